From an optimization exercise on the open Yosys and OpenROAD flow, aimed at small area and a short achievable clock period; shortcuts taken in it are not production practice. Function was checked by simulation only, so behaviour that the tests miss may differ from the original. Order is by start time. A run may have started before the one above it ended, and the first run may already hold edits. Some runs may be left out. An edit can pass the tests and still lose a function that they never use. Power and IR drop assume default switching activity.

<file path="design.v">
module AdderWrapper #(
    parameter WORD_WIDTH = 32
) (
    input clk,
    input reset_n,
    input [WORD_WIDTH-1:0] a,
    input [WORD_WIDTH-1:0] b,
    output cout,
    output [WORD_WIDTH-1:0] y
);
Adder #(.WORD_WIDTH(WORD_WIDTH)) adder_unit (
    .a(a), .b(b), .cout(cout), .y(y)
);
endmodule
module Adder #(
    parameter WORD_WIDTH = 32
) (
    input [WORD_WIDTH-1:0] a,
    input [WORD_WIDTH-1:0] b,
    output cout,
    output [WORD_WIDTH-1:0] y
);
wire [WORD_WIDTH:0] carry;
assign carry[0] = 1'b0;
assign cout = carry[WORD_WIDTH];
genvar witer;
generate
    for (witer = 0; witer < WORD_WIDTH; witer = witer+1) begin: FADDERS
        FullAdder fadd(.a(a[witer]), .b(b[witer]), .Cin(carry[witer]), .s(y[witer]), .Cout(carry[witer+1]));
    end
endgenerate
endmodule
module FullAdder (
    input a,
    input b,
    input Cin,
    output s,
    output Cout
);
assign s = a ^ b ^ Cin;
assign Cout = (a & b) | (a & Cin) | (b & Cin);
endmodule
module MultiplierWrapper #(
    parameter WORD_WIDTH = 8
) (
    input clk,
    input reset_n,
    input [WORD_WIDTH-1:0] a,
    input [WORD_WIDTH-1:0] b,
    output [WORD_WIDTH*2-1:0] y
);
Multiplier #(.WORD_WIDTH(WORD_WIDTH)) mul_unit (
    .a(a), .b(b), .y(y)
);
endmodule
module Multiplier #(
    parameter WORD_WIDTH = 8
) (
    input [WORD_WIDTH-1:0] a,
    input [WORD_WIDTH-1:0] b,
    output [WORD_WIDTH*2-1:0] y
);
assign y = a * b;
endmodule
module ProcessingElementWS #(
    parameter WORD_WIDTH = 8
) (
    input clk,       
    input reset_n,   
    input [1:0] control,   
    input  [WORD_WIDTH-1:0]   a_in,   
    input  [WORD_WIDTH*4-1:0] d_in,   
    output [WORD_WIDTH-1:0]   a_out,   
    output [WORD_WIDTH*4-1:0] d_out    
);
reg [WORD_WIDTH-1:0]   a_out_reg;
reg [WORD_WIDTH*4-1:0] psum_stored;
reg [WORD_WIDTH*4-1:0] weight_stored;
assign a_out = a_out_reg;
assign d_out = (control == 2'b01) ? weight_stored : psum_stored;
wire [WORD_WIDTH-1:0] w_val,     
                      a_val;     
wire [WORD_WIDTH*2-1:0] y_val;   
assign w_val = weight_stored[WORD_WIDTH-1:0];
assign a_val = a_out_reg;
Multiplier #(.WORD_WIDTH(WORD_WIDTH)) mul_unit (
    .a(w_val), .b(a_val), .y(y_val)
);
wire [WORD_WIDTH*4-1:0] ext_y_val,    
                        ps_out_val;   
wire ps_out_cout;   
assign ext_y_val = { {WORD_WIDTH*2{1'b0}}, y_val };
Adder #(.WORD_WIDTH(WORD_WIDTH*4)) add_unit (
    .a(ext_y_val), .b(d_in), .y(ps_out_val), .cout(ps_out_cout)
);
always @(posedge clk or negedge reset_n) begin
    if (!reset_n) begin
        a_out_reg <= 0;
        psum_stored <= 0;
        weight_stored <= 0;
    end 
    else begin
        case (control)
            2'b00: begin   
                a_out_reg <= 0;
                psum_stored <= 0;
                weight_stored <= 0;
            end
            2'b01: begin   
                weight_stored <= d_in;
            end
            2'b10: begin   
                a_out_reg <= a_in;
                psum_stored <= ps_out_val;
            end
            default: begin
                a_out_reg <= 0;
                psum_stored <= 0;
                weight_stored <= 0;
            end
        endcase
    end
end
endmodule
module SystolicArrayWS #(
    parameter ARR_WIDTH  = 8,
    parameter ARR_HEIGHT = 8,
    parameter WORD_WIDTH = 8
) (
    input clk,       
    input reset_n,   
    input [1:0] control,   
    input [WORD_WIDTH*ARR_WIDTH-1:0]  w_in_vec,   
    input [WORD_WIDTH*ARR_HEIGHT-1:0] a_in_vec,   
    output [WORD_WIDTH*4*ARR_WIDTH-1:0] ps_out_vec   
);
wire [WORD_WIDTH*4-1:0] w_in   [0:ARR_WIDTH-1];
wire [WORD_WIDTH-1:0]   a_in   [0:ARR_HEIGHT-1];
wire [WORD_WIDTH*4-1:0] ps_out [0:ARR_WIDTH-1];
genvar w_in_idx;
genvar a_in_idx;
genvar ps_out_idx;
generate
    for (w_in_idx = 0; w_in_idx < ARR_WIDTH; w_in_idx = w_in_idx+1) begin
        assign w_in[w_in_idx] = { {WORD_WIDTH*3{1'b0}}, w_in_vec[(w_in_idx+1)*WORD_WIDTH-1:w_in_idx*WORD_WIDTH] };
    end
    for (a_in_idx = 0; a_in_idx < ARR_HEIGHT; a_in_idx = a_in_idx+1) begin
        assign a_in[a_in_idx] = a_in_vec[(a_in_idx+1)*WORD_WIDTH-1:a_in_idx*WORD_WIDTH];
    end
    for (ps_out_idx = 0; ps_out_idx < ARR_WIDTH; ps_out_idx = ps_out_idx+1) begin
        assign ps_out_vec[(ps_out_idx+1)*WORD_WIDTH*4-1:ps_out_idx*WORD_WIDTH*4] = ps_out[ps_out_idx];
    end
endgenerate
wire [WORD_WIDTH-1:0]   a_in_arr [0:ARR_HEIGHT*ARR_WIDTH-1];
wire [WORD_WIDTH*4-1:0] d_in_arr [0:ARR_HEIGHT*ARR_WIDTH-1];
wire [WORD_WIDTH-1:0]   a_out_arr [0:ARR_HEIGHT*ARR_WIDTH-1];
wire [WORD_WIDTH*4-1:0] d_out_arr [0:ARR_HEIGHT*ARR_WIDTH-1];
genvar ro_idx;
genvar co_idx;
generate
    for (ro_idx = 0; ro_idx < ARR_HEIGHT; ro_idx = ro_idx+1) begin
        for (co_idx = 0; co_idx < ARR_WIDTH; co_idx = co_idx+1) begin
            ProcessingElementWS #(
                .WORD_WIDTH(WORD_WIDTH)
            ) pe_unit (
                .clk(clk), .reset_n(reset_n),
                .control(control),
                .a_in(a_in_arr[ro_idx*ARR_WIDTH+co_idx]), .d_in(d_in_arr[ro_idx*ARR_WIDTH+co_idx]),
                .a_out(a_out_arr[ro_idx*ARR_WIDTH+co_idx]), .d_out(d_out_arr[ro_idx*ARR_WIDTH+co_idx])
            );
        end
    end
    for (ro_idx = 0; ro_idx < ARR_HEIGHT-1; ro_idx = ro_idx+1) begin
        for (co_idx = 0; co_idx < ARR_WIDTH; co_idx = co_idx+1) begin
            assign d_in_arr[(ro_idx+1)*ARR_WIDTH+co_idx] = d_out_arr[ro_idx*ARR_WIDTH+co_idx];
        end
    end
    for (co_idx = 0; co_idx < ARR_WIDTH-1; co_idx = co_idx+1) begin
        for (ro_idx = 0; ro_idx < ARR_HEIGHT; ro_idx = ro_idx+1) begin
            assign a_in_arr[ro_idx*ARR_WIDTH+co_idx+1] = a_out_arr[ro_idx*ARR_WIDTH+co_idx];
        end
    end
    for (co_idx = 0; co_idx < ARR_WIDTH; co_idx = co_idx+1) begin
        assign d_in_arr[co_idx] = (control == 2'b01) ? w_in[co_idx] : 0;
        assign ps_out[co_idx] = d_out_arr[(ARR_HEIGHT-1)*ARR_WIDTH+co_idx];
    end
    for (ro_idx = 0; ro_idx < ARR_HEIGHT; ro_idx = ro_idx+1) begin
        assign a_in_arr[ARR_WIDTH*ro_idx] = a_in[ro_idx];
    end
endgenerate
endmodule
</file>
<file path="run.sh">
#!/bin/bash
# synth_recipe.tcl (not shown) runs the flow's synth.tcl, then flattens the netlist and writes it again
# the make line also repeats each setting of config.mk as NAME=value (left out here)
make -C /OpenROAD-flow-scripts/flow DESIGN_CONFIG=/design/flow/config.mk WORK_HOME=/design/flow/orfs CLKGATE_MAP_FILE= SYNTH_SCRIPT=/design/flow/synth_recipe.tcl finish
</file>
<file path="config.mk">
export PLATFORM = sky130hd
export DESIGN_NAME = SystolicArrayWS
export DESIGN_NICKNAME = SystolicArrayWS
export VERILOG_FILES = /design/flow/design.v
export SDC_FILE = /design/flow/constraint.sdc
export NUM_CORES = 8
export LEC_CHECK = 0
export CAP_MARGIN = 20
export CORE_MARGIN = 2
export CORE_UTILIZATION = 40
export SLEW_MARGIN = 20
</file>
<file path="constraint.sdc">
create_clock -name core_clock -period 11.0 [get_ports {clk}]
set_input_delay 2.2000 -clock core_clock [delete_from_list [all_inputs] [get_ports {clk}]]
set_output_delay 2.2000 -clock core_clock [all_outputs]
set_load 0.01 [all_outputs]
</file>
==> reports/metrics.json, run 1 <==
{
  "status": {
    "run_status": "timing/DRC/antenna clean"
  },
  "detailed_routing": {
    "routed-wl-met2_mm": 312.9,
    "wl_per_cell_um": 19.66,
    "wl_met1_mm": 362.2,
    "routed_wirelength_mm": 730.3,
    "remaining_drc_errors": 0,
    "met3RoutedLength_mm": 38.38,
    "route.detailed.vias_per_inst": 5.191,
    "route.vias.total": 192800,
    "highest_layer": "met5",
    "ant_nets": 0,
    "drt_pre_antenna_iters": 5,
    "first_iteration_detailed_routing_drc_count": 13490
  },
  "critical_path": {
    "timing.reg2reg.setup_slack_ns": 1.06,
    "cpMaxStageDelayCell": "sky130_fd_sc_hd__clkdlybuf4s50_1",
    "cp_slowest_stage_delay_ns": 0.50,
    "capture_instance_of_the_worst_register_to_register_path": "genblk4[6].genblk1[6].pe_unit.psum_stored[21]$_DFFE_PN0N_",
    "r2r_cell_count": 28,
    "crit_path_start_kind": "input pin",
    "end_kind": "flip-flop",
    "required_ns": 11.89,
    "path_common_cell": "sky130_fd_sc_hd__fa_1",
    "worst-setup-path-type": "input pin to flip-flop",
    "crit_fanout": 11,
    "cp_data_arrival_time_ns": 11.64,
    "worst_r2r_startpoint": "genblk4[6].genblk1[6].pe_unit.weight_stored[3]$_DFFE_PN0N_"
  },
  "global_route": {
    "grt_antenna_before_repair": 43,
    "grt_first_pass_wirelength_mm": 1183,
    "global_route.usage.total_pct": 21.42,
    "grt_pass1_vias": 201400,
    "grt_max_degree": 203,
    "grt_overflow": 0
  },
  "floorplanning": {
    "die-height_um": 829.2,
    "initial_core_util_pct": 40.07,
    "coreArea_um2": 679800,
    "die_w_um": 829.2,
    "io_pins": 388,
    "fp-row-count": 303,
    "die_area_um2": 687600
  },
  "timing": {
    "period_share_pct": 97.70,
    "totalNegativeSetupSlack_ns": 0,
    "postLayoutSetupSlackWorst_ns": 0.2535,
    "final-max-slew-violation-count": 0,
    "setup_viol": 0,
    "transition_time_at_the_pin_with_the_least_slew_margin_ns": 1.137,
    "fin_skew_ns": 0.05468,
    "timing.slew.headroom_pct": 23.37,
    "timing.final.hold_violations": 0,
    "period_minus_slack_ns": 10.75,
    "clock.fmax_mhz": 93.05
  },
  "flow_run": {
    "number_of_max_cap_violations": 0
  },
  "yosys": {
    "postSynth.asyncResetShare_pct": 100.0,
    "synth_cells": 28470,
    "yosys_register_bits": 3008,
    "yosysWarnings": 2,
    "post_synth_instance_area_um2": 272400,
    "synth-seq-area-share_pct": 27.64,
    "ys_types": 59,
    "synth_enable_flop_cells": 0,
    "synth_top_flop_cell": "sky130_fd_sc_hd__dfrtp_1",
    "synthesis.area_per_instance_um2": 9.567
  },
  "finish": {
    "post_route_cells_drive_above_1_share_pct": 4.046,
    "finish.net_count": 33830,
    "flow.area_growth_from_synthesis_pct": 8.837,
    "fin_area_um2": 296400,
    "postLayoutCoreUtil_pct": 43.61,
    "fillerInstances": 65030,
    "largest_register_ffs": 1312
  },
  "placed_design": {
    "io_buffer_count": 323,
    "placement.cell_area_um2": 283900,
    "gp_congestion": 0.8886,
    "pre_cts_slack_ns": -0.9072,
    "hpwl_mm": 570.5
  },
  "pwr": {
    "vdd.ir_drop.worst_mv": 0.1226,
    "pwr_density_cell_nw_per_um2": 84.94,
    "total_design_power_mw": 25.18,
    "static-leakage-power_nw": 163.2
  },
  "min_path": {
    "worstHoldStart": "genblk4[4].genblk1[5].pe_unit.weight_stored[18]$_DFFE_PN0N_",
    "holdPathEnd": "genblk4[5].genblk1[5].pe_unit.weight_stored[18]$_DFFE_PN0N_",
    "hold_class": "flip-flop to flip-flop",
    "whs_path_depth": 2
  },
  "clock_tree": {
    "tritoncts": "yes",
    "quantity_of_hold_fixing_buffers_added_after_cts": 0,
    "clock_path_buffers": 4,
    "cts_inserted_buffers": 355,
    "clk_root_buffer_cell": "sky130_fd_sc_hd__clkbuf_16",
    "post_cts_clock_slew_at_the_launch_and_capture_registers_of_the_worst_setup_and_hold_paths_ns": 0.06,
    "cts_sinks": 3008,
    "clk_latency_ns": 1.05,
    "htreeDepth": 5
  }
}
==> placed cells by master, fill, tap and decap left out, types with 75 or more instances in the layout <==
cell                              instances
sky130_fd_sc_hd__clkbuf_8                75
sky130_fd_sc_hd__o21ai_0                628
sky130_fd_sc_hd__dfrtp_1               3008
sky130_fd_sc_hd__a21oi_1                341
sky130_fd_sc_hd__buf_4                  377
sky130_fd_sc_hd__xnor2_1                382
sky130_fd_sc_hd__mux2i_1                108
sky130_fd_sc_hd__ha_1                  2656
sky130_fd_sc_hd__nor2b_1                128
sky130_fd_sc_hd__clkdlybuf4s50_1        321
sky130_fd_sc_hd__and2_1                2381
sky130_fd_sc_hd__nor3_1                  92
sky130_fd_sc_hd__fa_1                  3164
sky130_fd_sc_hd__clkbuf_16              360
sky130_fd_sc_hd__a211oi_1               156
sky130_fd_sc_hd__a21o_1                 341
sky130_fd_sc_hd__inv_1                 3279
sky130_fd_sc_hd__nand2_1               6719
sky130_fd_sc_hd__xor2_1                 264
sky130_fd_sc_hd__a22o_1                1760
sky130_fd_sc_hd__nor2_1                 342
sky130_fd_sc_hd__o21a_1                 175
==> report_power, final <==
part / total, mW / switching (mW) / internal, mW
Sequential: 11.4 / 0.219 / 11.1
Clock: 12.6 / 5.19 / 7.46
Combinational: 1.18 / 0.891 / 0.285
Total: 25.2 / 6.30 / 18.9
==> cell usage after synthesis (8+ instances only) <==
| cell type | count | share of area, % |
|---|---|---|
| sky130_fd_sc_hd__a2111oi_0 | 8 | 0.026 |
| sky130_fd_sc_hd__a2111oi_2 | 32 | 0.18 |
| sky130_fd_sc_hd__a211o_1 | 41 | 0.13 |
| sky130_fd_sc_hd__a211oi_1 | 156 | 0.43 |
| sky130_fd_sc_hd__a21o_1 | 341 | 0.94 |
| sky130_fd_sc_hd__a21oi_1 | 341 | 0.63 |
| sky130_fd_sc_hd__a21oi_2 | 18 | 0.058 |
| sky130_fd_sc_hd__a22o_1 | 1760 | 5.7 |
| sky130_fd_sc_hd__a2bb2oi_1 | 37 | 0.12 |
| sky130_fd_sc_hd__a31oi_1 | 31 | 0.071 |
| sky130_fd_sc_hd__and2_1 | 2381 | 5.5 |
| sky130_fd_sc_hd__and3_1 | 43 | 0.099 |
| sky130_fd_sc_hd__buf_1 | 52 | 0.072 |
| sky130_fd_sc_hd__buf_2 | 109 | 0.20 |
| sky130_fd_sc_hd__buf_4 | 64 | 0.18 |
| sky130_fd_sc_hd__clkbuf_1 | 1583 | 2.2 |
| sky130_fd_sc_hd__dfrtp_1 | 3008 | 28 |
| sky130_fd_sc_hd__fa_1 | 3200 | 24 |
| sky130_fd_sc_hd__ha_1 | 2656 | 12 |
| sky130_fd_sc_hd__inv_1 | 3279 | 4.5 |
| sky130_fd_sc_hd__mux2i_1 | 108 | 0.40 |
| sky130_fd_sc_hd__nand2_1 | 6719 | 9.3 |
| sky130_fd_sc_hd__nand2b_1 | 43 | 0.099 |
| sky130_fd_sc_hd__nand3_1 | 66 | 0.12 |
| sky130_fd_sc_hd__nand4_1 | 21 | 0.048 |
| sky130_fd_sc_hd__nor2_1 | 342 | 0.47 |
| sky130_fd_sc_hd__nor2b_1 | 130 | 0.30 |
| sky130_fd_sc_hd__nor3_1 | 92 | 0.17 |
| sky130_fd_sc_hd__nor4_1 | 12 | 0.028 |
| sky130_fd_sc_hd__o211a_1 | 9 | 0.033 |
| sky130_fd_sc_hd__o211ai_1 | 12 | 0.033 |
| sky130_fd_sc_hd__o21a_1 | 175 | 0.48 |
| sky130_fd_sc_hd__o21ai_0 | 628 | 1.2 |
| sky130_fd_sc_hd__o21bai_1 | 60 | 0.17 |
| sky130_fd_sc_hd__o311a_1 | 9 | 0.033 |
| sky130_fd_sc_hd__o31a_1 | 49 | 0.16 |
| sky130_fd_sc_hd__o31ai_1 | 62 | 0.17 |
| sky130_fd_sc_hd__o41a_1 | 10 | 0.041 |
| sky130_fd_sc_hd__o41ai_1 | 43 | 0.14 |
| sky130_fd_sc_hd__or2_2 | 11 | 0.025 |
| sky130_fd_sc_hd__or4_1 | 27 | 0.074 |
| sky130_fd_sc_hd__xnor2_1 | 382 | 1.2 |
| sky130_fd_sc_hd__xor2_1 | 264 | 0.85 |
==> through the flow <==
stage	std cells	hold slack (ns)
floorplan	28530	0.4386
global placement	36470	0.4525
detailed placement	36470	0.4561
CTS	37120	0.4563
global route	37140	0.4848
finish	37140	0.4539
==> how the worst max path moves through the flow <==
| stage | slack, ns | start | cells after the start | end |
|---|---|---|---|---|
| 2_1_floorplan | -0.03 | control[1] | 27 | genblk4[3].genblk1[2].pe_unit.psum_stored[18]$_DFFE_PN0N_ |
| 3_3_place_gp | -0.83 | control[0] | 28 | genblk4[4].genblk1[3].pe_unit.psum_stored[19]$_DFFE_PN0N_ |
| 3_5_place_dp | -0.91 | control[0] | 26 | genblk4[4].genblk1[3].pe_unit.psum_stored[19]$_DFFE_PN0N_ |
| 4_1_cts | 0.24 | control[0] | 31 | genblk4[6].genblk1[3].pe_unit.psum_stored[21]$_DFFE_PN0N_ |
| 5_1_grt | -0.003 | control[1] | 31 | genblk4[5].genblk1[0].pe_unit.psum_stored[20]$_DFFE_PN0N_ |
| 6_report | 0.25 | control[1] | 31 | genblk4[5].genblk1[7].pe_unit.psum_stored[20]$_DFFE_PN0N_ |
==> critical path, delay by kind of cell <==
kind                     cells  cell delay (ns)
AND/OR/NAND/NOR              3             0.29
buffers and inverters        6             1.18
AO/OA/AOI/OAI                1             0.19
adder cells (fa/ha/maj)     21             7.75
==> cell type report <==
| type | count | area, um^2 | area share, % |
|---|---|---|---|
| inverter | 3279 | 12310 | 4.152 |
| sequential | 3008 | 75270 | 25.39 |
| clock inverter | 156 | 2166 | 0.7306 |
| tap | 8997 | 11260 | 3.797 |
| antenna | 18 | 45.04 | 0.01519 |
| multi-input combinational | 20440 | 178000 | 60.04 |
| timing repair buffer | 755 | 7187 | 2.424 |
| clock buffer | 489 | 10220 | 3.448 |
==> layer usage <==
metal	vias up	track usage [%]
met5	-	0
met4	14	4.553
met3	753	2.623
met2	4352	32.05
met1	98090	33.21
li1	89590	-
==> logic make-up (layout without fill, tap and decap cells) <==
kind of cell / after synthesis / in the layout / share of synthesized area, %
multiplexers: 108 / 108 / 0.3969
flip-flops: 3008 / 3008 / 27.64
other: 1 / 82 / 0.001377
AO/OA/AOI/OAI: 3853 / 3853 / 10.75
adder cells (fa/ha/maj): 5856 / 5856 / 35.72
buffers and inverters: 5087 / 4679 / 7.149
XOR/XNOR: 646 / 646 / 2.077
AND/OR/NAND/NOR: 9911 / 9911 / 16.27
==> repair_timing <==
action,in CTS,in global routing
gates resized for setup,0,9
endpoints found under the setup margin,0,23
setup buffers,0,3
==> run 2: changes to the inputs <==
==> design.v (replaced) <==
module AdderWrapper #(
    parameter WORD_WIDTH = 32
) (
    input clk,
    input reset_n,
    input [WORD_WIDTH-1:0] a,
    input [WORD_WIDTH-1:0] b,
    output cout,
    output [WORD_WIDTH-1:0] y
);
Adder #(.WORD_WIDTH(WORD_WIDTH)) adder_unit (
    .a(a), .b(b), .cout(cout), .y(y)
);
endmodule
module Adder #(
    parameter WORD_WIDTH = 32
) (
    input [WORD_WIDTH-1:0] a,
    input [WORD_WIDTH-1:0] b,
    output cout,
    output [WORD_WIDTH-1:0] y
);
wire [WORD_WIDTH:0] carry;
assign carry[0] = 1'b0;
assign cout = carry[WORD_WIDTH];
genvar witer;
generate
    for (witer = 0; witer < WORD_WIDTH; witer = witer+1) begin: FADDERS
        FullAdder fadd(.a(a[witer]), .b(b[witer]), .Cin(carry[witer]), .s(y[witer]), .Cout(carry[witer+1]));
    end
endgenerate
endmodule
module FullAdder (
    input a,
    input b,
    input Cin,
    output s,
    output Cout
);
assign s = a ^ b ^ Cin;
assign Cout = (a & b) | (a & Cin) | (b & Cin);
endmodule
module MultiplierWrapper #(
    parameter WORD_WIDTH = 8
) (
    input clk,
    input reset_n,
    input [WORD_WIDTH-1:0] a,
    input [WORD_WIDTH-1:0] b,
    output [WORD_WIDTH*2-1:0] y
);
Multiplier #(.WORD_WIDTH(WORD_WIDTH)) mul_unit (
    .a(a), .b(b), .y(y)
);
endmodule
module Multiplier #(
    parameter WORD_WIDTH = 8
) (
    input [WORD_WIDTH-1:0] a,
    input [WORD_WIDTH-1:0] b,
    output [WORD_WIDTH*2-1:0] y
);
assign y = a * b;
endmodule
module ProcessingElementWS #(
    parameter WORD_WIDTH = 8,
    parameter PS_IN_W    = 16,    
    parameter PS_OUT_W   = 16
) (
    input clk,
    input reset_n,
    input ld,    
    input cp,    
    input  [WORD_WIDTH-1:0] a_in,
    input  [WORD_WIDTH-1:0] w_in,
    input  [(PS_IN_W>0?PS_IN_W:1)-1:0] ps_in,
    output [WORD_WIDTH-1:0] a_out,
    output [WORD_WIDTH-1:0] w_out,
    output [PS_OUT_W-1:0]   ps_out
);
reg [WORD_WIDTH-1:0] a_reg;
reg [WORD_WIDTH-1:0] w_reg;
reg [PS_OUT_W-1:0]   ps_reg;
assign a_out  = a_reg;
assign w_out  = w_reg;
assign ps_out = ps_reg;
wire [PS_OUT_W-1:0] ps_next;
generate
    if (PS_IN_W > 0) begin : g_acc
        assign ps_next = ps_in + w_reg * a_reg;
    end else begin : g_first
        assign ps_next = w_reg * a_reg;
    end
endgenerate
always @(posedge clk or negedge reset_n) begin
    if (!reset_n) begin
        a_reg  <= 0;
        w_reg  <= 0;
        ps_reg <= 0;
    end else if (cp) begin
        a_reg  <= a_in;
        ps_reg <= ps_next;
    end else if (ld) begin
        w_reg  <= w_in;
    end else begin
        a_reg  <= 0;
        w_reg  <= 0;
        ps_reg <= 0;
    end
end
endmodule
module SystolicArrayWS #(
    parameter ARR_WIDTH  = 8,
    parameter ARR_HEIGHT = 8,
    parameter WORD_WIDTH = 8
) (
    input clk,
    input reset_n,
    input [1:0] control,
    input [WORD_WIDTH*ARR_WIDTH-1:0]  w_in_vec,
    input [WORD_WIDTH*ARR_HEIGHT-1:0] a_in_vec,
    output [WORD_WIDTH*4*ARR_WIDTH-1:0] ps_out_vec
);
function integer psw;
    input integer r;
    begin
        psw = (r == 0) ? 16 : (r == 1) ? 17 : (r <= 3) ? 18 : 19;
    end
endfunction
localparam PW = 19;    
wire ld = ~control[1] &  control[0];
wire cp =  control[1] & ~control[0];
wire [WORD_WIDTH-1:0] a_w [0:ARR_HEIGHT-1][0:ARR_WIDTH];
wire [WORD_WIDTH-1:0] w_w [0:ARR_HEIGHT][0:ARR_WIDTH-1];
wire [PW-1:0]         p_w [0:ARR_HEIGHT][0:ARR_WIDTH-1];
genvar r, c;
generate
    for (r = 0; r < ARR_HEIGHT; r = r + 1) begin : g_a
        assign a_w[r][0] = a_in_vec[r*WORD_WIDTH +: WORD_WIDTH];
    end
    for (c = 0; c < ARR_WIDTH; c = c + 1) begin : g_w
        assign w_w[0][c] = w_in_vec[c*WORD_WIDTH +: WORD_WIDTH];
        assign p_w[0][c] = {PW{1'b0}};
    end
    for (r = 0; r < ARR_HEIGHT; r = r + 1) begin : g_row
        for (c = 0; c < ARR_WIDTH; c = c + 1) begin : g_col
            wire [psw(r)-1:0] ps_o;
            ProcessingElementWS #(
                .WORD_WIDTH(WORD_WIDTH),
                .PS_IN_W(r == 0 ? 0 : psw(r-1)),
                .PS_OUT_W(psw(r))
            ) pe_unit (
                .clk(clk), .reset_n(reset_n), .ld(ld), .cp(cp),
                .a_in(a_w[r][c]), .w_in(w_w[r][c]),
                .ps_in(p_w[r][c][(r == 0 ? 1 : psw(r-1))-1:0]),
                .a_out(a_w[r][c+1]), .w_out(w_w[r+1][c]), .ps_out(ps_o)
            );
            assign p_w[r+1][c] = {{(PW-psw(r)){1'b0}}, ps_o};
        end
    end
    for (c = 0; c < ARR_WIDTH; c = c + 1) begin : g_out
        assign ps_out_vec[c*32 +: 32] = ld ? {{(32-WORD_WIDTH){1'b0}}, w_w[ARR_HEIGHT][c]}
                                           : {{(32-PW){1'b0}}, p_w[ARR_HEIGHT][c]};
    end
endgenerate
endmodule
==> run 2 against run 1 <==
- combinational power down 35%
- first-iteration DRC count fell by 27%
- utilization decreased by 0.32 points
- critical endpoint is now ps_out_vec[71]
- non-clock buffer count is 387 lower
- routed wire length is 16% lower
- register-to-register slack gained 3.2 ns
- cell count shrank 5.3%
- largest power group unchanged
- die area is 7.9% lower
- global-route usage decreased by 2.0 points
==> reports/metrics.json, run 2 <==
{
  "status": {
    "run_status": {"value": "timing/DRC/antenna clean", "change": "unchanged"}
  },
  "detailed_routing": {
    "drt_pre_antenna_iters": {"value": 5, "change": "unchanged"},
    "wl_per_cell": {"value": 17.43, "unit": "um", "change": "was 19.66 um"},
    "routed_wirelength": {"value": 613.1, "unit": "mm", "change": "was 730.3 mm"},
    "ant_nets": {"value": 0, "change": "unchanged"},
    "remaining_drc_errors": {"value": 0, "change": "unchanged"},
    "first_iteration_detailed_routing_drc_count": {"value": 9789, "change": "was 13490"},
    "route.vias.total": {"value": 182700, "change": "was 192800"},
    "route.detailed.vias_per_inst": {"value": 5.194, "change": "was 5.191"}
  },
  "timing": {
    "grt_setup_unrepaired": "no",
    "totalNegativeSetupSlack": {"value": 0, "unit": "ns", "change": "unchanged"},
    "period_share": {"value": 65.84, "unit": "%", "change": "was 97.70%"},
    "clock.fmax": {"value": 138.1, "unit": "MHz", "change": "was 93.05 MHz"},
    "setup_viol": {"value": 0, "change": "unchanged"},
    "timing.slew.headroom": {"value": 32.15, "unit": "%", "change": "was 23.37%"},
    "timing.final.hold_violations": {"value": 0, "change": "unchanged"},
    "transition_time_at_the_pin_with_the_least_slew_margin": {"value": 1.018, "unit": "ns", "change": "was 1.137 ns"},
    "period_minus_slack": {"value": 7.242, "unit": "ns", "change": "was 10.75 ns"},
    "final-max-slew-violation-count": {"value": 0, "change": "unchanged"},
    "fin_skew": {"value": 0.04337, "unit": "ns", "change": "was 0.05468 ns"}
  },
  "yosys": {
    "synth_top_flop_cell": {"value": "sky130_fd_sc_hd__dfrtp_1", "change": "unchanged"},
    "synth-seq-area-share": {"value": 21.79, "unit": "%", "change": "was 27.64%"},
    "synthesis.area_per_instance": {"value": 9.258, "unit": "um^2", "change": "was 9.567 um^2"},
    "postSynth.asyncResetShare": {"value": 100.0, "unit": "%", "change": "unchanged"},
    "area_share_of_the_leading_cell_type_in_the_synthesized_netlist": {"value": 21.79, "unit": "%", "change": "was 27.64%"},
    "yosysWarnings": {"value": 7, "change": "was 2"},
    "ys_types": {"value": 90, "change": "was 59"},
    "post_synth_instance_area": {"value": 250800, "unit": "um^2", "change": "was 272400 um^2"},
    "synth_top_cells_by_area": {"value": "sky130_fd_sc_hd__dfrtp_1, sky130_fd_sc_hd__fa_1, sky130_fd_sc_hd__ha_1", "change": "unchanged"},
    "synth.most_common_cell": {"value": "sky130_fd_sc_hd__inv_1", "change": "was sky130_fd_sc_hd__nand2_1"},
    "synth_top_cells_by_count": {"value": "sky130_fd_sc_hd__inv_1, sky130_fd_sc_hd__ha_1, sky130_fd_sc_hd__and2_1", "change": "was sky130_fd_sc_hd__nand2_1, sky130_fd_sc_hd__inv_1, sky130_fd_sc_hd__fa_1"},
    "yosys_register_bits": {"value": 2184, "change": "was 3008"},
    "synth_enable_flop_cells": {"value": 0, "change": "unchanged"},
    "synth_cells": {"value": 27090, "change": "was 28470"},
    "synth.largest_area_cell": {"value": "sky130_fd_sc_hd__dfrtp_1", "change": "unchanged"}
  },
  "floorplanning": {
    "io_pins": {"value": 388, "change": "unchanged"},
    "die_w": {"value": 795.8, "unit": "um", "change": "was 829.2 um"},
    "die_area": {"value": 633300, "unit": "um^2", "change": "was 687600 um^2"},
    "initial_core_util": {"value": 40.18, "unit": "%", "change": "was 40.07%"},
    "coreArea": {"value": 624100, "unit": "um^2", "change": "was 679800 um^2"},
    "die-height": {"value": 795.8, "unit": "um", "change": "was 829.2 um"},
    "fp-row-count": {"value": 290, "change": "was 303"}
  },
  "finish": {
    "fin_area": {"value": 270200, "unit": "um^2", "change": "was 296400 um^2"},
    "post_route_cells_drive_above_1_share": {"value": 2.591, "unit": "%", "change": "was 4.046%"},
    "number_of_cells_in_the_finished_layout_apart_from_fillers": {"value": 35170, "change": "was 37140"},
    "mostFrequentLayoutCell": {"value": "sky130_fd_sc_hd__inv_1", "change": "was sky130_fd_sc_hd__nand2_1"},
    "largest_register_ffs": {"value": 1160, "change": "was 1312"},
    "mostFrequentLayoutCells": {"value": "sky130_fd_sc_hd__inv_1, sky130_fd_sc_hd__ha_1, sky130_fd_sc_hd__and2_1", "change": "was sky130_fd_sc_hd__nand2_1, sky130_fd_sc_hd__inv_1, sky130_fd_sc_hd__fa_1"},
    "flow.area_growth_from_synthesis": {"value": 7.743, "unit": "%", "change": "was 8.837%"},
    "finish.net_count": {"value": 32320, "change": "was 33830"}
  },
  "min_path": {
    "whs_path_depth": {"value": 2, "change": "unchanged"},
    "hold_class": {"value": "flip-flop to flip-flop", "change": "unchanged"}
  },
  "pwr": {
    "vdd.ir_drop.worst": {"value": 0.1176, "unit": "mV", "change": "was 0.1226 mV"},
    "pwr_density_cell": {"value": 69.77, "unit": "nW/um^2", "change": "was 84.94 nW/um^2"},
    "static-leakage-power": {"value": 143.2, "unit": "nW", "change": "was 163.2 nW"}
  },
  "critical_path": {
    "kind_of_cell_adding_the_most_delay_to_the_critical_path": {"value": "buffers and inverters", "change": "was adder cells"},
    "critPathBufInv": {"value": 4, "change": "was 6"},
    "end_kind": {"value": "primary output", "change": "was flip-flop"},
    "cp_depth": {"value": 6, "change": "was 31"},
    "cp_slowest_stage_delay": {"value": 0.76, "unit": "ns", "change": "was 0.50 ns"},
    "cp_data_arrival_time": {"value": 5.04, "unit": "ns", "change": "was 11.64 ns"},
    "r2r_cell_count": {"value": 23, "change": "was 28"},
    "crit_fanout": {"value": 105, "change": "was 11"},
    "crit_path_start_kind": {"value": "input pin", "change": "unchanged"},
    "worst-setup-path-type": {"value": "input pin to primary output", "change": "was input pin to flip-flop"},
    "cpMaxStageDelayCell": {"value": "sky130_fd_sc_hd__nor2b_4", "change": "was sky130_fd_sc_hd__clkdlybuf4s50_1"},
    "required": {"value": 8.80, "unit": "ns", "change": "was 11.89 ns"},
    "cp_cell_sequence": "buf_2 -> buf_4 -> nor2b_4 -> buf_12 -> mux2_2 -> clkdlybuf4s50_1"
  },
  "global_route": {
    "grt_antenna_before_repair": {"value": 63, "change": "was 43"},
    "grt_max_degree": {"value": 172, "change": "was 203"},
    "grt_pass1_vias": {"value": 186100, "change": "was 201400"},
    "global_route.usage.total": {"value": 19.40, "unit": "%", "change": "was 21.42%"},
    "grt_overflow": {"value": 0, "change": "unchanged"},
    "grt_first_pass_wirelength": {"value": 1019, "unit": "mm", "change": "was 1183 mm"}
  },
  "clock_tree": {
    "tritoncts": {"value": "yes", "change": "unchanged"},
    "quantity_of_hold_fixing_buffers_added_after_cts": {"value": 0, "change": "unchanged"},
    "postCtsSetupRepairBufs": {"value": 0, "change": "unchanged"},
    "cts_sinks": {"value": 2184, "change": "was 3008"},
    "clock_path_buffers": {"value": 4, "change": "unchanged"},
    "post_cts_clock_slew_at_the_launch_and_capture_registers_of_the_worst_setup_and_hold_paths": {"value": 0.05, "unit": "ns", "change": "was 0.06 ns"},
    "clk_root_buffer_cell": {"value": "sky130_fd_sc_hd__clkbuf_16", "change": "unchanged"},
    "cts_repair_resize_count": {"value": 0, "change": "unchanged"},
    "cts_inserted_buffers": {"value": 283, "change": "was 355"},
    "clk_latency": {"value": 0.99, "unit": "ns", "change": "was 1.05 ns"},
    "htreeDepth": {"value": 5, "change": "unchanged"}
  },
  "placed_design": {
    "io_buffer_count": {"value": 283, "change": "was 323"},
    "post-place-cells": {"value": 34640, "change": "was 36470"},
    "placement.cell_area": {"value": 260500, "unit": "um^2", "change": "was 283900 um^2"},
    "hpwl": {"value": 479.6, "unit": "mm", "change": "was 570.5 mm"},
    "gp_congestion": {"value": 0.8773, "change": "was 0.8886"}
  },
  "flow_run": {
    "number_of_max_cap_violations": {"value": 0, "change": "unchanged"}
  }
}
## run 2: cell count changes in the layout (fill, tap and decap cells not counted), sizes merged, moves of 584 or more
| cell | previous run | this run |
|---|---|---|
| dfrtp | 3008 | 2184 |
| o21ai | 632 | 1421 |
| a21oi | 359 | 1126 |
| and2 | 2381 | 3220 |
| fa | 3200 | 2360 |
| nand2 | 6719 | 2323 |
| a22o | 1760 | 1176 |
## run 2: kinds of logic (layout without fill, tap and decap cells)
logic type                 after synthesis  after routing  share of synthesized area, %
AOI/OAI and AO/OA                     5598           5598                         15.13
adders and majority gates             5584           5584                         34.93
and+or+nand+nor                       7132           7132                         14.95
xor gates and xnor gates              1472           1472                         5.141
buffers and inverters                 5033           4668                         7.701
DFF                                   2184           2184                         21.79
other                                    1            123                      0.001495
muxes                                   82             82                        0.3597
## run 2: cell type report
type / count / area (um^2)
Fill cell: 60690 / 353900
Multi-Input combinational cell: 19970 / 177200
Sequential cell: 2184 / 54650
Inverter: 3796 / 14250
Tap cell: 8322 / 10410
Clock buffer: 369 / 7974
Timing Repair Buffer: 368 / 3929
Clock inverter: 135 / 1693
Antenna cell: 19 / 47.55
## run 2: worst paths after layout
check / endpoint / start / slack (ns)
worst min register to register: g_row[7].g_col[7].pe_unit.ps_reg[11]$_DFFE_PN0P_ / g_row[7].g_col[7].pe_unit.ps_reg[11]$_DFFE_PN0P_ / 0.47
max in group asynchronous: g_row[7].g_col[6].pe_unit.ps_reg[4]$_DFFE_PN0P_ / reset_n / 7.74
min in group asynchronous: g_row[0].g_col[7].pe_unit.w_reg[3]$_DFFE_PN0N_ / reset_n / 1.16
worst min-delay path: g_row[7].g_col[7].pe_unit.ps_reg[11]$_DFFE_PN0P_ / g_row[7].g_col[7].pe_unit.ps_reg[11]$_DFFE_PN0P_ / 0.47
worst max-delay path: ps_out_vec[71] / control[1] / 3.76
worst max register to register: g_row[7].g_col[0].pe_unit.ps_reg[18]$_DFFE_PN0P_ / g_row[7].g_col[0].pe_unit.w_reg[3]$_DFFE_PN0N_ / 4.21
## run 2: worst reg2reg max path: cells and delay by family, from the launching register on
kind | cells | cell delay, ns
AO/OA/AOI/OAI | 11 | 2.52
adder cells (fa/ha/maj) | 6 | 2.51
flip-flops | 1 | 0.70
AND/OR/NAND/NOR | 2 | 0.53
XOR/XNOR | 2 | 0.32
buffers and inverters | 2 | 0.09
## run 2: power by group
part | leakage [nW] | total [mW] | switching, mW | internal, mW
clock network | 4.70 | 9.78 | 4.03 | 5.75
logic | 108 | 0.771 | 0.580 | 0.191
registers | 30.4 | 8.30 | 0.205 | 8.10
total | 143 | 18.9 | 4.81 | 14.0
## run 2: through the flow
stage	setup slack (ns)	hold slack, ns	total power [mW]	utilization [%]
after floorplan	5.115	0.4407	8.786	-
after global placement	3.748	0.4575	9.229	41.73
after detailed placement	3.728	0.4641	9.241	41.74
after CTS	3.722	0.4760	19.19	43.29
after global routing	3.656	0.5022	19.57	43.29
final	3.758	0.4706	18.85	43.29
## run 2: layer usage
metal  up-vias  part of all wire, %  global-route usage [%]
met5         -                0.068                       0
met4        66                  1.8                   3.374
met3       669                  3.8                   2.269
met2      2481                   44                   30.54
met1     90970                   50                   28.96
li1      88470                    -                       -
==> run 3: changes to the inputs <==
==> design.v (replaced) <==
module FA (
    input  a,
    input  b,
    input  ci,
    output s,
    output co
);
assign s  = a ^ b ^ ci;
assign co = (a & b) | (a & ci) | (b & ci);
endmodule
module HA (
    input  a,
    input  b,
    output s,
    output co
);
assign s  = a ^ b;
assign co = a & b;
endmodule
module MAC_R0 (
    input  [7:0] w,
    input  [7:0] a,
    output [15:0] y
);
    wire [63:0] pp;
    genvar i, j;
    generate for (i = 0; i < 8; i = i + 1) begin : g_i
        for (j = 0; j < 8; j = j + 1) begin : g_j
            assign pp[i*8+j] = w[i] & a[j];
        end
    end endgenerate
    wire s1, c2;
    HA u_s1 (.a(pp[6]), .b(pp[13]), .s(s1), .co(c2));
    wire s3, c4;
    FA u_s3 (.a(pp[7]), .b(pp[14]), .ci(pp[21]), .s(s3), .co(c4));
    wire s5, c6;
    HA u_s5 (.a(pp[28]), .b(pp[35]), .s(s5), .co(c6));
    wire s7, c8;
    FA u_s7 (.a(pp[15]), .b(pp[22]), .ci(pp[29]), .s(s7), .co(c8));
    wire s9, c10;
    HA u_s9 (.a(pp[36]), .b(pp[43]), .s(s9), .co(c10));
    wire s11, c12;
    FA u_s11 (.a(pp[23]), .b(pp[30]), .ci(pp[37]), .s(s11), .co(c12));
    wire s13, c14;
    HA u_s13 (.a(pp[4]), .b(pp[11]), .s(s13), .co(c14));
    wire s15, c16;
    FA u_s15 (.a(pp[5]), .b(pp[12]), .ci(pp[19]), .s(s15), .co(c16));
    wire s17, c18;
    HA u_s17 (.a(pp[26]), .b(pp[33]), .s(s17), .co(c18));
    wire s19, c20;
    FA u_s19 (.a(s1), .b(pp[20]), .ci(pp[27]), .s(s19), .co(c20));
    wire s21, c22;
    FA u_s21 (.a(pp[34]), .b(pp[41]), .ci(pp[48]), .s(s21), .co(c22));
    wire s23, c24;
    FA u_s23 (.a(c2), .b(s3), .ci(s5), .s(s23), .co(c24));
    wire s25, c26;
    FA u_s25 (.a(pp[42]), .b(pp[49]), .ci(pp[56]), .s(s25), .co(c26));
    wire s27, c28;
    FA u_s27 (.a(c4), .b(c6), .ci(s7), .s(s27), .co(c28));
    wire s29, c30;
    FA u_s29 (.a(s9), .b(pp[50]), .ci(pp[57]), .s(s29), .co(c30));
    wire s31, c32;
    FA u_s31 (.a(c8), .b(c10), .ci(s11), .s(s31), .co(c32));
    wire s33, c34;
    FA u_s33 (.a(pp[44]), .b(pp[51]), .ci(pp[58]), .s(s33), .co(c34));
    wire s35, c36;
    FA u_s35 (.a(c12), .b(pp[31]), .ci(pp[38]), .s(s35), .co(c36));
    wire s37, c38;
    FA u_s37 (.a(pp[45]), .b(pp[52]), .ci(pp[59]), .s(s37), .co(c38));
    wire s39, c40;
    FA u_s39 (.a(pp[39]), .b(pp[46]), .ci(pp[53]), .s(s39), .co(c40));
    wire s41, c42;
    HA u_s41 (.a(pp[3]), .b(pp[10]), .s(s41), .co(c42));
    wire s43, c44;
    FA u_s43 (.a(s13), .b(pp[18]), .ci(pp[25]), .s(s43), .co(c44));
    wire s45, c46;
    FA u_s45 (.a(c14), .b(s15), .ci(s17), .s(s45), .co(c46));
    wire s47, c48;
    FA u_s47 (.a(c16), .b(c18), .ci(s19), .s(s47), .co(c48));
    wire s49, c50;
    FA u_s49 (.a(c20), .b(c22), .ci(s23), .s(s49), .co(c50));
    wire s51, c52;
    FA u_s51 (.a(c24), .b(c26), .ci(s27), .s(s51), .co(c52));
    wire s53, c54;
    FA u_s53 (.a(c28), .b(c30), .ci(s31), .s(s53), .co(c54));
    wire s55, c56;
    FA u_s55 (.a(c32), .b(c34), .ci(s35), .s(s55), .co(c56));
    wire s57, c58;
    FA u_s57 (.a(c36), .b(c38), .ci(s39), .s(s57), .co(c58));
    wire s59, c60;
    FA u_s59 (.a(c40), .b(pp[47]), .ci(pp[54]), .s(s59), .co(c60));
    wire s61, c62;
    HA u_s61 (.a(pp[2]), .b(pp[9]), .s(s61), .co(c62));
    wire s63, c64;
    FA u_s63 (.a(s41), .b(pp[17]), .ci(pp[24]), .s(s63), .co(c64));
    wire s65, c66;
    FA u_s65 (.a(c42), .b(s43), .ci(pp[32]), .s(s65), .co(c66));
    wire s67, c68;
    FA u_s67 (.a(c44), .b(s45), .ci(pp[40]), .s(s67), .co(c68));
    wire s69, c70;
    FA u_s69 (.a(c46), .b(s47), .ci(s21), .s(s69), .co(c70));
    wire s71, c72;
    FA u_s71 (.a(c48), .b(s49), .ci(s25), .s(s71), .co(c72));
    wire s73, c74;
    FA u_s73 (.a(c50), .b(s51), .ci(s29), .s(s73), .co(c74));
    wire s75, c76;
    FA u_s75 (.a(c52), .b(s53), .ci(s33), .s(s75), .co(c76));
    wire s77, c78;
    FA u_s77 (.a(c54), .b(s55), .ci(s37), .s(s77), .co(c78));
    wire s79, c80;
    FA u_s79 (.a(c56), .b(s57), .ci(pp[60]), .s(s79), .co(c80));
    wire s81, c82;
    FA u_s81 (.a(c58), .b(s59), .ci(pp[61]), .s(s81), .co(c82));
    wire s83, c84;
    FA u_s83 (.a(c60), .b(pp[55]), .ci(pp[62]), .s(s83), .co(c84));
    wire [15:0] x = {1'b0, c84, c82, c80, c78, c76, c74, c72, c70, c68, c66, c64, c62, s61, pp[1], pp[0]};
    wire [15:0] z = {1'b0, pp[63], s83, s81, s79, s77, s75, s73, s71, s69, s67, s65, s63, pp[16], pp[8], 1'b0};
    assign y = x + z;
endmodule
module MAC_R1 (
    input  [7:0] w,
    input  [7:0] a,
    input  [15:0] p,
    output [16:0] y
);
    wire [63:0] pp;
    genvar i, j;
    generate for (i = 0; i < 8; i = i + 1) begin : g_i
        for (j = 0; j < 8; j = j + 1) begin : g_j
            assign pp[i*8+j] = w[i] & a[j];
        end
    end endgenerate
    wire s1, c2;
    HA u_s1 (.a(pp[5]), .b(pp[12]), .s(s1), .co(c2));
    wire s3, c4;
    FA u_s3 (.a(pp[6]), .b(pp[13]), .ci(pp[20]), .s(s3), .co(c4));
    wire s5, c6;
    HA u_s5 (.a(pp[27]), .b(pp[34]), .s(s5), .co(c6));
    wire s7, c8;
    FA u_s7 (.a(pp[7]), .b(pp[14]), .ci(pp[21]), .s(s7), .co(c8));
    wire s9, c10;
    FA u_s9 (.a(pp[28]), .b(pp[35]), .ci(pp[42]), .s(s9), .co(c10));
    wire s11, c12;
    HA u_s11 (.a(pp[49]), .b(pp[56]), .s(s11), .co(c12));
    wire s13, c14;
    FA u_s13 (.a(pp[15]), .b(pp[22]), .ci(pp[29]), .s(s13), .co(c14));
    wire s15, c16;
    FA u_s15 (.a(pp[36]), .b(pp[43]), .ci(pp[50]), .s(s15), .co(c16));
    wire s17, c18;
    HA u_s17 (.a(pp[57]), .b(p[8]), .s(s17), .co(c18));
    wire s19, c20;
    FA u_s19 (.a(pp[23]), .b(pp[30]), .ci(pp[37]), .s(s19), .co(c20));
    wire s21, c22;
    FA u_s21 (.a(pp[44]), .b(pp[51]), .ci(pp[58]), .s(s21), .co(c22));
    wire s23, c24;
    FA u_s23 (.a(pp[31]), .b(pp[38]), .ci(pp[45]), .s(s23), .co(c24));
    wire s25, c26;
    HA u_s25 (.a(pp[3]), .b(pp[10]), .s(s25), .co(c26));
    wire s27, c28;
    FA u_s27 (.a(pp[4]), .b(pp[11]), .ci(pp[18]), .s(s27), .co(c28));
    wire s29, c30;
    HA u_s29 (.a(pp[25]), .b(pp[32]), .s(s29), .co(c30));
    wire s31, c32;
    FA u_s31 (.a(s1), .b(pp[19]), .ci(pp[26]), .s(s31), .co(c32));
    wire s33, c34;
    FA u_s33 (.a(pp[33]), .b(pp[40]), .ci(p[5]), .s(s33), .co(c34));
    wire s35, c36;
    FA u_s35 (.a(c2), .b(s3), .ci(s5), .s(s35), .co(c36));
    wire s37, c38;
    FA u_s37 (.a(pp[41]), .b(pp[48]), .ci(p[6]), .s(s37), .co(c38));
    wire s39, c40;
    FA u_s39 (.a(c4), .b(c6), .ci(s7), .s(s39), .co(c40));
    wire s41, c42;
    FA u_s41 (.a(s9), .b(s11), .ci(p[7]), .s(s41), .co(c42));
    wire s43, c44;
    FA u_s43 (.a(c8), .b(c10), .ci(c12), .s(s43), .co(c44));
    wire s45, c46;
    FA u_s45 (.a(s13), .b(s15), .ci(s17), .s(s45), .co(c46));
    wire s47, c48;
    FA u_s47 (.a(c14), .b(c16), .ci(c18), .s(s47), .co(c48));
    wire s49, c50;
    FA u_s49 (.a(s19), .b(s21), .ci(p[9]), .s(s49), .co(c50));
    wire s51, c52;
    FA u_s51 (.a(c20), .b(c22), .ci(s23), .s(s51), .co(c52));
    wire s53, c54;
    FA u_s53 (.a(pp[52]), .b(pp[59]), .ci(p[10]), .s(s53), .co(c54));
    wire s55, c56;
    FA u_s55 (.a(c24), .b(pp[39]), .ci(pp[46]), .s(s55), .co(c56));
    wire s57, c58;
    FA u_s57 (.a(pp[53]), .b(pp[60]), .ci(p[11]), .s(s57), .co(c58));
    wire s59, c60;
    FA u_s59 (.a(pp[47]), .b(pp[54]), .ci(pp[61]), .s(s59), .co(c60));
    wire s61, c62;
    HA u_s61 (.a(pp[2]), .b(pp[9]), .s(s61), .co(c62));
    wire s63, c64;
    FA u_s63 (.a(s25), .b(pp[17]), .ci(pp[24]), .s(s63), .co(c64));
    wire s65, c66;
    FA u_s65 (.a(c26), .b(s27), .ci(s29), .s(s65), .co(c66));
    wire s67, c68;
    FA u_s67 (.a(c28), .b(c30), .ci(s31), .s(s67), .co(c68));
    wire s69, c70;
    FA u_s69 (.a(c32), .b(c34), .ci(s35), .s(s69), .co(c70));
    wire s71, c72;
    FA u_s71 (.a(c36), .b(c38), .ci(s39), .s(s71), .co(c72));
    wire s73, c74;
    FA u_s73 (.a(c40), .b(c42), .ci(s43), .s(s73), .co(c74));
    wire s75, c76;
    FA u_s75 (.a(c44), .b(c46), .ci(s47), .s(s75), .co(c76));
    wire s77, c78;
    FA u_s77 (.a(c48), .b(c50), .ci(s51), .s(s77), .co(c78));
    wire s79, c80;
    FA u_s79 (.a(c52), .b(c54), .ci(s55), .s(s79), .co(c80));
    wire s81, c82;
    FA u_s81 (.a(c56), .b(c58), .ci(s59), .s(s81), .co(c82));
    wire s83, c84;
    FA u_s83 (.a(c60), .b(pp[55]), .ci(pp[62]), .s(s83), .co(c84));
    wire s85, c86;
    HA u_s85 (.a(pp[1]), .b(pp[8]), .s(s85), .co(c86));
    wire s87, c88;
    FA u_s87 (.a(s61), .b(pp[16]), .ci(p[2]), .s(s87), .co(c88));
    wire s89, c90;
    FA u_s89 (.a(c62), .b(s63), .ci(p[3]), .s(s89), .co(c90));
    wire s91, c92;
    FA u_s91 (.a(c64), .b(s65), .ci(p[4]), .s(s91), .co(c92));
    wire s93, c94;
    FA u_s93 (.a(c66), .b(s67), .ci(s33), .s(s93), .co(c94));
    wire s95, c96;
    FA u_s95 (.a(c68), .b(s69), .ci(s37), .s(s95), .co(c96));
    wire s97, c98;
    FA u_s97 (.a(c70), .b(s71), .ci(s41), .s(s97), .co(c98));
    wire s99, c100;
    FA u_s99 (.a(c72), .b(s73), .ci(s45), .s(s99), .co(c100));
    wire s101, c102;
    FA u_s101 (.a(c74), .b(s75), .ci(s49), .s(s101), .co(c102));
    wire s103, c104;
    FA u_s103 (.a(c76), .b(s77), .ci(s53), .s(s103), .co(c104));
    wire s105, c106;
    FA u_s105 (.a(c78), .b(s79), .ci(s57), .s(s105), .co(c106));
    wire s107, c108;
    FA u_s107 (.a(c80), .b(s81), .ci(p[12]), .s(s107), .co(c108));
    wire s109, c110;
    FA u_s109 (.a(c82), .b(s83), .ci(p[13]), .s(s109), .co(c110));
    wire s111, c112;
    FA u_s111 (.a(c84), .b(pp[63]), .ci(p[14]), .s(s111), .co(c112));
    wire [16:0] x = {1'b0, c112, c110, c108, c106, c104, c102, c100, c98, c96, c94, c92, c90, c88, c86, s85, pp[0]};
    wire [16:0] z = {1'b0, p[15], s111, s109, s107, s105, s103, s101, s99, s97, s95, s93, s91, s89, s87, p[1], p[0]};
    assign y = x + z;
endmodule
module MAC_R2 (
    input  [7:0] w,
    input  [7:0] a,
    input  [16:0] p,
    output [17:0] y
);
    wire [63:0] pp;
    genvar i, j;
    generate for (i = 0; i < 8; i = i + 1) begin : g_i
        for (j = 0; j < 8; j = j + 1) begin : g_j
            assign pp[i*8+j] = w[i] & a[j];
        end
    end endgenerate
    wire s1, c2;
    HA u_s1 (.a(pp[5]), .b(pp[12]), .s(s1), .co(c2));
    wire s3, c4;
    FA u_s3 (.a(pp[6]), .b(pp[13]), .ci(pp[20]), .s(s3), .co(c4));
    wire s5, c6;
    HA u_s5 (.a(pp[27]), .b(pp[34]), .s(s5), .co(c6));
    wire s7, c8;
    FA u_s7 (.a(pp[7]), .b(pp[14]), .ci(pp[21]), .s(s7), .co(c8));
    wire s9, c10;
    FA u_s9 (.a(pp[28]), .b(pp[35]), .ci(pp[42]), .s(s9), .co(c10));
    wire s11, c12;
    HA u_s11 (.a(pp[49]), .b(pp[56]), .s(s11), .co(c12));
    wire s13, c14;
    FA u_s13 (.a(pp[15]), .b(pp[22]), .ci(pp[29]), .s(s13), .co(c14));
    wire s15, c16;
    FA u_s15 (.a(pp[36]), .b(pp[43]), .ci(pp[50]), .s(s15), .co(c16));
    wire s17, c18;
    HA u_s17 (.a(pp[57]), .b(p[8]), .s(s17), .co(c18));
    wire s19, c20;
    FA u_s19 (.a(pp[23]), .b(pp[30]), .ci(pp[37]), .s(s19), .co(c20));
    wire s21, c22;
    FA u_s21 (.a(pp[44]), .b(pp[51]), .ci(pp[58]), .s(s21), .co(c22));
    wire s23, c24;
    FA u_s23 (.a(pp[31]), .b(pp[38]), .ci(pp[45]), .s(s23), .co(c24));
    wire s25, c26;
    HA u_s25 (.a(pp[3]), .b(pp[10]), .s(s25), .co(c26));
    wire s27, c28;
    FA u_s27 (.a(pp[4]), .b(pp[11]), .ci(pp[18]), .s(s27), .co(c28));
    wire s29, c30;
    HA u_s29 (.a(pp[25]), .b(pp[32]), .s(s29), .co(c30));
    wire s31, c32;
    FA u_s31 (.a(s1), .b(pp[19]), .ci(pp[26]), .s(s31), .co(c32));
    wire s33, c34;
    FA u_s33 (.a(pp[33]), .b(pp[40]), .ci(p[5]), .s(s33), .co(c34));
    wire s35, c36;
    FA u_s35 (.a(c2), .b(s3), .ci(s5), .s(s35), .co(c36));
    wire s37, c38;
    FA u_s37 (.a(pp[41]), .b(pp[48]), .ci(p[6]), .s(s37), .co(c38));
    wire s39, c40;
    FA u_s39 (.a(c4), .b(c6), .ci(s7), .s(s39), .co(c40));
    wire s41, c42;
    FA u_s41 (.a(s9), .b(s11), .ci(p[7]), .s(s41), .co(c42));
    wire s43, c44;
    FA u_s43 (.a(c8), .b(c10), .ci(c12), .s(s43), .co(c44));
    wire s45, c46;
    FA u_s45 (.a(s13), .b(s15), .ci(s17), .s(s45), .co(c46));
    wire s47, c48;
    FA u_s47 (.a(c14), .b(c16), .ci(c18), .s(s47), .co(c48));
    wire s49, c50;
    FA u_s49 (.a(s19), .b(s21), .ci(p[9]), .s(s49), .co(c50));
    wire s51, c52;
    FA u_s51 (.a(c20), .b(c22), .ci(s23), .s(s51), .co(c52));
    wire s53, c54;
    FA u_s53 (.a(pp[52]), .b(pp[59]), .ci(p[10]), .s(s53), .co(c54));
    wire s55, c56;
    FA u_s55 (.a(c24), .b(pp[39]), .ci(pp[46]), .s(s55), .co(c56));
    wire s57, c58;
    FA u_s57 (.a(pp[53]), .b(pp[60]), .ci(p[11]), .s(s57), .co(c58));
    wire s59, c60;
    FA u_s59 (.a(pp[47]), .b(pp[54]), .ci(pp[61]), .s(s59), .co(c60));
    wire s61, c62;
    HA u_s61 (.a(pp[2]), .b(pp[9]), .s(s61), .co(c62));
    wire s63, c64;
    FA u_s63 (.a(s25), .b(pp[17]), .ci(pp[24]), .s(s63), .co(c64));
    wire s65, c66;
    FA u_s65 (.a(c26), .b(s27), .ci(s29), .s(s65), .co(c66));
    wire s67, c68;
    FA u_s67 (.a(c28), .b(c30), .ci(s31), .s(s67), .co(c68));
    wire s69, c70;
    FA u_s69 (.a(c32), .b(c34), .ci(s35), .s(s69), .co(c70));
    wire s71, c72;
    FA u_s71 (.a(c36), .b(c38), .ci(s39), .s(s71), .co(c72));
    wire s73, c74;
    FA u_s73 (.a(c40), .b(c42), .ci(s43), .s(s73), .co(c74));
    wire s75, c76;
    FA u_s75 (.a(c44), .b(c46), .ci(s47), .s(s75), .co(c76));
    wire s77, c78;
    FA u_s77 (.a(c48), .b(c50), .ci(s51), .s(s77), .co(c78));
    wire s79, c80;
    FA u_s79 (.a(c52), .b(c54), .ci(s55), .s(s79), .co(c80));
    wire s81, c82;
    FA u_s81 (.a(c56), .b(c58), .ci(s59), .s(s81), .co(c82));
    wire s83, c84;
    FA u_s83 (.a(c60), .b(pp[55]), .ci(pp[62]), .s(s83), .co(c84));
    wire s85, c86;
    HA u_s85 (.a(pp[1]), .b(pp[8]), .s(s85), .co(c86));
    wire s87, c88;
    FA u_s87 (.a(s61), .b(pp[16]), .ci(p[2]), .s(s87), .co(c88));
    wire s89, c90;
    FA u_s89 (.a(c62), .b(s63), .ci(p[3]), .s(s89), .co(c90));
    wire s91, c92;
    FA u_s91 (.a(c64), .b(s65), .ci(p[4]), .s(s91), .co(c92));
    wire s93, c94;
    FA u_s93 (.a(c66), .b(s67), .ci(s33), .s(s93), .co(c94));
    wire s95, c96;
    FA u_s95 (.a(c68), .b(s69), .ci(s37), .s(s95), .co(c96));
    wire s97, c98;
    FA u_s97 (.a(c70), .b(s71), .ci(s41), .s(s97), .co(c98));
    wire s99, c100;
    FA u_s99 (.a(c72), .b(s73), .ci(s45), .s(s99), .co(c100));
    wire s101, c102;
    FA u_s101 (.a(c74), .b(s75), .ci(s49), .s(s101), .co(c102));
    wire s103, c104;
    FA u_s103 (.a(c76), .b(s77), .ci(s53), .s(s103), .co(c104));
    wire s105, c106;
    FA u_s105 (.a(c78), .b(s79), .ci(s57), .s(s105), .co(c106));
    wire s107, c108;
    FA u_s107 (.a(c80), .b(s81), .ci(p[12]), .s(s107), .co(c108));
    wire s109, c110;
    FA u_s109 (.a(c82), .b(s83), .ci(p[13]), .s(s109), .co(c110));
    wire s111, c112;
    FA u_s111 (.a(c84), .b(pp[63]), .ci(p[14]), .s(s111), .co(c112));
    wire [17:0] x = {1'b0, p[16], c112, c110, c108, c106, c104, c102, c100, c98, c96, c94, c92, c90, c88, c86, s85, pp[0]};
    wire [17:0] z = {1'b0, 1'b0, p[15], s111, s109, s107, s105, s103, s101, s99, s97, s95, s93, s91, s89, s87, p[1], p[0]};
    assign y = x + z;
endmodule
module MAC_R3 (
    input  [7:0] w,
    input  [7:0] a,
    input  [17:0] p,
    output [17:0] y
);
    wire [63:0] pp;
    genvar i, j;
    generate for (i = 0; i < 8; i = i + 1) begin : g_i
        for (j = 0; j < 8; j = j + 1) begin : g_j
            assign pp[i*8+j] = w[i] & a[j];
        end
    end endgenerate
    wire s1, c2;
    HA u_s1 (.a(pp[5]), .b(pp[12]), .s(s1), .co(c2));
    wire s3, c4;
    FA u_s3 (.a(pp[6]), .b(pp[13]), .ci(pp[20]), .s(s3), .co(c4));
    wire s5, c6;
    HA u_s5 (.a(pp[27]), .b(pp[34]), .s(s5), .co(c6));
    wire s7, c8;
    FA u_s7 (.a(pp[7]), .b(pp[14]), .ci(pp[21]), .s(s7), .co(c8));
    wire s9, c10;
    FA u_s9 (.a(pp[28]), .b(pp[35]), .ci(pp[42]), .s(s9), .co(c10));
    wire s11, c12;
    HA u_s11 (.a(pp[49]), .b(pp[56]), .s(s11), .co(c12));
    wire s13, c14;
    FA u_s13 (.a(pp[15]), .b(pp[22]), .ci(pp[29]), .s(s13), .co(c14));
    wire s15, c16;
    FA u_s15 (.a(pp[36]), .b(pp[43]), .ci(pp[50]), .s(s15), .co(c16));
    wire s17, c18;
    HA u_s17 (.a(pp[57]), .b(p[8]), .s(s17), .co(c18));
    wire s19, c20;
    FA u_s19 (.a(pp[23]), .b(pp[30]), .ci(pp[37]), .s(s19), .co(c20));
    wire s21, c22;
    FA u_s21 (.a(pp[44]), .b(pp[51]), .ci(pp[58]), .s(s21), .co(c22));
    wire s23, c24;
    FA u_s23 (.a(pp[31]), .b(pp[38]), .ci(pp[45]), .s(s23), .co(c24));
    wire s25, c26;
    HA u_s25 (.a(pp[3]), .b(pp[10]), .s(s25), .co(c26));
    wire s27, c28;
    FA u_s27 (.a(pp[4]), .b(pp[11]), .ci(pp[18]), .s(s27), .co(c28));
    wire s29, c30;
    HA u_s29 (.a(pp[25]), .b(pp[32]), .s(s29), .co(c30));
    wire s31, c32;
    FA u_s31 (.a(s1), .b(pp[19]), .ci(pp[26]), .s(s31), .co(c32));
    wire s33, c34;
    FA u_s33 (.a(pp[33]), .b(pp[40]), .ci(p[5]), .s(s33), .co(c34));
    wire s35, c36;
    FA u_s35 (.a(c2), .b(s3), .ci(s5), .s(s35), .co(c36));
    wire s37, c38;
    FA u_s37 (.a(pp[41]), .b(pp[48]), .ci(p[6]), .s(s37), .co(c38));
    wire s39, c40;
    FA u_s39 (.a(c4), .b(c6), .ci(s7), .s(s39), .co(c40));
    wire s41, c42;
    FA u_s41 (.a(s9), .b(s11), .ci(p[7]), .s(s41), .co(c42));
    wire s43, c44;
    FA u_s43 (.a(c8), .b(c10), .ci(c12), .s(s43), .co(c44));
    wire s45, c46;
    FA u_s45 (.a(s13), .b(s15), .ci(s17), .s(s45), .co(c46));
    wire s47, c48;
    FA u_s47 (.a(c14), .b(c16), .ci(c18), .s(s47), .co(c48));
    wire s49, c50;
    FA u_s49 (.a(s19), .b(s21), .ci(p[9]), .s(s49), .co(c50));
    wire s51, c52;
    FA u_s51 (.a(c20), .b(c22), .ci(s23), .s(s51), .co(c52));
    wire s53, c54;
    FA u_s53 (.a(pp[52]), .b(pp[59]), .ci(p[10]), .s(s53), .co(c54));
    wire s55, c56;
    FA u_s55 (.a(c24), .b(pp[39]), .ci(pp[46]), .s(s55), .co(c56));
    wire s57, c58;
    FA u_s57 (.a(pp[53]), .b(pp[60]), .ci(p[11]), .s(s57), .co(c58));
    wire s59, c60;
    FA u_s59 (.a(pp[47]), .b(pp[54]), .ci(pp[61]), .s(s59), .co(c60));
    wire s61, c62;
    HA u_s61 (.a(pp[2]), .b(pp[9]), .s(s61), .co(c62));
    wire s63, c64;
    FA u_s63 (.a(s25), .b(pp[17]), .ci(pp[24]), .s(s63), .co(c64));
    wire s65, c66;
    FA u_s65 (.a(c26), .b(s27), .ci(s29), .s(s65), .co(c66));
    wire s67, c68;
    FA u_s67 (.a(c28), .b(c30), .ci(s31), .s(s67), .co(c68));
    wire s69, c70;
    FA u_s69 (.a(c32), .b(c34), .ci(s35), .s(s69), .co(c70));
    wire s71, c72;
    FA u_s71 (.a(c36), .b(c38), .ci(s39), .s(s71), .co(c72));
    wire s73, c74;
    FA u_s73 (.a(c40), .b(c42), .ci(s43), .s(s73), .co(c74));
    wire s75, c76;
    FA u_s75 (.a(c44), .b(c46), .ci(s47), .s(s75), .co(c76));
    wire s77, c78;
    FA u_s77 (.a(c48), .b(c50), .ci(s51), .s(s77), .co(c78));
    wire s79, c80;
    FA u_s79 (.a(c52), .b(c54), .ci(s55), .s(s79), .co(c80));
    wire s81, c82;
    FA u_s81 (.a(c56), .b(c58), .ci(s59), .s(s81), .co(c82));
    wire s83, c84;
    FA u_s83 (.a(c60), .b(pp[55]), .ci(pp[62]), .s(s83), .co(c84));
    wire s85, c86;
    HA u_s85 (.a(pp[1]), .b(pp[8]), .s(s85), .co(c86));
    wire s87, c88;
    FA u_s87 (.a(s61), .b(pp[16]), .ci(p[2]), .s(s87), .co(c88));
    wire s89, c90;
    FA u_s89 (.a(c62), .b(s63), .ci(p[3]), .s(s89), .co(c90));
    wire s91, c92;
    FA u_s91 (.a(c64), .b(s65), .ci(p[4]), .s(s91), .co(c92));
    wire s93, c94;
    FA u_s93 (.a(c66), .b(s67), .ci(s33), .s(s93), .co(c94));
    wire s95, c96;
    FA u_s95 (.a(c68), .b(s69), .ci(s37), .s(s95), .co(c96));
    wire s97, c98;
    FA u_s97 (.a(c70), .b(s71), .ci(s41), .s(s97), .co(c98));
    wire s99, c100;
    FA u_s99 (.a(c72), .b(s73), .ci(s45), .s(s99), .co(c100));
    wire s101, c102;
    FA u_s101 (.a(c74), .b(s75), .ci(s49), .s(s101), .co(c102));
    wire s103, c104;
    FA u_s103 (.a(c76), .b(s77), .ci(s53), .s(s103), .co(c104));
    wire s105, c106;
    FA u_s105 (.a(c78), .b(s79), .ci(s57), .s(s105), .co(c106));
    wire s107, c108;
    FA u_s107 (.a(c80), .b(s81), .ci(p[12]), .s(s107), .co(c108));
    wire s109, c110;
    FA u_s109 (.a(c82), .b(s83), .ci(p[13]), .s(s109), .co(c110));
    wire s111, c112;
    FA u_s111 (.a(c84), .b(pp[63]), .ci(p[14]), .s(s111), .co(c112));
    wire [17:0] x = {p[17], p[16], c112, c110, c108, c106, c104, c102, c100, c98, c96, c94, c92, c90, c88, c86, s85, pp[0]};
    wire [17:0] z = {1'b0, 1'b0, p[15], s111, s109, s107, s105, s103, s101, s99, s97, s95, s93, s91, s89, s87, p[1], p[0]};
    assign y = x + z;
endmodule
module MAC_R4 (
    input  [7:0] w,
    input  [7:0] a,
    input  [17:0] p,
    output [18:0] y
);
    wire [63:0] pp;
    genvar i, j;
    generate for (i = 0; i < 8; i = i + 1) begin : g_i
        for (j = 0; j < 8; j = j + 1) begin : g_j
            assign pp[i*8+j] = w[i] & a[j];
        end
    end endgenerate
    wire s1, c2;
    HA u_s1 (.a(pp[5]), .b(pp[12]), .s(s1), .co(c2));
    wire s3, c4;
    FA u_s3 (.a(pp[6]), .b(pp[13]), .ci(pp[20]), .s(s3), .co(c4));
    wire s5, c6;
    HA u_s5 (.a(pp[27]), .b(pp[34]), .s(s5), .co(c6));
    wire s7, c8;
    FA u_s7 (.a(pp[7]), .b(pp[14]), .ci(pp[21]), .s(s7), .co(c8));
    wire s9, c10;
    FA u_s9 (.a(pp[28]), .b(pp[35]), .ci(pp[42]), .s(s9), .co(c10));
    wire s11, c12;
    HA u_s11 (.a(pp[49]), .b(pp[56]), .s(s11), .co(c12));
    wire s13, c14;
    FA u_s13 (.a(pp[15]), .b(pp[22]), .ci(pp[29]), .s(s13), .co(c14));
    wire s15, c16;
    FA u_s15 (.a(pp[36]), .b(pp[43]), .ci(pp[50]), .s(s15), .co(c16));
    wire s17, c18;
    HA u_s17 (.a(pp[57]), .b(p[8]), .s(s17), .co(c18));
    wire s19, c20;
    FA u_s19 (.a(pp[23]), .b(pp[30]), .ci(pp[37]), .s(s19), .co(c20));
    wire s21, c22;
    FA u_s21 (.a(pp[44]), .b(pp[51]), .ci(pp[58]), .s(s21), .co(c22));
    wire s23, c24;
    FA u_s23 (.a(pp[31]), .b(pp[38]), .ci(pp[45]), .s(s23), .co(c24));
    wire s25, c26;
    HA u_s25 (.a(pp[3]), .b(pp[10]), .s(s25), .co(c26));
    wire s27, c28;
    FA u_s27 (.a(pp[4]), .b(pp[11]), .ci(pp[18]), .s(s27), .co(c28));
    wire s29, c30;
    HA u_s29 (.a(pp[25]), .b(pp[32]), .s(s29), .co(c30));
    wire s31, c32;
    FA u_s31 (.a(s1), .b(pp[19]), .ci(pp[26]), .s(s31), .co(c32));
    wire s33, c34;
    FA u_s33 (.a(pp[33]), .b(pp[40]), .ci(p[5]), .s(s33), .co(c34));
    wire s35, c36;
    FA u_s35 (.a(c2), .b(s3), .ci(s5), .s(s35), .co(c36));
    wire s37, c38;
    FA u_s37 (.a(pp[41]), .b(pp[48]), .ci(p[6]), .s(s37), .co(c38));
    wire s39, c40;
    FA u_s39 (.a(c4), .b(c6), .ci(s7), .s(s39), .co(c40));
    wire s41, c42;
    FA u_s41 (.a(s9), .b(s11), .ci(p[7]), .s(s41), .co(c42));
    wire s43, c44;
    FA u_s43 (.a(c8), .b(c10), .ci(c12), .s(s43), .co(c44));
    wire s45, c46;
    FA u_s45 (.a(s13), .b(s15), .ci(s17), .s(s45), .co(c46));
    wire s47, c48;
    FA u_s47 (.a(c14), .b(c16), .ci(c18), .s(s47), .co(c48));
    wire s49, c50;
    FA u_s49 (.a(s19), .b(s21), .ci(p[9]), .s(s49), .co(c50));
    wire s51, c52;
    FA u_s51 (.a(c20), .b(c22), .ci(s23), .s(s51), .co(c52));
    wire s53, c54;
    FA u_s53 (.a(pp[52]), .b(pp[59]), .ci(p[10]), .s(s53), .co(c54));
    wire s55, c56;
    FA u_s55 (.a(c24), .b(pp[39]), .ci(pp[46]), .s(s55), .co(c56));
    wire s57, c58;
    FA u_s57 (.a(pp[53]), .b(pp[60]), .ci(p[11]), .s(s57), .co(c58));
    wire s59, c60;
    FA u_s59 (.a(pp[47]), .b(pp[54]), .ci(pp[61]), .s(s59), .co(c60));
    wire s61, c62;
    HA u_s61 (.a(pp[2]), .b(pp[9]), .s(s61), .co(c62));
    wire s63, c64;
    FA u_s63 (.a(s25), .b(pp[17]), .ci(pp[24]), .s(s63), .co(c64));
    wire s65, c66;
    FA u_s65 (.a(c26), .b(s27), .ci(s29), .s(s65), .co(c66));
    wire s67, c68;
    FA u_s67 (.a(c28), .b(c30), .ci(s31), .s(s67), .co(c68));
    wire s69, c70;
    FA u_s69 (.a(c32), .b(c34), .ci(s35), .s(s69), .co(c70));
    wire s71, c72;
    FA u_s71 (.a(c36), .b(c38), .ci(s39), .s(s71), .co(c72));
    wire s73, c74;
    FA u_s73 (.a(c40), .b(c42), .ci(s43), .s(s73), .co(c74));
    wire s75, c76;
    FA u_s75 (.a(c44), .b(c46), .ci(s47), .s(s75), .co(c76));
    wire s77, c78;
    FA u_s77 (.a(c48), .b(c50), .ci(s51), .s(s77), .co(c78));
    wire s79, c80;
    FA u_s79 (.a(c52), .b(c54), .ci(s55), .s(s79), .co(c80));
    wire s81, c82;
    FA u_s81 (.a(c56), .b(c58), .ci(s59), .s(s81), .co(c82));
    wire s83, c84;
    FA u_s83 (.a(c60), .b(pp[55]), .ci(pp[62]), .s(s83), .co(c84));
    wire s85, c86;
    HA u_s85 (.a(pp[1]), .b(pp[8]), .s(s85), .co(c86));
    wire s87, c88;
    FA u_s87 (.a(s61), .b(pp[16]), .ci(p[2]), .s(s87), .co(c88));
    wire s89, c90;
    FA u_s89 (.a(c62), .b(s63), .ci(p[3]), .s(s89), .co(c90));
    wire s91, c92;
    FA u_s91 (.a(c64), .b(s65), .ci(p[4]), .s(s91), .co(c92));
    wire s93, c94;
    FA u_s93 (.a(c66), .b(s67), .ci(s33), .s(s93), .co(c94));
    wire s95, c96;
    FA u_s95 (.a(c68), .b(s69), .ci(s37), .s(s95), .co(c96));
    wire s97, c98;
    FA u_s97 (.a(c70), .b(s71), .ci(s41), .s(s97), .co(c98));
    wire s99, c100;
    FA u_s99 (.a(c72), .b(s73), .ci(s45), .s(s99), .co(c100));
    wire s101, c102;
    FA u_s101 (.a(c74), .b(s75), .ci(s49), .s(s101), .co(c102));
    wire s103, c104;
    FA u_s103 (.a(c76), .b(s77), .ci(s53), .s(s103), .co(c104));
    wire s105, c106;
    FA u_s105 (.a(c78), .b(s79), .ci(s57), .s(s105), .co(c106));
    wire s107, c108;
    FA u_s107 (.a(c80), .b(s81), .ci(p[12]), .s(s107), .co(c108));
    wire s109, c110;
    FA u_s109 (.a(c82), .b(s83), .ci(p[13]), .s(s109), .co(c110));
    wire s111, c112;
    FA u_s111 (.a(c84), .b(pp[63]), .ci(p[14]), .s(s111), .co(c112));
    wire [18:0] x = {1'b0, p[17], p[16], c112, c110, c108, c106, c104, c102, c100, c98, c96, c94, c92, c90, c88, c86, s85, pp[0]};
    wire [18:0] z = {1'b0, 1'b0, 1'b0, p[15], s111, s109, s107, s105, s103, s101, s99, s97, s95, s93, s91, s89, s87, p[1], p[0]};
    assign y = x + z;
endmodule
module MAC_R5 (
    input  [7:0] w,
    input  [7:0] a,
    input  [18:0] p,
    output [18:0] y
);
    wire [63:0] pp;
    genvar i, j;
    generate for (i = 0; i < 8; i = i + 1) begin : g_i
        for (j = 0; j < 8; j = j + 1) begin : g_j
            assign pp[i*8+j] = w[i] & a[j];
        end
    end endgenerate
    wire s1, c2;
    HA u_s1 (.a(pp[5]), .b(pp[12]), .s(s1), .co(c2));
    wire s3, c4;
    FA u_s3 (.a(pp[6]), .b(pp[13]), .ci(pp[20]), .s(s3), .co(c4));
    wire s5, c6;
    HA u_s5 (.a(pp[27]), .b(pp[34]), .s(s5), .co(c6));
    wire s7, c8;
    FA u_s7 (.a(pp[7]), .b(pp[14]), .ci(pp[21]), .s(s7), .co(c8));
    wire s9, c10;
    FA u_s9 (.a(pp[28]), .b(pp[35]), .ci(pp[42]), .s(s9), .co(c10));
    wire s11, c12;
    HA u_s11 (.a(pp[49]), .b(pp[56]), .s(s11), .co(c12));
    wire s13, c14;
    FA u_s13 (.a(pp[15]), .b(pp[22]), .ci(pp[29]), .s(s13), .co(c14));
    wire s15, c16;
    FA u_s15 (.a(pp[36]), .b(pp[43]), .ci(pp[50]), .s(s15), .co(c16));
    wire s17, c18;
    HA u_s17 (.a(pp[57]), .b(p[8]), .s(s17), .co(c18));
    wire s19, c20;
    FA u_s19 (.a(pp[23]), .b(pp[30]), .ci(pp[37]), .s(s19), .co(c20));
    wire s21, c22;
    FA u_s21 (.a(pp[44]), .b(pp[51]), .ci(pp[58]), .s(s21), .co(c22));
    wire s23, c24;
    FA u_s23 (.a(pp[31]), .b(pp[38]), .ci(pp[45]), .s(s23), .co(c24));
    wire s25, c26;
    HA u_s25 (.a(pp[3]), .b(pp[10]), .s(s25), .co(c26));
    wire s27, c28;
    FA u_s27 (.a(pp[4]), .b(pp[11]), .ci(pp[18]), .s(s27), .co(c28));
    wire s29, c30;
    HA u_s29 (.a(pp[25]), .b(pp[32]), .s(s29), .co(c30));
    wire s31, c32;
    FA u_s31 (.a(s1), .b(pp[19]), .ci(pp[26]), .s(s31), .co(c32));
    wire s33, c34;
    FA u_s33 (.a(pp[33]), .b(pp[40]), .ci(p[5]), .s(s33), .co(c34));
    wire s35, c36;
    FA u_s35 (.a(c2), .b(s3), .ci(s5), .s(s35), .co(c36));
    wire s37, c38;
    FA u_s37 (.a(pp[41]), .b(pp[48]), .ci(p[6]), .s(s37), .co(c38));
    wire s39, c40;
    FA u_s39 (.a(c4), .b(c6), .ci(s7), .s(s39), .co(c40));
    wire s41, c42;
    FA u_s41 (.a(s9), .b(s11), .ci(p[7]), .s(s41), .co(c42));
    wire s43, c44;
    FA u_s43 (.a(c8), .b(c10), .ci(c12), .s(s43), .co(c44));
    wire s45, c46;
    FA u_s45 (.a(s13), .b(s15), .ci(s17), .s(s45), .co(c46));
    wire s47, c48;
    FA u_s47 (.a(c14), .b(c16), .ci(c18), .s(s47), .co(c48));
    wire s49, c50;
    FA u_s49 (.a(s19), .b(s21), .ci(p[9]), .s(s49), .co(c50));
    wire s51, c52;
    FA u_s51 (.a(c20), .b(c22), .ci(s23), .s(s51), .co(c52));
    wire s53, c54;
    FA u_s53 (.a(pp[52]), .b(pp[59]), .ci(p[10]), .s(s53), .co(c54));
    wire s55, c56;
    FA u_s55 (.a(c24), .b(pp[39]), .ci(pp[46]), .s(s55), .co(c56));
    wire s57, c58;
    FA u_s57 (.a(pp[53]), .b(pp[60]), .ci(p[11]), .s(s57), .co(c58));
    wire s59, c60;
    FA u_s59 (.a(pp[47]), .b(pp[54]), .ci(pp[61]), .s(s59), .co(c60));
    wire s61, c62;
    HA u_s61 (.a(pp[2]), .b(pp[9]), .s(s61), .co(c62));
    wire s63, c64;
    FA u_s63 (.a(s25), .b(pp[17]), .ci(pp[24]), .s(s63), .co(c64));
    wire s65, c66;
    FA u_s65 (.a(c26), .b(s27), .ci(s29), .s(s65), .co(c66));
    wire s67, c68;
    FA u_s67 (.a(c28), .b(c30), .ci(s31), .s(s67), .co(c68));
    wire s69, c70;
    FA u_s69 (.a(c32), .b(c34), .ci(s35), .s(s69), .co(c70));
    wire s71, c72;
    FA u_s71 (.a(c36), .b(c38), .ci(s39), .s(s71), .co(c72));
    wire s73, c74;
    FA u_s73 (.a(c40), .b(c42), .ci(s43), .s(s73), .co(c74));
    wire s75, c76;
    FA u_s75 (.a(c44), .b(c46), .ci(s47), .s(s75), .co(c76));
    wire s77, c78;
    FA u_s77 (.a(c48), .b(c50), .ci(s51), .s(s77), .co(c78));
    wire s79, c80;
    FA u_s79 (.a(c52), .b(c54), .ci(s55), .s(s79), .co(c80));
    wire s81, c82;
    FA u_s81 (.a(c56), .b(c58), .ci(s59), .s(s81), .co(c82));
    wire s83, c84;
    FA u_s83 (.a(c60), .b(pp[55]), .ci(pp[62]), .s(s83), .co(c84));
    wire s85, c86;
    HA u_s85 (.a(pp[1]), .b(pp[8]), .s(s85), .co(c86));
    wire s87, c88;
    FA u_s87 (.a(s61), .b(pp[16]), .ci(p[2]), .s(s87), .co(c88));
    wire s89, c90;
    FA u_s89 (.a(c62), .b(s63), .ci(p[3]), .s(s89), .co(c90));
    wire s91, c92;
    FA u_s91 (.a(c64), .b(s65), .ci(p[4]), .s(s91), .co(c92));
    wire s93, c94;
    FA u_s93 (.a(c66), .b(s67), .ci(s33), .s(s93), .co(c94));
    wire s95, c96;
    FA u_s95 (.a(c68), .b(s69), .ci(s37), .s(s95), .co(c96));
    wire s97, c98;
    FA u_s97 (.a(c70), .b(s71), .ci(s41), .s(s97), .co(c98));
    wire s99, c100;
    FA u_s99 (.a(c72), .b(s73), .ci(s45), .s(s99), .co(c100));
    wire s101, c102;
    FA u_s101 (.a(c74), .b(s75), .ci(s49), .s(s101), .co(c102));
    wire s103, c104;
    FA u_s103 (.a(c76), .b(s77), .ci(s53), .s(s103), .co(c104));
    wire s105, c106;
    FA u_s105 (.a(c78), .b(s79), .ci(s57), .s(s105), .co(c106));
    wire s107, c108;
    FA u_s107 (.a(c80), .b(s81), .ci(p[12]), .s(s107), .co(c108));
    wire s109, c110;
    FA u_s109 (.a(c82), .b(s83), .ci(p[13]), .s(s109), .co(c110));
    wire s111, c112;
    FA u_s111 (.a(c84), .b(pp[63]), .ci(p[14]), .s(s111), .co(c112));
    wire [18:0] x = {p[18], p[17], p[16], c112, c110, c108, c106, c104, c102, c100, c98, c96, c94, c92, c90, c88, c86, s85, pp[0]};
    wire [18:0] z = {1'b0, 1'b0, 1'b0, p[15], s111, s109, s107, s105, s103, s101, s99, s97, s95, s93, s91, s89, s87, p[1], p[0]};
    assign y = x + z;
endmodule
module MAC_R6 (
    input  [7:0] w,
    input  [7:0] a,
    input  [18:0] p,
    output [18:0] y
);
    wire [63:0] pp;
    genvar i, j;
    generate for (i = 0; i < 8; i = i + 1) begin : g_i
        for (j = 0; j < 8; j = j + 1) begin : g_j
            assign pp[i*8+j] = w[i] & a[j];
        end
    end endgenerate
    wire s1, c2;
    HA u_s1 (.a(pp[5]), .b(pp[12]), .s(s1), .co(c2));
    wire s3, c4;
    FA u_s3 (.a(pp[6]), .b(pp[13]), .ci(pp[20]), .s(s3), .co(c4));
    wire s5, c6;
    HA u_s5 (.a(pp[27]), .b(pp[34]), .s(s5), .co(c6));
    wire s7, c8;
    FA u_s7 (.a(pp[7]), .b(pp[14]), .ci(pp[21]), .s(s7), .co(c8));
    wire s9, c10;
    FA u_s9 (.a(pp[28]), .b(pp[35]), .ci(pp[42]), .s(s9), .co(c10));
    wire s11, c12;
    HA u_s11 (.a(pp[49]), .b(pp[56]), .s(s11), .co(c12));
    wire s13, c14;
    FA u_s13 (.a(pp[15]), .b(pp[22]), .ci(pp[29]), .s(s13), .co(c14));
    wire s15, c16;
    FA u_s15 (.a(pp[36]), .b(pp[43]), .ci(pp[50]), .s(s15), .co(c16));
    wire s17, c18;
    HA u_s17 (.a(pp[57]), .b(p[8]), .s(s17), .co(c18));
    wire s19, c20;
    FA u_s19 (.a(pp[23]), .b(pp[30]), .ci(pp[37]), .s(s19), .co(c20));
    wire s21, c22;
    FA u_s21 (.a(pp[44]), .b(pp[51]), .ci(pp[58]), .s(s21), .co(c22));
    wire s23, c24;
    FA u_s23 (.a(pp[31]), .b(pp[38]), .ci(pp[45]), .s(s23), .co(c24));
    wire s25, c26;
    HA u_s25 (.a(pp[3]), .b(pp[10]), .s(s25), .co(c26));
    wire s27, c28;
    FA u_s27 (.a(pp[4]), .b(pp[11]), .ci(pp[18]), .s(s27), .co(c28));
    wire s29, c30;
    HA u_s29 (.a(pp[25]), .b(pp[32]), .s(s29), .co(c30));
    wire s31, c32;
    FA u_s31 (.a(s1), .b(pp[19]), .ci(pp[26]), .s(s31), .co(c32));
    wire s33, c34;
    FA u_s33 (.a(pp[33]), .b(pp[40]), .ci(p[5]), .s(s33), .co(c34));
    wire s35, c36;
    FA u_s35 (.a(c2), .b(s3), .ci(s5), .s(s35), .co(c36));
    wire s37, c38;
    FA u_s37 (.a(pp[41]), .b(pp[48]), .ci(p[6]), .s(s37), .co(c38));
    wire s39, c40;
    FA u_s39 (.a(c4), .b(c6), .ci(s7), .s(s39), .co(c40));
    wire s41, c42;
    FA u_s41 (.a(s9), .b(s11), .ci(p[7]), .s(s41), .co(c42));
    wire s43, c44;
    FA u_s43 (.a(c8), .b(c10), .ci(c12), .s(s43), .co(c44));
    wire s45, c46;
    FA u_s45 (.a(s13), .b(s15), .ci(s17), .s(s45), .co(c46));
    wire s47, c48;
    FA u_s47 (.a(c14), .b(c16), .ci(c18), .s(s47), .co(c48));
    wire s49, c50;
    FA u_s49 (.a(s19), .b(s21), .ci(p[9]), .s(s49), .co(c50));
    wire s51, c52;
    FA u_s51 (.a(c20), .b(c22), .ci(s23), .s(s51), .co(c52));
    wire s53, c54;
    FA u_s53 (.a(pp[52]), .b(pp[59]), .ci(p[10]), .s(s53), .co(c54));
    wire s55, c56;
    FA u_s55 (.a(c24), .b(pp[39]), .ci(pp[46]), .s(s55), .co(c56));
    wire s57, c58;
    FA u_s57 (.a(pp[53]), .b(pp[60]), .ci(p[11]), .s(s57), .co(c58));
    wire s59, c60;
    FA u_s59 (.a(pp[47]), .b(pp[54]), .ci(pp[61]), .s(s59), .co(c60));
    wire s61, c62;
    HA u_s61 (.a(pp[2]), .b(pp[9]), .s(s61), .co(c62));
    wire s63, c64;
    FA u_s63 (.a(s25), .b(pp[17]), .ci(pp[24]), .s(s63), .co(c64));
    wire s65, c66;
    FA u_s65 (.a(c26), .b(s27), .ci(s29), .s(s65), .co(c66));
    wire s67, c68;
    FA u_s67 (.a(c28), .b(c30), .ci(s31), .s(s67), .co(c68));
    wire s69, c70;
    FA u_s69 (.a(c32), .b(c34), .ci(s35), .s(s69), .co(c70));
    wire s71, c72;
    FA u_s71 (.a(c36), .b(c38), .ci(s39), .s(s71), .co(c72));
    wire s73, c74;
    FA u_s73 (.a(c40), .b(c42), .ci(s43), .s(s73), .co(c74));
    wire s75, c76;
    FA u_s75 (.a(c44), .b(c46), .ci(s47), .s(s75), .co(c76));
    wire s77, c78;
    FA u_s77 (.a(c48), .b(c50), .ci(s51), .s(s77), .co(c78));
    wire s79, c80;
    FA u_s79 (.a(c52), .b(c54), .ci(s55), .s(s79), .co(c80));
    wire s81, c82;
    FA u_s81 (.a(c56), .b(c58), .ci(s59), .s(s81), .co(c82));
    wire s83, c84;
    FA u_s83 (.a(c60), .b(pp[55]), .ci(pp[62]), .s(s83), .co(c84));
    wire s85, c86;
    HA u_s85 (.a(pp[1]), .b(pp[8]), .s(s85), .co(c86));
    wire s87, c88;
    FA u_s87 (.a(s61), .b(pp[16]), .ci(p[2]), .s(s87), .co(c88));
    wire s89, c90;
    FA u_s89 (.a(c62), .b(s63), .ci(p[3]), .s(s89), .co(c90));
    wire s91, c92;
    FA u_s91 (.a(c64), .b(s65), .ci(p[4]), .s(s91), .co(c92));
    wire s93, c94;
    FA u_s93 (.a(c66), .b(s67), .ci(s33), .s(s93), .co(c94));
    wire s95, c96;
    FA u_s95 (.a(c68), .b(s69), .ci(s37), .s(s95), .co(c96));
    wire s97, c98;
    FA u_s97 (.a(c70), .b(s71), .ci(s41), .s(s97), .co(c98));
    wire s99, c100;
    FA u_s99 (.a(c72), .b(s73), .ci(s45), .s(s99), .co(c100));
    wire s101, c102;
    FA u_s101 (.a(c74), .b(s75), .ci(s49), .s(s101), .co(c102));
    wire s103, c104;
    FA u_s103 (.a(c76), .b(s77), .ci(s53), .s(s103), .co(c104));
    wire s105, c106;
    FA u_s105 (.a(c78), .b(s79), .ci(s57), .s(s105), .co(c106));
    wire s107, c108;
    FA u_s107 (.a(c80), .b(s81), .ci(p[12]), .s(s107), .co(c108));
    wire s109, c110;
    FA u_s109 (.a(c82), .b(s83), .ci(p[13]), .s(s109), .co(c110));
    wire s111, c112;
    FA u_s111 (.a(c84), .b(pp[63]), .ci(p[14]), .s(s111), .co(c112));
    wire [18:0] x = {p[18], p[17], p[16], c112, c110, c108, c106, c104, c102, c100, c98, c96, c94, c92, c90, c88, c86, s85, pp[0]};
    wire [18:0] z = {1'b0, 1'b0, 1'b0, p[15], s111, s109, s107, s105, s103, s101, s99, s97, s95, s93, s91, s89, s87, p[1], p[0]};
    assign y = x + z;
endmodule
module MAC_R7 (
    input  [7:0] w,
    input  [7:0] a,
    input  [18:0] p,
    output [18:0] y
);
    wire [63:0] pp;
    genvar i, j;
    generate for (i = 0; i < 8; i = i + 1) begin : g_i
        for (j = 0; j < 8; j = j + 1) begin : g_j
            assign pp[i*8+j] = w[i] & a[j];
        end
    end endgenerate
    wire s1, c2;
    HA u_s1 (.a(pp[5]), .b(pp[12]), .s(s1), .co(c2));
    wire s3, c4;
    FA u_s3 (.a(pp[6]), .b(pp[13]), .ci(pp[20]), .s(s3), .co(c4));
    wire s5, c6;
    HA u_s5 (.a(pp[27]), .b(pp[34]), .s(s5), .co(c6));
    wire s7, c8;
    FA u_s7 (.a(pp[7]), .b(pp[14]), .ci(pp[21]), .s(s7), .co(c8));
    wire s9, c10;
    FA u_s9 (.a(pp[28]), .b(pp[35]), .ci(pp[42]), .s(s9), .co(c10));
    wire s11, c12;
    HA u_s11 (.a(pp[49]), .b(pp[56]), .s(s11), .co(c12));
    wire s13, c14;
    FA u_s13 (.a(pp[15]), .b(pp[22]), .ci(pp[29]), .s(s13), .co(c14));
    wire s15, c16;
    FA u_s15 (.a(pp[36]), .b(pp[43]), .ci(pp[50]), .s(s15), .co(c16));
    wire s17, c18;
    HA u_s17 (.a(pp[57]), .b(p[8]), .s(s17), .co(c18));
    wire s19, c20;
    FA u_s19 (.a(pp[23]), .b(pp[30]), .ci(pp[37]), .s(s19), .co(c20));
    wire s21, c22;
    FA u_s21 (.a(pp[44]), .b(pp[51]), .ci(pp[58]), .s(s21), .co(c22));
    wire s23, c24;
    FA u_s23 (.a(pp[31]), .b(pp[38]), .ci(pp[45]), .s(s23), .co(c24));
    wire s25, c26;
    HA u_s25 (.a(pp[3]), .b(pp[10]), .s(s25), .co(c26));
    wire s27, c28;
    FA u_s27 (.a(pp[4]), .b(pp[11]), .ci(pp[18]), .s(s27), .co(c28));
    wire s29, c30;
    HA u_s29 (.a(pp[25]), .b(pp[32]), .s(s29), .co(c30));
    wire s31, c32;
    FA u_s31 (.a(s1), .b(pp[19]), .ci(pp[26]), .s(s31), .co(c32));
    wire s33, c34;
    FA u_s33 (.a(pp[33]), .b(pp[40]), .ci(p[5]), .s(s33), .co(c34));
    wire s35, c36;
    FA u_s35 (.a(c2), .b(s3), .ci(s5), .s(s35), .co(c36));
    wire s37, c38;
    FA u_s37 (.a(pp[41]), .b(pp[48]), .ci(p[6]), .s(s37), .co(c38));
    wire s39, c40;
    FA u_s39 (.a(c4), .b(c6), .ci(s7), .s(s39), .co(c40));
    wire s41, c42;
    FA u_s41 (.a(s9), .b(s11), .ci(p[7]), .s(s41), .co(c42));
    wire s43, c44;
    FA u_s43 (.a(c8), .b(c10), .ci(c12), .s(s43), .co(c44));
    wire s45, c46;
    FA u_s45 (.a(s13), .b(s15), .ci(s17), .s(s45), .co(c46));
    wire s47, c48;
    FA u_s47 (.a(c14), .b(c16), .ci(c18), .s(s47), .co(c48));
    wire s49, c50;
    FA u_s49 (.a(s19), .b(s21), .ci(p[9]), .s(s49), .co(c50));
    wire s51, c52;
    FA u_s51 (.a(c20), .b(c22), .ci(s23), .s(s51), .co(c52));
    wire s53, c54;
    FA u_s53 (.a(pp[52]), .b(pp[59]), .ci(p[10]), .s(s53), .co(c54));
    wire s55, c56;
    FA u_s55 (.a(c24), .b(pp[39]), .ci(pp[46]), .s(s55), .co(c56));
    wire s57, c58;
    FA u_s57 (.a(pp[53]), .b(pp[60]), .ci(p[11]), .s(s57), .co(c58));
    wire s59, c60;
    FA u_s59 (.a(pp[47]), .b(pp[54]), .ci(pp[61]), .s(s59), .co(c60));
    wire s61, c62;
    HA u_s61 (.a(pp[2]), .b(pp[9]), .s(s61), .co(c62));
    wire s63, c64;
    FA u_s63 (.a(s25), .b(pp[17]), .ci(pp[24]), .s(s63), .co(c64));
    wire s65, c66;
    FA u_s65 (.a(c26), .b(s27), .ci(s29), .s(s65), .co(c66));
    wire s67, c68;
    FA u_s67 (.a(c28), .b(c30), .ci(s31), .s(s67), .co(c68));
    wire s69, c70;
    FA u_s69 (.a(c32), .b(c34), .ci(s35), .s(s69), .co(c70));
    wire s71, c72;
    FA u_s71 (.a(c36), .b(c38), .ci(s39), .s(s71), .co(c72));
    wire s73, c74;
    FA u_s73 (.a(c40), .b(c42), .ci(s43), .s(s73), .co(c74));
    wire s75, c76;
    FA u_s75 (.a(c44), .b(c46), .ci(s47), .s(s75), .co(c76));
    wire s77, c78;
    FA u_s77 (.a(c48), .b(c50), .ci(s51), .s(s77), .co(c78));
    wire s79, c80;
    FA u_s79 (.a(c52), .b(c54), .ci(s55), .s(s79), .co(c80));
    wire s81, c82;
    FA u_s81 (.a(c56), .b(c58), .ci(s59), .s(s81), .co(c82));
    wire s83, c84;
    FA u_s83 (.a(c60), .b(pp[55]), .ci(pp[62]), .s(s83), .co(c84));
    wire s85, c86;
    HA u_s85 (.a(pp[1]), .b(pp[8]), .s(s85), .co(c86));
    wire s87, c88;
    FA u_s87 (.a(s61), .b(pp[16]), .ci(p[2]), .s(s87), .co(c88));
    wire s89, c90;
    FA u_s89 (.a(c62), .b(s63), .ci(p[3]), .s(s89), .co(c90));
    wire s91, c92;
    FA u_s91 (.a(c64), .b(s65), .ci(p[4]), .s(s91), .co(c92));
    wire s93, c94;
    FA u_s93 (.a(c66), .b(s67), .ci(s33), .s(s93), .co(c94));
    wire s95, c96;
    FA u_s95 (.a(c68), .b(s69), .ci(s37), .s(s95), .co(c96));
    wire s97, c98;
    FA u_s97 (.a(c70), .b(s71), .ci(s41), .s(s97), .co(c98));
    wire s99, c100;
    FA u_s99 (.a(c72), .b(s73), .ci(s45), .s(s99), .co(c100));
    wire s101, c102;
    FA u_s101 (.a(c74), .b(s75), .ci(s49), .s(s101), .co(c102));
    wire s103, c104;
    FA u_s103 (.a(c76), .b(s77), .ci(s53), .s(s103), .co(c104));
    wire s105, c106;
    FA u_s105 (.a(c78), .b(s79), .ci(s57), .s(s105), .co(c106));
    wire s107, c108;
    FA u_s107 (.a(c80), .b(s81), .ci(p[12]), .s(s107), .co(c108));
    wire s109, c110;
    FA u_s109 (.a(c82), .b(s83), .ci(p[13]), .s(s109), .co(c110));
    wire s111, c112;
    FA u_s111 (.a(c84), .b(pp[63]), .ci(p[14]), .s(s111), .co(c112));
    wire [18:0] x = {p[18], p[17], p[16], c112, c110, c108, c106, c104, c102, c100, c98, c96, c94, c92, c90, c88, c86, s85, pp[0]};
    wire [18:0] z = {1'b0, 1'b0, 1'b0, p[15], s111, s109, s107, s105, s103, s101, s99, s97, s95, s93, s91, s89, s87, p[1], p[0]};
    assign y = x + z;
endmodule
module ProcessingElementWS #(
    parameter ROW      = 0,
    parameter PS_IN_W  = 1,     
    parameter PS_OUT_W = 16
) (
    input clk,
    input reset_n,
    input ld,    
    input cp,    
    input  [7:0]          a_in,
    input  [7:0]          w_in,
    input  [PS_IN_W-1:0]  ps_in,
    output [7:0]          a_out,
    output [7:0]          w_out,
    output [PS_OUT_W-1:0] ps_out
);
reg [7:0]          a_reg;
reg [7:0]          w_reg;
reg [PS_OUT_W-1:0] ps_reg;
assign a_out  = a_reg;
assign w_out  = w_reg;
assign ps_out = ps_reg;
wire [PS_OUT_W-1:0] ps_next;
generate
    case (ROW)
        0: MAC_R0 u_mac (.w(w_reg), .a(a_reg), .y(ps_next));
        1: MAC_R1 u_mac (.w(w_reg), .a(a_reg), .p(ps_in), .y(ps_next));
        2: MAC_R2 u_mac (.w(w_reg), .a(a_reg), .p(ps_in), .y(ps_next));
        3: MAC_R3 u_mac (.w(w_reg), .a(a_reg), .p(ps_in), .y(ps_next));
        4: MAC_R4 u_mac (.w(w_reg), .a(a_reg), .p(ps_in), .y(ps_next));
        5: MAC_R5 u_mac (.w(w_reg), .a(a_reg), .p(ps_in), .y(ps_next));
        6: MAC_R6 u_mac (.w(w_reg), .a(a_reg), .p(ps_in), .y(ps_next));
        default: MAC_R7 u_mac (.w(w_reg), .a(a_reg), .p(ps_in), .y(ps_next));
    endcase
endgenerate
always @(posedge clk or negedge reset_n) begin
    if (!reset_n) begin
        a_reg  <= 0;
        w_reg  <= 0;
        ps_reg <= 0;
    end else if (cp) begin
        a_reg  <= a_in;
        ps_reg <= ps_next;
    end else if (ld) begin
        w_reg  <= w_in;
    end else begin
        a_reg  <= 0;
        w_reg  <= 0;
        ps_reg <= 0;
    end
end
endmodule
module SystolicArrayWS #(
    parameter ARR_WIDTH  = 8,
    parameter ARR_HEIGHT = 8,
    parameter WORD_WIDTH = 8
) (
    input clk,
    input reset_n,
    input [1:0] control,
    input [WORD_WIDTH*ARR_WIDTH-1:0]  w_in_vec,
    input [WORD_WIDTH*ARR_HEIGHT-1:0] a_in_vec,
    output [WORD_WIDTH*4*ARR_WIDTH-1:0] ps_out_vec
);
function integer psw;
    input integer r;
    begin
        psw = (r == 0) ? 16 : (r == 1) ? 17 : (r <= 3) ? 18 : 19;
    end
endfunction
localparam PW = 19;    
wire ld = ~control[1] &  control[0];
wire cp =  control[1] & ~control[0];
wire [WORD_WIDTH-1:0] a_w [0:ARR_HEIGHT-1][0:ARR_WIDTH];
wire [WORD_WIDTH-1:0] w_w [0:ARR_HEIGHT][0:ARR_WIDTH-1];
wire [PW-1:0]         p_w [0:ARR_HEIGHT][0:ARR_WIDTH-1];
genvar r, c;
generate
    for (r = 0; r < ARR_HEIGHT; r = r + 1) begin : g_a
        assign a_w[r][0] = a_in_vec[r*WORD_WIDTH +: WORD_WIDTH];
    end
    for (c = 0; c < ARR_WIDTH; c = c + 1) begin : g_w
        assign w_w[0][c] = w_in_vec[c*WORD_WIDTH +: WORD_WIDTH];
        assign p_w[0][c] = {PW{1'b0}};
    end
    for (r = 0; r < ARR_HEIGHT; r = r + 1) begin : g_row
        for (c = 0; c < ARR_WIDTH; c = c + 1) begin : g_col
            wire [psw(r)-1:0] ps_o;
            ProcessingElementWS #(
                .ROW(r),
                .PS_IN_W(r == 0 ? 1 : psw(r-1)),
                .PS_OUT_W(psw(r))
            ) pe_unit (
                .clk(clk), .reset_n(reset_n), .ld(ld), .cp(cp),
                .a_in(a_w[r][c]), .w_in(w_w[r][c]),
                .ps_in(p_w[r][c][(r == 0 ? 1 : psw(r-1))-1:0]),
                .a_out(a_w[r][c+1]), .w_out(w_w[r+1][c]), .ps_out(ps_o)
            );
            assign p_w[r+1][c] = {{(PW-psw(r)){1'b0}}, ps_o};
        end
    end
    for (c = 0; c < ARR_WIDTH; c = c + 1) begin : g_out
        assign ps_out_vec[c*32 +: 32] = ld ? {{(32-WORD_WIDTH){1'b0}}, w_w[ARR_HEIGHT][c]}
                                           : {{(32-PW){1'b0}}, p_w[ARR_HEIGHT][c]};
    end
endgenerate
endmodule
==> run 3 against run 2 <==
- global-route usage fell by 0.47 points
- total power fell by 0.56%
- critical path type unchanged
- clock skew rose by 0.0091 ns
- sequential power barely moved
- critical endpoint is now ps_out_vec[36]
- worst hold slack got worse by 0.0033 ns
==> reports/metrics.json, run 3 <==
{
  "floorplanning": {
    "die_area": {"value": 581400, "unit": "um^2", "change": "was 633300 um^2"},
    "initial_core_util": {"value": 40.15, "unit": "%", "change": "was 40.18%"},
    "die_w": {"value": 762.5, "unit": "um", "change": "was 795.8 um"},
    "fp-row-count": {"value": 278, "change": "was 290"},
    "io_pins": {"value": 388, "change": "unchanged"},
    "die-height": {"value": 762.5, "unit": "um", "change": "was 795.8 um"},
    "coreArea": {"value": 573200, "unit": "um^2", "change": "was 624100 um^2"}
  },
  "finish": {
    "largest_register_ffs": {"value": 1160, "change": "unchanged"},
    "layout.area.seq": {"value": 54650, "unit": "um^2", "change": "unchanged"},
    "finish.net_count": {"value": 28880, "change": "was 32320"},
    "mostFrequentLayoutCell": {"value": "sky130_fd_sc_hd__inv_1", "change": "unchanged"},
    "flow.area_growth_from_synthesis": {"value": 7.594, "unit": "%", "change": "was 7.743%"},
    "area_occupied_by_multi_input_gates": {"value": 152100, "unit": "um^2", "change": "was 177200 um^2"},
    "mostFrequentLayoutCells": {"value": "sky130_fd_sc_hd__inv_1, sky130_fd_sc_hd__fa_1, sky130_fd_sc_hd__and2_1", "change": "was sky130_fd_sc_hd__inv_1, sky130_fd_sc_hd__ha_1, sky130_fd_sc_hd__and2_1"},
    "fillerInstances": {"value": 55560, "change": "was 60690"},
    "post_route_cells_drive_above_1_share": {"value": 3.009, "unit": "%", "change": "was 2.591%"}
  },
  "pwr": {
    "static-leakage-power": {"value": 123.0, "unit": "nW", "change": "was 143.2 nW"},
    "total_design_power": {"value": 18.75, "unit": "mW", "change": "was 18.85 mW"},
    "pwr_density_cell": {"value": 75.71, "unit": "nW/um^2", "change": "was 69.77 nW/um^2"},
    "vdd.ir_drop.worst": {"value": 0.1065, "unit": "mV", "change": "was 0.1176 mV"}
  },
  "placed_design": {
    "io_buffer_count": {"value": 283, "change": "unchanged"},
    "gp_congestion": {"value": 0.8339, "change": "was 0.8773"},
    "hpwl": {"value": 419.7, "unit": "mm", "change": "was 479.6 mm"}
  },
  "global_route": {
    "global_route.usage.total": {"value": 18.93, "unit": "%", "change": "was 19.40%"},
    "grt_first_pass_wirelength": {"value": 913.7, "unit": "mm", "change": "was 1019 mm"},
    "grt_pass1_vias": {"value": 165600, "change": "was 186100"},
    "grt_overflow": {"value": 0, "change": "unchanged"},
    "grt_max_degree": {"value": 192, "change": "was 172"},
    "grt_antenna_before_repair": {"value": 14, "change": "was 63"}
  },
  "timing": {
    "grt_setup_unrepaired": {"value": "no", "change": "unchanged"},
    "period_share": {"value": 68.20, "unit": "%", "change": "was 65.84%"},
    "setup_viol": {"value": 0, "change": "unchanged"},
    "final-max-slew-violation-count": {"value": 0, "change": "unchanged"},
    "transition_time_at_the_pin_with_the_least_slew_margin": {"value": 1.129, "unit": "ns", "change": "was 1.018 ns"},
    "timing.slew.headroom": {"value": 24.72, "unit": "%", "change": "was 32.15%"},
    "timing.final.hold_violations": {"value": 0, "change": "unchanged"},
    "totalNegativeSetupSlack": {"value": 0, "unit": "ns", "change": "unchanged"},
    "clock.fmax": {"value": 133.3, "unit": "MHz", "change": "was 138.1 MHz"},
    "fin_skew": {"value": 0.05248, "unit": "ns", "change": "was 0.04337 ns"},
    "period_minus_slack": {"value": 7.502, "unit": "ns", "change": "was 7.242 ns"}
  },
  "detailed_routing": {
    "highest_layer": {"value": "met5", "change": "unchanged"},
    "routed_wirelength": {"value": 539.6, "unit": "mm", "change": "was 613.1 mm"},
    "first_iteration_detailed_routing_drc_count": {"value": 8360, "change": "was 9789"},
    "drt_pre_antenna_iters": {"value": 6, "change": "was 5"},
    "route.vias.total": {"value": 158900, "change": "was 182700"},
    "remaining_drc_errors": {"value": 0, "change": "unchanged"},
    "met3RoutedLength": {"value": 17.97, "unit": "mm", "change": "was 23.33 mm"},
    "wl_met1": {"value": 281.4, "unit": "mm", "change": "was 308.2 mm"},
    "wl_per_cell": {"value": 16.87, "unit": "um", "change": "was 17.43 um"},
    "routed-wl-met2": {"value": 232.8, "unit": "mm", "change": "was 269.8 mm"},
    "route.detailed.vias_per_inst": {"value": 4.966, "change": "was 5.194"},
    "ant_nets": {"value": 0, "change": "unchanged"}
  },
  "min_path": {
    "hold_class": {"value": "flip-flop to flip-flop", "change": "unchanged"},
    "worstHoldStart": {"value": "g_row[1].g_col[3].pe_unit.ps_reg[14]$_DFFE_PN0P_", "change": "was g_row[7].g_col[7].pe_unit.ps_reg[11]$_DFFE_PN0P_"}
  },
  "yosys": {
    "synth_top_cells_by_count": {"value": "sky130_fd_sc_hd__inv_1, sky130_fd_sc_hd__fa_1, sky130_fd_sc_hd__and2_1", "change": "was sky130_fd_sc_hd__inv_1, sky130_fd_sc_hd__ha_1, sky130_fd_sc_hd__and2_1"},
    "area_share_of_the_leading_cell_type_in_the_synthesized_netlist": {"value": 26.17, "unit": "%", "change": "was 21.79%"},
    "postSynth.asyncResetShare": {"value": 100.0, "unit": "%", "change": "unchanged"},
    "synth.largest_area_cell": {"value": "sky130_fd_sc_hd__fa_1", "change": "was sky130_fd_sc_hd__dfrtp_1"},
    "post_synth_instance_area": {"value": 230100, "unit": "um^2", "change": "was 250800 um^2"},
    "ys_types": {"value": 91, "change": "was 90"},
    "yosys_register_bits": {"value": 2184, "change": "unchanged"},
    "synth_cells": {"value": 24910, "change": "was 27090"},
    "synth_top_cells_by_area": {"value": "sky130_fd_sc_hd__fa_1, sky130_fd_sc_hd__dfrtp_1, sky130_fd_sc_hd__ha_1", "change": "was sky130_fd_sc_hd__dfrtp_1, sky130_fd_sc_hd__fa_1, sky130_fd_sc_hd__ha_1"},
    "synth-seq-area-share": {"value": 23.75, "unit": "%", "change": "was 21.79%"},
    "synthesis.area_per_instance": {"value": 9.238, "unit": "um^2", "change": "was 9.258 um^2"},
    "synth.most_common_cell": {"value": "sky130_fd_sc_hd__inv_1", "change": "unchanged"},
    "synth_enable_flop_cells": {"value": 0, "change": "unchanged"},
    "yosysWarnings": {"value": 9, "change": "was 7"},
    "synth_top_flop_cell": {"value": "sky130_fd_sc_hd__dfrtp_1", "change": "unchanged"}
  },
  "critical_path": {
    "worst_r2r_startpoint": {"value": "g_row[7].g_col[7].pe_unit.w_reg[2]$_DFFE_PN0N_", "change": "was g_row[7].g_col[0].pe_unit.w_reg[3]$_DFFE_PN0N_"},
    "crit_path_start_kind": {"value": "input pin", "change": "unchanged"},
    "path_common_cell": "sky130_fd_sc_hd__clkdlybuf4s50_1",
    "critPathBufInv": {"value": 3, "change": "was 4"},
    "cp_cell_sequence": {"value": "clkdlybuf4s50_1 -> nor2b_4 -> buf_12 -> mux2_2 -> clkdlybuf4s50_1", "change": "was buf_2 -> buf_4 -> nor2b_4 -> buf_12 -> mux2_2 -> clkdlybuf4s50_1"},
    "cpMaxStageDelayCell": {"value": "sky130_fd_sc_hd__nor2b_4", "change": "unchanged"},
    "cp_slowest_stage_delay": {"value": 0.79, "unit": "ns", "change": "was 0.76 ns"},
    "cp_data_arrival_time": {"value": 5.30, "unit": "ns", "change": "was 5.04 ns"},
    "worst-setup-path-type": {"value": "input pin to primary output", "change": "unchanged"},
    "kind_of_cell_adding_the_most_delay_to_the_critical_path": {"value": "buffers and inverters", "change": "unchanged"},
    "critical_path.startpoint": {"value": "control[0]", "change": "was control[1]"},
    "end_kind": {"value": "primary output", "change": "unchanged"},
    "crit_fanout": {"value": 169, "change": "was 105"},
    "required": {"value": 8.80, "unit": "ns", "change": "about the same"}
  },
  "flow_run": {
    "number_of_max_cap_violations": {"value": 0, "change": "unchanged"}
  },
  "clock_tree": {
    "post_cts_clock_slew_at_the_launch_and_capture_registers_of_the_worst_setup_and_hold_paths": {"value": 0.06, "unit": "ns", "change": "was 0.05 ns"},
    "postCtsSetupRepairBufs": {"value": 0, "change": "unchanged"},
    "clock_path_buffers": {"value": 4, "change": "unchanged"},
    "htreeDepth": {"value": 5, "change": "unchanged"},
    "clk_latency": {"value": 0.98, "unit": "ns", "change": "was 0.99 ns"},
    "cts_repair_resize_count": {"value": 0, "change": "unchanged"},
    "clk_root_buffer_cell": {"value": "sky130_fd_sc_hd__clkbuf_16", "change": "unchanged"},
    "tritoncts": {"value": "yes", "change": "unchanged"},
    "cts_inserted_buffers": {"value": 285, "change": "was 283"},
    "quantity_of_hold_fixing_buffers_added_after_cts": {"value": 0, "change": "unchanged"},
    "cts_sinks": {"value": 2184, "change": "unchanged"}
  },
  "status": {
    "run_status": {"value": "timing/DRC/antenna clean", "change": "unchanged"}
  }
}
==> run 3: changes by cell type in the layout (fill, tap and decap cells not counted), sizes merged, moves of 317 or more <==
cell   delta
a21oi   -523
and2    -317
xnor2   -434
inv     +964
fa      +648
ha     -1688
==> run 3: worst reg2reg max path, stage by stage (launching register included) <==
cell and delay [ns]:
sky130_fd_sc_hd__dfrtp_1 0.55, sky130_fd_sc_hd__and2_1 0.25, sky130_fd_sc_hd__fa_1 0.53, sky130_fd_sc_hd__inv_1 0.05, sky130_fd_sc_hd__fa_1 0.49, sky130_fd_sc_hd__inv_1 0.06
sky130_fd_sc_hd__fa_1 0.55, sky130_fd_sc_hd__inv_1 0.06, sky130_fd_sc_hd__fa_1 0.50, sky130_fd_sc_hd__inv_1 0.04, sky130_fd_sc_hd__ha_1 0.31, sky130_fd_sc_hd__o21ai_0 0.09
sky130_fd_sc_hd__a21oi_1 0.08, sky130_fd_sc_hd__o41ai_2 0.55, sky130_fd_sc_hd__o21ai_1 0.23, sky130_fd_sc_hd__a41oi_1 0.33, sky130_fd_sc_hd__xor2_1 0.57, sky130_fd_sc_hd__o21ai_0 0.15
==> run 3: kinds of logic (layout without fill, tap and decap cells) <==
| family | count (synthesis) | after routing | share of synthesized area (%) |
|---|---|---|---|
| adder cells (fa/ha/maj) | 4544 | 4544 | 34.52 |
| buffers and inverters | 6229 | 5639 | 10.33 |
| multiplexers | 73 | 73 | 0.3523 |
| other | 1 | 109 | 0.001629 |
| flip-flops | 2184 | 2184 | 23.75 |
| AND/OR/NAND/NOR | 6804 | 6804 | 15.14 |
| XOR/XNOR | 871 | 871 | 3.315 |
| AO/OA/AOI/OAI | 4205 | 4205 | 12.59 |
==> run 3: report_power, final <==
group | internal, mW | leakage (nW) | total [mW] | switching [mW]
Clock | 5.71 | 4.68 | 9.69 | 3.98
Sequential | 8.10 | 30.4 | 8.30 | 0.199
Combinational | 0.189 | 87.9 | 0.759 | 0.570
Total | 14.0 | 123 | 18.7 | 4.75
==> run 3: final timing paths <==
check                                                              endpoint  slack [ns]  cells after the start
setup reg to reg           g_row[7].g_col[7].pe_unit.ps_reg[17]$_DFFE_PN0P_        5.48                     17
hold / removal             g_row[1].g_col[3].pe_unit.ps_reg[14]$_DFFE_PN0P_        0.47                      2
min in group asynchronous   g_row[7].g_col[7].pe_unit.ps_reg[3]$_DFFE_PN0P_        1.14                      1
max in group asynchronous    g_row[0].g_col[7].pe_unit.w_reg[0]$_DFFE_PN0N_        7.69                      3
setup / recovery                                             ps_out_vec[36]        3.50                      5
hold reg to reg            g_row[1].g_col[3].pe_unit.ps_reg[14]$_DFFE_PN0P_        0.47                      2
==> run 3: routing by layer <==
metal / global-route usage [%] / vias to the layer above
met3: 2.040 / 466
met1: 29.35 / 79920
met4: 2.661 / 22
met2: 29.10 / 1992
li1: - / 76460
met5: 0 / -
==> run 3: metrics by stage <==
| stage | util [%] | setup slack, ns | instances | instance area [um^2] | hold slack (ns) |
|---|---|---|---|---|---|
| 6_report | 43.20 | 3.498 | 31990 | 247600 | 0.4673 |
| 5_1_grt | 43.19 | 3.342 | 31990 | 247600 | 0.4911 |
| 4_1_cts | 43.19 | 3.448 | 31980 | 247600 | 0.4734 |
| 3_5_place_dp | 41.51 | 3.462 | 31470 | 238000 | 0.4607 |
| 3_3_place_gp | 41.51 | 3.498 | 31470 | 238000 | 0.4508 |
| 2_1_floorplan | - | 5.317 | 25010 | 230500 | 0.4387 |
==> run 3: cell type report <==
type                            count  share of cell area, %
Multi-Input combinational cell  16600                  61.44
Sequential cell                  2184                  22.07
Inverter                         4762                  7.219
Tap cell                         7560                  3.820
Clock buffer                      395                  3.320
Timing Repair Buffer              365                  1.563
Clock inverter                    117                 0.5665
Antenna cell                        5               0.005053
==> run 4: changes to the inputs <==
--- a/design.v
+++ b/design.v
@@ -115,7 +115,12 @@
     FA u_s83 (.a(c60), .b(pp[55]), .ci(pp[62]), .s(s83), .co(c84));
     wire [15:0] x = {1'b0, c84, c82, c80, c78, c76, c74, c72, c70, c68, c66, c64, c62, s61, pp[1], pp[0]};
     wire [15:0] z = {1'b0, pp[63], s83, s81, s79, s77, s75, s73, s71, s69, s67, s65, s63, pp[16], pp[8], 1'b0};
-    assign y = x + z;
+    wire [16:0] cc;
+    assign cc[0] = 1'b0;
+    genvar k;
+    generate for (k = 0; k < 16; k = k + 1) begin : g_rc
+        FA u_fa (.a(x[k]), .b(z[k]), .ci(cc[k]), .s(y[k]), .co(cc[k+1]));
+    end endgenerate
 endmodule
 module MAC_R1 (
     input  [7:0] w,
@@ -244,7 +249,12 @@
     FA u_s111 (.a(c84), .b(pp[63]), .ci(p[14]), .s(s111), .co(c112));
     wire [16:0] x = {1'b0, c112, c110, c108, c106, c104, c102, c100, c98, c96, c94, c92, c90, c88, c86, s85, pp[0]};
     wire [16:0] z = {1'b0, p[15], s111, s109, s107, s105, s103, s101, s99, s97, s95, s93, s91, s89, s87, p[1], p[0]};
-    assign y = x + z;
+    wire [17:0] cc;
+    assign cc[0] = 1'b0;
+    genvar k;
+    generate for (k = 0; k < 17; k = k + 1) begin : g_rc
+        FA u_fa (.a(x[k]), .b(z[k]), .ci(cc[k]), .s(y[k]), .co(cc[k+1]));
+    end endgenerate
 endmodule
 module MAC_R2 (
     input  [7:0] w,
@@ -373,7 +383,12 @@
     FA u_s111 (.a(c84), .b(pp[63]), .ci(p[14]), .s(s111), .co(c112));
     wire [17:0] x = {1'b0, p[16], c112, c110, c108, c106, c104, c102, c100, c98, c96, c94, c92, c90, c88, c86, s85, pp[0]};
     wire [17:0] z = {1'b0, 1'b0, p[15], s111, s109, s107, s105, s103, s101, s99, s97, s95, s93, s91, s89, s87, p[1], p[0]};
-    assign y = x + z;
+    wire [18:0] cc;
+    assign cc[0] = 1'b0;
+    genvar k;
+    generate for (k = 0; k < 18; k = k + 1) begin : g_rc
+        FA u_fa (.a(x[k]), .b(z[k]), .ci(cc[k]), .s(y[k]), .co(cc[k+1]));
+    end endgenerate
 endmodule
 module MAC_R3 (
     input  [7:0] w,
@@ -502,7 +517,12 @@
     FA u_s111 (.a(c84), .b(pp[63]), .ci(p[14]), .s(s111), .co(c112));
     wire [17:0] x = {p[17], p[16], c112, c110, c108, c106, c104, c102, c100, c98, c96, c94, c92, c90, c88, c86, s85, pp[0]};
     wire [17:0] z = {1'b0, 1'b0, p[15], s111, s109, s107, s105, s103, s101, s99, s97, s95, s93, s91, s89, s87, p[1], p[0]};
-    assign y = x + z;
+    wire [18:0] cc;
+    assign cc[0] = 1'b0;
+    genvar k;
+    generate for (k = 0; k < 18; k = k + 1) begin : g_rc
+        FA u_fa (.a(x[k]), .b(z[k]), .ci(cc[k]), .s(y[k]), .co(cc[k+1]));
+    end endgenerate
 endmodule
 module MAC_R4 (
     input  [7:0] w,
@@ -631,7 +651,12 @@
     FA u_s111 (.a(c84), .b(pp[63]), .ci(p[14]), .s(s111), .co(c112));
     wire [18:0] x = {1'b0, p[17], p[16], c112, c110, c108, c106, c104, c102, c100, c98, c96, c94, c92, c90, c88, c86, s85, pp[0]};
     wire [18:0] z = {1'b0, 1'b0, 1'b0, p[15], s111, s109, s107, s105, s103, s101, s99, s97, s95, s93, s91, s89, s87, p[1], p[0]};
-    assign y = x + z;
+    wire [19:0] cc;
+    assign cc[0] = 1'b0;
+    genvar k;
+    generate for (k = 0; k < 19; k = k + 1) begin : g_rc
+        FA u_fa (.a(x[k]), .b(z[k]), .ci(cc[k]), .s(y[k]), .co(cc[k+1]));
+    end endgenerate
 endmodule
 module MAC_R5 (
     input  [7:0] w,
@@ -760,7 +785,12 @@
     FA u_s111 (.a(c84), .b(pp[63]), .ci(p[14]), .s(s111), .co(c112));
     wire [18:0] x = {p[18], p[17], p[16], c112, c110, c108, c106, c104, c102, c100, c98, c96, c94, c92, c90, c88, c86, s85, pp[0]};
     wire [18:0] z = {1'b0, 1'b0, 1'b0, p[15], s111, s109, s107, s105, s103, s101, s99, s97, s95, s93, s91, s89, s87, p[1], p[0]};
-    assign y = x + z;
+    wire [19:0] cc;
+    assign cc[0] = 1'b0;
+    genvar k;
+    generate for (k = 0; k < 19; k = k + 1) begin : g_rc
+        FA u_fa (.a(x[k]), .b(z[k]), .ci(cc[k]), .s(y[k]), .co(cc[k+1]));
+    end endgenerate
 endmodule
 module MAC_R6 (
     input  [7:0] w,
@@ -889,7 +919,12 @@
     FA u_s111 (.a(c84), .b(pp[63]), .ci(p[14]), .s(s111), .co(c112));
     wire [18:0] x = {p[18], p[17], p[16], c112, c110, c108, c106, c104, c102, c100, c98, c96, c94, c92, c90, c88, c86, s85, pp[0]};
     wire [18:0] z = {1'b0, 1'b0, 1'b0, p[15], s111, s109, s107, s105, s103, s101, s99, s97, s95, s93, s91, s89, s87, p[1], p[0]};
-    assign y = x + z;
+    wire [19:0] cc;
+    assign cc[0] = 1'b0;
+    genvar k;
+    generate for (k = 0; k < 19; k = k + 1) begin : g_rc
+        FA u_fa (.a(x[k]), .b(z[k]), .ci(cc[k]), .s(y[k]), .co(cc[k+1]));
+    end endgenerate
 endmodule
 module MAC_R7 (
     input  [7:0] w,
@@ -1018,7 +1053,12 @@
     FA u_s111 (.a(c84), .b(pp[63]), .ci(p[14]), .s(s111), .co(c112));
     wire [18:0] x = {p[18], p[17], p[16], c112, c110, c108, c106, c104, c102, c100, c98, c96, c94, c92, c90, c88, c86, s85, pp[0]};
     wire [18:0] z = {1'b0, 1'b0, 1'b0, p[15], s111, s109, s107, s105, s103, s101, s99, s97, s95, s93, s91, s89, s87, p[1], p[0]};
-    assign y = x + z;
+    wire [19:0] cc;
+    assign cc[0] = 1'b0;
+    genvar k;
+    generate for (k = 0; k < 19; k = k + 1) begin : g_rc
+        FA u_fa (.a(x[k]), .b(z[k]), .ci(cc[k]), .s(y[k]), .co(cc[k+1]));
+    end endgenerate
 endmodule
 module ProcessingElementWS #(
     parameter ROW      = 0,
==> run 4 against run 3 <==
- still clean
- combinational power down 2%
- flip-flop and latch count unchanged
- fmax down 13%
- total power up 1.4%
- synthesized area down 9.8%
- die area down 9.8%
- critical endpoint is now g_row[7].g_col[2].pe_unit.ps_reg[18]$_DFFE_PN0P_
- largest cell class unchanged
==> reports/metrics.json, run 4 <==
{
  "status": {
    "run_status": {"value": "timing/DRC/antenna clean", "change": "unchanged"}
  },
  "global_route": {
    "grt_overflow": {"value": 0, "change": "unchanged"},
    "grt_antenna_before_repair": {"value": 16, "change": "was 14"},
    "grt_max_degree": {"value": 196, "change": "was 192"},
    "global_route.usage.total": {"value": 18.67, "unit": "%", "change": "was 18.93%"},
    "grt_first_pass_wirelength": {"value": 783.3, "unit": "mm", "change": "was 913.7 mm"},
    "grt_pass1_vias": {"value": 133500, "change": "was 165600"}
  },
  "critical_path": {
    "worst-setup-path-type": {"value": "flip-flop to flip-flop", "change": "was input pin to primary output"},
    "cp_data_arrival_time": {"value": 9.49, "unit": "ns", "change": "was 5.30 ns"},
    "cp_cell_sequence": {"value": "and2_1 -> ha_1 -> inv_1 -> fa_1 -> fa_1 -> fa_1 -> inv_1 -> fa_1 -> fa_1 -> fa_1 -> fa_1 -> fa_1 -> fa_1 -> fa_1 -> fa_1 -> fa_1 -> fa_1 -> fa_1 -> fa_1 -> ha_1 -> ha_1 -> xor2_1 -> a22o_1", "change": "was clkdlybuf4s50_1 -> nor2b_4 -> buf_12 -> mux2_2 -> clkdlybuf4s50_1"},
    "r2r_cell_count": {"value": 23, "change": "was 17"},
    "cpMaxStageDelayCell": {"value": "sky130_fd_sc_hd__fa_1", "change": "was sky130_fd_sc_hd__nor2b_4"},
    "cp_slowest_stage_delay": {"value": 0.54, "unit": "ns", "change": "was 0.79 ns"},
    "worst_r2r_startpoint": {"value": "g_row[7].g_col[2].pe_unit.a_reg[2]$_DFFE_PN0P_", "change": "was g_row[7].g_col[7].pe_unit.w_reg[2]$_DFFE_PN0N_"},
    "kind_of_cell_adding_the_most_delay_to_the_critical_path": {"value": "adder cells", "change": "was buffers and inverters"},
    "end_kind": {"value": "flip-flop", "change": "was primary output"},
    "required": {"value": 11.82, "unit": "ns", "change": "was 8.80 ns"},
    "timing.reg2reg.setup_slack": {"value": 2.33, "unit": "ns", "change": "was 5.48 ns"},
    "cp_depth": {"value": 23, "change": "was 5"},
    "capture_instance_of_the_worst_register_to_register_path": {"value": "g_row[7].g_col[2].pe_unit.ps_reg[18]$_DFFE_PN0P_", "change": "was g_row[7].g_col[7].pe_unit.ps_reg[17]$_DFFE_PN0P_"},
    "critPathBufInv": {"value": 2, "change": "was 3"},
    "crit_fanout": {"value": 10, "change": "was 169"},
    "path_common_cell": {"value": "sky130_fd_sc_hd__fa_1", "change": "was sky130_fd_sc_hd__clkdlybuf4s50_1"},
    "crit_path_start_kind": {"value": "flip-flop", "change": "was input pin"}
  },
  "yosys": {
    "synth-simple-area-share": {"value": 11.53, "unit": "%", "change": "was 15.14%"},
    "synth-compound-area-share": {"value": 9.222, "unit": "%", "change": "was 12.59%"},
    "post_synth_instance_area": {"value": 207500, "unit": "um^2", "change": "was 230100 um^2"},
    "postSynth.asyncResetShare": {"value": 100.0, "unit": "%", "change": "unchanged"},
    "synth_xor_area_share": {"value": 0.1351, "unit": "%", "change": "was 3.315%"},
    "ys_types": {"value": 20, "change": "was 91"},
    "area_share_of_the_leading_cell_type_in_the_synthesized_netlist": {"value": 37.74, "unit": "%", "change": "was 26.17%"},
    "yosys_register_bits": {"value": 2184, "change": "unchanged"},
    "post_synth_mux_area_share": {"value": 0.3473, "unit": "%", "change": "was 0.3523%"},
    "synth_top_cells_by_area": {"value": "sky130_fd_sc_hd__fa_1, sky130_fd_sc_hd__dfrtp_1, sky130_fd_sc_hd__and2_1", "change": "was sky130_fd_sc_hd__fa_1, sky130_fd_sc_hd__dfrtp_1, sky130_fd_sc_hd__ha_1"},
    "synth_cells": {"value": 18750, "change": "was 24910"},
    "synth_top_cells_by_count": {"value": "sky130_fd_sc_hd__inv_1, sky130_fd_sc_hd__fa_1, sky130_fd_sc_hd__and2_1", "change": "unchanged"},
    "post_synth_fa_ha_maj_area_fraction": {"value": 41.64, "unit": "%", "change": "was 34.52%"},
    "synth.most_common_cell": {"value": "sky130_fd_sc_hd__inv_1", "change": "unchanged"},
    "synth_enable_flop_cells": {"value": 0, "change": "unchanged"},
    "synthesis.area_per_instance": {"value": 11.07, "unit": "um^2", "change": "was 9.238 um^2"},
    "synth-seq-area-share": {"value": 26.33, "unit": "%", "change": "was 23.75%"},
    "synth_top_family_by_area": {"value": "adder cells", "change": "unchanged"},
    "yosysWarnings": {"value": 9, "change": "unchanged"},
    "synth_top_flop_cell": {"value": "sky130_fd_sc_hd__dfrtp_1", "change": "unchanged"},
    "synth.largest_area_cell": {"value": "sky130_fd_sc_hd__fa_1", "change": "unchanged"}
  },
  "placed_design": {
    "io_buffer_count": {"value": 283, "change": "unchanged"},
    "hpwl": {"value": 365.5, "unit": "mm", "change": "was 419.7 mm"},
    "gp_congestion": {"value": 0.8298, "change": "was 0.8339"},
    "pre_cts_slack": {"value": 2.309, "unit": "ns", "change": "was 3.462 ns"}
  },
  "clock_tree": {
    "quantity_of_hold_fixing_buffers_added_after_cts": {"value": 0, "change": "unchanged"},
    "clk_latency": {"value": 0.96, "unit": "ns", "change": "was 0.98 ns"},
    "cts_sinks": {"value": 2184, "change": "unchanged"},
    "tritoncts": {"value": "yes", "change": "unchanged"},
    "cts_repair_resize_count": {"value": 0, "change": "unchanged"},
    "htreeDepth": {"value": 5, "change": "unchanged"},
    "post_cts_clock_slew_at_the_launch_and_capture_registers_of_the_worst_setup_and_hold_paths": {"value": 0.07, "unit": "ns", "change": "was 0.06 ns"},
    "cts_inserted_buffers": {"value": 282, "change": "was 285"},
    "postCtsSetupRepairBufs": {"value": 0, "change": "unchanged"},
    "clock_path_buffers": {"value": 4, "change": "unchanged"},
    "clk_root_buffer_cell": {"value": "sky130_fd_sc_hd__clkbuf_16", "change": "unchanged"}
  },
  "floorplanning": {
    "io_pins": {"value": 388, "change": "unchanged"},
    "coreArea": {"value": 516900, "unit": "um^2", "change": "was 573200 um^2"},
    "die_w": {"value": 724.3, "unit": "um", "change": "was 762.5 um"},
    "die-height": {"value": 724.3, "unit": "um", "change": "was 762.5 um"},
    "initial_core_util": {"value": 40.15, "unit": "%", "change": "about the same"},
    "die_area": {"value": 524600, "unit": "um^2", "change": "was 581400 um^2"},
    "fp-row-count": {"value": 264, "change": "was 278"}
  },
  "timing": {
    "timing.slew.headroom": {"value": 22.35, "unit": "%", "change": "was 24.72%"},
    "transition_time_at_the_pin_with_the_least_slew_margin": {"value": 1.165, "unit": "ns", "change": "was 1.129 ns"},
    "setup_viol": {"value": 0, "change": "unchanged"},
    "postLayoutSetupSlackWorst": {"value": 2.334, "unit": "ns", "change": "was 3.498 ns"},
    "period_share": {"value": 78.78, "unit": "%", "change": "was 68.20%"},
    "final-max-slew-violation-count": {"value": 0, "change": "unchanged"},
    "timing.final.hold_violations": {"value": 0, "change": "unchanged"},
    "clock.fmax": {"value": 115.4, "unit": "MHz", "change": "was 133.3 MHz"},
    "totalNegativeSetupSlack": {"value": 0, "unit": "ns", "change": "unchanged"},
    "grt_setup_unrepaired": {"value": "no", "change": "unchanged"},
    "period_minus_slack": {"value": 8.666, "unit": "ns", "change": "was 7.502 ns"},
    "fin_skew": {"value": 0.06286, "unit": "ns", "change": "was 0.05248 ns"}
  },
  "finish": {
    "flow.area_growth_from_synthesis": {"value": 8.080, "unit": "%", "change": "was 7.594%"},
    "postLayoutCoreUtil": {"value": 43.39, "unit": "%", "change": "was 43.20%"},
    "largest_register_ffs": {"value": 1160, "change": "unchanged"},
    "post_route_cells_drive_above_1_share": {"value": 3.347, "unit": "%", "change": "was 3.009%"},
    "finish.net_count": {"value": 22990, "change": "was 28880"},
    "mostFrequentLayoutCell": {"value": "sky130_fd_sc_hd__inv_1", "change": "unchanged"},
    "mostFrequentLayoutCells": {"value": "sky130_fd_sc_hd__inv_1, sky130_fd_sc_hd__fa_1, sky130_fd_sc_hd__and2_1", "change": "unchanged"}
  },
  "min_path": {
    "worstHoldStart": {"value": "g_row[7].g_col[5].pe_unit.ps_reg[1]$_DFFE_PN0P_", "change": "was g_row[1].g_col[3].pe_unit.ps_reg[14]$_DFFE_PN0P_"},
    "whs_path_depth": {"value": 1, "change": "was 2"},
    "holdPathEnd": {"value": "g_row[7].g_col[5].pe_unit.ps_reg[1]$_DFFE_PN0P_", "change": "was g_row[1].g_col[3].pe_unit.ps_reg[14]$_DFFE_PN0P_"},
    "hold_class": {"value": "flip-flop to flip-flop", "change": "unchanged"}
  },
  "pwr": {
    "static-leakage-power": {"value": 104.4, "unit": "nW", "change": "was 123.0 nW"},
    "vdd.ir_drop.worst": {"value": 0.1118, "unit": "mV", "change": "was 0.1065 mV"},
    "pwr_density_cell": {"value": 84.76, "unit": "nW/um^2", "change": "was 75.71 nW/um^2"}
  },
  "detailed_routing": {
    "route.detailed.vias_per_inst": {"value": 4.856, "change": "was 4.966"},
    "route.vias.total": {"value": 123600, "change": "was 158900"},
    "first_iteration_detailed_routing_drc_count": {"value": 7292, "change": "was 8360"},
    "remaining_drc_errors": {"value": 0, "change": "unchanged"},
    "ant_nets": {"value": 0, "change": "unchanged"},
    "routed_wirelength": {"value": 472.7, "unit": "mm", "change": "was 539.6 mm"},
    "drt_pre_antenna_iters": {"value": 5, "change": "was 6"},
    "wl_per_cell": {"value": 18.58, "unit": "um", "change": "was 16.87 um"}
  },
  "flow_run": {
    "number_of_max_cap_violations": {"value": 0, "change": "unchanged"}
  }
}
-- run 4: changes by cell type after synthesis, moves of 311 or more --
cell / delta
sky130_fd_sc_hd__a21oi_1: -601
sky130_fd_sc_hd__a22o_1: +805
sky130_fd_sc_hd__buf_2: +311
sky130_fd_sc_hd__clkbuf_1: -706
sky130_fd_sc_hd__fa_1: +904
sky130_fd_sc_hd__ha_1: -888
sky130_fd_sc_hd__inv_1: -417
sky130_fd_sc_hd__nand2_1: -1620
sky130_fd_sc_hd__nor2_1: -471
sky130_fd_sc_hd__o21ai_0: -1134
sky130_fd_sc_hd__xnor2_1: -409
sky130_fd_sc_hd__xor2_1: -430
-- run 4: cell families after synthesis --
group,Yosys count
buffers and inverters,5545
adder cells (fa/ha/maj),4560
AND/OR/NAND/NOR,4179
AO/OA/AOI/OAI,2184
flip-flops,2184
multiplexers,64
XOR/XNOR,32
other,1
-- run 4: worst reg2reg max path, cell delays in order, from the launching register on --
cell and delay (ns):
sky130_fd_sc_hd__dfrtp_1 0.50, sky130_fd_sc_hd__and2_1 0.23, sky130_fd_sc_hd__ha_1 0.29, sky130_fd_sc_hd__inv_1 0.08
sky130_fd_sc_hd__fa_1 0.44, sky130_fd_sc_hd__fa_1 0.54, sky130_fd_sc_hd__fa_1 0.17, sky130_fd_sc_hd__inv_1 0.06
sky130_fd_sc_hd__fa_1 0.44, sky130_fd_sc_hd__fa_1 0.48, sky130_fd_sc_hd__fa_1 0.46, sky130_fd_sc_hd__fa_1 0.46
sky130_fd_sc_hd__fa_1 0.46, sky130_fd_sc_hd__fa_1 0.47, sky130_fd_sc_hd__fa_1 0.48, sky130_fd_sc_hd__fa_1 0.47
sky130_fd_sc_hd__fa_1 0.46, sky130_fd_sc_hd__fa_1 0.46, sky130_fd_sc_hd__fa_1 0.46, sky130_fd_sc_hd__fa_1 0.40
sky130_fd_sc_hd__ha_1 0.19, sky130_fd_sc_hd__ha_1 0.18, sky130_fd_sc_hd__xor2_1 0.15, sky130_fd_sc_hd__a22o_1 0.19
-- run 4: cell type report --
cell class              count  area (um^2)
repair buffers            365         3829
clock inverters           139         1939
inverters                4345        16310
multi-input cells       11120       130900
diodes                      4        10.01
fillers                 48480       292600
clock buffers             368         8008
flip-flops and latches   2184        54650
well taps                6916         8653
-- run 4: how the worst max path moves through the flow --
stage | startpoint | endpoint | slack, ns
floorplan | g_row[7].g_col[7].pe_unit.w_reg[1]$_DFFE_PN0N_ | g_row[7].g_col[7].pe_unit.ps_reg[18]$_DFFE_PN0P_ | 2.66
global placement | g_row[7].g_col[7].pe_unit.w_reg[1]$_DFFE_PN0N_ | g_row[7].g_col[7].pe_unit.ps_reg[18]$_DFFE_PN0P_ | 2.33
detailed placement | g_row[7].g_col[2].pe_unit.a_reg[2]$_DFFE_PN0P_ | g_row[7].g_col[2].pe_unit.ps_reg[18]$_DFFE_PN0P_ | 2.31
CTS | g_row[7].g_col[1].pe_unit.a_reg[3]$_DFFE_PN0P_ | g_row[7].g_col[1].pe_unit.ps_reg[18]$_DFFE_PN0P_ | 2.27
global route | g_row[5].g_col[0].pe_unit.w_reg[2]$_DFFE_PN0N_ | g_row[5].g_col[0].pe_unit.ps_reg[18]$_DFFE_PN0P_ | 1.96
finish | g_row[7].g_col[2].pe_unit.a_reg[2]$_DFFE_PN0P_ | g_row[7].g_col[2].pe_unit.ps_reg[18]$_DFFE_PN0P_ | 2.33
-- run 4: power by group --
| part | switching, mW | internal, mW | leakage [nW] |
|---|---|---|---|
| clock | 3.92 | 6.06 | 4.84 |
| combinational | 0.567 | 0.176 | 69.2 |
| sequential | 0.195 | 8.10 | 30.4 |
| total | 4.68 | 14.3 | 104 |
-- run 4: layer usage --
metal	wire (um)	track usage (%)
met4	10060	3.805
met1	234600	29.00
met5	47	0
met3	19760	2.313
met2	208200	28.08
-- run 4: through the flow --
stage / total power, mW / cell area [um^2] / std cells / hold WS, ns
2_1_floorplan: 8.801 / 207900 / 18850 / 0.4492
6_report: 19.01 / 224300 / 25440 / 0.4792
3_3_place_gp: 9.196 / 214300 / 24930 / 0.4684
3_5_place_dp: 9.205 / 214300 / 24930 / 0.4704
4_1_cts: 19.31 / 224300 / 25440 / 0.4870
5_1_grt: 19.69 / 224300 / 25440 / 0.5011
--- run 5: outline of the changes from run 4 ---
design.v: 1169 -> 2642 lines; modules unchanged: 2
  PPG: new, 7 lines
  NSP: new, 9 lines
  NSN: new, 9 lines
  NSNI: new, 9 lines
  DEC: new, 12 lines
  DECO: new, 8 lines
  OLO: new, 8 lines
  OHI: new, 7 lines
  MAC_R0: edited, 105 -> 181 lines
  MAC_R1: edited, 134 -> 221 lines, not shown
  MAC_R2: edited, 134 -> 220 lines, not shown
  MAC_R3: edited, 134 -> 221 lines, not shown
  MAC_R4: edited, 134 -> 220 lines, not shown
  MAC_R5: edited, 134 -> 223 lines, not shown
  MAC_R6: edited, 134 -> 223 lines, not shown
  MAC_R7: edited, 134 -> 331 lines, shown in part
  PE_R0: new, 62 lines
  PE_R1: new, 64 lines
  PE_R2: new, 64 lines
  PE_R3: new, 64 lines
  PE_R4: new, 64 lines
  PE_R5: new, 64 lines
  PE_R6: new, 64 lines
  PE_R7: new, 54 lines
  SystolicArrayWS: edited, 55 -> 214 lines
  removed: ProcessingElementWS
==> module PPG as of run 5 <==
module PPG (
    input  a,
    input  b,
    output y
);
assign y = ~(a | b);
endmodule
==> module NSP as of run 5 <==
module NSP (
    input  e1,
    input  d,
    input  e2,
    input  q,
    output y
);
assign y = (e1 & d) | (e2 & q);
endmodule
==> module NSN as of run 5 <==
module NSN (
    input  n1,
    input  d,
    input  n2,
    input  q,
    output y
);
assign y = (n1 | d) & (n2 | q);
endmodule
==> module NSNI as of run 5 <==
module NSNI (
    input  n1,
    input  d,
    input  n2,
    input  q,
    output y
);
assign y = (n1 | ~d) & (n2 | q);
endmodule
==> module DEC as of run 5 <==
module DEC (
    input  [1:0] control,
    output ld,
    output cp,
    output nld,
    output ncp
);
assign ld  = ~control[1] &  control[0];
assign cp  =  control[1] & ~control[0];
assign nld = ~ld;
assign ncp = ~cp;
endmodule
==> module DECO as of run 5 <==
module DECO (
    input  [1:0] control,
    output ld,
    output nld
);
assign ld  = ~control[1] & control[0];
assign nld = control[1] | ~control[0];
endmodule
==> module OLO as of run 5 <==
module OLO (
    input  ld,
    input  wn,
    input  p,
    output y
);
assign y = ld ? ~wn : p;
endmodule
==> module OHI as of run 5 <==
module OHI (
    input  nld,
    input  p,
    output y
);
assign y = nld & p;
endmodule
==> module MAC_R0 as of run 5 <==
module MAC_R0 (
    input  [7:0] wn,    
    input  [7:0] an,    
    output [1:0] yc,   
    output [15:0] y
);
    wire [63:0] pp;
    PPG u_pp0 (.a(wn[0]), .b(an[0]), .y(y[0]));
    PPG u_pp1 (.a(wn[0]), .b(an[1]), .y(pp[1]));
    PPG u_pp2 (.a(wn[0]), .b(an[2]), .y(pp[2]));
    PPG u_pp3 (.a(wn[0]), .b(an[3]), .y(pp[3]));
    PPG u_pp4 (.a(wn[0]), .b(an[4]), .y(pp[4]));
    PPG u_pp5 (.a(wn[0]), .b(an[5]), .y(pp[5]));
    PPG u_pp6 (.a(wn[0]), .b(an[6]), .y(pp[6]));
    PPG u_pp7 (.a(wn[0]), .b(an[7]), .y(pp[7]));
    PPG u_pp8 (.a(wn[1]), .b(an[0]), .y(pp[8]));
    PPG u_pp9 (.a(wn[1]), .b(an[1]), .y(pp[9]));
    PPG u_pp10 (.a(wn[1]), .b(an[2]), .y(pp[10]));
    PPG u_pp11 (.a(wn[1]), .b(an[3]), .y(pp[11]));
    PPG u_pp12 (.a(wn[1]), .b(an[4]), .y(pp[12]));
    PPG u_pp13 (.a(wn[1]), .b(an[5]), .y(pp[13]));
    PPG u_pp14 (.a(wn[1]), .b(an[6]), .y(pp[14]));
    PPG u_pp15 (.a(wn[1]), .b(an[7]), .y(pp[15]));
    PPG u_pp16 (.a(wn[2]), .b(an[0]), .y(pp[16]));
    PPG u_pp17 (.a(wn[2]), .b(an[1]), .y(pp[17]));
    PPG u_pp18 (.a(wn[2]), .b(an[2]), .y(pp[18]));
    PPG u_pp19 (.a(wn[2]), .b(an[3]), .y(pp[19]));
    PPG u_pp20 (.a(wn[2]), .b(an[4]), .y(pp[20]));
    PPG u_pp21 (.a(wn[2]), .b(an[5]), .y(pp[21]));
    PPG u_pp22 (.a(wn[2]), .b(an[6]), .y(pp[22]));
    PPG u_pp23 (.a(wn[2]), .b(an[7]), .y(pp[23]));
    PPG u_pp24 (.a(wn[3]), .b(an[0]), .y(pp[24]));
    PPG u_pp25 (.a(wn[3]), .b(an[1]), .y(pp[25]));
    PPG u_pp26 (.a(wn[3]), .b(an[2]), .y(pp[26]));
    PPG u_pp27 (.a(wn[3]), .b(an[3]), .y(pp[27]));
    PPG u_pp28 (.a(wn[3]), .b(an[4]), .y(pp[28]));
    PPG u_pp29 (.a(wn[3]), .b(an[5]), .y(pp[29]));
    PPG u_pp30 (.a(wn[3]), .b(an[6]), .y(pp[30]));
    PPG u_pp31 (.a(wn[3]), .b(an[7]), .y(pp[31]));
    PPG u_pp32 (.a(wn[4]), .b(an[0]), .y(pp[32]));
    PPG u_pp33 (.a(wn[4]), .b(an[1]), .y(pp[33]));
    PPG u_pp34 (.a(wn[4]), .b(an[2]), .y(pp[34]));
    PPG u_pp35 (.a(wn[4]), .b(an[3]), .y(pp[35]));
    PPG u_pp36 (.a(wn[4]), .b(an[4]), .y(pp[36]));
    PPG u_pp37 (.a(wn[4]), .b(an[5]), .y(pp[37]));
    PPG u_pp38 (.a(wn[4]), .b(an[6]), .y(pp[38]));
    PPG u_pp39 (.a(wn[4]), .b(an[7]), .y(pp[39]));
    PPG u_pp40 (.a(wn[5]), .b(an[0]), .y(pp[40]));
    PPG u_pp41 (.a(wn[5]), .b(an[1]), .y(pp[41]));
    PPG u_pp42 (.a(wn[5]), .b(an[2]), .y(pp[42]));
    PPG u_pp43 (.a(wn[5]), .b(an[3]), .y(pp[43]));
    PPG u_pp44 (.a(wn[5]), .b(an[4]), .y(pp[44]));
    PPG u_pp45 (.a(wn[5]), .b(an[5]), .y(pp[45]));
    PPG u_pp46 (.a(wn[5]), .b(an[6]), .y(pp[46]));
    PPG u_pp47 (.a(wn[5]), .b(an[7]), .y(pp[47]));
    PPG u_pp48 (.a(wn[6]), .b(an[0]), .y(pp[48]));
    PPG u_pp49 (.a(wn[6]), .b(an[1]), .y(pp[49]));
    PPG u_pp50 (.a(wn[6]), .b(an[2]), .y(pp[50]));
    PPG u_pp51 (.a(wn[6]), .b(an[3]), .y(pp[51]));
    PPG u_pp52 (.a(wn[6]), .b(an[4]), .y(pp[52]));
    PPG u_pp53 (.a(wn[6]), .b(an[5]), .y(pp[53]));
    PPG u_pp54 (.a(wn[6]), .b(an[6]), .y(pp[54]));
    PPG u_pp55 (.a(wn[6]), .b(an[7]), .y(pp[55]));
    PPG u_pp56 (.a(wn[7]), .b(an[0]), .y(pp[56]));
    PPG u_pp57 (.a(wn[7]), .b(an[1]), .y(pp[57]));
    PPG u_pp58 (.a(wn[7]), .b(an[2]), .y(pp[58]));
    PPG u_pp59 (.a(wn[7]), .b(an[3]), .y(pp[59]));
    PPG u_pp60 (.a(wn[7]), .b(an[4]), .y(pp[60]));
    PPG u_pp61 (.a(wn[7]), .b(an[5]), .y(pp[61]));
    PPG u_pp62 (.a(wn[7]), .b(an[6]), .y(pp[62]));
    PPG u_pp63 (.a(wn[7]), .b(an[7]), .y(pp[63]));
    wire c2;
    HA u_s1 (.a(pp[1]), .b(pp[8]), .s(y[1]), .co(c2));
    wire s3, c4;
    FA u_s3 (.a(pp[16]), .b(pp[2]), .ci(pp[9]), .s(s3), .co(c4));
    wire c6;
    HA u_s5 (.a(c2), .b(s3), .s(y[2]), .co(c6));
    wire s7, c8;
    FA u_s7 (.a(pp[10]), .b(pp[17]), .ci(pp[24]), .s(s7), .co(c8));
    wire s9, c10;
    FA u_s9 (.a(pp[3]), .b(c4), .ci(s7), .s(s9), .co(c10));
    wire c12;
    HA u_s11 (.a(c6), .b(s9), .s(y[3]), .co(c12));
    wire s13, c14;
    FA u_s13 (.a(pp[11]), .b(pp[18]), .ci(pp[25]), .s(s13), .co(c14));
    wire s15, c16;
    FA u_s15 (.a(pp[32]), .b(pp[4]), .ci(c8), .s(s15), .co(c16));
    wire s17, c18;
    FA u_s17 (.a(s13), .b(c10), .ci(s15), .s(s17), .co(c18));
    wire c20;
    HA u_s19 (.a(c12), .b(s17), .s(y[4]), .co(c20));
    wire s21, c22;
    FA u_s21 (.a(pp[12]), .b(pp[19]), .ci(pp[26]), .s(s21), .co(c22));
    wire s23, c24;
    FA u_s23 (.a(pp[33]), .b(pp[40]), .ci(pp[5]), .s(s23), .co(c24));
    wire s25, c26;
    FA u_s25 (.a(c14), .b(s21), .ci(s23), .s(s25), .co(c26));
    wire s27, c28;
    FA u_s27 (.a(c16), .b(s25), .ci(c18), .s(s27), .co(c28));
    wire c30;
    HA u_s29 (.a(c20), .b(s27), .s(y[5]), .co(c30));
    wire s31, c32;
    FA u_s31 (.a(pp[13]), .b(pp[20]), .ci(pp[27]), .s(s31), .co(c32));
    wire s33, c34;
    FA u_s33 (.a(pp[34]), .b(pp[41]), .ci(pp[48]), .s(s33), .co(c34));
    wire s35, c36;
    FA u_s35 (.a(pp[6]), .b(c22), .ci(c24), .s(s35), .co(c36));
    wire s37, c38;
    FA u_s37 (.a(s31), .b(s33), .ci(c26), .s(s37), .co(c38));
    wire s39, c40;
    FA u_s39 (.a(s35), .b(s37), .ci(c28), .s(s39), .co(c40));
    wire c42;
    HA u_s41 (.a(c30), .b(s39), .s(y[6]), .co(c42));
    wire s43, c44;
    FA u_s43 (.a(pp[14]), .b(pp[21]), .ci(pp[28]), .s(s43), .co(c44));
    wire s45, c46;
    FA u_s45 (.a(pp[35]), .b(pp[42]), .ci(pp[49]), .s(s45), .co(c46));
    wire s47, c48;
    FA u_s47 (.a(pp[56]), .b(pp[7]), .ci(c32), .s(s47), .co(c48));
    wire s49, c50;
    FA u_s49 (.a(c34), .b(s43), .ci(s45), .s(s49), .co(c50));
    wire s51, c52;
    FA u_s51 (.a(c36), .b(s47), .ci(s49), .s(s51), .co(c52));
    wire s53, c54;
    FA u_s53 (.a(c38), .b(s51), .ci(c40), .s(s53), .co(c54));
    wire c56;
    HA u_s55 (.a(c42), .b(s53), .s(y[7]), .co(c56));
    wire s57, c58;
    FA u_s57 (.a(pp[15]), .b(pp[22]), .ci(pp[29]), .s(s57), .co(c58));
    wire s59, c60;
    FA u_s59 (.a(pp[36]), .b(pp[43]), .ci(pp[50]), .s(s59), .co(c60));
    wire s61, c62;
    FA u_s61 (.a(pp[57]), .b(c44), .ci(c46), .s(s61), .co(c62));
    wire s63, c64;
    FA u_s63 (.a(s57), .b(s59), .ci(c48), .s(s63), .co(c64));
    wire s65, c66;
    FA u_s65 (.a(c50), .b(s61), .ci(s63), .s(s65), .co(c66));
    wire s67, c68;
    FA u_s67 (.a(c52), .b(s65), .ci(c54), .s(s67), .co(c68));
    wire c70;
    HA u_s69 (.a(c56), .b(s67), .s(y[8]), .co(c70));
    wire s71, c72;
    FA u_s71 (.a(pp[23]), .b(pp[30]), .ci(pp[37]), .s(s71), .co(c72));
    wire s73, c74;
    FA u_s73 (.a(pp[44]), .b(pp[51]), .ci(pp[58]), .s(s73), .co(c74));
    wire s75, c76;
    FA u_s75 (.a(c58), .b(c60), .ci(s71), .s(s75), .co(c76));
    wire s77, c78;
    FA u_s77 (.a(s73), .b(c62), .ci(s75), .s(s77), .co(c78));
    wire s79, c80;
    FA u_s79 (.a(c64), .b(s77), .ci(c66), .s(s79), .co(c80));
    FA u_s81 (.a(s79), .b(c68), .ci(c70), .s(y[9]), .co(yc[0]));
    wire s83, c84;
    FA u_s83 (.a(pp[31]), .b(pp[38]), .ci(pp[45]), .s(s83), .co(c84));
    wire s85, c86;
    FA u_s85 (.a(pp[52]), .b(pp[59]), .ci(c72), .s(s85), .co(c86));
    wire s87, c88;
    FA u_s87 (.a(c74), .b(s83), .ci(c76), .s(s87), .co(c88));
    wire s89, c90;
    FA u_s89 (.a(s85), .b(c78), .ci(s87), .s(s89), .co(c90));
    wire c92;
    HA u_s91 (.a(s89), .b(c80), .s(y[10]), .co(c92));
    wire s93, c94;
    FA u_s93 (.a(pp[39]), .b(pp[46]), .ci(pp[53]), .s(s93), .co(c94));
    wire s95, c96;
    FA u_s95 (.a(pp[60]), .b(c84), .ci(s93), .s(s95), .co(c96));
    wire s97, c98;
    FA u_s97 (.a(c86), .b(s95), .ci(c88), .s(s97), .co(c98));
    wire c100;
    FA u_s99 (.a(s97), .b(c90), .ci(c92), .s(y[11]), .co(c100));
    wire s101, c102;
    FA u_s101 (.a(pp[47]), .b(pp[54]), .ci(pp[61]), .s(s101), .co(c102));
    wire s103, c104;
    FA u_s103 (.a(c94), .b(s101), .ci(c96), .s(s103), .co(c104));
    wire c106;
    FA u_s105 (.a(s103), .b(c98), .ci(c100), .s(y[12]), .co(c106));
    wire s107, c108;
    FA u_s107 (.a(pp[55]), .b(pp[62]), .ci(c102), .s(s107), .co(c108));
    FA u_s109 (.a(s107), .b(c104), .ci(c106), .s(y[13]), .co(yc[1]));
    HA u_s111 (.a(pp[63]), .b(c108), .s(y[14]), .co(y[15]));
endmodule
==> module MAC_R7, changes in run 5, first 43 of 401 lines <==
@@ -1,134 +1,331 @@
 module MAC_R7 (
-    input  [7:0] w,
-    input  [7:0] a,
+    input  [7:0] wn,    
+    input  [7:0] an,    
     input  [18:0] p,
+    input  [2:0] pc,    
     output [18:0] y
 );
     wire [63:0] pp;
-    genvar i, j;
-    generate for (i = 0; i < 8; i = i + 1) begin : g_i
-        for (j = 0; j < 8; j = j + 1) begin : g_j
-            assign pp[i*8+j] = w[i] & a[j];
-        end
-    end endgenerate
+    PPG u_pp0 (.a(wn[0]), .b(an[0]), .y(pp[0]));
+    PPG u_pp1 (.a(wn[0]), .b(an[1]), .y(pp[1]));
+    PPG u_pp2 (.a(wn[0]), .b(an[2]), .y(pp[2]));
+    PPG u_pp3 (.a(wn[0]), .b(an[3]), .y(pp[3]));
+    PPG u_pp4 (.a(wn[0]), .b(an[4]), .y(pp[4]));
+    PPG u_pp5 (.a(wn[0]), .b(an[5]), .y(pp[5]));
+    PPG u_pp6 (.a(wn[0]), .b(an[6]), .y(pp[6]));
+    PPG u_pp7 (.a(wn[0]), .b(an[7]), .y(pp[7]));
+    PPG u_pp8 (.a(wn[1]), .b(an[0]), .y(pp[8]));
+    PPG u_pp9 (.a(wn[1]), .b(an[1]), .y(pp[9]));
+    PPG u_pp10 (.a(wn[1]), .b(an[2]), .y(pp[10]));
+    PPG u_pp11 (.a(wn[1]), .b(an[3]), .y(pp[11]));
+    PPG u_pp12 (.a(wn[1]), .b(an[4]), .y(pp[12]));
+    PPG u_pp13 (.a(wn[1]), .b(an[5]), .y(pp[13]));
+    PPG u_pp14 (.a(wn[1]), .b(an[6]), .y(pp[14]));
+    PPG u_pp15 (.a(wn[1]), .b(an[7]), .y(pp[15]));
+    PPG u_pp16 (.a(wn[2]), .b(an[0]), .y(pp[16]));
+    PPG u_pp17 (.a(wn[2]), .b(an[1]), .y(pp[17]));
+    PPG u_pp18 (.a(wn[2]), .b(an[2]), .y(pp[18]));
+    PPG u_pp19 (.a(wn[2]), .b(an[3]), .y(pp[19]));
+    PPG u_pp20 (.a(wn[2]), .b(an[4]), .y(pp[20]));
+    PPG u_pp21 (.a(wn[2]), .b(an[5]), .y(pp[21]));
+    PPG u_pp22 (.a(wn[2]), .b(an[6]), .y(pp[22]));
+    PPG u_pp23 (.a(wn[2]), .b(an[7]), .y(pp[23]));
+    PPG u_pp24 (.a(wn[3]), .b(an[0]), .y(pp[24]));
+    PPG u_pp25 (.a(wn[3]), .b(an[1]), .y(pp[25]));
==> module PE_R0 as of run 5 <==
module PE_R0 #(
    parameter COL = 0
) (
    input clk,
    input reset_n,
    input ld,     
    input cp,     
    input nld,
    input ncp,
    input  [7:0] a_in,    
    input  [7:0] w_in,    
    output [7:0] an_out,
    output [7:0] wn_out,
    output [1:0] pc_out,
    output [15:0] ps_out
);
reg [7:0] an_reg;
reg [7:0] wn_reg;
reg [15:0] ps_reg;
reg [1:0] pc_reg;
assign an_out = an_reg;
assign wn_out = wn_reg;
assign ps_out = ps_reg;
assign pc_out = pc_reg;
wire [7:0] an_next;
wire [7:0] wn_next;
wire [15:0] ps_sum;
wire [15:0] ps_next;
wire [1:0] pc_sum;
wire [1:0] pc_next;
MAC_R0 u_mac (.wn(wn_reg), .an(an_reg), .yc(pc_sum), .y(ps_sum));
genvar i;
generate
    for (i = 0; i < 8; i = i + 1) begin : g_aw
        if (COL == 0) begin : g_a0
            NSNI u_nsa (.n1(ncp), .d(a_in[i]), .n2(nld), .q(an_reg[i]), .y(an_next[i]));
        end else begin : g_a
            NSN u_nsa (.n1(ncp), .d(a_in[i]), .n2(nld), .q(an_reg[i]), .y(an_next[i]));
        end
        NSNI u_nsw (.n1(nld), .d(w_in[i]), .n2(ncp), .q(wn_reg[i]), .y(wn_next[i]));
    end
    for (i = 0; i < 16; i = i + 1) begin : g_ps
        NSP u_nsp (.e1(cp), .d(ps_sum[i]), .e2(ld), .q(ps_reg[i]), .y(ps_next[i]));
    end
    for (i = 0; i < 2; i = i + 1) begin : g_pc
        NSP u_nsc (.e1(cp), .d(pc_sum[i]), .e2(ld), .q(pc_reg[i]), .y(pc_next[i]));
    end
endgenerate
always @(posedge clk or negedge reset_n) begin
    if (!reset_n) begin
        an_reg <= 8'hff;
        wn_reg <= 8'hff;
        ps_reg <= 0;
        pc_reg <= 0;
    end else begin
        an_reg <= an_next;
        wn_reg <= wn_next;
        ps_reg <= ps_next;
        pc_reg <= pc_next;
    end
end
endmodule
==> module PE_R1 as of run 5 <==
module PE_R1 #(
    parameter COL = 0
) (
    input clk,
    input reset_n,
    input ld,     
    input cp,     
    input nld,
    input ncp,
    input  [7:0] a_in,    
    input  [7:0] w_in,    
    input  [15:0] ps_in,
    input  [1:0] pc_in,
    output [7:0] an_out,
    output [7:0] wn_out,
    output [2:0] pc_out,
    output [16:0] ps_out
);
reg [7:0] an_reg;
reg [7:0] wn_reg;
reg [16:0] ps_reg;
reg [2:0] pc_reg;
assign an_out = an_reg;
assign wn_out = wn_reg;
assign ps_out = ps_reg;
assign pc_out = pc_reg;
wire [7:0] an_next;
wire [7:0] wn_next;
wire [16:0] ps_sum;
wire [16:0] ps_next;
wire [2:0] pc_sum;
wire [2:0] pc_next;
MAC_R1 u_mac (.wn(wn_reg), .an(an_reg), .p(ps_in), .pc(pc_in), .yc(pc_sum), .y(ps_sum));
genvar i;
generate
    for (i = 0; i < 8; i = i + 1) begin : g_aw
        if (COL == 0) begin : g_a0
            NSNI u_nsa (.n1(ncp), .d(a_in[i]), .n2(nld), .q(an_reg[i]), .y(an_next[i]));
        end else begin : g_a
            NSN u_nsa (.n1(ncp), .d(a_in[i]), .n2(nld), .q(an_reg[i]), .y(an_next[i]));
        end
        NSN u_nsw (.n1(nld), .d(w_in[i]), .n2(ncp), .q(wn_reg[i]), .y(wn_next[i]));
    end
    for (i = 0; i < 17; i = i + 1) begin : g_ps
        NSP u_nsp (.e1(cp), .d(ps_sum[i]), .e2(ld), .q(ps_reg[i]), .y(ps_next[i]));
    end
    for (i = 0; i < 3; i = i + 1) begin : g_pc
        NSP u_nsc (.e1(cp), .d(pc_sum[i]), .e2(ld), .q(pc_reg[i]), .y(pc_next[i]));
    end
endgenerate
always @(posedge clk or negedge reset_n) begin
    if (!reset_n) begin
        an_reg <= 8'hff;
        wn_reg <= 8'hff;
        ps_reg <= 0;
        pc_reg <= 0;
    end else begin
        an_reg <= an_next;
        wn_reg <= wn_next;
        ps_reg <= ps_next;
        pc_reg <= pc_next;
    end
end
endmodule
==> module PE_R2 as of run 5 <==
module PE_R2 #(
    parameter COL = 0
) (
    input clk,
    input reset_n,
    input ld,     
    input cp,     
    input nld,
    input ncp,
    input  [7:0] a_in,    
    input  [7:0] w_in,    
    input  [16:0] ps_in,
    input  [2:0] pc_in,
    output [7:0] an_out,
    output [7:0] wn_out,
    output [2:0] pc_out,
    output [17:0] ps_out
);
reg [7:0] an_reg;
reg [7:0] wn_reg;
reg [17:0] ps_reg;
reg [2:0] pc_reg;
assign an_out = an_reg;
assign wn_out = wn_reg;
assign ps_out = ps_reg;
assign pc_out = pc_reg;
wire [7:0] an_next;
wire [7:0] wn_next;
wire [17:0] ps_sum;
wire [17:0] ps_next;
wire [2:0] pc_sum;
wire [2:0] pc_next;
MAC_R2 u_mac (.wn(wn_reg), .an(an_reg), .p(ps_in), .pc(pc_in), .yc(pc_sum), .y(ps_sum));
genvar i;
generate
    for (i = 0; i < 8; i = i + 1) begin : g_aw
        if (COL == 0) begin : g_a0
            NSNI u_nsa (.n1(ncp), .d(a_in[i]), .n2(nld), .q(an_reg[i]), .y(an_next[i]));
        end else begin : g_a
            NSN u_nsa (.n1(ncp), .d(a_in[i]), .n2(nld), .q(an_reg[i]), .y(an_next[i]));
        end
        NSN u_nsw (.n1(nld), .d(w_in[i]), .n2(ncp), .q(wn_reg[i]), .y(wn_next[i]));
    end
    for (i = 0; i < 18; i = i + 1) begin : g_ps
        NSP u_nsp (.e1(cp), .d(ps_sum[i]), .e2(ld), .q(ps_reg[i]), .y(ps_next[i]));
    end
    for (i = 0; i < 3; i = i + 1) begin : g_pc
        NSP u_nsc (.e1(cp), .d(pc_sum[i]), .e2(ld), .q(pc_reg[i]), .y(pc_next[i]));
    end
endgenerate
always @(posedge clk or negedge reset_n) begin
    if (!reset_n) begin
        an_reg <= 8'hff;
        wn_reg <= 8'hff;
        ps_reg <= 0;
        pc_reg <= 0;
    end else begin
        an_reg <= an_next;
        wn_reg <= wn_next;
        ps_reg <= ps_next;
        pc_reg <= pc_next;
    end
end
endmodule
==> module PE_R3 as of run 5 <==
module PE_R3 #(
    parameter COL = 0
) (
    input clk,
    input reset_n,
    input ld,     
    input cp,     
    input nld,
    input ncp,
    input  [7:0] a_in,    
    input  [7:0] w_in,    
    input  [17:0] ps_in,
    input  [2:0] pc_in,
    output [7:0] an_out,
    output [7:0] wn_out,
    output [2:0] pc_out,
    output [17:0] ps_out
);
reg [7:0] an_reg;
reg [7:0] wn_reg;
reg [17:0] ps_reg;
reg [2:0] pc_reg;
assign an_out = an_reg;
assign wn_out = wn_reg;
assign ps_out = ps_reg;
assign pc_out = pc_reg;
wire [7:0] an_next;
wire [7:0] wn_next;
wire [17:0] ps_sum;
wire [17:0] ps_next;
wire [2:0] pc_sum;
wire [2:0] pc_next;
MAC_R3 u_mac (.wn(wn_reg), .an(an_reg), .p(ps_in), .pc(pc_in), .yc(pc_sum), .y(ps_sum));
genvar i;
generate
    for (i = 0; i < 8; i = i + 1) begin : g_aw
        if (COL == 0) begin : g_a0
            NSNI u_nsa (.n1(ncp), .d(a_in[i]), .n2(nld), .q(an_reg[i]), .y(an_next[i]));
        end else begin : g_a
            NSN u_nsa (.n1(ncp), .d(a_in[i]), .n2(nld), .q(an_reg[i]), .y(an_next[i]));
        end
        NSN u_nsw (.n1(nld), .d(w_in[i]), .n2(ncp), .q(wn_reg[i]), .y(wn_next[i]));
    end
    for (i = 0; i < 18; i = i + 1) begin : g_ps
        NSP u_nsp (.e1(cp), .d(ps_sum[i]), .e2(ld), .q(ps_reg[i]), .y(ps_next[i]));
    end
    for (i = 0; i < 3; i = i + 1) begin : g_pc
        NSP u_nsc (.e1(cp), .d(pc_sum[i]), .e2(ld), .q(pc_reg[i]), .y(pc_next[i]));
    end
endgenerate
always @(posedge clk or negedge reset_n) begin
    if (!reset_n) begin
        an_reg <= 8'hff;
        wn_reg <= 8'hff;
        ps_reg <= 0;
        pc_reg <= 0;
    end else begin
        an_reg <= an_next;
        wn_reg <= wn_next;
        ps_reg <= ps_next;
        pc_reg <= pc_next;
    end
end
endmodule
==> module PE_R4 as of run 5 <==
module PE_R4 #(
    parameter COL = 0
) (
    input clk,
    input reset_n,
    input ld,     
    input cp,     
    input nld,
    input ncp,
    input  [7:0] a_in,    
    input  [7:0] w_in,    
    input  [17:0] ps_in,
    input  [2:0] pc_in,
    output [7:0] an_out,
    output [7:0] wn_out,
    output [2:0] pc_out,
    output [18:0] ps_out
);
reg [7:0] an_reg;
reg [7:0] wn_reg;
reg [18:0] ps_reg;
reg [2:0] pc_reg;
assign an_out = an_reg;
assign wn_out = wn_reg;
assign ps_out = ps_reg;
assign pc_out = pc_reg;
wire [7:0] an_next;
wire [7:0] wn_next;
wire [18:0] ps_sum;
wire [18:0] ps_next;
wire [2:0] pc_sum;
wire [2:0] pc_next;
MAC_R4 u_mac (.wn(wn_reg), .an(an_reg), .p(ps_in), .pc(pc_in), .yc(pc_sum), .y(ps_sum));
genvar i;
generate
    for (i = 0; i < 8; i = i + 1) begin : g_aw
        if (COL == 0) begin : g_a0
            NSNI u_nsa (.n1(ncp), .d(a_in[i]), .n2(nld), .q(an_reg[i]), .y(an_next[i]));
        end else begin : g_a
            NSN u_nsa (.n1(ncp), .d(a_in[i]), .n2(nld), .q(an_reg[i]), .y(an_next[i]));
        end
        NSN u_nsw (.n1(nld), .d(w_in[i]), .n2(ncp), .q(wn_reg[i]), .y(wn_next[i]));
    end
    for (i = 0; i < 19; i = i + 1) begin : g_ps
        NSP u_nsp (.e1(cp), .d(ps_sum[i]), .e2(ld), .q(ps_reg[i]), .y(ps_next[i]));
    end
    for (i = 0; i < 3; i = i + 1) begin : g_pc
        NSP u_nsc (.e1(cp), .d(pc_sum[i]), .e2(ld), .q(pc_reg[i]), .y(pc_next[i]));
    end
endgenerate
always @(posedge clk or negedge reset_n) begin
    if (!reset_n) begin
        an_reg <= 8'hff;
        wn_reg <= 8'hff;
        ps_reg <= 0;
        pc_reg <= 0;
    end else begin
        an_reg <= an_next;
        wn_reg <= wn_next;
        ps_reg <= ps_next;
        pc_reg <= pc_next;
    end
end
endmodule
==> module PE_R5 as of run 5 <==
module PE_R5 #(
    parameter COL = 0
) (
    input clk,
    input reset_n,
    input ld,     
    input cp,     
    input nld,
    input ncp,
    input  [7:0] a_in,    
    input  [7:0] w_in,    
    input  [18:0] ps_in,
    input  [2:0] pc_in,
    output [7:0] an_out,
    output [7:0] wn_out,
    output [2:0] pc_out,
    output [18:0] ps_out
);
reg [7:0] an_reg;
reg [7:0] wn_reg;
reg [18:0] ps_reg;
reg [2:0] pc_reg;
assign an_out = an_reg;
assign wn_out = wn_reg;
assign ps_out = ps_reg;
assign pc_out = pc_reg;
wire [7:0] an_next;
wire [7:0] wn_next;
wire [18:0] ps_sum;
wire [18:0] ps_next;
wire [2:0] pc_sum;
wire [2:0] pc_next;
MAC_R5 u_mac (.wn(wn_reg), .an(an_reg), .p(ps_in), .pc(pc_in), .yc(pc_sum), .y(ps_sum));
genvar i;
generate
    for (i = 0; i < 8; i = i + 1) begin : g_aw
        if (COL == 0) begin : g_a0
            NSNI u_nsa (.n1(ncp), .d(a_in[i]), .n2(nld), .q(an_reg[i]), .y(an_next[i]));
        end else begin : g_a
            NSN u_nsa (.n1(ncp), .d(a_in[i]), .n2(nld), .q(an_reg[i]), .y(an_next[i]));
        end
        NSN u_nsw (.n1(nld), .d(w_in[i]), .n2(ncp), .q(wn_reg[i]), .y(wn_next[i]));
    end
    for (i = 0; i < 19; i = i + 1) begin : g_ps
        NSP u_nsp (.e1(cp), .d(ps_sum[i]), .e2(ld), .q(ps_reg[i]), .y(ps_next[i]));
    end
    for (i = 0; i < 3; i = i + 1) begin : g_pc
        NSP u_nsc (.e1(cp), .d(pc_sum[i]), .e2(ld), .q(pc_reg[i]), .y(pc_next[i]));
    end
endgenerate
always @(posedge clk or negedge reset_n) begin
    if (!reset_n) begin
        an_reg <= 8'hff;
        wn_reg <= 8'hff;
        ps_reg <= 0;
        pc_reg <= 0;
    end else begin
        an_reg <= an_next;
        wn_reg <= wn_next;
        ps_reg <= ps_next;
        pc_reg <= pc_next;
    end
end
endmodule
==> module PE_R6 as of run 5 <==
module PE_R6 #(
    parameter COL = 0
) (
    input clk,
    input reset_n,
    input ld,     
    input cp,     
    input nld,
    input ncp,
    input  [7:0] a_in,    
    input  [7:0] w_in,    
    input  [18:0] ps_in,
    input  [2:0] pc_in,
    output [7:0] an_out,
    output [7:0] wn_out,
    output [2:0] pc_out,
    output [18:0] ps_out
);
reg [7:0] an_reg;
reg [7:0] wn_reg;
reg [18:0] ps_reg;
reg [2:0] pc_reg;
assign an_out = an_reg;
assign wn_out = wn_reg;
assign ps_out = ps_reg;
assign pc_out = pc_reg;
wire [7:0] an_next;
wire [7:0] wn_next;
wire [18:0] ps_sum;
wire [18:0] ps_next;
wire [2:0] pc_sum;
wire [2:0] pc_next;
MAC_R6 u_mac (.wn(wn_reg), .an(an_reg), .p(ps_in), .pc(pc_in), .yc(pc_sum), .y(ps_sum));
genvar i;
generate
    for (i = 0; i < 8; i = i + 1) begin : g_aw
        if (COL == 0) begin : g_a0
            NSNI u_nsa (.n1(ncp), .d(a_in[i]), .n2(nld), .q(an_reg[i]), .y(an_next[i]));
        end else begin : g_a
            NSN u_nsa (.n1(ncp), .d(a_in[i]), .n2(nld), .q(an_reg[i]), .y(an_next[i]));
        end
        NSN u_nsw (.n1(nld), .d(w_in[i]), .n2(ncp), .q(wn_reg[i]), .y(wn_next[i]));
    end
    for (i = 0; i < 19; i = i + 1) begin : g_ps
        NSP u_nsp (.e1(cp), .d(ps_sum[i]), .e2(ld), .q(ps_reg[i]), .y(ps_next[i]));
    end
    for (i = 0; i < 3; i = i + 1) begin : g_pc
        NSP u_nsc (.e1(cp), .d(pc_sum[i]), .e2(ld), .q(pc_reg[i]), .y(pc_next[i]));
    end
endgenerate
always @(posedge clk or negedge reset_n) begin
    if (!reset_n) begin
        an_reg <= 8'hff;
        wn_reg <= 8'hff;
        ps_reg <= 0;
        pc_reg <= 0;
    end else begin
        an_reg <= an_next;
        wn_reg <= wn_next;
        ps_reg <= ps_next;
        pc_reg <= pc_next;
    end
end
endmodule
==> module PE_R7 as of run 5 <==
module PE_R7 #(
    parameter COL = 0
) (
    input clk,
    input reset_n,
    input ld,     
    input cp,     
    input nld,
    input ncp,
    input  [7:0] a_in,    
    input  [7:0] w_in,    
    input  [18:0] ps_in,
    input  [2:0] pc_in,
    output [7:0] an_out,
    output [7:0] wn_out,
    output [18:0] ps_out
);
reg [7:0] an_reg;
reg [7:0] wn_reg;
reg [18:0] ps_reg;
assign an_out = an_reg;
assign wn_out = wn_reg;
assign ps_out = ps_reg;
wire [7:0] an_next;
wire [7:0] wn_next;
wire [18:0] ps_sum;
wire [18:0] ps_next;
MAC_R7 u_mac (.wn(wn_reg), .an(an_reg), .p(ps_in), .pc(pc_in), .y(ps_sum));
genvar i;
generate
    for (i = 0; i < 8; i = i + 1) begin : g_aw
        if (COL == 0) begin : g_a0
            NSNI u_nsa (.n1(ncp), .d(a_in[i]), .n2(nld), .q(an_reg[i]), .y(an_next[i]));
        end else begin : g_a
            NSN u_nsa (.n1(ncp), .d(a_in[i]), .n2(nld), .q(an_reg[i]), .y(an_next[i]));
        end
        NSN u_nsw (.n1(nld), .d(w_in[i]), .n2(ncp), .q(wn_reg[i]), .y(wn_next[i]));
    end
    for (i = 0; i < 19; i = i + 1) begin : g_ps
        NSP u_nsp (.e1(cp), .d(ps_sum[i]), .e2(ld), .q(ps_reg[i]), .y(ps_next[i]));
    end
endgenerate
always @(posedge clk or negedge reset_n) begin
    if (!reset_n) begin
        an_reg <= 8'hff;
        wn_reg <= 8'hff;
        ps_reg <= 0;
    end else begin
        an_reg <= an_next;
        wn_reg <= wn_next;
        ps_reg <= ps_next;
    end
end
endmodule
==> module SystolicArrayWS as of run 5 <==
module SystolicArrayWS #(
    parameter ARR_WIDTH  = 8,
    parameter ARR_HEIGHT = 8,
    parameter WORD_WIDTH = 8
) (
    input clk,
    input reset_n,
    input [1:0] control,
    input [WORD_WIDTH*ARR_WIDTH-1:0]  w_in_vec,
    input [WORD_WIDTH*ARR_HEIGHT-1:0] a_in_vec,
    output [WORD_WIDTH*4*ARR_WIDTH-1:0] ps_out_vec
);
wire ld, cp, nld, ncp;
DEC u_dec (.control(control), .ld(ld), .cp(cp), .nld(nld), .ncp(ncp));
wire [7:0] wn_0 [0:7];
wire [7:0] wn_1 [0:7];
wire [7:0] wn_2 [0:7];
wire [7:0] wn_3 [0:7];
wire [7:0] wn_4 [0:7];
wire [7:0] wn_5 [0:7];
wire [7:0] wn_6 [0:7];
wire [7:0] wn_7 [0:7];
wire [7:0] wn_8 [0:7];
wire [7:0] an_0 [0:8];
wire [15:0] ps_0 [0:7];
wire [1:0] pc_0 [0:7];
wire [7:0] an_1 [0:8];
wire [16:0] ps_1 [0:7];
wire [2:0] pc_1 [0:7];
wire [7:0] an_2 [0:8];
wire [17:0] ps_2 [0:7];
wire [2:0] pc_2 [0:7];
wire [7:0] an_3 [0:8];
wire [17:0] ps_3 [0:7];
wire [2:0] pc_3 [0:7];
wire [7:0] an_4 [0:8];
wire [18:0] ps_4 [0:7];
wire [2:0] pc_4 [0:7];
wire [7:0] an_5 [0:8];
wire [18:0] ps_5 [0:7];
wire [2:0] pc_5 [0:7];
wire [7:0] an_6 [0:8];
wire [18:0] ps_6 [0:7];
wire [2:0] pc_6 [0:7];
wire [7:0] an_7 [0:8];
wire [18:0] ps_7 [0:7];
genvar c;
generate
    for (c = 0; c < 8; c = c + 1) begin : g_in
        assign wn_0[c] = w_in_vec[c*8 +: 8];
    end
    assign an_0[0] = a_in_vec[0 +: 8];
    assign an_1[0] = a_in_vec[8 +: 8];
    assign an_2[0] = a_in_vec[16 +: 8];
    assign an_3[0] = a_in_vec[24 +: 8];
    assign an_4[0] = a_in_vec[32 +: 8];
    assign an_5[0] = a_in_vec[40 +: 8];
    assign an_6[0] = a_in_vec[48 +: 8];
    assign an_7[0] = a_in_vec[56 +: 8];
    for (c = 0; c < 8; c = c + 1) begin : g_row0
        PE_R0 #(.COL(c)) pe_unit (
            .clk(clk),
            .reset_n(reset_n),
            .ld(ld),
            .cp(cp),
            .nld(nld),
            .ncp(ncp),
            .a_in(an_0[c]),
            .w_in(wn_0[c]),
            .an_out(an_0[c+1]),
            .wn_out(wn_1[c]),
            .pc_out(pc_0[c]),
            .ps_out(ps_0[c])
        );
    end
    for (c = 0; c < 8; c = c + 1) begin : g_row1
        PE_R1 #(.COL(c)) pe_unit (
            .clk(clk),
            .reset_n(reset_n),
            .ld(ld),
            .cp(cp),
            .nld(nld),
            .ncp(ncp),
            .a_in(an_1[c]),
            .w_in(wn_1[c]),
            .ps_in(ps_0[c]),
            .pc_in(pc_0[c]),
            .an_out(an_1[c+1]),
            .wn_out(wn_2[c]),
            .pc_out(pc_1[c]),
            .ps_out(ps_1[c])
        );
    end
    for (c = 0; c < 8; c = c + 1) begin : g_row2
        PE_R2 #(.COL(c)) pe_unit (
            .clk(clk),
            .reset_n(reset_n),
            .ld(ld),
            .cp(cp),
            .nld(nld),
            .ncp(ncp),
            .a_in(an_2[c]),
            .w_in(wn_2[c]),
            .ps_in(ps_1[c]),
            .pc_in(pc_1[c]),
            .an_out(an_2[c+1]),
            .wn_out(wn_3[c]),
            .pc_out(pc_2[c]),
            .ps_out(ps_2[c])
        );
    end
    for (c = 0; c < 8; c = c + 1) begin : g_row3
        PE_R3 #(.COL(c)) pe_unit (
            .clk(clk),
            .reset_n(reset_n),
            .ld(ld),
            .cp(cp),
            .nld(nld),
            .ncp(ncp),
            .a_in(an_3[c]),
            .w_in(wn_3[c]),
            .ps_in(ps_2[c]),
            .pc_in(pc_2[c]),
            .an_out(an_3[c+1]),
            .wn_out(wn_4[c]),
            .pc_out(pc_3[c]),
            .ps_out(ps_3[c])
        );
    end
    for (c = 0; c < 8; c = c + 1) begin : g_row4
        PE_R4 #(.COL(c)) pe_unit (
            .clk(clk),
            .reset_n(reset_n),
            .ld(ld),
            .cp(cp),
            .nld(nld),
            .ncp(ncp),
            .a_in(an_4[c]),
            .w_in(wn_4[c]),
            .ps_in(ps_3[c]),
            .pc_in(pc_3[c]),
            .an_out(an_4[c+1]),
            .wn_out(wn_5[c]),
            .pc_out(pc_4[c]),
            .ps_out(ps_4[c])
        );
    end
    for (c = 0; c < 8; c = c + 1) begin : g_row5
        PE_R5 #(.COL(c)) pe_unit (
            .clk(clk),
            .reset_n(reset_n),
            .ld(ld),
            .cp(cp),
            .nld(nld),
            .ncp(ncp),
            .a_in(an_5[c]),
            .w_in(wn_5[c]),
            .ps_in(ps_4[c]),
            .pc_in(pc_4[c]),
            .an_out(an_5[c+1]),
            .wn_out(wn_6[c]),
            .pc_out(pc_5[c]),
            .ps_out(ps_5[c])
        );
    end
    for (c = 0; c < 8; c = c + 1) begin : g_row6
        PE_R6 #(.COL(c)) pe_unit (
            .clk(clk),
            .reset_n(reset_n),
            .ld(ld),
            .cp(cp),
            .nld(nld),
            .ncp(ncp),
            .a_in(an_6[c]),
            .w_in(wn_6[c]),
            .ps_in(ps_5[c]),
            .pc_in(pc_5[c]),
            .an_out(an_6[c+1]),
            .wn_out(wn_7[c]),
            .pc_out(pc_6[c]),
            .ps_out(ps_6[c])
        );
    end
    for (c = 0; c < 8; c = c + 1) begin : g_row7
        PE_R7 #(.COL(c)) pe_unit (
            .clk(clk),
            .reset_n(reset_n),
            .ld(ld),
            .cp(cp),
            .nld(nld),
            .ncp(ncp),
            .a_in(an_7[c]),
            .w_in(wn_7[c]),
            .ps_in(ps_6[c]),
            .pc_in(pc_6[c]),
            .an_out(an_7[c+1]),
            .wn_out(wn_8[c]),
            .ps_out(ps_7[c])
        );
    end
    for (c = 0; c < 8; c = c + 1) begin : g_out
        wire old, onld;
        DECO u_deco (.control(control), .ld(old), .nld(onld));
        genvar b;
        for (b = 0; b < 8; b = b + 1) begin : g_lo
            OLO u_o (.ld(old), .wn(wn_8[c][b]), .p(ps_7[c][b]), .y(ps_out_vec[c*32+b]));
        end
        for (b = 8; b < 19; b = b + 1) begin : g_hi
            OHI u_o (.nld(onld), .p(ps_7[c][b]), .y(ps_out_vec[c*32+b]));
        end
        assign ps_out_vec[c*32+31:c*32+19] = 13'd0;
    end
endgenerate
endmodule
--- a/config.mk
+++ b/config.mk
@@ -7,5 +7,7 @@
 export LEC_CHECK = 0
 export CAP_MARGIN = 20
 export CORE_MARGIN = 2
-export CORE_UTILIZATION = 40
+export CORE_UTILIZATION = 55
 export SLEW_MARGIN = 20
+export SYNTH_HIERARCHICAL = 1
+export SYNTH_MINIMUM_KEEP_SIZE = 0
==> run 5 against run 4 <==
- combinational power up 3.8%
- critical endpoint is now ps_out_vec[231]
- count of clock-buffer cells in the layout increased by 52
- worst hold slack improved by 0.0023 ns
- via count down 1.7%
- cell count shrank 20%
- still clean
==> reports/metrics.json, run 5 <==
{
  "critical_path": {
    "required": {"value": 8.80, "unit": "ns", "change": "was 11.82 ns"},
    "cp_slowest_stage_delay": {"value": 0.82, "unit": "ns", "change": "was 0.54 ns"},
    "capture_instance_of_the_worst_register_to_register_path": {"value": "g_row7[6].pe_unit.ps_reg[17]$_DFF_PN0_", "change": "was g_row[7].g_col[2].pe_unit.ps_reg[18]$_DFFE_PN0P_"},
    "crit_fanout": {"value": 20, "change": "was 10"},
    "cp_data_arrival_time": {"value": 4.75, "unit": "ns", "change": "was 9.49 ns"},
    "cpMaxStageDelayCell": {"value": "sky130_fd_sc_hd__nor2b_1", "change": "was sky130_fd_sc_hd__fa_1"},
    "end_kind": {"value": "primary output", "change": "was flip-flop"},
    "r2r_cell_count": {"value": 14, "change": "was 23"},
    "crit_path_start_kind": {"value": "input pin", "change": "was flip-flop"},
    "timing.reg2reg.setup_slack": {"value": 5.91, "unit": "ns", "change": "was 2.33 ns"},
    "path_common_cell": {"value": "sky130_fd_sc_hd__clkdlybuf4s50_1", "change": "was sky130_fd_sc_hd__fa_1"},
    "cp_cell_sequence": {"value": "clkdlybuf4s50_1 -> buf_4 -> nor2b_1 -> mux2i_1 -> clkdlybuf4s50_1", "change": "was and2_1 -> ha_1 -> inv_1 -> fa_1 -> fa_1 -> fa_1 -> inv_1 -> fa_1 -> fa_1 -> fa_1 -> fa_1 -> fa_1 -> fa_1 -> fa_1 -> fa_1 -> fa_1 -> fa_1 -> fa_1 -> fa_1 -> ha_1 -> ha_1 -> xor2_1 -> a22o_1"},
    "worst-setup-path-type": {"value": "input pin to primary output", "change": "was flip-flop to flip-flop"},
    "worst_r2r_startpoint": {"value": "g_row7[6].pe_unit.wn_reg[3]$_DFF_PN1_", "change": "was g_row[7].g_col[2].pe_unit.a_reg[2]$_DFFE_PN0P_"}
  },
  "clock_tree": {
    "clock_path_buffers": {"value": 4, "change": "unchanged"},
    "cts_repair_resize_count": {"value": 0, "change": "unchanged"},
    "clk_root_buffer_cell": {"value": "sky130_fd_sc_hd__clkbuf_16", "change": "unchanged"},
    "cts_sinks": {"value": 2344, "change": "was 2184"},
    "tritoncts": {"value": "yes", "change": "unchanged"},
    "postCtsSetupRepairBufs": {"value": 0, "change": "unchanged"},
    "cts_inserted_buffers": {"value": 292, "change": "was 282"},
    "clk_latency": {"value": 0.94, "unit": "ns", "change": "was 0.96 ns"},
    "htreeDepth": {"value": 5, "change": "unchanged"},
    "post_cts_clock_slew_at_the_launch_and_capture_registers_of_the_worst_setup_and_hold_paths": {"value": 0.05, "unit": "ns", "change": "was 0.07 ns"},
    "quantity_of_hold_fixing_buffers_added_after_cts": {"value": 0, "change": "unchanged"}
  },
  "pwr": {
    "cell_internal_pwr": {"value": 15.07, "unit": "mW", "change": "was 14.33 mW"},
    "p_switching": {"value": 4.734, "unit": "mW", "change": "was 4.680 mW"},
    "vdd.ir_drop.worst": {"value": 0.1020, "unit": "mV", "change": "was 0.1118 mV"},
    "pwr-share-seq": {"value": 45.3, "unit": "%", "change": "was 43.6%"},
    "static-leakage-power": {"value": 104.0, "unit": "nW", "change": "was 104.4 nW"},
    "pwr_density_cell": {"value": 94.28, "unit": "nW/um^2", "change": "was 84.76 nW/um^2"},
    "power.clock.fraction": {"value": 50.8, "unit": "%", "change": "was 52.5%"},
    "total_design_power": {"value": 19.81, "unit": "mW", "change": "was 19.01 mW"},
    "power_switching_share": {"value": 23.91, "unit": "%", "change": "was 24.62%"},
    "combinationalPowerShare": {"value": 3.9, "unit": "%", "change": "about the same"}
  },
  "floorplanning": {
    "io_pins": {"value": 388, "change": "unchanged"},
    "die-height": {"value": 593.1, "unit": "um", "change": "was 724.3 um"},
    "die_w": {"value": 593.1, "unit": "um", "change": "was 724.3 um"},
    "die_area": {"value": 351800, "unit": "um^2", "change": "was 524600 um^2"},
    "coreArea": {"value": 345900, "unit": "um^2", "change": "was 516900 um^2"},
    "initial_core_util": {"value": 55.18, "unit": "%", "change": "was 40.15%"},
    "fp-row-count": {"value": 216, "change": "was 264"}
  },
  "yosys": {
    "synth.most_common_cell": {"value": "sky130_fd_sc_hd__nor2_1", "change": "was sky130_fd_sc_hd__inv_1"},
    "synthesis.area_per_instance": {"value": 12.91, "unit": "um^2", "change": "was 11.07 um^2"},
    "post_synth_instance_area": {"value": 190900, "unit": "um^2", "change": "was 207500 um^2"},
    "yosys_register_bits": {"value": 2344, "change": "was 2184"},
    "postSynth.asyncResetShare": {"value": 100.0, "unit": "%", "change": "unchanged"},
    "ys_types": {"value": 41, "change": "was 20"},
    "synth_top_cells_by_area": {"value": "sky130_fd_sc_hd__fa_1, sky130_fd_sc_hd__dfrtp_1, sky130_fd_sc_hd__dfstp_2", "change": "was sky130_fd_sc_hd__fa_1, sky130_fd_sc_hd__dfrtp_1, sky130_fd_sc_hd__and2_1"},
    "synth-seq-area-share": {"value": 31.40, "unit": "%", "change": "was 26.33%"},
    "synth_cells": {"value": 14790, "change": "was 18750"},
    "synth_top_flop_cell": {"value": "sky130_fd_sc_hd__dfrtp_1", "change": "unchanged"},
    "area_share_of_the_leading_cell_type_in_the_synthesized_netlist": {"value": 40.02, "unit": "%", "change": "was 37.74%"},
    "synth_enable_flop_cells": {"value": 0, "change": "unchanged"},
    "synth.largest_area_cell": {"value": "sky130_fd_sc_hd__fa_1", "change": "unchanged"},
    "synth_top_cells_by_count": {"value": "sky130_fd_sc_hd__nor2_1, sky130_fd_sc_hd__fa_1, sky130_fd_sc_hd__a22o_1, sky130_fd_sc_hd__dfrtp_1, sky130_fd_sc_hd__dfstp_2", "change": "was sky130_fd_sc_hd__inv_1, sky130_fd_sc_hd__fa_1, sky130_fd_sc_hd__and2_1"},
    "yosysWarnings": {"value": 71, "change": "was 9"}
  },
  "min_path": {
    "worstHoldStart": {"value": "g_row7[1].pe_unit.ps_reg[14]$_DFF_PN0_", "change": "was g_row[7].g_col[5].pe_unit.ps_reg[1]$_DFFE_PN0P_"},
    "holdPathEnd": {"value": "g_row7[1].pe_unit.ps_reg[14]$_DFF_PN0_", "change": "was g_row[7].g_col[5].pe_unit.ps_reg[1]$_DFFE_PN0P_"},
    "hold_class": {"value": "flip-flop to flip-flop", "change": "unchanged"},
    "whs_path_depth": {"value": 1, "change": "unchanged"}
  },
  "finish": {
    "mostFrequentLayoutCell": {"value": "sky130_fd_sc_hd__nor2_1", "change": "was sky130_fd_sc_hd__inv_1"},
    "mostFrequentLayoutCells": {"value": "sky130_fd_sc_hd__nor2_1, sky130_fd_sc_hd__fa_1, sky130_fd_sc_hd__a22o_1, sky130_fd_sc_hd__dfrtp_1, sky130_fd_sc_hd__dfstp_2", "change": "was sky130_fd_sc_hd__inv_1, sky130_fd_sc_hd__fa_1, sky130_fd_sc_hd__and2_1"},
    "postLayoutCoreUtil": {"value": 60.72, "unit": "%", "change": "was 43.39%"},
    "fin_area": {"value": 210100, "unit": "um^2", "change": "was 224300 um^2"},
    "number_of_cells_in_the_finished_layout_apart_from_fillers": {"value": 20260, "change": "was 25440"},
    "finish.net_count": {"value": 20300, "change": "was 22990"},
    "post_route_cells_drive_above_1_share": {"value": 10.31, "unit": "%", "change": "was 3.347%"},
    "flow.area_growth_from_synthesis": {"value": 10.04, "unit": "%", "change": "was 8.080%"}
  },
  "timing": {
    "postLayoutSetupSlackWorst": {"value": 4.052, "unit": "ns", "change": "was 2.334 ns"},
    "timing.final.hold_violations": {"value": 0, "change": "unchanged"},
    "period_share": {"value": 63.16, "unit": "%", "change": "was 78.78%"},
    "fin_skew": {"value": 0.03357, "unit": "ns", "change": "was 0.06286 ns"},
    "clock.fmax": {"value": 143.9, "unit": "MHz", "change": "was 115.4 MHz"},
    "transition_time_at_the_pin_with_the_least_slew_margin": {"value": 1.249, "unit": "ns", "change": "was 1.165 ns"},
    "hold-worst-slack": {"value": 0.4815, "unit": "ns", "change": "was 0.4792 ns"},
    "period_minus_slack": {"value": 6.948, "unit": "ns", "change": "was 8.666 ns"},
    "final-max-slew-violation-count": {"value": 0, "change": "unchanged"},
    "timing.slew.headroom": {"value": 16.74, "unit": "%", "change": "was 22.35%"},
    "grt_setup_unrepaired": {"value": "no", "change": "unchanged"},
    "totalNegativeSetupSlack": {"value": 0, "unit": "ns", "change": "unchanged"},
    "setup_viol": {"value": 0, "change": "unchanged"}
  },
  "global_route": {
    "grt_antenna_before_repair": {"value": 1, "change": "was 16"},
    "grt_max_degree": {"value": 215, "change": "was 196"},
    "grt_overflow": {"value": 0, "change": "unchanged"},
    "grt_pass1_vias": {"value": 133900, "change": "was 133500"},
    "global_route.usage.total": {"value": 26.48, "unit": "%", "change": "was 18.67%"},
    "grt_first_pass_wirelength": {"value": 755.1, "unit": "mm", "change": "was 783.3 mm"}
  },
  "placed_design": {
    "post-place-cells": {"value": 19720, "change": "was 24930"},
    "gp_congestion": {"value": 0.8422, "change": "was 0.8298"},
    "hpwl": {"value": 333.7, "unit": "mm", "change": "was 365.5 mm"},
    "placement.cell_area": {"value": 200000, "unit": "um^2", "change": "was 214300 um^2"},
    "io_buffer_count": {"value": 283, "change": "unchanged"},
    "pre_cts_slack": {"value": 4.008, "unit": "ns", "change": "was 2.309 ns"}
  },
  "detailed_routing": {
    "remaining_drc_errors": {"value": 0, "change": "unchanged"},
    "route.detailed.vias_per_inst": {"value": 5.998, "change": "was 4.856"},
    "route.vias.total": {"value": 121500, "change": "was 123600"},
    "drt_pre_antenna_iters": {"value": 6, "change": "was 5"},
    "first_iteration_detailed_routing_drc_count": {"value": 8286, "change": "was 7292"},
    "routed_wirelength": {"value": 451.7, "unit": "mm", "change": "was 472.7 mm"},
    "wl_per_cell": {"value": 22.30, "unit": "um", "change": "was 18.58 um"},
    "ant_nets": {"value": 0, "change": "unchanged"}
  },
  "flow_run": {
    "number_of_max_cap_violations": {"value": 0, "change": "unchanged"}
  },
  "status": {
    "run_status": {"value": "timing/DRC/antenna clean", "change": "unchanged"}
  }
}
## run 5: worst max-delay path: cells and delay by family
kind	cells	cell delay, ns
buf+inv	3	1.38
simple gates	1	0.82
mux	1	0.29
## run 5: how the worst max path moves through the flow
stage               startpoint                                    end  slack (ns)  cells past startpoint
floorplan           control[0]  g_row0[0].pe_unit.pc_reg[0]$_DFF_PN0_       -6.21                      2
global placement    control[0]                        ps_out_vec[231]        4.02                      5
global route        control[0]                        ps_out_vec[230]        3.86                      5
detailed placement  control[0]                        ps_out_vec[231]        4.01                      5
finish              control[0]                        ps_out_vec[231]        4.05                      5
CTS                 control[0]                        ps_out_vec[231]        3.99                      5
## run 5: power groups by stage
stage	Sequential (mW)	Combinational, mW	Clock (mW)
final	8.97	0.771	10.1
after detailed placement	9.11	0.787	0
after global placement	9.10	0.763	0
after floorplan	9.01	0.454	0
after global routing	8.98	0.868	10.7
after CTS	8.97	0.789	10.3
## run 5: logic make-up after synthesis
family,after synthesis,synth area share [%]
xor+xnor,80,0.3671
other cells,1,0.001965
compound gates,2608,11.59
simple gates,4516,9.186
fa+ha+maj,4736,46.05
buf+inv,440,1.070
flops,2344,31.40
mux,64,0.3356
## run 5: Yosys stat by module, one instance, submodules excluded, a selection
module	cell area, um^2	flops+latches
SystolicArrayWS	784.5	0
FA	20.02	0
HA	12.51	0
NSP	8.758	0
NSN	8.758	0
OHI	6.256	0
PPG	3.754	0
## run 5: final cells by class
class	count	area [um^2]
tap	4578	5728
sequential	2344	59940
clock inverter	120	1543
inverter	336	1261
multi-input combinational	12110	129300
antenna	1	2.502
fill	27610	135900
timing repair buffer	353	3764
clock buffer	420	8504
## run 5: routing by layer
metal / track usage [%] / up-vias / part of all wire (%)
met3: 2.834 / 492 / 4.4
li1: - / 52050 / -
met5: 0 / - / 0
met4: 4.645 / 0 / 1.5
met1: 42.61 / 65970 / 49
met2: 39.64 / 2992 / 45
==> run 6: changes to the inputs <==
--- a/config.mk
+++ b/config.mk
@@ -8,6 +8,7 @@
 export CAP_MARGIN = 20
 export CORE_MARGIN = 2
 export CORE_UTILIZATION = 55
+export SETUP_SLACK_MARGIN = 5.0
 export SLEW_MARGIN = 20
 export SYNTH_HIERARCHICAL = 1
 export SYNTH_MINIMUM_KEEP_SIZE = 0
==> run 6 against run 5 <==
- critical path type unchanged
- fmax is 18% higher
- sequential share of layout area hardly changed
- via count hardly changed
- non-clock buffer count is 17 higher
- utilization is 0.097 points higher
- setup slack better by 1.0 ns
- first-iteration DRC count is 1.0% higher
- clock power hardly changed
- largest power group unchanged
- still clean on timing, DRC and antenna
- largest cell class unchanged
==> reports/metrics.json, run 6 <==
{
  "status": {
    "run_status": {"value": "timing/DRC/antenna clean", "change": "unchanged"}
  },
  "timing": {
    "grt_setup_unrepaired": {"value": "no", "change": "unchanged"},
    "timing.slew.headroom": {"value": 16.93, "unit": "%", "change": "was 16.74%"},
    "postLayoutSetupSlackWorst": {"value": 5.090, "unit": "ns", "change": "was 4.052 ns"},
    "final-max-slew-violation-count": {"value": 0, "change": "unchanged"},
    "transition_time_at_the_pin_with_the_least_slew_margin": {"value": 1.246, "unit": "ns", "change": "was 1.249 ns"},
    "period_minus_slack": {"value": 5.910, "unit": "ns", "change": "was 6.948 ns"},
    "timing.final.hold_violations": {"value": 0, "change": "unchanged"},
    "hold-worst-slack": {"value": 0.4812, "unit": "ns", "change": "was 0.4815 ns"},
    "setup_viol": {"value": 0, "change": "unchanged"},
    "period_share": {"value": 53.73, "unit": "%", "change": "was 63.16%"},
    "fin_skew": {"value": 0.03698, "unit": "ns", "change": "was 0.03357 ns"},
    "clock.fmax": {"value": 169.2, "unit": "MHz", "change": "was 143.9 MHz"}
  },
  "detailed_routing": {
    "remaining_drc_errors": {"value": 0, "change": "unchanged"},
    "routed-wl-met2": {"value": 202.4, "unit": "mm", "change": "was 201.6 mm"},
    "ant_nets": {"value": 0, "change": "unchanged"},
    "highest_layer": {"value": "met4", "change": "unchanged"},
    "met3RoutedLength": {"value": 20.14, "unit": "mm", "change": "was 19.95 mm"},
    "wl_met1": {"value": 223.2, "unit": "mm", "change": "about the same"},
    "first_iteration_detailed_routing_drc_count": {"value": 8373, "change": "was 8286"},
    "routed_wirelength": {"value": 453.1, "unit": "mm", "change": "was 451.7 mm"},
    "wl_per_cell": {"value": 22.34, "unit": "um", "change": "was 22.30 um"},
    "route.vias.total": {"value": 121600, "change": "was 121500"},
    "drt_pre_antenna_iters": {"value": 5, "change": "was 6"},
    "route.detailed.vias_per_inst": {"value": 5.996, "change": "was 5.998"}
  },
  "finish": {
    "finish.net_count": {"value": 20320, "change": "was 20300"},
    "post_route_cells_drive_above_1_share": {"value": 10.52, "unit": "%", "change": "was 10.31%"},
    "mostFrequentLayoutCells": {"value": "sky130_fd_sc_hd__nor2_1, sky130_fd_sc_hd__fa_1, sky130_fd_sc_hd__a22o_1, sky130_fd_sc_hd__dfrtp_1, sky130_fd_sc_hd__dfstp_2", "change": "unchanged"},
    "flow.area_growth_from_synthesis": {"value": 10.22, "unit": "%", "change": "was 10.04%"},
    "mostFrequentLayoutCell": {"value": "sky130_fd_sc_hd__nor2_1", "change": "unchanged"},
    "postLayoutCoreUtil": {"value": 60.82, "unit": "%", "change": "was 60.72%"},
    "number_of_cells_in_the_finished_layout_apart_from_fillers": {"value": 20280, "change": "was 20260"}
  },
  "clock_tree": {
    "cts_inserted_buffers": {"value": 292, "change": "unchanged"},
    "post_cts_clock_slew_at_the_launch_and_capture_registers_of_the_worst_setup_and_hold_paths": {"value": 0.05, "unit": "ns", "change": "about the same"},
    "clk_latency": {"value": 0.93, "unit": "ns", "change": "was 0.94 ns"},
    "clock_path_buffers": {"value": 4, "change": "unchanged"},
    "clk_root_buffer_cell": {"value": "sky130_fd_sc_hd__clkbuf_16", "change": "unchanged"},
    "cts_sinks": {"value": 2344, "change": "unchanged"},
    "tritoncts": {"value": "yes", "change": "unchanged"},
    "htreeDepth": {"value": 5, "change": "unchanged"}
  },
  "critical_path": {
    "cpMaxStageDelayCell": {"value": "sky130_fd_sc_hd__clkdlybuf4s50_1", "change": "was sky130_fd_sc_hd__nor2b_1"},
    "crit_path_start_kind": {"value": "input pin", "change": "unchanged"},
    "end_kind": {"value": "primary output", "change": "unchanged"},
    "cp_slowest_stage_delay": {"value": 0.57, "unit": "ns", "change": "was 0.82 ns"},
    "cp_data_arrival_time": {"value": 3.71, "unit": "ns", "change": "was 4.75 ns"},
    "crit_fanout": {"value": 10, "change": "was 20"},
    "kind_of_cell_adding_the_most_delay_to_the_critical_path": {"value": "buffers and inverters", "change": "unchanged"},
    "critPathBufInv": {"value": 3, "change": "unchanged"},
    "worst-setup-path-type": {"value": "input pin to primary output", "change": "unchanged"},
    "required": {"value": 8.80, "unit": "ns", "change": "about the same"},
    "cp_cell_sequence": {"value": "buf_4 -> buf_12 -> nor2b_4 -> mux2i_1 -> clkdlybuf4s50_1", "change": "was clkdlybuf4s50_1 -> buf_4 -> nor2b_1 -> mux2i_1 -> clkdlybuf4s50_1"}
  },
  "placed_design": {
    "post-place-cells": {"value": 19720, "change": "unchanged"},
    "io_buffer_count": {"value": 283, "change": "unchanged"},
    "pre_cts_slack": {"value": 4.008, "unit": "ns", "change": "unchanged"},
    "gp_congestion": {"value": 0.8422, "change": "unchanged"},
    "hpwl": {"value": 333.7, "unit": "mm", "change": "unchanged"}
  },
  "floorplanning": {
    "die_area": {"value": 351800, "unit": "um^2", "change": "unchanged"},
    "coreArea": {"value": 345900, "unit": "um^2", "change": "unchanged"},
    "die-height": {"value": 593.1, "unit": "um", "change": "unchanged"},
    "initial_core_util": {"value": 55.18, "unit": "%", "change": "unchanged"},
    "die_w": {"value": 593.1, "unit": "um", "change": "unchanged"},
    "io_pins": {"value": 388, "change": "unchanged"},
    "fp-row-count": {"value": 216, "change": "unchanged"}
  },
  "pwr": {
    "combinationalPowerShare": {"value": 4.0, "unit": "%", "change": "was 3.9%"},
    "p_switching": {"value": 4.738, "unit": "mW", "change": "was 4.734 mW"},
    "vdd.ir_drop.worst": {"value": 0.1020, "unit": "mV", "change": "about the same"},
    "pwr-share-seq": {"value": 45.3, "unit": "%", "change": "about the same"},
    "cell_internal_pwr": {"value": 15.08, "unit": "mW", "change": "was 15.07 mW"},
    "power.clock.fraction": {"value": 50.8, "unit": "%", "change": "about the same"},
    "power_switching_share": {"value": 23.91, "unit": "%", "change": "about the same"},
    "pwr_density_cell": {"value": 94.20, "unit": "nW/um^2", "change": "was 94.28 nW/um^2"},
    "static-leakage-power": {"value": 104.3, "unit": "nW", "change": "was 104.0 nW"}
  },
  "global_route": {
    "grt_pass1_vias": {"value": 134100, "change": "was 133900"},
    "grt_first_pass_wirelength": {"value": 757.1, "unit": "mm", "change": "was 755.1 mm"},
    "grt_antenna_before_repair": {"value": 1, "change": "unchanged"},
    "global_route.usage.total": {"value": 26.58, "unit": "%", "change": "was 26.48%"},
    "grt_overflow": {"value": 0, "change": "unchanged"},
    "grt_max_degree": {"value": 215, "change": "unchanged"}
  },
  "yosys": {
    "synth-seq-area-share": {"value": 31.40, "unit": "%", "change": "unchanged"},
    "postSynth.asyncResetShare": {"value": 100.0, "unit": "%", "change": "unchanged"},
    "yosysWarnings": {"value": 71, "change": "unchanged"},
    "synth.most_common_cell": {"value": "sky130_fd_sc_hd__nor2_1", "change": "unchanged"},
    "synth_top_cells_by_count": {"value": "sky130_fd_sc_hd__nor2_1, sky130_fd_sc_hd__fa_1, sky130_fd_sc_hd__a22o_1, sky130_fd_sc_hd__dfrtp_1, sky130_fd_sc_hd__dfstp_2", "change": "unchanged"},
    "synth_top_flop_cell": {"value": "sky130_fd_sc_hd__dfrtp_1", "change": "unchanged"},
    "synth_cells": {"value": 14790, "change": "unchanged"},
    "area_share_of_the_leading_cell_type_in_the_synthesized_netlist": {"value": 40.02, "unit": "%", "change": "unchanged"},
    "ys_types": {"value": 41, "change": "unchanged"},
    "synth_enable_flop_cells": {"value": 0, "change": "unchanged"},
    "synth.largest_area_cell": {"value": "sky130_fd_sc_hd__fa_1", "change": "unchanged"},
    "synth_top_cells_by_area": {"value": "sky130_fd_sc_hd__fa_1, sky130_fd_sc_hd__dfrtp_1, sky130_fd_sc_hd__dfstp_2", "change": "unchanged"},
    "yosys_register_bits": {"value": 2344, "change": "unchanged"},
    "synthesis.area_per_instance": {"value": 12.91, "unit": "um^2", "change": "unchanged"},
    "post_synth_instance_area": {"value": 190900, "unit": "um^2", "change": "unchanged"}
  },
  "flow_run": {
    "number_of_max_cap_violations": {"value": 0, "change": "unchanged"}
  },
  "min_path": {
    "hold_class": {"value": "flip-flop to flip-flop", "change": "unchanged"}
  }
}
run 6: cell families (layout without fill, tap and decap cells):
kind of cell	after synthesis	in the layout	synth area share (%)
DFF	2344	2344	31.40
AOI/OAI and AO/OA	2608	2608	11.59
xor gates and xnor gates	80	80	0.3671
adders and majority gates	4736	4736	46.05
and+or+nand+nor	4516	4517	9.186
buffers and inverters	440	1246	1.070
muxes	64	64	0.3356
other	1	105	0.001965
run 6: timing repair:
item / in CTS / in global routing
cloned: 3 / 0
setup endpoints to repair: 152 / 1
gates resized for setup: 46 / 1
buffers inserted: 15 / 0
hold buffers: 0 / 0
run 6: worst paths after layout:
check | from | cells after the start | slack [ns] | end
setup / recovery | control[0] | 5 | 5.09 | ps_out_vec[32]
hold reg to reg | g_row7[1].pe_unit.ps_reg[14]$_DFF_PN0_ | 1 | 0.48 | g_row7[1].pe_unit.ps_reg[14]$_DFF_PN0_
hold / removal | g_row7[1].pe_unit.ps_reg[14]$_DFF_PN0_ | 1 | 0.48 | g_row7[1].pe_unit.ps_reg[14]$_DFF_PN0_
max in group asynchronous | reset_n | 3 | 7.63 | g_row0[4].pe_unit.ps_reg[11]$_DFF_PN0_
min in group asynchronous | reset_n | 1 | 1.22 | g_row7[0].pe_unit.ps_reg[3]$_DFF_PN0_
setup reg to reg | g_row7[6].pe_unit.wn_reg[3]$_DFF_PN1_ | 14 | 5.93 | g_row7[6].pe_unit.ps_reg[17]$_DFF_PN0_
run 6: worst reg2reg max path, cell delays in order (launching register included):
cell                      delay, ns
sky130_fd_sc_hd__dfstp_2       0.69
sky130_fd_sc_hd__nor2_1        0.11
sky130_fd_sc_hd__fa_1          0.44
sky130_fd_sc_hd__fa_1          0.40
sky130_fd_sc_hd__fa_1          0.57
sky130_fd_sc_hd__fa_1          0.42
sky130_fd_sc_hd__ha_1          0.36
sky130_fd_sc_hd__a21oi_1       0.16
sky130_fd_sc_hd__nor2_1        0.07
sky130_fd_sc_hd__nor2_1        0.30
sky130_fd_sc_hd__a21oi_1       0.20
sky130_fd_sc_hd__or3_1         0.39
sky130_fd_sc_hd__fa_1          0.39
sky130_fd_sc_hd__xor2_1        0.31
sky130_fd_sc_hd__a22o_1        0.20
run 6: per-stage QoR:
stage               power (mW)  cell area [um^2]  TNS [ns]
finish                   19.82            210400         0
global route             20.54            210400         0
CTS                      20.11            210400         0
detailed placement       9.893            200000         0
global placement         9.866            200000         0
floorplan                9.463            191300  -9580.05
run 6: cell type report:
cell class	count	area [um^2]
well taps	4578	5728
repair buffers	370	4003
multi-input cells	12110	129400
clock buffers	420	8504
flip-flops and latches	2344	59940
diodes	1	2.502
clock inverters	120	1543
fillers	27560	135500
inverters	336	1261
run 6: power by group through the flow:
| stage | Sequential, mW | Clock [mW] | Combinational [mW] |
|---|---|---|---|
| after floorplan | 9.01 | 0 | 0.454 |
| after global placement | 9.10 | 0 | 0.763 |
| after detailed placement | 9.11 | 0 | 0.787 |
| after CTS | 8.97 | 10.3 | 0.807 |
| after global routing | 8.98 | 10.7 | 0.886 |
| final | 8.97 | 10.1 | 0.787 |
run 6: routing by layer:
metal | vias to the layer above | global-route usage [%]
met5 | - | 0
met4 | 0 | 4.878
met3 | 475 | 2.834
met2 | 2973 | 39.86
met1 | 66060 | 42.63
li1 | 52090 | -
run 6: per-module statistics from Yosys (local to each module, per instance), excerpt:
module | copies in the design | cell area (um^2) | flops+latches | cells inside
HA | 792 | 12.51 | 0 | 1
NSN | 896 | 8.758 | 0 | 1
FA | 3776 | 20.02 | 0 | 1
PPG | 4096 | 3.754 | 0 | 1
OLO | 64 | 13.76 | 0 | 2
DEC | 1 | 27.53 | 0 | 4
MAC_R7 | 8 | 839.6 | 0 | 105
DECO | 8 | 12.51 | 0 | 2
SystolicArrayWS | 1 | 784.5 | 0 | 105
OHI | 88 | 6.256 | 0 | 1
NSNI | 128 | 12.51 | 0 | 3
==> run 7: changes to the inputs <==
--- a/design.v
+++ b/design.v
@@ -89,7 +89,7 @@
 module MAC_R0 (
     input  [7:0] wn,    
     input  [7:0] an,    
-    output [1:0] yc,   
+    output [0:0] yc,   
     output [15:0] y
 );
     wire [63:0] pp;
@@ -237,7 +237,8 @@
     FA u_s77 (.a(s73), .b(c62), .ci(s75), .s(s77), .co(c78));
     wire s79, c80;
     FA u_s79 (.a(c64), .b(s77), .ci(c66), .s(s79), .co(c80));
-    FA u_s81 (.a(s79), .b(c68), .ci(c70), .s(y[9]), .co(yc[0]));
+    wire c82;
+    FA u_s81 (.a(s79), .b(c68), .ci(c70), .s(y[9]), .co(c82));
     wire s83, c84;
     FA u_s83 (.a(pp[31]), .b(pp[38]), .ci(pp[45]), .s(s83), .co(c84));
     wire s85, c86;
@@ -246,8 +247,7 @@
     FA u_s87 (.a(c74), .b(s83), .ci(c76), .s(s87), .co(c88));
     wire s89, c90;
     FA u_s89 (.a(s85), .b(c78), .ci(s87), .s(s89), .co(c90));
-    wire c92;
-    HA u_s91 (.a(s89), .b(c80), .s(y[10]), .co(c92));
+    FA u_s91 (.a(s89), .b(c80), .ci(c82), .s(y[10]), .co(yc[0]));
     wire s93, c94;
     FA u_s93 (.a(pp[39]), .b(pp[46]), .ci(pp[53]), .s(s93), .co(c94));
     wire s95, c96;
@@ -255,7 +255,7 @@
     wire s97, c98;
     FA u_s97 (.a(c86), .b(s95), .ci(c88), .s(s97), .co(c98));
     wire c100;
-    FA u_s99 (.a(s97), .b(c90), .ci(c92), .s(y[11]), .co(c100));
+    HA u_s99 (.a(s97), .b(c90), .s(y[11]), .co(c100));
     wire s101, c102;
     FA u_s101 (.a(pp[47]), .b(pp[54]), .ci(pp[61]), .s(s101), .co(c102));
     wire s103, c104;
@@ -264,15 +264,16 @@
     FA u_s105 (.a(s103), .b(c98), .ci(c100), .s(y[12]), .co(c106));
     wire s107, c108;
     FA u_s107 (.a(pp[55]), .b(pp[62]), .ci(c102), .s(s107), .co(c108));
-    FA u_s109 (.a(s107), .b(c104), .ci(c106), .s(y[13]), .co(yc[1]));
-    HA u_s111 (.a(pp[63]), .b(c108), .s(y[14]), .co(y[15]));
+    wire c110;
+    FA u_s109 (.a(s107), .b(c104), .ci(c106), .s(y[13]), .co(c110));
+    FA u_s111 (.a(pp[63]), .b(c108), .ci(c110), .s(y[14]), .co(y[15]));
 endmodule
 module MAC_R1 (
     input  [7:0] wn,    
     input  [7:0] an,    
     input  [15:0] p,
-    input  [1:0] pc,    
-    output [2:0] yc,   
+    input  [0:0] pc,    
+    output [1:0] yc,   
     output [16:0] y
 );
     wire [63:0] pp;
@@ -426,7 +427,8 @@
     FA u_s83 (.a(s79), .b(c66), .ci(s81), .s(s83), .co(c84));
     wire s85, c86;
     FA u_s85 (.a(c68), .b(s83), .ci(c70), .s(s85), .co(c86));
-    HA u_s87 (.a(c72), .b(s85), .s(y[8]), .co(yc[0]));
+    wire c88;
+    HA u_s87 (.a(c72), .b(s85), .s(y[8]), .co(c88));
     wire s89, c90;
     FA u_s89 (.a(p[9]), .b(pp[23]), .ci(pp[30]), .s(s89), .co(c90));
     wire s91, c92;
@@ -439,61 +441,62 @@
     FA u_s97 (.a(c80), .b(s93), .ci(s95), .s(s97), .co(c98));
     wire s99, c100;
     FA u_s99 (.a(c82), .b(s97), .ci(c84), .s(s99), .co(c100));
-    HA u_s101 (.a(s99), .b(c86), .s(y[9]), .co(yc[1]));
+    FA u_s101 (.a(s99), .b(c86), .ci(c88), .s(y[9]), .co(yc[0]));
     wire s103, c104;
-    FA u_s103 (.a(p[10]), .b(pc[0]), .ci(pp[31]), .s(s103), .co(c104));
+    FA u_s103 (.a(p[10]), .b(pp[31]), .ci(pp[38]), .s(s103), .co(c104));
     wire s105, c106;
-    FA u_s105 (.a(pp[38]), .b(pp[45]), .ci(pp[52]), .s(s105), .co(c106));
+    FA u_s105 (.a(pp[45]), .b(pp[52]), .ci(pp[59]), .s(s105), .co(c106));
     wire s107, c108;
-    FA u_s107 (.a(pp[59]), .b(c90), .ci(c92), .s(s107), .co(c108));
+    FA u_s107 (.a(c90), .b(c92), .ci(s103), .s(s107), .co(c108));
     wire s109, c110;
-    FA u_s109 (.a(s103), .b(s105), .ci(c94), .s(s109), .co(c110));
+    FA u_s109 (.a(s105), .b(c94), .ci(s107), .s(s109), .co(c110));
     wire s111, c112;
-    FA u_s111 (.a(s107), .b(c96), .ci(s109), .s(s111), .co(c112));
+    FA u_s111 (.a(c96), .b(s109), .ci(c98), .s(s111), .co(c112));
     wire c114;
-    FA u_s113 (.a(c98), .b(s111), .ci(c100), .s(y[10]), .co(c114));
+    HA u_s113 (.a(s111), .b(c100), .s(y[10]), .co(c114));
     wire s115, c116;
-    FA u_s115 (.a(p[11]), .b(pp[39]), .ci(pp[46]), .s(s115), .co(c116));
+    FA u_s115 (.a(p[11]), .b(pc[0]), .ci(pp[39]), .s(s115), .co(c116));
     wire s117, c118;
-    FA u_s117 (.a(pp[53]), .b(pp[60]), .ci(c104), .s(s117), .co(c118));
+    FA u_s117 (.a(pp[46]), .b(pp[53]), .ci(pp[60]), .s(s117), .co(c118));
     wire s119, c120;
-    FA u_s119 (.a(c106), .b(s115), .ci(s117), .s(s119), .co(c120));
+    FA u_s119 (.a(c104), .b(c106), .ci(s115), .s(s119), .co(c120));
     wire s121, c122;
-    FA u_s121 (.a(c108), .b(c110), .ci(s119), .s(s121), .co(c122));
-    wire c124;
-    FA u_s123 (.a(c112), .b(s121), .ci(c114), .s(y[11]), .co(c124));
-    wire s125, c126;
-    FA u_s125 (.a(p[12]), .b(pp[47]), .ci(pp[54]), .s(s125), .co(c126));
+    FA u_s121 (.a(s117), .b(c108), .ci(s119), .s(s121), .co(c122));
+    wire s123, c124;
+    FA u_s123 (.a(c110), .b(s121), .ci(c112), .s(s123), .co(c124));
+    wire c126;
+    HA u_s125 (.a(c114), .b(s123), .s(y[11]), .co(c126));
     wire s127, c128;
-    FA u_s127 (.a(pp[61]), .b(c116), .ci(s125), .s(s127), .co(c128));
+    FA u_s127 (.a(p[12]), .b(pp[47]), .ci(pp[54]), .s(s127), .co(c128));
     wire s129, c130;
-    FA u_s129 (.a(c118), .b(s127), .ci(c120), .s(s129), .co(c130));
-    FA u_s131 (.a(s129), .b(c122), .ci(c124), .s(y[12]), .co(yc[2]));
+    FA u_s129 (.a(pp[61]), .b(c116), .ci(c118), .s(s129), .co(c130));
+    wire s131, c132;
+    FA u_s131 (.a(s127), .b(c120), .ci(s129), .s(s131), .co(c132));
     wire s133, c134;
-    FA u_s133 (.a(p[13]), .b(pp[55]), .ci(pp[62]), .s(s133), .co(c134));
-    wire s135, c136;
-    FA u_s135 (.a(c126), .b(s133), .ci(c128), .s(s135), .co(c136));
-    wire c138;
-    HA u_s137 (.a(s135), .b(c130), .s(y[13]), .co(c138));
+    FA u_s133 (.a(c122), .b(s131), .ci(c124), .s(s133), .co(c134));
+    wire c136;
+    HA u_s135 (.a(c126), .b(s133), .s(y[12]), .co(c136));
+    wire s137, c138;
+    FA u_s137 (.a(p[13]), .b(pp[55]), .ci(pp[62]), .s(s137), .co(c138));
     wire s139, c140;
-    FA u_s139 (.a(p[14]), .b(pc[1]), .ci(pp[63]), .s(s139), .co(c140));
+    FA u_s139 (.a(c128), .b(s137), .ci(c130), .s(s139), .co(c140));
     wire s141, c142;
-    FA u_s141 (.a(c134), .b(s139), .ci(c136), .s(s141), .co(c142));
+    FA u_s141 (.a(s139), .b(c132), .ci(c134), .s(s141), .co(c142));
     wire c144;
-    HA u_s143 (.a(s141), .b(c138), .s(y[14]), .co(c144));
+    HA u_s143 (.a(c136), .b(s141), .s(y[13]), .co(c144));
     wire s145, c146;
-    FA u_s145 (.a(p[15]), .b(c140), .ci(c142), .s(s145), .co(c146));
-    wire c148;
-    HA u_s147 (.a(c144), .b(s145), .s(y[15]), .co(c148));
-    wire c150;
-    HA u_s149 (.a(c146), .b(c148), .s(y[16]), .co(c150));
+    FA u_s145 (.a(p[14]), .b(pp[63]), .ci(c138), .s(s145), .co(c146));
+    wire s147, c148;
+    FA u_s147 (.a(s145), .b(c140), .ci(c142), .s(s147), .co(c148));
+    HA u_s149 (.a(c144), .b(s147), .s(y[14]), .co(yc[1]));
+    FA u_s151 (.a(p[15]), .b(c146), .ci(c148), .s(y[15]), .co(y[16]));
 endmodule
 module MAC_R2 (
     input  [7:0] wn,    
     input  [7:0] an,    
     input  [16:0] p,
-    input  [2:0] pc,    
-    output [2:0] yc,   
+    input  [1:0] pc,    
+    output [1:0] yc,   
     output [17:0] y
 );
     wire [63:0] pp;
@@ -647,22 +650,23 @@
     FA u_s83 (.a(s79), .b(c66), .ci(s81), .s(s83), .co(c84));
     wire s85, c86;
     FA u_s85 (.a(c68), .b(s83), .ci(c70), .s(s85), .co(c86));
-    HA u_s87 (.a(c72), .b(s85), .s(y[8]), .co(yc[0]));
+    wire c88;
+    HA u_s87 (.a(c72), .b(s85), .s(y[8]), .co(c88));
     wire s89, c90;
-    FA u_s89 (.a(p[9]), .b(pc[0]), .ci(pp[23]), .s(s89), .co(c90));
+    FA u_s89 (.a(p[9]), .b(pp[23]), .ci(pp[30]), .s(s89), .co(c90));
     wire s91, c92;
-    FA u_s91 (.a(pp[30]), .b(pp[37]), .ci(pp[44]), .s(s91), .co(c92));
+    FA u_s91 (.a(pp[37]), .b(pp[44]), .ci(pp[51]), .s(s91), .co(c92));
     wire s93, c94;
-    FA u_s93 (.a(pp[51]), .b(pp[58]), .ci(c74), .s(s93), .co(c94));
+    FA u_s93 (.a(pp[58]), .b(c74), .ci(c76), .s(s93), .co(c94));
     wire s95, c96;
-    FA u_s95 (.a(c76), .b(s89), .ci(s91), .s(s95), .co(c96));
+    FA u_s95 (.a(s89), .b(s91), .ci(c78), .s(s95), .co(c96));
     wire s97, c98;
-    FA u_s97 (.a(c78), .b(c80), .ci(s93), .s(s97), .co(c98));
+    FA u_s97 (.a(c80), .b(s93), .ci(s95), .s(s97), .co(c98));
     wire s99, c100;
-    FA u_s99 (.a(s95), .b(c82), .ci(s97), .s(s99), .co(c100));
-    FA u_s101 (.a(c84), .b(s99), .ci(c86), .s(y[9]), .co(yc[1]));
+    FA u_s99 (.a(c82), .b(s97), .ci(c84), .s(s99), .co(c100));
+    FA u_s101 (.a(s99), .b(c86), .ci(c88), .s(y[9]), .co(yc[0]));
     wire s103, c104;
-    FA u_s103 (.a(p[10]), .b(pc[1]), .ci(pp[31]), .s(s103), .co(c104));
+    FA u_s103 (.a(p[10]), .b(pc[0]), .ci(pp[31]), .s(s103), .co(c104));
     wire s105, c106;
     FA u_s105 (.a(pp[38]), .b(pp[45]), .ci(pp[52]), .s(s105), .co(c106));
     wire s107, c108;
@@ -678,9 +682,9 @@
     wire s117, c118;
     FA u_s117 (.a(pp[53]), .b(pp[60]), .ci(c104), .s(s117), .co(c118));
     wire s119, c120;
-    FA u_s119 (.a(c106), .b(s115), .ci(c108), .s(s119), .co(c120));
+    FA u_s119 (.a(c106), .b(s115), .ci(s117), .s(s119), .co(c120));
     wire s121, c122;
-    FA u_s121 (.a(s117), .b(c110), .ci(s119), .s(s121), .co(c122));
+    FA u_s121 (.a(c108), .b(c110), .ci(s119), .s(s121), .co(c122));
     wire c124;
     FA u_s123 (.a(c112), .b(s121), .ci(c114), .s(y[11]), .co(c124));
     wire s125, c126;
@@ -690,30 +694,28 @@
     wire s129, c130;
     FA u_s129 (.a(c118), .b(s127), .ci(c120), .s(s129), .co(c130));
     wire c132;
-    FA u_s131 (.a(c122), .b(s129), .ci(c124), .s(y[12]), .co(c132));
+    FA u_s131 (.a(s129), .b(c122), .ci(c124), .s(y[12]), .co(c132));
     wire s133, c134;
-    FA u_s133 (.a(p[13]), .b(pc[2]), .ci(pp[55]), .s(s133), .co(c134));
+    FA u_s133 (.a(p[13]), .b(pp[55]), .ci(pp[62]), .s(s133), .co(c134));
     wire s135, c136;
-    FA u_s135 (.a(pp[62]), .b(c126), .ci(s133), .s(s135), .co(c136));
-    wire s137, c138;
-    FA u_s137 (.a(c128), .b(s135), .ci(c130), .s(s137), .co(c138));
-    wire c140;
-    HA u_s139 (.a(s137), .b(c132), .s(y[13]), .co(c140));
-    wire s141, c142;
-    FA u_s141 (.a(p[14]), .b(pp[63]), .ci(c134), .s(s141), .co(c142));
+    FA u_s135 (.a(c126), .b(s133), .ci(c128), .s(s135), .co(c136));
+    FA u_s137 (.a(s135), .b(c130), .ci(c132), .s(y[13]), .co(yc[1]));
+    wire s139, c140;
+    FA u_s139 (.a(p[14]), .b(pp[63]), .ci(c134), .s(s139), .co(c140));
+    wire c142;
+    HA u_s141 (.a(s139), .b(c136), .s(y[14]), .co(c142));
     wire s143, c144;
-    FA u_s143 (.a(s141), .b(c136), .ci(c138), .s(s143), .co(c144));
-    HA u_s145 (.a(s143), .b(c140), .s(y[14]), .co(yc[2]));
-    wire c148;
-    FA u_s147 (.a(p[15]), .b(c142), .ci(c144), .s(y[15]), .co(c148));
-    HA u_s149 (.a(p[16]), .b(c148), .s(y[16]), .co(y[17]));
+    FA u_s143 (.a(p[15]), .b(pc[1]), .ci(c140), .s(s143), .co(c144));
+    wire c146;
+    HA u_s145 (.a(s143), .b(c142), .s(y[15]), .co(c146));
+    FA u_s147 (.a(p[16]), .b(c144), .ci(c146), .s(y[16]), .co(y[17]));
 endmodule
 module MAC_R3 (
     input  [7:0] wn,    
     input  [7:0] an,    
     input  [17:0] p,
-    input  [2:0] pc,    
-    output [2:0] yc,   
+    input  [1:0] pc,    
+    output [1:0] yc,   
     output [17:0] y
 );
     wire [63:0] pp;
@@ -867,22 +869,23 @@
     FA u_s83 (.a(s79), .b(c66), .ci(s81), .s(s83), .co(c84));
     wire s85, c86;
     FA u_s85 (.a(c68), .b(s83), .ci(c70), .s(s85), .co(c86));
-    HA u_s87 (.a(c72), .b(s85), .s(y[8]), .co(yc[0]));
+    wire c88;
+    HA u_s87 (.a(c72), .b(s85), .s(y[8]), .co(c88));
     wire s89, c90;
-    FA u_s89 (.a(p[9]), .b(pc[0]), .ci(pp[23]), .s(s89), .co(c90));
+    FA u_s89 (.a(p[9]), .b(pp[23]), .ci(pp[30]), .s(s89), .co(c90));
     wire s91, c92;
-    FA u_s91 (.a(pp[30]), .b(pp[37]), .ci(pp[44]), .s(s91), .co(c92));
+    FA u_s91 (.a(pp[37]), .b(pp[44]), .ci(pp[51]), .s(s91), .co(c92));
     wire s93, c94;
-    FA u_s93 (.a(pp[51]), .b(pp[58]), .ci(c74), .s(s93), .co(c94));
+    FA u_s93 (.a(pp[58]), .b(c74), .ci(c76), .s(s93), .co(c94));
     wire s95, c96;
-    FA u_s95 (.a(c76), .b(s89), .ci(s91), .s(s95), .co(c96));
+    FA u_s95 (.a(s89), .b(s91), .ci(c78), .s(s95), .co(c96));
     wire s97, c98;
-    FA u_s97 (.a(c78), .b(c80), .ci(s93), .s(s97), .co(c98));
+    FA u_s97 (.a(c80), .b(s93), .ci(s95), .s(s97), .co(c98));
     wire s99, c100;
-    FA u_s99 (.a(s95), .b(c82), .ci(s97), .s(s99), .co(c100));
-    FA u_s101 (.a(c84), .b(s99), .ci(c86), .s(y[9]), .co(yc[1]));
+    FA u_s99 (.a(c82), .b(s97), .ci(c84), .s(s99), .co(c100));
+    FA u_s101 (.a(s99), .b(c86), .ci(c88), .s(y[9]), .co(yc[0]));
     wire s103, c104;
-    FA u_s103 (.a(p[10]), .b(pc[1]), .ci(pp[31]), .s(s103), .co(c104));
+    FA u_s103 (.a(p[10]), .b(pc[0]), .ci(pp[31]), .s(s103), .co(c104));
     wire s105, c106;
     FA u_s105 (.a(pp[38]), .b(pp[45]), .ci(pp[52]), .s(s105), .co(c106));
     wire s107, c108;
@@ -898,9 +901,9 @@
     wire s117, c118;
     FA u_s117 (.a(pp[53]), .b(pp[60]), .ci(c104), .s(s117), .co(c118));
     wire s119, c120;
-    FA u_s119 (.a(c106), .b(s115), .ci(c108), .s(s119), .co(c120));
+    FA u_s119 (.a(c106), .b(s115), .ci(s117), .s(s119), .co(c120));
     wire s121, c122;
-    FA u_s121 (.a(s117), .b(c110), .ci(s119), .s(s121), .co(c122));
+    FA u_s121 (.a(c108), .b(c110), .ci(s119), .s(s121), .co(c122));
     wire c124;
     FA u_s123 (.a(c112), .b(s121), .ci(c114), .s(y[11]), .co(c124));
     wire s125, c126;
@@ -910,22 +913,22 @@
     wire s129, c130;
     FA u_s129 (.a(c118), .b(s127), .ci(c120), .s(s129), .co(c130));
     wire c132;
-    FA u_s131 (.a(c122), .b(s129), .ci(c124), .s(y[12]), .co(c132));
+    FA u_s131 (.a(s129), .b(c122), .ci(c124), .s(y[12]), .co(c132));
     wire s133, c134;
     FA u_s133 (.a(p[13]), .b(pp[55]), .ci(pp[62]), .s(s133), .co(c134));
     wire s135, c136;
     FA u_s135 (.a(c126), .b(s133), .ci(c128), .s(s135), .co(c136));
-    FA u_s137 (.a(s135), .b(c130), .ci(c132), .s(y[13]), .co(yc[2]));
+    wire c138;
+    FA u_s137 (.a(s135), .b(c130), .ci(c132), .s(y[13]), .co(c138));
     wire s139, c140;
-    FA u_s139 (.a(p[14]), .b(pp[63]), .ci(c134), .s(s139), .co(c140));
-    wire c142;
-    HA u_s141 (.a(s139), .b(c136), .s(y[14]), .co(c142));
-    wire s143, c144;
-    FA u_s143 (.a(p[15]), .b(pc[2]), .ci(c140), .s(s143), .co(c144));
+    FA u_s139 (.a(p[14]), .b(pc[1]), .ci(pp[63]), .s(s139), .co(c140));
+    wire s141, c142;
+    FA u_s141 (.a(c134), .b(s139), .ci(c136), .s(s141), .co(c142));
+    HA u_s143 (.a(s141), .b(c138), .s(y[14]), .co(yc[1]));
     wire c146;
-    HA u_s145 (.a(s143), .b(c142), .s(y[15]), .co(c146));
+    FA u_s145 (.a(p[15]), .b(c140), .ci(c142), .s(y[15]), .co(c146));
     wire c148;
-    FA u_s147 (.a(p[16]), .b(c144), .ci(c146), .s(y[16]), .co(c148));
+    HA u_s147 (.a(p[16]), .b(c146), .s(y[16]), .co(c148));
     wire c150;
     HA u_s149 (.a(p[17]), .b(c148), .s(y[17]), .co(c150));
 endmodule
@@ -933,8 +936,8 @@
     input  [7:0] wn,    
     input  [7:0] an,    
     input  [17:0] p,
-    input  [2:0] pc,    
-    output [2:0] yc,   
+    input  [1:0] pc,    
+    output [1:0] yc,   
     output [18:0] y
 );
     wire [63:0] pp;
@@ -1088,22 +1091,23 @@
     FA u_s83 (.a(s79), .b(c66), .ci(s81), .s(s83), .co(c84));
     wire s85, c86;
     FA u_s85 (.a(c68), .b(s83), .ci(c70), .s(s85), .co(c86));
-    HA u_s87 (.a(c72), .b(s85), .s(y[8]), .co(yc[0]));
+    wire c88;
+    HA u_s87 (.a(c72), .b(s85), .s(y[8]), .co(c88));
     wire s89, c90;
-    FA u_s89 (.a(p[9]), .b(pc[0]), .ci(pp[23]), .s(s89), .co(c90));
+    FA u_s89 (.a(p[9]), .b(pp[23]), .ci(pp[30]), .s(s89), .co(c90));
     wire s91, c92;
-    FA u_s91 (.a(pp[30]), .b(pp[37]), .ci(pp[44]), .s(s91), .co(c92));
+    FA u_s91 (.a(pp[37]), .b(pp[44]), .ci(pp[51]), .s(s91), .co(c92));
     wire s93, c94;
-    FA u_s93 (.a(pp[51]), .b(pp[58]), .ci(c74), .s(s93), .co(c94));
+    FA u_s93 (.a(pp[58]), .b(c74), .ci(c76), .s(s93), .co(c94));
     wire s95, c96;
-    FA u_s95 (.a(c76), .b(s89), .ci(s91), .s(s95), .co(c96));
+    FA u_s95 (.a(s89), .b(s91), .ci(c78), .s(s95), .co(c96));
     wire s97, c98;
-    FA u_s97 (.a(c78), .b(c80), .ci(s93), .s(s97), .co(c98));
+    FA u_s97 (.a(c80), .b(s93), .ci(s95), .s(s97), .co(c98));
     wire s99, c100;
-    FA u_s99 (.a(s95), .b(c82), .ci(s97), .s(s99), .co(c100));
-    FA u_s101 (.a(c84), .b(s99), .ci(c86), .s(y[9]), .co(yc[1]));
+    FA u_s99 (.a(c82), .b(s97), .ci(c84), .s(s99), .co(c100));
+    FA u_s101 (.a(s99), .b(c86), .ci(c88), .s(y[9]), .co(yc[0]));
     wire s103, c104;
-    FA u_s103 (.a(p[10]), .b(pc[1]), .ci(pp[31]), .s(s103), .co(c104));
+    FA u_s103 (.a(p[10]), .b(pc[0]), .ci(pp[31]), .s(s103), .co(c104));
     wire s105, c106;
     FA u_s105 (.a(pp[38]), .b(pp[45]), .ci(pp[52]), .s(s105), .co(c106));
     wire s107, c108;
@@ -1119,9 +1123,9 @@
     wire s117, c118;
     FA u_s117 (.a(pp[53]), .b(pp[60]), .ci(c104), .s(s117), .co(c118));
     wire s119, c120;
-    FA u_s119 (.a(c106), .b(s115), .ci(c108), .s(s119), .co(c120));
+    FA u_s119 (.a(c106), .b(s115), .ci(s117), .s(s119), .co(c120));
     wire s121, c122;
-    FA u_s121 (.a(s117), .b(c110), .ci(s119), .s(s121), .co(c122));
+    FA u_s121 (.a(c108), .b(c110), .ci(s119), .s(s121), .co(c122));
     wire c124;
     FA u_s123 (.a(c112), .b(s121), .ci(c114), .s(y[11]), .co(c124));
     wire s125, c126;
@@ -1131,30 +1135,30 @@
     wire s129, c130;
     FA u_s129 (.a(c118), .b(s127), .ci(c120), .s(s129), .co(c130));
     wire c132;
-    FA u_s131 (.a(c122), .b(s129), .ci(c124), .s(y[12]), .co(c132));
+    FA u_s131 (.a(s129), .b(c122), .ci(c124), .s(y[12]), .co(c132));
     wire s133, c134;
     FA u_s133 (.a(p[13]), .b(pp[55]), .ci(pp[62]), .s(s133), .co(c134));
     wire s135, c136;
     FA u_s135 (.a(c126), .b(s133), .ci(c128), .s(s135), .co(c136));
-    wire c138;
-    FA u_s137 (.a(s135), .b(c130), .ci(c132), .s(y[13]), .co(c138));
+    FA u_s137 (.a(s135), .b(c130), .ci(c132), .s(y[13]), .co(yc[1]));
     wire s139, c140;
-    FA u_s139 (.a(p[14]), .b(pc[2]), .ci(pp[63]), .s(s139), .co(c140));
-    wire s141, c142;
-    FA u_s141 (.a(c134), .b(s139), .ci(c136), .s(s141), .co(c142));
-    HA u_s143 (.a(s141), .b(c138), .s(y[14]), .co(yc[2]));
+    FA u_s139 (.a(p[14]), .b(pp[63]), .ci(c134), .s(s139), .co(c140));
+    wire c142;
+    HA u_s141 (.a(s139), .b(c136), .s(y[14]), .co(c142));
+    wire s143, c144;
+    FA u_s143 (.a(p[15]), .b(pc[1]), .ci(c140), .s(s143), .co(c144));
     wire c146;
-    FA u_s145 (.a(p[15]), .b(c140), .ci(c142), .s(y[15]), .co(c146));
+    HA u_s145 (.a(s143), .b(c142), .s(y[15]), .co(c146));
     wire c148;
-    HA u_s147 (.a(p[16]), .b(c146), .s(y[16]), .co(c148));
+    FA u_s147 (.a(p[16]), .b(c144), .ci(c146), .s(y[16]), .co(c148));
     HA u_s149 (.a(p[17]), .b(c148), .s(y[17]), .co(y[18]));
 endmodule
 module MAC_R5 (
     input  [7:0] wn,    
     input  [7:0] an,    
     input  [18:0] p,
-    input  [2:0] pc,    
-    output [2:0] yc,   
+    input  [1:0] pc,    
+    output [1:0] yc,   
     output [18:0] y
 );
     wire [63:0] pp;
@@ -1308,22 +1312,23 @@
     FA u_s83 (.a(s79), .b(c66), .ci(s81), .s(s83), .co(c84));
     wire s85, c86;
     FA u_s85 (.a(c68), .b(s83), .ci(c70), .s(s85), .co(c86));
-    HA u_s87 (.a(c72), .b(s85), .s(y[8]), .co(yc[0]));
+    wire c88;
+    HA u_s87 (.a(c72), .b(s85), .s(y[8]), .co(c88));
     wire s89, c90;
-    FA u_s89 (.a(p[9]), .b(pc[0]), .ci(pp[23]), .s(s89), .co(c90));
+    FA u_s89 (.a(p[9]), .b(pp[23]), .ci(pp[30]), .s(s89), .co(c90));
     wire s91, c92;
-    FA u_s91 (.a(pp[30]), .b(pp[37]), .ci(pp[44]), .s(s91), .co(c92));
+    FA u_s91 (.a(pp[37]), .b(pp[44]), .ci(pp[51]), .s(s91), .co(c92));
     wire s93, c94;
-    FA u_s93 (.a(pp[51]), .b(pp[58]), .ci(c74), .s(s93), .co(c94));
+    FA u_s93 (.a(pp[58]), .b(c74), .ci(c76), .s(s93), .co(c94));
     wire s95, c96;
-    FA u_s95 (.a(c76), .b(s89), .ci(s91), .s(s95), .co(c96));
+    FA u_s95 (.a(s89), .b(s91), .ci(c78), .s(s95), .co(c96));
     wire s97, c98;
-    FA u_s97 (.a(c78), .b(c80), .ci(s93), .s(s97), .co(c98));
+    FA u_s97 (.a(c80), .b(s93), .ci(s95), .s(s97), .co(c98));
     wire s99, c100;
-    FA u_s99 (.a(s95), .b(c82), .ci(s97), .s(s99), .co(c100));
-    FA u_s101 (.a(c84), .b(s99), .ci(c86), .s(y[9]), .co(yc[1]));
+    FA u_s99 (.a(c82), .b(s97), .ci(c84), .s(s99), .co(c100));
+    FA u_s101 (.a(s99), .b(c86), .ci(c88), .s(y[9]), .co(yc[0]));
     wire s103, c104;
-    FA u_s103 (.a(p[10]), .b(pc[1]), .ci(pp[31]), .s(s103), .co(c104));
+    FA u_s103 (.a(p[10]), .b(pc[0]), .ci(pp[31]), .s(s103), .co(c104));
     wire s105, c106;
     FA u_s105 (.a(pp[38]), .b(pp[45]), .ci(pp[52]), .s(s105), .co(c106));
     wire s107, c108;
@@ -1339,9 +1344,9 @@
     wire s117, c118;
     FA u_s117 (.a(pp[53]), .b(pp[60]), .ci(c104), .s(s117), .co(c118));
     wire s119, c120;
-    FA u_s119 (.a(c106), .b(s115), .ci(c108), .s(s119), .co(c120));
+    FA u_s119 (.a(c106), .b(s115), .ci(s117), .s(s119), .co(c120));
     wire s121, c122;
-    FA u_s121 (.a(s117), .b(c110), .ci(s119), .s(s121), .co(c122));
+    FA u_s121 (.a(c108), .b(c110), .ci(s119), .s(s121), .co(c122));
     wire c124;
     FA u_s123 (.a(c112), .b(s121), .ci(c114), .s(y[11]), .co(c124));
     wire s125, c126;
@@ -1351,22 +1356,22 @@
     wire s129, c130;
     FA u_s129 (.a(c118), .b(s127), .ci(c120), .s(s129), .co(c130));
     wire c132;
-    FA u_s131 (.a(c122), .b(s129), .ci(c124), .s(y[12]), .co(c132));
+    FA u_s131 (.a(s129), .b(c122), .ci(c124), .s(y[12]), .co(c132));
     wire s133, c134;
     FA u_s133 (.a(p[13]), .b(pp[55]), .ci(pp[62]), .s(s133), .co(c134));
     wire s135, c136;
     FA u_s135 (.a(c126), .b(s133), .ci(c128), .s(s135), .co(c136));
-    FA u_s137 (.a(s135), .b(c130), .ci(c132), .s(y[13]), .co(yc[2]));
+    wire c138;
+    FA u_s137 (.a(s135), .b(c130), .ci(c132), .s(y[13]), .co(c138));
     wire s139, c140;
-    FA u_s139 (.a(p[14]), .b(pp[63]), .ci(c134), .s(s139), .co(c140));
-    wire c142;
-    HA u_s141 (.a(s139), .b(c136), .s(y[14]), .co(c142));
-    wire s143, c144;
-    FA u_s143 (.a(p[15]), .b(pc[2]), .ci(c140), .s(s143), .co(c144));
+    FA u_s139 (.a(p[14]), .b(pc[1]), .ci(pp[63]), .s(s139), .co(c140));
+    wire s141, c142;
+    FA u_s141 (.a(c134), .b(s139), .ci(c136), .s(s141), .co(c142));
+    HA u_s143 (.a(s141), .b(c138), .s(y[14]), .co(yc[1]));
     wire c146;
-    HA u_s145 (.a(s143), .b(c142), .s(y[15]), .co(c146));
+    FA u_s145 (.a(p[15]), .b(c140), .ci(c142), .s(y[15]), .co(c146));
     wire c148;
-    FA u_s147 (.a(p[16]), .b(c144), .ci(c146), .s(y[16]), .co(c148));
+    HA u_s147 (.a(p[16]), .b(c146), .s(y[16]), .co(c148));
     wire c150;
     HA u_s149 (.a(p[17]), .b(c148), .s(y[17]), .co(c150));
     wire c152;
@@ -1376,8 +1381,8 @@
     input  [7:0] wn,    
     input  [7:0] an,    
     input  [18:0] p,
-    input  [2:0] pc,    
-    output [2:0] yc,   
+    input  [1:0] pc,    
+    output [1:0] yc,   
     output [18:0] y
 );
     wire [63:0] pp;
@@ -1531,22 +1536,23 @@
     FA u_s83 (.a(s79), .b(c66), .ci(s81), .s(s83), .co(c84));
     wire s85, c86;
     FA u_s85 (.a(c68), .b(s83), .ci(c70), .s(s85), .co(c86));
-    HA u_s87 (.a(c72), .b(s85), .s(y[8]), .co(yc[0]));
+    wire c88;
+    HA u_s87 (.a(c72), .b(s85), .s(y[8]), .co(c88));
     wire s89, c90;
-    FA u_s89 (.a(p[9]), .b(pc[0]), .ci(pp[23]), .s(s89), .co(c90));
+    FA u_s89 (.a(p[9]), .b(pp[23]), .ci(pp[30]), .s(s89), .co(c90));
     wire s91, c92;
-    FA u_s91 (.a(pp[30]), .b(pp[37]), .ci(pp[44]), .s(s91), .co(c92));
+    FA u_s91 (.a(pp[37]), .b(pp[44]), .ci(pp[51]), .s(s91), .co(c92));
     wire s93, c94;
-    FA u_s93 (.a(pp[51]), .b(pp[58]), .ci(c74), .s(s93), .co(c94));
+    FA u_s93 (.a(pp[58]), .b(c74), .ci(c76), .s(s93), .co(c94));
     wire s95, c96;
-    FA u_s95 (.a(c76), .b(s89), .ci(s91), .s(s95), .co(c96));
+    FA u_s95 (.a(s89), .b(s91), .ci(c78), .s(s95), .co(c96));
     wire s97, c98;
-    FA u_s97 (.a(c78), .b(c80), .ci(s93), .s(s97), .co(c98));
+    FA u_s97 (.a(c80), .b(s93), .ci(s95), .s(s97), .co(c98));
     wire s99, c100;
-    FA u_s99 (.a(s95), .b(c82), .ci(s97), .s(s99), .co(c100));
-    FA u_s101 (.a(c84), .b(s99), .ci(c86), .s(y[9]), .co(yc[1]));
+    FA u_s99 (.a(c82), .b(s97), .ci(c84), .s(s99), .co(c100));
+    FA u_s101 (.a(s99), .b(c86), .ci(c88), .s(y[9]), .co(yc[0]));
     wire s103, c104;
-    FA u_s103 (.a(p[10]), .b(pc[1]), .ci(pp[31]), .s(s103), .co(c104));
+    FA u_s103 (.a(p[10]), .b(pc[0]), .ci(pp[31]), .s(s103), .co(c104));
     wire s105, c106;
     FA u_s105 (.a(pp[38]), .b(pp[45]), .ci(pp[52]), .s(s105), .co(c106));
     wire s107, c108;
@@ -1562,9 +1568,9 @@
     wire s117, c118;
     FA u_s117 (.a(pp[53]), .b(pp[60]), .ci(c104), .s(s117), .co(c118));
     wire s119, c120;
-    FA u_s119 (.a(c106), .b(s115), .ci(c108), .s(s119), .co(c120));
+    FA u_s119 (.a(c106), .b(s115), .ci(s117), .s(s119), .co(c120));
     wire s121, c122;
-    FA u_s121 (.a(s117), .b(c110), .ci(s119), .s(s121), .co(c122));
+    FA u_s121 (.a(c108), .b(c110), .ci(s119), .s(s121), .co(c122));
     wire c124;
     FA u_s123 (.a(c112), .b(s121), .ci(c114), .s(y[11]), .co(c124));
     wire s125, c126;
@@ -1574,22 +1580,22 @@
     wire s129, c130;
     FA u_s129 (.a(c118), .b(s127), .ci(c120), .s(s129), .co(c130));
     wire c132;
-    FA u_s131 (.a(c122), .b(s129), .ci(c124), .s(y[12]), .co(c132));
+    FA u_s131 (.a(s129), .b(c122), .ci(c124), .s(y[12]), .co(c132));
     wire s133, c134;
     FA u_s133 (.a(p[13]), .b(pp[55]), .ci(pp[62]), .s(s133), .co(c134));
     wire s135, c136;
     FA u_s135 (.a(c126), .b(s133), .ci(c128), .s(s135), .co(c136));
-    wire c138;
-    FA u_s137 (.a(s135), .b(c130), .ci(c132), .s(y[13]), .co(c138));
+    FA u_s137 (.a(s135), .b(c130), .ci(c132), .s(y[13]), .co(yc[1]));
     wire s139, c140;
-    FA u_s139 (.a(p[14]), .b(pc[2]), .ci(pp[63]), .s(s139), .co(c140));
-    wire s141, c142;
-    FA u_s141 (.a(c134), .b(s139), .ci(c136), .s(s141), .co(c142));
-    HA u_s143 (.a(s141), .b(c138), .s(y[14]), .co(yc[2]));
+    FA u_s139 (.a(p[14]), .b(pp[63]), .ci(c134), .s(s139), .co(c140));
+    wire c142;
+    HA u_s141 (.a(s139), .b(c136), .s(y[14]), .co(c142));
+    wire s143, c144;
+    FA u_s143 (.a(p[15]), .b(pc[1]), .ci(c140), .s(s143), .co(c144));
     wire c146;
-    FA u_s145 (.a(p[15]), .b(c140), .ci(c142), .s(y[15]), .co(c146));
+    HA u_s145 (.a(s143), .b(c142), .s(y[15]), .co(c146));
     wire c148;
-    HA u_s147 (.a(p[16]), .b(c146), .s(y[16]), .co(c148));
+    FA u_s147 (.a(p[16]), .b(c144), .ci(c146), .s(y[16]), .co(c148));
     wire c150;
     HA u_s149 (.a(p[17]), .b(c148), .s(y[17]), .co(c150));
     wire c152;
@@ -1599,7 +1605,7 @@
     input  [7:0] wn,    
     input  [7:0] an,    
     input  [18:0] p,
-    input  [2:0] pc,    
+    input  [1:0] pc,    
     output [18:0] y
 );
     wire [63:0] pp;
@@ -1686,148 +1692,146 @@
     wire s17, c18;
     HA u_s17 (.a(pp[50]), .b(pp[57]), .s(s17), .co(c18));
     wire s19, c20;
-    FA u_s19 (.a(p[9]), .b(pc[0]), .ci(pp[23]), .s(s19), .co(c20));
+    FA u_s19 (.a(p[9]), .b(pp[23]), .ci(pp[30]), .s(s19), .co(c20));
     wire s21, c22;
-    FA u_s21 (.a(pp[30]), .b(pp[37]), .ci(pp[44]), .s(s21), .co(c22));
+    FA u_s21 (.a(pp[37]), .b(pp[44]), .ci(pp[51]), .s(s21), .co(c22));
     wire s23, c24;
-    HA u_s23 (.a(pp[51]), .b(pp[58]), .s(s23), .co(c24));
+    FA u_s23 (.a(p[10]), .b(pc[0]), .ci(pp[31]), .s(s23), .co(c24));
     wire s25, c26;
-    FA u_s25 (.a(p[10]), .b(pc[1]), .ci(pp[31]), .s(s25), .co(c26));
+    HA u_s25 (.a(pp[38]), .b(pp[45]), .s(s25), .co(c26));
     wire s27, c28;
-    FA u_s27 (.a(pp[38]), .b(pp[45]), .ci(pp[52]), .s(s27), .co(c28));
+    HA u_s27 (.a(p[11]), .b(pp[39]), .s(s27), .co(c28));
     wire s29, c30;
-    HA u_s29 (.a(p[11]), .b(pp[39]), .s(s29), .co(c30));
+    HA u_s29 (.a(p[3]), .b(pp[10]), .s(s29), .co(c30));
     wire s31, c32;
-    HA u_s31 (.a(p[3]), .b(pp[10]), .s(s31), .co(c32));
+    FA u_s31 (.a(p[4]), .b(pp[11]), .ci(pp[18]), .s(s31), .co(c32));
     wire s33, c34;
-    FA u_s33 (.a(p[4]), .b(pp[11]), .ci(pp[18]), .s(s33), .co(c34));
+    HA u_s33 (.a(pp[25]), .b(pp[32]), .s(s33), .co(c34));
     wire s35, c36;
-    HA u_s35 (.a(pp[25]), .b(pp[32]), .s(s35), .co(c36));
+    FA u_s35 (.a(pp[19]), .b(pp[26]), .ci(pp[33]), .s(s35), .co(c36));
     wire s37, c38;
-    FA u_s37 (.a(pp[19]), .b(pp[26]), .ci(pp[33]), .s(s37), .co(c38));
+    FA u_s37 (.a(pp[40]), .b(pp[5]), .ci(s1), .s(s37), .co(c38));
     wire s39, c40;
-    FA u_s39 (.a(pp[40]), .b(pp[5]), .ci(s1), .s(s39), .co(c40));
+    FA u_s39 (.a(pp[41]), .b(pp[48]), .ci(pp[6]), .s(s39), .co(c40));
     wire s41, c42;
-    FA u_s41 (.a(pp[41]), .b(pp[48]), .ci(pp[6]), .s(s41), .co(c42));
+    FA u_s41 (.a(c2), .b(s5), .ci(s3), .s(s41), .co(c42));
     wire s43, c44;
-    FA u_s43 (.a(c2), .b(s5), .ci(s3), .s(s43), .co(c44));
+    FA u_s43 (.a(pp[7]), .b(c6), .ci(s11), .s(s43), .co(c44));
     wire s45, c46;
-    FA u_s45 (.a(pp[7]), .b(c6), .ci(s11), .s(s45), .co(c46));
+    FA u_s45 (.a(c4), .b(s7), .ci(s9), .s(s45), .co(c46));
     wire s47, c48;
-    FA u_s47 (.a(c4), .b(s7), .ci(s9), .s(s47), .co(c48));
+    FA u_s47 (.a(c12), .b(s17), .ci(c10), .s(s47), .co(c48));
     wire s49, c50;
-    FA u_s49 (.a(c12), .b(s17), .ci(c10), .s(s49), .co(c50));
+    FA u_s49 (.a(c8), .b(s13), .ci(s15), .s(s49), .co(c50));
     wire s51, c52;
-    FA u_s51 (.a(c8), .b(s13), .ci(s15), .s(s51), .co(c52));
+    FA u_s51 (.a(pp[58]), .b(c18), .ci(c14), .s(s51), .co(c52));
     wire s53, c54;
-    FA u_s53 (.a(c18), .b(s23), .ci(c14), .s(s53), .co(c54));
+    FA u_s53 (.a(c16), .b(s19), .ci(s21), .s(s53), .co(c54));
     wire s55, c56;
-    FA u_s55 (.a(c16), .b(s19), .ci(s21), .s(s55), .co(c56));
+    FA u_s55 (.a(pp[52]), .b(pp[59]), .ci(s25), .s(s55), .co(c56));
     wire s57, c58;
-    FA u_s57 (.a(pp[59]), .b(c24), .ci(c20), .s(s57), .co(c58));
+    FA u_s57 (.a(c20), .b(c22), .ci(s23), .s(s57), .co(c58));
     wire s59, c60;
-    FA u_s59 (.a(c22), .b(s25), .ci(s27), .s(s59), .co(c60));
+    FA u_s59 (.a(pp[46]), .b(pp[53]), .ci(pp[60]), .s(s59), .co(c60));
     wire s61, c62;
-    FA u_s61 (.a(pp[46]), .b(pp[53]), .ci(pp[60]), .s(s61), .co(c62));
+    FA u_s61 (.a(c26), .b(s27), .ci(c24), .s(s61), .co(c62));
     wire s63, c64;
-    FA u_s63 (.a(s29), .b(c26), .ci(c28), .s(s63), .co(c64));
+    FA u_s63 (.a(p[12]), .b(pp[47]), .ci(pp[54]), .s(s63), .co(c64));
     wire s65, c66;
-    FA u_s65 (.a(p[12]), .b(pp[47]), .ci(pp[54]), .s(s65), .co(c66));
+    HA u_s65 (.a(pp[61]), .b(c28), .s(s65), .co(c66));
     wire s67, c68;
-    HA u_s67 (.a(pp[61]), .b(c30), .s(s67), .co(c68));
+    HA u_s67 (.a(p[13]), .b(pp[55]), .s(s67), .co(c68));
     wire s69, c70;
-    HA u_s69 (.a(p[13]), .b(pp[55]), .s(s69), .co(c70));
+    HA u_s69 (.a(p[2]), .b(pp[16]), .s(s69), .co(c70));
     wire s71, c72;
-    HA u_s71 (.a(p[2]), .b(pp[16]), .s(s71), .co(c72));
+    FA u_s71 (.a(pp[17]), .b(pp[24]), .ci(pp[3]), .s(s71), .co(c72));
     wire s73, c74;
-    FA u_s73 (.a(pp[17]), .b(pp[24]), .ci(pp[3]), .s(s73), .co(c74));
+    FA u_s73 (.a(pp[4]), .b(c30), .ci(s33), .s(s73), .co(c74));
     wire s75, c76;
-    FA u_s75 (.a(pp[4]), .b(c32), .ci(s35), .s(s75), .co(c76));
+    FA u_s75 (.a(c34), .b(c32), .ci(s35), .s(s75), .co(c76));
     wire s77, c78;
-    FA u_s77 (.a(c36), .b(c34), .ci(s37), .s(s77), .co(c78));
+    FA u_s77 (.a(c36), .b(s39), .ci(c38), .s(s77), .co(c78));
     wire s79, c80;
-    FA u_s79 (.a(c38), .b(s41), .ci(c40), .s(s79), .co(c80));
+    FA u_s79 (.a(c40), .b(s43), .ci(c42), .s(s79), .co(c80));
     wire s81, c82;
-    FA u_s81 (.a(c42), .b(s45), .ci(c44), .s(s81), .co(c82));
+    FA u_s81 (.a(c44), .b(s47), .ci(c46), .s(s81), .co(c82));
     wire s83, c84;
-    FA u_s83 (.a(c46), .b(s49), .ci(c48), .s(s83), .co(c84));
+    FA u_s83 (.a(c48), .b(s51), .ci(c50), .s(s83), .co(c84));
     wire s85, c86;
-    FA u_s85 (.a(c50), .b(s53), .ci(c52), .s(s85), .co(c86));
+    FA u_s85 (.a(s55), .b(c52), .ci(c54), .s(s85), .co(c86));
     wire s87, c88;
-    FA u_s87 (.a(c54), .b(s57), .ci(c56), .s(s87), .co(c88));
+    FA u_s87 (.a(s59), .b(c56), .ci(s61), .s(s87), .co(c88));
     wire s89, c90;
-    FA u_s89 (.a(s61), .b(c58), .ci(s63), .s(s89), .co(c90));
+    FA u_s89 (.a(c60), .b(s63), .ci(s65), .s(s89), .co(c90));
     wire s91, c92;
-    FA u_s91 (.a(c62), .b(s65), .ci(s67), .s(s91), .co(c92));
+    FA u_s91 (.a(pp[62]), .b(s67), .ci(c64), .s(s91), .co(c92));
     wire s93, c94;
-    FA u_s93 (.a(pp[62]), .b(s69), .ci(c66), .s(s93), .co(c94));
+    FA u_s93 (.a(p[14]), .b(pc[1]), .ci(pp[63]), .s(s93), .co(c94));
     wire s95, c96;
-    HA u_s95 (.a(p[14]), .b(pp[63]), .s(s95), .co(c96));
+    HA u_s95 (.a(p[1]), .b(pp[1]), .s(s95), .co(c96));
     wire s97, c98;
-    HA u_s97 (.a(p[1]), .b(pp[1]), .s(s97), .co(c98));
+    FA u_s97 (.a(pp[2]), .b(pp[9]), .ci(s69), .s(s97), .co(c98));
     wire s99, c100;
-    FA u_s99 (.a(pp[2]), .b(pp[9]), .ci(s71), .s(s99), .co(c100));
+    FA u_s99 (.a(c70), .b(s29), .ci(s71), .s(s99), .co(c100));
     wire s101, c102;
     FA u_s101 (.a(c72), .b(s31), .ci(s73), .s(s101), .co(c102));
     wire s103, c104;
-    FA u_s103 (.a(c74), .b(s33), .ci(s75), .s(s103), .co(c104));
+    FA u_s103 (.a(c74), .b(s37), .ci(s75), .s(s103), .co(c104));
     wire s105, c106;
-    FA u_s105 (.a(c76), .b(s39), .ci(s77), .s(s105), .co(c106));
+    FA u_s105 (.a(c76), .b(s41), .ci(s77), .s(s105), .co(c106));
     wire s107, c108;
-    FA u_s107 (.a(c78), .b(s43), .ci(s79), .s(s107), .co(c108));
+    FA u_s107 (.a(s45), .b(c78), .ci(s79), .s(s107), .co(c108));
     wire s109, c110;
-    FA u_s109 (.a(s47), .b(c80), .ci(s81), .s(s109), .co(c110));
+    FA u_s109 (.a(s49), .b(c80), .ci(s81), .s(s109), .co(c110));
     wire s111, c112;
-    FA u_s111 (.a(s51), .b(c82), .ci(s83), .s(s111), .co(c112));
+    FA u_s111 (.a(s53), .b(c82), .ci(s83), .s(s111), .co(c112));
     wire s113, c114;
-    FA u_s113 (.a(s55), .b(c84), .ci(s85), .s(s113), .co(c114));
+    FA u_s113 (.a(s57), .b(c84), .ci(s85), .s(s113), .co(c114));
     wire s115, c116;
-    FA u_s115 (.a(s59), .b(c86), .ci(s87), .s(s115), .co(c116));
+    FA u_s115 (.a(c58), .b(s87), .ci(c86), .s(s115), .co(c116));
     wire s117, c118;
-    FA u_s117 (.a(c60), .b(c88), .ci(s89), .s(s117), .co(c118));
+    FA u_s117 (.a(c62), .b(s89), .ci(c88), .s(s117), .co(c118));
     wire s119, c120;
-    FA u_s119 (.a(c64), .b(s91), .ci(c90), .s(s119), .co(c120));
+    FA u_s119 (.a(c66), .b(s91), .ci(c90), .s(s119), .co(c120));
     wire s121, c122;
     FA u_s121 (.a(c68), .b(s93), .ci(c92), .s(s121), .co(c122));
     wire s123, c124;
-    FA u_s123 (.a(c70), .b(s95), .ci(c94), .s(s123), .co(c124));
-    wire s125, c126;
-    FA u_s125 (.a(p[15]), .b(pc[2]), .ci(c96), .s(s125), .co(c126));
+    HA u_s123 (.a(p[15]), .b(c94), .s(s123), .co(c124));
     wire [18:0] g0, p0;
     assign g0[0] = p[0] & pp[0];
     assign p0[0] = p[0] ^ pp[0];
-    assign g0[1] = pp[8] & s97;
-    assign p0[1] = pp[8] ^ s97;
-    assign g0[2] = c98 & s99;
-    assign p0[2] = c98 ^ s99;
-    assign g0[3] = c100 & s101;
-    assign p0[3] = c100 ^ s101;
-    assign g0[4] = c102 & s103;
-    assign p0[4] = c102 ^ s103;
-    assign g0[5] = c104 & s105;
-    assign p0[5] = c104 ^ s105;
-    assign g0[6] = c106 & s107;
-    assign p0[6] = c106 ^ s107;
-    assign g0[7] = c108 & s109;
-    assign p0[7] = c108 ^ s109;
-    assign g0[8] = c110 & s111;
-    assign p0[8] = c110 ^ s111;
-    assign g0[9] = c112 & s113;
-    assign p0[9] = c112 ^ s113;
-    assign g0[10] = c114 & s115;
-    assign p0[10] = c114 ^ s115;
-    assign g0[11] = c116 & s117;
-    assign p0[11] = c116 ^ s117;
-    assign g0[12] = c118 & s119;
-    assign p0[12] = c118 ^ s119;
-    assign g0[13] = s121 & c120;
-    assign p0[13] = s121 ^ c120;
-    assign g0[14] = s123 & c122;
-    assign p0[14] = s123 ^ c122;
-    assign g0[15] = s125 & c124;
-    assign p0[15] = s125 ^ c124;
-    assign g0[16] = p[16] & c126;
-    assign p0[16] = p[16] ^ c126;
+    assign g0[1] = pp[8] & s95;
+    assign p0[1] = pp[8] ^ s95;
+    assign g0[2] = c96 & s97;
+    assign p0[2] = c96 ^ s97;
+    assign g0[3] = c98 & s99;
+    assign p0[3] = c98 ^ s99;
+    assign g0[4] = c100 & s101;
+    assign p0[4] = c100 ^ s101;
+    assign g0[5] = c102 & s103;
+    assign p0[5] = c102 ^ s103;
+    assign g0[6] = c104 & s105;
+    assign p0[6] = c104 ^ s105;
+    assign g0[7] = c106 & s107;
+    assign p0[7] = c106 ^ s107;
+    assign g0[8] = c108 & s109;
+    assign p0[8] = c108 ^ s109;
+    assign g0[9] = c110 & s111;
+    assign p0[9] = c110 ^ s111;
+    assign g0[10] = c112 & s113;
+    assign p0[10] = c112 ^ s113;
+    assign g0[11] = c114 & s115;
+    assign p0[11] = c114 ^ s115;
+    assign g0[12] = s117 & c116;
+    assign p0[12] = s117 ^ c116;
+    assign g0[13] = s119 & c118;
+    assign p0[13] = s119 ^ c118;
+    assign g0[14] = s121 & c120;
+    assign p0[14] = s121 ^ c120;
+    assign g0[15] = s123 & c122;
+    assign p0[15] = s123 ^ c122;
+    assign g0[16] = p[16] & c124;
+    assign p0[16] = p[16] ^ c124;
     assign g0[17] = p[17] & 1'b0;
     assign p0[17] = p[17] ^ 1'b0;
     assign g0[18] = p[18] & 1'b0;
@@ -1939,13 +1943,13 @@
     input  [7:0] w_in,    
     output [7:0] an_out,
     output [7:0] wn_out,
-    output [1:0] pc_out,
+    output [0:0] pc_out,
     output [15:0] ps_out
 );
 reg [7:0] an_reg;
 reg [7:0] wn_reg;
 reg [15:0] ps_reg;
-reg [1:0] pc_reg;
+reg [0:0] pc_reg;
 assign an_out = an_reg;
 assign wn_out = wn_reg;
 assign ps_out = ps_reg;
@@ -1954,8 +1958,8 @@
 wire [7:0] wn_next;
 wire [15:0] ps_sum;
 wire [15:0] ps_next;
-wire [1:0] pc_sum;
-wire [1:0] pc_next;
+wire [0:0] pc_sum;
+wire [0:0] pc_next;
 MAC_R0 u_mac (.wn(wn_reg), .an(an_reg), .yc(pc_sum), .y(ps_sum));
 genvar i;
 generate
@@ -1970,7 +1974,7 @@
     for (i = 0; i < 16; i = i + 1) begin : g_ps
         NSP u_nsp (.e1(cp), .d(ps_sum[i]), .e2(ld), .q(ps_reg[i]), .y(ps_next[i]));
     end
-    for (i = 0; i < 2; i = i + 1) begin : g_pc
+    for (i = 0; i < 1; i = i + 1) begin : g_pc
         NSP u_nsc (.e1(cp), .d(pc_sum[i]), .e2(ld), .q(pc_reg[i]), .y(pc_next[i]));
     end
 endgenerate
@@ -2000,16 +2004,16 @@
     input  [7:0] a_in,    
     input  [7:0] w_in,    
     input  [15:0] ps_in,
-    input  [1:0] pc_in,
+    input  [0:0] pc_in,
     output [7:0] an_out,
     output [7:0] wn_out,
-    output [2:0] pc_out,
+    output [1:0] pc_out,
     output [16:0] ps_out
 );
 reg [7:0] an_reg;
 reg [7:0] wn_reg;
 reg [16:0] ps_reg;
-reg [2:0] pc_reg;
+reg [1:0] pc_reg;
 assign an_out = an_reg;
 assign wn_out = wn_reg;
 assign ps_out = ps_reg;
@@ -2018,8 +2022,8 @@
 wire [7:0] wn_next;
 wire [16:0] ps_sum;
 wire [16:0] ps_next;
-wire [2:0] pc_sum;
-wire [2:0] pc_next;
+wire [1:0] pc_sum;
+wire [1:0] pc_next;
 MAC_R1 u_mac (.wn(wn_reg), .an(an_reg), .p(ps_in), .pc(pc_in), .yc(pc_sum), .y(ps_sum));
 genvar i;
 generate
@@ -2034,7 +2038,7 @@
     for (i = 0; i < 17; i = i + 1) begin : g_ps
         NSP u_nsp (.e1(cp), .d(ps_sum[i]), .e2(ld), .q(ps_reg[i]), .y(ps_next[i]));
     end
-    for (i = 0; i < 3; i = i + 1) begin : g_pc
+    for (i = 0; i < 2; i = i + 1) begin : g_pc
         NSP u_nsc (.e1(cp), .d(pc_sum[i]), .e2(ld), .q(pc_reg[i]), .y(pc_next[i]));
     end
 endgenerate
@@ -2064,16 +2068,16 @@
     input  [7:0] a_in,    
     input  [7:0] w_in,    
     input  [16:0] ps_in,
-    input  [2:0] pc_in,
+    input  [1:0] pc_in,
     output [7:0] an_out,
     output [7:0] wn_out,
-    output [2:0] pc_out,
+    output [1:0] pc_out,
     output [17:0] ps_out
 );
 reg [7:0] an_reg;
 reg [7:0] wn_reg;
 reg [17:0] ps_reg;
-reg [2:0] pc_reg;
+reg [1:0] pc_reg;
 assign an_out = an_reg;
 assign wn_out = wn_reg;
 assign ps_out = ps_reg;
@@ -2082,8 +2086,8 @@
 wire [7:0] wn_next;
 wire [17:0] ps_sum;
 wire [17:0] ps_next;
-wire [2:0] pc_sum;
-wire [2:0] pc_next;
+wire [1:0] pc_sum;
+wire [1:0] pc_next;
 MAC_R2 u_mac (.wn(wn_reg), .an(an_reg), .p(ps_in), .pc(pc_in), .yc(pc_sum), .y(ps_sum));
 genvar i;
 generate
@@ -2098,7 +2102,7 @@
     for (i = 0; i < 18; i = i + 1) begin : g_ps
         NSP u_nsp (.e1(cp), .d(ps_sum[i]), .e2(ld), .q(ps_reg[i]), .y(ps_next[i]));
     end
-    for (i = 0; i < 3; i = i + 1) begin : g_pc
+    for (i = 0; i < 2; i = i + 1) begin : g_pc
         NSP u_nsc (.e1(cp), .d(pc_sum[i]), .e2(ld), .q(pc_reg[i]), .y(pc_next[i]));
     end
 endgenerate
@@ -2128,16 +2132,16 @@
     input  [7:0] a_in,    
     input  [7:0] w_in,    
     input  [17:0] ps_in,
-    input  [2:0] pc_in,
+    input  [1:0] pc_in,
     output [7:0] an_out,
     output [7:0] wn_out,
-    output [2:0] pc_out,
+    output [1:0] pc_out,
     output [17:0] ps_out
 );
 reg [7:0] an_reg;
 reg [7:0] wn_reg;
 reg [17:0] ps_reg;
-reg [2:0] pc_reg;
+reg [1:0] pc_reg;
 assign an_out = an_reg;
 assign wn_out = wn_reg;
 assign ps_out = ps_reg;
@@ -2146,8 +2150,8 @@
 wire [7:0] wn_next;
 wire [17:0] ps_sum;
 wire [17:0] ps_next;
-wire [2:0] pc_sum;
-wire [2:0] pc_next;
+wire [1:0] pc_sum;
+wire [1:0] pc_next;
 MAC_R3 u_mac (.wn(wn_reg), .an(an_reg), .p(ps_in), .pc(pc_in), .yc(pc_sum), .y(ps_sum));
 genvar i;
 generate
@@ -2162,7 +2166,7 @@
     for (i = 0; i < 18; i = i + 1) begin : g_ps
         NSP u_nsp (.e1(cp), .d(ps_sum[i]), .e2(ld), .q(ps_reg[i]), .y(ps_next[i]));
     end
-    for (i = 0; i < 3; i = i + 1) begin : g_pc
+    for (i = 0; i < 2; i = i + 1) begin : g_pc
         NSP u_nsc (.e1(cp), .d(pc_sum[i]), .e2(ld), .q(pc_reg[i]), .y(pc_next[i]));
     end
 endgenerate
@@ -2192,16 +2196,16 @@
     input  [7:0] a_in,    
     input  [7:0] w_in,    
     input  [17:0] ps_in,
-    input  [2:0] pc_in,
+    input  [1:0] pc_in,
     output [7:0] an_out,
     output [7:0] wn_out,
-    output [2:0] pc_out,
+    output [1:0] pc_out,
     output [18:0] ps_out
 );
 reg [7:0] an_reg;
 reg [7:0] wn_reg;
 reg [18:0] ps_reg;
-reg [2:0] pc_reg;
+reg [1:0] pc_reg;
 assign an_out = an_reg;
 assign wn_out = wn_reg;
 assign ps_out = ps_reg;
@@ -2210,8 +2214,8 @@
 wire [7:0] wn_next;
 wire [18:0] ps_sum;
 wire [18:0] ps_next;
-wire [2:0] pc_sum;
-wire [2:0] pc_next;
+wire [1:0] pc_sum;
+wire [1:0] pc_next;
 MAC_R4 u_mac (.wn(wn_reg), .an(an_reg), .p(ps_in), .pc(pc_in), .yc(pc_sum), .y(ps_sum));
 genvar i;
 generate
@@ -2226,7 +2230,7 @@
     for (i = 0; i < 19; i = i + 1) begin : g_ps
         NSP u_nsp (.e1(cp), .d(ps_sum[i]), .e2(ld), .q(ps_reg[i]), .y(ps_next[i]));
     end
-    for (i = 0; i < 3; i = i + 1) begin : g_pc
+    for (i = 0; i < 2; i = i + 1) begin : g_pc
         NSP u_nsc (.e1(cp), .d(pc_sum[i]), .e2(ld), .q(pc_reg[i]), .y(pc_next[i]));
     end
 endgenerate
@@ -2256,16 +2260,16 @@
     input  [7:0] a_in,    
     input  [7:0] w_in,    
     input  [18:0] ps_in,
-    input  [2:0] pc_in,
+    input  [1:0] pc_in,
     output [7:0] an_out,
     output [7:0] wn_out,
-    output [2:0] pc_out,
+    output [1:0] pc_out,
     output [18:0] ps_out
 );
 reg [7:0] an_reg;
 reg [7:0] wn_reg;
 reg [18:0] ps_reg;
-reg [2:0] pc_reg;
+reg [1:0] pc_reg;
 assign an_out = an_reg;
 assign wn_out = wn_reg;
 assign ps_out = ps_reg;
@@ -2274,8 +2278,8 @@
 wire [7:0] wn_next;
 wire [18:0] ps_sum;
 wire [18:0] ps_next;
-wire [2:0] pc_sum;
-wire [2:0] pc_next;
+wire [1:0] pc_sum;
+wire [1:0] pc_next;
 MAC_R5 u_mac (.wn(wn_reg), .an(an_reg), .p(ps_in), .pc(pc_in), .yc(pc_sum), .y(ps_sum));
 genvar i;
 generate
@@ -2290,7 +2294,7 @@
     for (i = 0; i < 19; i = i + 1) begin : g_ps
         NSP u_nsp (.e1(cp), .d(ps_sum[i]), .e2(ld), .q(ps_reg[i]), .y(ps_next[i]));
     end
-    for (i = 0; i < 3; i = i + 1) begin : g_pc
+    for (i = 0; i < 2; i = i + 1) begin : g_pc
         NSP u_nsc (.e1(cp), .d(pc_sum[i]), .e2(ld), .q(pc_reg[i]), .y(pc_next[i]));
     end
 endgenerate
@@ -2320,16 +2324,16 @@
     input  [7:0] a_in,    
     input  [7:0] w_in,    
     input  [18:0] ps_in,
-    input  [2:0] pc_in,
+    input  [1:0] pc_in,
     output [7:0] an_out,
     output [7:0] wn_out,
-    output [2:0] pc_out,
+    output [1:0] pc_out,
     output [18:0] ps_out
 );
 reg [7:0] an_reg;
 reg [7:0] wn_reg;
 reg [18:0] ps_reg;
-reg [2:0] pc_reg;
+reg [1:0] pc_reg;
 assign an_out = an_reg;
 assign wn_out = wn_reg;
 assign ps_out = ps_reg;
@@ -2338,8 +2342,8 @@
 wire [7:0] wn_next;
 wire [18:0] ps_sum;
 wire [18:0] ps_next;
-wire [2:0] pc_sum;
-wire [2:0] pc_next;
+wire [1:0] pc_sum;
+wire [1:0] pc_next;
 MAC_R6 u_mac (.wn(wn_reg), .an(an_reg), .p(ps_in), .pc(pc_in), .yc(pc_sum), .y(ps_sum));
 genvar i;
 generate
@@ -2354,7 +2358,7 @@
     for (i = 0; i < 19; i = i + 1) begin : g_ps
         NSP u_nsp (.e1(cp), .d(ps_sum[i]), .e2(ld), .q(ps_reg[i]), .y(ps_next[i]));
     end
-    for (i = 0; i < 3; i = i + 1) begin : g_pc
+    for (i = 0; i < 2; i = i + 1) begin : g_pc
         NSP u_nsc (.e1(cp), .d(pc_sum[i]), .e2(ld), .q(pc_reg[i]), .y(pc_next[i]));
     end
 endgenerate
@@ -2384,7 +2388,7 @@
     input  [7:0] a_in,    
     input  [7:0] w_in,    
     input  [18:0] ps_in,
-    input  [2:0] pc_in,
+    input  [1:0] pc_in,
     output [7:0] an_out,
     output [7:0] wn_out,
     output [18:0] ps_out
@@ -2451,25 +2455,25 @@
 wire [7:0] wn_8 [0:7];
 wire [7:0] an_0 [0:8];
 wire [15:0] ps_0 [0:7];
-wire [1:0] pc_0 [0:7];
+wire [0:0] pc_0 [0:7];
 wire [7:0] an_1 [0:8];
 wire [16:0] ps_1 [0:7];
-wire [2:0] pc_1 [0:7];
+wire [1:0] pc_1 [0:7];
 wire [7:0] an_2 [0:8];
 wire [17:0] ps_2 [0:7];
-wire [2:0] pc_2 [0:7];
+wire [1:0] pc_2 [0:7];
 wire [7:0] an_3 [0:8];
 wire [17:0] ps_3 [0:7];
-wire [2:0] pc_3 [0:7];
+wire [1:0] pc_3 [0:7];
 wire [7:0] an_4 [0:8];
 wire [18:0] ps_4 [0:7];
-wire [2:0] pc_4 [0:7];
+wire [1:0] pc_4 [0:7];
 wire [7:0] an_5 [0:8];
 wire [18:0] ps_5 [0:7];
-wire [2:0] pc_5 [0:7];
+wire [1:0] pc_5 [0:7];
 wire [7:0] an_6 [0:8];
 wire [18:0] ps_6 [0:7];
-wire [2:0] pc_6 [0:7];
+wire [1:0] pc_6 [0:7];
 wire [7:0] an_7 [0:8];
 wire [18:0] ps_7 [0:7];
 genvar c;
==> flow/run.sh (new file) <==
#!/bin/bash
# Layout flow: the standard ORFS flow (standard.sh), with
#  - pin regions that follow the array's dataflow (io.tcl),
#  - timing repair aimed below the clock period (SETUP_SLACK_MARGIN),
#  - small port buffers (every port still gets one),
#  - other settings from settings.sh.
# Each tool's output stays in orfs/logs/; standard.sh's own output goes to standard.log.
set -euo pipefail
here=$(pwd)
source "$here/flow/settings.sh"
bash "$here/standard.sh" \
  IO_CONSTRAINTS="$here/flow/io.tcl" \
  SETUP_SLACK_MARGIN="$MARGIN" \
  BUFFER_PORTS_ARGS="-buffer_cell $PORT_BUF" \
  $EXTRA \
  finish > "$here/standard.log" 2>&1
==> flow/io.tcl (new file) <==
# Pin regions that follow the array's dataflow: activations enter on the left
# (row 0 at the top), weights on the top (column 0 at the left), partial sums
# leave at the bottom (column 0 at the left), with control in the middle of
# the bottom edge, next to the output multiplexers it drives.
set block [ord::get_db_block]
set die [$block getDieArea]
set dbu [$block getDbUnitsPerMicron]
set w [expr {double([$die xMax] - [$die xMin]) / $dbu}]
set h [expr {double([$die yMax] - [$die yMin]) / $dbu}]
set m 4.0

proc seg {len n k m} {
  set step [expr {($len - 2 * $m) / $n}]
  set lo [expr {$m + $k * $step}]
  set hi [expr {$lo + $step}]
  return [list [format %.2f $lo] [format %.2f $hi]]
}

for {set c 0} {$c < 8} {incr c} {
  set pins {}
  for {set b 0} {$b < 32} {incr b} { lappend pins "ps_out_vec\[[expr {32 * $c + $b}]\]" }
  lassign [seg $w 8 $c $m] lo hi
  set_io_pin_constraint -pin_names $pins -region bottom:$lo-$hi

  set pins {}
  for {set b 0} {$b < 8} {incr b} { lappend pins "w_in_vec\[[expr {8 * $c + $b}]\]" }
  set_io_pin_constraint -pin_names $pins -region top:$lo-$hi
}
for {set r 0} {$r < 8} {incr r} {
  set pins {}
  for {set b 0} {$b < 8} {incr b} { lappend pins "a_in_vec\[[expr {8 * $r + $b}]\]" }
  # row 0 at the top of the left edge
  lassign [seg $h 8 [expr {7 - $r}] $m] lo hi
  set_io_pin_constraint -pin_names $pins -region left:$lo-$hi
}
set mid [expr {$w / 2.0}]
set_io_pin_constraint -pin_names {control[0] control[1]} \
  -region bottom:[format %.2f [expr {$mid - 15}]]-[format %.2f [expr {$mid + 15}]]
==> flow/settings.sh (new file) <==
MARGIN=5.75
PORT_BUF=sky130_fd_sc_hd__buf_2
EXTRA="CTS_CLUSTER_SIZE=30 CTS_CLUSTER_DIAMETER=100"
==> standard.sh (new file) <==
#!/bin/bash
# synth_recipe.tcl (not shown) runs the flow's synth.tcl, then flattens the netlist and writes it again
# the make line also repeats each setting of config.mk as NAME=value (left out here)
make -C /OpenROAD-flow-scripts/flow DESIGN_CONFIG=/design/flow/config.mk WORK_HOME=/design/flow/orfs CLKGATE_MAP_FILE= SYNTH_SCRIPT=/design/flow/synth_recipe.tcl "${@:-finish}"
--- a/config.mk
+++ b/config.mk
@@ -8,7 +8,6 @@
 export CAP_MARGIN = 20
 export CORE_MARGIN = 2
 export CORE_UTILIZATION = 55
-export SETUP_SLACK_MARGIN = 5.0
 export SLEW_MARGIN = 20
 export SYNTH_HIERARCHICAL = 1
 export SYNTH_MINIMUM_KEEP_SIZE = 0
removed: run.sh
==> run 7 against run 6 <==
- sequential share of layout area rose by 0.18 points
- flip-flop and latch count is 56 lower
- synthesized cell count down 0.81%
- combinational power is 0.6% higher
- fmax rose by 13%
- sequential power down 2.6%
- register-to-register slack got worse by 0.12 ns
- total power down 21%
- routed wire length is 0.68% lower
- highest routed layer unchanged
==> reports/metrics.json, run 7 <==
{
  "clock_tree": {
    "clk_latency": {"value": 0.91, "unit": "ns", "change": "was 0.93 ns"},
    "cts_inserted_buffers": {"value": 135, "change": "was 292"},
    "quantity_of_hold_fixing_buffers_added_after_cts": {"value": 0, "change": "unchanged"},
    "htreeDepth": {"value": 4, "change": "was 5"},
    "post_cts_clock_slew_at_the_launch_and_capture_registers_of_the_worst_setup_and_hold_paths": {"value": 0.09, "unit": "ns", "change": "was 0.05 ns"},
    "clock_path_buffers": {"value": 4, "change": "unchanged"},
    "clk_root_buffer_cell": {"value": "sky130_fd_sc_hd__clkbuf_16", "change": "unchanged"},
    "cts_sinks": {"value": 2288, "change": "was 2344"},
    "tritoncts": {"value": "yes", "change": "unchanged"}
  },
  "yosys": {
    "postSynth.asyncResetShare": {"value": 100.0, "unit": "%", "change": "unchanged"},
    "yosysWarnings": {"value": 71, "change": "unchanged"},
    "yosys_register_bits": {"value": 2288, "change": "was 2344"},
    "synth_cells": {"value": 14670, "change": "was 14790"},
    "synth_top_cells_by_area": {"value": "sky130_fd_sc_hd__fa_1, sky130_fd_sc_hd__dfrtp_1, sky130_fd_sc_hd__dfstp_2", "change": "unchanged"},
    "post_synth_instance_area": {"value": 189000, "unit": "um^2", "change": "was 190900 um^2"},
    "synth_top_cells_by_count": {"value": "sky130_fd_sc_hd__nor2_1, sky130_fd_sc_hd__fa_1, sky130_fd_sc_hd__a22o_1, sky130_fd_sc_hd__dfrtp_1, sky130_fd_sc_hd__dfstp_2", "change": "unchanged"},
    "synth-seq-area-share": {"value": 30.98, "unit": "%", "change": "was 31.40%"},
    "synth_enable_flop_cells": {"value": 0, "change": "unchanged"},
    "ys_types": {"value": 41, "change": "unchanged"},
    "synth.largest_area_cell": {"value": "sky130_fd_sc_hd__fa_1", "change": "unchanged"},
    "synthesis.area_per_instance": {"value": 12.88, "unit": "um^2", "change": "was 12.91 um^2"},
    "synth_top_flop_cell": {"value": "sky130_fd_sc_hd__dfrtp_1", "change": "unchanged"},
    "area_share_of_the_leading_cell_type_in_the_synthesized_netlist": {"value": 40.51, "unit": "%", "change": "was 40.02%"},
    "synth.most_common_cell": {"value": "sky130_fd_sc_hd__nor2_1", "change": "unchanged"}
  },
  "finish": {
    "post_route_cells_drive_above_1_share": {"value": 12.79, "unit": "%", "change": "was 10.52%"},
    "mostFrequentLayoutCells": {"value": "sky130_fd_sc_hd__nor2_1, sky130_fd_sc_hd__fa_1, sky130_fd_sc_hd__a22o_1, sky130_fd_sc_hd__dfrtp_1, sky130_fd_sc_hd__dfstp_2", "change": "unchanged"},
    "flow.area_growth_from_synthesis": {"value": 8.074, "unit": "%", "change": "was 10.22%"},
    "mostFrequentLayoutCell": {"value": "sky130_fd_sc_hd__nor2_1", "change": "unchanged"},
    "number_of_cells_in_the_finished_layout_apart_from_fillers": {"value": 20120, "change": "was 20280"},
    "fillerInstances": {"value": 27510, "change": "was 27560"},
    "fin_area": {"value": 204200, "unit": "um^2", "change": "was 210400 um^2"},
    "finish.net_count": {"value": 20320, "change": "about the same"}
  },
  "timing": {
    "period_minus_slack": {"value": 5.241, "unit": "ns", "change": "was 5.910 ns"},
    "timing.slew.headroom": {"value": 23.04, "unit": "%", "change": "was 16.93%"},
    "grt_setup_unrepaired": {"value": "yes", "change": "was no"},
    "period_share": {"value": 47.64, "unit": "%", "change": "was 53.73%"},
    "fin_skew": {"value": 0.03356, "unit": "ns", "change": "was 0.03698 ns"},
    "timing.final.hold_violations": {"value": 0, "change": "unchanged"},
    "setup_viol": {"value": 0, "change": "unchanged"},
    "transition_time_at_the_pin_with_the_least_slew_margin": {"value": 1.154, "unit": "ns", "change": "was 1.246 ns"},
    "clock.fmax": {"value": 190.8, "unit": "MHz", "change": "was 169.2 MHz"},
    "final-max-slew-violation-count": {"value": 0, "change": "unchanged"}
  },
  "pwr": {
    "vdd.ir_drop.worst": {"value": 0.1085, "unit": "mV", "change": "was 0.1020 mV"},
    "total_design_power": {"value": 15.74, "unit": "mW", "change": "was 19.82 mW"},
    "static-leakage-power": {"value": 102.2, "unit": "nW", "change": "was 104.3 nW"},
    "pwr_density_cell": {"value": 77.09, "unit": "nW/um^2", "change": "was 94.20 nW/um^2"}
  },
  "critical_path": {
    "critical_path.startpoint": {"value": "control[0]", "change": "unchanged"},
    "worst-setup-path-type": {"value": "input pin to primary output", "change": "unchanged"},
    "crit_path_start_kind": {"value": "input pin", "change": "unchanged"},
    "r2r_cell_count": {"value": 12, "change": "was 14"},
    "required": {"value": 8.80, "unit": "ns", "change": "about the same"},
    "timing.critical_path.to": {"value": "ps_out_vec[6]", "change": "was ps_out_vec[32]"},
    "end_kind": {"value": "primary output", "change": "unchanged"},
    "crit_fanout": {"value": 8, "change": "was 10"},
    "cp_data_arrival_time": {"value": 3.04, "unit": "ns", "change": "was 3.71 ns"},
    "timing.reg2reg.setup_slack": {"value": 5.81, "unit": "ns", "change": "was 5.93 ns"},
    "worst_r2r_startpoint": {"value": "g_row1[6].pe_unit.an_reg[5]$_DFF_PN1_", "change": "was g_row7[6].pe_unit.wn_reg[3]$_DFF_PN1_"},
    "capture_instance_of_the_worst_register_to_register_path": {"value": "g_row1[6].pe_unit.ps_reg[15]$_DFF_PN0_", "change": "was g_row7[6].pe_unit.ps_reg[17]$_DFF_PN0_"}
  },
  "detailed_routing": {
    "route.vias.total": {"value": 121200, "change": "was 121600"},
    "remaining_drc_errors": {"value": 0, "change": "unchanged"},
    "routed_wirelength": {"value": 450.0, "unit": "mm", "change": "was 453.1 mm"},
    "drt_pre_antenna_iters": {"value": 6, "change": "was 5"},
    "first_iteration_detailed_routing_drc_count": {"value": 6935, "change": "was 8373"},
    "wl_per_cell": {"value": 22.37, "unit": "um", "change": "was 22.34 um"},
    "route.detailed.vias_per_inst": {"value": 6.027, "change": "was 5.996"},
    "ant_nets": {"value": 0, "change": "unchanged"}
  },
  "global_route": {
    "grt_use_met1": {"value": 33.56, "unit": "%", "change": "was 42.63%"},
    "grt_antenna_before_repair": {"value": 1, "change": "unchanged"},
    "grt_max_degree": {"value": 199, "change": "was 215"},
    "grt_pass1_vias": {"value": 139900, "change": "was 134100"},
    "grt-busiest-layer": {"value": "met2", "change": "was met1"},
    "grt_util_met3": {"value": 1.973, "unit": "%", "change": "was 2.834%"},
    "grt_first_pass_wirelength": {"value": 747.4, "unit": "mm", "change": "was 757.1 mm"},
    "met2_usage": {"value": 49.33, "unit": "%", "change": "was 39.86%"},
    "global_route.usage.total": {"value": 26.55, "unit": "%", "change": "was 26.58%"},
    "grt_overflow": {"value": 0, "change": "unchanged"}
  },
  "floorplanning": {
    "fp-row-count": {"value": 215, "change": "was 216"},
    "die_area": {"value": 348300, "unit": "um^2", "change": "was 351800 um^2"},
    "io_pins": {"value": 388, "change": "unchanged"},
    "coreArea": {"value": 342400, "unit": "um^2", "change": "was 345900 um^2"},
    "die-height": {"value": 590.1, "unit": "um", "change": "was 593.1 um"},
    "die_w": {"value": 590.1, "unit": "um", "change": "was 593.1 um"},
    "initial_core_util": {"value": 55.18, "unit": "%", "change": "about the same"}
  },
  "placed_design": {
    "gp_congestion": {"value": 0.8570, "change": "was 0.8422"},
    "placement.cell_area": {"value": 196600, "unit": "um^2", "change": "was 200000 um^2"},
    "hpwl": {"value": 333.7, "unit": "mm", "change": "about the same"},
    "post-place-cells": {"value": 19570, "change": "was 19720"},
    "io_buffer_count": {"value": 283, "change": "unchanged"}
  },
  "flow_run": {
    "number_of_max_cap_violations": {"value": 0, "change": "unchanged"}
  },
  "min_path": {
    "hold_class": {"value": "flip-flop to flip-flop", "change": "unchanged"}
  },
  "status": {
    "run_status": {"value": "timing/DRC/antenna clean", "change": "unchanged"}
  }
}
## run 7: cell count changes after synthesis
cell | before | now
sky130_fd_sc_hd__a22o_1 | 1320 | 1264
sky130_fd_sc_hd__dfrtp_1 | 1320 | 1264
sky130_fd_sc_hd__fa_1 | 3816 | 3824
sky130_fd_sc_hd__ha_1 | 920 | 904
## run 7: layer usage
layer	vias up	routed length, um
met5	-	0
met4	0	11370
met3	661	11590
met2	2169	252900
met1	66960	174200
li1	51450	-
## run 7: kinds of logic after synthesis
family                     count (synthesis)  share of synthesized area, %
AOI/OAI and AO/OA                       2552                         11.45
DFF                                     2288                         30.98
other                                      1                      0.001985
buffers and inverters                    440                         1.081
adders and majority gates               4728                         46.50
xor gates and xnor gates                  80                        0.3708
and+or+nand+nor                         4516                         9.280
muxes                                     64                        0.3390
## run 7: layout make-up
type,count,area (um^2),area share (%)
multi-input combinational,12040,128900,63.12
sequential,2288,58540,28.66
tap,4557,5702,2.792
timing repair buffer,652,4895,2.397
clock buffer,148,3572,1.749
clock inverter,89,1331,0.6519
inverter,336,1261,0.6176
antenna,2,5.005,0.002451
## run 7: repair_timing
item / CTS / global route
pin swaps: 0 / 2
setup endpoints to repair: 152 / 74
endpoints found under the hold margin: 0 / 0
gates resized for setup: 34 / 13
buffers inserted: 10 / 291
cloned: 1 / 3
## run 7: report_power, final
part           internal [mW]  switching [mW]
Combinational          0.203           0.589
Clock                   2.75            3.45
Sequential              8.54           0.206
## run 7: worst min-delay path by stage
stage                     slack, ns                                     end  depth (start not counted)                              startpoint
after floorplan                0.45  g_row7[0].pe_unit.ps_reg[10]$_DFF_PN0_                          1  g_row7[0].pe_unit.ps_reg[10]$_DFF_PN0_
after global placement         0.48  g_row7[0].pe_unit.ps_reg[10]$_DFF_PN0_                          1  g_row7[0].pe_unit.ps_reg[10]$_DFF_PN0_
after detailed placement       0.47  g_row7[0].pe_unit.ps_reg[10]$_DFF_PN0_                          1  g_row7[0].pe_unit.ps_reg[10]$_DFF_PN0_
after CTS                      0.51  g_row7[1].pe_unit.ps_reg[18]$_DFF_PN0_                          1  g_row7[1].pe_unit.ps_reg[18]$_DFF_PN0_
after global routing           0.52  g_row7[3].pe_unit.ps_reg[10]$_DFF_PN0_                          1  g_row7[3].pe_unit.ps_reg[10]$_DFF_PN0_
final                          0.51  g_row7[0].pe_unit.ps_reg[10]$_DFF_PN0_                          1  g_row7[0].pe_unit.ps_reg[10]$_DFF_PN0_
## run 7: stage by stage
| stage | hold slack [ns] | setup WS [ns] | setup TNS [ns] | utilization (%) |
|---|---|---|---|---|
| after floorplan | 0.4548 | -5.591 | -8445.20 | - |
| after global placement | 0.4814 | 4.913 | 0 | 57.41 |
| after detailed placement | 0.4724 | 4.756 | 0 | 57.41 |
| after CTS | 0.5091 | 5.752 | 0 | 58.94 |
| after global routing | 0.5182 | 5.699 | 0 | 59.63 |
| final | 0.5057 | 5.759 | 0 | 59.63 |
## run 7: worst max-delay path, stage by stage
cell                      delay, ns
sky130_fd_sc_hd__buf_16        0.12
sky130_fd_sc_hd__nor2b_4       0.17
sky130_fd_sc_hd__buf_12        0.15
sky130_fd_sc_hd__mux2i_2       0.22
sky130_fd_sc_hd__buf_2         0.16
## run 7: modules after synthesis, one instance, submodules excluded, a selection
| module | flops+latches | cells |
|---|---|---|
| FA | 0 | 1 |
| SystolicArrayWS | 0 | 105 |
| OLO | 0 | 2 |
| DEC | 0 | 4 |
| NSP | 0 | 1 |
| DECO | 0 | 2 |
==> run 8: changes to the inputs <==
--- a/design.v
+++ b/design.v
@@ -79,6 +79,20 @@
 );
 assign y = ld ? ~wn : p;
 endmodule
+module ND2 (
+    input  a,
+    input  b,
+    output y
+);
+assign y = ~(a & b);
+endmodule
+module ND2B (
+    input  a_n,
+    input  b,
+    output y
+);
+assign y = ~(~a_n & b);
+endmodule
 module OHI (
     input  nld,
     input  p,
@@ -2635,7 +2649,10 @@
         DECO u_deco (.control(control), .ld(old), .nld(onld));
         genvar b;
         for (b = 0; b < 8; b = b + 1) begin : g_lo
-            OLO u_o (.ld(old), .wn(wn_8[c][b]), .p(ps_7[c][b]), .y(ps_out_vec[c*32+b]));
+            wire t1, t2;
+            ND2B u_t1 (.a_n(wn_8[c][b]), .b(old), .y(t1));
+            ND2 u_t2 (.a(onld), .b(ps_7[c][b]), .y(t2));
+            ND2 u_o (.a(t1), .b(t2), .y(ps_out_vec[c*32+b]));
         end
         for (b = 8; b < 19; b = b + 1) begin : g_hi
             OHI u_o (.nld(onld), .p(ps_7[c][b]), .y(ps_out_vec[c*32+b]));
==> run 8 against run 7 <==
- utilization decreased by 0.32 points
- sequential share of layout area increased by 0.15 points
- design area decreased by 0.53%
- still clean
- sequential power about the same
- non-clock buffer count decreased by 113
- critical path type unchanged
==> reports/metrics.json, run 8 <==
{
  "status": {
    "run_status": {"value": "timing/DRC/antenna clean", "change": "unchanged"}
  },
  "detailed_routing": {
    "ant_nets": {"value": 0, "change": "unchanged"},
    "routed_wirelength": {"value": 448.0, "unit": "mm", "change": "was 450.0 mm"},
    "drt_pre_antenna_iters": {"value": 6, "change": "unchanged"},
    "route.vias.total": {"value": 120900, "change": "was 121200"},
    "wl_met1": {"value": 173.4, "unit": "mm", "change": "was 174.2 mm"},
    "highest_layer": {"value": "met4", "change": "unchanged"},
    "route.detailed.vias_per_inst": {"value": 6.023, "change": "was 6.027"},
    "wl_per_cell": {"value": 22.32, "unit": "um", "change": "was 22.37 um"},
    "remaining_drc_errors": {"value": 0, "change": "unchanged"},
    "routed-wl-met2": {"value": 251.4, "unit": "mm", "change": "was 252.9 mm"},
    "met3RoutedLength": {"value": 11.41, "unit": "mm", "change": "was 11.59 mm"},
    "first_iteration_detailed_routing_drc_count": {"value": 6727, "change": "was 6935"}
  },
  "critical_path": {
    "crit_path_start_kind": {"value": "input pin", "change": "unchanged"},
    "cp_cell_sequence": {"value": "buf_12 -> nand2b_4 -> and2_1 -> buf_2", "change": "was buf_16 -> nor2b_4 -> buf_12 -> mux2i_2 -> buf_2"},
    "cp_data_arrival_time": {"value": 3.03, "unit": "ns", "change": "was 3.04 ns"},
    "cpMaxStageDelayCell": {"value": "sky130_fd_sc_hd__nand2b_4", "change": "was sky130_fd_sc_hd__mux2i_2"},
    "cp_slowest_stage_delay": {"value": 0.28, "unit": "ns", "change": "was 0.22 ns"},
    "crit_fanout": {"value": 24, "change": "was 8"},
    "required": {"value": 8.80, "unit": "ns", "change": "about the same"},
    "worst-setup-path-type": {"value": "input pin to primary output", "change": "unchanged"},
    "end_kind": {"value": "primary output", "change": "unchanged"},
    "timing.reg2reg.setup_slack": {"value": 5.85, "unit": "ns", "change": "was 5.81 ns"}
  },
  "finish": {
    "area_occupied_by_multi_input_gates": {"value": 129200, "unit": "um^2", "change": "was 128900 um^2"},
    "mostFrequentLayoutCell": {"value": "sky130_fd_sc_hd__nor2_1", "change": "unchanged"},
    "finish.net_count": {"value": 20270, "change": "was 20320"},
    "layout.area.seq": {"value": 58540, "unit": "um^2", "change": "unchanged"},
    "number_of_cells_in_the_finished_layout_apart_from_fillers": {"value": 20070, "change": "was 20120"},
    "fillerInstances": {"value": 27860, "change": "was 27510"},
    "mostFrequentLayoutCells": {"value": "sky130_fd_sc_hd__nor2_1, sky130_fd_sc_hd__fa_1, sky130_fd_sc_hd__a22o_1, sky130_fd_sc_hd__dfrtp_1, sky130_fd_sc_hd__dfstp_2", "change": "unchanged"},
    "post_route_cells_drive_above_1_share": {"value": 12.06, "unit": "%", "change": "was 12.79%"},
    "flow.area_growth_from_synthesis": {"value": 7.496, "unit": "%", "change": "was 8.074%"},
    "postLayoutCoreUtil": {"value": 59.31, "unit": "%", "change": "was 59.63%"}
  },
  "floorplanning": {
    "die_w": {"value": 590.1, "unit": "um", "change": "unchanged"},
    "fp-row-count": {"value": 215, "change": "unchanged"},
    "coreArea": {"value": 342400, "unit": "um^2", "change": "unchanged"},
    "die_area": {"value": 348300, "unit": "um^2", "change": "unchanged"},
    "initial_core_util": {"value": 55.18, "unit": "%", "change": "unchanged"},
    "die-height": {"value": 590.1, "unit": "um", "change": "unchanged"},
    "io_pins": {"value": 388, "change": "unchanged"}
  },
  "yosys": {
    "synth.most_common_cell": {"value": "sky130_fd_sc_hd__nor2_1", "change": "unchanged"},
    "synth_top_cells_by_area": {"value": "sky130_fd_sc_hd__fa_1, sky130_fd_sc_hd__dfrtp_1, sky130_fd_sc_hd__dfstp_2", "change": "unchanged"},
    "synth.largest_area_cell": {"value": "sky130_fd_sc_hd__fa_1", "change": "unchanged"},
    "synth_enable_flop_cells": {"value": 0, "change": "unchanged"},
    "postSynth.asyncResetShare": {"value": 100.0, "unit": "%", "change": "unchanged"},
    "area_share_of_the_leading_cell_type_in_the_synthesized_netlist": {"value": 40.51, "unit": "%", "change": "unchanged"},
    "synthesis.area_per_instance": {"value": 12.83, "unit": "um^2", "change": "was 12.88 um^2"},
    "yosysWarnings": {"value": 71, "change": "unchanged"},
    "synth_top_flop_cell": {"value": "sky130_fd_sc_hd__dfrtp_1", "change": "unchanged"},
    "synth_cells": {"value": 14730, "change": "was 14670"},
    "synth_top_cells_by_count": {"value": "sky130_fd_sc_hd__nor2_1, sky130_fd_sc_hd__fa_1, sky130_fd_sc_hd__a22o_1, sky130_fd_sc_hd__dfrtp_1, sky130_fd_sc_hd__dfstp_2", "change": "unchanged"},
    "yosys_register_bits": {"value": 2288, "change": "unchanged"},
    "synth-seq-area-share": {"value": 30.98, "unit": "%", "change": "unchanged"},
    "ys_types": {"value": 40, "change": "was 41"},
    "post_synth_instance_area": {"value": 189000, "unit": "um^2", "change": "unchanged"}
  },
  "timing": {
    "fin_skew": {"value": 0.03490, "unit": "ns", "change": "was 0.03356 ns"},
    "timing.final.hold_violations": {"value": 0, "change": "unchanged"},
    "clock.fmax": {"value": 191.3, "unit": "MHz", "change": "was 190.8 MHz"},
    "period_minus_slack": {"value": 5.228, "unit": "ns", "change": "was 5.241 ns"},
    "period_share": {"value": 47.53, "unit": "%", "change": "was 47.64%"},
    "timing.slew.headroom": {"value": 14.25, "unit": "%", "change": "was 23.04%"},
    "final-max-slew-violation-count": {"value": 0, "change": "unchanged"},
    "transition_time_at_the_pin_with_the_least_slew_margin": {"value": 1.286, "unit": "ns", "change": "was 1.154 ns"},
    "grt_setup_unrepaired": {"value": "yes", "change": "unchanged"},
    "setup_viol": {"value": 0, "change": "unchanged"}
  },
  "pwr": {
    "pwr_density_cell": {"value": 76.92, "unit": "nW/um^2", "change": "was 77.09 nW/um^2"},
    "static-leakage-power": {"value": 102.0, "unit": "nW", "change": "was 102.2 nW"},
    "vdd.ir_drop.worst": {"value": 0.1102, "unit": "mV", "change": "was 0.1085 mV"}
  },
  "clock_tree": {
    "clk_root_buffer_cell": {"value": "sky130_fd_sc_hd__clkbuf_16", "change": "unchanged"},
    "clock_path_buffers": {"value": 4, "change": "unchanged"},
    "post_cts_clock_slew_at_the_launch_and_capture_registers_of_the_worst_setup_and_hold_paths": {"value": 0.08, "unit": "ns", "change": "was 0.09 ns"},
    "htreeDepth": {"value": 4, "change": "unchanged"},
    "cts_inserted_buffers": {"value": 135, "change": "unchanged"},
    "cts_sinks": {"value": 2288, "change": "unchanged"},
    "tritoncts": {"value": "yes", "change": "unchanged"},
    "clk_latency": {"value": 0.91, "unit": "ns", "change": "about the same"}
  },
  "global_route": {
    "grt_first_pass_wirelength": {"value": 746.4, "unit": "mm", "change": "was 747.4 mm"},
    "grt_pass1_vias": {"value": 139600, "change": "was 139900"},
    "grt_overflow": {"value": 0, "change": "unchanged"},
    "grt_antenna_before_repair": {"value": 1, "change": "unchanged"},
    "grt_max_degree": {"value": 216, "change": "was 199"},
    "global_route.usage.total": {"value": 26.47, "unit": "%", "change": "was 26.55%"}
  },
  "placed_design": {
    "gp_congestion": {"value": 0.8705, "change": "was 0.8570"},
    "post-place-cells": {"value": 19630, "change": "was 19570"},
    "io_buffer_count": {"value": 283, "change": "unchanged"},
    "hpwl": {"value": 333.6, "unit": "mm", "change": "was 333.7 mm"}
  },
  "flow_run": {
    "number_of_max_cap_violations": {"value": 0, "change": "unchanged"}
  },
  "min_path": {
    "hold_class": {"value": "flip-flop to flip-flop", "change": "unchanged"}
  }
}
==> run 8: cell count changes after synthesis <==
cell | previous run | this run
sky130_fd_sc_hd__mux2i_1 | 64 | 0
sky130_fd_sc_hd__inv_1 | 336 | 272
sky130_fd_sc_hd__nand2_1 | 24 | 152
sky130_fd_sc_hd__nand2b_1 | 18 | 82
==> run 8: per-stage QoR <==
stage	worst slack, ns	power [mW]	hold WS (ns)	TNS, ns	cell area [um^2]
3_3_place_gp	5.281	9.613	0.4869	0	196600
3_5_place_dp	5.199	9.641	0.4717	0	196600
2_1_floorplan	-5.591	9.246	0.4548	-8445.20	189400
4_1_cts	5.762	15.84	0.4987	0	201600
5_1_grt	5.696	16.25	0.5164	0	203100
6_report	5.772	15.62	0.4927	0	203100
==> run 8: what timing repair did <==
action | in CTS | in global routing
buffers inserted | 0 | 192
cloned | 0 | 5
setup endpoints to repair | 152 | 63
hold buffers | 0 | 0
resized for setup | 40 | 3
==> run 8: cells by family after synthesis <==
logic type | Yosys count | synth area share [%]
XOR/XNOR | 80 | 0.3708
other | 1 | 0.001985
buffers and inverters | 376 | 0.9535
AO/OA/AOI/OAI | 2552 | 11.45
AND/OR/NAND/NOR | 4708 | 9.746
flip-flops | 2288 | 30.98
adder cells (fa/ha/maj) | 4728 | 46.50
==> run 8: Yosys stat by module (local to each module, per instance), a selection <==
module	area [um^2]	copies in the design
ND2	3.754	128
NSNI	12.51	128
OHI	6.256	88
DECO	12.51	8
MAC_R7	839.6	8
HA	12.51	776
DEC	27.53	1
NSN	8.758	896
SystolicArrayWS	784.5	1
ND2B	6.256	64
FA	20.02	3784
==> run 8: power by group <==
group          leakage [nW]  switching, mW  internal [mW]
combinational          71.2          0.583          0.182
sequential             28.4          0.206           8.54
clock                  2.33           3.48           2.64
==> run 8: layer usage <==
layer / vias up / GRT usage (%)
met2: 2112 / 49.25
li1: 51400 / -
met4: 0 / 6.744
met1: 66680 / 33.49
met3: 699 / 1.936
met5: - / 0
==> run 8: area by class of cell <==
| cell class | instances | area share (%) |
|---|---|---|
| sequential | 2288 | 28.82 |
| antenna | 1 | 0.001232 |
| timing repair buffer | 539 | 1.890 |
| multi-input combinational | 12180 | 63.60 |
| clock inverter | 91 | 0.6172 |
| inverter | 272 | 0.5027 |
| clock buffer | 149 | 1.762 |
| tap | 4557 | 2.807 |
==> run 8: path summary, 6_finish.rpt <==
path,start,end,cells past startpoint
worst max-delay path,control[1],ps_out_vec[176],4
worst min-delay path,g_row7[0].pe_unit.ps_reg[10]$_DFF_PN0_,g_row7[0].pe_unit.ps_reg[10]$_DFF_PN0_,1
worst max register to register,g_row1[3].pe_unit.wn_reg[2]$_DFF_PN1_,g_row1[3].pe_unit.ps_reg[15]$_DFF_PN0_,12
worst min register to register,g_row7[0].pe_unit.ps_reg[10]$_DFF_PN0_,g_row7[0].pe_unit.ps_reg[10]$_DFF_PN0_,1
max in group asynchronous,reset_n,g_row0[5].pe_unit.ps_reg[12]$_DFF_PN0_,4
min in group asynchronous,reset_n,g_row6[7].pe_unit.ps_reg[6]$_DFF_PN0_,1
==> run 8: worst max-delay path, delay by kind of cell <==
family	cells	cell delay, ns
AND/OR/NAND/NOR	2	0.45
buffers and inverters	2	0.36
## Run 9: large edit since run 8, in outline
design.v: 2663 -> 2576 lines; modules unchanged: 13
  NR2: new, 7 lines
  INV: new, 6 lines
  RES7: new, 7 lines
  MAC_R0: edited, 182 -> 182 lines
  MAC_R1: edited, 223 -> 216 lines, not shown
  MAC_R2: edited, 219 -> 224 lines, not shown
  MAC_R3: edited, 222 -> 219 lines
  MAC_R4: edited, 221 -> 218 lines
  MAC_R5: edited, 224 -> 221 lines
  MAC_R6: edited, 224 -> 221 lines
  MAC_R7: edited, 329 -> 221 lines, shown in part
  PE_R1: edited, 64 -> 64 lines
  PE_R2: edited, 64 -> 64 lines
  PE_R3: edited, 64 -> 64 lines
  PE_R4: edited, 64 -> 64 lines
  PE_R5: edited, 64 -> 64 lines
  PE_R6: edited, 64 -> 64 lines
  PE_R7: edited, 54 -> 64 lines
  SystolicArrayWS: edited, 217 -> 222 lines
==> module NR2 as of run 9 <==
module NR2 (
    input  a,
    input  b,
    output y
);
assign y = ~(a | b);
endmodule
==> module INV as of run 9 <==
module INV (
    input  a,
    output y
);
assign y = ~a;
endmodule
==> module RES7 as of run 9 <==
module RES7 (
    input  [9:0] s,
    input  [2:0] pc,
    output [9:0] y
);
assign y = s + (10'd1 & {10{pc[0]}}) + (10'd2 & {10{pc[1]}}) + (10'd64 & {10{pc[2]}});
endmodule
==> module MAC_R0, changes in run 9 <==
@@ -149,8 +149,7 @@
     FA u_s77 (.a(s73), .b(c62), .ci(s75), .s(s77), .co(c78));
     wire s79, c80;
     FA u_s79 (.a(c64), .b(s77), .ci(c66), .s(s79), .co(c80));
-    wire c82;
-    FA u_s81 (.a(s79), .b(c68), .ci(c70), .s(y[9]), .co(c82));
+    FA u_s81 (.a(s79), .b(c68), .ci(c70), .s(y[9]), .co(yc[0]));
     wire s83, c84;
     FA u_s83 (.a(pp[31]), .b(pp[38]), .ci(pp[45]), .s(s83), .co(c84));
     wire s85, c86;
@@ -159,7 +158,8 @@
     FA u_s87 (.a(c74), .b(s83), .ci(c76), .s(s87), .co(c88));
     wire s89, c90;
     FA u_s89 (.a(s85), .b(c78), .ci(s87), .s(s89), .co(c90));
-    FA u_s91 (.a(s89), .b(c80), .ci(c82), .s(y[10]), .co(yc[0]));
+    wire c92;
+    HA u_s91 (.a(s89), .b(c80), .s(y[10]), .co(c92));
     wire s93, c94;
     FA u_s93 (.a(pp[39]), .b(pp[46]), .ci(pp[53]), .s(s93), .co(c94));
     wire s95, c96;
@@ -167,7 +167,7 @@
     wire s97, c98;
     FA u_s97 (.a(c86), .b(s95), .ci(c88), .s(s97), .co(c98));
     wire c100;
-    HA u_s99 (.a(s97), .b(c90), .s(y[11]), .co(c100));
+    FA u_s99 (.a(s97), .b(c90), .ci(c92), .s(y[11]), .co(c100));
     wire s101, c102;
     FA u_s101 (.a(pp[47]), .b(pp[54]), .ci(pp[61]), .s(s101), .co(c102));
     wire s103, c104;
==> module MAC_R3, changes in run 9 <==
@@ -2,8 +2,8 @@
     input  [7:0] wn,    
     input  [7:0] an,    
     input  [17:0] p,
-    input  [1:0] pc,    
-    output [1:0] yc,   
+    input  [2:0] pc,    
+    output [2:0] yc,   
     output [17:0] y
 );
     wire [63:0] pp;
@@ -157,23 +157,22 @@
     FA u_s83 (.a(s79), .b(c66), .ci(s81), .s(s83), .co(c84));
     wire s85, c86;
     FA u_s85 (.a(c68), .b(s83), .ci(c70), .s(s85), .co(c86));
-    wire c88;
-    HA u_s87 (.a(c72), .b(s85), .s(y[8]), .co(c88));
+    HA u_s87 (.a(c72), .b(s85), .s(y[8]), .co(yc[0]));
     wire s89, c90;
-    FA u_s89 (.a(p[9]), .b(pp[23]), .ci(pp[30]), .s(s89), .co(c90));
+    FA u_s89 (.a(p[9]), .b(pc[0]), .ci(pp[23]), .s(s89), .co(c90));
     wire s91, c92;
-    FA u_s91 (.a(pp[37]), .b(pp[44]), .ci(pp[51]), .s(s91), .co(c92));
+    FA u_s91 (.a(pp[30]), .b(pp[37]), .ci(pp[44]), .s(s91), .co(c92));
     wire s93, c94;
-    FA u_s93 (.a(pp[58]), .b(c74), .ci(c76), .s(s93), .co(c94));
+    FA u_s93 (.a(pp[51]), .b(pp[58]), .ci(c74), .s(s93), .co(c94));
     wire s95, c96;
-    FA u_s95 (.a(s89), .b(s91), .ci(c78), .s(s95), .co(c96));
+    FA u_s95 (.a(c76), .b(s89), .ci(s91), .s(s95), .co(c96));
     wire s97, c98;
-    FA u_s97 (.a(c80), .b(s93), .ci(s95), .s(s97), .co(c98));
+    FA u_s97 (.a(c78), .b(c80), .ci(s93), .s(s97), .co(c98));
     wire s99, c100;
-    FA u_s99 (.a(c82), .b(s97), .ci(c84), .s(s99), .co(c100));
-    FA u_s101 (.a(s99), .b(c86), .ci(c88), .s(y[9]), .co(yc[0]));
+    FA u_s99 (.a(s95), .b(c82), .ci(s97), .s(s99), .co(c100));
+    FA u_s101 (.a(c84), .b(s99), .ci(c86), .s(y[9]), .co(yc[1]));
     wire s103, c104;
-    FA u_s103 (.a(p[10]), .b(pc[0]), .ci(pp[31]), .s(s103), .co(c104));
+    FA u_s103 (.a(p[10]), .b(pc[1]), .ci(pp[31]), .s(s103), .co(c104));
     wire s105, c106;
     FA u_s105 (.a(pp[38]), .b(pp[45]), .ci(pp[52]), .s(s105), .co(c106));
     wire s107, c108;
@@ -189,9 +188,9 @@
     wire s117, c118;
     FA u_s117 (.a(pp[53]), .b(pp[60]), .ci(c104), .s(s117), .co(c118));
     wire s119, c120;
-    FA u_s119 (.a(c106), .b(s115), .ci(s117), .s(s119), .co(c120));
+    FA u_s119 (.a(c106), .b(s115), .ci(c108), .s(s119), .co(c120));
     wire s121, c122;
-    FA u_s121 (.a(c108), .b(c110), .ci(s119), .s(s121), .co(c122));
+    FA u_s121 (.a(s117), .b(c110), .ci(s119), .s(s121), .co(c122));
     wire c124;
     FA u_s123 (.a(c112), .b(s121), .ci(c114), .s(y[11]), .co(c124));
     wire s125, c126;
@@ -201,7 +200,7 @@
     wire s129, c130;
     FA u_s129 (.a(c118), .b(s127), .ci(c120), .s(s129), .co(c130));
     wire c132;
-    FA u_s131 (.a(s129), .b(c122), .ci(c124), .s(y[12]), .co(c132));
+    FA u_s131 (.a(c122), .b(s129), .ci(c124), .s(y[12]), .co(c132));
     wire s133, c134;
     FA u_s133 (.a(p[13]), .b(pp[55]), .ci(pp[62]), .s(s133), .co(c134));
     wire s135, c136;
@@ -209,14 +208,12 @@
     wire c138;
     FA u_s137 (.a(s135), .b(c130), .ci(c132), .s(y[13]), .co(c138));
     wire s139, c140;
-    FA u_s139 (.a(p[14]), .b(pc[1]), .ci(pp[63]), .s(s139), .co(c140));
-    wire s141, c142;
-    FA u_s141 (.a(c134), .b(s139), .ci(c136), .s(s141), .co(c142));
-    HA u_s143 (.a(s141), .b(c138), .s(y[14]), .co(yc[1]));
+    FA u_s139 (.a(p[14]), .b(pp[63]), .ci(c134), .s(s139), .co(c140));
+    FA u_s141 (.a(s139), .b(c136), .ci(c138), .s(y[14]), .co(yc[2]));
+    wire c144;
+    FA u_s143 (.a(p[15]), .b(pc[2]), .ci(c140), .s(y[15]), .co(c144));
     wire c146;
-    FA u_s145 (.a(p[15]), .b(c140), .ci(c142), .s(y[15]), .co(c146));
+    HA u_s145 (.a(p[16]), .b(c144), .s(y[16]), .co(c146));
     wire c148;
-    HA u_s147 (.a(p[16]), .b(c146), .s(y[16]), .co(c148));
-    wire c150;
-    HA u_s149 (.a(p[17]), .b(c148), .s(y[17]), .co(c150));
+    HA u_s147 (.a(p[17]), .b(c146), .s(y[17]), .co(c148));
 endmodule
==> module MAC_R4, changes in run 9 <==
@@ -2,8 +2,8 @@
     input  [7:0] wn,    
     input  [7:0] an,    
     input  [17:0] p,
-    input  [1:0] pc,    
-    output [1:0] yc,   
+    input  [2:0] pc,    
+    output [2:0] yc,   
     output [18:0] y
 );
     wire [63:0] pp;
@@ -157,23 +157,22 @@
     FA u_s83 (.a(s79), .b(c66), .ci(s81), .s(s83), .co(c84));
     wire s85, c86;
     FA u_s85 (.a(c68), .b(s83), .ci(c70), .s(s85), .co(c86));
-    wire c88;
-    HA u_s87 (.a(c72), .b(s85), .s(y[8]), .co(c88));
+    HA u_s87 (.a(c72), .b(s85), .s(y[8]), .co(yc[0]));
     wire s89, c90;
-    FA u_s89 (.a(p[9]), .b(pp[23]), .ci(pp[30]), .s(s89), .co(c90));
+    FA u_s89 (.a(p[9]), .b(pc[0]), .ci(pp[23]), .s(s89), .co(c90));
     wire s91, c92;
-    FA u_s91 (.a(pp[37]), .b(pp[44]), .ci(pp[51]), .s(s91), .co(c92));
+    FA u_s91 (.a(pp[30]), .b(pp[37]), .ci(pp[44]), .s(s91), .co(c92));
     wire s93, c94;
-    FA u_s93 (.a(pp[58]), .b(c74), .ci(c76), .s(s93), .co(c94));
+    FA u_s93 (.a(pp[51]), .b(pp[58]), .ci(c74), .s(s93), .co(c94));
     wire s95, c96;
-    FA u_s95 (.a(s89), .b(s91), .ci(c78), .s(s95), .co(c96));
+    FA u_s95 (.a(c76), .b(s89), .ci(s91), .s(s95), .co(c96));
     wire s97, c98;
-    FA u_s97 (.a(c80), .b(s93), .ci(s95), .s(s97), .co(c98));
+    FA u_s97 (.a(c78), .b(c80), .ci(s93), .s(s97), .co(c98));
     wire s99, c100;
-    FA u_s99 (.a(c82), .b(s97), .ci(c84), .s(s99), .co(c100));
-    FA u_s101 (.a(s99), .b(c86), .ci(c88), .s(y[9]), .co(yc[0]));
+    FA u_s99 (.a(s95), .b(c82), .ci(s97), .s(s99), .co(c100));
+    FA u_s101 (.a(c84), .b(s99), .ci(c86), .s(y[9]), .co(yc[1]));
     wire s103, c104;
-    FA u_s103 (.a(p[10]), .b(pc[0]), .ci(pp[31]), .s(s103), .co(c104));
+    FA u_s103 (.a(p[10]), .b(pc[1]), .ci(pp[31]), .s(s103), .co(c104));
     wire s105, c106;
     FA u_s105 (.a(pp[38]), .b(pp[45]), .ci(pp[52]), .s(s105), .co(c106));
     wire s107, c108;
@@ -189,9 +188,9 @@
     wire s117, c118;
     FA u_s117 (.a(pp[53]), .b(pp[60]), .ci(c104), .s(s117), .co(c118));
     wire s119, c120;
-    FA u_s119 (.a(c106), .b(s115), .ci(s117), .s(s119), .co(c120));
+    FA u_s119 (.a(c106), .b(s115), .ci(c108), .s(s119), .co(c120));
     wire s121, c122;
-    FA u_s121 (.a(c108), .b(c110), .ci(s119), .s(s121), .co(c122));
+    FA u_s121 (.a(s117), .b(c110), .ci(s119), .s(s121), .co(c122));
     wire c124;
     FA u_s123 (.a(c112), .b(s121), .ci(c114), .s(y[11]), .co(c124));
     wire s125, c126;
@@ -201,21 +200,19 @@
     wire s129, c130;
     FA u_s129 (.a(c118), .b(s127), .ci(c120), .s(s129), .co(c130));
     wire c132;
-    FA u_s131 (.a(s129), .b(c122), .ci(c124), .s(y[12]), .co(c132));
+    FA u_s131 (.a(c122), .b(s129), .ci(c124), .s(y[12]), .co(c132));
     wire s133, c134;
     FA u_s133 (.a(p[13]), .b(pp[55]), .ci(pp[62]), .s(s133), .co(c134));
     wire s135, c136;
     FA u_s135 (.a(c126), .b(s133), .ci(c128), .s(s135), .co(c136));
-    FA u_s137 (.a(s135), .b(c130), .ci(c132), .s(y[13]), .co(yc[1]));
+    wire c138;
+    FA u_s137 (.a(s135), .b(c130), .ci(c132), .s(y[13]), .co(c138));
     wire s139, c140;
     FA u_s139 (.a(p[14]), .b(pp[63]), .ci(c134), .s(s139), .co(c140));
-    wire c142;
-    HA u_s141 (.a(s139), .b(c136), .s(y[14]), .co(c142));
-    wire s143, c144;
-    FA u_s143 (.a(p[15]), .b(pc[1]), .ci(c140), .s(s143), .co(c144));
+    FA u_s141 (.a(s139), .b(c136), .ci(c138), .s(y[14]), .co(yc[2]));
+    wire c144;
+    FA u_s143 (.a(p[15]), .b(pc[2]), .ci(c140), .s(y[15]), .co(c144));
     wire c146;
-    HA u_s145 (.a(s143), .b(c142), .s(y[15]), .co(c146));
-    wire c148;
-    FA u_s147 (.a(p[16]), .b(c144), .ci(c146), .s(y[16]), .co(c148));
-    HA u_s149 (.a(p[17]), .b(c148), .s(y[17]), .co(y[18]));
+    HA u_s145 (.a(p[16]), .b(c144), .s(y[16]), .co(c146));
+    HA u_s147 (.a(p[17]), .b(c146), .s(y[17]), .co(y[18]));
 endmodule
==> module MAC_R5, changes in run 9 <==
@@ -2,8 +2,8 @@
     input  [7:0] wn,    
     input  [7:0] an,    
     input  [18:0] p,
-    input  [1:0] pc,    
-    output [1:0] yc,   
+    input  [2:0] pc,    
+    output [2:0] yc,   
     output [18:0] y
 );
     wire [63:0] pp;
@@ -157,23 +157,22 @@
     FA u_s83 (.a(s79), .b(c66), .ci(s81), .s(s83), .co(c84));
     wire s85, c86;
     FA u_s85 (.a(c68), .b(s83), .ci(c70), .s(s85), .co(c86));
-    wire c88;
-    HA u_s87 (.a(c72), .b(s85), .s(y[8]), .co(c88));
+    HA u_s87 (.a(c72), .b(s85), .s(y[8]), .co(yc[0]));
     wire s89, c90;
-    FA u_s89 (.a(p[9]), .b(pp[23]), .ci(pp[30]), .s(s89), .co(c90));
+    FA u_s89 (.a(p[9]), .b(pc[0]), .ci(pp[23]), .s(s89), .co(c90));
     wire s91, c92;
-    FA u_s91 (.a(pp[37]), .b(pp[44]), .ci(pp[51]), .s(s91), .co(c92));
+    FA u_s91 (.a(pp[30]), .b(pp[37]), .ci(pp[44]), .s(s91), .co(c92));
     wire s93, c94;
-    FA u_s93 (.a(pp[58]), .b(c74), .ci(c76), .s(s93), .co(c94));
+    FA u_s93 (.a(pp[51]), .b(pp[58]), .ci(c74), .s(s93), .co(c94));
     wire s95, c96;
-    FA u_s95 (.a(s89), .b(s91), .ci(c78), .s(s95), .co(c96));
+    FA u_s95 (.a(c76), .b(s89), .ci(s91), .s(s95), .co(c96));
     wire s97, c98;
-    FA u_s97 (.a(c80), .b(s93), .ci(s95), .s(s97), .co(c98));
+    FA u_s97 (.a(c78), .b(c80), .ci(s93), .s(s97), .co(c98));
     wire s99, c100;
-    FA u_s99 (.a(c82), .b(s97), .ci(c84), .s(s99), .co(c100));
-    FA u_s101 (.a(s99), .b(c86), .ci(c88), .s(y[9]), .co(yc[0]));
+    FA u_s99 (.a(s95), .b(c82), .ci(s97), .s(s99), .co(c100));
+    FA u_s101 (.a(c84), .b(s99), .ci(c86), .s(y[9]), .co(yc[1]));
     wire s103, c104;
-    FA u_s103 (.a(p[10]), .b(pc[0]), .ci(pp[31]), .s(s103), .co(c104));
+    FA u_s103 (.a(p[10]), .b(pc[1]), .ci(pp[31]), .s(s103), .co(c104));
     wire s105, c106;
     FA u_s105 (.a(pp[38]), .b(pp[45]), .ci(pp[52]), .s(s105), .co(c106));
     wire s107, c108;
@@ -189,9 +188,9 @@
     wire s117, c118;
     FA u_s117 (.a(pp[53]), .b(pp[60]), .ci(c104), .s(s117), .co(c118));
     wire s119, c120;
-    FA u_s119 (.a(c106), .b(s115), .ci(s117), .s(s119), .co(c120));
+    FA u_s119 (.a(c106), .b(s115), .ci(c108), .s(s119), .co(c120));
     wire s121, c122;
-    FA u_s121 (.a(c108), .b(c110), .ci(s119), .s(s121), .co(c122));
+    FA u_s121 (.a(s117), .b(c110), .ci(s119), .s(s121), .co(c122));
     wire c124;
     FA u_s123 (.a(c112), .b(s121), .ci(c114), .s(y[11]), .co(c124));
     wire s125, c126;
@@ -201,7 +200,7 @@
     wire s129, c130;
     FA u_s129 (.a(c118), .b(s127), .ci(c120), .s(s129), .co(c130));
     wire c132;
-    FA u_s131 (.a(s129), .b(c122), .ci(c124), .s(y[12]), .co(c132));
+    FA u_s131 (.a(c122), .b(s129), .ci(c124), .s(y[12]), .co(c132));
     wire s133, c134;
     FA u_s133 (.a(p[13]), .b(pp[55]), .ci(pp[62]), .s(s133), .co(c134));
     wire s135, c136;
@@ -209,16 +208,14 @@
     wire c138;
     FA u_s137 (.a(s135), .b(c130), .ci(c132), .s(y[13]), .co(c138));
     wire s139, c140;
-    FA u_s139 (.a(p[14]), .b(pc[1]), .ci(pp[63]), .s(s139), .co(c140));
-    wire s141, c142;
-    FA u_s141 (.a(c134), .b(s139), .ci(c136), .s(s141), .co(c142));
-    HA u_s143 (.a(s141), .b(c138), .s(y[14]), .co(yc[1]));
+    FA u_s139 (.a(p[14]), .b(pp[63]), .ci(c134), .s(s139), .co(c140));
+    FA u_s141 (.a(s139), .b(c136), .ci(c138), .s(y[14]), .co(yc[2]));
+    wire c144;
+    FA u_s143 (.a(p[15]), .b(pc[2]), .ci(c140), .s(y[15]), .co(c144));
     wire c146;
-    FA u_s145 (.a(p[15]), .b(c140), .ci(c142), .s(y[15]), .co(c146));
+    HA u_s145 (.a(p[16]), .b(c144), .s(y[16]), .co(c146));
     wire c148;
-    HA u_s147 (.a(p[16]), .b(c146), .s(y[16]), .co(c148));
+    HA u_s147 (.a(p[17]), .b(c146), .s(y[17]), .co(c148));
     wire c150;
-    HA u_s149 (.a(p[17]), .b(c148), .s(y[17]), .co(c150));
-    wire c152;
-    HA u_s151 (.a(p[18]), .b(c150), .s(y[18]), .co(c152));
+    HA u_s149 (.a(p[18]), .b(c148), .s(y[18]), .co(c150));
 endmodule
==> module MAC_R6, changes in run 9 <==
@@ -2,8 +2,8 @@
     input  [7:0] wn,    
     input  [7:0] an,    
     input  [18:0] p,
-    input  [1:0] pc,    
-    output [1:0] yc,   
+    input  [2:0] pc,    
+    output [2:0] yc,   
     output [18:0] y
 );
     wire [63:0] pp;
@@ -157,23 +157,22 @@
     FA u_s83 (.a(s79), .b(c66), .ci(s81), .s(s83), .co(c84));
     wire s85, c86;
     FA u_s85 (.a(c68), .b(s83), .ci(c70), .s(s85), .co(c86));
-    wire c88;
-    HA u_s87 (.a(c72), .b(s85), .s(y[8]), .co(c88));
+    HA u_s87 (.a(c72), .b(s85), .s(y[8]), .co(yc[0]));
     wire s89, c90;
-    FA u_s89 (.a(p[9]), .b(pp[23]), .ci(pp[30]), .s(s89), .co(c90));
+    FA u_s89 (.a(p[9]), .b(pc[0]), .ci(pp[23]), .s(s89), .co(c90));
     wire s91, c92;
-    FA u_s91 (.a(pp[37]), .b(pp[44]), .ci(pp[51]), .s(s91), .co(c92));
+    FA u_s91 (.a(pp[30]), .b(pp[37]), .ci(pp[44]), .s(s91), .co(c92));
     wire s93, c94;
-    FA u_s93 (.a(pp[58]), .b(c74), .ci(c76), .s(s93), .co(c94));
+    FA u_s93 (.a(pp[51]), .b(pp[58]), .ci(c74), .s(s93), .co(c94));
     wire s95, c96;
-    FA u_s95 (.a(s89), .b(s91), .ci(c78), .s(s95), .co(c96));
+    FA u_s95 (.a(c76), .b(s89), .ci(s91), .s(s95), .co(c96));
     wire s97, c98;
-    FA u_s97 (.a(c80), .b(s93), .ci(s95), .s(s97), .co(c98));
+    FA u_s97 (.a(c78), .b(c80), .ci(s93), .s(s97), .co(c98));
     wire s99, c100;
-    FA u_s99 (.a(c82), .b(s97), .ci(c84), .s(s99), .co(c100));
-    FA u_s101 (.a(s99), .b(c86), .ci(c88), .s(y[9]), .co(yc[0]));
+    FA u_s99 (.a(s95), .b(c82), .ci(s97), .s(s99), .co(c100));
+    FA u_s101 (.a(c84), .b(s99), .ci(c86), .s(y[9]), .co(yc[1]));
     wire s103, c104;
-    FA u_s103 (.a(p[10]), .b(pc[0]), .ci(pp[31]), .s(s103), .co(c104));
+    FA u_s103 (.a(p[10]), .b(pc[1]), .ci(pp[31]), .s(s103), .co(c104));
     wire s105, c106;
     FA u_s105 (.a(pp[38]), .b(pp[45]), .ci(pp[52]), .s(s105), .co(c106));
     wire s107, c108;
@@ -189,9 +188,9 @@
     wire s117, c118;
     FA u_s117 (.a(pp[53]), .b(pp[60]), .ci(c104), .s(s117), .co(c118));
     wire s119, c120;
-    FA u_s119 (.a(c106), .b(s115), .ci(s117), .s(s119), .co(c120));
+    FA u_s119 (.a(c106), .b(s115), .ci(c108), .s(s119), .co(c120));
     wire s121, c122;
-    FA u_s121 (.a(c108), .b(c110), .ci(s119), .s(s121), .co(c122));
+    FA u_s121 (.a(s117), .b(c110), .ci(s119), .s(s121), .co(c122));
     wire c124;
     FA u_s123 (.a(c112), .b(s121), .ci(c114), .s(y[11]), .co(c124));
     wire s125, c126;
@@ -201,24 +200,22 @@
     wire s129, c130;
     FA u_s129 (.a(c118), .b(s127), .ci(c120), .s(s129), .co(c130));
     wire c132;
-    FA u_s131 (.a(s129), .b(c122), .ci(c124), .s(y[12]), .co(c132));
+    FA u_s131 (.a(c122), .b(s129), .ci(c124), .s(y[12]), .co(c132));
     wire s133, c134;
     FA u_s133 (.a(p[13]), .b(pp[55]), .ci(pp[62]), .s(s133), .co(c134));
     wire s135, c136;
     FA u_s135 (.a(c126), .b(s133), .ci(c128), .s(s135), .co(c136));
-    FA u_s137 (.a(s135), .b(c130), .ci(c132), .s(y[13]), .co(yc[1]));
+    wire c138;
+    FA u_s137 (.a(s135), .b(c130), .ci(c132), .s(y[13]), .co(c138));
     wire s139, c140;
     FA u_s139 (.a(p[14]), .b(pp[63]), .ci(c134), .s(s139), .co(c140));
-    wire c142;
-    HA u_s141 (.a(s139), .b(c136), .s(y[14]), .co(c142));
-    wire s143, c144;
-    FA u_s143 (.a(p[15]), .b(pc[1]), .ci(c140), .s(s143), .co(c144));
+    FA u_s141 (.a(s139), .b(c136), .ci(c138), .s(y[14]), .co(yc[2]));
+    wire c144;
+    FA u_s143 (.a(p[15]), .b(pc[2]), .ci(c140), .s(y[15]), .co(c144));
     wire c146;
-    HA u_s145 (.a(s143), .b(c142), .s(y[15]), .co(c146));
+    HA u_s145 (.a(p[16]), .b(c144), .s(y[16]), .co(c146));
     wire c148;
-    FA u_s147 (.a(p[16]), .b(c144), .ci(c146), .s(y[16]), .co(c148));
+    HA u_s147 (.a(p[17]), .b(c146), .s(y[17]), .co(c148));
     wire c150;
-    HA u_s149 (.a(p[17]), .b(c148), .s(y[17]), .co(c150));
-    wire c152;
-    HA u_s151 (.a(p[18]), .b(c150), .s(y[18]), .co(c152));
+    HA u_s149 (.a(p[18]), .b(c148), .s(y[18]), .co(c150));
 endmodule
==> module MAC_R7, changes in run 9, first 45 of 368 lines <==
@@ -2,7 +2,8 @@
     input  [7:0] wn,    
     input  [7:0] an,    
     input  [18:0] p,
-    input  [1:0] pc,    
+    input  [2:0] pc,    
+    output [2:0] yc,   
     output [18:0] y
 );
     wire [63:0] pp;
@@ -70,260 +71,151 @@
     PPG u_pp61 (.a(wn[7]), .b(an[5]), .y(pp[61]));
     PPG u_pp62 (.a(wn[7]), .b(an[6]), .y(pp[62]));
     PPG u_pp63 (.a(wn[7]), .b(an[7]), .y(pp[63]));
-    wire s1, c2;
-    HA u_s1 (.a(p[5]), .b(pp[12]), .s(s1), .co(c2));
+    wire c2;
+    HA u_s1 (.a(p[0]), .b(pp[0]), .s(y[0]), .co(c2));
     wire s3, c4;
-    FA u_s3 (.a(p[6]), .b(pp[13]), .ci(pp[20]), .s(s3), .co(c4));
-    wire s5, c6;
-    HA u_s5 (.a(pp[27]), .b(pp[34]), .s(s5), .co(c6));
+    FA u_s3 (.a(p[1]), .b(pp[1]), .ci(pp[8]), .s(s3), .co(c4));
+    wire c6;
+    HA u_s5 (.a(c2), .b(s3), .s(y[1]), .co(c6));
     wire s7, c8;
-    FA u_s7 (.a(p[7]), .b(pp[14]), .ci(pp[21]), .s(s7), .co(c8));
+    FA u_s7 (.a(p[2]), .b(pp[16]), .ci(pp[2]), .s(s7), .co(c8));
     wire s9, c10;
-    FA u_s9 (.a(pp[28]), .b(pp[35]), .ci(pp[42]), .s(s9), .co(c10));
-    wire s11, c12;
-    HA u_s11 (.a(pp[49]), .b(pp[56]), .s(s11), .co(c12));
+    FA u_s9 (.a(pp[9]), .b(c4), .ci(s7), .s(s9), .co(c10));
+    wire c12;
+    HA u_s11 (.a(c6), .b(s9), .s(y[2]), .co(c12));
     wire s13, c14;
-    FA u_s13 (.a(p[8]), .b(pp[15]), .ci(pp[22]), .s(s13), .co(c14));
+    FA u_s13 (.a(p[3]), .b(pp[10]), .ci(pp[17]), .s(s13), .co(c14));
     wire s15, c16;
-    FA u_s15 (.a(pp[29]), .b(pp[36]), .ci(pp[43]), .s(s15), .co(c16));
+    FA u_s15 (.a(pp[24]), .b(pp[3]), .ci(c8), .s(s15), .co(c16));
     wire s17, c18;
-    HA u_s17 (.a(pp[50]), .b(pp[57]), .s(s17), .co(c18));
-    wire s19, c20;
-    FA u_s19 (.a(p[9]), .b(pp[23]), .ci(pp[30]), .s(s19), .co(c20));
==> module PE_R1, changes in run 9 <==
@@ -13,13 +13,13 @@
     input  [0:0] pc_in,
     output [7:0] an_out,
     output [7:0] wn_out,
-    output [1:0] pc_out,
+    output [2:0] pc_out,
     output [16:0] ps_out
 );
 reg [7:0] an_reg;
 reg [7:0] wn_reg;
 reg [16:0] ps_reg;
-reg [1:0] pc_reg;
+reg [2:0] pc_reg;
 assign an_out = an_reg;
 assign wn_out = wn_reg;
 assign ps_out = ps_reg;
@@ -28,8 +28,8 @@
 wire [7:0] wn_next;
 wire [16:0] ps_sum;
 wire [16:0] ps_next;
-wire [1:0] pc_sum;
-wire [1:0] pc_next;
+wire [2:0] pc_sum;
+wire [2:0] pc_next;
 MAC_R1 u_mac (.wn(wn_reg), .an(an_reg), .p(ps_in), .pc(pc_in), .yc(pc_sum), .y(ps_sum));
 genvar i;
 generate
@@ -44,7 +44,7 @@
     for (i = 0; i < 17; i = i + 1) begin : g_ps
         NSP u_nsp (.e1(cp), .d(ps_sum[i]), .e2(ld), .q(ps_reg[i]), .y(ps_next[i]));
     end
-    for (i = 0; i < 2; i = i + 1) begin : g_pc
+    for (i = 0; i < 3; i = i + 1) begin : g_pc
         NSP u_nsc (.e1(cp), .d(pc_sum[i]), .e2(ld), .q(pc_reg[i]), .y(pc_next[i]));
     end
 endgenerate
==> module PE_R2, changes in run 9 <==
@@ -10,16 +10,16 @@
     input  [7:0] a_in,    
     input  [7:0] w_in,    
     input  [16:0] ps_in,
-    input  [1:0] pc_in,
+    input  [2:0] pc_in,
     output [7:0] an_out,
     output [7:0] wn_out,
-    output [1:0] pc_out,
+    output [2:0] pc_out,
     output [17:0] ps_out
 );
 reg [7:0] an_reg;
 reg [7:0] wn_reg;
 reg [17:0] ps_reg;
-reg [1:0] pc_reg;
+reg [2:0] pc_reg;
 assign an_out = an_reg;
 assign wn_out = wn_reg;
 assign ps_out = ps_reg;
@@ -28,8 +28,8 @@
 wire [7:0] wn_next;
 wire [17:0] ps_sum;
 wire [17:0] ps_next;
-wire [1:0] pc_sum;
-wire [1:0] pc_next;
+wire [2:0] pc_sum;
+wire [2:0] pc_next;
 MAC_R2 u_mac (.wn(wn_reg), .an(an_reg), .p(ps_in), .pc(pc_in), .yc(pc_sum), .y(ps_sum));
 genvar i;
 generate
@@ -44,7 +44,7 @@
     for (i = 0; i < 18; i = i + 1) begin : g_ps
         NSP u_nsp (.e1(cp), .d(ps_sum[i]), .e2(ld), .q(ps_reg[i]), .y(ps_next[i]));
     end
-    for (i = 0; i < 2; i = i + 1) begin : g_pc
+    for (i = 0; i < 3; i = i + 1) begin : g_pc
         NSP u_nsc (.e1(cp), .d(pc_sum[i]), .e2(ld), .q(pc_reg[i]), .y(pc_next[i]));
     end
 endgenerate
==> module PE_R3, changes in run 9 <==
@@ -10,16 +10,16 @@
     input  [7:0] a_in,    
     input  [7:0] w_in,    
     input  [17:0] ps_in,
-    input  [1:0] pc_in,
+    input  [2:0] pc_in,
     output [7:0] an_out,
     output [7:0] wn_out,
-    output [1:0] pc_out,
+    output [2:0] pc_out,
     output [17:0] ps_out
 );
 reg [7:0] an_reg;
 reg [7:0] wn_reg;
 reg [17:0] ps_reg;
-reg [1:0] pc_reg;
+reg [2:0] pc_reg;
 assign an_out = an_reg;
 assign wn_out = wn_reg;
 assign ps_out = ps_reg;
@@ -28,8 +28,8 @@
 wire [7:0] wn_next;
 wire [17:0] ps_sum;
 wire [17:0] ps_next;
-wire [1:0] pc_sum;
-wire [1:0] pc_next;
+wire [2:0] pc_sum;
+wire [2:0] pc_next;
 MAC_R3 u_mac (.wn(wn_reg), .an(an_reg), .p(ps_in), .pc(pc_in), .yc(pc_sum), .y(ps_sum));
 genvar i;
 generate
@@ -44,7 +44,7 @@
     for (i = 0; i < 18; i = i + 1) begin : g_ps
         NSP u_nsp (.e1(cp), .d(ps_sum[i]), .e2(ld), .q(ps_reg[i]), .y(ps_next[i]));
     end
-    for (i = 0; i < 2; i = i + 1) begin : g_pc
+    for (i = 0; i < 3; i = i + 1) begin : g_pc
         NSP u_nsc (.e1(cp), .d(pc_sum[i]), .e2(ld), .q(pc_reg[i]), .y(pc_next[i]));
     end
 endgenerate
==> module PE_R4, changes in run 9 <==
@@ -10,16 +10,16 @@
     input  [7:0] a_in,    
     input  [7:0] w_in,    
     input  [17:0] ps_in,
-    input  [1:0] pc_in,
+    input  [2:0] pc_in,
     output [7:0] an_out,
     output [7:0] wn_out,
-    output [1:0] pc_out,
+    output [2:0] pc_out,
     output [18:0] ps_out
 );
 reg [7:0] an_reg;
 reg [7:0] wn_reg;
 reg [18:0] ps_reg;
-reg [1:0] pc_reg;
+reg [2:0] pc_reg;
 assign an_out = an_reg;
 assign wn_out = wn_reg;
 assign ps_out = ps_reg;
@@ -28,8 +28,8 @@
 wire [7:0] wn_next;
 wire [18:0] ps_sum;
 wire [18:0] ps_next;
-wire [1:0] pc_sum;
-wire [1:0] pc_next;
+wire [2:0] pc_sum;
+wire [2:0] pc_next;
 MAC_R4 u_mac (.wn(wn_reg), .an(an_reg), .p(ps_in), .pc(pc_in), .yc(pc_sum), .y(ps_sum));
 genvar i;
 generate
@@ -44,7 +44,7 @@
     for (i = 0; i < 19; i = i + 1) begin : g_ps
         NSP u_nsp (.e1(cp), .d(ps_sum[i]), .e2(ld), .q(ps_reg[i]), .y(ps_next[i]));
     end
-    for (i = 0; i < 2; i = i + 1) begin : g_pc
+    for (i = 0; i < 3; i = i + 1) begin : g_pc
         NSP u_nsc (.e1(cp), .d(pc_sum[i]), .e2(ld), .q(pc_reg[i]), .y(pc_next[i]));
     end
 endgenerate
==> module PE_R5, changes in run 9 <==
@@ -10,16 +10,16 @@
     input  [7:0] a_in,    
     input  [7:0] w_in,    
     input  [18:0] ps_in,
-    input  [1:0] pc_in,
+    input  [2:0] pc_in,
     output [7:0] an_out,
     output [7:0] wn_out,
-    output [1:0] pc_out,
+    output [2:0] pc_out,
     output [18:0] ps_out
 );
 reg [7:0] an_reg;
 reg [7:0] wn_reg;
 reg [18:0] ps_reg;
-reg [1:0] pc_reg;
+reg [2:0] pc_reg;
 assign an_out = an_reg;
 assign wn_out = wn_reg;
 assign ps_out = ps_reg;
@@ -28,8 +28,8 @@
 wire [7:0] wn_next;
 wire [18:0] ps_sum;
 wire [18:0] ps_next;
-wire [1:0] pc_sum;
-wire [1:0] pc_next;
+wire [2:0] pc_sum;
+wire [2:0] pc_next;
 MAC_R5 u_mac (.wn(wn_reg), .an(an_reg), .p(ps_in), .pc(pc_in), .yc(pc_sum), .y(ps_sum));
 genvar i;
 generate
@@ -44,7 +44,7 @@
     for (i = 0; i < 19; i = i + 1) begin : g_ps
         NSP u_nsp (.e1(cp), .d(ps_sum[i]), .e2(ld), .q(ps_reg[i]), .y(ps_next[i]));
     end
-    for (i = 0; i < 2; i = i + 1) begin : g_pc
+    for (i = 0; i < 3; i = i + 1) begin : g_pc
         NSP u_nsc (.e1(cp), .d(pc_sum[i]), .e2(ld), .q(pc_reg[i]), .y(pc_next[i]));
     end
 endgenerate
==> module PE_R6, changes in run 9 <==
@@ -10,16 +10,16 @@
     input  [7:0] a_in,    
     input  [7:0] w_in,    
     input  [18:0] ps_in,
-    input  [1:0] pc_in,
+    input  [2:0] pc_in,
     output [7:0] an_out,
     output [7:0] wn_out,
-    output [1:0] pc_out,
+    output [2:0] pc_out,
     output [18:0] ps_out
 );
 reg [7:0] an_reg;
 reg [7:0] wn_reg;
 reg [18:0] ps_reg;
-reg [1:0] pc_reg;
+reg [2:0] pc_reg;
 assign an_out = an_reg;
 assign wn_out = wn_reg;
 assign ps_out = ps_reg;
@@ -28,8 +28,8 @@
 wire [7:0] wn_next;
 wire [18:0] ps_sum;
 wire [18:0] ps_next;
-wire [1:0] pc_sum;
-wire [1:0] pc_next;
+wire [2:0] pc_sum;
+wire [2:0] pc_next;
 MAC_R6 u_mac (.wn(wn_reg), .an(an_reg), .p(ps_in), .pc(pc_in), .yc(pc_sum), .y(ps_sum));
 genvar i;
 generate
@@ -44,7 +44,7 @@
     for (i = 0; i < 19; i = i + 1) begin : g_ps
         NSP u_nsp (.e1(cp), .d(ps_sum[i]), .e2(ld), .q(ps_reg[i]), .y(ps_next[i]));
     end
-    for (i = 0; i < 2; i = i + 1) begin : g_pc
+    for (i = 0; i < 3; i = i + 1) begin : g_pc
         NSP u_nsc (.e1(cp), .d(pc_sum[i]), .e2(ld), .q(pc_reg[i]), .y(pc_next[i]));
     end
 endgenerate
==> module PE_R7 as of run 9 <==
module PE_R7 #(
    parameter COL = 0
) (
    input clk,
    input reset_n,
    input ld,     
    input cp,     
    input nld,
    input ncp,
    input  [7:0] a_in,    
    input  [7:0] w_in,    
    input  [18:0] ps_in,
    input  [2:0] pc_in,
    output [7:0] an_out,
    output [7:0] wn_out,
    output [2:0] pc_out,
    output [18:0] ps_out
);
reg [7:0] an_reg;
reg [7:0] wn_reg;
reg [18:0] ps_reg;
reg [2:0] pc_reg;
assign an_out = an_reg;
assign wn_out = wn_reg;
assign ps_out = ps_reg;
assign pc_out = pc_reg;
wire [7:0] an_next;
wire [7:0] wn_next;
wire [18:0] ps_sum;
wire [18:0] ps_next;
wire [2:0] pc_sum;
wire [2:0] pc_next;
MAC_R7 u_mac (.wn(wn_reg), .an(an_reg), .p(ps_in), .pc(pc_in), .yc(pc_sum), .y(ps_sum));
genvar i;
generate
    for (i = 0; i < 8; i = i + 1) begin : g_aw
        if (COL == 0) begin : g_a0
            NSNI u_nsa (.n1(ncp), .d(a_in[i]), .n2(nld), .q(an_reg[i]), .y(an_next[i]));
        end else begin : g_a
            NSN u_nsa (.n1(ncp), .d(a_in[i]), .n2(nld), .q(an_reg[i]), .y(an_next[i]));
        end
        NSN u_nsw (.n1(nld), .d(w_in[i]), .n2(ncp), .q(wn_reg[i]), .y(wn_next[i]));
    end
    for (i = 0; i < 19; i = i + 1) begin : g_ps
        NSP u_nsp (.e1(cp), .d(ps_sum[i]), .e2(ld), .q(ps_reg[i]), .y(ps_next[i]));
    end
    for (i = 0; i < 3; i = i + 1) begin : g_pc
        NSP u_nsc (.e1(cp), .d(pc_sum[i]), .e2(ld), .q(pc_reg[i]), .y(pc_next[i]));
    end
endgenerate
always @(posedge clk or negedge reset_n) begin
    if (!reset_n) begin
        an_reg <= 8'hff;
        wn_reg <= 8'hff;
        ps_reg <= 0;
        pc_reg <= 0;
    end else begin
        an_reg <= an_next;
        wn_reg <= wn_next;
        ps_reg <= ps_next;
        pc_reg <= pc_next;
    end
end
endmodule
==> module SystolicArrayWS, changes in run 9 <==
@@ -26,24 +26,25 @@
 wire [0:0] pc_0 [0:7];
 wire [7:0] an_1 [0:8];
 wire [16:0] ps_1 [0:7];
-wire [1:0] pc_1 [0:7];
+wire [2:0] pc_1 [0:7];
 wire [7:0] an_2 [0:8];
 wire [17:0] ps_2 [0:7];
-wire [1:0] pc_2 [0:7];
+wire [2:0] pc_2 [0:7];
 wire [7:0] an_3 [0:8];
 wire [17:0] ps_3 [0:7];
-wire [1:0] pc_3 [0:7];
+wire [2:0] pc_3 [0:7];
 wire [7:0] an_4 [0:8];
 wire [18:0] ps_4 [0:7];
-wire [1:0] pc_4 [0:7];
+wire [2:0] pc_4 [0:7];
 wire [7:0] an_5 [0:8];
 wire [18:0] ps_5 [0:7];
-wire [1:0] pc_5 [0:7];
+wire [2:0] pc_5 [0:7];
 wire [7:0] an_6 [0:8];
 wire [18:0] ps_6 [0:7];
-wire [1:0] pc_6 [0:7];
+wire [2:0] pc_6 [0:7];
 wire [7:0] an_7 [0:8];
 wire [18:0] ps_7 [0:7];
+wire [2:0] pc_7 [0:7];
 genvar c;
 generate
     for (c = 0; c < 8; c = c + 1) begin : g_in
@@ -195,21 +196,25 @@
             .pc_in(pc_6[c]),
             .an_out(an_7[c+1]),
             .wn_out(wn_8[c]),
+            .pc_out(pc_7[c]),
             .ps_out(ps_7[c])
         );
     end
     for (c = 0; c < 8; c = c + 1) begin : g_out
         wire old, onld;
+        wire [18:0] p7;
+        assign p7[8:0] = ps_7[c][8:0];
+        RES7 u_res (.s(ps_7[c][18:9]), .pc(pc_7[c]), .y(p7[18:9]));
         DECO u_deco (.control(control), .ld(old), .nld(onld));
         genvar b;
         for (b = 0; b < 8; b = b + 1) begin : g_lo
             wire t1, t2;
             ND2B u_t1 (.a_n(wn_8[c][b]), .b(old), .y(t1));
-            ND2 u_t2 (.a(onld), .b(ps_7[c][b]), .y(t2));
+            ND2 u_t2 (.a(onld), .b(p7[b]), .y(t2));
             ND2 u_o (.a(t1), .b(t2), .y(ps_out_vec[c*32+b]));
         end
         for (b = 8; b < 19; b = b + 1) begin : g_hi
-            OHI u_o (.nld(onld), .p(ps_7[c][b]), .y(ps_out_vec[c*32+b]));
+            OHI u_o (.nld(onld), .p(p7[b]), .y(ps_out_vec[c*32+b]));
         end
         assign ps_out_vec[c*32+31:c*32+19] = 13'd0;
     end
==> run 9 against run 8 <==
- cell count decreased by 2.5%
- utilization down 0.36 points
- critical endpoint is now ps_out_vec[49]
- sequential power up 3.2%
- clock skew fell by 0.0033 ns
- register-to-register slack better by 0.10 ns
- synthesized area shrank 0.15%
- first-iteration DRC count decreased by 2.0%
- combinational power is 2% lower
- setup slack better by 0.0091 ns
- largest cell class unchanged
- synthesized cell count fell by 2.1%
- count of clock-buffer cells in the layout increased by 5
- fmax rose by 0.17%
==> reports/metrics.json, run 9 <==
{
  "placed_design": {
    "hpwl": {"value": 333.8, "unit": "mm", "change": "was 333.6 mm"},
    "io_buffer_count": {"value": 283, "change": "unchanged"},
    "pre_cts_slack": {"value": 5.176, "unit": "ns", "change": "was 5.199 ns"},
    "gp_congestion": {"value": 0.8577, "change": "was 0.8705"}
  },
  "yosys": {
    "yosys_register_bits": {"value": 2360, "change": "was 2288"},
    "synth.largest_area_cell": {"value": "sky130_fd_sc_hd__fa_1", "change": "unchanged"},
    "synth-simple-area-share": {"value": 9.601, "unit": "%", "change": "was 9.746%"},
    "synth_top_flop_cell": {"value": "sky130_fd_sc_hd__dfrtp_1", "change": "unchanged"},
    "postSynth.asyncResetShare": {"value": 100.0, "unit": "%", "change": "unchanged"},
    "synthesis.area_per_instance": {"value": 13.08, "unit": "um^2", "change": "was 12.83 um^2"},
    "synth_top_cells_by_area": {"value": "sky130_fd_sc_hd__fa_1, sky130_fd_sc_hd__dfrtp_1, sky130_fd_sc_hd__dfstp_2", "change": "unchanged"},
    "yosysWarnings": {"value": 71, "change": "unchanged"},
    "ys_types": {"value": 35, "change": "was 40"},
    "synth_enable_flop_cells": {"value": 0, "change": "unchanged"},
    "synth-seq-area-share": {"value": 31.98, "unit": "%", "change": "was 30.98%"},
    "synth_cells": {"value": 14420, "change": "was 14730"},
    "post_synth_instance_area": {"value": 188700, "unit": "um^2", "change": "was 189000 um^2"},
    "area_share_of_the_leading_cell_type_in_the_synthesized_netlist": {"value": 41.25, "unit": "%", "change": "was 40.51%"},
    "post_synth_fa_ha_maj_area_fraction": {"value": 46.40, "unit": "%", "change": "was 46.50%"},
    "synth-compound-area-share": {"value": 11.03, "unit": "%", "change": "was 11.45%"},
    "synth_xor_area_share": {"value": 0.2600, "unit": "%", "change": "was 0.3708%"},
    "synth.most_common_cell": {"value": "sky130_fd_sc_hd__nor2_1", "change": "unchanged"},
    "synth_top_cells_by_count": {"value": "sky130_fd_sc_hd__nor2_1, sky130_fd_sc_hd__fa_1, sky130_fd_sc_hd__a22o_1, sky130_fd_sc_hd__dfrtp_1, sky130_fd_sc_hd__dfstp_2", "change": "unchanged"},
    "synth_top_family_by_area": {"value": "adder cells", "change": "unchanged"},
    "post_synth_mux_area_share": {"value": 0, "unit": "%", "change": "unchanged"}
  },
  "timing": {
    "period_minus_slack": {"value": 5.219, "unit": "ns", "change": "was 5.228 ns"},
    "timing.final.hold_violations": {"value": 0, "change": "unchanged"},
    "totalNegativeSetupSlack": {"value": 0, "unit": "ns", "change": "unchanged"},
    "period_share": {"value": 47.44, "unit": "%", "change": "was 47.53%"},
    "grt_setup_unrepaired": {"value": "yes", "change": "unchanged"},
    "timing.slew.headroom": {"value": 18.13, "unit": "%", "change": "was 14.25%"},
    "fin_skew": {"value": 0.03161, "unit": "ns", "change": "was 0.03490 ns"},
    "setup_viol": {"value": 0, "change": "unchanged"},
    "postLayoutSetupSlackWorst": {"value": 5.781, "unit": "ns", "change": "was 5.772 ns"},
    "transition_time_at_the_pin_with_the_least_slew_margin": {"value": 1.228, "unit": "ns", "change": "was 1.286 ns"},
    "clock.fmax": {"value": 191.6, "unit": "MHz", "change": "was 191.3 MHz"},
    "final-max-slew-violation-count": {"value": 0, "change": "unchanged"}
  },
  "pwr": {
    "static-leakage-power": {"value": 100.8, "unit": "nW", "change": "was 102.0 nW"},
    "pwr_density_cell": {"value": 80.21, "unit": "nW/um^2", "change": "was 76.92 nW/um^2"},
    "vdd.ir_drop.worst": {"value": 0.1161, "unit": "mV", "change": "was 0.1102 mV"}
  },
  "finish": {
    "mostFrequentLayoutCell": {"value": "sky130_fd_sc_hd__nor2_1", "change": "unchanged"},
    "mostFrequentLayoutCells": {"value": "sky130_fd_sc_hd__nor2_1, sky130_fd_sc_hd__fa_1, sky130_fd_sc_hd__a22o_1, sky130_fd_sc_hd__dfrtp_1, sky130_fd_sc_hd__dfstp_2", "change": "unchanged"},
    "finish.net_count": {"value": 19710, "change": "was 20270"},
    "flow.area_growth_from_synthesis": {"value": 6.916, "unit": "%", "change": "was 7.496%"},
    "post_route_cells_drive_above_1_share": {"value": 11.07, "unit": "%", "change": "was 12.06%"}
  },
  "detailed_routing": {
    "remaining_drc_errors": {"value": 0, "change": "unchanged"},
    "route.vias.total": {"value": 118700, "change": "was 120900"},
    "drt_pre_antenna_iters": {"value": 7, "change": "was 6"},
    "wl_per_cell": {"value": 22.80, "unit": "um", "change": "was 22.32 um"},
    "route.detailed.vias_per_inst": {"value": 6.061, "change": "was 6.023"},
    "routed_wirelength": {"value": 446.4, "unit": "mm", "change": "was 448.0 mm"},
    "ant_nets": {"value": 0, "change": "unchanged"},
    "first_iteration_detailed_routing_drc_count": {"value": 6595, "change": "was 6727"}
  },
  "clock_tree": {
    "postCtsSetupRepairBufs": {"value": 0, "change": "unchanged"},
    "clock_path_buffers": {"value": 4, "change": "unchanged"},
    "htreeDepth": {"value": 4, "change": "unchanged"},
    "clk_root_buffer_cell": {"value": "sky130_fd_sc_hd__clkbuf_16", "change": "unchanged"},
    "cts_inserted_buffers": {"value": 140, "change": "was 135"},
    "cts_sinks": {"value": 2360, "change": "was 2288"},
    "post_cts_clock_slew_at_the_launch_and_capture_registers_of_the_worst_setup_and_hold_paths": {"value": 0.11, "unit": "ns", "change": "was 0.08 ns"},
    "clk_latency": {"value": 0.88, "unit": "ns", "change": "was 0.91 ns"},
    "tritoncts": {"value": "yes", "change": "unchanged"}
  },
  "floorplanning": {
    "die_area": {"value": 347700, "unit": "um^2", "change": "was 348300 um^2"},
    "initial_core_util": {"value": 55.14, "unit": "%", "change": "was 55.18%"},
    "die-height": {"value": 589.7, "unit": "um", "change": "was 590.1 um"},
    "fp-row-count": {"value": 215, "change": "unchanged"},
    "die_w": {"value": 589.7, "unit": "um", "change": "was 590.1 um"},
    "coreArea": {"value": 342200, "unit": "um^2", "change": "was 342400 um^2"},
    "io_pins": {"value": 388, "change": "unchanged"}
  },
  "critical_path": {
    "crit_path_start_kind": {"value": "input pin", "change": "unchanged"},
    "cp_cell_sequence": {"value": "buf_12 -> nand2b_4 -> and2_1 -> buf_2", "change": "unchanged"},
    "cpMaxStageDelayCell": {"value": "sky130_fd_sc_hd__nand2b_4", "change": "unchanged"},
    "end_kind": {"value": "primary output", "change": "unchanged"},
    "cp_data_arrival_time": {"value": 3.02, "unit": "ns", "change": "was 3.03 ns"},
    "cp_slowest_stage_delay": {"value": 0.27, "unit": "ns", "change": "was 0.28 ns"},
    "worst-setup-path-type": {"value": "input pin to primary output", "change": "unchanged"},
    "crit_fanout": {"value": 20, "change": "was 24"},
    "required": {"value": 8.80, "unit": "ns", "change": "about the same"}
  },
  "global_route": {
    "grt_max_degree": {"value": 200, "change": "was 216"},
    "global_route.usage.total": {"value": 26.61, "unit": "%", "change": "was 26.47%"},
    "grt_antenna_before_repair": {"value": 1, "change": "unchanged"},
    "grt_overflow": {"value": 0, "change": "unchanged"},
    "grt_pass1_vias": {"value": 138200, "change": "was 139600"},
    "grt_first_pass_wirelength": {"value": 746.0, "unit": "mm", "change": "was 746.4 mm"}
  },
  "status": {
    "run_status": {"value": "timing/DRC/antenna clean", "change": "unchanged"}
  },
  "flow_run": {
    "number_of_max_cap_violations": {"value": 0, "change": "unchanged"}
  },
  "min_path": {
    "hold_class": {"value": "flip-flop to flip-flop", "change": "unchanged"}
  }
}
==> run 9: worst max-delay path, delay by kind of cell <==
kind	cells	cell delay, ns
and+or+nand+nor	2	0.43
buffers and inverters	2	0.36
==> run 9: timing repair <==
item	in CTS	in global routing
hold buffers	0	0
resized for setup	40	1
setup endpoints to repair	152	19
gates cloned	0	1
==> run 9: kinds of logic (layout without fill, tap and decap cells) <==
group | count (synthesis) | count (layout)
adder cells (fa/ha/maj) | 4664 | 4664
XOR/XNOR | 56 | 56
AND/OR/NAND/NOR | 4636 | 4636
flip-flops | 2360 | 2360
AO/OA/AOI/OAI | 2448 | 2448
other | 1 | 106
buffers and inverters | 256 | 751
==> run 9: per-module statistics from Yosys (local to each module, per instance), a selection <==
module           flip-flops and latches  cells inside  copies in the design
ND2                                   0             1                   128
NSP                                   0             1                  1336
RES7                                  0            39                     8
FA                                    0             1                  3888
PPG                                   0             1                  4096
ND2B                                  0             1                    64
NSNI                                  0             3                   128
NSN                                   0             1                   896
HA                                    0             1                   744
SystolicArrayWS                       0           105                     1
DECO                                  0             2                     8
DEC                                   0             4                     1
OHI                                   0             1                    88
==> run 9: worst paths after layout <==
path,startpoint,to,slack [ns],cells after the start
min reg2reg,g_row7[5].pe_unit.ps_reg[8]$_DFF_PN0_,g_row7[5].pe_unit.ps_reg[8]$_DFF_PN0_,0.51,1
max in group asynchronous,reset_n,g_row1[2].pe_unit.ps_reg[13]$_DFF_PN0_,7.43,4
max reg2reg,g_row7[7].pe_unit.wn_reg[3]$_DFF_PN1_,g_row7[7].pe_unit.ps_reg[14]$_DFF_PN0_,5.95,11
max,control[1],ps_out_vec[49],5.78,4
min in group asynchronous,reset_n,g_row7[7].pe_unit.ps_reg[4]$_DFF_PN0_,1.26,1
min,g_row7[5].pe_unit.ps_reg[8]$_DFF_PN0_,g_row7[5].pe_unit.ps_reg[8]$_DFF_PN0_,0.51,1
==> run 9: area by class of cell <==
type / instances / area, um^2
sequential: 2360 / 60340
clock inverter: 96 / 1479
inverter: 144 / 540.5
multi-input combinational: 11910 / 127500
fill: 27730 / 140500
tap: 4557 / 5702
clock buffer: 154 / 3702
antenna: 2 / 5.005
timing repair buffer: 357 / 2450
==> run 9: layer usage <==
metal / track usage, % / vias up / share of wire [%]
li1: - / 49970 / -
met1: 33.94 / 65670 / 39
met2: 49.35 / 2359 / 56
met3: 1.774 / 669 / 2.7
met4: 6.895 / 0 / 2.5
met5: 0 / - / 0
==> run 9: power breakdown <==
group / leakage (nW) / internal (mW) / switching (mW)
logic: 68.9 / 0.168 / 0.584
registers: 29.4 / 8.80 / 0.213
clock network: 2.49 / 2.82 / 3.60
==> run 9: through the flow <==
stage	instance area [um^2]	hold slack, ns	cells	util, %	total power, mW
floorplan	189100	0.4548	14520	-	9.520
global placement	196300	0.4885	19320	57.37	9.897
detailed placement	196300	0.4840	19320	57.37	9.925
CTS	201700	0.5060	19570	58.93	16.44
global route	201700	0.5195	19580	58.95	16.84
finish	201700	0.5076	19580	58.95	16.18
==> run 10: changes to the inputs <==
--- a/design.v
+++ b/design.v
@@ -79,6 +79,13 @@
 );
 assign y = ld ? ~wn : p;
 endmodule
+module X2 (
+    input  a,
+    input  b,
+    output y
+);
+assign y = a ^ b;
+endmodule
 module ND2 (
     input  a,
     input  b,
--- a/flow/io.tcl
+++ b/flow/io.tcl
@@ -16,11 +16,18 @@
   return [list [format %.2f $lo] [format %.2f $hi]]
 }
 
+set span 450.0
+set x0 [expr {($w - $span) / 2.0}]
+set zeros {}
 for {set c 0} {$c < 8} {incr c} {
   set pins {}
-  for {set b 0} {$b < 32} {incr b} { lappend pins "ps_out_vec\[[expr {32 * $c + $b}]\]" }
+  for {set b 0} {$b < 19} {incr b} { lappend pins "ps_out_vec\[[expr {32 * $c + $b}]\]" }
+  for {set b 19} {$b < 32} {incr b} { lappend zeros "ps_out_vec\[[expr {32 * $c + $b}]\]" }
+  lassign [seg $span 8 $c 0] lo hi
+  set lo [format %.2f [expr {$x0 + $lo}]]
+  set hi [format %.2f [expr {$x0 + $hi}]]
+  set_io_pin_constraint -pin_names $pins -region bottom:$lo-$hi
   lassign [seg $w 8 $c $m] lo hi
-  set_io_pin_constraint -pin_names $pins -region bottom:$lo-$hi
 
   set pins {}
   for {set b 0} {$b < 8} {incr b} { lappend pins "w_in_vec\[[expr {8 * $c + $b}]\]" }
@@ -33,6 +40,8 @@
   lassign [seg $h 8 [expr {7 - $r}] $m] lo hi
   set_io_pin_constraint -pin_names $pins -region left:$lo-$hi
 }
+# the outputs that are always 0 go on the right edge
+set_io_pin_constraint -pin_names $zeros -region right:*
 set mid [expr {$w / 2.0}]
 set_io_pin_constraint -pin_names {control[0] control[1]} \
   -region bottom:[format %.2f [expr {$mid - 15}]]-[format %.2f [expr {$mid + 15}]]
==> run 10 against run 9 <==
- still clean
- total power is 2.7% lower
- register-to-register slack barely moved
- flip-flop and latch count unchanged
- clock skew up 0.018 ns
- die area unchanged
- design area is 0.31% lower
- count of clock-buffer cells in the layout shrank 14
- cell count decreased by 0.16%
- setup slack gained 0.019 ns
- fmax increased by 0.37%
- largest cell class unchanged
- highest routed layer unchanged
==> reports/metrics.json, run 10 <==
{
  "status": {
    "run_status": {"value": "timing/DRC/antenna clean", "change": "unchanged"}
  },
  "floorplanning": {
    "initial_core_util": {"value": 55.14, "unit": "%", "change": "unchanged"},
    "die_w": {"value": 589.7, "unit": "um", "change": "unchanged"},
    "io_pins": {"value": 388, "change": "unchanged"},
    "die-height": {"value": 589.7, "unit": "um", "change": "unchanged"},
    "die_area": {"value": 347700, "unit": "um^2", "change": "unchanged"},
    "fp-row-count": {"value": 215, "change": "unchanged"},
    "coreArea": {"value": 342200, "unit": "um^2", "change": "unchanged"}
  },
  "yosys": {
    "synth_top_cells_by_area": {"value": "sky130_fd_sc_hd__fa_1, sky130_fd_sc_hd__dfrtp_1, sky130_fd_sc_hd__dfstp_2", "change": "unchanged"},
    "postSynth.asyncResetShare": {"value": 100.0, "unit": "%", "change": "unchanged"},
    "yosys_register_bits": {"value": 2360, "change": "unchanged"},
    "synth_cells": {"value": 14420, "change": "unchanged"},
    "ys_types": {"value": 35, "change": "unchanged"},
    "synth_top_cells_by_count": {"value": "sky130_fd_sc_hd__nor2_1, sky130_fd_sc_hd__fa_1, sky130_fd_sc_hd__a22o_1, sky130_fd_sc_hd__dfrtp_1, sky130_fd_sc_hd__dfstp_2", "change": "unchanged"},
    "area_share_of_the_leading_cell_type_in_the_synthesized_netlist": {"value": 41.25, "unit": "%", "change": "unchanged"},
    "synthesis.area_per_instance": {"value": 13.08, "unit": "um^2", "change": "unchanged"},
    "yosysWarnings": {"value": 71, "change": "unchanged"},
    "synth-seq-area-share": {"value": 31.98, "unit": "%", "change": "unchanged"},
    "post_synth_instance_area": {"value": 188700, "unit": "um^2", "change": "unchanged"},
    "synth_top_flop_cell": {"value": "sky130_fd_sc_hd__dfrtp_1", "change": "unchanged"},
    "synth.largest_area_cell": {"value": "sky130_fd_sc_hd__fa_1", "change": "unchanged"},
    "synth.most_common_cell": {"value": "sky130_fd_sc_hd__nor2_1", "change": "unchanged"},
    "synth_enable_flop_cells": {"value": 0, "change": "unchanged"}
  },
  "pwr": {
    "vdd.ir_drop.worst": {"value": 0.1298, "unit": "mV", "change": "was 0.1161 mV"},
    "pwr_density_cell": {"value": 78.27, "unit": "nW/um^2", "change": "was 80.21 nW/um^2"},
    "combinationalPowerShare": {"value": 4.8, "unit": "%", "change": "was 4.7%"},
    "power_switching_share": {"value": 27.11, "unit": "%", "change": "was 27.14%"},
    "cell_internal_pwr": {"value": 11.47, "unit": "mW", "change": "was 11.79 mW"},
    "static-leakage-power": {"value": 100.5, "unit": "nW", "change": "was 100.8 nW"},
    "p_switching": {"value": 4.267, "unit": "mW", "change": "was 4.392 mW"},
    "power.clock.fraction": {"value": 37.9, "unit": "%", "change": "was 39.6%"},
    "total_design_power": {"value": 15.74, "unit": "mW", "change": "was 16.18 mW"},
    "pwr-share-seq": {"value": 57.3, "unit": "%", "change": "was 55.7%"}
  },
  "timing": {
    "period_minus_slack": {"value": 5.200, "unit": "ns", "change": "was 5.219 ns"},
    "clock.fmax": {"value": 192.3, "unit": "MHz", "change": "was 191.6 MHz"},
    "setup_viol": {"value": 0, "change": "unchanged"},
    "period_share": {"value": 47.27, "unit": "%", "change": "was 47.44%"},
    "final-max-slew-violation-count": {"value": 0, "change": "unchanged"},
    "grt_setup_unrepaired": {"value": "no", "change": "was yes"},
    "fin_skew": {"value": 0.04916, "unit": "ns", "change": "was 0.03161 ns"},
    "transition_time_at_the_pin_with_the_least_slew_margin": {"value": 1.166, "unit": "ns", "change": "was 1.228 ns"},
    "timing.final.hold_violations": {"value": 0, "change": "unchanged"},
    "timing.slew.headroom": {"value": 22.24, "unit": "%", "change": "was 18.13%"}
  },
  "finish": {
    "number_of_cells_in_the_finished_layout_apart_from_fillers": {"value": 19550, "change": "was 19580"},
    "post_route_cells_drive_above_1_share": {"value": 10.84, "unit": "%", "change": "was 11.07%"},
    "area_occupied_by_multi_input_gates": {"value": 127500, "unit": "um^2", "change": "about the same"},
    "mostFrequentLayoutCell": {"value": "sky130_fd_sc_hd__nor2_1", "change": "unchanged"},
    "fillerInstances": {"value": 27790, "change": "was 27730"},
    "finish.net_count": {"value": 19680, "change": "was 19710"},
    "layout.area.seq": {"value": 60340, "unit": "um^2", "change": "unchanged"},
    "flow.area_growth_from_synthesis": {"value": 6.580, "unit": "%", "change": "was 6.916%"},
    "mostFrequentLayoutCells": {"value": "sky130_fd_sc_hd__nor2_1, sky130_fd_sc_hd__fa_1, sky130_fd_sc_hd__a22o_1, sky130_fd_sc_hd__dfrtp_1, sky130_fd_sc_hd__dfstp_2", "change": "unchanged"}
  },
  "clock_tree": {
    "cts_inserted_buffers": {"value": 125, "change": "was 140"},
    "post_cts_clock_slew_at_the_launch_and_capture_registers_of_the_worst_setup_and_hold_paths": {"value": 0.09, "unit": "ns", "change": "was 0.11 ns"},
    "postCtsSetupRepairBufs": {"value": 0, "change": "unchanged"},
    "tritoncts": {"value": "yes", "change": "unchanged"},
    "clock_path_buffers": {"value": 4, "change": "unchanged"},
    "cts_sinks": {"value": 2360, "change": "unchanged"},
    "quantity_of_hold_fixing_buffers_added_after_cts": {"value": 0, "change": "unchanged"},
    "clk_root_buffer_cell": {"value": "sky130_fd_sc_hd__clkbuf_16", "change": "unchanged"},
    "clk_latency": {"value": 0.97, "unit": "ns", "change": "was 0.88 ns"},
    "htreeDepth": {"value": 3, "change": "was 4"}
  },
  "placed_design": {
    "post-place-cells": {"value": 19310, "change": "was 19320"},
    "hpwl": {"value": 330.7, "unit": "mm", "change": "was 333.8 mm"},
    "io_buffer_count": {"value": 283, "change": "unchanged"},
    "gp_congestion": {"value": 0.8711, "change": "was 0.8577"}
  },
  "global_route": {
    "global_route.usage.total": {"value": 26.64, "unit": "%", "change": "was 26.61%"},
    "grt_antenna_before_repair": {"value": 1, "change": "unchanged"},
    "grt_overflow": {"value": 0, "change": "unchanged"},
    "grt_first_pass_wirelength": {"value": 748.5, "unit": "mm", "change": "was 746.0 mm"},
    "grt_max_degree": {"value": 201, "change": "was 200"},
    "grt_pass1_vias": {"value": 137900, "change": "was 138200"}
  },
  "detailed_routing": {
    "route.detailed.vias_per_inst": {"value": 6.065, "change": "was 6.061"},
    "wl_per_cell": {"value": 22.76, "unit": "um", "change": "was 22.80 um"},
    "routed_wirelength": {"value": 444.9, "unit": "mm", "change": "was 446.4 mm"},
    "drt_pre_antenna_iters": {"value": 6, "change": "was 7"},
    "remaining_drc_errors": {"value": 0, "change": "unchanged"},
    "first_iteration_detailed_routing_drc_count": {"value": 7152, "change": "was 6595"},
    "ant_nets": {"value": 0, "change": "unchanged"},
    "route.vias.total": {"value": 118500, "change": "was 118700"}
  },
  "critical_path": {
    "cp_data_arrival_time": {"value": 3.00, "unit": "ns", "change": "was 3.02 ns"},
    "crit_fanout": {"value": 21, "change": "was 20"},
    "worst-setup-path-type": {"value": "input pin to primary output", "change": "unchanged"},
    "r2r_cell_count": {"value": 12, "change": "was 11"},
    "cpMaxStageDelayCell": {"value": "sky130_fd_sc_hd__nand2b_2", "change": "was sky130_fd_sc_hd__nand2b_4"},
    "cp_cell_sequence": {"value": "buf_12 -> nand2b_2 -> and2_1 -> buf_2", "change": "was buf_12 -> nand2b_4 -> and2_1 -> buf_2"},
    "cp_slowest_stage_delay": {"value": 0.29, "unit": "ns", "change": "was 0.27 ns"},
    "crit_path_start_kind": {"value": "input pin", "change": "unchanged"},
    "end_kind": {"value": "primary output", "change": "unchanged"},
    "required": {"value": 8.80, "unit": "ns", "change": "about the same"}
  },
  "min_path": {
    "whs_path_depth": {"value": 1, "change": "unchanged"},
    "hold_class": {"value": "flip-flop to flip-flop", "change": "unchanged"}
  },
  "flow_run": {
    "number_of_max_cap_violations": {"value": 0, "change": "unchanged"}
  }
}
==> run 10: critical path, delay by kind of cell <==
family	cells	cell delay (ns)
AND/OR/NAND/NOR	2	0.49
buffers and inverters	2	0.30
==> run 10: per-layer routing <==
metal	global-route usage, %	up-vias	share of wire (%)
met5	0	-	0
met4	6.552	0	2.4
met3	1.601	600	2.6
met2	49.23	2367	56
met1	34.39	65700	39
li1	-	49880	-
==> run 10: area by class of cell <==
type,instances,area share [%]
inverters,144,0.2688
clock buffers,140,1.615
multi-input cells,11910,63.41
well taps,4557,2.835
flip-flops and latches,2360,30.01
clock inverters,93,0.6776
diodes,2,0.002489
repair buffers,342,1.183
==> run 10: path summary, 6_finish.rpt <==
| path | startpoint | to | slack [ns] |
|---|---|---|---|
| setup / recovery | control[1] | ps_out_vec[240] | 5.80 |
| hold / removal | g_row7[0].pe_unit.ps_reg[10]$_DFF_PN0_ | g_row7[0].pe_unit.ps_reg[10]$_DFF_PN0_ | 0.51 |
| setup reg to reg | g_row0[1].pe_unit.an_reg[5]$_DFF_PN1_ | g_row0[1].pe_unit.ps_reg[14]$_DFF_PN0_ | 5.94 |
| hold reg to reg | g_row7[0].pe_unit.ps_reg[10]$_DFF_PN0_ | g_row7[0].pe_unit.ps_reg[10]$_DFF_PN0_ | 0.51 |
| max in group asynchronous | reset_n | g_row5[0].pe_unit.ps_reg[17]$_DFF_PN0_ | 7.51 |
| min in group asynchronous | reset_n | g_row6[7].pe_unit.ps_reg[2]$_DFF_PN0_ | 1.25 |
==> run 10: modules after synthesis (local to each module, per instance), excerpt <==
module,area (um^2),flops+latches
FA,20.02,0
PPG,3.754,0
OHI,6.256,0
RES7,290.3,0
HA,12.51,0
NSN,8.758,0
ND2,3.754,0
ND2B,6.256,0
NSNI,12.51,0
DECO,12.51,0
NSP,8.758,0
SystolicArrayWS,784.5,0
DEC,27.53,0
==> run 10: cell families (layout without fill, tap and decap cells) <==
logic type               after synthesis  in the layout  synth area share [%]
buffers and inverters                256            719                0.7215
flip-flops                          2360           2360                 31.98
AND/OR/NAND/NOR                     4636           4637                 9.601
AO/OA/AOI/OAI                       2448           2448                 11.04
XOR/XNOR                              56             56                0.2600
other                                  1            106              0.001988
adder cells (fa/ha/maj)             4664           4664                 46.40
==> run 10: what timing repair did <==
action | in CTS | in global routing
pin swaps | 0 | 0
setup endpoints to repair | 152 | 149
cloned | 0 | 2
gates resized for setup | 39 | 2
==> run 10: power by group through the flow <==
stage | registers [mW] | logic, mW | clock network (mW)
final | 9.02 | 0.750 | 5.97
after global placement | 9.17 | 0.732 | 0
after global routing | 9.04 | 0.850 | 6.48
after floorplan | 9.07 | 0.451 | 0
after CTS | 9.02 | 0.765 | 6.19
after detailed placement | 9.17 | 0.758 | 0
==> run 10: metrics by stage <==
step	hold slack [ns]	util, %	instance area [um^2]	TNS, ns	setup WS (ns)
after CTS	0.5158	58.75	201000	0	5.761
after floorplan	0.4548	-	189100	-9917.10	-6.391
after global routing	0.5314	58.77	201100	0	5.762
final	0.5092	58.77	201100	0	5.800
after global placement	0.4863	57.36	196300	0	5.301
after detailed placement	0.4853	57.36	196300	0	5.165
==> run 11: changes to the inputs <==
--- a/design.v
+++ b/design.v
@@ -53,23 +53,33 @@
 endmodule
 module DEC (
     input  [1:0] control,
+    input  valid,
     output ld,
     output cp,
     output nld,
-    output ncp
-);
-assign ld  = ~control[1] &  control[0];
-assign cp  =  control[1] & ~control[0];
-assign nld = ~ld;
-assign ncp = ~cp;
+    output ncp,
+    output ldv,
+    output cpv,
+    output nldv,
+    output ncpv
+);
+assign ld   = ~control[1] &  control[0];
+assign cp   =  control[1] & ~control[0];
+assign nld  = ~ld;
+assign ncp  = ~cp;
+assign ldv  = ld & valid;
+assign cpv  = cp & valid;
+assign nldv = ~ldv;
+assign ncpv = ~cpv;
 endmodule
 module DECO (
     input  [1:0] control,
-    output ld,
-    output nld
+    input  valid,
+    output sw,
+    output sp
 );
-assign ld  = ~control[1] & control[0];
-assign nld = control[1] | ~control[0];
+assign sw = ~control[1] & control[0] & valid;
+assign sp = (control[1] | ~control[0]) & valid;
 endmodule
 module OLO (
     input  ld,
@@ -1853,11 +1863,12 @@
     parameter COL = 0
 ) (
     input clk,
-    input reset_n,
-    input ld,     
-    input cp,     
-    input nld,
-    input ncp,
+    input ldv,    
+    input cpv,    
+    input nldv,
+    input ncpv,
+    input nld,    
+    input ncp,    
     input  [7:0] a_in,    
     input  [7:0] w_in,    
     output [7:0] an_out,
@@ -1884,42 +1895,36 @@
 generate
     for (i = 0; i < 8; i = i + 1) begin : g_aw
         if (COL == 0) begin : g_a0
-            NSNI u_nsa (.n1(ncp), .d(a_in[i]), .n2(nld), .q(an_reg[i]), .y(an_next[i]));
+            NSNI u_nsa (.n1(ncp), .d(a_in[i]), .n2(nldv), .q(an_reg[i]), .y(an_next[i]));
         end else begin : g_a
-            NSN u_nsa (.n1(ncp), .d(a_in[i]), .n2(nld), .q(an_reg[i]), .y(an_next[i]));
+            NSN u_nsa (.n1(ncpv), .d(a_in[i]), .n2(nldv), .q(an_reg[i]), .y(an_next[i]));
         end
-        NSNI u_nsw (.n1(nld), .d(w_in[i]), .n2(ncp), .q(wn_reg[i]), .y(wn_next[i]));
+        NSNI u_nsw (.n1(nld), .d(w_in[i]), .n2(ncpv), .q(wn_reg[i]), .y(wn_next[i]));
     end
     for (i = 0; i < 16; i = i + 1) begin : g_ps
-        NSP u_nsp (.e1(cp), .d(ps_sum[i]), .e2(ld), .q(ps_reg[i]), .y(ps_next[i]));
+        NSP u_nsp (.e1(cpv), .d(ps_sum[i]), .e2(ldv), .q(ps_reg[i]), .y(ps_next[i]));
     end
     for (i = 0; i < 1; i = i + 1) begin : g_pc
-        NSP u_nsc (.e1(cp), .d(pc_sum[i]), .e2(ld), .q(pc_reg[i]), .y(pc_next[i]));
+        NSP u_nsc (.e1(cpv), .d(pc_sum[i]), .e2(ldv), .q(pc_reg[i]), .y(pc_next[i]));
     end
 endgenerate
-always @(posedge clk or negedge reset_n) begin
-    if (!reset_n) begin
-        an_reg <= 8'hff;
-        wn_reg <= 8'hff;
-        ps_reg <= 0;
-        pc_reg <= 0;
-    end else begin
-        an_reg <= an_next;
-        wn_reg <= wn_next;
-        ps_reg <= ps_next;
-        pc_reg <= pc_next;
-    end
+always @(posedge clk) begin
+    an_reg <= an_next;
+    wn_reg <= wn_next;
+    ps_reg <= ps_next;
+    pc_reg <= pc_next;
 end
 endmodule
 module PE_R1 #(
     parameter COL = 0
 ) (
     input clk,
-    input reset_n,
-    input ld,     
-    input cp,     
-    input nld,
-    input ncp,
+    input ldv,    
+    input cpv,    
+    input nldv,
+    input ncpv,
+    input nld,    
+    input ncp,    
     input  [7:0] a_in,    
     input  [7:0] w_in,    
     input  [15:0] ps_in,
@@ -1948,42 +1953,36 @@
 generate
     for (i = 0; i < 8; i = i + 1) begin : g_aw
         if (COL == 0) begin : g_a0
-            NSNI u_nsa (.n1(ncp), .d(a_in[i]), .n2(nld), .q(an_reg[i]), .y(an_next[i]));
+            NSNI u_nsa (.n1(ncp), .d(a_in[i]), .n2(nldv), .q(an_reg[i]), .y(an_next[i]));
         end else begin : g_a
-            NSN u_nsa (.n1(ncp), .d(a_in[i]), .n2(nld), .q(an_reg[i]), .y(an_next[i]));
+            NSN u_nsa (.n1(ncpv), .d(a_in[i]), .n2(nldv), .q(an_reg[i]), .y(an_next[i]));
         end
-        NSN u_nsw (.n1(nld), .d(w_in[i]), .n2(ncp), .q(wn_reg[i]), .y(wn_next[i]));
+        NSN u_nsw (.n1(nldv), .d(w_in[i]), .n2(ncpv), .q(wn_reg[i]), .y(wn_next[i]));
     end
     for (i = 0; i < 17; i = i + 1) begin : g_ps
-        NSP u_nsp (.e1(cp), .d(ps_sum[i]), .e2(ld), .q(ps_reg[i]), .y(ps_next[i]));
+        NSP u_nsp (.e1(cpv), .d(ps_sum[i]), .e2(ldv), .q(ps_reg[i]), .y(ps_next[i]));
     end
     for (i = 0; i < 3; i = i + 1) begin : g_pc
-        NSP u_nsc (.e1(cp), .d(pc_sum[i]), .e2(ld), .q(pc_reg[i]), .y(pc_next[i]));
+        NSP u_nsc (.e1(cpv), .d(pc_sum[i]), .e2(ldv), .q(pc_reg[i]), .y(pc_next[i]));
     end
 endgenerate
-always @(posedge clk or negedge reset_n) begin
-    if (!reset_n) begin
-        an_reg <= 8'hff;
-        wn_reg <= 8'hff;
-        ps_reg <= 0;
-        pc_reg <= 0;
-    end else begin
-        an_reg <= an_next;
-        wn_reg <= wn_next;
-        ps_reg <= ps_next;
-        pc_reg <= pc_next;
-    end
+always @(posedge clk) begin
+    an_reg <= an_next;
+    wn_reg <= wn_next;
+    ps_reg <= ps_next;
+    pc_reg <= pc_next;
 end
 endmodule
 module PE_R2 #(
     parameter COL = 0
 ) (
     input clk,
-    input reset_n,
-    input ld,     
-    input cp,     
-    input nld,
-    input ncp,
+    input ldv,    
+    input cpv,    
+    input nldv,
+    input ncpv,
+    input nld,    
+    input ncp,    
     input  [7:0] a_in,    
     input  [7:0] w_in,    
     input  [16:0] ps_in,
@@ -2012,42 +2011,36 @@
 generate
     for (i = 0; i < 8; i = i + 1) begin : g_aw
         if (COL == 0) begin : g_a0
-            NSNI u_nsa (.n1(ncp), .d(a_in[i]), .n2(nld), .q(an_reg[i]), .y(an_next[i]));
+            NSNI u_nsa (.n1(ncp), .d(a_in[i]), .n2(nldv), .q(an_reg[i]), .y(an_next[i]));
         end else begin : g_a
-            NSN u_nsa (.n1(ncp), .d(a_in[i]), .n2(nld), .q(an_reg[i]), .y(an_next[i]));
+            NSN u_nsa (.n1(ncpv), .d(a_in[i]), .n2(nldv), .q(an_reg[i]), .y(an_next[i]));
         end
-        NSN u_nsw (.n1(nld), .d(w_in[i]), .n2(ncp), .q(wn_reg[i]), .y(wn_next[i]));
+        NSN u_nsw (.n1(nldv), .d(w_in[i]), .n2(ncpv), .q(wn_reg[i]), .y(wn_next[i]));
     end
     for (i = 0; i < 18; i = i + 1) begin : g_ps
-        NSP u_nsp (.e1(cp), .d(ps_sum[i]), .e2(ld), .q(ps_reg[i]), .y(ps_next[i]));
+        NSP u_nsp (.e1(cpv), .d(ps_sum[i]), .e2(ldv), .q(ps_reg[i]), .y(ps_next[i]));
     end
     for (i = 0; i < 3; i = i + 1) begin : g_pc
-        NSP u_nsc (.e1(cp), .d(pc_sum[i]), .e2(ld), .q(pc_reg[i]), .y(pc_next[i]));
+        NSP u_nsc (.e1(cpv), .d(pc_sum[i]), .e2(ldv), .q(pc_reg[i]), .y(pc_next[i]));
     end
 endgenerate
-always @(posedge clk or negedge reset_n) begin
-    if (!reset_n) begin
-        an_reg <= 8'hff;
-        wn_reg <= 8'hff;
-        ps_reg <= 0;
-        pc_reg <= 0;
-    end else begin
-        an_reg <= an_next;
-        wn_reg <= wn_next;
-        ps_reg <= ps_next;
-        pc_reg <= pc_next;
-    end
+always @(posedge clk) begin
+    an_reg <= an_next;
+    wn_reg <= wn_next;
+    ps_reg <= ps_next;
+    pc_reg <= pc_next;
 end
 endmodule
 module PE_R3 #(
     parameter COL = 0
 ) (
     input clk,
-    input reset_n,
-    input ld,     
-    input cp,     
-    input nld,
-    input ncp,
+    input ldv,    
+    input cpv,    
+    input nldv,
+    input ncpv,
+    input nld,    
+    input ncp,    
     input  [7:0] a_in,    
     input  [7:0] w_in,    
     input  [17:0] ps_in,
@@ -2076,42 +2069,36 @@
 generate
     for (i = 0; i < 8; i = i + 1) begin : g_aw
         if (COL == 0) begin : g_a0
-            NSNI u_nsa (.n1(ncp), .d(a_in[i]), .n2(nld), .q(an_reg[i]), .y(an_next[i]));
+            NSNI u_nsa (.n1(ncp), .d(a_in[i]), .n2(nldv), .q(an_reg[i]), .y(an_next[i]));
         end else begin : g_a
-            NSN u_nsa (.n1(ncp), .d(a_in[i]), .n2(nld), .q(an_reg[i]), .y(an_next[i]));
+            NSN u_nsa (.n1(ncpv), .d(a_in[i]), .n2(nldv), .q(an_reg[i]), .y(an_next[i]));
         end
-        NSN u_nsw (.n1(nld), .d(w_in[i]), .n2(ncp), .q(wn_reg[i]), .y(wn_next[i]));
+        NSN u_nsw (.n1(nldv), .d(w_in[i]), .n2(ncpv), .q(wn_reg[i]), .y(wn_next[i]));
     end
     for (i = 0; i < 18; i = i + 1) begin : g_ps
-        NSP u_nsp (.e1(cp), .d(ps_sum[i]), .e2(ld), .q(ps_reg[i]), .y(ps_next[i]));
+        NSP u_nsp (.e1(cpv), .d(ps_sum[i]), .e2(ldv), .q(ps_reg[i]), .y(ps_next[i]));
     end
     for (i = 0; i < 3; i = i + 1) begin : g_pc
-        NSP u_nsc (.e1(cp), .d(pc_sum[i]), .e2(ld), .q(pc_reg[i]), .y(pc_next[i]));
+        NSP u_nsc (.e1(cpv), .d(pc_sum[i]), .e2(ldv), .q(pc_reg[i]), .y(pc_next[i]));
     end
 endgenerate
-always @(posedge clk or negedge reset_n) begin
-    if (!reset_n) begin
-        an_reg <= 8'hff;
-        wn_reg <= 8'hff;
-        ps_reg <= 0;
-        pc_reg <= 0;
-    end else begin
-        an_reg <= an_next;
-        wn_reg <= wn_next;
-        ps_reg <= ps_next;
-        pc_reg <= pc_next;
-    end
+always @(posedge clk) begin
+    an_reg <= an_next;
+    wn_reg <= wn_next;
+    ps_reg <= ps_next;
+    pc_reg <= pc_next;
 end
 endmodule
 module PE_R4 #(
     parameter COL = 0
 ) (
     input clk,
-    input reset_n,
-    input ld,     
-    input cp,     
-    input nld,
-    input ncp,
+    input ldv,    
+    input cpv,    
+    input nldv,
+    input ncpv,
+    input nld,    
+    input ncp,    
     input  [7:0] a_in,    
     input  [7:0] w_in,    
     input  [17:0] ps_in,
@@ -2140,42 +2127,36 @@
 generate
     for (i = 0; i < 8; i = i + 1) begin : g_aw
         if (COL == 0) begin : g_a0
-            NSNI u_nsa (.n1(ncp), .d(a_in[i]), .n2(nld), .q(an_reg[i]), .y(an_next[i]));
+            NSNI u_nsa (.n1(ncp), .d(a_in[i]), .n2(nldv), .q(an_reg[i]), .y(an_next[i]));
         end else begin : g_a
-            NSN u_nsa (.n1(ncp), .d(a_in[i]), .n2(nld), .q(an_reg[i]), .y(an_next[i]));
+            NSN u_nsa (.n1(ncpv), .d(a_in[i]), .n2(nldv), .q(an_reg[i]), .y(an_next[i]));
         end
-        NSN u_nsw (.n1(nld), .d(w_in[i]), .n2(ncp), .q(wn_reg[i]), .y(wn_next[i]));
+        NSN u_nsw (.n1(nldv), .d(w_in[i]), .n2(ncpv), .q(wn_reg[i]), .y(wn_next[i]));
     end
     for (i = 0; i < 19; i = i + 1) begin : g_ps
-        NSP u_nsp (.e1(cp), .d(ps_sum[i]), .e2(ld), .q(ps_reg[i]), .y(ps_next[i]));
+        NSP u_nsp (.e1(cpv), .d(ps_sum[i]), .e2(ldv), .q(ps_reg[i]), .y(ps_next[i]));
     end
     for (i = 0; i < 3; i = i + 1) begin : g_pc
-        NSP u_nsc (.e1(cp), .d(pc_sum[i]), .e2(ld), .q(pc_reg[i]), .y(pc_next[i]));
+        NSP u_nsc (.e1(cpv), .d(pc_sum[i]), .e2(ldv), .q(pc_reg[i]), .y(pc_next[i]));
     end
 endgenerate
-always @(posedge clk or negedge reset_n) begin
-    if (!reset_n) begin
-        an_reg <= 8'hff;
-        wn_reg <= 8'hff;
-        ps_reg <= 0;
-        pc_reg <= 0;
-    end else begin
-        an_reg <= an_next;
-        wn_reg <= wn_next;
-        ps_reg <= ps_next;
-        pc_reg <= pc_next;
-    end
+always @(posedge clk) begin
+    an_reg <= an_next;
+    wn_reg <= wn_next;
+    ps_reg <= ps_next;
+    pc_reg <= pc_next;
 end
 endmodule
 module PE_R5 #(
     parameter COL = 0
 ) (
     input clk,
-    input reset_n,
-    input ld,     
-    input cp,     
-    input nld,
-    input ncp,
+    input ldv,    
+    input cpv,    
+    input nldv,
+    input ncpv,
+    input nld,    
+    input ncp,    
     input  [7:0] a_in,    
     input  [7:0] w_in,    
     input  [18:0] ps_in,
@@ -2204,42 +2185,36 @@
 generate
     for (i = 0; i < 8; i = i + 1) begin : g_aw
         if (COL == 0) begin : g_a0
-            NSNI u_nsa (.n1(ncp), .d(a_in[i]), .n2(nld), .q(an_reg[i]), .y(an_next[i]));
+            NSNI u_nsa (.n1(ncp), .d(a_in[i]), .n2(nldv), .q(an_reg[i]), .y(an_next[i]));
         end else begin : g_a
-            NSN u_nsa (.n1(ncp), .d(a_in[i]), .n2(nld), .q(an_reg[i]), .y(an_next[i]));
+            NSN u_nsa (.n1(ncpv), .d(a_in[i]), .n2(nldv), .q(an_reg[i]), .y(an_next[i]));
         end
-        NSN u_nsw (.n1(nld), .d(w_in[i]), .n2(ncp), .q(wn_reg[i]), .y(wn_next[i]));
+        NSN u_nsw (.n1(nldv), .d(w_in[i]), .n2(ncpv), .q(wn_reg[i]), .y(wn_next[i]));
     end
     for (i = 0; i < 19; i = i + 1) begin : g_ps
-        NSP u_nsp (.e1(cp), .d(ps_sum[i]), .e2(ld), .q(ps_reg[i]), .y(ps_next[i]));
+        NSP u_nsp (.e1(cpv), .d(ps_sum[i]), .e2(ldv), .q(ps_reg[i]), .y(ps_next[i]));
     end
     for (i = 0; i < 3; i = i + 1) begin : g_pc
-        NSP u_nsc (.e1(cp), .d(pc_sum[i]), .e2(ld), .q(pc_reg[i]), .y(pc_next[i]));
+        NSP u_nsc (.e1(cpv), .d(pc_sum[i]), .e2(ldv), .q(pc_reg[i]), .y(pc_next[i]));
     end
 endgenerate
-always @(posedge clk or negedge reset_n) begin
-    if (!reset_n) begin
-        an_reg <= 8'hff;
-        wn_reg <= 8'hff;
-        ps_reg <= 0;
-        pc_reg <= 0;
-    end else begin
-        an_reg <= an_next;
-        wn_reg <= wn_next;
-        ps_reg <= ps_next;
-        pc_reg <= pc_next;
-    end
+always @(posedge clk) begin
+    an_reg <= an_next;
+    wn_reg <= wn_next;
+    ps_reg <= ps_next;
+    pc_reg <= pc_next;
 end
 endmodule
 module PE_R6 #(
     parameter COL = 0
 ) (
     input clk,
-    input reset_n,
-    input ld,     
-    input cp,     
-    input nld,
-    input ncp,
+    input ldv,    
+    input cpv,    
+    input nldv,
+    input ncpv,
+    input nld,    
+    input ncp,    
     input  [7:0] a_in,    
     input  [7:0] w_in,    
     input  [18:0] ps_in,
@@ -2268,42 +2243,36 @@
 generate
     for (i = 0; i < 8; i = i + 1) begin : g_aw
         if (COL == 0) begin : g_a0
-            NSNI u_nsa (.n1(ncp), .d(a_in[i]), .n2(nld), .q(an_reg[i]), .y(an_next[i]));
+            NSNI u_nsa (.n1(ncp), .d(a_in[i]), .n2(nldv), .q(an_reg[i]), .y(an_next[i]));
         end else begin : g_a
-            NSN u_nsa (.n1(ncp), .d(a_in[i]), .n2(nld), .q(an_reg[i]), .y(an_next[i]));
+            NSN u_nsa (.n1(ncpv), .d(a_in[i]), .n2(nldv), .q(an_reg[i]), .y(an_next[i]));
         end
-        NSN u_nsw (.n1(nld), .d(w_in[i]), .n2(ncp), .q(wn_reg[i]), .y(wn_next[i]));
+        NSN u_nsw (.n1(nldv), .d(w_in[i]), .n2(ncpv), .q(wn_reg[i]), .y(wn_next[i]));
     end
     for (i = 0; i < 19; i = i + 1) begin : g_ps
-        NSP u_nsp (.e1(cp), .d(ps_sum[i]), .e2(ld), .q(ps_reg[i]), .y(ps_next[i]));
+        NSP u_nsp (.e1(cpv), .d(ps_sum[i]), .e2(ldv), .q(ps_reg[i]), .y(ps_next[i]));
     end
     for (i = 0; i < 3; i = i + 1) begin : g_pc
-        NSP u_nsc (.e1(cp), .d(pc_sum[i]), .e2(ld), .q(pc_reg[i]), .y(pc_next[i]));
+        NSP u_nsc (.e1(cpv), .d(pc_sum[i]), .e2(ldv), .q(pc_reg[i]), .y(pc_next[i]));
     end
 endgenerate
-always @(posedge clk or negedge reset_n) begin
-    if (!reset_n) begin
-        an_reg <= 8'hff;
-        wn_reg <= 8'hff;
-        ps_reg <= 0;
-        pc_reg <= 0;
-    end else begin
-        an_reg <= an_next;
-        wn_reg <= wn_next;
-        ps_reg <= ps_next;
-        pc_reg <= pc_next;
-    end
+always @(posedge clk) begin
+    an_reg <= an_next;
+    wn_reg <= wn_next;
+    ps_reg <= ps_next;
+    pc_reg <= pc_next;
 end
 endmodule
 module PE_R7 #(
     parameter COL = 0
 ) (
     input clk,
-    input reset_n,
-    input ld,     
-    input cp,     
-    input nld,
-    input ncp,
+    input ldv,    
+    input cpv,    
+    input nldv,
+    input ncpv,
+    input nld,    
+    input ncp,    
     input  [7:0] a_in,    
     input  [7:0] w_in,    
     input  [18:0] ps_in,
@@ -2332,31 +2301,24 @@
 generate
     for (i = 0; i < 8; i = i + 1) begin : g_aw
         if (COL == 0) begin : g_a0
-            NSNI u_nsa (.n1(ncp), .d(a_in[i]), .n2(nld), .q(an_reg[i]), .y(an_next[i]));
+            NSNI u_nsa (.n1(ncp), .d(a_in[i]), .n2(nldv), .q(an_reg[i]), .y(an_next[i]));
         end else begin : g_a
-            NSN u_nsa (.n1(ncp), .d(a_in[i]), .n2(nld), .q(an_reg[i]), .y(an_next[i]));
+            NSN u_nsa (.n1(ncpv), .d(a_in[i]), .n2(nldv), .q(an_reg[i]), .y(an_next[i]));
         end
-        NSN u_nsw (.n1(nld), .d(w_in[i]), .n2(ncp), .q(wn_reg[i]), .y(wn_next[i]));
+        NSN u_nsw (.n1(nldv), .d(w_in[i]), .n2(ncpv), .q(wn_reg[i]), .y(wn_next[i]));
     end
     for (i = 0; i < 19; i = i + 1) begin : g_ps
-        NSP u_nsp (.e1(cp), .d(ps_sum[i]), .e2(ld), .q(ps_reg[i]), .y(ps_next[i]));
+        NSP u_nsp (.e1(cpv), .d(ps_sum[i]), .e2(ldv), .q(ps_reg[i]), .y(ps_next[i]));
     end
     for (i = 0; i < 3; i = i + 1) begin : g_pc
-        NSP u_nsc (.e1(cp), .d(pc_sum[i]), .e2(ld), .q(pc_reg[i]), .y(pc_next[i]));
+        NSP u_nsc (.e1(cpv), .d(pc_sum[i]), .e2(ldv), .q(pc_reg[i]), .y(pc_next[i]));
     end
 endgenerate
-always @(posedge clk or negedge reset_n) begin
-    if (!reset_n) begin
-        an_reg <= 8'hff;
-        wn_reg <= 8'hff;
-        ps_reg <= 0;
-        pc_reg <= 0;
-    end else begin
-        an_reg <= an_next;
-        wn_reg <= wn_next;
-        ps_reg <= ps_next;
-        pc_reg <= pc_next;
-    end
+always @(posedge clk) begin
+    an_reg <= an_next;
+    wn_reg <= wn_next;
+    ps_reg <= ps_next;
+    pc_reg <= pc_next;
 end
 endmodule
 module SystolicArrayWS #(
@@ -2371,8 +2333,14 @@
     input [WORD_WIDTH*ARR_HEIGHT-1:0] a_in_vec,
     output [WORD_WIDTH*4*ARR_WIDTH-1:0] ps_out_vec
 );
-wire ld, cp, nld, ncp;
-DEC u_dec (.control(control), .ld(ld), .cp(cp), .nld(nld), .ncp(ncp));
+reg valid;
+always @(posedge clk or negedge reset_n) begin
+    if (!reset_n) valid <= 1'b0;
+    else          valid <= 1'b1;
+end
+wire ld, cp, nld, ncp, ldv, cpv, nldv, ncpv;
+DEC u_dec (.control(control), .valid(valid), .ld(ld), .cp(cp), .nld(nld), .ncp(ncp),
+           .ldv(ldv), .cpv(cpv), .nldv(nldv), .ncpv(ncpv));
 wire [7:0] wn_0 [0:7];
 wire [7:0] wn_1 [0:7];
 wire [7:0] wn_2 [0:7];
@@ -2422,9 +2390,10 @@
     for (c = 0; c < 8; c = c + 1) begin : g_row0
         PE_R0 #(.COL(c)) pe_unit (
             .clk(clk),
-            .reset_n(reset_n),
-            .ld(ld),
-            .cp(cp),
+            .ldv(ldv),
+            .cpv(cpv),
+            .nldv(nldv),
+            .ncpv(ncpv),
             .nld(nld),
             .ncp(ncp),
             .a_in(an_0[c]),
@@ -2438,9 +2407,10 @@
     for (c = 0; c < 8; c = c + 1) begin : g_row1
         PE_R1 #(.COL(c)) pe_unit (
             .clk(clk),
-            .reset_n(reset_n),
-            .ld(ld),
-            .cp(cp),
+            .ldv(ldv),
+            .cpv(cpv),
+            .nldv(nldv),
+            .ncpv(ncpv),
             .nld(nld),
             .ncp(ncp),
             .a_in(an_1[c]),
@@ -2456,9 +2426,10 @@
     for (c = 0; c < 8; c = c + 1) begin : g_row2
         PE_R2 #(.COL(c)) pe_unit (
             .clk(clk),
-            .reset_n(reset_n),
-            .ld(ld),
-            .cp(cp),
+            .ldv(ldv),
+            .cpv(cpv),
+            .nldv(nldv),
+            .ncpv(ncpv),
             .nld(nld),
             .ncp(ncp),
             .a_in(an_2[c]),
@@ -2474,9 +2445,10 @@
     for (c = 0; c < 8; c = c + 1) begin : g_row3
         PE_R3 #(.COL(c)) pe_unit (
             .clk(clk),
-            .reset_n(reset_n),
-            .ld(ld),
-            .cp(cp),
+            .ldv(ldv),
+            .cpv(cpv),
+            .nldv(nldv),
+            .ncpv(ncpv),
             .nld(nld),
             .ncp(ncp),
             .a_in(an_3[c]),
@@ -2492,9 +2464,10 @@
     for (c = 0; c < 8; c = c + 1) begin : g_row4
         PE_R4 #(.COL(c)) pe_unit (
             .clk(clk),
-            .reset_n(reset_n),
-            .ld(ld),
-            .cp(cp),
+            .ldv(ldv),
+            .cpv(cpv),
+            .nldv(nldv),
+            .ncpv(ncpv),
             .nld(nld),
             .ncp(ncp),
             .a_in(an_4[c]),
@@ -2510,9 +2483,10 @@
     for (c = 0; c < 8; c = c + 1) begin : g_row5
         PE_R5 #(.COL(c)) pe_unit (
             .clk(clk),
-            .reset_n(reset_n),
-            .ld(ld),
-            .cp(cp),
+            .ldv(ldv),
+            .cpv(cpv),
+            .nldv(nldv),
+            .ncpv(ncpv),
             .nld(nld),
             .ncp(ncp),
             .a_in(an_5[c]),
@@ -2528,9 +2502,10 @@
     for (c = 0; c < 8; c = c + 1) begin : g_row6
         PE_R6 #(.COL(c)) pe_unit (
             .clk(clk),
-            .reset_n(reset_n),
-            .ld(ld),
-            .cp(cp),
+            .ldv(ldv),
+            .cpv(cpv),
+            .nldv(nldv),
+            .ncpv(ncpv),
             .nld(nld),
             .ncp(ncp),
             .a_in(an_6[c]),
@@ -2546,9 +2521,10 @@
     for (c = 0; c < 8; c = c + 1) begin : g_row7
         PE_R7 #(.COL(c)) pe_unit (
             .clk(clk),
-            .reset_n(reset_n),
-            .ld(ld),
-            .cp(cp),
+            .ldv(ldv),
+            .cpv(cpv),
+            .nldv(nldv),
+            .ncpv(ncpv),
             .nld(nld),
             .ncp(ncp),
             .a_in(an_7[c]),
@@ -2562,20 +2538,20 @@
         );
     end
     for (c = 0; c < 8; c = c + 1) begin : g_out
-        wire old, onld;
+        wire sw, sp;
         wire [18:0] p7;
         assign p7[8:0] = ps_7[c][8:0];
         RES7 u_res (.s(ps_7[c][18:9]), .pc(pc_7[c]), .y(p7[18:9]));
-        DECO u_deco (.control(control), .ld(old), .nld(onld));
+        DECO u_deco (.control(control), .valid(valid), .sw(sw), .sp(sp));
         genvar b;
         for (b = 0; b < 8; b = b + 1) begin : g_lo
             wire t1, t2;
-            ND2B u_t1 (.a_n(wn_8[c][b]), .b(old), .y(t1));
-            ND2 u_t2 (.a(onld), .b(p7[b]), .y(t2));
+            ND2B u_t1 (.a_n(wn_8[c][b]), .b(sw), .y(t1));
+            ND2 u_t2 (.a(sp), .b(p7[b]), .y(t2));
             ND2 u_o (.a(t1), .b(t2), .y(ps_out_vec[c*32+b]));
         end
         for (b = 8; b < 19; b = b + 1) begin : g_hi
-            OHI u_o (.nld(onld), .p(p7[b]), .y(ps_out_vec[c*32+b]));
+            OHI u_o (.nld(sp), .p(p7[b]), .y(ps_out_vec[c*32+b]));
         end
         assign ps_out_vec[c*32+31:c*32+19] = 13'd0;
     end
==> run 11 against run 10 <==
- still clean on timing, DRC and antenna
- via count decreased by 3.3%
- critical path depth increased by 3
- register-to-register slack improved by 0.04 ns
- largest power group unchanged
==> reports/metrics.json, run 11 <==
{
  "status": {
    "run_status": {"value": "timing/DRC/antenna clean", "change": "unchanged"}
  },
  "placed_design": {
    "hpwl": {"value": 314.7, "unit": "mm", "change": "was 330.7 mm"},
    "gp_congestion": {"value": 0.8624, "change": "was 0.8711"},
    "io_buffer_count": {"value": 283, "change": "unchanged"}
  },
  "critical_path": {
    "required": {"value": 8.80, "unit": "ns", "change": "about the same"},
    "crit_fanout": {"value": 7, "change": "was 21"},
    "cpMaxStageDelayCell": {"value": "sky130_fd_sc_hd__a21boi_4", "change": "was sky130_fd_sc_hd__nand2b_2"},
    "crit_path_start_kind": {"value": "input pin", "change": "unchanged"},
    "capture_instance_of_the_worst_register_to_register_path": {"value": "g_row7[7].pe_unit.ps_reg[14]$_DFF_P_", "change": "was g_row0[1].pe_unit.ps_reg[14]$_DFF_PN0_"},
    "end_kind": {"value": "primary output", "change": "unchanged"},
    "cp_slowest_stage_delay": {"value": 0.16, "unit": "ns", "change": "was 0.29 ns"},
    "timing.reg2reg.setup_slack": {"value": 5.98, "unit": "ns", "change": "was 5.94 ns"},
    "cp_data_arrival_time": {"value": 3.07, "unit": "ns", "change": "was 3.00 ns"},
    "worst_r2r_startpoint": {"value": "g_row7[7].pe_unit.wn_reg[1]$_DFF_P_", "change": "was g_row0[1].pe_unit.an_reg[5]$_DFF_PN1_"},
    "cp_cell_sequence": {"value": "buf_16 -> inv_8 -> a21boi_4 -> buf_12 -> clkbuf_16 -> and2_1 -> buf_2", "change": "was buf_12 -> nand2b_2 -> and2_1 -> buf_2"},
    "r2r_cell_count": {"value": 11, "change": "was 12"},
    "worst-setup-path-type": {"value": "input pin to primary output", "change": "unchanged"}
  },
  "timing": {
    "grt_setup_unrepaired": {"value": "yes", "change": "was no"},
    "timing.slew.headroom": {"value": 17.33, "unit": "%", "change": "was 22.24%"},
    "period_share": {"value": 47.87, "unit": "%", "change": "was 47.27%"},
    "totalNegativeSetupSlack": {"value": 0, "unit": "ns", "change": "unchanged"},
    "fin_skew": {"value": 0.03762, "unit": "ns", "change": "was 0.04916 ns"},
    "setup_viol": {"value": 0, "change": "unchanged"},
    "transition_time_at_the_pin_with_the_least_slew_margin": {"value": 1.240, "unit": "ns", "change": "was 1.166 ns"},
    "final-max-slew-violation-count": {"value": 0, "change": "unchanged"},
    "clock.fmax": {"value": 189.9, "unit": "MHz", "change": "was 192.3 MHz"},
    "period_minus_slack": {"value": 5.266, "unit": "ns", "change": "was 5.200 ns"},
    "timing.final.hold_violations": {"value": 0, "change": "unchanged"}
  },
  "detailed_routing": {
    "routed_wirelength": {"value": 416.1, "unit": "mm", "change": "was 444.9 mm"},
    "ant_nets": {"value": 0, "change": "unchanged"},
    "route.vias.total": {"value": 114600, "change": "was 118500"},
    "wl_met1": {"value": 161.0, "unit": "mm", "change": "was 172.8 mm"},
    "wl_per_cell": {"value": 21.68, "unit": "um", "change": "was 22.76 um"},
    "remaining_drc_errors": {"value": 0, "change": "unchanged"},
    "drt_pre_antenna_iters": {"value": 5, "change": "was 6"},
    "route.detailed.vias_per_inst": {"value": 5.972, "change": "was 6.065"},
    "routed-wl-met2": {"value": 233.6, "unit": "mm", "change": "was 249.9 mm"},
    "highest_layer": {"value": "met4", "change": "unchanged"},
    "met3RoutedLength": {"value": 11.39, "unit": "mm", "change": "was 11.50 mm"},
    "first_iteration_detailed_routing_drc_count": {"value": 6281, "change": "was 7152"}
  },
  "clock_tree": {
    "clock_path_buffers": {"value": 4, "change": "unchanged"},
    "post_cts_clock_slew_at_the_launch_and_capture_registers_of_the_worst_setup_and_hold_paths": {"value": 0.09, "unit": "ns", "change": "about the same"},
    "clk_latency": {"value": 0.88, "unit": "ns", "change": "was 0.97 ns"},
    "cts_inserted_buffers": {"value": 138, "change": "was 125"},
    "cts_sinks": {"value": 2361, "change": "was 2360"},
    "htreeDepth": {"value": 4, "change": "was 3"},
    "tritoncts": {"value": "yes", "change": "unchanged"},
    "quantity_of_hold_fixing_buffers_added_after_cts": {"value": 0, "change": "unchanged"},
    "clk_root_buffer_cell": {"value": "sky130_fd_sc_hd__clkbuf_16", "change": "unchanged"}
  },
  "yosys": {
    "yosysWarnings": {"value": 71, "change": "unchanged"},
    "synth_cells": {"value": 14430, "change": "was 14420"},
    "post_synth_instance_area": {"value": 175700, "unit": "um^2", "change": "was 188700 um^2"},
    "synthesis.area_per_instance": {"value": 12.17, "unit": "um^2", "change": "was 13.08 um^2"}
  },
  "pwr": {
    "total_design_power": {"value": 15.24, "unit": "mW", "change": "was 15.74 mW"},
    "pwr_density_cell": {"value": 81.10, "unit": "nW/um^2", "change": "was 78.27 nW/um^2"},
    "vdd.ir_drop.worst": {"value": 0.1099, "unit": "mV", "change": "was 0.1298 mV"},
    "static-leakage-power": {"value": 89.71, "unit": "nW", "change": "was 100.5 nW"}
  },
  "global_route": {
    "grt_antenna_before_repair": {"value": 2, "change": "was 1"},
    "grt_first_pass_wirelength": {"value": 696.1, "unit": "mm", "change": "was 748.5 mm"},
    "grt_max_degree": {"value": 205, "change": "was 201"},
    "global_route.usage.total": {"value": 26.44, "unit": "%", "change": "was 26.64%"},
    "grt_pass1_vias": {"value": 130400, "change": "was 137900"},
    "grt_overflow": {"value": 0, "change": "unchanged"}
  },
  "floorplanning": {
    "io_pins": {"value": 388, "change": "unchanged"},
    "die-height": {"value": 569.2, "unit": "um", "change": "was 589.7 um"},
    "initial_core_util": {"value": 55.28, "unit": "%", "change": "was 55.14%"},
    "fp-row-count": {"value": 207, "change": "was 215"},
    "die_area": {"value": 323900, "unit": "um^2", "change": "was 347700 um^2"},
    "coreArea": {"value": 317800, "unit": "um^2", "change": "was 342200 um^2"},
    "die_w": {"value": 569.2, "unit": "um", "change": "was 589.7 um"}
  },
  "finish": {
    "mostFrequentLayoutCells": {"value": "sky130_fd_sc_hd__nor2_1, sky130_fd_sc_hd__fa_1, sky130_fd_sc_hd__dfxtp_1", "change": "was sky130_fd_sc_hd__nor2_1, sky130_fd_sc_hd__fa_1, sky130_fd_sc_hd__a22o_1, sky130_fd_sc_hd__dfrtp_1, sky130_fd_sc_hd__dfstp_2"},
    "flow.area_growth_from_synthesis": {"value": 6.950, "unit": "%", "change": "was 6.580%"},
    "layout.area.seq": {"value": 47270, "unit": "um^2", "change": "was 60340 um^2"},
    "fillerInstances": {"value": 26080, "change": "was 27790"},
    "finish.net_count": {"value": 19700, "change": "was 19680"},
    "mostFrequentLayoutCell": {"value": "sky130_fd_sc_hd__nor2_1", "change": "unchanged"},
    "post_route_cells_drive_above_1_share": {"value": 4.210, "unit": "%", "change": "was 10.84%"},
    "area_occupied_by_multi_input_gates": {"value": 127600, "unit": "um^2", "change": "was 127500 um^2"}
  },
  "min_path": {
    "holdPathEnd": {"value": "g_row7[5].pe_unit.ps_reg[8]$_DFF_P_", "change": "was g_row7[0].pe_unit.ps_reg[10]$_DFF_PN0_"},
    "worstHoldStart": {"value": "g_row7[5].pe_unit.ps_reg[8]$_DFF_P_", "change": "was g_row7[0].pe_unit.ps_reg[10]$_DFF_PN0_"},
    "whs_path_depth": {"value": 1, "change": "unchanged"},
    "hold_class": {"value": "flip-flop to flip-flop", "change": "unchanged"}
  },
  "flow_run": {
    "number_of_max_cap_violations": {"value": 0, "change": "unchanged"}
  }
}
[run 11: area by class of cell]
cell class	instances	area share [%]
repair buffers	344	1.257
clock buffers	155	1.955
inverters	152	0.3077
well taps	4180	2.784
diodes	2	0.002664
multi-input cells	11910	67.90
flip-flops and latches	2361	25.16
clock inverters	89	0.6347
[run 11: worst max path at each step]
stage	startpoint	endpoint	slack (ns)	cells after the start
CTS	control[0]	ps_out_vec[160]	5.75	5
global route	control[1]	ps_out_vec[238]	5.70	7
global placement	control[1]	ps_out_vec[242]	4.96	5
floorplan	control[0]	g_row0[1].pe_unit.an_reg[0]$_DFF_P_	-10.87	2
finish	control[1]	ps_out_vec[238]	5.73	7
detailed placement	control[1]	ps_out_vec[241]	4.85	5
[run 11: timing repair]
item | 4_1_cts | 5_1_grt
endpoints found under the hold margin | 0 | 0
pin swaps | 8 | 3
gates resized for setup | 32 | 38
buffers inserted | 12 | 1
cloned | 0 | 5
endpoints found under the setup margin | 152 | 151
[run 11: metal layers]
metal  track usage, %  vias up
met1            32.89    61960
met4            6.412        0
li1                 -    49930
met3            1.739      568
met2            49.86     2169
met5                0        -
[run 11: critical path, delay by kind of cell]
kind                   cells  cell delay (ns)
AOI/OAI and AO/OA          1             0.16
and+or+nand+nor            1             0.11
buffers and inverters      5             0.58
[run 11: report_power, final]
group / switching (mW) / leakage (nW) / internal, mW / total (mW)
Combinational: 0.299 / 68.3 / 0.0960 / 0.395
Sequential: 0.113 / 19.1 / 8.57 / 8.69
Clock: 3.44 / 2.35 / 2.71 / 6.15
[run 11: stage by stage]
| stage | cell area, um^2 | worst slack [ns] | instances | util, % | hold WS, ns |
|---|---|---|---|---|---|
| finish | 187900 | 5.734 | 19190 | 59.12 | 0.4836 |
| global placement | 182400 | 4.964 | 18930 | 57.40 | 0.4602 |
| floorplan | 176100 | -10.87 | 14540 | - | 0.4309 |
| global route | 187900 | 5.697 | 19190 | 59.12 | 0.4981 |
| CTS | 187600 | 5.750 | 19190 | 59.03 | 0.4866 |
| detailed placement | 182400 | 4.850 | 18930 | 57.40 | 0.4547 |
==> run 12: changes to the inputs <==
--- a/design.v
+++ b/design.v
@@ -96,6 +96,30 @@
 );
 assign y = a ^ b;
 endmodule
+module OLF (
+    input  t1,
+    input  t2,
+    input  nv,
+    output y
+);
+assign y = ~((t1 & t2) | nv);
+endmodule
+module OH3 (
+    input  nld,
+    input  p,
+    input  v,
+    output y
+);
+assign y = nld & p & v;
+endmodule
+module DECO2 (
+    input  [1:0] control,
+    output ld,
+    output nld
+);
+assign ld  = ~control[1] & control[0];
+assign nld = control[1] | ~control[0];
+endmodule
 module ND2 (
     input  a,
     input  b,
@@ -131,11 +155,11 @@
 assign y = nld & p;
 endmodule
 module RES7 (
-    input  [9:0] s,
-    input  [2:0] pc,
-    output [9:0] y
+    input  [8:0] s,
+    input  [1:0] pc,
+    output [8:0] y
 );
-assign y = s + (10'd1 & {10{pc[0]}}) + (10'd2 & {10{pc[1]}}) + (10'd64 & {10{pc[2]}});
+assign y = s + (9'd1 & {9{pc[0]}}) + (9'd32 & {9{pc[1]}});
 endmodule
 module MAC_R0 (
     input  [7:0] wn,    
@@ -288,7 +312,8 @@
     FA u_s77 (.a(s73), .b(c62), .ci(s75), .s(s77), .co(c78));
     wire s79, c80;
     FA u_s79 (.a(c64), .b(s77), .ci(c66), .s(s79), .co(c80));
-    FA u_s81 (.a(s79), .b(c68), .ci(c70), .s(y[9]), .co(yc[0]));
+    wire c82;
+    FA u_s81 (.a(s79), .b(c68), .ci(c70), .s(y[9]), .co(c82));
     wire s83, c84;
     FA u_s83 (.a(pp[31]), .b(pp[38]), .ci(pp[45]), .s(s83), .co(c84));
     wire s85, c86;
@@ -297,8 +322,7 @@
     FA u_s87 (.a(c74), .b(s83), .ci(c76), .s(s87), .co(c88));
     wire s89, c90;
     FA u_s89 (.a(s85), .b(c78), .ci(s87), .s(s89), .co(c90));
-    wire c92;
-    HA u_s91 (.a(s89), .b(c80), .s(y[10]), .co(c92));
+    FA u_s91 (.a(s89), .b(c80), .ci(c82), .s(y[10]), .co(yc[0]));
     wire s93, c94;
     FA u_s93 (.a(pp[39]), .b(pp[46]), .ci(pp[53]), .s(s93), .co(c94));
     wire s95, c96;
@@ -306,7 +330,7 @@
     wire s97, c98;
     FA u_s97 (.a(c86), .b(s95), .ci(c88), .s(s97), .co(c98));
     wire c100;
-    FA u_s99 (.a(s97), .b(c90), .ci(c92), .s(y[11]), .co(c100));
+    HA u_s99 (.a(s97), .b(c90), .s(y[11]), .co(c100));
     wire s101, c102;
     FA u_s101 (.a(pp[47]), .b(pp[54]), .ci(pp[61]), .s(s101), .co(c102));
     wire s103, c104;
@@ -324,7 +348,7 @@
     input  [7:0] an,    
     input  [15:0] p,
     input  [0:0] pc,    
-    output [2:0] yc,   
+    output [1:0] yc,   
     output [16:0] y
 );
     wire [63:0] pp;
@@ -478,7 +502,8 @@
     FA u_s83 (.a(s79), .b(c66), .ci(s81), .s(s83), .co(c84));
     wire s85, c86;
     FA u_s85 (.a(c68), .b(s83), .ci(c70), .s(s85), .co(c86));
-    HA u_s87 (.a(c72), .b(s85), .s(y[8]), .co(yc[0]));
+    wire c88;
+    HA u_s87 (.a(c72), .b(s85), .s(y[8]), .co(c88));
     wire s89, c90;
     FA u_s89 (.a(p[9]), .b(pp[23]), .ci(pp[30]), .s(s89), .co(c90));
     wire s91, c92;
@@ -491,56 +516,62 @@
     FA u_s97 (.a(c80), .b(s93), .ci(s95), .s(s97), .co(c98));
     wire s99, c100;
     FA u_s99 (.a(c82), .b(s97), .ci(c84), .s(s99), .co(c100));
-    wire c102;
-    HA u_s101 (.a(s99), .b(c86), .s(y[9]), .co(c102));
+    FA u_s101 (.a(s99), .b(c86), .ci(c88), .s(y[9]), .co(yc[0]));
     wire s103, c104;
-    FA u_s103 (.a(p[10]), .b(pc[0]), .ci(pp[31]), .s(s103), .co(c104));
+    FA u_s103 (.a(p[10]), .b(pp[31]), .ci(pp[38]), .s(s103), .co(c104));
     wire s105, c106;
-    FA u_s105 (.a(pp[38]), .b(pp[45]), .ci(pp[52]), .s(s105), .co(c106));
+    FA u_s105 (.a(pp[45]), .b(pp[52]), .ci(pp[59]), .s(s105), .co(c106));
     wire s107, c108;
-    FA u_s107 (.a(pp[59]), .b(c90), .ci(c92), .s(s107), .co(c108));
+    FA u_s107 (.a(c90), .b(c92), .ci(s103), .s(s107), .co(c108));
     wire s109, c110;
-    FA u_s109 (.a(s103), .b(s105), .ci(c94), .s(s109), .co(c110));
+    FA u_s109 (.a(s105), .b(c94), .ci(s107), .s(s109), .co(c110));
     wire s111, c112;
-    FA u_s111 (.a(s107), .b(c96), .ci(s109), .s(s111), .co(c112));
-    wire s113, c114;
-    FA u_s113 (.a(c98), .b(s111), .ci(c100), .s(s113), .co(c114));
-    HA u_s115 (.a(s113), .b(c102), .s(y[10]), .co(yc[1]));
+    FA u_s111 (.a(c96), .b(s109), .ci(c98), .s(s111), .co(c112));
+    wire c114;
+    HA u_s113 (.a(s111), .b(c100), .s(y[10]), .co(c114));
+    wire s115, c116;
+    FA u_s115 (.a(p[11]), .b(pc[0]), .ci(pp[39]), .s(s115), .co(c116));
     wire s117, c118;
-    FA u_s117 (.a(p[11]), .b(pp[39]), .ci(pp[46]), .s(s117), .co(c118));
+    FA u_s117 (.a(pp[46]), .b(pp[53]), .ci(pp[60]), .s(s117), .co(c118));
     wire s119, c120;
-    FA u_s119 (.a(pp[53]), .b(pp[60]), .ci(c104), .s(s119), .co(c120));
+    FA u_s119 (.a(c104), .b(c106), .ci(s115), .s(s119), .co(c120));
     wire s121, c122;
-    FA u_s121 (.a(c106), .b(s117), .ci(s119), .s(s121), .co(c122));
+    FA u_s121 (.a(s117), .b(c108), .ci(s119), .s(s121), .co(c122));
     wire s123, c124;
-    FA u_s123 (.a(c108), .b(c110), .ci(s121), .s(s123), .co(c124));
+    FA u_s123 (.a(c110), .b(s121), .ci(c112), .s(s123), .co(c124));
     wire c126;
-    FA u_s125 (.a(c112), .b(s123), .ci(c114), .s(y[11]), .co(c126));
+    HA u_s125 (.a(c114), .b(s123), .s(y[11]), .co(c126));
     wire s127, c128;
     FA u_s127 (.a(p[12]), .b(pp[47]), .ci(pp[54]), .s(s127), .co(c128));
     wire s129, c130;
-    FA u_s129 (.a(pp[61]), .b(c118), .ci(s127), .s(s129), .co(c130));
+    FA u_s129 (.a(pp[61]), .b(c116), .ci(c118), .s(s129), .co(c130));
     wire s131, c132;
-    FA u_s131 (.a(c120), .b(s129), .ci(c122), .s(s131), .co(c132));
-    wire c134;
-    FA u_s133 (.a(s131), .b(c124), .ci(c126), .s(y[12]), .co(c134));
-    wire s135, c136;
-    FA u_s135 (.a(p[13]), .b(pp[55]), .ci(pp[62]), .s(s135), .co(c136));
+    FA u_s131 (.a(s127), .b(c120), .ci(s129), .s(s131), .co(c132));
+    wire s133, c134;
+    FA u_s133 (.a(c122), .b(s131), .ci(c124), .s(s133), .co(c134));
+    wire c136;
+    HA u_s135 (.a(c126), .b(s133), .s(y[12]), .co(c136));
     wire s137, c138;
-    FA u_s137 (.a(c128), .b(s135), .ci(c130), .s(s137), .co(c138));
-    FA u_s139 (.a(s137), .b(c132), .ci(c134), .s(y[13]), .co(yc[2]));
+    FA u_s137 (.a(p[13]), .b(pp[55]), .ci(pp[62]), .s(s137), .co(c138));
+    wire s139, c140;
+    FA u_s139 (.a(c128), .b(s137), .ci(c130), .s(s139), .co(c140));
     wire s141, c142;
-    FA u_s141 (.a(p[14]), .b(pp[63]), .ci(c136), .s(s141), .co(c142));
+    FA u_s141 (.a(s139), .b(c132), .ci(c134), .s(s141), .co(c142));
     wire c144;
-    HA u_s143 (.a(s141), .b(c138), .s(y[14]), .co(c144));
-    FA u_s145 (.a(p[15]), .b(c142), .ci(c144), .s(y[15]), .co(y[16]));
+    HA u_s143 (.a(c136), .b(s141), .s(y[13]), .co(c144));
+    wire s145, c146;
+    FA u_s145 (.a(p[14]), .b(pp[63]), .ci(c138), .s(s145), .co(c146));
+    wire s147, c148;
+    FA u_s147 (.a(s145), .b(c140), .ci(c142), .s(s147), .co(c148));
+    HA u_s149 (.a(c144), .b(s147), .s(y[14]), .co(yc[1]));
+    FA u_s151 (.a(p[15]), .b(c146), .ci(c148), .s(y[15]), .co(y[16]));
 endmodule
 module MAC_R2 (
     input  [7:0] wn,    
     input  [7:0] an,    
     input  [16:0] p,
-    input  [2:0] pc,    
-    output [2:0] yc,   
+    input  [1:0] pc,    
+    output [1:0] yc,   
     output [17:0] y
 );
     wire [63:0] pp;
@@ -694,77 +725,72 @@
     FA u_s83 (.a(s79), .b(c66), .ci(s81), .s(s83), .co(c84));
     wire s85, c86;
     FA u_s85 (.a(c68), .b(s83), .ci(c70), .s(s85), .co(c86));
-    HA u_s87 (.a(c72), .b(s85), .s(y[8]), .co(yc[0]));
+    wire c88;
+    HA u_s87 (.a(c72), .b(s85), .s(y[8]), .co(c88));
     wire s89, c90;
-    FA u_s89 (.a(p[9]), .b(pc[0]), .ci(pp[23]), .s(s89), .co(c90));
+    FA u_s89 (.a(p[9]), .b(pp[23]), .ci(pp[30]), .s(s89), .co(c90));
     wire s91, c92;
-    FA u_s91 (.a(pp[30]), .b(pp[37]), .ci(pp[44]), .s(s91), .co(c92));
+    FA u_s91 (.a(pp[37]), .b(pp[44]), .ci(pp[51]), .s(s91), .co(c92));
     wire s93, c94;
-    FA u_s93 (.a(pp[51]), .b(pp[58]), .ci(c74), .s(s93), .co(c94));
+    FA u_s93 (.a(pp[58]), .b(c74), .ci(c76), .s(s93), .co(c94));
     wire s95, c96;
-    FA u_s95 (.a(c76), .b(s89), .ci(s91), .s(s95), .co(c96));
+    FA u_s95 (.a(s89), .b(s91), .ci(c78), .s(s95), .co(c96));
     wire s97, c98;
-    FA u_s97 (.a(c78), .b(c80), .ci(s93), .s(s97), .co(c98));
+    FA u_s97 (.a(c80), .b(s93), .ci(s95), .s(s97), .co(c98));
     wire s99, c100;
-    FA u_s99 (.a(s95), .b(c82), .ci(s97), .s(s99), .co(c100));
-    FA u_s101 (.a(c84), .b(s99), .ci(c86), .s(y[9]), .co(yc[1]));
+    FA u_s99 (.a(c82), .b(s97), .ci(c84), .s(s99), .co(c100));
+    FA u_s101 (.a(s99), .b(c86), .ci(c88), .s(y[9]), .co(yc[0]));
     wire s103, c104;
-    FA u_s103 (.a(p[10]), .b(pp[31]), .ci(pp[38]), .s(s103), .co(c104));
+    FA u_s103 (.a(p[10]), .b(pc[0]), .ci(pp[31]), .s(s103), .co(c104));
     wire s105, c106;
-    FA u_s105 (.a(pp[45]), .b(pp[52]), .ci(pp[59]), .s(s105), .co(c106));
+    FA u_s105 (.a(pp[38]), .b(pp[45]), .ci(pp[52]), .s(s105), .co(c106));
     wire s107, c108;
-    FA u_s107 (.a(c90), .b(c92), .ci(s103), .s(s107), .co(c108));
+    FA u_s107 (.a(pp[59]), .b(c90), .ci(c92), .s(s107), .co(c108));
     wire s109, c110;
-    FA u_s109 (.a(s105), .b(c94), .ci(c96), .s(s109), .co(c110));
+    FA u_s109 (.a(s103), .b(s105), .ci(c94), .s(s109), .co(c110));
     wire s111, c112;
-    FA u_s111 (.a(s107), .b(c98), .ci(s109), .s(s111), .co(c112));
+    FA u_s111 (.a(s107), .b(c96), .ci(s109), .s(s111), .co(c112));
     wire c114;
-    HA u_s113 (.a(c100), .b(s111), .s(y[10]), .co(c114));
+    FA u_s113 (.a(c98), .b(s111), .ci(c100), .s(y[10]), .co(c114));
     wire s115, c116;
-    FA u_s115 (.a(p[11]), .b(pc[1]), .ci(pp[39]), .s(s115), .co(c116));
+    FA u_s115 (.a(p[11]), .b(pp[39]), .ci(pp[46]), .s(s115), .co(c116));
     wire s117, c118;
-    FA u_s117 (.a(pp[46]), .b(pp[53]), .ci(pp[60]), .s(s117), .co(c118));
+    FA u_s117 (.a(pp[53]), .b(pp[60]), .ci(c104), .s(s117), .co(c118));
     wire s119, c120;
-    FA u_s119 (.a(c104), .b(c106), .ci(s115), .s(s119), .co(c120));
+    FA u_s119 (.a(c106), .b(s115), .ci(s117), .s(s119), .co(c120));
     wire s121, c122;
-    FA u_s121 (.a(s117), .b(c108), .ci(s119), .s(s121), .co(c122));
-    wire s123, c124;
-    FA u_s123 (.a(c110), .b(s121), .ci(c112), .s(s123), .co(c124));
-    wire c126;
-    HA u_s125 (.a(c114), .b(s123), .s(y[11]), .co(c126));
+    FA u_s121 (.a(c108), .b(c110), .ci(s119), .s(s121), .co(c122));
+    wire c124;
+    FA u_s123 (.a(c112), .b(s121), .ci(c114), .s(y[11]), .co(c124));
+    wire s125, c126;
+    FA u_s125 (.a(p[12]), .b(pp[47]), .ci(pp[54]), .s(s125), .co(c126));
     wire s127, c128;
-    FA u_s127 (.a(p[12]), .b(pp[47]), .ci(pp[54]), .s(s127), .co(c128));
+    FA u_s127 (.a(pp[61]), .b(c116), .ci(s125), .s(s127), .co(c128));
     wire s129, c130;
-    FA u_s129 (.a(pp[61]), .b(c116), .ci(c118), .s(s129), .co(c130));
-    wire s131, c132;
-    FA u_s131 (.a(s127), .b(c120), .ci(s129), .s(s131), .co(c132));
+    FA u_s129 (.a(c118), .b(s127), .ci(c120), .s(s129), .co(c130));
+    wire c132;
+    FA u_s131 (.a(s129), .b(c122), .ci(c124), .s(y[12]), .co(c132));
     wire s133, c134;
-    FA u_s133 (.a(c122), .b(s131), .ci(c124), .s(s133), .co(c134));
-    wire c136;
-    HA u_s135 (.a(c126), .b(s133), .s(y[12]), .co(c136));
-    wire s137, c138;
-    FA u_s137 (.a(p[13]), .b(pp[55]), .ci(pp[62]), .s(s137), .co(c138));
+    FA u_s133 (.a(p[13]), .b(pp[55]), .ci(pp[62]), .s(s133), .co(c134));
+    wire s135, c136;
+    FA u_s135 (.a(c126), .b(s133), .ci(c128), .s(s135), .co(c136));
+    FA u_s137 (.a(s135), .b(c130), .ci(c132), .s(y[13]), .co(yc[1]));
     wire s139, c140;
-    FA u_s139 (.a(c128), .b(s137), .ci(c130), .s(s139), .co(c140));
-    wire s141, c142;
-    FA u_s141 (.a(s139), .b(c132), .ci(c134), .s(s141), .co(c142));
-    wire c144;
-    HA u_s143 (.a(c136), .b(s141), .s(y[13]), .co(c144));
-    wire s145, c146;
-    FA u_s145 (.a(p[14]), .b(pc[2]), .ci(pp[63]), .s(s145), .co(c146));
-    wire s147, c148;
-    FA u_s147 (.a(c138), .b(s145), .ci(c140), .s(s147), .co(c148));
-    FA u_s149 (.a(s147), .b(c142), .ci(c144), .s(y[14]), .co(yc[2]));
-    wire c152;
-    FA u_s151 (.a(p[15]), .b(c146), .ci(c148), .s(y[15]), .co(c152));
-    HA u_s153 (.a(p[16]), .b(c152), .s(y[16]), .co(y[17]));
+    FA u_s139 (.a(p[14]), .b(pp[63]), .ci(c134), .s(s139), .co(c140));
+    wire c142;
+    HA u_s141 (.a(s139), .b(c136), .s(y[14]), .co(c142));
+    wire s143, c144;
+    FA u_s143 (.a(p[15]), .b(pc[1]), .ci(c140), .s(s143), .co(c144));
+    wire c146;
+    HA u_s145 (.a(s143), .b(c142), .s(y[15]), .co(c146));
+    FA u_s147 (.a(p[16]), .b(c144), .ci(c146), .s(y[16]), .co(y[17]));
 endmodule
 module MAC_R3 (
     input  [7:0] wn,    
     input  [7:0] an,    
     input  [17:0] p,
-    input  [2:0] pc,    
-    output [2:0] yc,   
+    input  [1:0] pc,    
+    output [1:0] yc,   
     output [17:0] y
 );
     wire [63:0] pp;
@@ -918,22 +944,23 @@
     FA u_s83 (.a(s79), .b(c66), .ci(s81), .s(s83), .co(c84));
     wire s85, c86;
     FA u_s85 (.a(c68), .b(s83), .ci(c70), .s(s85), .co(c86));
-    HA u_s87 (.a(c72), .b(s85), .s(y[8]), .co(yc[0]));
+    wire c88;
+    HA u_s87 (.a(c72), .b(s85), .s(y[8]), .co(c88));
     wire s89, c90;
-    FA u_s89 (.a(p[9]), .b(pc[0]), .ci(pp[23]), .s(s89), .co(c90));
+    FA u_s89 (.a(p[9]), .b(pp[23]), .ci(pp[30]), .s(s89), .co(c90));
     wire s91, c92;
-    FA u_s91 (.a(pp[30]), .b(pp[37]), .ci(pp[44]), .s(s91), .co(c92));
+    FA u_s91 (.a(pp[37]), .b(pp[44]), .ci(pp[51]), .s(s91), .co(c92));
     wire s93, c94;
-    FA u_s93 (.a(pp[51]), .b(pp[58]), .ci(c74), .s(s93), .co(c94));
+    FA u_s93 (.a(pp[58]), .b(c74), .ci(c76), .s(s93), .co(c94));
     wire s95, c96;
-    FA u_s95 (.a(c76), .b(s89), .ci(s91), .s(s95), .co(c96));
+    FA u_s95 (.a(s89), .b(s91), .ci(c78), .s(s95), .co(c96));
     wire s97, c98;
-    FA u_s97 (.a(c78), .b(c80), .ci(s93), .s(s97), .co(c98));
+    FA u_s97 (.a(c80), .b(s93), .ci(s95), .s(s97), .co(c98));
     wire s99, c100;
-    FA u_s99 (.a(s95), .b(c82), .ci(s97), .s(s99), .co(c100));
-    FA u_s101 (.a(c84), .b(s99), .ci(c86), .s(y[9]), .co(yc[1]));
+    FA u_s99 (.a(c82), .b(s97), .ci(c84), .s(s99), .co(c100));
+    FA u_s101 (.a(s99), .b(c86), .ci(c88), .s(y[9]), .co(yc[0]));
     wire s103, c104;
-    FA u_s103 (.a(p[10]), .b(pc[1]), .ci(pp[31]), .s(s103), .co(c104));
+    FA u_s103 (.a(p[10]), .b(pc[0]), .ci(pp[31]), .s(s103), .co(c104));
     wire s105, c106;
     FA u_s105 (.a(pp[38]), .b(pp[45]), .ci(pp[52]), .s(s105), .co(c106));
     wire s107, c108;
@@ -949,9 +976,9 @@
     wire s117, c118;
     FA u_s117 (.a(pp[53]), .b(pp[60]), .ci(c104), .s(s117), .co(c118));
     wire s119, c120;
-    FA u_s119 (.a(c106), .b(s115), .ci(c108), .s(s119), .co(c120));
+    FA u_s119 (.a(c106), .b(s115), .ci(s117), .s(s119), .co(c120));
     wire s121, c122;
-    FA u_s121 (.a(s117), .b(c110), .ci(s119), .s(s121), .co(c122));
+    FA u_s121 (.a(c108), .b(c110), .ci(s119), .s(s121), .co(c122));
     wire c124;
     FA u_s123 (.a(c112), .b(s121), .ci(c114), .s(y[11]), .co(c124));
     wire s125, c126;
@@ -961,7 +988,7 @@
     wire s129, c130;
     FA u_s129 (.a(c118), .b(s127), .ci(c120), .s(s129), .co(c130));
     wire c132;
-    FA u_s131 (.a(c122), .b(s129), .ci(c124), .s(y[12]), .co(c132));
+    FA u_s131 (.a(s129), .b(c122), .ci(c124), .s(y[12]), .co(c132));
     wire s133, c134;
     FA u_s133 (.a(p[13]), .b(pp[55]), .ci(pp[62]), .s(s133), .co(c134));
     wire s135, c136;
@@ -969,21 +996,23 @@
     wire c138;
     FA u_s137 (.a(s135), .b(c130), .ci(c132), .s(y[13]), .co(c138));
     wire s139, c140;
-    FA u_s139 (.a(p[14]), .b(pp[63]), .ci(c134), .s(s139), .co(c140));
-    FA u_s141 (.a(s139), .b(c136), .ci(c138), .s(y[14]), .co(yc[2]));
-    wire c144;
-    FA u_s143 (.a(p[15]), .b(pc[2]), .ci(c140), .s(y[15]), .co(c144));
+    FA u_s139 (.a(p[14]), .b(pc[1]), .ci(pp[63]), .s(s139), .co(c140));
+    wire s141, c142;
+    FA u_s141 (.a(c134), .b(s139), .ci(c136), .s(s141), .co(c142));
+    HA u_s143 (.a(s141), .b(c138), .s(y[14]), .co(yc[1]));
     wire c146;
-    HA u_s145 (.a(p[16]), .b(c144), .s(y[16]), .co(c146));
+    FA u_s145 (.a(p[15]), .b(c140), .ci(c142), .s(y[15]), .co(c146));
     wire c148;
-    HA u_s147 (.a(p[17]), .b(c146), .s(y[17]), .co(c148));
+    HA u_s147 (.a(p[16]), .b(c146), .s(y[16]), .co(c148));
+    wire c150;
+    HA u_s149 (.a(p[17]), .b(c148), .s(y[17]), .co(c150));
 endmodule
 module MAC_R4 (
     input  [7:0] wn,    
     input  [7:0] an,    
     input  [17:0] p,
-    input  [2:0] pc,    
-    output [2:0] yc,   
+    input  [1:0] pc,    
+    output [1:0] yc,   
     output [18:0] y
 );
     wire [63:0] pp;
@@ -1137,22 +1166,23 @@
     FA u_s83 (.a(s79), .b(c66), .ci(s81), .s(s83), .co(c84));
     wire s85, c86;
     FA u_s85 (.a(c68), .b(s83), .ci(c70), .s(s85), .co(c86));
-    HA u_s87 (.a(c72), .b(s85), .s(y[8]), .co(yc[0]));
+    wire c88;
+    HA u_s87 (.a(c72), .b(s85), .s(y[8]), .co(c88));
     wire s89, c90;
-    FA u_s89 (.a(p[9]), .b(pc[0]), .ci(pp[23]), .s(s89), .co(c90));
+    FA u_s89 (.a(p[9]), .b(pp[23]), .ci(pp[30]), .s(s89), .co(c90));
     wire s91, c92;
-    FA u_s91 (.a(pp[30]), .b(pp[37]), .ci(pp[44]), .s(s91), .co(c92));
+    FA u_s91 (.a(pp[37]), .b(pp[44]), .ci(pp[51]), .s(s91), .co(c92));
     wire s93, c94;
-    FA u_s93 (.a(pp[51]), .b(pp[58]), .ci(c74), .s(s93), .co(c94));
+    FA u_s93 (.a(pp[58]), .b(c74), .ci(c76), .s(s93), .co(c94));
     wire s95, c96;
-    FA u_s95 (.a(c76), .b(s89), .ci(s91), .s(s95), .co(c96));
+    FA u_s95 (.a(s89), .b(s91), .ci(c78), .s(s95), .co(c96));
     wire s97, c98;
-    FA u_s97 (.a(c78), .b(c80), .ci(s93), .s(s97), .co(c98));
+    FA u_s97 (.a(c80), .b(s93), .ci(s95), .s(s97), .co(c98));
     wire s99, c100;
-    FA u_s99 (.a(s95), .b(c82), .ci(s97), .s(s99), .co(c100));
-    FA u_s101 (.a(c84), .b(s99), .ci(c86), .s(y[9]), .co(yc[1]));
+    FA u_s99 (.a(c82), .b(s97), .ci(c84), .s(s99), .co(c100));
+    FA u_s101 (.a(s99), .b(c86), .ci(c88), .s(y[9]), .co(yc[0]));
     wire s103, c104;
-    FA u_s103 (.a(p[10]), .b(pc[1]), .ci(pp[31]), .s(s103), .co(c104));
+    FA u_s103 (.a(p[10]), .b(pc[0]), .ci(pp[31]), .s(s103), .co(c104));
     wire s105, c106;
     FA u_s105 (.a(pp[38]), .b(pp[45]), .ci(pp[52]), .s(s105), .co(c106));
     wire s107, c108;
@@ -1168,9 +1198,9 @@
     wire s117, c118;
     FA u_s117 (.a(pp[53]), .b(pp[60]), .ci(c104), .s(s117), .co(c118));
     wire s119, c120;
-    FA u_s119 (.a(c106), .b(s115), .ci(c108), .s(s119), .co(c120));
+    FA u_s119 (.a(c106), .b(s115), .ci(s117), .s(s119), .co(c120));
     wire s121, c122;
-    FA u_s121 (.a(s117), .b(c110), .ci(s119), .s(s121), .co(c122));
+    FA u_s121 (.a(c108), .b(c110), .ci(s119), .s(s121), .co(c122));
     wire c124;
     FA u_s123 (.a(c112), .b(s121), .ci(c114), .s(y[11]), .co(c124));
     wire s125, c126;
@@ -1180,28 +1210,30 @@
     wire s129, c130;
     FA u_s129 (.a(c118), .b(s127), .ci(c120), .s(s129), .co(c130));
     wire c132;
-    FA u_s131 (.a(c122), .b(s129), .ci(c124), .s(y[12]), .co(c132));
+    FA u_s131 (.a(s129), .b(c122), .ci(c124), .s(y[12]), .co(c132));
     wire s133, c134;
     FA u_s133 (.a(p[13]), .b(pp[55]), .ci(pp[62]), .s(s133), .co(c134));
     wire s135, c136;
     FA u_s135 (.a(c126), .b(s133), .ci(c128), .s(s135), .co(c136));
-    wire c138;
-    FA u_s137 (.a(s135), .b(c130), .ci(c132), .s(y[13]), .co(c138));
+    FA u_s137 (.a(s135), .b(c130), .ci(c132), .s(y[13]), .co(yc[1]));
     wire s139, c140;
     FA u_s139 (.a(p[14]), .b(pp[63]), .ci(c134), .s(s139), .co(c140));
-    FA u_s141 (.a(s139), .b(c136), .ci(c138), .s(y[14]), .co(yc[2]));
-    wire c144;
-    FA u_s143 (.a(p[15]), .b(pc[2]), .ci(c140), .s(y[15]), .co(c144));
+    wire c142;
+    HA u_s141 (.a(s139), .b(c136), .s(y[14]), .co(c142));
+    wire s143, c144;
+    FA u_s143 (.a(p[15]), .b(pc[1]), .ci(c140), .s(s143), .co(c144));
     wire c146;
-    HA u_s145 (.a(p[16]), .b(c144), .s(y[16]), .co(c146));
-    HA u_s147 (.a(p[17]), .b(c146), .s(y[17]), .co(y[18]));
+    HA u_s145 (.a(s143), .b(c142), .s(y[15]), .co(c146));
+    wire c148;
+    FA u_s147 (.a(p[16]), .b(c144), .ci(c146), .s(y[16]), .co(c148));
+    HA u_s149 (.a(p[17]), .b(c148), .s(y[17]), .co(y[18]));
 endmodule
 module MAC_R5 (
     input  [7:0] wn,    
     input  [7:0] an,    
     input  [18:0] p,
-    input  [2:0] pc,    
-    output [2:0] yc,   
+    input  [1:0] pc,    
+    output [1:0] yc,   
     output [18:0] y
 );
     wire [63:0] pp;
@@ -1355,22 +1387,23 @@
     FA u_s83 (.a(s79), .b(c66), .ci(s81), .s(s83), .co(c84));
     wire s85, c86;
     FA u_s85 (.a(c68), .b(s83), .ci(c70), .s(s85), .co(c86));
-    HA u_s87 (.a(c72), .b(s85), .s(y[8]), .co(yc[0]));
+    wire c88;
+    HA u_s87 (.a(c72), .b(s85), .s(y[8]), .co(c88));
     wire s89, c90;
-    FA u_s89 (.a(p[9]), .b(pc[0]), .ci(pp[23]), .s(s89), .co(c90));
+    FA u_s89 (.a(p[9]), .b(pp[23]), .ci(pp[30]), .s(s89), .co(c90));
     wire s91, c92;
-    FA u_s91 (.a(pp[30]), .b(pp[37]), .ci(pp[44]), .s(s91), .co(c92));
+    FA u_s91 (.a(pp[37]), .b(pp[44]), .ci(pp[51]), .s(s91), .co(c92));
     wire s93, c94;
-    FA u_s93 (.a(pp[51]), .b(pp[58]), .ci(c74), .s(s93), .co(c94));
+    FA u_s93 (.a(pp[58]), .b(c74), .ci(c76), .s(s93), .co(c94));
     wire s95, c96;
-    FA u_s95 (.a(c76), .b(s89), .ci(s91), .s(s95), .co(c96));
+    FA u_s95 (.a(s89), .b(s91), .ci(c78), .s(s95), .co(c96));
     wire s97, c98;
-    FA u_s97 (.a(c78), .b(c80), .ci(s93), .s(s97), .co(c98));
+    FA u_s97 (.a(c80), .b(s93), .ci(s95), .s(s97), .co(c98));
     wire s99, c100;
-    FA u_s99 (.a(s95), .b(c82), .ci(s97), .s(s99), .co(c100));
-    FA u_s101 (.a(c84), .b(s99), .ci(c86), .s(y[9]), .co(yc[1]));
+    FA u_s99 (.a(c82), .b(s97), .ci(c84), .s(s99), .co(c100));
+    FA u_s101 (.a(s99), .b(c86), .ci(c88), .s(y[9]), .co(yc[0]));
     wire s103, c104;
-    FA u_s103 (.a(p[10]), .b(pc[1]), .ci(pp[31]), .s(s103), .co(c104));
+    FA u_s103 (.a(p[10]), .b(pc[0]), .ci(pp[31]), .s(s103), .co(c104));
     wire s105, c106;
     FA u_s105 (.a(pp[38]), .b(pp[45]), .ci(pp[52]), .s(s105), .co(c106));
     wire s107, c108;
@@ -1386,9 +1419,9 @@
     wire s117, c118;
     FA u_s117 (.a(pp[53]), .b(pp[60]), .ci(c104), .s(s117), .co(c118));
     wire s119, c120;
-    FA u_s119 (.a(c106), .b(s115), .ci(c108), .s(s119), .co(c120));
+    FA u_s119 (.a(c106), .b(s115), .ci(s117), .s(s119), .co(c120));
     wire s121, c122;
-    FA u_s121 (.a(s117), .b(c110), .ci(s119), .s(s121), .co(c122));
+    FA u_s121 (.a(c108), .b(c110), .ci(s119), .s(s121), .co(c122));
     wire c124;
     FA u_s123 (.a(c112), .b(s121), .ci(c114), .s(y[11]), .co(c124));
     wire s125, c126;
@@ -1398,7 +1431,7 @@
     wire s129, c130;
     FA u_s129 (.a(c118), .b(s127), .ci(c120), .s(s129), .co(c130));
     wire c132;
-    FA u_s131 (.a(c122), .b(s129), .ci(c124), .s(y[12]), .co(c132));
+    FA u_s131 (.a(s129), .b(c122), .ci(c124), .s(y[12]), .co(c132));
     wire s133, c134;
     FA u_s133 (.a(p[13]), .b(pp[55]), .ci(pp[62]), .s(s133), .co(c134));
     wire s135, c136;
@@ -1406,23 +1439,25 @@
     wire c138;
     FA u_s137 (.a(s135), .b(c130), .ci(c132), .s(y[13]), .co(c138));
     wire s139, c140;
-    FA u_s139 (.a(p[14]), .b(pp[63]), .ci(c134), .s(s139), .co(c140));
-    FA u_s141 (.a(s139), .b(c136), .ci(c138), .s(y[14]), .co(yc[2]));
-    wire c144;
-    FA u_s143 (.a(p[15]), .b(pc[2]), .ci(c140), .s(y[15]), .co(c144));
+    FA u_s139 (.a(p[14]), .b(pc[1]), .ci(pp[63]), .s(s139), .co(c140));
+    wire s141, c142;
+    FA u_s141 (.a(c134), .b(s139), .ci(c136), .s(s141), .co(c142));
+    HA u_s143 (.a(s141), .b(c138), .s(y[14]), .co(yc[1]));
     wire c146;
-    HA u_s145 (.a(p[16]), .b(c144), .s(y[16]), .co(c146));
+    FA u_s145 (.a(p[15]), .b(c140), .ci(c142), .s(y[15]), .co(c146));
     wire c148;
-    HA u_s147 (.a(p[17]), .b(c146), .s(y[17]), .co(c148));
+    HA u_s147 (.a(p[16]), .b(c146), .s(y[16]), .co(c148));
     wire c150;
-    HA u_s149 (.a(p[18]), .b(c148), .s(y[18]), .co(c150));
+    HA u_s149 (.a(p[17]), .b(c148), .s(y[17]), .co(c150));
+    wire c152;
+    HA u_s151 (.a(p[18]), .b(c150), .s(y[18]), .co(c152));
 endmodule
 module MAC_R6 (
     input  [7:0] wn,    
     input  [7:0] an,    
     input  [18:0] p,
-    input  [2:0] pc,    
-    output [2:0] yc,   
+    input  [1:0] pc,    
+    output [1:0] yc,   
     output [18:0] y
 );
     wire [63:0] pp;
@@ -1576,22 +1611,23 @@
     FA u_s83 (.a(s79), .b(c66), .ci(s81), .s(s83), .co(c84));
     wire s85, c86;
     FA u_s85 (.a(c68), .b(s83), .ci(c70), .s(s85), .co(c86));
-    HA u_s87 (.a(c72), .b(s85), .s(y[8]), .co(yc[0]));
+    wire c88;
+    HA u_s87 (.a(c72), .b(s85), .s(y[8]), .co(c88));
     wire s89, c90;
-    FA u_s89 (.a(p[9]), .b(pc[0]), .ci(pp[23]), .s(s89), .co(c90));
+    FA u_s89 (.a(p[9]), .b(pp[23]), .ci(pp[30]), .s(s89), .co(c90));
     wire s91, c92;
-    FA u_s91 (.a(pp[30]), .b(pp[37]), .ci(pp[44]), .s(s91), .co(c92));
+    FA u_s91 (.a(pp[37]), .b(pp[44]), .ci(pp[51]), .s(s91), .co(c92));
     wire s93, c94;
-    FA u_s93 (.a(pp[51]), .b(pp[58]), .ci(c74), .s(s93), .co(c94));
+    FA u_s93 (.a(pp[58]), .b(c74), .ci(c76), .s(s93), .co(c94));
     wire s95, c96;
-    FA u_s95 (.a(c76), .b(s89), .ci(s91), .s(s95), .co(c96));
+    FA u_s95 (.a(s89), .b(s91), .ci(c78), .s(s95), .co(c96));
     wire s97, c98;
-    FA u_s97 (.a(c78), .b(c80), .ci(s93), .s(s97), .co(c98));
+    FA u_s97 (.a(c80), .b(s93), .ci(s95), .s(s97), .co(c98));
     wire s99, c100;
-    FA u_s99 (.a(s95), .b(c82), .ci(s97), .s(s99), .co(c100));
-    FA u_s101 (.a(c84), .b(s99), .ci(c86), .s(y[9]), .co(yc[1]));
+    FA u_s99 (.a(c82), .b(s97), .ci(c84), .s(s99), .co(c100));
+    FA u_s101 (.a(s99), .b(c86), .ci(c88), .s(y[9]), .co(yc[0]));
     wire s103, c104;
-    FA u_s103 (.a(p[10]), .b(pc[1]), .ci(pp[31]), .s(s103), .co(c104));
+    FA u_s103 (.a(p[10]), .b(pc[0]), .ci(pp[31]), .s(s103), .co(c104));
     wire s105, c106;
     FA u_s105 (.a(pp[38]), .b(pp[45]), .ci(pp[52]), .s(s105), .co(c106));
     wire s107, c108;
@@ -1607,9 +1643,9 @@
     wire s117, c118;
     FA u_s117 (.a(pp[53]), .b(pp[60]), .ci(c104), .s(s117), .co(c118));
     wire s119, c120;
-    FA u_s119 (.a(c106), .b(s115), .ci(c108), .s(s119), .co(c120));
+    FA u_s119 (.a(c106), .b(s115), .ci(s117), .s(s119), .co(c120));
     wire s121, c122;
-    FA u_s121 (.a(s117), .b(c110), .ci(s119), .s(s121), .co(c122));
+    FA u_s121 (.a(c108), .b(c110), .ci(s119), .s(s121), .co(c122));
     wire c124;
     FA u_s123 (.a(c112), .b(s121), .ci(c114), .s(y[11]), .co(c124));
     wire s125, c126;
@@ -1619,31 +1655,33 @@
     wire s129, c130;
     FA u_s129 (.a(c118), .b(s127), .ci(c120), .s(s129), .co(c130));
     wire c132;
-    FA u_s131 (.a(c122), .b(s129), .ci(c124), .s(y[12]), .co(c132));
+    FA u_s131 (.a(s129), .b(c122), .ci(c124), .s(y[12]), .co(c132));
     wire s133, c134;
     FA u_s133 (.a(p[13]), .b(pp[55]), .ci(pp[62]), .s(s133), .co(c134));
     wire s135, c136;
     FA u_s135 (.a(c126), .b(s133), .ci(c128), .s(s135), .co(c136));
-    wire c138;
-    FA u_s137 (.a(s135), .b(c130), .ci(c132), .s(y[13]), .co(c138));
+    FA u_s137 (.a(s135), .b(c130), .ci(c132), .s(y[13]), .co(yc[1]));
     wire s139, c140;
     FA u_s139 (.a(p[14]), .b(pp[63]), .ci(c134), .s(s139), .co(c140));
-    FA u_s141 (.a(s139), .b(c136), .ci(c138), .s(y[14]), .co(yc[2]));
-    wire c144;
-    FA u_s143 (.a(p[15]), .b(pc[2]), .ci(c140), .s(y[15]), .co(c144));
+    wire c142;
+    HA u_s141 (.a(s139), .b(c136), .s(y[14]), .co(c142));
+    wire s143, c144;
+    FA u_s143 (.a(p[15]), .b(pc[1]), .ci(c140), .s(s143), .co(c144));
     wire c146;
-    HA u_s145 (.a(p[16]), .b(c144), .s(y[16]), .co(c146));
+    HA u_s145 (.a(s143), .b(c142), .s(y[15]), .co(c146));
     wire c148;
-    HA u_s147 (.a(p[17]), .b(c146), .s(y[17]), .co(c148));
+    FA u_s147 (.a(p[16]), .b(c144), .ci(c146), .s(y[16]), .co(c148));
     wire c150;
-    HA u_s149 (.a(p[18]), .b(c148), .s(y[18]), .co(c150));
+    HA u_s149 (.a(p[17]), .b(c148), .s(y[17]), .co(c150));
+    wire c152;
+    HA u_s151 (.a(p[18]), .b(c150), .s(y[18]), .co(c152));
 endmodule
 module MAC_R7 (
     input  [7:0] wn,    
     input  [7:0] an,    
     input  [18:0] p,
-    input  [2:0] pc,    
-    output [2:0] yc,   
+    input  [1:0] pc,    
+    output [1:0] yc,   
     output [18:0] y
 );
     wire [63:0] pp;
@@ -1797,22 +1835,23 @@
     FA u_s83 (.a(s79), .b(c66), .ci(s81), .s(s83), .co(c84));
     wire s85, c86;
     FA u_s85 (.a(c68), .b(s83), .ci(c70), .s(s85), .co(c86));
-    HA u_s87 (.a(c72), .b(s85), .s(y[8]), .co(yc[0]));
+    wire c88;
+    HA u_s87 (.a(c72), .b(s85), .s(y[8]), .co(c88));
     wire s89, c90;
-    FA u_s89 (.a(p[9]), .b(pc[0]), .ci(pp[23]), .s(s89), .co(c90));
+    FA u_s89 (.a(p[9]), .b(pp[23]), .ci(pp[30]), .s(s89), .co(c90));
     wire s91, c92;
-    FA u_s91 (.a(pp[30]), .b(pp[37]), .ci(pp[44]), .s(s91), .co(c92));
+    FA u_s91 (.a(pp[37]), .b(pp[44]), .ci(pp[51]), .s(s91), .co(c92));
     wire s93, c94;
-    FA u_s93 (.a(pp[51]), .b(pp[58]), .ci(c74), .s(s93), .co(c94));
+    FA u_s93 (.a(pp[58]), .b(c74), .ci(c76), .s(s93), .co(c94));
     wire s95, c96;
-    FA u_s95 (.a(c76), .b(s89), .ci(s91), .s(s95), .co(c96));
+    FA u_s95 (.a(s89), .b(s91), .ci(c78), .s(s95), .co(c96));
     wire s97, c98;
-    FA u_s97 (.a(c78), .b(c80), .ci(s93), .s(s97), .co(c98));
+    FA u_s97 (.a(c80), .b(s93), .ci(s95), .s(s97), .co(c98));
     wire s99, c100;
-    FA u_s99 (.a(s95), .b(c82), .ci(s97), .s(s99), .co(c100));
-    FA u_s101 (.a(c84), .b(s99), .ci(c86), .s(y[9]), .co(yc[1]));
+    FA u_s99 (.a(c82), .b(s97), .ci(c84), .s(s99), .co(c100));
+    FA u_s101 (.a(s99), .b(c86), .ci(c88), .s(y[9]), .co(yc[0]));
     wire s103, c104;
-    FA u_s103 (.a(p[10]), .b(pc[1]), .ci(pp[31]), .s(s103), .co(c104));
+    FA u_s103 (.a(p[10]), .b(pc[0]), .ci(pp[31]), .s(s103), .co(c104));
     wire s105, c106;
     FA u_s105 (.a(pp[38]), .b(pp[45]), .ci(pp[52]), .s(s105), .co(c106));
     wire s107, c108;
@@ -1828,9 +1867,9 @@
     wire s117, c118;
     FA u_s117 (.a(pp[53]), .b(pp[60]), .ci(c104), .s(s117), .co(c118));
     wire s119, c120;
-    FA u_s119 (.a(c106), .b(s115), .ci(c108), .s(s119), .co(c120));
+    FA u_s119 (.a(c106), .b(s115), .ci(s117), .s(s119), .co(c120));
     wire s121, c122;
-    FA u_s121 (.a(s117), .b(c110), .ci(s119), .s(s121), .co(c122));
+    FA u_s121 (.a(c108), .b(c110), .ci(s119), .s(s121), .co(c122));
     wire c124;
     FA u_s123 (.a(c112), .b(s121), .ci(c114), .s(y[11]), .co(c124));
     wire s125, c126;
@@ -1840,7 +1879,7 @@
     wire s129, c130;
     FA u_s129 (.a(c118), .b(s127), .ci(c120), .s(s129), .co(c130));
     wire c132;
-    FA u_s131 (.a(c122), .b(s129), .ci(c124), .s(y[12]), .co(c132));
+    FA u_s131 (.a(s129), .b(c122), .ci(c124), .s(y[12]), .co(c132));
     wire s133, c134;
     FA u_s133 (.a(p[13]), .b(pp[55]), .ci(pp[62]), .s(s133), .co(c134));
     wire s135, c136;
@@ -1848,16 +1887,18 @@
     wire c138;
     FA u_s137 (.a(s135), .b(c130), .ci(c132), .s(y[13]), .co(c138));
     wire s139, c140;
-    FA u_s139 (.a(p[14]), .b(pp[63]), .ci(c134), .s(s139), .co(c140));
-    FA u_s141 (.a(s139), .b(c136), .ci(c138), .s(y[14]), .co(yc[2]));
-    wire c144;
-    FA u_s143 (.a(p[15]), .b(pc[2]), .ci(c140), .s(y[15]), .co(c144));
+    FA u_s139 (.a(p[14]), .b(pc[1]), .ci(pp[63]), .s(s139), .co(c140));
+    wire s141, c142;
+    FA u_s141 (.a(c134), .b(s139), .ci(c136), .s(s141), .co(c142));
+    HA u_s143 (.a(s141), .b(c138), .s(y[14]), .co(yc[1]));
     wire c146;
-    HA u_s145 (.a(p[16]), .b(c144), .s(y[16]), .co(c146));
+    FA u_s145 (.a(p[15]), .b(c140), .ci(c142), .s(y[15]), .co(c146));
     wire c148;
-    HA u_s147 (.a(p[17]), .b(c146), .s(y[17]), .co(c148));
+    HA u_s147 (.a(p[16]), .b(c146), .s(y[16]), .co(c148));
     wire c150;
-    HA u_s149 (.a(p[18]), .b(c148), .s(y[18]), .co(c150));
+    HA u_s149 (.a(p[17]), .b(c148), .s(y[17]), .co(c150));
+    wire c152;
+    HA u_s151 (.a(p[18]), .b(c150), .s(y[18]), .co(c152));
 endmodule
 module PE_R0 #(
     parameter COL = 0
@@ -1931,13 +1972,13 @@
     input  [0:0] pc_in,
     output [7:0] an_out,
     output [7:0] wn_out,
-    output [2:0] pc_out,
+    output [1:0] pc_out,
     output [16:0] ps_out
 );
 reg [7:0] an_reg;
 reg [7:0] wn_reg;
 reg [16:0] ps_reg;
-reg [2:0] pc_reg;
+reg [1:0] pc_reg;
 assign an_out = an_reg;
 assign wn_out = wn_reg;
 assign ps_out = ps_reg;
@@ -1946,8 +1987,8 @@
 wire [7:0] wn_next;
 wire [16:0] ps_sum;
 wire [16:0] ps_next;
-wire [2:0] pc_sum;
-wire [2:0] pc_next;
+wire [1:0] pc_sum;
+wire [1:0] pc_next;
 MAC_R1 u_mac (.wn(wn_reg), .an(an_reg), .p(ps_in), .pc(pc_in), .yc(pc_sum), .y(ps_sum));
 genvar i;
 generate
@@ -1962,7 +2003,7 @@
     for (i = 0; i < 17; i = i + 1) begin : g_ps
         NSP u_nsp (.e1(cpv), .d(ps_sum[i]), .e2(ldv), .q(ps_reg[i]), .y(ps_next[i]));
     end
-    for (i = 0; i < 3; i = i + 1) begin : g_pc
+    for (i = 0; i < 2; i = i + 1) begin : g_pc
         NSP u_nsc (.e1(cpv), .d(pc_sum[i]), .e2(ldv), .q(pc_reg[i]), .y(pc_next[i]));
     end
 endgenerate
@@ -1986,16 +2027,16 @@
     input  [7:0] a_in,    
     input  [7:0] w_in,    
     input  [16:0] ps_in,
-    input  [2:0] pc_in,
+    input  [1:0] pc_in,
     output [7:0] an_out,
     output [7:0] wn_out,
-    output [2:0] pc_out,
+    output [1:0] pc_out,
     output [17:0] ps_out
 );
 reg [7:0] an_reg;
 reg [7:0] wn_reg;
 reg [17:0] ps_reg;
-reg [2:0] pc_reg;
+reg [1:0] pc_reg;
 assign an_out = an_reg;
 assign wn_out = wn_reg;
 assign ps_out = ps_reg;
@@ -2004,8 +2045,8 @@
 wire [7:0] wn_next;
 wire [17:0] ps_sum;
 wire [17:0] ps_next;
-wire [2:0] pc_sum;
-wire [2:0] pc_next;
+wire [1:0] pc_sum;
+wire [1:0] pc_next;
 MAC_R2 u_mac (.wn(wn_reg), .an(an_reg), .p(ps_in), .pc(pc_in), .yc(pc_sum), .y(ps_sum));
 genvar i;
 generate
@@ -2020,7 +2061,7 @@
     for (i = 0; i < 18; i = i + 1) begin : g_ps
         NSP u_nsp (.e1(cpv), .d(ps_sum[i]), .e2(ldv), .q(ps_reg[i]), .y(ps_next[i]));
     end
-    for (i = 0; i < 3; i = i + 1) begin : g_pc
+    for (i = 0; i < 2; i = i + 1) begin : g_pc
         NSP u_nsc (.e1(cpv), .d(pc_sum[i]), .e2(ldv), .q(pc_reg[i]), .y(pc_next[i]));
     end
 endgenerate
@@ -2044,16 +2085,16 @@
     input  [7:0] a_in,    
     input  [7:0] w_in,    
     input  [17:0] ps_in,
-    input  [2:0] pc_in,
+    input  [1:0] pc_in,
     output [7:0] an_out,
     output [7:0] wn_out,
-    output [2:0] pc_out,
+    output [1:0] pc_out,
     output [17:0] ps_out
 );
 reg [7:0] an_reg;
 reg [7:0] wn_reg;
 reg [17:0] ps_reg;
-reg [2:0] pc_reg;
+reg [1:0] pc_reg;
 assign an_out = an_reg;
 assign wn_out = wn_reg;
 assign ps_out = ps_reg;
@@ -2062,8 +2103,8 @@
 wire [7:0] wn_next;
 wire [17:0] ps_sum;
 wire [17:0] ps_next;
-wire [2:0] pc_sum;
-wire [2:0] pc_next;
+wire [1:0] pc_sum;
+wire [1:0] pc_next;
 MAC_R3 u_mac (.wn(wn_reg), .an(an_reg), .p(ps_in), .pc(pc_in), .yc(pc_sum), .y(ps_sum));
 genvar i;
 generate
@@ -2078,7 +2119,7 @@
     for (i = 0; i < 18; i = i + 1) begin : g_ps
         NSP u_nsp (.e1(cpv), .d(ps_sum[i]), .e2(ldv), .q(ps_reg[i]), .y(ps_next[i]));
     end
-    for (i = 0; i < 3; i = i + 1) begin : g_pc
+    for (i = 0; i < 2; i = i + 1) begin : g_pc
         NSP u_nsc (.e1(cpv), .d(pc_sum[i]), .e2(ldv), .q(pc_reg[i]), .y(pc_next[i]));
     end
 endgenerate
@@ -2102,16 +2143,16 @@
     input  [7:0] a_in,    
     input  [7:0] w_in,    
     input  [17:0] ps_in,
-    input  [2:0] pc_in,
+    input  [1:0] pc_in,
     output [7:0] an_out,
     output [7:0] wn_out,
-    output [2:0] pc_out,
+    output [1:0] pc_out,
     output [18:0] ps_out
 );
 reg [7:0] an_reg;
 reg [7:0] wn_reg;
 reg [18:0] ps_reg;
-reg [2:0] pc_reg;
+reg [1:0] pc_reg;
 assign an_out = an_reg;
 assign wn_out = wn_reg;
 assign ps_out = ps_reg;
@@ -2120,8 +2161,8 @@
 wire [7:0] wn_next;
 wire [18:0] ps_sum;
 wire [18:0] ps_next;
-wire [2:0] pc_sum;
-wire [2:0] pc_next;
+wire [1:0] pc_sum;
+wire [1:0] pc_next;
 MAC_R4 u_mac (.wn(wn_reg), .an(an_reg), .p(ps_in), .pc(pc_in), .yc(pc_sum), .y(ps_sum));
 genvar i;
 generate
@@ -2136,7 +2177,7 @@
     for (i = 0; i < 19; i = i + 1) begin : g_ps
         NSP u_nsp (.e1(cpv), .d(ps_sum[i]), .e2(ldv), .q(ps_reg[i]), .y(ps_next[i]));
     end
-    for (i = 0; i < 3; i = i + 1) begin : g_pc
+    for (i = 0; i < 2; i = i + 1) begin : g_pc
         NSP u_nsc (.e1(cpv), .d(pc_sum[i]), .e2(ldv), .q(pc_reg[i]), .y(pc_next[i]));
     end
 endgenerate
@@ -2160,16 +2201,16 @@
     input  [7:0] a_in,    
     input  [7:0] w_in,    
     input  [18:0] ps_in,
-    input  [2:0] pc_in,
+    input  [1:0] pc_in,
     output [7:0] an_out,
     output [7:0] wn_out,
-    output [2:0] pc_out,
+    output [1:0] pc_out,
     output [18:0] ps_out
 );
 reg [7:0] an_reg;
 reg [7:0] wn_reg;
 reg [18:0] ps_reg;
-reg [2:0] pc_reg;
+reg [1:0] pc_reg;
 assign an_out = an_reg;
 assign wn_out = wn_reg;
 assign ps_out = ps_reg;
@@ -2178,8 +2219,8 @@
 wire [7:0] wn_next;
 wire [18:0] ps_sum;
 wire [18:0] ps_next;
-wire [2:0] pc_sum;
-wire [2:0] pc_next;
+wire [1:0] pc_sum;
+wire [1:0] pc_next;
 MAC_R5 u_mac (.wn(wn_reg), .an(an_reg), .p(ps_in), .pc(pc_in), .yc(pc_sum), .y(ps_sum));
 genvar i;
 generate
@@ -2194,7 +2235,7 @@
     for (i = 0; i < 19; i = i + 1) begin : g_ps
         NSP u_nsp (.e1(cpv), .d(ps_sum[i]), .e2(ldv), .q(ps_reg[i]), .y(ps_next[i]));
     end
-    for (i = 0; i < 3; i = i + 1) begin : g_pc
+    for (i = 0; i < 2; i = i + 1) begin : g_pc
         NSP u_nsc (.e1(cpv), .d(pc_sum[i]), .e2(ldv), .q(pc_reg[i]), .y(pc_next[i]));
     end
 endgenerate
@@ -2218,16 +2259,16 @@
     input  [7:0] a_in,    
     input  [7:0] w_in,    
     input  [18:0] ps_in,
-    input  [2:0] pc_in,
+    input  [1:0] pc_in,
     output [7:0] an_out,
     output [7:0] wn_out,
-    output [2:0] pc_out,
+    output [1:0] pc_out,
     output [18:0] ps_out
 );
 reg [7:0] an_reg;
 reg [7:0] wn_reg;
 reg [18:0] ps_reg;
-reg [2:0] pc_reg;
+reg [1:0] pc_reg;
 assign an_out = an_reg;
 assign wn_out = wn_reg;
 assign ps_out = ps_reg;
@@ -2236,8 +2277,8 @@
 wire [7:0] wn_next;
 wire [18:0] ps_sum;
 wire [18:0] ps_next;
-wire [2:0] pc_sum;
-wire [2:0] pc_next;
+wire [1:0] pc_sum;
+wire [1:0] pc_next;
 MAC_R6 u_mac (.wn(wn_reg), .an(an_reg), .p(ps_in), .pc(pc_in), .yc(pc_sum), .y(ps_sum));
 genvar i;
 generate
@@ -2252,7 +2293,7 @@
     for (i = 0; i < 19; i = i + 1) begin : g_ps
         NSP u_nsp (.e1(cpv), .d(ps_sum[i]), .e2(ldv), .q(ps_reg[i]), .y(ps_next[i]));
     end
-    for (i = 0; i < 3; i = i + 1) begin : g_pc
+    for (i = 0; i < 2; i = i + 1) begin : g_pc
         NSP u_nsc (.e1(cpv), .d(pc_sum[i]), .e2(ldv), .q(pc_reg[i]), .y(pc_next[i]));
     end
 endgenerate
@@ -2276,16 +2317,16 @@
     input  [7:0] a_in,    
     input  [7:0] w_in,    
     input  [18:0] ps_in,
-    input  [2:0] pc_in,
+    input  [1:0] pc_in,
     output [7:0] an_out,
     output [7:0] wn_out,
-    output [2:0] pc_out,
+    output [1:0] pc_out,
     output [18:0] ps_out
 );
 reg [7:0] an_reg;
 reg [7:0] wn_reg;
 reg [18:0] ps_reg;
-reg [2:0] pc_reg;
+reg [1:0] pc_reg;
 assign an_out = an_reg;
 assign wn_out = wn_reg;
 assign ps_out = ps_reg;
@@ -2294,8 +2335,8 @@
 wire [7:0] wn_next;
 wire [18:0] ps_sum;
 wire [18:0] ps_next;
-wire [2:0] pc_sum;
-wire [2:0] pc_next;
+wire [1:0] pc_sum;
+wire [1:0] pc_next;
 MAC_R7 u_mac (.wn(wn_reg), .an(an_reg), .p(ps_in), .pc(pc_in), .yc(pc_sum), .y(ps_sum));
 genvar i;
 generate
@@ -2310,7 +2351,7 @@
     for (i = 0; i < 19; i = i + 1) begin : g_ps
         NSP u_nsp (.e1(cpv), .d(ps_sum[i]), .e2(ldv), .q(ps_reg[i]), .y(ps_next[i]));
     end
-    for (i = 0; i < 3; i = i + 1) begin : g_pc
+    for (i = 0; i < 2; i = i + 1) begin : g_pc
         NSP u_nsc (.e1(cpv), .d(pc_sum[i]), .e2(ldv), .q(pc_reg[i]), .y(pc_next[i]));
     end
 endgenerate
@@ -2355,25 +2396,27 @@
 wire [0:0] pc_0 [0:7];
 wire [7:0] an_1 [0:8];
 wire [16:0] ps_1 [0:7];
-wire [2:0] pc_1 [0:7];
+wire [1:0] pc_1 [0:7];
 wire [7:0] an_2 [0:8];
 wire [17:0] ps_2 [0:7];
-wire [2:0] pc_2 [0:7];
+wire [1:0] pc_2 [0:7];
 wire [7:0] an_3 [0:8];
 wire [17:0] ps_3 [0:7];
-wire [2:0] pc_3 [0:7];
+wire [1:0] pc_3 [0:7];
 wire [7:0] an_4 [0:8];
 wire [18:0] ps_4 [0:7];
-wire [2:0] pc_4 [0:7];
+wire [1:0] pc_4 [0:7];
 wire [7:0] an_5 [0:8];
 wire [18:0] ps_5 [0:7];
-wire [2:0] pc_5 [0:7];
+wire [1:0] pc_5 [0:7];
 wire [7:0] an_6 [0:8];
 wire [18:0] ps_6 [0:7];
-wire [2:0] pc_6 [0:7];
+wire [1:0] pc_6 [0:7];
 wire [7:0] an_7 [0:8];
 wire [18:0] ps_7 [0:7];
-wire [2:0] pc_7 [0:7];
+wire [1:0] pc_7 [0:7];
+wire nvalid;
+INV u_nv (.a(valid), .y(nvalid));
 genvar c;
 generate
     for (c = 0; c < 8; c = c + 1) begin : g_in
@@ -2540,18 +2583,18 @@
     for (c = 0; c < 8; c = c + 1) begin : g_out
         wire sw, sp;
         wire [18:0] p7;
-        assign p7[8:0] = ps_7[c][8:0];
-        RES7 u_res (.s(ps_7[c][18:9]), .pc(pc_7[c]), .y(p7[18:9]));
-        DECO u_deco (.control(control), .valid(valid), .sw(sw), .sp(sp));
+        assign p7[9:0] = ps_7[c][9:0];
+        RES7 u_res (.s(ps_7[c][18:10]), .pc(pc_7[c]), .y(p7[18:10]));
+        DECO2 u_deco (.control(control), .ld(sw), .nld(sp));
         genvar b;
         for (b = 0; b < 8; b = b + 1) begin : g_lo
             wire t1, t2;
             ND2B u_t1 (.a_n(wn_8[c][b]), .b(sw), .y(t1));
             ND2 u_t2 (.a(sp), .b(p7[b]), .y(t2));
-            ND2 u_o (.a(t1), .b(t2), .y(ps_out_vec[c*32+b]));
+            OLF u_o (.t1(t1), .t2(t2), .nv(nvalid), .y(ps_out_vec[c*32+b]));
         end
         for (b = 8; b < 19; b = b + 1) begin : g_hi
-            OHI u_o (.nld(sp), .p(p7[b]), .y(ps_out_vec[c*32+b]));
+            OH3 u_o (.nld(sp), .p(p7[b]), .v(valid), .y(ps_out_vec[c*32+b]));
         end
         assign ps_out_vec[c*32+31:c*32+19] = 13'd0;
     end
==> run 12 against run 11 <==
- first-iteration DRC count is 1.1% higher
- clock skew hardly changed
- design area down 0.83%
- clock power is 1% higher
- flip-flop and latch count is 56 lower
- still clean
- via count decreased by 0.62%
==> reports/metrics.json, run 12 <==
{
  "status": {
    "run_status": {"value": "timing/DRC/antenna clean", "change": "unchanged"}
  },
  "pwr": {
    "pwr-share-seq": {"value": 56.2, "unit": "%", "change": "was 57.0%"},
    "power.clock.fraction": {"value": 41.2, "unit": "%", "change": "was 40.4%"},
    "pwr_density_cell": {"value": 81.05, "unit": "nW/um^2", "change": "was 81.10 nW/um^2"},
    "static-leakage-power": {"value": 88.97, "unit": "nW", "change": "was 89.71 nW"},
    "p_switching": {"value": 3.861, "unit": "mW", "change": "was 3.854 mW"},
    "combinationalPowerShare": {"value": 2.6, "unit": "%", "change": "about the same"},
    "power_switching_share": {"value": 25.57, "unit": "%", "change": "was 25.29%"},
    "cell_internal_pwr": {"value": 11.24, "unit": "mW", "change": "was 11.38 mW"},
    "vdd.ir_drop.worst": {"value": 0.1249, "unit": "mV", "change": "was 0.1099 mV"}
  },
  "critical_path": {
    "cp_slowest_stage_delay": {"value": 0.23, "unit": "ns", "change": "was 0.16 ns"},
    "critical_path.startpoint": {"value": "control[1]", "change": "unchanged"},
    "required": {"value": 8.80, "unit": "ns", "change": "about the same"},
    "crit_fanout": {"value": 17, "change": "was 7"},
    "cpMaxStageDelayCell": {"value": "sky130_fd_sc_hd__nor2b_4", "change": "was sky130_fd_sc_hd__a21boi_4"},
    "crit_path_start_kind": {"value": "input pin", "change": "unchanged"},
    "worst-setup-path-type": {"value": "input pin to primary output", "change": "unchanged"},
    "kind_of_cell_adding_the_most_delay_to_the_critical_path": {"value": "simple AND/OR/NAND/NOR gates", "change": "was buffers and inverters"},
    "worst_r2r_startpoint": {"value": "g_row3[0].pe_unit.an_reg[2]$_DFF_P_", "change": "was g_row7[7].pe_unit.wn_reg[1]$_DFF_P_"},
    "cp_data_arrival_time": {"value": 3.02, "unit": "ns", "change": "was 3.07 ns"},
    "cp_cell_sequence": {"value": "buf_16 -> nor2b_4 -> nand2b_1 -> a21oi_2 -> buf_2", "change": "was buf_16 -> inv_8 -> a21boi_4 -> buf_12 -> clkbuf_16 -> and2_1 -> buf_2"},
    "critPathBufInv": {"value": 2, "change": "was 5"},
    "end_kind": {"value": "primary output", "change": "unchanged"}
  },
  "clock_tree": {
    "clk_latency": {"value": 0.89, "unit": "ns", "change": "was 0.88 ns"},
    "tritoncts": {"value": "yes", "change": "unchanged"},
    "cts_inserted_buffers": {"value": 139, "change": "was 138"},
    "htreeDepth": {"value": 4, "change": "unchanged"},
    "clk_root_buffer_cell": {"value": "sky130_fd_sc_hd__clkbuf_16", "change": "unchanged"},
    "clock_path_buffers": {"value": 4, "change": "unchanged"},
    "post_cts_clock_slew_at_the_launch_and_capture_registers_of_the_worst_setup_and_hold_paths": {"value": 0.10, "unit": "ns", "change": "was 0.09 ns"},
    "cts_sinks": {"value": 2305, "change": "was 2361"}
  },
  "timing": {
    "final-max-slew-violation-count": {"value": 0, "change": "unchanged"},
    "period_minus_slack": {"value": 5.224, "unit": "ns", "change": "was 5.266 ns"},
    "timing.final.hold_violations": {"value": 0, "change": "unchanged"},
    "totalNegativeSetupSlack": {"value": 0, "unit": "ns", "change": "unchanged"},
    "grt_setup_unrepaired": {"value": "no", "change": "was yes"},
    "timing.slew.headroom": {"value": 2.346, "unit": "%", "change": "was 17.33%"},
    "clock.fmax": {"value": 191.4, "unit": "MHz", "change": "was 189.9 MHz"},
    "period_share": {"value": 47.49, "unit": "%", "change": "was 47.87%"},
    "transition_time_at_the_pin_with_the_least_slew_margin": {"value": 1.465, "unit": "ns", "change": "was 1.240 ns"},
    "setup_viol": {"value": 0, "change": "unchanged"},
    "fin_skew": {"value": 0.03724, "unit": "ns", "change": "was 0.03762 ns"}
  },
  "detailed_routing": {
    "wl_per_cell": {"value": 21.76, "unit": "um", "change": "was 21.68 um"},
    "first_iteration_detailed_routing_drc_count": {"value": 6348, "change": "was 6281"},
    "drt_pre_antenna_iters": {"value": 5, "change": "unchanged"},
    "route.vias.total": {"value": 113900, "change": "was 114600"},
    "remaining_drc_errors": {"value": 0, "change": "unchanged"},
    "routed_wirelength": {"value": 413.2, "unit": "mm", "change": "was 416.1 mm"},
    "route.detailed.vias_per_inst": {"value": 5.999, "change": "was 5.972"},
    "ant_nets": {"value": 0, "change": "unchanged"}
  },
  "floorplanning": {
    "die_w": {"value": 566.5, "unit": "um", "change": "was 569.2 um"},
    "fp-row-count": {"value": 206, "change": "was 207"},
    "coreArea": {"value": 315000, "unit": "um^2", "change": "was 317800 um^2"},
    "die-height": {"value": 566.5, "unit": "um", "change": "was 569.2 um"},
    "io_pins": {"value": 388, "change": "unchanged"},
    "die_area": {"value": 320900, "unit": "um^2", "change": "was 323900 um^2"},
    "initial_core_util": {"value": 55.25, "unit": "%", "change": "was 55.28%"}
  },
  "finish": {
    "post_route_cells_drive_above_1_share": {"value": 4.843, "unit": "%", "change": "was 4.210%"},
    "mostFrequentLayoutCells": {"value": "sky130_fd_sc_hd__nor2_1, sky130_fd_sc_hd__fa_1, sky130_fd_sc_hd__dfxtp_1", "change": "unchanged"},
    "mostFrequentLayoutCell": {"value": "sky130_fd_sc_hd__nor2_1", "change": "unchanged"},
    "number_of_cells_in_the_finished_layout_apart_from_fillers": {"value": 18990, "change": "was 19190"},
    "finish.net_count": {"value": 19550, "change": "was 19700"},
    "flow.area_growth_from_synthesis": {"value": 7.058, "unit": "%", "change": "was 6.950%"}
  },
  "global_route": {
    "global_route.usage.total": {"value": 26.25, "unit": "%", "change": "was 26.44%"},
    "grt_pass1_vias": {"value": 130700, "change": "was 130400"},
    "grt_antenna_before_repair": {"value": 1, "change": "was 2"},
    "grt_first_pass_wirelength": {"value": 687.3, "unit": "mm", "change": "was 696.1 mm"},
    "grt_overflow": {"value": 0, "change": "unchanged"},
    "grt_max_degree": {"value": 200, "change": "was 205"}
  },
  "placed_design": {
    "gp_congestion": {"value": 0.8554, "change": "was 0.8624"},
    "post-place-cells": {"value": 18720, "change": "was 18930"},
    "io_buffer_count": {"value": 283, "change": "unchanged"},
    "hpwl": {"value": 309.8, "unit": "mm", "change": "was 314.7 mm"}
  },
  "yosys": {
    "synth_cells": {"value": 14230, "change": "was 14430"},
    "synthesis.area_per_instance": {"value": 12.23, "unit": "um^2", "change": "was 12.17 um^2"},
    "yosysWarnings": {"value": 71, "change": "unchanged"},
    "post_synth_instance_area": {"value": 174000, "unit": "um^2", "change": "was 175700 um^2"}
  },
  "flow_run": {
    "number_of_max_cap_violations": {"value": 0, "change": "unchanged"}
  },
  "min_path": {
    "worstHoldStart": {"value": "g_row2[6].pe_unit.ps_reg[17]$_DFF_P_", "change": "was g_row7[5].pe_unit.ps_reg[8]$_DFF_P_"},
    "hold_class": {"value": "flip-flop to flip-flop", "change": "unchanged"}
  }
}
==> run 12: repair_timing <==
action | CTS | global route
setup buffers | 0 | 5
pin swaps | 0 | 3
resized for setup | 41 | 41
gates cloned | 3 | 13
endpoints found under the setup margin | 152 | 87
hold buffers | 0 | 0
==> run 12: metal layers <==
layer,part of all wire (%),vias up,GRT usage [%],wire [um]
li1,-,49360,-,-
met1,38,61480,32.23,158700
met2,56,2392,49.64,231800
met5,0,-,0,0
met4,2.7,0,7.040,11070
met3,2.8,684,1.803,11630
==> run 12: power by group through the flow <==
stage               logic [mW]  registers, mW  clock network, mW
floorplan                0.282           8.63                  0
global placement         0.365           8.67                  0
detailed placement       0.377           8.68                  0
CTS                      0.388           8.48               6.42
global route             0.436           8.50               6.69
finish                   0.396           8.48               6.22
==> run 12: area by class of cell <==
class / count / area [um^2]
clock buffers: 155 / 3706
well taps: 4160 / 5205
diodes: 4 / 10.01
flip-flops and latches: 2305 / 46200
repair buffers: 334 / 2150
inverters: 129 / 485.5
multi-input cells: 11810 / 127200
fillers: 26000 / 128700
clock inverters: 89 / 1309
==> run 12: per-stage QoR <==
step / hold WS [ns] / area (um^2) / total power [mW] / setup WS, ns / utilization (%)
after floorplan: 0.4310 / 174400 / 8.911 / -11.91 / -
after global placement: 0.4588 / 180800 / 9.040 / 5.245 / 57.41
after detailed placement: 0.4596 / 180800 / 9.053 / 5.127 / 57.41
after CTS: 0.4869 / 186000 / 15.29 / 5.748 / 59.06
after global routing: 0.5018 / 186300 / 15.63 / 5.736 / 59.15
final: 0.4865 / 186300 / 15.10 / 5.776 / 59.15
==> run 12: path summary, 6_finish.rpt <==
| kind | to | slack (ns) | cells after the start |
|---|---|---|---|
| setup / recovery | ps_out_vec[229] | 5.78 | 5 |
| setup reg to reg | g_row3[0].pe_unit.ps_reg[14]$_DFF_P_ | 5.90 | 12 |
| min in group asynchronous | valid$_DFF_PN0_ | 1.19 | 1 |
| hold reg to reg | g_row2[6].pe_unit.ps_reg[17]$_DFF_P_ | 0.49 | 1 |
| hold / removal | g_row2[6].pe_unit.ps_reg[17]$_DFF_P_ | 0.49 | 1 |
| max in group asynchronous | valid$_DFF_PN0_ | 9.59 | 1 |
==> run 13: changes to the inputs <==
==> flow/run.sh (replaced) <==
#!/bin/bash
# Layout flow: the standard ORFS flow (standard.sh) with extra settings:
#  - pin regions that follow the array's dataflow (io.tcl),
#  - timing repair aimed below the clock period, port buffer cell and
#    clock-tree options (settings.sh).
# Every port still gets a buffer; the clock period and constraints are the standard flow's.
# Each tool's full output stays in orfs/logs/; standard.sh's output goes to
# standard.log in this folder.
set -euo pipefail
here=$(pwd)
source "$here/flow/settings.sh"
bash "$here/standard.sh" IO_CONSTRAINTS="$here/flow/io.tcl" "${ARGS[@]}" finish \
  > "$here/standard.log" 2>&1
--- a/flow/io.tcl
+++ b/flow/io.tcl
@@ -1,7 +1,9 @@
 # Pin regions that follow the array's dataflow: activations enter on the left
-# (row 0 at the top), weights on the top (column 0 at the left), partial sums
-# leave at the bottom (column 0 at the left), with control in the middle of
-# the bottom edge, next to the output multiplexers it drives.
+# (row 0 at the top), weights on the top (column 0 at the left), the output
+# bits that carry partial sums leave at the bottom (column 0 at the left, all
+# within a span of 450 um in the middle), with control in the middle of the
+# bottom edge, next to the output multiplexers it drives. The output bits
+# that are always 0 (bits 19 to 31 of each word) go on the right edge.
 set block [ord::get_db_block]
 set die [$block getDieArea]
 set dbu [$block getDbUnitsPerMicron]
==> flow/settings.sh (replaced) <==
# Extra ORFS variables for standard.sh (make command-line assignments).
ARGS=(
  "SETUP_SLACK_MARGIN=5.75"
  "BUFFER_PORTS_ARGS=-buffer_cell sky130_fd_sc_hd__buf_2"
  "CTS_ARGS=-sink_clustering_enable -repair_clock_nets -sink_clustering_size 20 -sink_clustering_max_diameter 60 -dont_use_dummy_load -sink_clustering_buffer sky130_fd_sc_hd__clkbuf_8"
)
==> run 13 against run 12 <==
- via count hardly changed
- setup slack worse by 0.0037 ns
- cell count stayed put
==> reports/metrics.json, run 13 <==
{
  "placed_design": {
    "io_buffer_count": {"value": 283, "change": "unchanged"},
    "hpwl": {"value": 309.8, "unit": "mm", "change": "unchanged"},
    "gp_congestion": {"value": 0.8554, "change": "unchanged"},
    "post-place-cells": {"value": 18720, "change": "unchanged"}
  },
  "global_route": {
    "grt-busiest-layer": {"value": "met2", "change": "unchanged"},
    "grt_util_met3": {"value": 2.292, "unit": "%", "change": "was 1.803%"},
    "global_route.usage.total": {"value": 26.32, "unit": "%", "change": "was 26.25%"},
    "grt_overflow": {"value": 0, "change": "unchanged"},
    "grt_max_degree": {"value": 200, "change": "unchanged"},
    "grt_antenna_before_repair": {"value": 1, "change": "unchanged"},
    "grt_first_pass_wirelength": {"value": 688.8, "unit": "mm", "change": "was 687.3 mm"},
    "grt_pass1_vias": {"value": 131300, "change": "was 130700"},
    "met2_usage": {"value": 49.57, "unit": "%", "change": "was 49.64%"},
    "grt_use_met1": {"value": 32.05, "unit": "%", "change": "was 32.23%"}
  },
  "detailed_routing": {
    "route.vias.total": {"value": 114000, "change": "was 113900"},
    "ant_nets": {"value": 0, "change": "unchanged"},
    "remaining_drc_errors": {"value": 0, "change": "unchanged"},
    "first_iteration_detailed_routing_drc_count": {"value": 6284, "change": "was 6348"},
    "wl_per_cell": {"value": 21.83, "unit": "um", "change": "was 21.76 um"},
    "drt_pre_antenna_iters": {"value": 5, "change": "unchanged"},
    "routed_wirelength": {"value": 414.4, "unit": "mm", "change": "was 413.2 mm"},
    "route.detailed.vias_per_inst": {"value": 6.004, "change": "was 5.999"}
  },
  "critical_path": {
    "required": {"value": 8.80, "unit": "ns", "change": "about the same"},
    "worst-setup-path-type": {"value": "input pin to primary output", "change": "unchanged"},
    "critical_path.startpoint": {"value": "control[1]", "change": "unchanged"},
    "end_kind": {"value": "primary output", "change": "unchanged"},
    "worst_r2r_startpoint": {"value": "g_row5[6].pe_unit.an_reg[3]$_DFF_P_", "change": "was g_row3[0].pe_unit.an_reg[2]$_DFF_P_"},
    "crit_path_start_kind": {"value": "input pin", "change": "unchanged"},
    "crit_fanout": {"value": 15, "change": "was 17"},
    "cp_data_arrival_time": {"value": 3.03, "unit": "ns", "change": "was 3.02 ns"}
  },
  "timing": {
    "final-max-slew-violation-count": {"value": 0, "change": "unchanged"},
    "transition_time_at_the_pin_with_the_least_slew_margin": {"value": 1.382, "unit": "ns", "change": "was 1.465 ns"},
    "period_minus_slack": {"value": 5.228, "unit": "ns", "change": "was 5.224 ns"},
    "setup_viol": {"value": 0, "change": "unchanged"},
    "fin_skew": {"value": 0.07904, "unit": "ns", "change": "was 0.03724 ns"},
    "grt_setup_unrepaired": {"value": "yes", "change": "was no"},
    "totalNegativeSetupSlack": {"value": 0, "unit": "ns", "change": "unchanged"},
    "period_share": {"value": 47.53, "unit": "%", "change": "was 47.49%"},
    "clock.fmax": {"value": 191.3, "unit": "MHz", "change": "was 191.4 MHz"},
    "timing.slew.headroom": {"value": 7.870, "unit": "%", "change": "was 2.346%"},
    "timing.final.hold_violations": {"value": 0, "change": "unchanged"}
  },
  "finish": {
    "fillerInstances": {"value": 26200, "change": "was 26000"},
    "flow.area_growth_from_synthesis": {"value": 6.239, "unit": "%", "change": "was 7.058%"},
    "finish.net_count": {"value": 19650, "change": "was 19550"},
    "mostFrequentLayoutCell": {"value": "sky130_fd_sc_hd__nor2_1", "change": "unchanged"},
    "mostFrequentLayoutCells": {"value": "sky130_fd_sc_hd__nor2_1, sky130_fd_sc_hd__fa_1, sky130_fd_sc_hd__dfxtp_1", "change": "unchanged"},
    "postLayoutCoreUtil": {"value": 58.70, "unit": "%", "change": "was 59.15%"},
    "number_of_cells_in_the_finished_layout_apart_from_fillers": {"value": 18990, "change": "unchanged"},
    "post_route_cells_drive_above_1_share": {"value": 4.878, "unit": "%", "change": "was 4.843%"}
  },
  "yosys": {
    "synth_cells": {"value": 14230, "change": "unchanged"},
    "post_synth_instance_area": {"value": 174000, "unit": "um^2", "change": "unchanged"},
    "yosysWarnings": {"value": 71, "change": "unchanged"},
    "synthesis.area_per_instance": {"value": 12.23, "unit": "um^2", "change": "unchanged"}
  },
  "pwr": {
    "vdd.ir_drop.worst": {"value": 0.1010, "unit": "mV", "change": "was 0.1249 mV"},
    "pwr_density_cell": {"value": 75.72, "unit": "nW/um^2", "change": "was 81.05 nW/um^2"},
    "static-leakage-power": {"value": 88.40, "unit": "nW", "change": "was 88.97 nW"},
    "total_design_power": {"value": 14.00, "unit": "mW", "change": "was 15.10 mW"}
  },
  "clock_tree": {
    "post_cts_clock_slew_at_the_launch_and_capture_registers_of_the_worst_setup_and_hold_paths": {"value": 0.05, "unit": "ns", "change": "was 0.10 ns"},
    "clk_root_buffer_cell": {"value": "sky130_fd_sc_hd__clkbuf_16", "change": "unchanged"},
    "quantity_of_hold_fixing_buffers_added_after_cts": {"value": 0, "change": "unchanged"},
    "clk_latency": {"value": 0.92, "unit": "ns", "change": "was 0.89 ns"},
    "clock_path_buffers": {"value": 4, "change": "unchanged"},
    "tritoncts": {"value": "yes", "change": "unchanged"},
    "cts_sinks": {"value": 2305, "change": "unchanged"},
    "htreeDepth": {"value": 4, "change": "unchanged"},
    "cts_inserted_buffers": {"value": 245, "change": "was 139"}
  },
  "floorplanning": {
    "io_pins": {"value": 388, "change": "unchanged"},
    "coreArea": {"value": 315000, "unit": "um^2", "change": "unchanged"},
    "fp-row-count": {"value": 206, "change": "unchanged"},
    "initial_core_util": {"value": 55.25, "unit": "%", "change": "unchanged"},
    "die-height": {"value": 566.5, "unit": "um", "change": "unchanged"},
    "die_w": {"value": 566.5, "unit": "um", "change": "unchanged"},
    "die_area": {"value": 320900, "unit": "um^2", "change": "unchanged"}
  },
  "status": {
    "run_status": {"value": "timing/DRC/antenna clean", "change": "unchanged"}
  },
  "min_path": {
    "hold_class": {"value": "flip-flop to flip-flop", "change": "unchanged"},
    "worstHoldStart": {"value": "g_row7[5].pe_unit.ps_reg[15]$_DFF_P_", "change": "was g_row2[6].pe_unit.ps_reg[17]$_DFF_P_"}
  },
  "flow_run": {
    "number_of_max_cap_violations": {"value": 0, "change": "unchanged"}
  }
}
-- run 13: cell count changes in the layout (fill, tap and decap cells not counted), sizes merged --
cell,delta
bufinv,-5
clkbuf,+90
clkinv,-36
clkinvlp,-2
diode,+2
inv,-46
nand2b,-3
-- run 13: where the power goes --
group / internal, mW / switching (mW) / leakage (nW)
Clock: 2.15 / 2.97 / 1.87
Sequential: 8.38 / 0.111 / 18.6
Combinational: 0.0910 / 0.304 / 67.9
Total: 10.6 / 3.38 / 88.4
-- run 13: final timing paths --
path	endpoint	slack, ns	cells past startpoint
worst max-delay path	ps_out_vec[5]	5.77	5
worst min-delay path	g_row7[5].pe_unit.ps_reg[15]$_DFF_P_	0.48	1
worst max register to register	g_row5[6].pe_unit.ps_reg[14]$_DFF_P_	5.89	12
worst min register to register	g_row7[5].pe_unit.ps_reg[15]$_DFF_P_	0.48	1
max in group asynchronous	valid$_DFF_PN0_	9.57	1
min in group asynchronous	valid$_DFF_PN0_	1.20	1
-- run 13: through the flow --
stage / hold WS [ns] / instance area [um^2] / setup WS [ns]
6_report: 0.4786 / 184900 / 5.772
5_1_grt: 0.4917 / 184900 / 5.742
4_1_cts: 0.4820 / 184600 / 5.748
3_5_place_dp: 0.4596 / 180800 / 5.127
3_3_place_gp: 0.4588 / 180800 / 5.245
2_1_floorplan: 0.4310 / 174400 / -11.91
-- run 13: repair_timing --
item	4_1_cts	5_1_grt
pin swaps	0	3
setup buffers	0	5
setup endpoints to repair	152	92
gates cloned	3	10
gates resized for setup	41	42
hold endpoints to repair	0	0
-- run 13: final cells by class --
cell class	instances	area, um^2	share of cell area (%)
tap	4160	5205	2.815
sequential	2305	46200	24.99
clock buffer	245	3608	1.952
antenna	6	15.01	0.008121
inverter	129	485.5	0.2626
multi-input combinational	11810	127200	68.81
timing repair buffer	334	2150	1.163
-- run 13: routing by layer --
layer / up-vias / wire, um
li1: 49420 / -
met1: 61410 / 157900
met2: 2421 / 231800
met3: 758 / 13280
met4: 0 / 11430
met5: - / 0
-- run 13: critical path, stage by stage --
cell and delay [ns]:
sky130_fd_sc_hd__buf_16 0.16, sky130_fd_sc_hd__nor2b_4 0.23, sky130_fd_sc_hd__nand2b_1 0.12, sky130_fd_sc_hd__a21oi_2 0.15, sky130_fd_sc_hd__buf_2 0.15

==> re-timing with driven ports <==
No port has a modelled driver above. Below, the same layouts with a new extraction and two added sets of constraints. Step 1 sets driving cells, clkbuf_16 on the clock port and buf_2 on the other inputs (assumed; they add their load-dependent delay and slew). Step 2 also shifts input and output timing later by t, the mid clock arrival at the registers, as if the neighbouring blocks saw the same clock. Slacks: no drivers / after step 1 / after step 2; pairs: no drivers / after step 1.
run | t (ns) | slack for setup (ns) | worst slew at a driven data input, ns
run 1 | 1.141 | 0.253 / 0.244 / -0.897 | 0.22
run 2 | 1.088 | 3.758 / 3.740 / 3.740 | 0.15
run 3 | 1.088 | 3.498 / 3.472 / 3.472 | 0.10
run 4 | 1.050 | 2.334 / 2.334 / 2.334 | 0.18
run 5 | 1.020 | 4.052 / 4.026 / 4.026 | 0.08
run 6 | 1.022 | 5.090 / 5.062 / 5.062 | 0.08
run 7 | 1.014 | 5.759 / 5.530 / 5.488 | 0.31
run 8 | 1.020 | 5.772 / 5.698 / 5.698 | 0.13
run 9 | 0.976 | 5.781 / 5.720 / 5.688 | 0.13
run 10 | 1.055 | 5.800 / 5.685 / 5.685 | 0.13
run 11 | 0.957 | 5.734 / 5.599 / 5.599 | 0.14
run 12 | 0.974 | 5.776 / 5.626 / 5.453 | 0.14
run 13 | 0.975 | 5.772 / 5.632 / 5.501 | 0.15
With both steps, setup timing fails in run 1, where it was met with ideal ports. For run 1, which loses most, drivers alone change the setup slack by -0.009 ns; drivers and shift together by -1.150 ns.
